Background: an optimization exercise with open tools, aiming at small area, a short achievable clock period and few clock cycles per item. Do not read the settings as production practice. Where RTL was checked, it was by simulation tests only, not by an equivalence proof against the original. Runs are listed by start time; runs that overlapped did not see each other's results, and the first one shown may already differ from the original design. Not every run is shown, and edits may drop behaviour that the tests do not exercise. No functional check of the RTL was part of runs 13, 14 and 28. Power and IR drop assume default switching activity.

==> design/flow/design.v <==
`timescale 1ns / 1ps
`timescale 1ns / 1ps
`timescale 1ns / 1ps
`timescale 1ns / 1ps
`timescale 1ns / 1ps
`timescale 1ns / 1ps
module func (
        input clk_i,
        input rst_i,
        input [ 7 : 0 ] a_bi,
        input [ 7 : 0 ] b_bi,
        input start_i,
        output [ 1 : 0 ] busy_o,
        output reg [ 4 : 0 ] y_bo
    );
    wire [2:0] c;
    wire [4:0] r;
    cb u_cb (.b7(b_bi[7]), .b6(b_bi[6]), .b5(b_bi[5]), .b4(b_bi[4]),
             .b3(b_bi[3]), .b2(b_bi[2]), .b1(b_bi[1]), .b0(b_bi[0]),
             .c2(c[2]), .c1(c[1]), .c0(c[0]));
    ac u_ac (.c2(c[2]), .c1(c[1]), .c0(c[0]),
             .a7(a_bi[7]), .a6(a_bi[6]), .a5(a_bi[5]), .a4(a_bi[4]),
             .a3(a_bi[3]), .a2(a_bi[2]), .a1(a_bi[1]), .a0(a_bi[0]),
             .y4(r[4]), .y3(r[3]), .y2(r[2]), .y1(r[1]), .y0(r[0]));
    assign busy_o = 2'b00;
    always @(posedge clk_i) begin
        if (rst_i)
            y_bo <= 5'd0;
        else if (start_i)
            y_bo <= r;
    end
endmodule
module cb ( 
    b7, b6, b5, b4, b3, b2, b1, b0,
    c2, c1, c0  );
  input  b7, b6, b5, b4, b3, b2, b1, b0;
  output c2, c1, c0;
  wire new_n13, new_n14, new_n15, new_n16, new_n17, new_n18, new_n19,
    new_n21, new_n22, new_n23, new_n24, new_n25, new_n26, new_n27, new_n28,
    new_n29, new_n30, new_n31, new_n32, new_n33, new_n34, new_n35;
  assign c2 = b7 | b6;
  assign new_n13 = b7 & b6;
  assign new_n14 = c2 & ~new_n13;
  assign new_n15 = ~b4 & ~b3;
  assign new_n16 = ~b7 & ~new_n15;
  assign new_n17 = b4 & b3;
  assign new_n18 = ~b5 & ~new_n17;
  assign new_n19 = ~new_n16 & new_n18;
  assign c1 = ~new_n14 & ~new_n19;
  assign new_n21 = ~b1 & ~b0;
  assign new_n22 = ~b6 & new_n15;
  assign new_n23 = ~new_n15 & ~new_n17;
  assign new_n24 = b2 & ~new_n23;
  assign new_n25 = b5 & new_n16;
  assign new_n26 = new_n24 & new_n25;
  assign new_n27 = ~new_n22 & ~new_n26;
  assign new_n28 = ~new_n21 & ~new_n27;
  assign new_n29 = b7 & ~c1;
  assign new_n30 = b1 & b0;
  assign new_n31 = new_n17 & new_n30;
  assign new_n32 = ~b5 & ~new_n31;
  assign new_n33 = ~new_n24 & new_n32;
  assign new_n34 = ~b6 & ~new_n33;
  assign new_n35 = ~new_n29 & ~new_n34;
  assign c0 = new_n28 | ~new_n35;
endmodule
module ac ( 
    c2, c1, c0, a7, a6, a5, a4, a3, a2, a1, a0,
    y4, y3, y2, y1, y0  );
  input  c2, c1, c0, a7, a6, a5, a4, a3, a2, a1, a0;
  output y4, y3, y2, y1, y0;
  wire new_n17, new_n18, new_n19, new_n20, new_n21, new_n22, new_n23,
    new_n24, new_n25, new_n26, new_n27, new_n28, new_n29, new_n30, new_n31,
    new_n32, new_n34, new_n35, new_n36, new_n38, new_n39, new_n40, new_n41,
    new_n42, new_n43, new_n44, new_n46, new_n47, new_n48, new_n49, new_n50,
    new_n51, new_n52, new_n53, new_n54, new_n55, new_n56, new_n57, new_n58,
    new_n59, new_n60, new_n61, new_n62, new_n64, new_n65, new_n66, new_n67,
    new_n68, new_n69, new_n70, new_n71, new_n72, new_n73, new_n74, new_n75,
    new_n76, new_n77, new_n78, new_n79, new_n80, new_n81, new_n82, new_n83,
    new_n84, new_n85, new_n86, new_n87, new_n88, new_n89, new_n90, new_n91,
    new_n92, new_n93, new_n94, new_n95, new_n96, new_n97, new_n98, new_n99;
  assign new_n17 = c2 & c1;
  assign new_n18 = c0 & new_n17;
  assign new_n19 = a5 & a4;
  assign new_n20 = c2 & a2;
  assign new_n21 = c1 & a1;
  assign new_n22 = ~c1 & ~a1;
  assign new_n23 = c0 & a0;
  assign new_n24 = ~new_n22 & new_n23;
  assign new_n25 = ~new_n21 & ~new_n24;
  assign new_n26 = ~new_n20 & new_n25;
  assign new_n27 = ~c2 & ~a2;
  assign new_n28 = a3 & ~new_n27;
  assign new_n29 = ~new_n26 & new_n28;
  assign new_n30 = new_n19 & new_n29;
  assign new_n31 = a7 & a6;
  assign new_n32 = new_n30 & new_n31;
  assign y4 = ~new_n18 & new_n32;
  assign new_n34 = ~new_n18 & ~new_n32;
  assign new_n35 = ~a7 & ~a6;
  assign new_n36 = ~new_n30 & new_n35;
  assign y3 = new_n34 & ~new_n36;
  assign new_n38 = new_n30 & new_n35;
  assign new_n39 = new_n34 & ~new_n38;
  assign new_n40 = ~a6 & ~a4;
  assign new_n41 = ~a5 & new_n40;
  assign new_n42 = ~new_n29 & new_n41;
  assign new_n43 = ~a7 & a6;
  assign new_n44 = ~new_n42 & ~new_n43;
  assign y2 = new_n39 & new_n44;
  assign new_n46 = ~a7 & ~a5;
  assign new_n47 = a7 & ~a6;
  assign new_n48 = ~new_n46 & ~new_n47;
  assign new_n49 = a4 & new_n46;
  assign new_n50 = ~new_n19 & ~new_n49;
  assign new_n51 = a3 & new_n20;
  assign new_n52 = ~new_n25 & new_n51;
  assign new_n53 = ~new_n50 & new_n52;
  assign new_n54 = ~new_n48 & ~new_n53;
  assign new_n55 = ~new_n42 & new_n54;
  assign new_n56 = new_n25 & new_n27;
  assign new_n57 = a7 & a5;
  assign new_n58 = ~a4 & ~new_n57;
  assign new_n59 = ~a3 & new_n58;
  assign new_n60 = new_n56 & new_n59;
  assign new_n61 = ~new_n47 & new_n60;
  assign new_n62 = ~new_n55 & ~new_n61;
  assign y1 = new_n39 & new_n62;
  assign new_n64 = ~c0 & ~a0;
  assign new_n65 = new_n21 & ~new_n64;
  assign new_n66 = ~new_n20 & ~new_n65;
  assign new_n67 = new_n22 & new_n64;
  assign new_n68 = ~new_n27 & ~new_n67;
  assign new_n69 = ~new_n66 & new_n68;
  assign new_n70 = a3 & new_n69;
  assign new_n71 = new_n40 & ~new_n70;
  assign new_n72 = new_n27 & new_n67;
  assign new_n73 = ~a3 & new_n72;
  assign new_n74 = ~new_n43 & ~new_n73;
  assign new_n75 = ~new_n71 & new_n74;
  assign new_n76 = a5 & new_n75;
  assign new_n77 = ~a3 & ~new_n69;
  assign new_n78 = ~new_n58 & ~new_n72;
  assign new_n79 = ~new_n77 & new_n78;
  assign new_n80 = a7 & a4;
  assign new_n81 = ~new_n60 & ~new_n80;
  assign new_n82 = ~new_n42 & new_n81;
  assign new_n83 = ~new_n79 & new_n82;
  assign new_n84 = ~new_n76 & new_n83;
  assign new_n85 = new_n53 & new_n75;
  assign new_n86 = a7 & ~a4;
  assign new_n87 = ~a5 & ~new_n86;
  assign new_n88 = ~new_n56 & new_n77;
  assign new_n89 = new_n35 & ~new_n72;
  assign new_n90 = ~new_n88 & new_n89;
  assign new_n91 = new_n87 & ~new_n90;
  assign new_n92 = ~new_n85 & ~new_n91;
  assign new_n93 = ~new_n84 & new_n92;
  assign new_n94 = new_n70 & new_n87;
  assign new_n95 = ~new_n49 & ~new_n94;
  assign new_n96 = a6 & ~new_n73;
  assign new_n97 = ~new_n53 & new_n96;
  assign new_n98 = ~new_n95 & new_n97;
  assign new_n99 = ~new_n93 & ~new_n98;
  assign y0 = new_n39 & ~new_n99;
endmodule
==> design/flow/constraint.sdc <==
create_clock -name core_clock -period 5.0 [get_ports {clk_i}]
set_input_delay 1.0000 -clock core_clock [delete_from_list [all_inputs] [get_ports {clk_i}]]
set_output_delay 1.0000 -clock core_clock [all_outputs]
set_load 0.01 [all_outputs]
==> design/flow/run.sh <==
#!/bin/bash
# synth_recipe.tcl (not shown) runs the flow's synth.tcl, then flattens the netlist and writes it again
# the make line also repeats each setting of config.mk as NAME=value (left out here)
make -C /OpenROAD-flow-scripts/flow DESIGN_CONFIG=/design/flow/config.mk WORK_HOME=/design/flow/orfs CLKGATE_MAP_FILE= SYNTH_SCRIPT=/design/flow/synth_recipe.tcl finish
==> design/flow/config.mk <==
export PLATFORM = sky130hd
export DESIGN_NAME = func
export DESIGN_NICKNAME = func
export VERILOG_FILES = /design/flow/design.v
export SDC_FILE = /design/flow/constraint.sdc
export NUM_CORES = 4
export LEC_CHECK = 0
export ABC_AREA = 1
export CAP_MARGIN = 20
export CORE_AREA = 2.5 2.5 57.5 57.5
export DIE_AREA = 0 0 60 60
export SLEW_MARGIN = 20
==> summary.txt, run 1 <==
Share of flip-flops with an asynchronous set or reset after synthesis: 0%
Gate Count Post-Synth: 135
Placed wire-length estimate after detailed placement: 1558 um
Post-synth cell types: 23
Clock transition at path regs: 0.05 ns
Ports: 26
Cell Pwr Density: 162.0 mW/mm^2
Classification of the worst-slack hold path: reg -> reg
Min Clock Period, post-route: 2.938 ns
Number of gates given a new drive strength after cts: 0
Power, Total: 0.0001721 W
Cell accounting for the most synthesized area: nand2_1
Fraction of the mapped netlist area in compound gates: 11.92%
Crit path depth: 17
Critical Path RT: 5.12 ns
Sequential share of the synthesized area: 12.38%
Die ar.: 0.003600 sq mm
Worst path slowest cell: clkdlybuf4s50_1
Cell types with the largest area share after synthesis: nand2_1, dfxtp_1, inv_1
Number of I/O port buffers: 23
Most frequently used cell type in the post-synthesis netlist: nand2_1
Master cell of the clock root buffer: clkbuf_4
Average cell area after synthesis: 5.987 sq um
Clock tree from TritonCTS: built
Number of enable flip-flop cells after synthesis: 0
Violation count after the first detailed-route iteration: 15
Starting density of the core: 27.14%
Portion of synthesized cell area occupied by the leading cell type: 14.86%
P_leak: 0.5036 nW
Largest net degree at the start of global routing: 9
Height of the die: 60 um
Most prevalent standard cell on the critical path: nand2_4
Via-to-Cell Ratio: 4.503
Unrepaired setup endpoints after global routing: no
DRC viols: 0
Registers with the most flip-flops: y_bo: 5 flops
Upper clock frequency limit: 340.4 MHz
Number of buffers between clock root and the deepest sink: 2
GRT Overall Usage: 11.66%
Mux contribution to synthesized area: 0%
Global-route congestion overflow total: 0
Data arrival time at the worst-slack endpoint: 3.06 ns
Kind of end point of the critical path: flop
Cells on Worst Hold Path: 2
Synth Cell Area: 808.3 sq um
NumNets Final: 183
Run status: no timing/DRC/antenna violations
Area added between synthesis and finish: 31.42%
Setup WS pre-CTS: 1.803 ns
H-Tree Depth: 1
Filler cell count: 321
Initial antenna violation count: 0
Share of post-route cells with drive strength above 1: 16.25%
Post-route worst hold slack: 0.4613 ns
Total CTS buffers: 3
Core region area: 0.002978 sq mm
Synth Warn #: 1
Routability congestion estimate from global placement: 0.7655
Commonest cells in the synthesized netlist: nand2_1, inv_1, a21oi_1, nand3_1, nor2_1
Final critical-path setup slack: 2.062 ns
Number of clock sinks: 5
Area share of and/or/nand/nor cells after synthesis: 52.17%
Gate family responsible for the most delay along the worst path: simple AND/OR/NAND/NOR gates
Critical path buffers and inverters: 3
Count of cells along the worst register-to-register path: 2
FF-to-FF setup slack: 4.41 ns
Via count of the first global-routing pass: 810
Dominant combinational cell family by area after synthesis: simple AND/OR/NAND/NOR gates
Peak VDD IR: 0.1351 mV
CP Launch Type: input port
First-pass GRT wire length: 3298 um
Cells along the critical path: clkdlybuf4s50_1 -> inv_1 -> ha_1 -> nor2_1 -> nand3_1 -> nand2_1 -> nand2_4 -> nand2_4 -> nand2_4 -> nand3_4 -> nand3_4 -> nor3_4 -> inv_2 -> nor3_2 -> nor2_2 -> nand2_1 -> a21oi_1
Largest Register: y_bo
Via Count: 869
Average wire length per cell after detail routing: 9.259 um
Total Wirelength: 1787 um
Most used flip-flop cell after synthesis: dfxtp_1
Crit-path max cell delay: 0.48 ns
Number of setup violations in the final report: 0
Final count of pins violating max slew: 0
Crit path kind: in -> reg
First drt pass iteration count: 4
Tcrit/Tclk final: 58.76%
Remaining antenna violation count: 0
N_diodes: 0
Clock latency on the worst-skew pair: 0.24 ns
Maximum clock skew at final layout: 0 ns
Final Util: 35.67%
DIE WIDTH: 60 um
XOR/XNOR share of the synthesized area: 0%
Number of flip-flops in the largest register: 5
Aggregate negative setup slack: 0 ns
Number of synthesized register bits: 5
Number of hold buffers added after cts: 0
Maximum fanout encountered on the critical timing path: 4
Hold violation total from the final report: 0
Setup bufs post-CTS: 0
Area share of fa/ha/maj cells after synthesis: 4.644%
Standard-cell rows: 20
Number of max-capacitance violations reported: 0
-- metrics by stage --
step	instances	area, sq um
6_report	193	1062
5_1_grt	193	1062
4_1_cts	193	1062
3_5_place_dp	189	1036
3_3_place_gp	189	1036
2_1_floorplan	136	812.0
-- layout by cell type (no fill, tap or decap), types with 3 or more instances in the layout --
| master | Yosys | routed |
|---|---|---|
| nand3_1 | 13 | 13 |
| inv_1 | 21 | 21 |
| clkbuf_4 | 0 | 3 |
| nor2_1 | 12 | 12 |
| nand2_2 | 3 | 3 |
| nor2_2 | 3 | 3 |
| clkdlybuf4s50_1 | 0 | 23 |
| nand2_1 | 32 | 32 |
| nand4_1 | 3 | 3 |
| a21oi_1 | 13 | 13 |
| inv_2 | 6 | 6 |
| ha_1 | 3 | 3 |
| o21ai_0 | 3 | 3 |
| nand3_2 | 3 | 3 |
| dfxtp_1 | 5 | 5 |
| nand2_4 | 3 | 3 |
-- layout make-up --
class | instances | area (sq um) | share of cell area, %
Multi-Input combinational cell | 101 | 563.0 | 53.00
Timing Repair Buffer | 23 | 230.2 | 21.67
Inverter | 27 | 101.3 | 9.541
Sequential cell | 5 | 100.1 | 9.423
Tap cell | 33 | 41.29 | 3.887
Clock buffer | 4 | 26.28 | 2.473
-- kinds of logic after synthesis --
group	count (synthesis)
compound gates	18
fa+ha+maj	3
buf+inv	30
flops	5
other cells	1
simple gates	78
-- per-layer routing --
layer  track usage [%]  vias to the layer above  wire length (um)
li1                  -                      474                 -
met1             14.14                      376               825
met2             19.41                       17               834
met3             4.329                        2               115
met4             2.857                        0                12
met5                 0                        -                 0
-- worst reg2reg max path, delay by kind of cell (launching register included) --
family | cells | cell delay [ns]
flops | 1 | 0.33
compound gates | 1 | 0.14
simple gates | 1 | 0.06
-- final timing paths --
| kind | startpoint | end |
|---|---|---|
| setup / recovery | b_bi[3] | y_bo[0]$_SDFFE_PP0P_ |
| hold / removal | y_bo[2]$_SDFFE_PP0P_ | y_bo[2]$_SDFFE_PP0P_ |
| setup reg to reg | y_bo[3]$_SDFFE_PP0P_ | y_bo[3]$_SDFFE_PP0P_ |
| hold reg to reg | y_bo[2]$_SDFFE_PP0P_ | y_bo[2]$_SDFFE_PP0P_ |
-- power breakdown --
part | switching [W] | internal [W]
combinational | 0.0000443 | 0.0000360
sequential | 0.00000136 | 0.0000427
clock | 0.0000175 | 0.0000302
total | 0.0000631 | 0.000109
Testbench counts, summed over its fixed seeds: cycles 2,400, items 2,400.
==> run 2, diff against run 1 <==
--- a/design/flow/config.mk
+++ b/design/flow/config.mk
@@ -9,4 +9,5 @@
 export CAP_MARGIN = 20
 export CORE_AREA = 2.5 2.5 57.5 57.5
 export DIE_AREA = 0 0 60 60
+export SETUP_SLACK_MARGIN = 2.5
 export SLEW_MARGIN = 20
==> run 2 against run 1 <==
Against the previous run: first-iteration DRC count rose by 80%; critical path type unchanged; via count rose by 7.1%; hold slack improved by 0.0028 ns; utilization rose by 6.7 points.
==> summary.txt, run 2 <==
Run status: no timing/DRC/antenna violations (unchanged)
Master cell of the clock root buffer: clkbuf_4 (unchanged)
Via-to-Cell Ratio: 4.655 (was 4.503)
Placed wire-length estimate after detailed placement: 1599 um (was 1558 um)
Ports: 26 (unchanged)
Hold worst-path end: y_bo[2]$_SDFFE_PP0P_ (unchanged)
Clock tree from TritonCTS: built (unchanged)
Height of the die: 60 um (unchanged)
Synth Warn #: 1 (unchanged)
Leading cell types in the layout, fill and taps excluded: nand2_1, inv_1, clkdlybuf4s50_1, inv_2, a21oi_1 (was nand2_1, clkdlybuf4s50_1, inv_1, nand3_1, a21oi_1)
Die ar.: 0.003600 sq mm (unchanged)
N_diodes: 0 (unchanged)
Number of max-capacitance violations reported: 0 (unchanged)
Remaining antenna violation count: 0 (unchanged)
Clock latency on the worst-skew pair: 0.24 ns (about the same)
Power, Total: 0.0001935 W (was 0.0001721 W)
NumNets Final: 190 (was 183)
GRT Overall Usage: 12.98% (was 11.66%)
Total Wirelength: 2131 um (was 1787 um)
Register cell area after layout: 100.1 sq um (unchanged)
Number of I/O port buffers: 23 (unchanged)
Crit path kind: in -> reg (unchanged)
Initial antenna violation count: 0 (unchanged)
Worst path slowest cell: ha_4 (was clkdlybuf4s50_1)
Unrepaired setup endpoints after global routing: yes (was no)
Tcrit/Tclk final: 49.45% (was 58.76%)
Classification of the worst-slack hold path: reg -> reg (unchanged)
Min Clock Period, post-route: 2.472 ns (was 2.938 ns)
H-Tree Depth: 1 (unchanged)
Aggregate negative setup slack: 0 ns (unchanged)
Cell accounting for the most synthesized area: nand2_1 (unchanged)
Design internal power: 0.0001189 W (was 0.0001090 W)
Count of cells along the worst register-to-register path: 2 (unchanged)
Most frequently used cell type in the post-synthesis netlist: nand2_1 (unchanged)
DIE WIDTH: 60 um (unchanged)
Number of synthesized register bits: 5 (unchanged)
First drt pass iteration count: 4 (unchanged)
Via count of the first global-routing pass: 900 (was 810)
Global-route congestion overflow total: 0 (unchanged)
Reg power frac: 22.8% (was 25.6%)
Cell Pwr Density: 153.3 mW/mm^2 (was 162.0 mW/mm^2)
Gate Count Post-Synth: 135 (unchanged)
Number of hold buffers added after cts: 0 (unchanged)
Clock transition at path regs: 0.05 ns (about the same)
Most used flip-flop cell after synthesis: dfxtp_1 (unchanged)
DRC viols: 0 (unchanged)
Most prevalent standard cell on the critical path: nand2_1 (was nand2_4)
Upper clock frequency limit: 404.5 MHz (was 340.4 MHz)
Cells along the critical path: buf_4 -> inv_4 -> ha_4 -> inv_2 -> nand2_2 -> buf_4 -> nor2_4 -> inv_4 -> nand3_4 -> nand3_4 -> buf_6 -> a21oi_2 -> nand3_1 -> nand2_1 -> nand2_1 -> nand2_1 -> a21oi_2 (was clkdlybuf4s50_1 -> inv_1 -> ha_1 -> nor2_1 -> nand3_1 -> nand2_1 -> nand2_4 -> nand2_4 -> nand2_4 -> nand3_4 -> nand3_4 -> nor3_4 -> inv_2 -> nor3_2 -> nor2_2 -> nand2_1 -> a21oi_1)
Reg-to-Reg End: y_bo[4]$_SDFFE_PP0P_ (was y_bo[3]$_SDFFE_PP0P_)
Clk network pwr share: 24.4% (was 27.7%)
Number of buffers between clock root and the deepest sink: 2 (unchanged)
FF-to-FF setup slack: 4.42 ns (was 4.41 ns)
Routability congestion estimate from global placement: 0.7637 (was 0.7655)
Standard-cell rows: 20 (unchanged)
Maximum fanout encountered on the critical timing path: 4 (unchanged)
Peak VDD IR: 0.1353 mV (was 0.1351 mV)
Number of clock sinks: 5 (unchanged)
Share of flip-flops with an asynchronous set or reset after synthesis: 0% (unchanged)
Number of enable flip-flop cells after synthesis: 0 (unchanged)
Core region area: 0.002978 sq mm (unchanged)
Critical Path RT: 5.12 ns (about the same)
Data arrival time at the worst-slack endpoint: 2.60 ns (was 3.06 ns)
Area added between synthesis and finish: 56.19% (was 31.42%)
Switching part of the total power: 38.58% (was 36.68%)
Total CTS buffers: 3 (unchanged)
Largest net degree at the start of global routing: 9 (unchanged)
CP Launch Type: input port (unchanged)
Worst R2R Start: y_bo[4]$_SDFFE_PP0P_ (was y_bo[3]$_SDFFE_PP0P_)
Portion of synthesized cell area occupied by the leading cell type: 14.86% (unchanged)
Kind of end point of the critical path: flop (unchanged)
Post-synth cell types: 23 (unchanged)
Via Count: 931 (was 869)
Launch point of the worst hold path: y_bo[2]$_SDFFE_PP0P_ (unchanged)
Summed area of non-filler cells in the final layout: 0.001262 sq mm (was 0.001062 sq mm)
Registers with the most flip-flops: y_bo: 5 flops (unchanged)
Average cell area after synthesis: 5.987 sq um (unchanged)
Share of post-route cells with drive strength above 1: 38.32% (was 16.25%)
Gate family responsible for the most delay along the worst path: simple AND/OR/NAND/NOR gates (unchanged)
Commonest cells in the synthesized netlist: nand2_1, inv_1, a21oi_1, nand3_1, nor2_1 (unchanged)
Number of flip-flops in the largest register: 5 (unchanged)
Commonest non-fill, non-tap cell in the layout: nand2_1 (unchanged)
Filler cell count: 302 (was 321)
Starting density of the core: 27.14% (unchanged)
Cells on Worst Hold Path: 2 (unchanged)
Sequential share of the synthesized area: 12.38% (unchanged)
Largest Register: y_bo (unchanged)
Crit path depth: 17 (unchanged)
Area of the multi-input gates: 690.7 sq um (was 563.0 sq um)
Crit-path max cell delay: 0.19 ns (was 0.48 ns)
Share of power burned in combinational logic: 52.8% (was 46.6%)
Switching power: 0.00007467 W (was 0.00006311 W)
Final count of pins violating max slew: 0 (unchanged)
Maximum clock skew at final layout: 0 ns (unchanged)
Number of setup violations in the final report: 0 (unchanged)
Average wire length per cell after detail routing: 10.66 um (was 9.259 um)
P_leak: 0.5794 nW (was 0.5036 nW)
Critical path buffers and inverters: 6 (was 3)
Hold violation total from the final report: 0 (unchanged)
Standard cell area after detailed placement: 0.001036 sq mm (unchanged)
First-pass GRT wire length: 3726 um (was 3298 um)
Post-route worst hold slack: 0.4642 ns (was 0.4613 ns)
Violation count after the first detailed-route iteration: 27 (was 15)
Cell types with the largest area share after synthesis: nand2_1, dfxtp_1, inv_1 (unchanged)
Synth Cell Area: 808.3 sq um (unchanged)
[run 2: cell types whose count changed in the layout (fill, tap and decap cells not counted), moves of 5 or more]
cell and delta:
nand2_2 +5, buf_4 +6, nand2_1 -5, inv_1 -8
clkdlybuf4s50_1 -11
[run 2: per-stage QoR]
| stage | setup slack [ns] | utilization [%] | std cells |
|---|---|---|---|
| after floorplan | 2.498 | - | 136 |
| after global placement | 1.869 | 34.79 | 189 |
| after detailed placement | 1.813 | 34.79 | 189 |
| after CTS | 2.455 | 38.66 | 198 |
| after global routing | 2.373 | 42.39 | 200 |
| final | 2.528 | 42.39 | 200 |
[run 2: worst max path at each step]
stage	from	to
2_1_floorplan	b_bi[3]	y_bo[0]$_SDFFE_PP0P_
3_3_place_gp	b_bi[3]	y_bo[1]$_SDFFE_PP0P_
3_5_place_dp	b_bi[7]	y_bo[0]$_SDFFE_PP0P_
4_1_cts	b_bi[4]	y_bo[1]$_SDFFE_PP0P_
5_1_grt	b_bi[3]	y_bo[3]$_SDFFE_PP0P_
6_report	b_bi[7]	y_bo[0]$_SDFFE_PP0P_
[run 2: area by class of cell]
type / instances / area share [%]
clock buffer: 4 / 2.081
inverter: 27 / 8.821
multi-input combinational: 101 / 54.71
sequential: 5 / 7.929
tap: 33 / 3.271
timing repair buffer: 30 / 23.19
[run 2: tightest hold or removal path, delay by kind of cell (launching register included)]
kind               cells  cell delay [ns]
DFF                    1             0.30
and+or+nand+nor        1             0.06
AOI/OAI and AO/OA      1             0.05
[run 2: metal layers]
layer  global-route usage [%]  wire length, um  up-vias  part of all wire (%)
met5                        0                0        -                     0
met4                   0.9524                0        0                     0
met3                    3.463              128        0                   6.0
met2                    22.52             1061       22                    50
met1                    16.67              941      420                    44
li1                         -                -      489                     -
[run 2: cells by family after synthesis]
family | Yosys count | share of synthesized area, %
flip-flops | 5 | 12.38
AND/OR/NAND/NOR | 78 | 52.17
buffers and inverters | 30 | 18.42
adder cells (fa/ha/maj) | 3 | 4.644
AO/OA/AOI/OAI | 18 | 11.92
other | 1 | 0.4640
[run 2: power groups by stage]
stage               registers [W]  clock network, W  logic (W)
floorplan               0.0000461                 0  0.0000524
global placement        0.0000447                 0  0.0000799
detailed placement      0.0000448                 0  0.0000810
CTS                     0.0000441         0.0000500  0.0000905
global route            0.0000444         0.0000525   0.000114
finish                  0.0000441         0.0000473   0.000102
[run 2: what timing repair did]
action,in CTS,in global routing
resized for setup,42,28
buffers inserted,5,2
pin swaps,17,26
gates cloned,0,0
setup endpoints to repair,5,5
==> run 3, diff against run 2 <==
==> design/flow/flow/run.sh (new file) <==
#!/bin/bash
# Standard layout, with the port buffers made from sky130_fd_sc_hd__buf_2
# instead of the cell buffer_ports picks by default (a slow delay buffer).
set -euo pipefail
BUFFER_PORTS_ARGS="-buffer_cell sky130_fd_sc_hd__buf_2" bash standard.sh finish > standard.log 2>&1
==> design/flow/standard.sh (new file) <==
#!/bin/bash
# synth_recipe.tcl (not shown) runs the flow's synth.tcl, then flattens the netlist and writes it again
# the make line also repeats each setting of config.mk as NAME=value (left out here)
make -C /OpenROAD-flow-scripts/flow DESIGN_CONFIG=/design/flow/config.mk WORK_HOME=/design/flow/orfs CLKGATE_MAP_FILE= SYNTH_SCRIPT=/design/flow/synth_recipe.tcl "${@:-finish}"
--- a/design/flow/config.mk
+++ b/design/flow/config.mk
@@ -9,5 +9,4 @@
 export CAP_MARGIN = 20
 export CORE_AREA = 2.5 2.5 57.5 57.5
 export DIE_AREA = 0 0 60 60
-export SETUP_SLACK_MARGIN = 2.5
 export SLEW_MARGIN = 20
removed: design/flow/run.sh
==> run 3 against run 2 <==
Against the previous run: still clean on timing, DRC and antenna; maximum frequency decreased by 0.83%; hold slack better by 0.0025 ns; total power shrank 17%; register-to-register slack is essentially flat; utilization fell by 11 points; clock skew is the same; die area did not move; synthesized cell count unchanged; sequential share of layout area increased by 2.6 points; critical path type unchanged; largest power group unchanged; highest routed layer unchanged.
==> summary.txt, run 3 <==
Number of synthesized register bits: 5 (unchanged)
M1 GR Usage: 14.27% (was 16.67%)
Critical Path RT: 5.13 ns (was 5.12 ns)
First-pass GRT wire length: 3146 um (was 3726 um)
Sequential share of the synthesized area: 12.38% (unchanged)
Number of I/O port buffers: 23 (unchanged)
Crit-path max cell delay: 0.30 ns (was 0.19 ns)
GRT Overall Usage: 11.00% (was 12.98%)
N_diodes: 0 (unchanged)
Standard-cell rows: 20 (unchanged)
Reg-to-Reg End: y_bo[1]$_SDFFE_PP0P_ (was y_bo[4]$_SDFFE_PP0P_)
CP Launch Type: input port (unchanged)
Core region area: 0.002978 sq mm (unchanged)
Layer with the highest usage: met2 (unchanged)
Average wire length per cell after detail routing: 9.010 um (was 10.66 um)
P_leak: 0.5123 nW (was 0.5794 nW)
Clock tree from TritonCTS: built (unchanged)
Tcrit/Tclk final: 49.86% (was 49.45%)
Launch point of the worst hold path: y_bo[2]$_SDFFE_PP0P_ (unchanged)
Die ar.: 0.003600 sq mm (unchanged)
Height of the die: 60 um (unchanged)
Largest Register: y_bo (unchanged)
Worst R2R Start: y_bo[1]$_SDFFE_PP0P_ (was y_bo[4]$_SDFFE_PP0P_)
Cells along the critical path: buf_2 -> inv_1 -> ha_1 -> nor2_1 -> nand3_1 -> nand2_1 -> nand2_4 -> nand2_4 -> nand2_4 -> nand3_4 -> nand3_4 -> nor3_4 -> inv_2 -> nor3_2 -> nor2_2 -> nand2_1 -> a21oi_1 (was buf_4 -> inv_4 -> ha_4 -> inv_2 -> nand2_2 -> buf_4 -> nor2_4 -> inv_4 -> nand3_4 -> nand3_4 -> buf_6 -> a21oi_2 -> nand3_1 -> nand2_1 -> nand2_1 -> nand2_1 -> a21oi_2)
Number of enable flip-flop cells after synthesis: 0 (unchanged)
Initial antenna violation count: 0 (unchanged)
Number of setup violations in the final report: 0 (unchanged)
Maximum clock skew at final layout: 0 ns (unchanged)
Number of gates given a new drive strength after cts: 0 (was 42)
Global-route congestion overflow total: 0 (unchanged)
Maximum fanout encountered on the critical timing path: 4 (unchanged)
Total CTS buffers: 3 (unchanged)
Number of clock sinks: 5 (unchanged)
Cell Pwr Density: 169.8 mW/mm^2 (was 153.3 mW/mm^2)
Hold violation total from the final report: 0 (unchanged)
H-Tree Depth: 1 (unchanged)
Largest net degree at the start of global routing: 9 (unchanged)
Aggregate negative setup slack: 0 ns (unchanged)
DIE WIDTH: 60 um (unchanged)
Most frequently used cell type in the post-synthesis netlist: nand2_1 (unchanged)
Post-route worst hold slack: 0.4666 ns (was 0.4642 ns)
Critical path buffers and inverters: 3 (was 6)
Via Count: 881 (was 931)
Commonest cells in the synthesized netlist: nand2_1, inv_1, a21oi_1, nand3_1, nor2_1 (unchanged)
Data arrival time at the worst-slack endpoint: 2.62 ns (was 2.60 ns)
Gate Count Post-Synth: 135 (unchanged)
Placed wire-length estimate after detailed placement: 1511 um (was 1599 um)
Synth Warn #: 1 (unchanged)
Most prevalent standard cell on the critical path: nand2_4 (was nand2_1)
Filler cell count: 345 (was 302)
Via count of the first global-routing pass: 820 (was 900)
First drt pass iteration count: 4 (unchanged)
Master cell of the clock root buffer: clkbuf_4 (unchanged)
Average cell area after synthesis: 5.987 sq um (unchanged)
Leading cell types in the layout, fill and taps excluded: nand2_1, buf_2, inv_1, nand3_1, a21oi_1 (was nand2_1, inv_1, clkdlybuf4s50_1, inv_2, a21oi_1)
Met3 Use GR: 1.515% (was 3.463%)
Min Clock Period, post-route: 2.493 ns (was 2.472 ns)
Number of buffers between clock root and the deepest sink: 2 (unchanged)
Setup bufs post-CTS: 0 (was 5)
Area added between synthesis and finish: 17.18% (was 56.19%)
Area of the multi-input gates: 563.0 sq um (was 690.7 sq um)
Final Util: 31.81% (was 42.39%)
Portion of synthesized cell area occupied by the leading cell type: 14.86% (unchanged)
FF-to-FF setup slack: 4.42 ns (about the same)
Unrepaired setup endpoints after global routing: no (was yes)
Post-synth cell types: 23 (unchanged)
Number of cells after detailed placement: 189 (unchanged)
Remaining antenna violation count: 0 (unchanged)
Hold worst-path end: y_bo[2]$_SDFFE_PP0P_ (unchanged)
Cells on Worst Hold Path: 2 (unchanged)
Upper clock frequency limit: 401.1 MHz (was 404.5 MHz)
Cell accounting for the most synthesized area: nand2_1 (unchanged)
Met2 Usage GRT: 18.94% (was 22.52%)
Number of max-capacitance violations reported: 0 (unchanged)
Starting density of the core: 27.14% (unchanged)
Share of post-route cells with drive strength above 1: 30.63% (was 38.32%)
Ports: 26 (unchanged)
Share of flip-flops with an asynchronous set or reset after synthesis: 0% (unchanged)
Violation count after the first detailed-route iteration: 13 (was 27)
Via-to-Cell Ratio: 4.565 (was 4.655)
Routability congestion estimate from global placement: 0.8101 (was 0.7637)
Run status: no timing/DRC/antenna violations (unchanged)
Clock latency on the worst-skew pair: 0.24 ns (about the same)
Registers with the most flip-flops: y_bo: 5 flops (unchanged)
Cell types with the largest area share after synthesis: nand2_1, dfxtp_1, inv_1 (unchanged)
Total Wirelength: 1739 um (was 2131 um)
Kind of end point of the critical path: flop (unchanged)
Synth Cell Area: 808.3 sq um (unchanged)
Peak VDD IR: 0.1095 mV (was 0.1353 mV)
Final count of pins violating max slew: 0 (unchanged)
Power, Total: 0.0001608 W (was 0.0001935 W)
Gate family responsible for the most delay along the worst path: simple AND/OR/NAND/NOR gates (unchanged)
Classification of the worst-slack hold path: reg -> reg (unchanged)
NumNets Final: 183 (was 190)
DRC viols: 0 (unchanged)
Count of cells along the worst register-to-register path: 2 (unchanged)
Commonest non-fill, non-tap cell in the layout: nand2_1 (unchanged)
Filler-free cell count of the finished design: 193 (was 200)
Most used flip-flop cell after synthesis: dfxtp_1 (unchanged)
Register cell area after layout: 100.1 sq um (unchanged)
Clock transition at path regs: 0.04 ns (was 0.05 ns)
Crit path kind: in -> reg (unchanged)
Worst path slowest cell: ha_1 (was ha_4)
Number of flip-flops in the largest register: 5 (unchanged)
Number of hold buffers added after cts: 0 (unchanged)
-- run 3: cell count changes in the layout (fill, tap and decap cells not counted), sizes merged --
cell | before | now
buf | 11 | 23
clkdlybuf4s15 | 1 | 0
clkdlybuf4s50 | 12 | 0
dlygate4sd2 | 4 | 0
dlymetal6s2s | 2 | 0
-- run 3: area by class of cell --
cell class	instances	share of cell area [%]
repair buffers	23	12.15
flip-flops and latches	5	10.57
clock buffers	4	2.774
inverters	27	10.70
well taps	33	4.359
multi-input cells	101	59.45
-- run 3: logic make-up after synthesis --
kind of cell	after synthesis	synth area share, %
flip-flops	5	12.38
buffers and inverters	30	18.42
AND/OR/NAND/NOR	78	52.17
AO/OA/AOI/OAI	18	11.92
other	1	0.4640
adder cells (fa/ha/maj)	3	4.644
-- run 3: worst register-to-register path, delay by kind of cell (launching register included) --
kind             cells  cell delay, ns
AND/OR/NAND/NOR      1            0.05
AO/OA/AOI/OAI        1            0.14
flip-flops           1            0.33
-- run 3: where the power goes --
part / internal, W / switching, W / total, W
sequential: 0.0000428 / 0.00000121 / 0.0000440
combinational: 0.0000262 / 0.0000443 / 0.0000706
clock: 0.0000301 / 0.0000161 / 0.0000463
-- run 3: per-stage QoR --
| step | setup WS (ns) | cell area, sq um |
|---|---|---|
| after global routing | 2.296 | 947.2 |
| after global placement | 2.260 | 920.9 |
| after detailed placement | 2.252 | 920.9 |
| final | 2.507 | 947.2 |
| after floorplan | 2.488 | 812.0 |
| after CTS | 2.498 | 947.2 |
-- run 3: worst max path at each step --
stage / cells past startpoint / to / startpoint / slack, ns
5_1_grt: 21 / y_bo[0]$_SDFFE_PP0P_ / b_bi[3] / 2.30
3_3_place_gp: 17 / y_bo[0]$_SDFFE_PP0P_ / b_bi[3] / 2.26
4_1_cts: 17 / y_bo[0]$_SDFFE_PP0P_ / b_bi[3] / 2.50
2_1_floorplan: 16 / y_bo[0]$_SDFFE_PP0P_ / b_bi[3] / 2.49
3_5_place_dp: 17 / y_bo[0]$_SDFFE_PP0P_ / b_bi[3] / 2.25
6_report: 17 / y_bo[1]$_SDFFE_PP0P_ / b_bi[3] / 2.51
-- run 3: layer usage --
metal	part of all wire (%)	vias to the layer above	wire length [um]
met4	0	0	0
met5	0	-	0
met1	47	392	822
met2	48	17	840
met3	4.4	0	76
li1	-	472	-
==> run 4, diff against run 3 <==
==> design/flow/flow/run.sh (replaced) <==
#!/bin/bash
# Standard layout, with the port buffers made from sky130_fd_sc_hd__buf_1
# instead of the cell buffer_ports picks by default (a slow delay buffer).
set -euo pipefail
BUFFER_PORTS_ARGS="-buffer_cell sky130_fd_sc_hd__buf_1" bash standard.sh finish > standard.log 2>&1
--- a/design/flow/config.mk
+++ b/design/flow/config.mk
@@ -5,7 +5,7 @@
 export SDC_FILE = /design/flow/constraint.sdc
 export NUM_CORES = 4
 export LEC_CHECK = 0
-export ABC_AREA = 1
+export ABC_AREA = 0
 export CAP_MARGIN = 20
 export CORE_AREA = 2.5 2.5 57.5 57.5
 export DIE_AREA = 0 0 60 60
==> run 4 against run 3 <==
Against the previous run: final area is 1.6% lower; largest power group unchanged; die area unchanged; first-iteration DRC count up 130%; critical path depth decreased by 6; clock skew is the same; synthesized cell count is 13% lower; still clean on timing, DRC and antenna; count of clock-buffer cells in the layout did not move; largest cell class unchanged; total power is 1.3% higher.
==> summary.txt, run 4 <==
Run status: no timing/DRC/antenna violations (unchanged)
GRT Overall Usage: 13.64% (was 11.00%)
Filler cell count: 324 (was 345)
Placed wire-length estimate after detailed placement: 1829 um (was 1511 um)
Switching part of the total power: 38.14% (was 38.35%)
Cell Pwr Density: 174.8 mW/mm^2 (was 169.8 mW/mm^2)
Number of max-capacitance violations reported: 0 (unchanged)
Peak VDD IR: 0.04403 mV (was 0.1095 mV)
Min Clock Period, post-route: 3.282 ns (was 2.493 ns)
Setup bufs post-CTS: 0 (unchanged)
Height of the die: 60 um (unchanged)
Worst rel slew slack: 64.15%
Clock latency on the worst-skew pair: 0.24 ns (about the same)
Final count of pins violating max slew: 0 (unchanged)
Area added between synthesis and finish: 13.74% (was 17.18%)
Maximum fanout encountered on the critical timing path: 5 (was 4)
Maximum clock skew at final layout: 0 ns (unchanged)
Largest net degree at the start of global routing: 14 (was 9)
Master cell of the clock root buffer: clkbuf_4 (unchanged)
Hold violation total from the final report: 0 (unchanged)
First drt pass iteration count: 4 (unchanged)
Number of gates given a new drive strength after cts: 0 (unchanged)
Cell types with the largest area share after synthesis: dfxtp_1, o21ai_0, inv_1 (was nand2_1, dfxtp_1, inv_1)
Classification of the worst-slack hold path: reg -> reg (unchanged)
Filler-free cell count of the finished design: 170 (was 193)
Share of post-route cells with drive strength above 1: 10.22% (was 30.63%)
Summed area of non-filler cells in the final layout: 932.1 sq um (was 947.2 sq um)
Crit-path max cell delay: 0.52 ns (was 0.30 ns)
Sequential share of the synthesized area: 12.21% (was 12.38%)
Commonest non-fill, non-tap cell in the layout: buf_1 (was nand2_1)
Portion of synthesized cell area occupied by the leading cell type: 12.21% (was 14.86%)
N_diodes: 0 (unchanged)
Number of cells after detailed placement: 166 (was 189)
DRC viols: 0 (unchanged)
Critical Path RT: 5.19 ns (was 5.13 ns)
Critical path buffers and inverters: 2 (was 3)
Number of enable flip-flop cells after synthesis: 0 (unchanged)
Final Util: 31.30% (was 31.81%)
Reg power frac: 27.3% (about the same)
Commonest cells in the synthesized netlist: inv_1, nor2_1, o21ai_0 (was nand2_1, inv_1, a21oi_1, nand3_1, nor2_1)
Aggregate negative setup slack: 0 ns (unchanged)
Leading cell types in the layout, fill and taps excluded: buf_1, inv_1, nor2_1, o21ai_0, nand2_1 (was nand2_1, buf_2, inv_1, nand3_1, a21oi_1)
Share of flip-flops with an asynchronous set or reset after synthesis: 0% (unchanged)
Reg-to-Reg End: y_bo[4]$_SDFFE_PP0P_ (was y_bo[1]$_SDFFE_PP0P_)
Standard cell area after detailed placement: 905.9 sq um (was 920.9 sq um)
Unrepaired setup endpoints after global routing: no (unchanged)
Number of I/O port buffers: 23 (unchanged)
Cells on Worst Hold Path: 2 (unchanged)
Synth Cell Area: 819.5 sq um (was 808.3 sq um)
Average wire length per cell after detail routing: 13.07 um (was 9.010 um)
Worst R2R Start: y_bo[4]$_SDFFE_PP0P_ (was y_bo[1]$_SDFFE_PP0P_)
Gate family responsible for the most delay along the worst path: simple AND/OR/NAND/NOR gates (unchanged)
Via count of the first global-routing pass: 883 (was 820)
Via-to-Cell Ratio: 5.447 (was 4.565)
First-pass GRT wire length: 3808 um (was 3146 um)
Clock tree from TritonCTS: built (unchanged)
Worst slew pin tran: 0.5378 ns
Via Count: 926 (was 881)
Core region area: 0.002978 sq mm (unchanged)
Standard-cell rows: 20 (unchanged)
Registers with the most flip-flops: y_bo: 5 flops (unchanged)
Number of synthesized register bits: 5 (unchanged)
Kind of end point of the critical path: flop (unchanged)
Global-route congestion overflow total: 0 (unchanged)
Largest Register: y_bo (unchanged)
Number of setup violations in the final report: 0 (unchanged)
Starting density of the core: 27.52% (was 27.14%)
Routability congestion estimate from global placement: 0.8471 (was 0.8101)
Synth Warn #: 1 (unchanged)
DIE WIDTH: 60 um (unchanged)
Upper clock frequency limit: 304.7 MHz (was 401.1 MHz)
Total CTS buffers: 3 (unchanged)
Clock transition at path regs: 0.04 ns (about the same)
Most used flip-flop cell after synthesis: dfxtp_1 (unchanged)
Violation count after the first detailed-route iteration: 30 (was 13)
Design internal power: 0.0001008 W (was 0.00009914 W)
Launch point of the worst hold path: y_bo[0]$_SDFFE_PP0P_ (was y_bo[2]$_SDFFE_PP0P_)
Final critical-path setup slack: 1.718 ns (was 2.507 ns)
Worst path slowest cell: or4b_4 (was ha_1)
Data arrival time at the worst-slack endpoint: 3.47 ns (was 2.62 ns)
Crit path kind: in -> reg (unchanged)
Post-synth cell types: 51 (was 23)
NumNets Final: 160 (was 183)
Gate Count Post-Synth: 117 (was 135)
Total Wirelength: 2222 um (was 1739 um)
Number of flip-flops in the largest register: 5 (unchanged)
Number of buffers between clock root and the deepest sink: 2 (unchanged)
Clk network pwr share: 29.3% (was 28.8%)
Cells along the critical path: buf_1 -> inv_1 -> ha_1 -> or4b_4 -> o22ai_2 -> o31ai_1 -> nand3_2 -> nand2_2 -> maj3_2 -> or4b_1 -> nand3_1 (was buf_2 -> inv_1 -> ha_1 -> nor2_1 -> nand3_1 -> nand2_1 -> nand2_4 -> nand2_4 -> nand2_4 -> nand3_4 -> nand3_4 -> nor3_4 -> inv_2 -> nor3_2 -> nor2_2 -> nand2_1 -> a21oi_1)
Ports: 26 (unchanged)
Number of clock sinks: 5 (unchanged)
Remaining antenna violation count: 0 (unchanged)
Count of cells along the worst register-to-register path: 2 (unchanged)
Tcrit/Tclk final: 65.63% (was 49.86%)
Hold worst-path end: y_bo[0]$_SDFFE_PP0P_ (was y_bo[2]$_SDFFE_PP0P_)
Initial antenna violation count: 0 (unchanged)
Setup WS pre-CTS: 1.470 ns (was 2.252 ns)
Die ar.: 0.003600 sq mm (unchanged)
H-Tree Depth: 1 (unchanged)
P_leak: 0.3501 nW (was 0.5123 nW)
Average cell area after synthesis: 7.005 sq um (was 5.987 sq um)
Cell accounting for the most synthesized area: dfxtp_1 (was nand2_1)
Number of hold buffers added after cts: 0 (unchanged)
Share of power burned in combinational logic: 43.4% (was 43.9%)
CP Launch Type: input port (unchanged)
FF-to-FF setup slack: 4.39 ns (was 4.42 ns)
Switching power: 0.00006214 W (was 0.00006168 W)
==> run 4: layout make-up <==
type,instances,area (sq um),area share (%)
clock buffers,4,26.28,2.819
well taps,33,41.29,4.430
multi-input cells,93,633.1,67.92
flip-flops and latches,5,100.1,10.74
inverters,12,45.04,4.832
repair buffers,23,86.33,9.262
==> run 4: metrics by stage <==
step / hold WS [ns] / power (W)
2_1_floorplan: 0.4766 / 0.00009760
3_3_place_gp: 0.4402 / 0.0001138
3_5_place_dp: 0.4510 / 0.0001150
4_1_cts: 0.4583 / 0.0001645
5_1_grt: 0.4796 / 0.0001763
6_report: 0.4587 / 0.0001629
==> run 4: worst register-to-register path: stages, from the launching register on <==
cell and delay (ns):
dfxtp_1 0.31, a21oi_1 0.14, nor2_1 0.05
==> run 4: layer usage <==
metal,up-vias,global-route usage (%),part of all wire [%]
li1,478,-,-
met5,-,0,0
met2,31,23.91,48
met1,415,17.44,46
met4,0,3.810,0.86
met3,2,1.515,4.6
==> run 4: cell families after synthesis <==
group / count (synthesis) / share of synthesized area [%]
buffers and inverters: 20 / 10.99
adder cells (fa/ha/maj): 4 / 5.955
AND/OR/NAND/NOR: 44 / 29.62
AO/OA/AOI/OAI: 43 / 40.76
other: 1 / 0.4576
flip-flops: 5 / 12.21
==> run 4: worst max-delay path by stage <==
stage	from	depth (start not counted)	endpoint
after floorplan	b_bi[3]	10	y_bo[0]$_SDFFE_PP0P_
after detailed placement	b_bi[3]	11	y_bo[0]$_SDFFE_PP0P_
after global routing	b_bi[3]	11	y_bo[0]$_SDFFE_PP0P_
final	b_bi[3]	11	y_bo[0]$_SDFFE_PP0P_
after CTS	b_bi[3]	11	y_bo[0]$_SDFFE_PP0P_
after global placement	b_bi[3]	11	y_bo[0]$_SDFFE_PP0P_
==> run 4: power by group through the flow <==
stage	sequential (W)	combinational, W	clock [W]
3_3_place_gp	0.0000451	0.0000687	0
3_5_place_dp	0.0000453	0.0000697	0
2_1_floorplan	0.0000467	0.0000509	0
5_1_grt	0.0000449	0.0000797	0.0000518
4_1_cts	0.0000445	0.0000701	0.0000499
6_report	0.0000445	0.0000706	0.0000478
==> run 5, diff against run 4 <==
==> design/flow/flow/run.sh (replaced) <==
#!/bin/bash
# Standard layout with two changes: the port buffers are sky130_fd_sc_hd__buf_1
# instead of the cell buffer_ports picks by default (a slow delay buffer), and
# synthesis maps with flow/abc_area.script (ABC_AREA 1) instead of ORFS's.
set -euo pipefail
rm -rf scripts
cp -r "$FLOW_HOME/scripts" scripts
cp flow/abc_area.script scripts/abc_area.script
BUFFER_PORTS_ARGS="-buffer_cell sky130_fd_sc_hd__buf_1" bash standard.sh SCRIPTS_DIR=$PWD/scripts finish > standard.log 2>&1
==> design/flow/flow/abc_area.script (new file) <==
strash
&get -n
&dch
&nf -R 1000
&put
topo
stime -c
--- a/design/flow/config.mk
+++ b/design/flow/config.mk
@@ -5,7 +5,7 @@
 export SDC_FILE = /design/flow/constraint.sdc
 export NUM_CORES = 4
 export LEC_CHECK = 0
-export ABC_AREA = 0
+export ABC_AREA = 1
 export CAP_MARGIN = 20
 export CORE_AREA = 2.5 2.5 57.5 57.5
 export DIE_AREA = 0 0 60 60
==> run 5 against run 4 <==
Against the previous run: critical path depth increased by 6; synthesized cell count decreased by 28%; final area decreased by 24%; sequential share of layout area increased by 3.3 points; total power decreased by 15%; setup slack got worse by 0.077 ns; clock power decreased by 2%; count of clock-buffer cells in the layout unchanged; sequential cell count unchanged; hold slack improved by 0.033 ns; final cell count decreased by 16%; critical path type unchanged; largest cell class unchanged; largest power group unchanged.
==> summary.txt, run 5 <==
Most prevalent standard cell on the critical path: o21ai_0
Upper clock frequency limit: 297.7 MHz (was 304.7 MHz)
Worst R2R Start: y_bo[2]$_SDFFE_PP0P_ (was y_bo[4]$_SDFFE_PP0P_)
Die ar.: 0.003600 sq mm (unchanged)
First drt pass iteration count: 4 (unchanged)
Setup bufs post-CTS: 0 (unchanged)
Commonest non-fill, non-tap cell in the layout: buf_1 (unchanged)
Initial antenna violation count: 0 (unchanged)
Maximum clock skew at final layout: 0 ns (unchanged)
Cell Pwr Density: 194.8 mW/mm^2 (was 174.8 mW/mm^2)
Classification of the worst-slack hold path: reg -> reg (unchanged)
Master cell of the clock root buffer: clkbuf_4 (unchanged)
Most frequently used cell type in the post-synthesis netlist: nor2_1
Sequential share of the synthesized area: 17.62% (was 12.21%)
Post-synth cell types: 30 (was 51)
Routed wl met3: 138 um (was 103 um)
Total Wirelength: 1416 um (was 2222 um)
Number of enable flip-flop cells after synthesis: 0 (unchanged)
Clock transition at path regs: 0.05 ns (was 0.04 ns)
NumNets Final: 133 (was 160)
Filler-free cell count of the finished design: 143 (was 170)
Placed wire-length estimate after detailed placement: 1193 um (was 1829 um)
Registers with the most flip-flops: y_bo: 5 flops (unchanged)
Gate family responsible for the most delay along the worst path: compound AO/OA/AOI/OAI gates (was simple AND/OR/NAND/NOR gates)
Filler cell count: 354 (was 324)
Synth Warn #: 1 (unchanged)
Crit-path max cell delay: 0.37 ns (was 0.52 ns)
Area added between synthesis and finish: 25.11% (was 13.74%)
Number of max-capacitance violations reported: 0 (unchanged)
Share of power burned in combinational logic: 34.4% (was 43.4%)
Starting density of the core: 19.08% (was 27.52%)
Worst slew pin tran: 0.5133 ns (was 0.5378 ns)
DIE WIDTH: 60 um (unchanged)
Average wire length per cell after detail routing: 9.902 um (was 13.07 um)
Highest metal layer with signal wires: met4 (unchanged)
Standard-cell rows: 20 (unchanged)
Aggregate negative setup slack: 0 ns (unchanged)
Maximum fanout encountered on the critical timing path: 3 (was 5)
Number of clock sinks: 5 (unchanged)
Remaining antenna violation count: 0 (unchanged)
Cell accounting for the most synthesized area: dfxtp_1 (unchanged)
Final count of pins violating max slew: 0 (unchanged)
Violation count after the first detailed-route iteration: 20 (was 30)
Min Clock Period, post-route: 3.359 ns (was 3.282 ns)
Final critical-path setup slack: 1.641 ns (was 1.718 ns)
Switching part of the total power: 33.10% (was 38.14%)
H-Tree Depth: 1 (unchanged)
Crit path kind: in -> reg (unchanged)
Gate Count Post-Synth: 84 (was 117)
Number of flip-flops in the largest register: 5 (unchanged)
Unrepaired setup endpoints after global routing: no (unchanged)
Global-route congestion overflow total: 0 (unchanged)
Worst path slowest cell: a2111oi_0 (was or4b_4)
Met1 wire length: 653 um (was 1025 um)
Data arrival time at the worst-slack endpoint: 3.49 ns (was 3.47 ns)
Most used flip-flop cell after synthesis: dfxtp_1 (unchanged)
Number of synthesized register bits: 5 (unchanged)
Share of flip-flops with an asynchronous set or reset after synthesis: 0% (unchanged)
Synth Cell Area: 568.0 sq um (was 819.5 sq um)
CP Launch Type: input port (unchanged)
Number of gates given a new drive strength after cts: 0 (unchanged)
Via-to-Cell Ratio: 4.825 (was 5.447)
Switching power: 0.00004583 W (was 0.00006214 W)
GRT Overall Usage: 8.692% (was 13.64%)
Peak VDD IR: 0.07180 mV (was 0.04403 mV)
Portion of synthesized cell area occupied by the leading cell type: 17.62% (was 12.21%)
Critical path buffers and inverters: 2 (unchanged)
DRC viols: 0 (unchanged)
Start point of the critical path: b_bi[3] (unchanged)
Average cell area after synthesis: 6.762 sq um (was 7.005 sq um)
Setup WS pre-CTS: 1.380 ns (was 1.470 ns)
Design internal power: 0.00009261 W (was 0.0001008 W)
Launch point of the worst hold path: y_bo[3]$_SDFFE_PP0P_ (was y_bo[0]$_SDFFE_PP0P_)
Power, Total: 0.0001384 W (was 0.0001629 W)
N_diodes: 0 (unchanged)
Clock tree from TritonCTS: built (unchanged)
Tcrit/Tclk final: 67.18% (was 65.63%)
Hold violation total from the final report: 0 (unchanged)
P_leak: 0.2677 nW (was 0.3501 nW)
Via count of the first global-routing pass: 618 (was 883)
Number of buffers between clock root and the deepest sink: 2 (unchanged)
Critical Path RT: 5.13 ns (was 5.19 ns)
Final Util: 23.87% (was 31.30%)
Share of post-route cells with drive strength above 1: 2.727% (was 10.22%)
Total CTS buffers: 3 (unchanged)
Height of the die: 60 um (unchanged)
Number of I/O port buffers: 23 (unchanged)
Number of setup violations in the final report: 0 (unchanged)
Number of cells after detailed placement: 139 (was 166)
Clock latency on the worst-skew pair: 0.24 ns (about the same)
Worst rel slew slack: 65.47% (was 64.15%)
Cell types with the largest area share after synthesis: dfxtp_1, nor2_1, ha_1 (was dfxtp_1, o21ai_0, inv_1)
Ports: 26 (unchanged)
Largest Register: y_bo (unchanged)
Cells along the critical path: buf_1 -> clkinv_1 -> ha_1 -> nor2b_1 -> a32o_1 -> o21ai_0 -> o221ai_1 -> nand2_1 -> o21ai_0 -> o211a_1 -> nor4_1 -> a2111oi_0 -> o21ai_0 -> o221ai_1 -> o21ai_0 -> a22oi_1 -> nor2_1 (was buf_1 -> inv_1 -> ha_1 -> or4b_4 -> o22ai_2 -> o31ai_1 -> nand3_2 -> nand2_2 -> maj3_2 -> or4b_1 -> nand3_1)
Largest net degree at the start of global routing: 11 (was 14)
Commonest cells in the synthesized netlist: nor2_1, clkinv_1, o21ai_0 (was inv_1, nor2_1, o21ai_0)
Reg power frac: 31.9% (was 27.3%)
Clk network pwr share: 33.7% (was 29.3%)
Run status: no timing/DRC/antenna violations (unchanged)
First-pass GRT wire length: 2442 um (was 3808 um)
Via Count: 690 (was 926)
Routability congestion estimate from global placement: 0.8081 (was 0.8471)
Kind of end point of the critical path: flop (unchanged)
Met2 layer wire length in the routed design: 608 um (was 1073 um)
Number of hold buffers added after cts: 0 (unchanged)
Core region area: 0.002978 sq mm (unchanged)
Leading cell types in the layout, fill and taps excluded: buf_1, nor2_1, clkinv_1, o21ai_0 (was buf_1, inv_1, nor2_1, o21ai_0, nand2_1)
[run 5: cell count changes in the layout (fill, tap and decap cells not counted), moves of 3 or more]
cell,change
nor2b_1,+3
nand2_1,-5
o21ai_0,-3
inv_1,-12
a22oi_1,+4
o31ai_1,-3
nor2_1,+4
clkinv_1,+7
nand3_1,-3
[run 5: worst paths after layout]
check	depth (start not counted)	end	slack, ns
max	17	y_bo[0]$_SDFFE_PP0P_	1.64
min	2	y_bo[3]$_SDFFE_PP0P_	0.49
max reg2reg	2	y_bo[2]$_SDFFE_PP0P_	4.35
min reg2reg	2	y_bo[3]$_SDFFE_PP0P_	0.49
[run 5: kinds of logic (layout without fill, tap and decap cells)]
group | count (synthesis) | in the layout | share of synthesized area [%]
buffers and inverters | 9 | 34 | 7.269
adders and majority gates | 3 | 3 | 6.609
DFF | 5 | 5 | 17.62
AOI/OAI and AO/OA | 26 | 26 | 31.94
other | 1 | 2 | 0.6602
and+or+nand+nor | 40 | 40 | 35.91
[run 5: worst min-delay path, stage by stage, from the launching register on]
cell	delay, ns
dfxtp_1	0.32
a2bb2oi_1	0.06
nor2_1	0.07
[run 5: power groups by stage]
stage	registers (W)	clock network [W]	logic, W
3_5_place_dp	0.0000450	0	0.0000476
4_1_cts	0.0000443	0.0000486	0.0000478
6_report	0.0000441	0.0000467	0.0000476
2_1_floorplan	0.0000461	0	0.0000311
3_3_place_gp	0.0000450	0	0.0000478
5_1_grt	0.0000446	0.0000529	0.0000559
[run 5: layout make-up]
cell class	count	area, sq um	share of cell area, %
inverters	7	26.28	3.697
well taps	33	41.29	5.810
repair buffers	23	86.33	12.15
multi-input cells	71	430.4	60.56
flip-flops and latches	5	100.1	14.08
clock buffers	4	26.28	3.697
[run 5: metal layers]
metal,global-route usage (%),up-vias
li1,-,358
met1,10.12,294
met2,14.75,34
met3,4.329,4
met4,0.9524,0
met5,0,-
[run 5: per-stage QoR]
stage | hold WS [ns] | area [sq um]
finish | 0.4921 | 710.7
detailed placement | 0.4942 | 684.4
CTS | 0.5049 | 710.7
floorplan | 0.5242 | 571.8
global route | 0.5503 | 710.7
global placement | 0.4930 | 684.4
==> run 6, diff against run 5 <==
==> design/flow/flow/abc_area.script (replaced) <==
strash
dch
map -B 0.9
topo
stime -c
==> run 6 against run 5 <==
Against the previous run: still clean on timing, DRC and antenna; count of clock-buffer cells in the layout is the same; setup slack better by 0.36 ns; global-route usage increased by 2.1 points; critical endpoint unchanged; largest power group unchanged.
==> summary.txt, run 6 <==
Clock tree from TritonCTS: built (unchanged)
FF-to-FF setup slack: 4.39 ns (was 4.35 ns)
Via Count: 849 (was 690)
DIE WIDTH: 60 um (unchanged)
Synth Warn #: 1 (unchanged)
Number of buffers between clock root and the deepest sink: 2 (unchanged)
Number of setup violations in the final report: 0 (unchanged)
Via-to-Cell Ratio: 4.399 (was 4.825)
Routability congestion estimate from global placement: 0.7600 (was 0.8081)
Violation count after the first detailed-route iteration: 22 (was 20)
Cell Pwr Density: 180.2 mW/mm^2 (was 194.8 mW/mm^2)
Filler cell count: 348 (was 354)
DRC viols: 0 (unchanged)
Remaining antenna violation count: 0 (unchanged)
Synth Cell Area: 678.2 sq um (was 568.0 sq um)
Power, Total: 0.0001479 W (was 0.0001384 W)
Maximum fanout encountered on the critical timing path: 4 (was 3)
Commonest non-fill, non-tap cell in the layout: nand2_1 (was buf_1)
Cell types with the largest area share after synthesis: nand2_1, clkinv_1, dfxtp_1 (was dfxtp_1, nor2_1, ha_1)
Placed wire-length estimate after detailed placement: 1455 um (was 1193 um)
Post-synth cell types: 13 (was 30)
Clock latency on the worst-skew pair: 0.24 ns (about the same)
P_leak: 0.3349 nW (was 0.2677 nW)
N_diodes: 0 (unchanged)
Number of I/O port buffers: 23 (unchanged)
Design internal power: 0.00009284 W (was 0.00009261 W)
Clk network pwr share: 31.4% (was 33.7%)
Most frequently used cell type in the post-synthesis netlist: nand2_1 (was nor2_1)
Ports: 26 (unchanged)
Total CTS buffers: 3 (unchanged)
Largest Register: y_bo (unchanged)
Average cell area after synthesis: 5.061 sq um (was 6.762 sq um)
Count of cells along the worst register-to-register path: 2 (unchanged)
Clock transition at path regs: 0.04 ns (was 0.05 ns)
Commonest cells in the synthesized netlist: nand2_1, clkinv_1, nand3_1 (was nor2_1, clkinv_1, o21ai_0)
Maximum clock skew at final layout: 0 ns (unchanged)
H-Tree Depth: 1 (unchanged)
Worst R2R Start: y_bo[2]$_SDFFE_PP0P_ (unchanged)
Number of flip-flops in the largest register: 5 (unchanged)
Start point of the critical path: b_bi[7] (was b_bi[3])
Area of the multi-input gates: 465.4 sq um (was 430.4 sq um)
Portion of synthesized cell area occupied by the leading cell type: 21.03% (was 17.62%)
Total Wirelength: 1708 um (was 1416 um)
Final count of pins violating max slew: 0 (unchanged)
Aggregate negative setup slack: 0 ns (unchanged)
Final critical-path setup slack: 2.001 ns (was 1.641 ns)
Crit path kind: in -> reg (unchanged)
Global-route congestion overflow total: 0 (unchanged)
Critical Path RT: 5.12 ns (was 5.13 ns)
Share of flip-flops with an asynchronous set or reset after synthesis: 0% (unchanged)
Largest net degree at the start of global routing: 9 (was 11)
Initial antenna violation count: 0 (unchanged)
Number of max-capacitance violations reported: 0 (unchanged)
Setup WS pre-CTS: 1.739 ns (was 1.380 ns)
Hold violation total from the final report: 0 (unchanged)
Number of enable flip-flop cells after synthesis: 0 (unchanged)
Number of synthesized register bits: 5 (unchanged)
First drt pass iteration count: 4 (unchanged)
Die ar.: 0.003600 sq mm (unchanged)
Min Clock Period, post-route: 2.999 ns (was 3.359 ns)
Peak VDD IR: 0.07189 mV (was 0.07180 mV)
Upper clock frequency limit: 333.4 MHz (was 297.7 MHz)
Post-route worst hold slack: 0.4651 ns (was 0.4921 ns)
First-pass GRT wire length: 3049 um (was 2442 um)
Classification of the worst-slack hold path: reg -> reg (unchanged)
Setup bufs post-CTS: 0 (unchanged)
Reg power frac: 29.8% (was 31.9%)
Cell accounting for the most synthesized area: nand2_1 (was dfxtp_1)
Number of gates given a new drive strength after cts: 0 (unchanged)
Core region area: 0.002978 sq mm (unchanged)
Number of hold buffers added after cts: 0 (unchanged)
Master cell of the clock root buffer: clkbuf_4 (unchanged)
Tcrit/Tclk final: 59.99% (was 67.18%)
Gate Count Post-Synth: 134 (was 84)
Leading cell types in the layout, fill and taps excluded: nand2_1, clkinv_1, buf_1, nand3_1, nor2_1 (was buf_1, nor2_1, clkinv_1, o21ai_0)
Capturing instance or port of the critical path: y_bo[0]$_SDFFE_PP0P_ (unchanged)
Number of clock sinks: 5 (unchanged)
Standard cell area after detailed placement: 794.5 sq um (was 684.4 sq um)
GRT Overall Usage: 10.77% (was 8.692%)
Unrepaired setup endpoints after global routing: no (unchanged)
Sequential share of the synthesized area: 14.76% (was 17.62%)
Switching part of the total power: 37.24% (was 33.10%)
NumNets Final: 183 (was 133)
Height of the die: 60 um (unchanged)
Registers with the most flip-flops: y_bo: 5 flops (unchanged)
Average wire length per cell after detail routing: 8.850 um (was 9.902 um)
Starting density of the core: 22.77% (was 19.08%)
Run status: no timing/DRC/antenna violations (unchanged)
Via count of the first global-routing pass: 784 (was 618)
Share of post-route cells with drive strength above 1: 1.875% (was 2.727%)
Register cell area after layout: 100.1 sq um (unchanged)
Area added between synthesis and finish: 21.03% (was 25.11%)
Switching power: 0.00005508 W (was 0.00004583 W)
Data arrival time at the worst-slack endpoint: 3.12 ns (was 3.49 ns)
CP Launch Type: input port (unchanged)
Most used flip-flop cell after synthesis: dfxtp_1 (unchanged)
Reg-to-Reg End: y_bo[2]$_SDFFE_PP0P_ (unchanged)
Share of power burned in combinational logic: 38.8% (was 34.4%)
Standard-cell rows: 20 (unchanged)
Kind of end point of the critical path: flop (unchanged)
Summed area of non-filler cells in the final layout: 820.8 sq um (was 710.7 sq um)
## run 6: final cells by class
| class | count | area share, % |
|---|---|---|
| timing repair buffer | 23 | 10.52 |
| tap | 33 | 5.030 |
| clock buffer | 4 | 3.201 |
| multi-input combinational | 101 | 56.71 |
| inverter | 27 | 12.35 |
| sequential | 5 | 12.20 |
## run 6: worst min-delay path by stage
stage | start | endpoint | slack, ns | cells after the start
3_5_place_dp | y_bo[0]$_SDFFE_PP0P_ | y_bo[0]$_SDFFE_PP0P_ | 0.46 | 2
2_1_floorplan | y_bo[0]$_SDFFE_PP0P_ | y_bo[0]$_SDFFE_PP0P_ | 0.48 | 2
5_1_grt | y_bo[0]$_SDFFE_PP0P_ | y_bo[0]$_SDFFE_PP0P_ | 0.48 | 2
6_report | y_bo[0]$_SDFFE_PP0P_ | y_bo[0]$_SDFFE_PP0P_ | 0.47 | 2
3_3_place_gp | y_bo[3]$_SDFFE_PP0P_ | y_bo[3]$_SDFFE_PP0P_ | 0.46 | 2
4_1_cts | y_bo[0]$_SDFFE_PP0P_ | y_bo[0]$_SDFFE_PP0P_ | 0.47 | 2
## run 6: kinds of logic (layout without fill, tap and decap cells)
logic type      Yosys count  count (layout)  synth area share (%)
simple gates             78              78                 48.34
other cells               1               2                0.5530
buf+inv                  29              54                 17.16
compound gates           18              18                 13.65
flops                     5               5                 14.76
fa+ha+maj                 3               3                 5.536
## run 6: worst max-delay path, cell delays in order
cell and delay (ns):
buf_1 0.13, clkinv_1 0.10, ha_1 0.28, clkinv_1 0.07
nand2_1 0.10, nand2_1 0.06, nand2_1 0.06, clkinv_1 0.09
nand2_1 0.09, nand2_1 0.10, nand3_1 0.09, nand3_1 0.14
nor3_1 0.30, clkinv_1 0.14, nor3_1 0.16, nor2_1 0.09
nand2_1 0.08, a21oi_1 0.06
## run 6: stage by stage
step / std cells / util [%]
floorplan: 135 / -
global placement: 189 / 26.68
detailed placement: 189 / 26.68
CTS: 193 / 27.56
global route: 193 / 27.56
finish: 193 / 27.56
## run 6: power by group through the flow
stage | Combinational (W) | Clock [W] | Sequential, W
6_report | 0.0000574 | 0.0000464 | 0.0000441
5_1_grt | 0.0000673 | 0.0000511 | 0.0000443
4_1_cts | 0.0000578 | 0.0000486 | 0.0000442
3_5_place_dp | 0.0000574 | 0 | 0.0000449
3_3_place_gp | 0.0000574 | 0 | 0.0000447
2_1_floorplan | 0.0000389 | 0 | 0.0000461
## run 6: metal layers
metal / global-route usage, % / routed length [um] / up-vias
met5: 0 / 0 / -
met4: 3.810 / 0 / 0
met3: 2.597 / 91 / 0
met2: 17.86 / 791 / 15
met1: 13.45 / 825 / 357
li1: - / - / 477
==> run 7, diff against run 6 <==
==> design/flow/flow/abc_area.script (replaced) <==
strash
&get -n
&dch
&nf -R 1000
&put
topo
stime -c
--- a/design/flow/config.mk
+++ b/design/flow/config.mk
@@ -9,4 +9,5 @@
 export CAP_MARGIN = 20
 export CORE_AREA = 2.5 2.5 57.5 57.5
 export DIE_AREA = 0 0 60 60
+export SETUP_SLACK_MARGIN = 2.7
 export SLEW_MARGIN = 20
==> run 7 against run 6 <==
Against the previous run: non-clock buffer count up 8; still clean; critical endpoint unchanged; routed wire length grew 3.5%; global-route usage is 0.093 points higher; critical path depth stayed put; hold slack gained 0.075 ns; register-to-register slack lost 0.06 ns; clock power barely moved; first-iteration DRC count shrank 27%; count of clock-buffer cells in the layout unchanged; via count is 12% lower.
==> summary.txt, run 7 <==
Run status: no timing/DRC/antenna violations (unchanged)
Cell Pwr Density: 181.6 mW/mm^2 (was 180.2 mW/mm^2)
Upper clock frequency limit: 318.6 MHz (was 333.4 MHz)
Die ar.: 0.003600 sq mm (unchanged)
Cell types with the largest area share after synthesis: dfxtp_1, nor2_1, ha_1 (was nand2_1, clkinv_1, dfxtp_1)
CP Launch Type: input port (unchanged)
Total CTS buffers: 3 (unchanged)
Number of enable flip-flop cells after synthesis: 0 (unchanged)
P_leak: 0.3484 nW (was 0.3349 nW)
Remaining antenna violation count: 0 (unchanged)
Synth Cell Area: 568.0 sq um (was 678.2 sq um)
Leading cell types in the layout, fill and taps excluded: buf_1, nor2_1, buf_4, dfxtp_1, a21oi_1 (was nand2_1, clkinv_1, buf_1, nand3_1, nor2_1)
Portion of synthesized cell area occupied by the leading cell type: 17.62% (was 21.03%)
Number of I/O port buffers: 23 (unchanged)
Initial antenna violation count: 0 (unchanged)
Maximum fanout encountered on the critical timing path: 3 (was 4)
Share of flip-flops with an asynchronous set or reset after synthesis: 0% (unchanged)
Number of synthesized register bits: 5 (unchanged)
Routability congestion estimate from global placement: 0.8235 (was 0.7600)
Most frequently used cell type in the post-synthesis netlist: nor2_1 (was nand2_1)
Power, Total: 0.0001698 W (was 0.0001479 W)
Peak VDD IR: 0.04807 mV (was 0.07189 mV)
Average cell area after synthesis: 6.762 sq um (was 5.061 sq um)
Kind of end point of the critical path: flop (unchanged)
Area added between synthesis and finish: 64.54% (was 21.03%)
Via Count: 745 (was 849)
Largest net degree at the start of global routing: 11 (was 9)
DRC viols: 0 (unchanged)
Critical Path RT: 5.13 ns (was 5.12 ns)
Number of buffers between clock root and the deepest sink: 2 (unchanged)
Most used flip-flop cell after synthesis: dfxtp_1 (unchanged)
First-pass GRT wire length: 2980 um (was 3049 um)
H-Tree Depth: 1 (unchanged)
DIE WIDTH: 60 um (unchanged)
Final count of pins violating max slew: 0 (unchanged)
Starting density of the core: 19.08% (was 22.77%)
Master cell of the clock root buffer: clkbuf_4 (unchanged)
Commonest cells in the synthesized netlist: nor2_1, clkinv_1, o21ai_0 (was nand2_1, clkinv_1, nand3_1)
GRT Overall Usage: 10.86% (was 10.77%)
Largest Register: y_bo (unchanged)
Via count of the first global-routing pass: 742 (was 784)
Maximum clock skew at final layout: 0 ns (unchanged)
Commonest non-fill, non-tap cell in the layout: buf_1 (was nand2_1)
Standard cell area after detailed placement: 744.5 sq um (was 794.5 sq um)
Clock latency on the worst-skew pair: 0.24 ns (about the same)
Number of flip-flops in the largest register: 5 (unchanged)
NumNets Final: 141 (was 183)
First drt pass iteration count: 4 (unchanged)
Global-route congestion overflow total: 0 (unchanged)
Data arrival time at the worst-slack endpoint: 3.27 ns (was 3.12 ns)
Total Wirelength: 1768 um (was 1708 um)
Final Util: 31.39% (was 27.56%)
Height of the die: 60 um (unchanged)
Crit path kind: in -> reg (unchanged)
Gate Count Post-Synth: 84 (was 134)
Hold violation total from the final report: 0 (unchanged)
Core region area: 0.002978 sq mm (unchanged)
Unrepaired setup endpoints after global routing: yes (was no)
Cells on Worst Hold Path: 2 (unchanged)
Post-route worst hold slack: 0.5396 ns (was 0.4651 ns)
Aggregate negative setup slack: 0 ns (unchanged)
Clock transition at path regs: 0.04 ns (about the same)
Share of post-route cells with drive strength above 1: 29.66% (was 1.875%)
Placed wire-length estimate after detailed placement: 1326 um (was 1455 um)
N_diodes: 0 (unchanged)
Registers with the most flip-flops: y_bo: 5 flops (unchanged)
Standard-cell rows: 20 (unchanged)
Clock tree from TritonCTS: built (unchanged)
Average wire length per cell after detail routing: 11.71 um (was 8.850 um)
Summed area of non-filler cells in the final layout: 934.6 sq um (was 820.8 sq um)
Tcrit/Tclk final: 62.78% (was 59.99%)
Synth Warn #: 1 (unchanged)
Number of max-capacitance violations reported: 0 (unchanged)
Violation count after the first detailed-route iteration: 16 (was 22)
Sequential share of the synthesized area: 17.62% (was 14.76%)
Number of clock sinks: 5 (unchanged)
Ports: 26 (unchanged)
Via-to-Cell Ratio: 4.934 (was 4.399)
Classification of the worst-slack hold path: reg -> reg (unchanged)
Post-synth cell types: 30 (was 13)
Number of setup violations in the final report: 0 (unchanged)
Min Clock Period, post-route: 3.139 ns (was 2.999 ns)
Count of cells along the worst register-to-register path: 2 (unchanged)
Cell accounting for the most synthesized area: dfxtp_1 (was nand2_1)
[run 7: power breakdown]
part           internal [W]  total [W]  switching [W]
clock network     0.0000302  0.0000467      0.0000166
logic             0.0000386  0.0000786      0.0000400
registers         0.0000428  0.0000445     0.00000168
[run 7: repair_timing]
action                                  4_1_cts  5_1_grt
gates resized for setup                      25        2
buffers inserted                              7        1
pin swaps                                    10        7
endpoints found under the setup margin        5        5
hold buffers                                  0        0
[run 7: worst paths after layout]
| kind | from | end | slack, ns |
|---|---|---|---|
| setup / recovery | b_bi[4] | y_bo[0]$_SDFFE_PP0P_ | 1.86 |
| hold / removal | y_bo[3]$_SDFFE_PP0P_ | y_bo[3]$_SDFFE_PP0P_ | 0.54 |
| setup reg to reg | y_bo[0]$_SDFFE_PP0P_ | y_bo[0]$_SDFFE_PP0P_ | 4.33 |
| hold reg to reg | y_bo[3]$_SDFFE_PP0P_ | y_bo[3]$_SDFFE_PP0P_ | 0.54 |
[run 7: cells by family after synthesis]
logic type	synth area share, %
fa+ha+maj	6.609
flops	17.62
simple gates	35.91
other cells	0.6602
buf+inv	7.269
compound gates	31.94
[run 7: area by class of cell]
type	instances	area [sq um]
sequential	5	100.1
clock buffer	4	26.28
tap	33	41.29
multi-input combinational	71	550.5
inverter	7	46.29
fill	332	2043
timing repair buffer	31	170.2
[run 7: through the flow]
stage                     setup slack (ns)  cells
after global placement               1.410    139
final                                1.861    151
after CTS                            1.896    150
after global routing                 1.667    151
after floorplan                      1.914     85
after detailed placement             1.375    139
[run 7: worst max-delay path: stages]
cell and delay (ns):
buf_8 0.09, clkinv_8 0.04, ha_4 0.25, nor2b_4 0.03
a32o_1 0.20, o21ai_1 0.08, o221ai_2 0.12, nor2_1 0.14
nor2_1 0.06, o211a_1 0.23, nor2_2 0.10, nor3_1 0.05
a2111oi_1 0.36, o21ai_1 0.11, o221ai_1 0.08, o21ai_1 0.11
a22oi_1 0.15, nor2_1 0.07
[run 7: per-layer routing]
metal	global-route usage [%]	share of wire, %	up-vias
met5	0	0	-
met4	1.905	0	0
met3	3.680	5.9	0
met2	20.96	54	33
met1	11.27	40	337
li1	-	-	375
==> run 8, diff against run 7 <==
==> design/flow/flow/run.sh (replaced) <==
#!/bin/bash
# Standard layout, with the port buffers made from sky130_fd_sc_hd__buf_1
# instead of the cell buffer_ports picks by default (a slow delay buffer).
set -euo pipefail
BUFFER_PORTS_ARGS="-buffer_cell sky130_fd_sc_hd__buf_1" bash standard.sh finish > standard.log 2>&1
removed: design/flow/flow/abc_area.script
==> run 8 against run 7 <==
Against the previous run: still clean on timing, DRC and antenna; global-route usage increased by 1.2 points; routed wire length increased by 10%; die area unchanged; maximum frequency increased by 30%; non-clock buffer count decreased by 3; critical path depth decreased by 1; setup slack improved by 0.72 ns; utilization increased by 4.6 points; final area increased by 15%.
==> summary.txt, run 8 <==
Leading cell types in the layout, fill and taps excluded: nand2_1, buf_1, inv_1, nand3_1, a21oi_1 (was buf_1, nor2_1, buf_4, dfxtp_1, a21oi_1)
Total CTS buffers: 3 (unchanged)
N_diodes: 0 (unchanged)
Crit path kind: in -> reg (unchanged)
Upper clock frequency limit: 413.5 MHz (was 318.6 MHz)
Crit path depth: 17 (was 18)
Number of synthesized register bits: 5 (unchanged)
Share of flip-flops with an asynchronous set or reset after synthesis: 0% (unchanged)
Classification of the worst-slack hold path: reg -> reg (unchanged)
Final count of pins violating max slew: 0 (unchanged)
Area added between synthesis and finish: 32.51% (was 64.54%)
Commonest cells in the synthesized netlist: nand2_1, inv_1, a21oi_1, nand3_1, nor2_1 (was nor2_1, clkinv_1, o21ai_0)
Run status: no timing/DRC/antenna violations (unchanged)
Data arrival time at the worst-slack endpoint: 2.54 ns (was 3.27 ns)
Launch point of the worst hold path: y_bo[2]$_SDFFE_PP0P_ (was y_bo[3]$_SDFFE_PP0P_)
Critical Path RT: 5.12 ns (was 5.13 ns)
Number of I/O port buffers: 23 (unchanged)
Synth Warn #: 1 (unchanged)
Via count of the first global-routing pass: 839 (was 742)
Number of setup violations in the final report: 0 (unchanged)
Min Clock Period, post-route: 2.419 ns (was 3.139 ns)
Largest net degree at the start of global routing: 9 (was 11)
Number of max-capacitance violations reported: 0 (unchanged)
First drt pass iteration count: 4 (unchanged)
Number of clock sinks: 5 (unchanged)
DIE WIDTH: 60 um (unchanged)
Maximum clock skew at final layout: 0 ns (unchanged)
GRT Overall Usage: 12.03% (was 10.86%)
Crit-path max cell delay: 0.22 ns (was 0.36 ns)
CP Launch Type: input port (unchanged)
Standard-cell rows: 20 (unchanged)
Violation count after the first detailed-route iteration: 22 (was 16)
Initial antenna violation count: 0 (unchanged)
Post-synth cell types: 23 (was 30)
Synth Cell Area: 808.3 sq um (was 568.0 sq um)
Cells along the critical path: buf_12 -> inv_12 -> ha_4 -> nor2_1 -> nand3_1 -> nand2_1 -> nand2_4 -> nand2_4 -> nand2_4 -> nand3_4 -> nand3_4 -> nor3_4 -> inv_2 -> nor3_4 -> nor2_2 -> nand2_1 -> a21oi_1 (was buf_8 -> clkinv_8 -> ha_4 -> nor2b_4 -> a32o_1 -> o21ai_1 -> o221ai_2 -> nor2_1 -> nor2_1 -> o211a_1 -> nor2_2 -> nor3_1 -> a2111oi_1 -> o21ai_1 -> o221ai_1 -> o21ai_1 -> a22oi_1 -> nor2_1)
Critical path buffers and inverters: 3 (was 2)
Cells on Worst Hold Path: 2 (unchanged)
Via Count: 878 (was 745)
Number of buffers between clock root and the deepest sink: 2 (unchanged)
DRC viols: 0 (unchanged)
H-Tree Depth: 1 (unchanged)
Core region area: 0.002978 sq mm (unchanged)
Number of flip-flops in the largest register: 5 (unchanged)
Cell accounting for the most synthesized area: nand2_1 (was dfxtp_1)
Unrepaired setup endpoints after global routing: yes (unchanged)
Ports: 26 (unchanged)
First-pass GRT wire length: 3415 um (was 2980 um)
Total Wirelength: 1946 um (was 1768 um)
Most prevalent standard cell on the critical path: nand2_4
Via-to-Cell Ratio: 4.434 (was 4.934)
Largest Register: y_bo (unchanged)
Average wire length per cell after detail routing: 9.828 um (was 11.71 um)
P_leak: 0.4902 nW (was 0.3484 nW)
Peak VDD IR: 0.1311 mV (was 0.04807 mV)
Aggregate negative setup slack: 0 ns (unchanged)
Commonest non-fill, non-tap cell in the layout: nand2_1 (was buf_1)
Start point of the critical path: b_bi[3] (was b_bi[4])
Tcrit/Tclk final: 48.37% (was 62.78%)
Clock transition at path regs: 0.04 ns (about the same)
Final Util: 35.97% (was 31.39%)
Height of the die: 60 um (unchanged)
Most frequently used cell type in the post-synthesis netlist: nand2_1 (was nor2_1)
Remaining antenna violation count: 0 (unchanged)
Clock tree from TritonCTS: built (unchanged)
Starting density of the core: 27.14% (was 19.08%)
Cell Pwr Density: 160.6 mW/mm^2 (was 181.6 mW/mm^2)
NumNets Final: 188 (was 141)
Most used flip-flop cell after synthesis: dfxtp_1 (unchanged)
Sequential share of the synthesized area: 12.38% (was 17.62%)
Cell types with the largest area share after synthesis: nand2_1, dfxtp_1, inv_1 (was dfxtp_1, nor2_1, ha_1)
Maximum fanout encountered on the critical timing path: 4 (was 3)
Worst R2R Start: y_bo[1]$_SDFFE_PP0P_ (was y_bo[0]$_SDFFE_PP0P_)
Registers with the most flip-flops: y_bo: 5 flops (unchanged)
Routability congestion estimate from global placement: 0.8218 (was 0.8235)
Gate Count Post-Synth: 135 (was 84)
Master cell of the clock root buffer: clkbuf_4 (unchanged)
Gate family responsible for the most delay along the worst path: simple AND/OR/NAND/NOR gates (was compound AO/OA/AOI/OAI gates)
Count of cells along the worst register-to-register path: 2 (unchanged)
Clock latency on the worst-skew pair: 0.24 ns (about the same)
Kind of end point of the critical path: flop (unchanged)
Share of post-route cells with drive strength above 1: 27.88% (was 29.66%)
Portion of synthesized cell area occupied by the leading cell type: 14.86% (was 17.62%)
Number of enable flip-flop cells after synthesis: 0 (unchanged)
Global-route congestion overflow total: 0 (unchanged)
Hold violation total from the final report: 0 (unchanged)
Average cell area after synthesis: 5.987 sq um (was 6.762 sq um)
Worst path slowest cell: ha_4 (was a2111oi_1)
Placed wire-length estimate after detailed placement: 1571 um (was 1326 um)
Die ar.: 0.003600 sq mm (unchanged)
==> run 8: changes by cell type after synthesis, moves of 6 or more <==
cell	delta
nand2_1	+29
inv_1	+21
nand3_1	+13
a21oi_1	+8
clkinv_1	-7
inv_2	+6
==> run 8: final cells by class <==
type                    instances  area (sq um)
multi-input cells             101         631.9
repair buffers                 28         152.6
well taps                      33         41.29
fillers                       347          1907
clock buffers                   4         26.28
flip-flops and latches          5         100.1
inverters                      27         118.9
==> run 8: layer usage <==
metal,global-route usage [%],routed length (um),vias up
met4,0.6349,0,0
met5,0,0,-
met1,16.67,938,384
met3,3.030,58,0
met2,19.72,948,12
li1,-,-,482
==> run 8: per-stage QoR <==
stage	std cells	setup slack [ns]	area [sq um]	hold WS [ns]	total power (W)
2_1_floorplan	136	2.578	857.1	0.4823	0.0001021
3_3_place_gp	189	2.122	937.1	0.4543	0.0001177
3_5_place_dp	189	2.118	937.1	0.4615	0.0001180
4_1_cts	195	2.584	1018	0.4669	0.0001699
5_1_grt	198	2.412	1071	0.4806	0.0001895
6_report	198	2.581	1071	0.4641	0.0001720
==> run 8: repair_timing <==
item / 4_1_cts / 5_1_grt
cloned: 0 / 0
setup endpoints to repair: 5 / 5
pin swaps: 7 / 3
buffers inserted: 2 / 3
hold buffers: 0 / 0
resized for setup: 12 / 7
==> run 8: kinds of logic (layout without fill, tap and decap cells) <==
family	after synthesis	count (layout)	synth area share (%)
AOI/OAI and AO/OA	18	18	11.92
DFF	5	5	12.38
other	1	2	0.4640
adders and majority gates	3	3	4.644
and+or+nand+nor	78	78	52.17
buffers and inverters	30	59	18.42
==> run 8: tightest hold or removal path: stages (launching register included) <==
cell,delay [ns]
dfxtp_1,0.30
nand2_1,0.06
a21oi_1,0.06
==> run 8: where the power goes <==
part | internal, W | leakage [nW] | total [W] | switching, W
sequential | 0.0000428 | 0.0411 | 0.0000441 | 0.00000130
clock | 0.0000302 | 0.0150 | 0.0000466 | 0.0000165
combinational | 0.0000312 | 0.434 | 0.0000813 | 0.0000501
total | 0.000104 | 0.490 | 0.000172 | 0.0000679
==> run 8: worst paths after layout <==
kind                                             end  slack [ns]
worst max register to register  y_bo[1]$_SDFFE_PP0P_        4.42
worst max-delay path            y_bo[2]$_SDFFE_PP0P_        2.58
worst min register to register  y_bo[2]$_SDFFE_PP0P_        0.46
worst min-delay path            y_bo[2]$_SDFFE_PP0P_        0.46
==> run 9, diff against run 8 <==
--- a/design/flow/config.mk
+++ b/design/flow/config.mk
@@ -9,5 +9,4 @@
 export CAP_MARGIN = 20
 export CORE_AREA = 2.5 2.5 57.5 57.5
 export DIE_AREA = 0 0 60 60
-export SETUP_SLACK_MARGIN = 2.7
 export SLEW_MARGIN = 20
==> run 9 against run 8 <==
Against the previous run: first-iteration DRC count up 36%; combinational power decreased by 17%; maximum frequency decreased by 4.8%; total power is 8.7% lower; final cell count down 2.5%; global-route usage fell by 1.1 points; highest routed layer unchanged; register-to-register slack hardly changed; still clean.
==> summary.txt, run 9 <==
Area of the multi-input gates: 563.0 sq um (was 631.9 sq um)
Largest Register: y_bo (unchanged)
Sequential share of the synthesized area: 12.38% (unchanged)
Mux contribution to synthesized area: 0% (unchanged)
Switching part of the total power: 38.65% (was 39.45%)
DRC viols: 0 (unchanged)
Total Wirelength: 1733 um (was 1946 um)
NumNets Final: 183 (was 188)
Violation count after the first detailed-route iteration: 30 (was 22)
Via-to-Cell Ratio: 4.451 (was 4.434)
Setup bufs post-CTS: 0 (was 2)
Clock transition at path regs: 0.04 ns (about the same)
Maximum clock skew at final layout: 0 ns (unchanged)
CP Launch Type: input port (unchanged)
Filler-free cell count of the finished design: 193 (was 198)
Tcrit/Tclk final: 50.82% (was 48.37%)
Commonest non-fill, non-tap cell in the layout: nand2_1 (unchanged)
Aggregate negative setup slack: 0 ns (unchanged)
Most used flip-flop cell after synthesis: dfxtp_1 (unchanged)
Height of the die: 60 um (unchanged)
Register cell area after layout: 100.1 sq um (unchanged)
H-Tree Depth: 1 (unchanged)
Number of setup violations in the final report: 0 (unchanged)
Synth Warn #: 1 (unchanged)
Area added between synthesis and finish: 13.62% (was 32.51%)
Clock tree from TritonCTS: built (unchanged)
Gate Count Post-Synth: 135 (unchanged)
Number of synthesized register bits: 5 (unchanged)
Number of enable flip-flop cells after synthesis: 0 (unchanged)
Via Count: 859 (was 878)
First-pass GRT wire length: 3194 um (was 3415 um)
Design internal power: 0.00009633 W (was 0.0001041 W)
Largest net degree at the start of global routing: 9 (unchanged)
Master cell of the clock root buffer: clkbuf_4 (unchanged)
Fraction of the mapped netlist area in compound gates: 11.92% (unchanged)
First drt pass iteration count: 4 (unchanged)
Crit path kind: in -> reg (unchanged)
Area share of fa/ha/maj cells after synthesis: 4.644% (unchanged)
Post-route worst hold slack: 0.4673 ns (was 0.4641 ns)
Clock latency on the worst-skew pair: 0.23 ns (was 0.24 ns)
Number of clock sinks: 5 (unchanged)
Average wire length per cell after detail routing: 8.979 um (was 9.828 um)
Classification of the worst-slack hold path: reg -> reg (unchanged)
Portion of synthesized cell area occupied by the leading cell type: 14.86% (unchanged)
Core region area: 0.002978 sq mm (unchanged)
Min Clock Period, post-route: 2.541 ns (was 2.419 ns)
Dominant combinational cell family by area after synthesis: simple AND/OR/NAND/NOR gates (unchanged)
Reg power frac: 28.0% (was 25.6%)
Data arrival time at the worst-slack endpoint: 2.66 ns (was 2.54 ns)
N_diodes: 0 (unchanged)
Synth Cell Area: 808.3 sq um (unchanged)
GRT Overall Usage: 10.96% (was 12.03%)
Average cell area after synthesis: 5.987 sq um (unchanged)
Area share of and/or/nand/nor cells after synthesis: 52.17% (unchanged)
Share of post-route cells with drive strength above 1: 16.25% (was 27.88%)
Critical Path RT: 5.12 ns (about the same)
Cell accounting for the most synthesized area: nand2_1 (unchanged)
Standard-cell rows: 20 (unchanged)
Cell Pwr Density: 171.0 mW/mm^2 (was 160.6 mW/mm^2)
Kind of end point of the critical path: flop (unchanged)
DIE WIDTH: 60 um (unchanged)
Routability congestion estimate from global placement: 0.8176 (was 0.8218)
Number of max-capacitance violations reported: 0 (unchanged)
XOR/XNOR share of the synthesized area: 0% (unchanged)
Maximum fanout encountered on the critical timing path: 4 (unchanged)
Cell types with the largest area share after synthesis: nand2_1, dfxtp_1, inv_1 (unchanged)
Number of buffers between clock root and the deepest sink: 2 (unchanged)
Filler cell count: 344 (was 347)
Worst R2R Start: y_bo[0]$_SDFFE_PP0P_ (was y_bo[1]$_SDFFE_PP0P_)
Peak VDD IR: 0.1425 mV (was 0.1311 mV)
Run status: no timing/DRC/antenna violations (unchanged)
Via count of the first global-routing pass: 803 (was 839)
Initial antenna violation count: 0 (unchanged)
Number of cells after detailed placement: 189 (unchanged)
Final count of pins violating max slew: 0 (unchanged)
Commonest cells in the synthesized netlist: nand2_1, inv_1, a21oi_1, nand3_1, nor2_1 (unchanged)
Post-synth cell types: 23 (unchanged)
Remaining antenna violation count: 0 (unchanged)
Number of flip-flops in the largest register: 5 (unchanged)
Clk network pwr share: 29.0% (was 27.1%)
Die ar.: 0.003600 sq mm (unchanged)
Global-route congestion overflow total: 0 (unchanged)
Switching power: 0.00006069 W (was 0.00006785 W)
Start point of the critical path: b_bi[3] (unchanged)
Ports: 26 (unchanged)
Placed wire-length estimate after detailed placement: 1491 um (was 1571 um)
Starting density of the core: 27.14% (unchanged)
Registers with the most flip-flops: y_bo: 5 flops (unchanged)
Number of gates given a new drive strength after cts: 0 (was 12)
Most frequently used cell type in the post-synthesis netlist: nand2_1 (unchanged)
Number of I/O port buffers: 23 (unchanged)
Number of hold buffers added after cts: 0 (unchanged)
P_leak: 0.4428 nW (was 0.4902 nW)
Launch point of the worst hold path: y_bo[1]$_SDFFE_PP0P_ (was y_bo[2]$_SDFFE_PP0P_)
Unrepaired setup endpoints after global routing: no (was yes)
Total CTS buffers: 3 (unchanged)
Leading cell types in the layout, fill and taps excluded: nand2_1, buf_1, inv_1, nand3_1, a21oi_1 (unchanged)
Upper clock frequency limit: 393.6 MHz (was 413.5 MHz)
Share of power burned in combinational logic: 43.0% (was 47.3%)
Hold violation total from the final report: 0 (unchanged)
Share of flip-flops with an asynchronous set or reset after synthesis: 0% (unchanged)
## run 9: kinds of logic (layout without fill, tap and decap cells)
group | Yosys count | count (layout)
AND/OR/NAND/NOR | 78 | 78
buffers and inverters | 30 | 54
AO/OA/AOI/OAI | 18 | 18
flip-flops | 5 | 5
adder cells (fa/ha/maj) | 3 | 3
other | 1 | 2
## run 9: worst max-delay path: stages
cell and delay [ns]:
buf_1 0.09, inv_1 0.05, ha_1 0.30, nor2_1 0.11
nand3_1 0.07, nand2_1 0.11, nand2_4 0.08, nand2_4 0.08
nand2_4 0.06, nand3_4 0.07, nand3_4 0.08, nor3_4 0.18
inv_2 0.06, nor3_2 0.12, nor2_2 0.06, nand2_1 0.06
a21oi_1 0.06
## run 9: final timing paths
kind / to / slack [ns] / depth (start not counted)
max reg2reg: y_bo[0]$_SDFFE_PP0P_ / 4.41 / 2
min reg2reg: y_bo[1]$_SDFFE_PP0P_ / 0.47 / 2
max: y_bo[0]$_SDFFE_PP0P_ / 2.46 / 17
min: y_bo[1]$_SDFFE_PP0P_ / 0.47 / 2
## run 9: cell type report
cell class	instances	share of cell area, %
Clock buffer	4	2.861
Inverter	27	11.04
Multi-Input combinational cell	101	61.31
Sequential cell	5	10.90
Tap cell	33	4.496
Timing Repair Buffer	23	9.401
## run 9: routing by layer
layer | wire length, um | GRT usage [%] | vias up
li1 | - | - | 473
met3 | 108 | 3.247 | 0
met2 | 735 | 17.86 | 19
met5 | 0 | 0 | -
met1 | 890 | 14.81 | 367
met4 | 0 | 0.9524 | 0
## run 9: power groups by stage
| stage | logic [W] | registers [W] | clock network [W] |
|---|---|---|---|
| 2_1_floorplan | 0.0000524 | 0.0000461 | 0 |
| 3_3_place_gp | 0.0000685 | 0.0000447 | 0 |
| 3_5_place_dp | 0.0000680 | 0.0000447 | 0 |
| 4_1_cts | 0.0000684 | 0.0000440 | 0.0000476 |
| 5_1_grt | 0.0000789 | 0.0000442 | 0.0000496 |
| 6_report | 0.0000676 | 0.0000440 | 0.0000455 |
## run 9: through the flow
step / util (%) / setup slack (ns) / cell area (sq um) / total power [W]
after floorplan: - / 2.488 / 812.0 / 0.00009845
after global placement: 29.96 / 2.190 / 892.1 / 0.0001133
after detailed placement: 29.96 / 2.214 / 892.1 / 0.0001128
after CTS: 30.84 / 2.450 / 918.4 / 0.0001601
after global routing: 30.84 / 2.226 / 918.4 / 0.0001727
final: 30.84 / 2.459 / 918.4 / 0.0001570
==> run 10, diff against run 9 <==
==> design/flow/flow/run.sh (replaced) <==
#!/bin/bash
# Standard layout with two changes: the port buffers are sky130_fd_sc_hd__buf_1
# instead of the cell buffer_ports picks by default (a slow delay buffer), and
# synthesis maps with flow/abc_area.script (ABC_AREA 1) instead of ORFS's.
set -euo pipefail
rm -rf scripts
cp -r "$FLOW_HOME/scripts" scripts
cp flow/abc_area.script scripts/abc_area.script
BUFFER_PORTS_ARGS="-buffer_cell sky130_fd_sc_hd__buf_1" bash standard.sh SCRIPTS_DIR=$PWD/scripts finish > standard.log 2>&1
==> design/flow/flow/abc_area.script (new file) <==
strash
&get -n
&dch
&nf -R 1000
&put
topo
stime -c
buffer -c
upsize -c
dnsize -c
==> run 10 against run 9 <==
Against the previous run: highest routed layer unchanged; hold slack better by 0.030 ns; final cell count down 26%; total power is 7.3% lower; final area is 17% lower; routed wire length fell by 15%; largest power group unchanged.
==> summary.txt, run 10 <==
P_leak: 0.3048 nW (was 0.4428 nW)
Portion of synthesized cell area occupied by the leading cell type: 15.18% (was 14.86%)
Placed wire-length estimate after detailed placement: 1290 um (was 1491 um)
Peak VDD IR: 0.04926 mV (was 0.1425 mV)
Number of hold buffers added after cts: 0 (unchanged)
Area added between synthesis and finish: 16.13% (was 13.62%)
Final Util: 25.71% (was 30.84%)
Share of post-route cells with drive strength above 1: 14.55% (was 16.25%)
Tcrit/Tclk final: 65.79% (was 50.82%)
Number of gates given a new drive strength after cts: 0 (unchanged)
Setup bufs post-CTS: 0 (unchanged)
Number of max-capacitance violations reported: 0 (unchanged)
Number of I/O port buffers: 23 (unchanged)
Upper clock frequency limit: 304.0 MHz (was 393.6 MHz)
Ports: 26 (unchanged)
Filler cell count: 342 (was 344)
Post-synth cell types: 44 (was 23)
Cell accounting for the most synthesized area: dfxtp_1 (was nand2_1)
Commonest cells in the synthesized netlist: nor2_1, inv_1, dfxtp_1 (was nand2_1, inv_1, a21oi_1, nand3_1, nor2_1)
Maximum fanout encountered on the critical timing path: 3 (was 4)
Share of flip-flops with an asynchronous set or reset after synthesis: 0% (unchanged)
DIE WIDTH: 60 um (unchanged)
Registers with the most flip-flops: y_bo: 5 flops (unchanged)
Number of buffers between clock root and the deepest sink: 2 (unchanged)
Kind of end point of the critical path: flop (unchanged)
Unrepaired setup endpoints after global routing: no (unchanged)
Final count of pins violating max slew: 0 (unchanged)
Average cell area after synthesis: 7.579 sq um (was 5.987 sq um)
Critical Path RT: 5.12 ns (about the same)
Cell types with the largest area share after synthesis: dfxtp_1, nor2_1, ha_1 (was nand2_1, dfxtp_1, inv_1)
Run status: no timing/DRC/antenna violations (unchanged)
Commonest non-fill, non-tap cell in the layout: buf_1 (was nand2_1)
Global-route congestion overflow total: 0 (unchanged)
Core region area: 0.002978 sq mm (unchanged)
Number of clock sinks: 5 (unchanged)
N_diodes: 0 (unchanged)
Number of enable flip-flop cells after synthesis: 0 (unchanged)
Largest net degree at the start of global routing: 11 (was 9)
Area of the multi-input gates: 480.5 sq um (was 563.0 sq um)
Standard-cell rows: 20 (unchanged)
Via Count: 700 (was 859)
Master cell of the clock root buffer: clkbuf_4 (unchanged)
Total CTS buffers: 3 (unchanged)
Number of flip-flops in the largest register: 5 (unchanged)
Total Wirelength: 1469 um (was 1733 um)
Aggregate negative setup slack: 0 ns (unchanged)
Maximum clock skew at final layout: 0 ns (unchanged)
Gate Count Post-Synth: 87 (was 135)
Most used flip-flop cell after synthesis: dfxtp_1 (unchanged)
Sequential share of the synthesized area: 15.18% (was 12.38%)
Routability congestion estimate from global placement: 0.8051 (was 0.8176)
Cell Pwr Density: 190.0 mW/mm^2 (was 171.0 mW/mm^2)
NumNets Final: 133 (was 183)
Data arrival time at the worst-slack endpoint: 3.41 ns (was 2.66 ns)
Height of the die: 60 um (unchanged)
Initial antenna violation count: 0 (unchanged)
Average wire length per cell after detail routing: 10.27 um (was 8.979 um)
Classification of the worst-slack hold path: reg -> reg (unchanged)
Violation count after the first detailed-route iteration: 10 (was 30)
Min Clock Period, post-route: 3.290 ns (was 2.541 ns)
Synth Warn #: 1 (unchanged)
Synth Cell Area: 659.4 sq um (was 808.3 sq um)
Number of setup violations in the final report: 0 (unchanged)
First-pass GRT wire length: 2490 um (was 3194 um)
First drt pass iteration count: 4 (unchanged)
Leading cell types in the layout, fill and taps excluded: buf_1, nor2_1, inv_1, dfxtp_1 (was nand2_1, buf_1, inv_1, nand3_1, a21oi_1)
H-Tree Depth: 1 (unchanged)
Most frequently used cell type in the post-synthesis netlist: nor2_1 (was nand2_1)
GRT Overall Usage: 8.910% (was 10.96%)
Hold violation total from the final report: 0 (unchanged)
Remaining antenna violation count: 0 (unchanged)
Crit path kind: in -> reg (unchanged)
CP Launch Type: input port (unchanged)
Via-to-Cell Ratio: 4.895 (was 4.451)
Number of synthesized register bits: 5 (unchanged)
Via count of the first global-routing pass: 672 (was 803)
Clock transition at path regs: 0.04 ns (about the same)
Largest Register: y_bo (unchanged)
Clock latency on the worst-skew pair: 0.24 ns (was 0.23 ns)
DRC viols: 0 (unchanged)
Clock tree from TritonCTS: built (unchanged)
Register cell area after layout: 100.1 sq um (unchanged)
Starting density of the core: 22.14% (was 27.14%)
Die ar.: 0.003600 sq mm (unchanged)
run 10: cell count changes in the layout (fill, tap and decap cells not counted), moves of 3 or more:
| cell | delta |
|---|---|
| inv_1 | -15 |
| nand3_2 | -3 |
| a22oi_1 | +4 |
| inv_2 | -6 |
| o21ai_1 | +3 |
| nand2_1 | -29 |
| nand2_2 | -3 |
| a21oi_1 | -9 |
| nand3_1 | -13 |
| nand2_4 | -3 |
run 10: final timing paths:
path	startpoint	to	slack (ns)	cells past startpoint
hold reg to reg	y_bo[3]$_SDFFE_PP0P_	y_bo[3]$_SDFFE_PP0P_	0.50	2
hold / removal	y_bo[3]$_SDFFE_PP0P_	y_bo[3]$_SDFFE_PP0P_	0.50	2
setup / recovery	b_bi[3]	y_bo[0]$_SDFFE_PP0P_	1.71	17
setup reg to reg	y_bo[2]$_SDFFE_PP0P_	y_bo[2]$_SDFFE_PP0P_	4.34	2
run 10: cells by family (layout without fill, tap and decap cells):
family	count (synthesis)	in the layout	share of synthesized area, %
and+or+nand+nor	40	40	36.43
AOI/OAI and AO/OA	26	26	29.60
buffers and inverters	12	34	12.52
DFF	5	5	15.18
adders and majority gates	3	3	5.693
other	1	2	0.5687
run 10: per-stage QoR:
step | instance area, sq um | setup WS [ns] | hold slack [ns] | cells | total power [W]
after floorplan | 663.1 | 1.875 | 0.5236 | 88 | 0.00008795
after global placement | 739.5 | 1.548 | 0.4909 | 139 | 0.00009870
after detailed placement | 739.5 | 1.432 | 0.4964 | 139 | 0.0001009
after CTS | 765.7 | 1.685 | 0.5065 | 143 | 0.0001481
after global routing | 765.7 | 1.378 | 0.5499 | 143 | 0.0001589
final | 765.7 | 1.710 | 0.4969 | 143 | 0.0001455
run 10: power by group:
group	switching (W)	internal, W	total [W]
combinational	0.0000324	0.0000233	0.0000557
clock	0.0000156	0.0000301	0.0000457
sequential	0.00000130	0.0000428	0.0000441
run 10: cell type report:
class                      instances  share of cell area (%)
multi-input combinational         71                   62.75
inverter                           7                   4.085
tap                               33                   5.392
sequential                         5                   13.07
timing repair buffer              23                   11.27
clock buffer                       4                   3.431
run 10: worst max-delay path, cell delays in order:
cell	delay, ns
buf_1	0.10
inv_1	0.05
ha_1	0.31
nor2b_4	0.05
a311oi_1	0.29
o221ai_2	0.18
nor2_2	0.12
nor2_1	0.05
o211a_1	0.21
nor2_1	0.12
nor3_1	0.06
a2111oi_0	0.34
o21ai_1	0.12
o221ai_1	0.09
o21ai_1	0.11
a22oi_1	0.16
nor2_1	0.05
run 10: layer usage:
| layer | routed length (um) | vias up | track usage [%] |
|---|---|---|---|
| met3 | 122 | 0 | 3.247 |
| met5 | 0 | - | 0 |
| li1 | - | 360 | - |
| met2 | 764 | 22 | 15.53 |
| met1 | 582 | 318 | 9.456 |
| met4 | 0 | 0 | 4.127 |
==> run 11, diff against run 10 <==
==> design/flow/flow/abc_area.script (replaced) <==
strash
dch
map -D 1000 -B 0.9
topo
stime -c
buffer -c
upsize -c -D 1000
dnsize -c -D 1000
==> run 11 against run 10 <==
Against the previous run: via count grew 23%; sequential power is essentially flat; final cell count grew 35%; clock power is essentially flat; critical path type unchanged; critical endpoint unchanged; clock skew is the same; count of clock-buffer cells in the layout is the same; non-clock buffer count is the same; sequential cell count is the same.
==> summary.txt, run 11 <==
Synth Cell Area: 808.3 sq um (was 659.4 sq um)
First drt pass iteration count: 4 (unchanged)
Start point of the critical path: b_bi[3] (unchanged)
Clock latency on the worst-skew pair: 0.23 ns (was 0.24 ns)
Height of the die: 60 um (unchanged)
Placed wire-length estimate after detailed placement: 1491 um (was 1290 um)
Sequential share of the synthesized area: 12.38% (was 15.18%)
Upper clock frequency limit: 393.6 MHz (was 304.0 MHz)
N_diodes: 0 (unchanged)
Number of flip-flops in the largest register: 5 (unchanged)
Filler cell count: 344 (was 342)
Power, Total: 0.0001570 W (was 0.0001455 W)
Largest Register: y_bo (unchanged)
Number of I/O port buffers: 23 (unchanged)
Number of buffers between clock root and the deepest sink: 2 (unchanged)
Area share of fa/ha/maj cells after synthesis: 4.644% (was 5.693%)
Data arrival time at the worst-slack endpoint: 2.66 ns (was 3.41 ns)
Register cell area after layout: 100.1 sq um (unchanged)
Starting density of the core: 27.14% (was 22.14%)
Number of enable flip-flop cells after synthesis: 0 (unchanged)
Fraction of the mapped netlist area in compound gates: 11.92% (was 29.60%)
Count of cells along the worst register-to-register path: 2 (unchanged)
Synth Warn #: 1 (unchanged)
Total Wirelength: 1733 um (was 1469 um)
Number of max-capacitance violations reported: 0 (unchanged)
NumNets Final: 183 (was 133)
Violation count after the first detailed-route iteration: 30 (was 10)
Initial antenna violation count: 0 (unchanged)
Setup bufs post-CTS: 0 (unchanged)
Largest net degree at the start of global routing: 9 (was 11)
Reg-to-Reg End: y_bo[0]$_SDFFE_PP0P_ (was y_bo[2]$_SDFFE_PP0P_)
Cell types with the largest area share after synthesis: nand2_1, dfxtp_1, inv_1 (was dfxtp_1, nor2_1, ha_1)
Min Clock Period, post-route: 2.541 ns (was 3.290 ns)
Master cell of the clock root buffer: clkbuf_4 (unchanged)
Number of setup violations in the final report: 0 (unchanged)
Clock tree from TritonCTS: built (unchanged)
Run status: no timing/DRC/antenna violations (unchanged)
Average wire length per cell after detail routing: 8.979 um (was 10.27 um)
Portion of synthesized cell area occupied by the leading cell type: 14.86% (was 15.18%)
Capturing instance or port of the critical path: y_bo[0]$_SDFFE_PP0P_ (unchanged)
Number of gates given a new drive strength after cts: 0 (unchanged)
Leading cell types in the layout, fill and taps excluded: nand2_1, buf_1, inv_1, nand3_1, a21oi_1 (was buf_1, nor2_1, inv_1, dfxtp_1)
Most frequently used cell type in the post-synthesis netlist: nand2_1 (was nor2_1)
Number of hold buffers added after cts: 0 (unchanged)
Cell accounting for the most synthesized area: nand2_1 (was dfxtp_1)
Number of synthesized register bits: 5 (unchanged)
Unrepaired setup endpoints after global routing: no (unchanged)
Global-route congestion overflow total: 0 (unchanged)
Cell Pwr Density: 171.0 mW/mm^2 (was 190.0 mW/mm^2)
Area share of and/or/nand/nor cells after synthesis: 52.17% (was 36.43%)
XOR/XNOR share of the synthesized area: 0% (unchanged)
First-pass GRT wire length: 3194 um (was 2490 um)
Maximum fanout encountered on the critical timing path: 4 (was 3)
FF-to-FF setup slack: 4.41 ns (was 4.34 ns)
Launch point of the worst hold path: y_bo[1]$_SDFFE_PP0P_ (was y_bo[3]$_SDFFE_PP0P_)
Aggregate negative setup slack: 0 ns (unchanged)
Kind of end point of the critical path: flop (unchanged)
Remaining antenna violation count: 0 (unchanged)
Registers with the most flip-flops: y_bo: 5 flops (unchanged)
Hold violation total from the final report: 0 (unchanged)
Critical Path RT: 5.12 ns (about the same)
DRC viols: 0 (unchanged)
Ports: 26 (unchanged)
Crit path kind: in -> reg (unchanged)
Clock transition at path regs: 0.04 ns (about the same)
H-Tree Depth: 1 (unchanged)
P_leak: 0.4428 nW (was 0.3048 nW)
Share of flip-flops with an asynchronous set or reset after synthesis: 0% (unchanged)
Worst R2R Start: y_bo[0]$_SDFFE_PP0P_ (was y_bo[2]$_SDFFE_PP0P_)
Mux contribution to synthesized area: 0% (unchanged)
Area added between synthesis and finish: 13.62% (was 16.13%)
Commonest cells in the synthesized netlist: nand2_1, inv_1, a21oi_1, nand3_1, nor2_1 (was nor2_1, inv_1, dfxtp_1)
Tcrit/Tclk final: 50.82% (was 65.79%)
Standard cell area after detailed placement: 892.1 sq um (was 739.5 sq um)
Standard-cell rows: 20 (unchanged)
Die ar.: 0.003600 sq mm (unchanged)
Core region area: 0.002978 sq mm (unchanged)
DIE WIDTH: 60 um (unchanged)
Maximum clock skew at final layout: 0 ns (unchanged)
CP Launch Type: input port (unchanged)
Peak VDD IR: 0.1425 mV (was 0.04926 mV)
Dominant combinational cell family by area after synthesis: simple AND/OR/NAND/NOR gates (unchanged)
Share of post-route cells with drive strength above 1: 16.25% (was 14.55%)
Commonest non-fill, non-tap cell in the layout: nand2_1 (was buf_1)
Number of clock sinks: 5 (unchanged)
Post-route worst hold slack: 0.4673 ns (was 0.4969 ns)
Total CTS buffers: 3 (unchanged)
Area of the multi-input gates: 563.0 sq um (was 480.5 sq um)
Post-synth cell types: 23 (was 44)
Summed area of non-filler cells in the final layout: 918.4 sq um (was 765.7 sq um)
Gate Count Post-Synth: 135 (was 87)
Filler-free cell count of the finished design: 193 (was 143)
Routability congestion estimate from global placement: 0.8176 (was 0.8051)
Via-to-Cell Ratio: 4.451 (was 4.895)
Via Count: 859 (was 700)
Final count of pins violating max slew: 0 (unchanged)
Classification of the worst-slack hold path: reg -> reg (unchanged)
Via count of the first global-routing pass: 803 (was 672)
Average cell area after synthesis: 5.987 sq um (was 7.579 sq um)
GRT Overall Usage: 10.96% (was 8.910%)
Most used flip-flop cell after synthesis: dfxtp_1 (unchanged)
Number of cells after detailed placement: 189 (was 139)
## run 11: power breakdown
part	total (W)	leakage, nW	switching (W)	internal [W]
logic	0.0000676	0.387	0.0000441	0.0000234
clock network	0.0000455	0.0150	0.0000154	0.0000301
registers	0.0000440	0.0411	0.00000119	0.0000428
## run 11: metal layers
layer	up-vias	part of all wire [%]	global-route usage, %
met5	-	0	0
met4	0	0	0.9524
met3	0	6.2	3.247
met2	19	42	17.86
met1	367	51	14.81
li1	473	-	-
## run 11: worst min path at each step
stage	depth (start not counted)	to	slack (ns)
3_3_place_gp	2	y_bo[0]$_SDFFE_PP0P_	0.46
2_1_floorplan	2	y_bo[0]$_SDFFE_PP0P_	0.48
5_1_grt	2	y_bo[2]$_SDFFE_PP0P_	0.50
6_report	2	y_bo[1]$_SDFFE_PP0P_	0.47
4_1_cts	2	y_bo[2]$_SDFFE_PP0P_	0.47
3_5_place_dp	2	y_bo[4]$_SDFFE_PP0P_	0.46
## run 11: cells by family (layout without fill, tap and decap cells)
kind of cell / after synthesis / count (layout)
flops: 5 / 5
fa+ha+maj: 3 / 3
buf+inv: 30 / 54
other cells: 1 / 2
compound gates: 18 / 18
simple gates: 78 / 78
## run 11: cell type report
cell class / instances / area share, %
flip-flops and latches: 5 / 10.90
well taps: 33 / 4.496
multi-input cells: 101 / 61.31
inverters: 27 / 11.04
clock buffers: 4 / 2.861
repair buffers: 23 / 9.401
## run 11: worst max-delay path: stages
cell	delay, ns
buf_1	0.09
inv_1	0.05
ha_1	0.30
nor2_1	0.11
nand3_1	0.07
nand2_1	0.11
nand2_4	0.08
nand2_4	0.08
nand2_4	0.06
nand3_4	0.07
nand3_4	0.08
nor3_4	0.18
inv_2	0.06
nor3_2	0.12
nor2_2	0.06
nand2_1	0.06
a21oi_1	0.06
## run 11: stage by stage
stage	setup WS [ns]	utilization, %
after floorplan	2.488	-
after global placement	2.190	29.96
after detailed placement	2.214	29.96
after CTS	2.450	30.84
after global routing	2.226	30.84
final	2.459	30.84
==> run 12, diff against run 11 <==
==> design/flow/flow/abc_area.script (replaced) <==
strash
dch
map -D 1300 -B 0.9
topo
stime -c
buffer -c
upsize -c -D 1300
dnsize -c -D 1300
==> run 12 against run 11 <==
Against the previous run: routed wire length did not move; global-route usage did not move; still clean; via count unchanged; die area did not move.
==> summary.txt, run 12 <==
Filler cell count: 344 (unchanged)
Share of post-route cells with drive strength above 1: 16.25% (unchanged)
Largest net degree at the start of global routing: 9 (unchanged)
H-Tree Depth: 1 (unchanged)
Area of the multi-input gates: 563.0 sq um (unchanged)
Cell accounting for the most synthesized area: nand2_1 (unchanged)
DRC viols: 0 (unchanged)
Data arrival time at the worst-slack endpoint: 2.66 ns (about the same)
Core region area: 0.002978 sq mm (unchanged)
Remaining antenna violation count: 0 (unchanged)
Leading cell types in the layout, fill and taps excluded: nand2_1, buf_1, inv_1, nand3_1, a21oi_1 (unchanged)
Placed wire-length estimate after detailed placement: 1491 um (unchanged)
Number of hold buffers added after cts: 0 (unchanged)
Crit path kind: in -> reg (unchanged)
Area added between synthesis and finish: 13.62% (unchanged)
Maximum fanout encountered on the critical timing path: 4 (unchanged)
Kind of end point of the critical path: flop (unchanged)
DIE WIDTH: 60 um (unchanged)
Ports: 26 (unchanged)
Die ar.: 0.003600 sq mm (unchanged)
Run status: no timing/DRC/antenna violations (unchanged)
Average cell area after synthesis: 5.987 sq um (unchanged)
Number of clock sinks: 5 (unchanged)
Critical Path RT: 5.12 ns (about the same)
Power, Total: 0.0001570 W (unchanged)
Clock tree from TritonCTS: built (unchanged)
Total Wirelength: 1733 um (unchanged)
Number of synthesized register bits: 5 (unchanged)
First-pass GRT wire length: 3194 um (unchanged)
Number of enable flip-flop cells after synthesis: 0 (unchanged)
Violation count after the first detailed-route iteration: 30 (unchanged)
Average wire length per cell after detail routing: 8.979 um (unchanged)
Cell Pwr Density: 171.0 mW/mm^2 (unchanged)
Global-route congestion overflow total: 0 (unchanged)
Clock transition at path regs: 0.04 ns (about the same)
NumNets Final: 183 (unchanged)
Total CTS buffers: 3 (unchanged)
Final count of pins violating max slew: 0 (unchanged)
Setup WS pre-CTS: 2.214 ns (unchanged)
Clock latency on the worst-skew pair: 0.23 ns (about the same)
Synth Cell Area: 808.3 sq um (unchanged)
Register cell area after layout: 100.1 sq um (unchanged)
Via Count: 859 (unchanged)
Min Clock Period, post-route: 2.541 ns (unchanged)
Final Util: 30.84% (unchanged)
Summed area of non-filler cells in the final layout: 918.4 sq um (unchanged)
Tcrit/Tclk final: 50.82% (unchanged)
Most used flip-flop cell after synthesis: dfxtp_1 (unchanged)
Number of buffers between clock root and the deepest sink: 2 (unchanged)
Classification of the worst-slack hold path: reg -> reg (unchanged)
Commonest non-fill, non-tap cell in the layout: nand2_1 (unchanged)
Registers with the most flip-flops: y_bo: 5 flops (unchanged)
Unrepaired setup endpoints after global routing: no (unchanged)
Setup bufs post-CTS: 0 (unchanged)
Most frequently used cell type in the post-synthesis netlist: nand2_1 (unchanged)
P_leak: 0.4428 nW (unchanged)
Post-synth cell types: 23 (unchanged)
First drt pass iteration count: 4 (unchanged)
Number of setup violations in the final report: 0 (unchanged)
Peak VDD IR: 0.1425 mV (unchanged)
Largest Register: y_bo (unchanged)
Share of flip-flops with an asynchronous set or reset after synthesis: 0% (unchanged)
Routability congestion estimate from global placement: 0.8176 (unchanged)
GRT Overall Usage: 10.96% (unchanged)
Portion of synthesized cell area occupied by the leading cell type: 14.86% (unchanged)
Number of flip-flops in the largest register: 5 (unchanged)
Final critical-path setup slack: 2.459 ns (unchanged)
Via count of the first global-routing pass: 803 (unchanged)
Cell types with the largest area share after synthesis: nand2_1, dfxtp_1, inv_1 (unchanged)
Hold violation total from the final report: 0 (unchanged)
Number of max-capacitance violations reported: 0 (unchanged)
Starting density of the core: 27.14% (unchanged)
Gate Count Post-Synth: 135 (unchanged)
Via-to-Cell Ratio: 4.451 (unchanged)
Synth Warn #: 1 (unchanged)
Initial antenna violation count: 0 (unchanged)
Standard cell area after detailed placement: 892.1 sq um (unchanged)
Number of gates given a new drive strength after cts: 0 (unchanged)
Number of I/O port buffers: 23 (unchanged)
Commonest cells in the synthesized netlist: nand2_1, inv_1, a21oi_1, nand3_1, nor2_1 (unchanged)
Master cell of the clock root buffer: clkbuf_4 (unchanged)
Standard-cell rows: 20 (unchanged)
Maximum clock skew at final layout: 0 ns (unchanged)
Upper clock frequency limit: 393.6 MHz (unchanged)
Height of the die: 60 um (unchanged)
Aggregate negative setup slack: 0 ns (unchanged)
Sequential share of the synthesized area: 12.38% (unchanged)
N_diodes: 0 (unchanged)
CP Launch Type: input port (unchanged)
[run 12: metal layers]
metal	up-vias	wire length [um]	track usage [%]
met5	-	0	0
met4	0	0	0.9524
met3	0	108	3.247
met2	19	735	17.86
met1	367	890	14.81
li1	473	-	-
[run 12: cell families after synthesis]
kind of cell,after synthesis,synth area share (%)
AOI/OAI and AO/OA,18,11.92
DFF,5,12.38
buffers and inverters,30,18.42
other,1,0.4640
adders and majority gates,3,4.644
and+or+nand+nor,78,52.17
[run 12: final cells by class]
cell class / instances / share of cell area (%)
flip-flops and latches: 5 / 10.90
multi-input cells: 101 / 61.31
inverters: 27 / 11.04
clock buffers: 4 / 2.861
well taps: 33 / 4.496
repair buffers: 23 / 9.401
[run 12: worst paths after layout]
kind                             start                   end  slack, ns  cells after the start
setup / recovery               b_bi[3]  y_bo[0]$_SDFFE_PP0P_       2.46                     17
setup reg to reg  y_bo[0]$_SDFFE_PP0P_  y_bo[0]$_SDFFE_PP0P_       4.41                      2
hold / removal    y_bo[1]$_SDFFE_PP0P_  y_bo[1]$_SDFFE_PP0P_       0.47                      2
hold reg to reg   y_bo[1]$_SDFFE_PP0P_  y_bo[1]$_SDFFE_PP0P_       0.47                      2
[run 12: worst max-delay path: stages]
cell	delay, ns
buf_1	0.09
inv_1	0.05
ha_1	0.30
nor2_1	0.11
nand3_1	0.07
nand2_1	0.11
nand2_4	0.08
nand2_4	0.08
nand2_4	0.06
nand3_4	0.07
nand3_4	0.08
nor3_4	0.18
inv_2	0.06
nor3_2	0.12
nor2_2	0.06
nand2_1	0.06
a21oi_1	0.06
[run 12: metrics by stage]
step / cells / hold WS [ns]
6_report: 193 / 0.4673
5_1_grt: 193 / 0.5028
4_1_cts: 193 / 0.4717
3_5_place_dp: 189 / 0.4600
3_3_place_gp: 189 / 0.4563
2_1_floorplan: 136 / 0.4823
[run 12: power breakdown]
part / internal (W) / switching (W) / leakage (nW)
Sequential: 0.0000428 / 0.00000119 / 0.0411
Combinational: 0.0000234 / 0.0000441 / 0.387
Clock: 0.0000301 / 0.0000154 / 0.0150
Total: 0.0000963 / 0.0000607 / 0.443
==> run 13, diff against run 12 <==
==> design/flow/design.v (replaced) <==
`timescale 1ns / 1ps
`timescale 1ns / 1ps
`timescale 1ns / 1ps
`timescale 1ns / 1ps
`timescale 1ns / 1ps
`timescale 1ns / 1ps
module func (
        input clk_i,
        input rst_i,
        input [ 7 : 0 ] a_bi,
        input [ 7 : 0 ] b_bi,
        input start_i,
        output [ 1 : 0 ] busy_o,
        output reg [ 4 : 0 ] y_bo
    );
    wire [4:0] r;
    full u_full (.a7(a_bi[7]), .a6(a_bi[6]), .a5(a_bi[5]), .a4(a_bi[4]),
             .a3(a_bi[3]), .a2(a_bi[2]), .a1(a_bi[1]), .a0(a_bi[0]),
             .b7(b_bi[7]), .b6(b_bi[6]), .b5(b_bi[5]), .b4(b_bi[4]),
             .b3(b_bi[3]), .b2(b_bi[2]), .b1(b_bi[1]), .b0(b_bi[0]),
             .y4(r[4]), .y3(r[3]), .y2(r[2]), .y1(r[1]), .y0(r[0]));
    assign busy_o = 2'b00;
    always @(posedge clk_i) begin
        if (rst_i)
            y_bo <= 5'd0;
        else if (start_i)
            y_bo <= r;
    end
endmodule
module full ( 
    a7, a6, a5, a4, a3, a2, a1, a0, b7, b6, b5, b4, b3, b2, b1, b0,
    y4, y3, y2, y1, y0  );
  input  a7, a6, a5, a4, a3, a2, a1, a0, b7, b6, b5, b4, b3, b2, b1, b0;
  output y4, y3, y2, y1, y0;
  wire new_n22, new_n23, new_n24, new_n25, new_n26, new_n27, new_n28,
    new_n29, new_n30, new_n31, new_n32, new_n33, new_n34, new_n35, new_n36,
    new_n37, new_n38, new_n39, new_n40, new_n41, new_n42, new_n43, new_n44,
    new_n45, new_n46, new_n47, new_n48, new_n49, new_n50, new_n51, new_n52,
    new_n53, new_n54, new_n55, new_n56, new_n57, new_n58, new_n59, new_n60,
    new_n61, new_n62, new_n63, new_n65, new_n66, new_n68, new_n69, new_n70,
    new_n72, new_n73, new_n74, new_n75, new_n76, new_n77, new_n78, new_n79,
    new_n80, new_n81, new_n82, new_n83, new_n84, new_n85, new_n86, new_n87,
    new_n88, new_n89, new_n90, new_n91, new_n92, new_n93, new_n94, new_n95,
    new_n96, new_n97, new_n98, new_n99, new_n100, new_n101, new_n102,
    new_n103, new_n104, new_n105, new_n106, new_n107, new_n109, new_n110,
    new_n111, new_n112, new_n113, new_n114, new_n115, new_n116, new_n117,
    new_n118, new_n119, new_n120, new_n121, new_n122, new_n123, new_n124,
    new_n125, new_n126, new_n127, new_n128, new_n129, new_n130;
  assign new_n22 = ~b6 & ~b5;
  assign new_n23 = b4 & b3;
  assign new_n24 = b1 & b0;
  assign new_n25 = ~b2 & ~new_n24;
  assign new_n26 = new_n23 & ~new_n25;
  assign new_n27 = new_n22 & ~new_n26;
  assign new_n28 = ~a1 & new_n27;
  assign new_n29 = ~a1 & ~b6;
  assign new_n30 = ~b4 & ~b3;
  assign new_n31 = new_n22 & new_n30;
  assign new_n32 = ~new_n29 & ~new_n31;
  assign new_n33 = ~a0 & ~new_n32;
  assign new_n34 = ~new_n28 & ~new_n33;
  assign new_n35 = ~b7 & ~new_n34;
  assign new_n36 = ~b1 & ~b0;
  assign new_n37 = ~b7 & ~b2;
  assign new_n38 = new_n36 & new_n37;
  assign new_n39 = new_n31 & new_n38;
  assign new_n40 = ~new_n35 & ~new_n39;
  assign new_n41 = a3 & a2;
  assign new_n42 = new_n40 & new_n41;
  assign new_n43 = b6 & b5;
  assign new_n44 = b2 & new_n43;
  assign new_n45 = new_n23 & ~new_n36;
  assign new_n46 = new_n44 & new_n45;
  assign new_n47 = a0 & new_n46;
  assign new_n48 = ~b7 & ~new_n47;
  assign new_n49 = ~b5 & ~new_n23;
  assign new_n50 = b6 & ~new_n49;
  assign new_n51 = ~a0 & ~new_n50;
  assign new_n52 = a3 & a1;
  assign new_n53 = ~new_n51 & new_n52;
  assign new_n54 = ~new_n48 & new_n53;
  assign new_n55 = ~new_n42 & ~new_n54;
  assign new_n56 = ~a7 & ~a5;
  assign new_n57 = a7 & ~a6;
  assign new_n58 = ~new_n56 & ~new_n57;
  assign new_n59 = a5 & a4;
  assign new_n60 = ~a7 & a6;
  assign new_n61 = new_n59 & ~new_n60;
  assign new_n62 = new_n58 & new_n61;
  assign new_n63 = ~new_n55 & new_n62;
  assign y4 = a7 & new_n63;
  assign new_n65 = ~new_n60 & ~new_n63;
  assign new_n66 = ~a7 & new_n65;
  assign y3 = ~y4 & ~new_n66;
  assign new_n68 = ~a6 & ~a4;
  assign new_n69 = ~a5 & new_n68;
  assign new_n70 = new_n55 & new_n69;
  assign y2 = new_n65 & ~new_n70;
  assign new_n72 = ~new_n62 & ~new_n69;
  assign new_n73 = ~a4 & new_n40;
  assign new_n74 = ~a4 & ~a3;
  assign new_n75 = ~a2 & new_n74;
  assign new_n76 = ~new_n42 & ~new_n75;
  assign new_n77 = ~new_n73 & ~new_n76;
  assign new_n78 = ~new_n58 & new_n77;
  assign new_n79 = new_n72 & ~new_n78;
  assign new_n80 = new_n54 & ~new_n79;
  assign new_n81 = ~new_n58 & ~new_n70;
  assign new_n82 = ~new_n80 & new_n81;
  assign new_n83 = ~new_n77 & ~new_n80;
  assign new_n84 = a7 & a5;
  assign new_n85 = ~a7 & a4;
  assign new_n86 = ~new_n84 & ~new_n85;
  assign new_n87 = ~new_n69 & new_n86;
  assign new_n88 = ~a4 & ~new_n56;
  assign new_n89 = ~new_n84 & new_n88;
  assign new_n90 = a6 & ~new_n59;
  assign new_n91 = ~a3 & ~new_n61;
  assign new_n92 = ~new_n90 & new_n91;
  assign new_n93 = ~new_n89 & new_n92;
  assign new_n94 = ~new_n87 & ~new_n93;
  assign new_n95 = a1 & a0;
  assign new_n96 = new_n50 & new_n95;
  assign new_n97 = ~a2 & ~new_n96;
  assign new_n98 = ~new_n94 & new_n97;
  assign new_n99 = new_n41 & ~new_n72;
  assign new_n100 = a6 & ~new_n88;
  assign new_n101 = ~new_n68 & ~new_n100;
  assign new_n102 = a3 & ~new_n101;
  assign new_n103 = new_n87 & ~new_n102;
  assign new_n104 = ~new_n99 & ~new_n103;
  assign new_n105 = ~new_n98 & new_n104;
  assign new_n106 = new_n77 & new_n105;
  assign new_n107 = ~new_n83 & ~new_n106;
  assign y1 = ~new_n82 & ~new_n107;
  assign new_n109 = ~new_n82 & new_n107;
  assign new_n110 = a1 & ~new_n27;
  assign new_n111 = ~a0 & ~new_n46;
  assign new_n112 = ~new_n110 & new_n111;
  assign new_n113 = a2 & new_n32;
  assign new_n114 = ~new_n112 & new_n113;
  assign new_n115 = ~b7 & ~new_n94;
  assign new_n116 = ~new_n114 & new_n115;
  assign new_n117 = ~new_n109 & new_n116;
  assign new_n118 = new_n40 & ~new_n105;
  assign new_n119 = ~a6 & new_n59;
  assign new_n120 = ~new_n90 & ~new_n119;
  assign new_n121 = a3 & ~new_n120;
  assign new_n122 = a7 & a4;
  assign new_n123 = ~a2 & ~a1;
  assign new_n124 = ~a0 & new_n123;
  assign new_n125 = ~new_n122 & new_n124;
  assign new_n126 = new_n39 & new_n125;
  assign new_n127 = ~new_n89 & new_n126;
  assign new_n128 = ~new_n121 & new_n127;
  assign new_n129 = ~new_n118 & ~new_n128;
  assign new_n130 = ~new_n80 & new_n129;
  assign y0 = ~new_n117 & new_n130;
endmodule
==> run 13 against run 12 <==
Against the previous run: setup slack better by 0.32 ns; total power shrank 9.2%; global-route usage decreased by 1.0 points; final cell count fell by 5.7%; hold slack got worse by 0.0039 ns; clock skew stayed put; synthesized cell count down 8.9%; utilization shrank 4.5 points; area after synthesis fell by 20%; sequential cell count unchanged; sequential power about the same; critical path depth down 3; still clean; critical path type unchanged.
==> summary.txt, run 13 <==
First drt pass iteration count: 4 (unchanged)
Kind of end point of the critical path: flop (unchanged)
Hold violation total from the final report: 0 (unchanged)
Number of hold buffers added after cts: 0 (unchanged)
Average cell area after synthesis: 5.229 sq um (was 5.987 sq um)
Number of I/O port buffers: 23 (unchanged)
CP Launch Type: input port (unchanged)
Reg power frac: 31.1% (was 28.0%)
DIE WIDTH: 60 um (unchanged)
Crit path kind: in -> reg (unchanged)
Design internal power: 0.00009140 W (was 0.00009633 W)
Synth Warn #: 1 (unchanged)
P_leak: 0.4051 nW (was 0.4428 nW)
Switching part of the total power: 35.86% (was 38.65%)
Clk network pwr share: 34.2% (was 29.0%)
Via count of the first global-routing pass: 714 (was 803)
Peak VDD IR: 0.07829 mV (was 0.1425 mV)
Most frequently used cell type in the post-synthesis netlist: nand2_1 (unchanged)
Worst path slowest cell: or2_4 (was ha_1)
Launch point of the worst hold path: y_bo[2]$_SDFFE_PP0P_ (was y_bo[1]$_SDFFE_PP0P_)
Sequential share of the synthesized area: 15.56% (was 12.38%)
Data arrival time at the worst-slack endpoint: 2.36 ns (was 2.66 ns)
Clock transition at path regs: 0.05 ns (was 0.04 ns)
Commonest non-fill, non-tap cell in the layout: nand2_1 (unchanged)
Number of synthesized register bits: 5 (unchanged)
Master cell of the clock root buffer: clkbuf_4 (unchanged)
Final count of pins violating max slew: 0 (unchanged)
Final critical-path setup slack: 2.776 ns (was 2.459 ns)
Share of flip-flops with an asynchronous set or reset after synthesis: 0% (unchanged)
Number of clock sinks: 5 (unchanged)
N_diodes: 0 (unchanged)
Filler-free cell count of the finished design: 182 (was 193)
First-pass GRT wire length: 2732 um (was 3194 um)
Cell types with the largest area share after synthesis: nand2_1, dfxtp_1, inv_1 (unchanged)
Most prevalent standard cell on the critical path: nand2_1 (was nand2_4)
Global-route congestion overflow total: 0 (unchanged)
Maximum clock skew at final layout: 0 ns (unchanged)
FF-to-FF setup slack: 4.40 ns (was 4.41 ns)
Clock latency on the worst-skew pair: 0.25 ns (was 0.23 ns)
Die ar.: 0.003600 sq mm (unchanged)
Share of power burned in combinational logic: 34.7% (was 43.0%)
Cell accounting for the most synthesized area: nand2_1 (unchanged)
DRC viols: 0 (unchanged)
Synth Cell Area: 643.1 sq um (was 808.3 sq um)
Height of the die: 60 um (unchanged)
Unrepaired setup endpoints after global routing: no (unchanged)
Setup WS pre-CTS: 2.496 ns (was 2.214 ns)
Number of flip-flops in the largest register: 5 (unchanged)
Core region area: 0.002978 sq mm (unchanged)
Number of enable flip-flop cells after synthesis: 0 (unchanged)
Via Count: 803 (was 859)
Switching power: 0.00005111 W (was 0.00006069 W)
Number of cells after detailed placement: 178 (was 189)
Standard-cell rows: 20 (unchanged)
Starting density of the core: 21.60% (was 27.14%)
Gate Count Post-Synth: 123 (was 135)
Reg-to-Reg End: y_bo[1]$_SDFFE_PP0P_ (was y_bo[0]$_SDFFE_PP0P_)
Routability congestion estimate from global placement: 0.7815 (was 0.8176)
Total CTS buffers: 3 (unchanged)
Worst R2R Start: y_bo[1]$_SDFFE_PP0P_ (was y_bo[0]$_SDFFE_PP0P_)
Number of setup violations in the final report: 0 (unchanged)
Ports: 26 (unchanged)
Cell Pwr Density: 181.4 mW/mm^2 (was 171.0 mW/mm^2)
Share of post-route cells with drive strength above 1: 3.356% (was 16.25%)
Critical path buffers and inverters: 1 (was 3)
Maximum fanout encountered on the critical timing path: 4 (unchanged)
Count of cells along the worst register-to-register path: 2 (unchanged)
Number of gates given a new drive strength after cts: 0 (unchanged)
Portion of synthesized cell area occupied by the leading cell type: 25.68% (was 14.86%)
Average wire length per cell after detail routing: 8.659 um (was 8.979 um)
Aggregate negative setup slack: 0 ns (unchanged)
Remaining antenna violation count: 0 (unchanged)
Run status: no timing/DRC/antenna violations (unchanged)
Largest net degree at the start of global routing: 7 (was 9)
Crit-path max cell delay: 0.26 ns (was 0.30 ns)
Number of buffers between clock root and the deepest sink: 2 (unchanged)
Largest Register: y_bo (unchanged)
Gate family responsible for the most delay along the worst path: simple AND/OR/NAND/NOR gates (unchanged)
Crit path depth: 14 (was 17)
Leading cell types in the layout, fill and taps excluded: nand2_1, buf_1, inv_1, nand3_1, nor2_1 (was nand2_1, buf_1, inv_1, nand3_1, a21oi_1)
Cells along the critical path: buf_1 -> or2_4 -> nor3_2 -> nand3_1 -> nand3_1 -> nand2_1 -> nand3_1 -> nand2_1 -> nand2_1 -> nand2_1 -> nand2_1 -> nand2_1 -> nand2_1 -> a21oi_1 (was buf_1 -> inv_1 -> ha_1 -> nor2_1 -> nand3_1 -> nand2_1 -> nand2_4 -> nand2_4 -> nand2_4 -> nand3_4 -> nand3_4 -> nor3_4 -> inv_2 -> nor3_2 -> nor2_2 -> nand2_1 -> a21oi_1)
H-Tree Depth: 1 (unchanged)
Violation count after the first detailed-route iteration: 25 (was 30)
Hold worst-path end: y_bo[2]$_SDFFE_PP0P_ (was y_bo[1]$_SDFFE_PP0P_)
Most used flip-flop cell after synthesis: dfxtp_1 (unchanged)
Initial antenna violation count: 0 (unchanged)
Registers with the most flip-flops: y_bo: 5 flops (unchanged)
Cells on Worst Hold Path: 2 (unchanged)
Clock tree from TritonCTS: built (unchanged)
Tcrit/Tclk final: 44.48% (was 50.82%)
Classification of the worst-slack hold path: reg -> reg (unchanged)
Post-synth cell types: 20 (was 23)
Upper clock frequency limit: 449.6 MHz (was 393.6 MHz)
Commonest cells in the synthesized netlist: nand2_1, inv_1, nand3_1 (was nand2_1, inv_1, a21oi_1, nand3_1, nor2_1)
Number of max-capacitance violations reported: 0 (unchanged)
Min Clock Period, post-route: 2.224 ns (was 2.541 ns)
Setup bufs post-CTS: 0 (unchanged)
Total Wirelength: 1576 um (was 1733 um)
Placed wire-length estimate after detailed placement: 1350 um (was 1491 um)
Critical Path RT: 5.13 ns (was 5.12 ns)
GRT Overall Usage: 9.933% (was 10.96%)
Area added between synthesis and finish: 22.18% (was 13.62%)
NumNets Final: 170 (was 183)
Via-to-Cell Ratio: 4.412 (was 4.451)
## run 13: changes by cell type after synthesis, sizes merged, moves of 6 or more
| cell | before | now |
|---|---|---|
| nand2 | 38 | 44 |
| a21oi | 14 | 6 |
| inv | 27 | 21 |
| nor2 | 15 | 9 |
## run 13: through the flow
step	utilization [%]	hold WS (ns)	power [W]	cell area (sq um)
3_3_place_gp	25.50	0.4550	0.00009451	759.5
3_5_place_dp	25.50	0.4599	0.00009475	759.5
5_1_grt	26.39	0.4825	0.0001566	785.8
4_1_cts	26.39	0.4670	0.0001440	785.8
6_report	26.39	0.4634	0.0001425	785.8
2_1_floorplan	-	0.4817	0.00007898	646.9
## run 13: power groups by stage
stage | Combinational (W) | Clock (W) | Sequential, W
after global placement | 0.0000496 | 0 | 0.0000449
after detailed placement | 0.0000497 | 0 | 0.0000450
after global routing | 0.0000579 | 0.0000542 | 0.0000445
after floorplan | 0.0000326 | 0 | 0.0000463
final | 0.0000495 | 0.0000487 | 0.0000443
after CTS | 0.0000500 | 0.0000497 | 0.0000443
## run 13: worst max-delay path by stage
stage,startpoint,slack [ns],end
floorplan,b_bi[0],2.79,y_bo[0]$_SDFFE_PP0P_
global placement,b_bi[0],2.52,y_bo[0]$_SDFFE_PP0P_
detailed placement,b_bi[0],2.50,y_bo[0]$_SDFFE_PP0P_
CTS,b_bi[0],2.75,y_bo[0]$_SDFFE_PP0P_
global route,b_bi[5],2.52,y_bo[0]$_SDFFE_PP0P_
finish,b_bi[0],2.78,y_bo[0]$_SDFFE_PP0P_
## run 13: routing by layer
metal | global-route usage, % | share of wire, %
met5 | 0 | 0
met2 | 15.99 | 49
met3 | 3.896 | 4.3
met1 | 12.19 | 47
met4 | 2.857 | 0
## run 13: cell type report
class | count | area (sq um)
multi-input cells | 96 | 452.9
fillers | 345 | 2192
repair buffers | 23 | 86.33
inverters | 21 | 78.83
flip-flops and latches | 5 | 100.1
clock buffers | 4 | 26.28
well taps | 33 | 41.29
## run 13: logic make-up after synthesis
group | synth area share [%]
adders and majority gates | 1.945
and+or+nand+nor | 51.75
buffers and inverters | 14.59
AOI/OAI and AO/OA | 15.56
DFF | 15.56
other | 0.5831
## run 13: worst reg2reg max path, stage by stage, from the launching register on
cell and delay [ns]:
dfxtp_1 0.33, nand2_1 0.06, a21oi_1 0.14
==> run 14, diff against run 13 <==
==> design/flow/flow/run.sh (replaced) <==
#!/bin/bash
# Standard layout, with the port buffers made from sky130_fd_sc_hd__buf_1
# instead of the cell buffer_ports picks by default (a slow delay buffer).
set -euo pipefail
BUFFER_PORTS_ARGS="-buffer_cell sky130_fd_sc_hd__buf_1" bash standard.sh finish > standard.log 2>&1
removed: design/flow/flow/abc_area.script
==> run 14 against run 13 <==
Against the previous run: still clean on timing, DRC and antenna; maximum frequency increased by 2.4%; routed wire length is essentially flat; final cell count is the same; largest power group unchanged.
==> summary.txt, run 14 <==
Starting density of the core: 23.49% (was 21.60%)
Ports: 26 (unchanged)
Height of the die: 60 um (unchanged)
Initial antenna violation count: 0 (unchanged)
Cells on Worst Hold Path: 2 (unchanged)
Violation count after the first detailed-route iteration: 14 (was 25)
First-pass GRT wire length: 2780 um (was 2732 um)
Total CTS buffers: 3 (unchanged)
Area of the multi-input gates: 509.2 sq um (was 452.9 sq um)
Number of I/O port buffers: 23 (unchanged)
N_diodes: 0 (unchanged)
Area share of fa/ha/maj cells after synthesis: 1.789% (was 1.946%)
Number of enable flip-flop cells after synthesis: 0 (unchanged)
Final count of pins violating max slew: 0 (unchanged)
Commonest cells in the synthesized netlist: nand2_1, inv_1, nand3_1 (unchanged)
Min Clock Period, post-route: 2.171 ns (was 2.224 ns)
GRT Overall Usage: 9.760% (was 9.933%)
Hold worst-path end: y_bo[3]$_SDFFE_PP0P_ (was y_bo[2]$_SDFFE_PP0P_)
Sequential share of the synthesized area: 14.31% (was 15.56%)
Mux contribution to synthesized area: 0% (unchanged)
Largest Register: y_bo (unchanged)
Upper clock frequency limit: 460.6 MHz (was 449.6 MHz)
Maximum fanout encountered on the critical timing path: 4 (unchanged)
Final critical-path setup slack: 2.829 ns (was 2.776 ns)
DIE WIDTH: 60 um (unchanged)
Hold violation total from the final report: 0 (unchanged)
Share of post-route cells with drive strength above 1: 14.09% (was 3.356%)
Portion of synthesized cell area occupied by the leading cell type: 20.39% (was 25.68%)
H-Tree Depth: 1 (unchanged)
Cell types with the largest area share after synthesis: nand2_1, dfxtp_1, inv_1 (unchanged)
Number of setup violations in the final report: 0 (unchanged)
Share of flip-flops with an asynchronous set or reset after synthesis: 0% (unchanged)
Fraction of the mapped netlist area in compound gates: 15.92% (was 15.56%)
Setup WS pre-CTS: 2.577 ns (was 2.496 ns)
Synth Warn #: 1 (unchanged)
Clock latency on the worst-skew pair: 0.24 ns (was 0.25 ns)
Reg-to-Reg End: y_bo[0]$_SDFFE_PP0P_ (was y_bo[1]$_SDFFE_PP0P_)
Total Wirelength: 1575 um (was 1576 um)
Via count of the first global-routing pass: 726 (was 714)
Gate Count Post-Synth: 123 (unchanged)
Launch point of the worst hold path: y_bo[3]$_SDFFE_PP0P_ (was y_bo[2]$_SDFFE_PP0P_)
Classification of the worst-slack hold path: reg -> reg (unchanged)
Routability congestion estimate from global placement: 0.8184 (was 0.7815)
Standard cell area after detailed placement: 815.8 sq um (was 759.5 sq um)
Crit path kind: in -> reg (unchanged)
Peak VDD IR: 0.09261 mV (was 0.07829 mV)
Power, Total: 0.0001468 W (was 0.0001425 W)
FF-to-FF setup slack: 4.40 ns (about the same)
Largest net degree at the start of global routing: 7 (unchanged)
Post-synth cell types: 26 (was 20)
Placed wire-length estimate after detailed placement: 1384 um (was 1350 um)
Final Util: 28.28% (was 26.39%)
XOR/XNOR share of the synthesized area: 0% (unchanged)
Most used flip-flop cell after synthesis: dfxtp_1 (unchanged)
Core region area: 0.002978 sq mm (unchanged)
Register cell area after layout: 100.1 sq um (unchanged)
Number of synthesized register bits: 5 (unchanged)
Tcrit/Tclk final: 43.42% (was 44.48%)
Commonest non-fill, non-tap cell in the layout: nand2_1 (unchanged)
CP Launch Type: input port (unchanged)
Cell Pwr Density: 174.4 mW/mm^2 (was 181.4 mW/mm^2)
Leading cell types in the layout, fill and taps excluded: nand2_1, buf_1, inv_1, nand3_1, nor2_1 (unchanged)
Average wire length per cell after detail routing: 8.654 um (was 8.659 um)
Dominant combinational cell family by area after synthesis: simple AND/OR/NAND/NOR gates (unchanged)
Number of clock sinks: 5 (unchanged)
Worst R2R Start: y_bo[0]$_SDFFE_PP0P_ (was y_bo[1]$_SDFFE_PP0P_)
Global-route congestion overflow total: 0 (unchanged)
Via-to-Cell Ratio: 4.418 (was 4.412)
Area share of and/or/nand/nor cells after synthesis: 54.03% (was 51.75%)
Number of buffers between clock root and the deepest sink: 2 (unchanged)
Clock transition at path regs: 0.05 ns (about the same)
Die ar.: 0.003600 sq mm (unchanged)
Critical Path RT: 5.13 ns (about the same)
Most frequently used cell type in the post-synthesis netlist: nand2_1 (unchanged)
Master cell of the clock root buffer: clkbuf_4 (unchanged)
Filler cell count: 342 (was 345)
Run status: no timing/DRC/antenna violations (unchanged)
Registers with the most flip-flops: y_bo: 5 flops (unchanged)
Kind of end point of the critical path: flop (unchanged)
Clock tree from TritonCTS: built (unchanged)
Aggregate negative setup slack: 0 ns (unchanged)
Synth Cell Area: 699.4 sq um (was 643.1 sq um)
Average cell area after synthesis: 5.686 sq um (was 5.229 sq um)
NumNets Final: 170 (unchanged)
Area added between synthesis and finish: 20.39% (was 22.18%)
Count of cells along the worst register-to-register path: 2 (unchanged)
Via Count: 804 (was 803)
Number of max-capacitance violations reported: 0 (unchanged)
DRC viols: 0 (unchanged)
Standard-cell rows: 20 (unchanged)
Unrepaired setup endpoints after global routing: no (unchanged)
Setup bufs post-CTS: 0 (unchanged)
Data arrival time at the worst-slack endpoint: 2.30 ns (was 2.36 ns)
Cell accounting for the most synthesized area: nand2_1 (unchanged)
Number of gates given a new drive strength after cts: 0 (unchanged)
First drt pass iteration count: 4 (unchanged)
P_leak: 0.4147 nW (was 0.4051 nW)
Number of hold buffers added after cts: 0 (unchanged)
Number of flip-flops in the largest register: 5 (unchanged)
Maximum clock skew at final layout: 0 ns (unchanged)
Remaining antenna violation count: 0 (unchanged)
Summed area of non-filler cells in the final layout: 842.1 sq um (was 785.8 sq um)
-- run 14: cells by family after synthesis --
group / after synthesis
AOI/OAI and AO/OA: 16
DFF: 5
other: 1
adders and majority gates: 1
buffers and inverters: 23
and+or+nand+nor: 77
-- run 14: how the worst max path moves through the flow --
stage                        from              endpoint  slack [ns]  cells after the start
final                     b_bi[4]  y_bo[0]$_SDFFE_PP0P_        2.83                     16
after global routing      b_bi[6]  y_bo[0]$_SDFFE_PP0P_        2.60                     14
after CTS                 a_bi[6]  y_bo[0]$_SDFFE_PP0P_        2.83                     13
after detailed placement  a_bi[4]  y_bo[0]$_SDFFE_PP0P_        2.58                     14
after global placement    b_bi[6]  y_bo[0]$_SDFFE_PP0P_        2.59                     14
after floorplan           b_bi[0]  y_bo[0]$_SDFFE_PP0P_        2.84                     12
-- run 14: worst max-delay path: stages --
cell,delay [ns]
buf_1,0.09
nand2_1,0.06
inv_1,0.10
o21ai_1,0.09
nand2_1,0.07
nand3_1,0.08
a21oi_2,0.22
inv_1,0.09
nand3_1,0.10
nand2_1,0.06
inv_1,0.05
nand2_1,0.06
nand2_1,0.06
nand2_1,0.05
nand2_1,0.08
a21oi_2,0.05
-- run 14: cell type report --
class / instances / area share (%)
Multi-Input combinational cell: 96 / 60.48
Tap cell: 33 / 4.903
Timing Repair Buffer: 23 / 10.25
Sequential cell: 5 / 11.89
Inverter: 21 / 9.361
Clock buffer: 4 / 3.120
-- run 14: per-stage QoR --
stage,cells,hold slack [ns]
floorplan,124,0.4822
global placement,178,0.4604
detailed placement,178,0.4622
CTS,182,0.4697
global route,182,0.5049
finish,182,0.4661
-- run 14: layer usage --
metal	vias to the layer above	global-route usage, %	part of all wire [%]
met2	8	17.70	51
li1	444	-	-
met3	0	2.597	2.3
met5	-	0	0
met4	0	0	0
met1	352	12.21	47
-- run 14: report_power, final --
group          internal (W)  total [W]  leakage [nW]  switching, W
clock             0.0000302  0.0000475        0.0150     0.0000173
combinational     0.0000202  0.0000549         0.358     0.0000348
sequential        0.0000429  0.0000444        0.0413    0.00000152
==> run 15, diff against run 14 <==
==> design/flow/design.v (replaced) <==
`timescale 1ns / 1ps
`timescale 1ns / 1ps
`timescale 1ns / 1ps
`timescale 1ns / 1ps
`timescale 1ns / 1ps
`timescale 1ns / 1ps
module func (
        input clk_i,
        input rst_i,
        input [ 7 : 0 ] a_bi,
        input [ 7 : 0 ] b_bi,
        input start_i,
        output [ 1 : 0 ] busy_o,
        output reg [ 4 : 0 ] y_bo
    );
    wire [4:0] r;
    full u_full (.a7(a_bi[7]), .a6(a_bi[6]), .a5(a_bi[5]), .a4(a_bi[4]),
             .a3(a_bi[3]), .a2(a_bi[2]), .a1(a_bi[1]), .a0(a_bi[0]),
             .b7(b_bi[7]), .b6(b_bi[6]), .b5(b_bi[5]), .b4(b_bi[4]),
             .b3(b_bi[3]), .b2(b_bi[2]), .b1(b_bi[1]), .b0(b_bi[0]),
             .y4(r[4]), .y3(r[3]), .y2(r[2]), .y1(r[1]), .y0(r[0]));
    assign busy_o = 2'b00;
    always @(posedge clk_i) begin
        if (rst_i)
            y_bo <= 5'd0;
        else if (start_i)
            y_bo <= r;
    end
endmodule
module full ( 
    a7, a6, a5, a4, a3, a2, a1, a0, b7, b6, b5, b4, b3, b2, b1, b0,
    y4, y3, y2, y1, y0  );
  input  a7, a6, a5, a4, a3, a2, a1, a0, b7, b6, b5, b4, b3, b2, b1, b0;
  output y4, y3, y2, y1, y0;
  wire new_n22, new_n23, new_n24, new_n25, new_n26, new_n27, new_n28,
    new_n29, new_n30, new_n31, new_n32, new_n33, new_n34, new_n35, new_n36,
    new_n37, new_n38, new_n39, new_n40, new_n41, new_n42, new_n43, new_n44,
    new_n45, new_n46, new_n47, new_n48, new_n49, new_n50, new_n51, new_n52,
    new_n53, new_n54, new_n55, new_n56, new_n57, new_n58, new_n59, new_n60,
    new_n62, new_n63, new_n64, new_n66, new_n67, new_n68, new_n70, new_n71,
    new_n72, new_n73, new_n74, new_n75, new_n76, new_n77, new_n78, new_n79,
    new_n80, new_n81, new_n82, new_n83, new_n84, new_n85, new_n86, new_n87,
    new_n88, new_n89, new_n90, new_n91, new_n92, new_n93, new_n94, new_n95,
    new_n96, new_n97, new_n98, new_n99, new_n100, new_n101, new_n102,
    new_n103, new_n104, new_n105, new_n106, new_n108, new_n109, new_n110,
    new_n111, new_n112, new_n113, new_n114, new_n115, new_n116, new_n117,
    new_n118, new_n119, new_n120, new_n121, new_n122, new_n123;
  assign new_n22 = b4 & b3;
  assign new_n23 = ~b5 & ~new_n22;
  assign new_n24 = b1 & b0;
  assign new_n25 = ~b5 & ~b2;
  assign new_n26 = ~new_n24 & new_n25;
  assign new_n27 = ~new_n23 & ~new_n26;
  assign new_n28 = ~a1 & ~new_n27;
  assign new_n29 = a0 & ~new_n28;
  assign new_n30 = ~b7 & ~b6;
  assign new_n31 = ~b5 & ~b4;
  assign new_n32 = ~b3 & new_n31;
  assign new_n33 = a1 & ~new_n32;
  assign new_n34 = new_n30 & ~new_n33;
  assign new_n35 = ~new_n29 & new_n34;
  assign new_n36 = ~b1 & ~b0;
  assign new_n37 = ~b2 & new_n30;
  assign new_n38 = new_n36 & new_n37;
  assign new_n39 = new_n32 & new_n38;
  assign new_n40 = ~new_n35 & ~new_n39;
  assign new_n41 = a2 & new_n40;
  assign new_n42 = a1 & b6;
  assign new_n43 = b7 & new_n42;
  assign new_n44 = ~new_n23 & new_n43;
  assign new_n45 = b5 & b2;
  assign new_n46 = new_n22 & new_n45;
  assign new_n47 = ~new_n36 & new_n46;
  assign new_n48 = ~b7 & ~new_n47;
  assign new_n49 = a1 & a0;
  assign new_n50 = ~new_n30 & new_n49;
  assign new_n51 = ~new_n48 & new_n50;
  assign new_n52 = ~new_n44 & ~new_n51;
  assign new_n53 = ~new_n41 & new_n52;
  assign new_n54 = a3 & ~new_n53;
  assign new_n55 = a5 & a4;
  assign new_n56 = a7 & a6;
  assign new_n57 = ~a7 & a5;
  assign new_n58 = ~new_n56 & ~new_n57;
  assign new_n59 = new_n55 & ~new_n58;
  assign new_n60 = new_n54 & new_n59;
  assign y4 = a7 & new_n60;
  assign new_n62 = ~a7 & a6;
  assign new_n63 = ~new_n60 & ~new_n62;
  assign new_n64 = ~a7 & new_n63;
  assign y3 = ~y4 & ~new_n64;
  assign new_n66 = ~a6 & ~a5;
  assign new_n67 = ~a4 & new_n66;
  assign new_n68 = ~new_n54 & new_n67;
  assign y2 = new_n63 & ~new_n68;
  assign new_n70 = new_n59 & ~new_n62;
  assign new_n71 = ~new_n67 & ~new_n70;
  assign new_n72 = new_n54 & ~new_n71;
  assign new_n73 = a7 & ~a5;
  assign new_n74 = ~new_n57 & ~new_n73;
  assign new_n75 = a4 & a3;
  assign new_n76 = a2 & new_n75;
  assign new_n77 = new_n74 & new_n76;
  assign new_n78 = ~new_n52 & new_n77;
  assign new_n79 = new_n58 & ~new_n67;
  assign new_n80 = ~new_n78 & new_n79;
  assign new_n81 = ~a7 & ~a4;
  assign new_n82 = ~new_n73 & ~new_n81;
  assign new_n83 = ~new_n66 & ~new_n82;
  assign new_n84 = ~a4 & ~new_n74;
  assign new_n85 = a7 & a4;
  assign new_n86 = ~new_n84 & ~new_n85;
  assign new_n87 = ~a6 & ~new_n55;
  assign new_n88 = a6 & new_n55;
  assign new_n89 = ~new_n87 & ~new_n88;
  assign new_n90 = ~a3 & ~new_n89;
  assign new_n91 = new_n86 & new_n90;
  assign new_n92 = ~new_n83 & ~new_n91;
  assign new_n93 = a2 & ~new_n34;
  assign new_n94 = a0 & new_n44;
  assign new_n95 = ~new_n93 & ~new_n94;
  assign new_n96 = a1 & new_n27;
  assign new_n97 = ~a0 & ~new_n42;
  assign new_n98 = new_n48 & new_n97;
  assign new_n99 = ~new_n96 & new_n98;
  assign new_n100 = ~new_n95 & ~new_n99;
  assign new_n101 = ~new_n92 & ~new_n100;
  assign new_n102 = ~a4 & ~a3;
  assign new_n103 = ~a2 & new_n102;
  assign new_n104 = ~new_n40 & new_n103;
  assign new_n105 = new_n101 & new_n104;
  assign new_n106 = ~new_n80 & ~new_n105;
  assign y1 = ~new_n72 & new_n106;
  assign new_n108 = ~new_n80 & new_n104;
  assign new_n109 = a6 & new_n84;
  assign new_n110 = ~a3 & new_n83;
  assign new_n111 = ~new_n109 & ~new_n110;
  assign new_n112 = ~new_n78 & new_n111;
  assign new_n113 = ~new_n101 & new_n112;
  assign new_n114 = ~new_n72 & new_n113;
  assign new_n115 = ~new_n108 & ~new_n114;
  assign new_n116 = new_n66 & new_n85;
  assign new_n117 = ~a2 & ~a1;
  assign new_n118 = ~a0 & new_n117;
  assign new_n119 = new_n39 & new_n118;
  assign new_n120 = a3 & new_n89;
  assign new_n121 = new_n86 & ~new_n120;
  assign new_n122 = new_n119 & new_n121;
  assign new_n123 = ~new_n116 & ~new_n122;
  assign y0 = ~new_n115 & new_n123;
endmodule
==> run 15 against run 14 <==
Against the previous run: final area decreased by 6.4%; synthesized cell count is 4.1% higher; total power fell by 4.4%; critical endpoint unchanged; clock skew is the same.
==> summary.txt, run 15 <==
Min Clock Period, post-route: 2.024 ns (was 2.171 ns)
Sequential share of the synthesized area: 15.50% (was 14.31%)
Power, Total: 0.0001403 W (was 0.0001468 W)
Number of synthesized register bits: 5 (unchanged)
Synth Cell Area: 645.6 sq um (was 699.4 sq um)
Ports: 26 (unchanged)
Via-to-Cell Ratio: 4.310 (was 4.418)
NumNets Final: 174 (was 170)
Peak VDD IR: 0.1016 mV (was 0.09261 mV)
Cell Pwr Density: 178.0 mW/mm^2 (was 174.4 mW/mm^2)
Portion of synthesized cell area occupied by the leading cell type: 26.16% (was 20.39%)
Classification of the worst-slack hold path: reg -> reg (unchanged)
Aggregate negative setup slack: 0 ns (unchanged)
Clock latency on the worst-skew pair: 0.24 ns (about the same)
Share of power burned in combinational logic: 35.7% (was 37.4%)
Most used flip-flop cell after synthesis: dfxtp_1 (unchanged)
GRT Overall Usage: 9.760% (unchanged)
Average wire length per cell after detail routing: 8.519 um (was 8.654 um)
Clock tree from TritonCTS: built (unchanged)
Hold violation total from the final report: 0 (unchanged)
Clk network pwr share: 32.8% (was 32.4%)
Crit-path max cell delay: 0.23 ns (was 0.22 ns)
P_leak: 0.4118 nW (was 0.4147 nW)
Maximum clock skew at final layout: 0 ns (unchanged)
Design internal power: 0.00009049 W (was 0.00009326 W)
Registers with the most flip-flops: y_bo: 5 flops (unchanged)
Die ar.: 0.003600 sq mm (unchanged)
Post-synth cell types: 24 (was 26)
Standard-cell rows: 20 (unchanged)
Reg power frac: 31.5% (was 30.2%)
Run status: no timing/DRC/antenna violations (unchanged)
Number of enable flip-flop cells after synthesis: 0 (unchanged)
CP Launch Type: input port (unchanged)
Setup bufs post-CTS: 0 (unchanged)
Total CTS buffers: 3 (unchanged)
First drt pass iteration count: 4 (unchanged)
Number of hold buffers added after cts: 0 (unchanged)
First-pass GRT wire length: 2787 um (was 2780 um)
N_diodes: 0 (unchanged)
H-Tree Depth: 1 (unchanged)
Number of max-capacitance violations reported: 0 (unchanged)
Global-route congestion overflow total: 0 (unchanged)
Clock transition at path regs: 0.04 ns (was 0.05 ns)
DIE WIDTH: 60 um (unchanged)
Violation count after the first detailed-route iteration: 21 (was 14)
Number of setup violations in the final report: 0 (unchanged)
Via Count: 806 (was 804)
Switching part of the total power: 35.50% (was 36.48%)
Register cell area after layout: 100.1 sq um (unchanged)
Cells along the critical path: buf_1 -> inv_2 -> nand2_4 -> o21ai_2 -> or2_0 -> o21ai_1 -> nand2_1 -> nand2_1 -> nand2_1 -> nand2_1 -> a21oi_1 (was buf_1 -> nand2_1 -> inv_1 -> o21ai_1 -> nand2_1 -> nand3_1 -> a21oi_2 -> inv_1 -> nand3_1 -> nand2_1 -> inv_1 -> nand2_1 -> nand2_1 -> nand2_1 -> nand2_1 -> a21oi_2)
Commonest non-fill, non-tap cell in the layout: nand2_1 (unchanged)
Remaining antenna violation count: 0 (unchanged)
Number of buffers between clock root and the deepest sink: 2 (unchanged)
Commonest cells in the synthesized netlist: nand2_1, nor2_1, inv_1 (was nand2_1, inv_1, nand3_1)
Height of the die: 60 um (unchanged)
Cell types with the largest area share after synthesis: nand2_1, dfxtp_1, nor2_1 (was nand2_1, dfxtp_1, inv_1)
Total Wirelength: 1593 um (was 1575 um)
Final count of pins violating max slew: 0 (unchanged)
Initial antenna violation count: 0 (unchanged)
Layer with the highest usage: met2 (unchanged)
Average cell area after synthesis: 5.044 sq um (was 5.686 sq um)
Most prevalent standard cell on the critical path: nand2_1 (unchanged)
Routability congestion estimate from global placement: 0.8625 (was 0.8184)
Worst path slowest cell: buf_1 (was a21oi_2)
Met2 Usage GRT: 18.17% (was 17.70%)
Core region area: 0.002978 sq mm (unchanged)
Final Util: 26.47% (was 28.28%)
Tcrit/Tclk final: 40.48% (was 43.42%)
DRC viols: 0 (unchanged)
Critical Path RT: 5.12 ns (was 5.13 ns)
Largest Register: y_bo (unchanged)
Share of post-route cells with drive strength above 1: 6.494% (was 14.09%)
Number of gates given a new drive strength after cts: 0 (unchanged)
Met3 Use GR: 2.597% (unchanged)
Number of I/O port buffers: 23 (unchanged)
Largest net degree at the start of global routing: 8 (was 7)
Unrepaired setup endpoints after global routing: no (unchanged)
Switching power: 0.00004981 W (was 0.00005356 W)
Gate Count Post-Synth: 128 (was 123)
Filler cell count: 348 (was 342)
Leading cell types in the layout, fill and taps excluded: nand2_1, buf_1, nor2_1, inv_1, nand3_1 (was nand2_1, buf_1, inv_1, nand3_1, nor2_1)
Area added between synthesis and finish: 22.09% (was 20.39%)
Master cell of the clock root buffer: clkbuf_4 (unchanged)
Synth Warn #: 1 (unchanged)
Starting density of the core: 21.68% (was 23.49%)
Upper clock frequency limit: 494.1 MHz (was 460.6 MHz)
Number of clock sinks: 5 (unchanged)
Maximum fanout encountered on the critical timing path: 7 (was 4)
Kind of end point of the critical path: flop (unchanged)
Via count of the first global-routing pass: 730 (was 726)
Crit path kind: in -> reg (unchanged)
Share of flip-flops with an asynchronous set or reset after synthesis: 0% (unchanged)
Area of the multi-input gates: 455.4 sq um (was 509.2 sq um)
Most frequently used cell type in the post-synthesis netlist: nand2_1 (unchanged)
Data arrival time at the worst-slack endpoint: 2.15 ns (was 2.30 ns)
Placed wire-length estimate after detailed placement: 1385 um (was 1384 um)
M1 GR Usage: 11.82% (was 12.21%)
Number of flip-flops in the largest register: 5 (unchanged)
Cell accounting for the most synthesized area: nand2_1 (unchanged)
## run 15: worst paths after layout
check	slack, ns	cells past startpoint	startpoint	end
max	2.98	11	a_bi[7]	y_bo[0]$_SDFFE_PP0P_
min reg2reg	0.47	2	y_bo[0]$_SDFFE_PP0P_	y_bo[0]$_SDFFE_PP0P_
min	0.47	2	y_bo[0]$_SDFFE_PP0P_	y_bo[0]$_SDFFE_PP0P_
max reg2reg	4.36	4	y_bo[2]$_SDFFE_PP0P_	y_bo[2]$_SDFFE_PP0P_
## run 15: cell families after synthesis
group | after synthesis | share of synthesized area [%]
simple gates | 85 | 57.17
compound gates | 14 | 12.21
flops | 5 | 15.50
buf+inv | 23 | 14.53
other cells | 1 | 0.5808
## run 15: metal layers
layer  share of wire [%]  up-vias
met2                  49       16
met3                 3.8        0
met4                   0        0
li1                    -      447
met5                   0        -
met1                  47      343
## run 15: area by class of cell
type	instances	area share, %
flip-flops and latches	5	12.70
multi-input cells	101	57.78
clock buffers	4	3.333
inverters	21	10.00
repair buffers	23	10.95
well taps	33	5.238
## run 15: power groups by stage
| stage | sequential, W | combinational, W | clock (W) |
|---|---|---|---|
| CTS | 0.0000442 | 0.0000504 | 0.0000477 |
| floorplan | 0.0000463 | 0.0000322 | 0 |
| global placement | 0.0000449 | 0.0000501 | 0 |
| finish | 0.0000442 | 0.0000501 | 0.0000460 |
| detailed placement | 0.0000449 | 0.0000503 | 0 |
| global route | 0.0000443 | 0.0000590 | 0.0000511 |
## run 15: stage by stage
stage | setup WS, ns | hold slack [ns] | area, sq um | instances
after floorplan | 3.075 | 0.4814 | 649.4 | 129
after CTS | 2.970 | 0.4746 | 788.3 | 187
final | 2.976 | 0.4676 | 788.3 | 187
after global placement | 2.722 | 0.4553 | 762.0 | 183
after global routing | 2.758 | 0.4924 | 788.3 | 187
after detailed placement | 2.721 | 0.4608 | 762.0 | 183
## run 15: critical path: cells and delay by family
kind,cells,cell delay (ns)
buffers and inverters,2,0.34
AO/OA/AOI/OAI,3,0.24
AND/OR/NAND/NOR,6,0.57
Testbench counts for the RTL of run 15, summed over its fixed seeds: cycles 2,400, items 2,400.
==> run 16, diff against run 15 <==
==> design/flow/flow/run.sh (replaced) <==
#!/bin/bash
# Standard layout with two changes: the port buffers are sky130_fd_sc_hd__buf_1
# instead of the cell buffer_ports picks by default (a slow delay buffer), and
# synthesis maps with flow/abc_area.script (ABC_AREA 1) instead of ORFS's.
set -euo pipefail
rm -rf scripts
cp -r "$FLOW_HOME/scripts" scripts
cp flow/abc_area.script scripts/abc_area.script
BUFFER_PORTS_ARGS="-buffer_cell sky130_fd_sc_hd__buf_1" bash standard.sh SCRIPTS_DIR=$PWD/scripts finish > standard.log 2>&1
==> design/flow/flow/abc_area.script (new file) <==
strash
dch
map -D 1300 -B 0.9
topo
stime -c
buffer -c
upsize -c -D 1300
dnsize -c -D 1300
==> run 16 against run 15 <==
Against the previous run: die area is the same; still clean; via count shrank 0.62%; setup slack lost 0.11 ns; hold slack lost 0.0029 ns; sequential power is essentially flat; sequential cell count is the same; final cell count is the same; clock skew is the same; register-to-register slack is essentially flat; clock power grew 2%; utilization shrank 0.88 points.
==> summary.txt, run 16 <==
Run status: no timing/DRC/antenna violations (unchanged)
Share of post-route cells with drive strength above 1: 2.597% (was 6.494%)
Average wire length per cell after detail routing: 8.209 um (was 8.519 um)
NumNets Final: 174 (unchanged)
Maximum fanout encountered on the critical timing path: 7 (unchanged)
Most used flip-flop cell after synthesis: dfxtp_1 (unchanged)
Critical path buffers and inverters: 2 (unchanged)
GRT Overall Usage: 9.139% (was 9.760%)
Largest net degree at the start of global routing: 8 (unchanged)
Filler-free cell count of the finished design: 187 (unchanged)
Number of buffers between clock root and the deepest sink: 2 (unchanged)
DIE WIDTH: 60 um (unchanged)
Starting density of the core: 20.80% (was 21.68%)
Average cell area after synthesis: 4.839 sq um (was 5.044 sq um)
Unrepaired setup endpoints after global routing: no (unchanged)
Synth Cell Area: 619.3 sq um (was 645.6 sq um)
Commonest non-fill, non-tap cell in the layout: nand2_1 (unchanged)
Portion of synthesized cell area occupied by the leading cell type: 28.48% (was 26.16%)
Kind of end point of the critical path: flop (unchanged)
Gate Count Post-Synth: 128 (unchanged)
Reg power frac: 32.0% (was 31.5%)
Classification of the worst-slack hold path: reg -> reg (unchanged)
First drt pass iteration count: 4 (unchanged)
Routability congestion estimate from global placement: 0.8911 (was 0.8625)
Hold violation total from the final report: 0 (unchanged)
Area added between synthesis and finish: 23.03% (was 22.09%)
Cell types with the largest area share after synthesis: nand2_1, dfxtp_1, nor2_1 (unchanged)
Number of synthesized register bits: 5 (unchanged)
Total CTS buffers: 3 (unchanged)
Synth Warn #: 1 (unchanged)
Cells along the critical path: buf_1 -> inv_1 -> nand2_1 -> o21ai_0 -> or2_2 -> o21ai_0 -> nand2_1 -> nand2_1 -> nand2_1 -> nand2_1 -> a21oi_1 (was buf_1 -> inv_2 -> nand2_4 -> o21ai_2 -> or2_0 -> o21ai_1 -> nand2_1 -> nand2_1 -> nand2_1 -> nand2_1 -> a21oi_1)
Most prevalent standard cell on the critical path: nand2_1 (unchanged)
Standard-cell rows: 20 (unchanged)
Share of flip-flops with an asynchronous set or reset after synthesis: 0% (unchanged)
Cell Pwr Density: 181.7 mW/mm^2 (was 178.0 mW/mm^2)
Height of the die: 60 um (unchanged)
Aggregate negative setup slack: 0 ns (unchanged)
Sequential share of the synthesized area: 16.16% (was 15.50%)
Critical Path RT: 5.12 ns (about the same)
Initial antenna violation count: 0 (unchanged)
Post-synth cell types: 16 (was 24)
Dominant combinational cell family by area after synthesis: simple AND/OR/NAND/NOR gates (unchanged)
Area share of and/or/nand/nor cells after synthesis: 55.96% (was 57.17%)
Number of clock sinks: 5 (unchanged)
First-pass GRT wire length: 2573 um (was 2787 um)
Master cell of the clock root buffer: clkbuf_4 (unchanged)
Clock transition at path regs: 0.04 ns (about the same)
Number of enable flip-flop cells after synthesis: 0 (unchanged)
Data arrival time at the worst-slack endpoint: 2.26 ns (was 2.15 ns)
Via-to-Cell Ratio: 4.283 (was 4.310)
Largest Register: y_bo (unchanged)
Setup WS pre-CTS: 2.607 ns (was 2.721 ns)
Global-route congestion overflow total: 0 (unchanged)
Met2 Usage GRT: 14.75% (was 18.17%)
Ports: 26 (unchanged)
Met3 Use GR: 3.247% (was 2.597%)
Cell accounting for the most synthesized area: nand2_1 (unchanged)
Design internal power: 0.00008958 W (was 0.00009049 W)
Clk network pwr share: 34.0% (was 32.8%)
Registers with the most flip-flops: y_bo: 5 flops (unchanged)
Fraction of the mapped netlist area in compound gates: 12.12% (was 12.21%)
Leading cell types in the layout, fill and taps excluded: nand2_1, buf_1, nor2_1, inv_1, nand3_1 (unchanged)
Number of cells after detailed placement: 183 (unchanged)
Most frequently used cell type in the post-synthesis netlist: nand2_1 (unchanged)
P_leak: 0.4037 nW (was 0.4118 nW)
Switching power: 0.00004887 W (was 0.00004981 W)
Total Wirelength: 1535 um (was 1593 um)
M1 GR Usage: 12.08% (was 11.82%)
Worst R2R Start: y_bo[2]$_SDFFE_PP0P_ (unchanged)
CP Launch Type: input port (unchanged)
Commonest cells in the synthesized netlist: nand2_1, nor2_1, inv_1 (unchanged)
Area share of fa/ha/maj cells after synthesis: 0% (unchanged)
DRC viols: 0 (unchanged)
Maximum clock skew at final layout: 0 ns (unchanged)
Final critical-path setup slack: 2.866 ns (was 2.976 ns)
Number of flip-flops in the largest register: 5 (unchanged)
Number of max-capacitance violations reported: 0 (unchanged)
Tcrit/Tclk final: 42.69% (was 40.48%)
Gate family responsible for the most delay along the worst path: simple AND/OR/NAND/NOR gates (unchanged)
H-Tree Depth: 1 (unchanged)
Mux contribution to synthesized area: 0% (unchanged)
N_diodes: 0 (unchanged)
Number of hold buffers added after cts: 0 (unchanged)
Via count of the first global-routing pass: 663 (was 730)
Remaining antenna violation count: 0 (unchanged)
Violation count after the first detailed-route iteration: 21 (unchanged)
Worst path slowest cell: or2_2 (was buf_1)
Peak VDD IR: 0.09150 mV (was 0.1016 mV)
Share of power burned in combinational logic: 34.0% (was 35.7%)
Via Count: 801 (was 806)
Number of gates given a new drive strength after cts: 0 (unchanged)
Launch point of the worst hold path: y_bo[1]$_SDFFE_PP0P_ (was y_bo[0]$_SDFFE_PP0P_)
Clock tree from TritonCTS: built (unchanged)
Setup bufs post-CTS: 0 (unchanged)
Min Clock Period, post-route: 2.134 ns (was 2.024 ns)
Crit-path max cell delay: 0.29 ns (was 0.23 ns)
Final count of pins violating max slew: 0 (unchanged)
Placed wire-length estimate after detailed placement: 1320 um (was 1385 um)
Number of setup violations in the final report: 0 (unchanged)
Clock latency on the worst-skew pair: 0.24 ns (about the same)
Upper clock frequency limit: 468.5 MHz (was 494.1 MHz)
Core region area: 0.002978 sq mm (unchanged)
Switching part of the total power: 35.30% (was 35.50%)
XOR/XNOR share of the synthesized area: 0% (unchanged)
Die ar.: 0.003600 sq mm (unchanged)
Start point of the critical path: a_bi[7] (unchanged)
Crit path kind: in -> reg (unchanged)
Number of I/O port buffers: 23 (unchanged)
Layer with the highest usage: met2 (unchanged)
## run 16: worst reg2reg max path: cells and delay by family (launching register included)
| kind | cells | cell delay [ns] |
|---|---|---|
| flip-flops | 1 | 0.30 |
| AND/OR/NAND/NOR | 3 | 0.17 |
| buffers and inverters | 1 | 0.05 |
## run 16: path summary, 6_finish.rpt
kind | slack [ns] | depth (start not counted) | to
worst max register to register | 4.36 | 4 | y_bo[2]$_SDFFE_PP0P_
worst max-delay path | 2.87 | 11 | y_bo[0]$_SDFFE_PP0P_
worst min-delay path | 0.46 | 2 | y_bo[1]$_SDFFE_PP0P_
worst min register to register | 0.46 | 2 | y_bo[1]$_SDFFE_PP0P_
## run 16: logic make-up (layout without fill, tap and decap cells)
group,Yosys count,after routing
AOI/OAI and AO/OA,14,14
buffers and inverters,23,48
DFF,5,5
other,1,2
and+or+nand+nor,85,85
## run 16: metal layers
metal / up-vias / routed length [um]
li1: 449 / -
met1: 331 / 730
met2: 21 / 719
met3: 0 / 84
met4: 0 / 0
met5: - / 0
## run 16: power groups by stage
stage	clock [W]	sequential [W]	combinational, W
floorplan	0	0.0000463	0.0000297
global placement	0	0.0000449	0.0000473
detailed placement	0	0.0000451	0.0000471
CTS	0.0000487	0.0000443	0.0000472
global route	0.0000532	0.0000445	0.0000555
finish	0.0000471	0.0000443	0.0000470
## run 16: cell type report
class                           count  area (sq um)
Fill cell                         357          2216
Sequential cell                     5         100.1
Timing Repair Buffer               23         86.33
Clock buffer                        4         26.28
Multi-Input combinational cell    101         429.2
Tap cell                           33         41.29
Inverter                           21         78.83
## run 16: through the flow
stage | utilization [%] | cell area, sq um | power [W] | hold slack, ns
global route | 25.59 | 762.0 | 0.0001531 | 0.4809
CTS | 25.59 | 762.0 | 0.0001402 | 0.4689
detailed placement | 24.71 | 735.7 | 0.00009214 | 0.4616
floorplan | - | 623.1 | 0.00007601 | 0.4814
global placement | 24.71 | 735.7 | 0.00009219 | 0.4610
finish | 25.59 | 762.0 | 0.0001384 | 0.4647
==> run 17, diff against run 16 <==
==> design/flow/flow/abc_area.script (replaced) <==
strash
dch
map -B 0.5
topo
stime -c
buffer -c
upsize -c
dnsize -c
==> run 17 against run 16 <==
Against the previous run: still clean; non-clock buffer count unchanged; final cell count fell by 15%; maximum frequency up 7.9%; final area shrank 1.3%; utilization shrank 0.34 points; setup slack better by 0.16 ns; area after synthesis is 1.6% lower; total power is 2.4% higher; routed wire length is 2.4% lower; global-route usage up 0.13 points; via count fell by 10%; clock skew did not move.
==> summary.txt, run 17 <==
Run status: no timing/DRC/antenna violations (unchanged)
Switching power: 0.00005093 W (was 0.00004887 W)
Routability congestion estimate from global placement: 0.8091 (was 0.8911)
Dominant combinational cell family by area after synthesis: simple AND/OR/NAND/NOR gates (unchanged)
Total Wirelength: 1498 um (was 1535 um)
Share of power burned in combinational logic: 35.0% (was 34.0%)
Cells along the critical path: buf_1 -> nand2_1 -> nand3_2 -> o21ai_2 -> o31ai_2 -> nand2_1 -> nand3_1 -> nand2_1 -> nand2_1 -> a21oi_2 (was buf_1 -> inv_1 -> nand2_1 -> o21ai_0 -> or2_2 -> o21ai_0 -> nand2_1 -> nand2_1 -> nand2_1 -> nand2_1 -> a21oi_1)
Standard-cell rows: 20 (unchanged)
Post-synth cell types: 30 (was 16)
Area share of fa/ha/maj cells after synthesis: 0% (unchanged)
Highest metal layer with signal wires: met3 (unchanged)
Core region area: 0.002978 sq mm (unchanged)
Reg power frac: 31.2% (was 32.0%)
Initial antenna violation count: 0 (unchanged)
Number of clock sinks: 5 (unchanged)
XOR/XNOR share of the synthesized area: 1.437% (was 0%)
Setup bufs post-CTS: 0 (unchanged)
Synth Cell Area: 609.3 sq um (was 619.3 sq um)
Upper clock frequency limit: 505.5 MHz (was 468.5 MHz)
Design internal power: 0.00009085 W (was 0.00008958 W)
Number of enable flip-flop cells after synthesis: 0 (unchanged)
Clock transition at path regs: 0.04 ns (about the same)
Switching part of the total power: 35.92% (was 35.30%)
Clock tree from TritonCTS: built (unchanged)
Area share of and/or/nand/nor cells after synthesis: 44.35% (was 55.96%)
Summed area of non-filler cells in the final layout: 752.0 sq um (was 762.0 sq um)
Maximum clock skew at final layout: 0 ns (unchanged)
First-pass GRT wire length: 2608 um (was 2573 um)
Share of post-route cells with drive strength above 1: 13.49% (was 2.597%)
Final critical-path setup slack: 3.022 ns (was 2.866 ns)
Cell accounting for the most synthesized area: nand2_1 (unchanged)
Classification of the worst-slack hold path: reg -> reg (unchanged)
Aggregate negative setup slack: 0 ns (unchanged)
Data arrival time at the worst-slack endpoint: 2.11 ns (was 2.26 ns)
Filler cell count: 345 (was 357)
Fraction of the mapped netlist area in compound gates: 26.69% (was 12.12%)
Via Count: 720 (was 801)
Critical Path RT: 5.13 ns (was 5.12 ns)
Kind of end point of the critical path: flop (unchanged)
Crit path kind: in -> reg (unchanged)
Number of gates given a new drive strength after cts: 0 (unchanged)
Most prevalent standard cell on the critical path: nand2_1 (unchanged)
Sequential share of the synthesized area: 16.43% (was 16.16%)
Final count of pins violating max slew: 0 (unchanged)
Height of the die: 60 um (unchanged)
Worst R2R Start: y_bo[3]$_SDFFE_PP0P_ (was y_bo[2]$_SDFFE_PP0P_)
Starting density of the core: 20.46% (was 20.80%)
Number of max-capacitance violations reported: 0 (unchanged)
Clock latency on the worst-skew pair: 0.24 ns (about the same)
Most used flip-flop cell after synthesis: dfxtp_1 (unchanged)
Number of cells after detailed placement: 155 (was 183)
Mux contribution to synthesized area: 0% (unchanged)
Master cell of the clock root buffer: clkbuf_4 (unchanged)
Area of the multi-input gates: 449.2 sq um (was 429.2 sq um)
Commonest cells in the synthesized netlist: nand2_1, inv_1, nand3_1, nor2_1, a21oi_1 (was nand2_1, nor2_1, inv_1)
Peak VDD IR: 0.04547 mV (was 0.09150 mV)
Average cell area after synthesis: 6.093 sq um (was 4.839 sq um)
Tcrit/Tclk final: 39.57% (was 42.69%)
Cell types with the largest area share after synthesis: nand2_1, dfxtp_1, inv_1 (was nand2_1, dfxtp_1, nor2_1)
Cell Pwr Density: 188.5 mW/mm^2 (was 181.7 mW/mm^2)
Maximum fanout encountered on the critical timing path: 5 (was 7)
Start point of the critical path: a_bi[7] (unchanged)
Crit-path max cell delay: 0.23 ns (was 0.29 ns)
Routed wl met3: 68 um (was 84 um)
Total CTS buffers: 3 (unchanged)
Violation count after the first detailed-route iteration: 32 (was 21)
Largest Register: y_bo (unchanged)
Area added between synthesis and finish: 23.41% (was 23.03%)
Number of buffers between clock root and the deepest sink: 2 (unchanged)
First drt pass iteration count: 4 (unchanged)
Hold violation total from the final report: 0 (unchanged)
Number of hold buffers added after cts: 0 (unchanged)
Ports: 26 (unchanged)
DRC viols: 0 (unchanged)
Met2 layer wire length in the routed design: 700 um (was 719 um)
Leading cell types in the layout, fill and taps excluded: nand2_1, buf_1, inv_1, nand3_1, nor2_1 (was nand2_1, buf_1, nor2_1, inv_1, nand3_1)
Portion of synthesized cell area occupied by the leading cell type: 17.86% (was 28.48%)
Remaining antenna violation count: 0 (unchanged)
Placed wire-length estimate after detailed placement: 1262 um (was 1320 um)
Gate Count Post-Synth: 100 (was 128)
P_leak: 0.3239 nW (was 0.4037 nW)
Average wire length per cell after detail routing: 9.421 um (was 8.209 um)
Commonest non-fill, non-tap cell in the layout: nand2_1 (unchanged)
Global-route congestion overflow total: 0 (unchanged)
Met1 wire length: 730 um (unchanged)
Number of flip-flops in the largest register: 5 (unchanged)
Most frequently used cell type in the post-synthesis netlist: nand2_1 (unchanged)
Number of setup violations in the final report: 0 (unchanged)
Unrepaired setup endpoints after global routing: no (unchanged)
Setup WS pre-CTS: 2.778 ns (was 2.607 ns)
NumNets Final: 146 (was 174)
Register cell area after layout: 100.1 sq um (unchanged)
Registers with the most flip-flops: y_bo: 5 flops (unchanged)
Share of flip-flops with an asynchronous set or reset after synthesis: 0% (unchanged)
N_diodes: 0 (unchanged)
Min Clock Period, post-route: 1.978 ns (was 2.134 ns)
DIE WIDTH: 60 um (unchanged)
CP Launch Type: input port (unchanged)
Die ar.: 0.003600 sq mm (unchanged)
Final Util: 25.25% (was 25.59%)
Standard cell area after detailed placement: 725.7 sq um (was 735.7 sq um)
Worst path slowest cell: o31ai_2 (was or2_2)
Via count of the first global-routing pass: 668 (was 663)
Number of synthesized register bits: 5 (unchanged)
H-Tree Depth: 1 (unchanged)
Launch point of the worst hold path: y_bo[2]$_SDFFE_PP0P_ (was y_bo[1]$_SDFFE_PP0P_)
Filler-free cell count of the finished design: 159 (was 187)
Synth Warn #: 1 (unchanged)
Clk network pwr share: 33.8% (was 34.0%)
Via-to-Cell Ratio: 4.528 (was 4.283)
Largest net degree at the start of global routing: 8 (unchanged)
GRT Overall Usage: 9.268% (was 9.139%)
Number of I/O port buffers: 23 (unchanged)
## run 17: power by group through the flow
stage          Sequential, W   Clock, W  Combinational [W]
2_1_floorplan      0.0000462          0          0.0000322
3_3_place_gp       0.0000451          0          0.0000499
3_5_place_dp       0.0000449          0          0.0000495
4_1_cts            0.0000442  0.0000493          0.0000497
5_1_grt            0.0000446  0.0000507          0.0000572
6_report           0.0000442  0.0000479          0.0000496
## run 17: cell type report
| cell class | count | share of cell area [%] |
|---|---|---|
| multi-input combinational | 81 | 59.73 |
| timing repair buffer | 23 | 11.48 |
| tap | 33 | 5.491 |
| sequential | 5 | 13.31 |
| inverter | 13 | 6.489 |
| clock buffer | 4 | 3.494 |
## run 17: final timing paths
kind / end / slack [ns] / cells after the start
min: y_bo[2]$_SDFFE_PP0P_ / 0.47 / 2
max: y_bo[0]$_SDFFE_PP0P_ / 3.02 / 10
min reg2reg: y_bo[2]$_SDFFE_PP0P_ / 0.47 / 2
max reg2reg: y_bo[3]$_SDFFE_PP0P_ / 4.41 / 2
## run 17: critical path, delay by kind of cell
family	cells	cell delay [ns]
simple gates	6	0.56
buf+inv	1	0.20
compound gates	3	0.35
## run 17: logic make-up after synthesis
kind of cell / Yosys count
other cells: 1
simple gates: 57
xor+xnor: 1
flops: 5
compound gates: 21
buf+inv: 15
## run 17: per-stage QoR
step / power [W] / hold slack (ns)
after floorplan: 0.00007842 / 0.4828
after global placement: 0.00009496 / 0.4600
final: 0.0001418 / 0.4720
after global routing: 0.0001525 / 0.4897
after detailed placement: 0.00009441 / 0.4622
after CTS: 0.0001433 / 0.4719
## run 17: per-layer routing
| layer | vias to the layer above | GRT usage [%] |
|---|---|---|
| li1 | 390 | - |
| met1 | 317 | 12.71 |
| met2 | 13 | 13.98 |
| met3 | 0 | 2.814 |
| met4 | 0 | 2.540 |
| met5 | - | 0 |
==> run 18, diff against run 17 <==
==> design/flow/flow/abc_area.script (replaced) <==
strash
dch
map
topo
stime -c
buffer -c
upsize -c
dnsize -c
==> run 18 against run 17 <==
Against the previous run: final area decreased by 2.2%; sequential power about the same; non-clock buffer count unchanged; maximum frequency shrank 4.8%; sequential cell count is the same; total power down 1.3%; synthesized cell count down 2.0%; critical path type unchanged; largest cell class unchanged; largest power group unchanged.
==> summary.txt, run 18 <==
Clock latency on the worst-skew pair: 0.24 ns (about the same)
Synth Warn #: 1 (unchanged)
N_diodes: 0 (unchanged)
First-pass GRT wire length: 2780 um (was 2608 um)
Height of the die: 60 um (unchanged)
NumNets Final: 144 (was 146)
Crit path kind: in -> reg (unchanged)
Registers with the most flip-flops: y_bo: 5 flops (unchanged)
Final Util: 24.71% (was 25.25%)
Number of setup violations in the final report: 0 (unchanged)
Dominant combinational cell family by area after synthesis: simple AND/OR/NAND/NOR gates (unchanged)
Placed wire-length estimate after detailed placement: 1350 um (was 1262 um)
Post-synth cell types: 28 (was 30)
Share of post-route cells with drive strength above 1: 8.871% (was 13.49%)
Largest Register: y_bo (unchanged)
Tcrit/Tclk final: 41.57% (was 39.57%)
Number of max-capacitance violations reported: 0 (unchanged)
Portion of synthesized cell area occupied by the leading cell type: 16.88% (was 17.86%)
First drt pass iteration count: 4 (unchanged)
Aggregate negative setup slack: 0 ns (unchanged)
Maximum fanout encountered on the critical timing path: 6 (was 5)
Clock transition at path regs: 0.04 ns (about the same)
Ports: 26 (unchanged)
Most used flip-flop cell after synthesis: dfxtp_1 (unchanged)
Most frequently used cell type in the post-synthesis netlist: nand2_1 (unchanged)
Setup WS pre-CTS: 2.664 ns (was 2.778 ns)
Via Count: 768 (was 720)
P_leak: 0.2900 nW (was 0.3239 nW)
Number of flip-flops in the largest register: 5 (unchanged)
Synth Cell Area: 593.1 sq um (was 609.3 sq um)
Number of I/O port buffers: 23 (unchanged)
Initial antenna violation count: 0 (unchanged)
H-Tree Depth: 1 (unchanged)
Routability congestion estimate from global placement: 0.8852 (was 0.8091)
Unrepaired setup endpoints after global routing: no (unchanged)
Number of hold buffers added after cts: 0 (unchanged)
Hold violation total from the final report: 0 (unchanged)
Remaining antenna violation count: 0 (unchanged)
DIE WIDTH: 60 um (unchanged)
Commonest non-fill, non-tap cell in the layout: buf_1 (was nand2_1)
Starting density of the core: 19.92% (was 20.46%)
CP Launch Type: input port (unchanged)
Number of buffers between clock root and the deepest sink: 2 (unchanged)
Die ar.: 0.003600 sq mm (unchanged)
Number of enable flip-flop cells after synthesis: 0 (unchanged)
XOR/XNOR share of the synthesized area: 0% (was 1.437%)
Area share of and/or/nand/nor cells after synthesis: 39.87% (was 44.35%)
Share of flip-flops with an asynchronous set or reset after synthesis: 0% (unchanged)
Fraction of the mapped netlist area in compound gates: 32.49% (was 26.69%)
Total CTS buffers: 3 (unchanged)
Power, Total: 0.0001399 W (was 0.0001418 W)
Cell Pwr Density: 190.1 mW/mm^2 (was 188.5 mW/mm^2)
Average wire length per cell after detail routing: 10.14 um (was 9.421 um)
Sequential share of the synthesized area: 16.88% (was 16.43%)
Number of clock sinks: 5 (unchanged)
Setup bufs post-CTS: 0 (unchanged)
Cell accounting for the most synthesized area: dfxtp_1 (was nand2_1)
Gate Count Post-Synth: 98 (was 100)
Leading cell types in the layout, fill and taps excluded: buf_1, nand2_1, inv_1, nor2_1, a21oi_1 (was nand2_1, buf_1, inv_1, nand3_1, nor2_1)
Run status: no timing/DRC/antenna violations (unchanged)
Standard-cell rows: 20 (unchanged)
Classification of the worst-slack hold path: reg -> reg (unchanged)
Maximum clock skew at final layout: 0 ns (unchanged)
Area share of fa/ha/maj cells after synthesis: 0% (unchanged)
Critical Path RT: 5.13 ns (about the same)
Number of synthesized register bits: 5 (unchanged)
GRT Overall Usage: 9.663% (was 9.268%)
Number of gates given a new drive strength after cts: 0 (unchanged)
Kind of end point of the critical path: flop (unchanged)
Data arrival time at the worst-slack endpoint: 2.21 ns (was 2.11 ns)
Min Clock Period, post-route: 2.079 ns (was 1.978 ns)
Via-to-Cell Ratio: 4.892 (was 4.528)
Cell types with the largest area share after synthesis: dfxtp_1, nand2_1, a21oi_1 (was nand2_1, dfxtp_1, inv_1)
Peak VDD IR: 0.04621 mV (was 0.04547 mV)
DRC viols: 0 (unchanged)
Total Wirelength: 1592 um (was 1498 um)
Mux contribution to synthesized area: 0% (unchanged)
Final critical-path setup slack: 2.921 ns (was 3.022 ns)
Commonest cells in the synthesized netlist: nand2_1, inv_1, nor2_1 (was nand2_1, inv_1, nand3_1, nor2_1, a21oi_1)
Master cell of the clock root buffer: clkbuf_4 (unchanged)
Core region area: 0.002978 sq mm (unchanged)
Via count of the first global-routing pass: 727 (was 668)
Largest net degree at the start of global routing: 7 (was 8)
Area added between synthesis and finish: 24.05% (was 23.41%)
Global-route congestion overflow total: 0 (unchanged)
Average cell area after synthesis: 6.052 sq um (was 6.093 sq um)
Final count of pins violating max slew: 0 (unchanged)
Clock tree from TritonCTS: built (unchanged)
Violation count after the first detailed-route iteration: 28 (was 32)
Upper clock frequency limit: 481.1 MHz (was 505.5 MHz)
-- run 18: area by class of cell --
| class | instances | area, sq um |
|---|---|---|
| multi-input cells | 80 | 436.7 |
| clock buffers | 4 | 26.28 |
| well taps | 33 | 41.29 |
| repair buffers | 23 | 86.33 |
| fillers | 351 | 2242 |
| flip-flops and latches | 5 | 100.1 |
| inverters | 12 | 45.04 |
-- run 18: power breakdown --
group          switching [W]  total (W)  internal, W  leakage (nW)
clock              0.0000171  0.0000473    0.0000302        0.0150
sequential        0.00000145  0.0000443    0.0000429        0.0413
combinational      0.0000310  0.0000482    0.0000172         0.234
-- run 18: cell families (layout without fill, tap and decap cells) --
kind of cell | count (synthesis) | count (layout)
and+or+nand+nor | 51 | 51
AOI/OAI and AO/OA | 27 | 27
buffers and inverters | 14 | 39
DFF | 5 | 5
other | 1 | 2
-- run 18: per-layer routing --
metal / GRT usage, % / up-vias / wire length, um
li1: - / 402 / -
met1: 11.66 / 348 / 722
met2: 16.77 / 15 / 829
met3: 0.8658 / 3 / 26
met4: 5.079 / 0 / 13
met5: 0 / - / 0
-- run 18: worst max-delay path, cell delays in order --
cell,delay (ns)
buf_1,0.21
nand4_1,0.17
o21ai_1,0.18
o2bb2ai_2,0.15
nand2_2,0.09
nand2_2,0.09
a31oi_1,0.09
a22oi_1,0.18
nor2_1,0.05
-- run 18: stage by stage --
| step | instances | instance area, sq um | hold slack, ns |
|---|---|---|---|
| after floorplan | 99 | 596.8 | 0.4823 |
| after global placement | 153 | 709.4 | 0.4608 |
| after detailed placement | 153 | 709.4 | 0.4601 |
| after CTS | 157 | 735.7 | 0.4673 |
| after global routing | 157 | 735.7 | 0.4966 |
| final | 157 | 735.7 | 0.4662 |
-- run 18: final timing paths --
check / from / endpoint / slack (ns) / depth (start not counted)
setup / recovery: b_bi[5] / y_bo[3]$_SDFFE_PP0P_ / 2.92 / 9
hold / removal: y_bo[2]$_SDFFE_PP0P_ / y_bo[2]$_SDFFE_PP0P_ / 0.47 / 2
setup reg to reg: y_bo[3]$_SDFFE_PP0P_ / y_bo[3]$_SDFFE_PP0P_ / 4.34 / 2
hold reg to reg: y_bo[2]$_SDFFE_PP0P_ / y_bo[2]$_SDFFE_PP0P_ / 0.47 / 2
==> run 19, diff against run 18 <==
==> design/flow/flow/run.sh (replaced) <==
#!/bin/bash
# Standard layout (standard.sh) with two changes:
# - the port buffers are sky130_fd_sc_hd__buf_1 instead of the cell
#   buffer_ports picks by default (a slow delay buffer);
# - synthesis maps with flow/abc_area.script (ABC_AREA is 1) instead of
#   ORFS's own area script. The rest of ORFS's scripts are used unchanged.
# standard.sh's output goes to standard.log; each ORFS step writes its own
# log under orfs/logs/.
set -euo pipefail
rm -rf scripts
cp -r "$FLOW_HOME/scripts" scripts
cp flow/abc_area.script scripts/abc_area.script
BUFFER_PORTS_ARGS="-buffer_cell sky130_fd_sc_hd__buf_1" bash standard.sh SCRIPTS_DIR="$PWD/scripts" finish > standard.log 2>&1
==> design/flow/flow/abc_area.script (replaced) <==
strash
dch
map -B 0.5
topo
stime -c
buffer -c
upsize -c
dnsize -c
==> run 19 against run 18 <==
Against the previous run: still clean on timing, DRC and antenna; combinational power increased by 3%; synthesized cell count is 2.0% higher; routed wire length decreased by 5.9%; area after synthesis up 2.7%.
==> summary.txt, run 19 <==
Crit-path max cell delay: 0.23 ns (was 0.21 ns)
Die ar.: 0.003600 sq mm (unchanged)
Maximum clock skew at final layout: 0 ns (unchanged)
Final count of pins violating max slew: 0 (unchanged)
DIE WIDTH: 60 um (unchanged)
Data arrival time at the worst-slack endpoint: 2.11 ns (was 2.21 ns)
Number of hold buffers added after cts: 0 (unchanged)
Portion of synthesized cell area occupied by the leading cell type: 17.86% (was 16.88%)
XOR/XNOR share of the synthesized area: 1.437% (was 0%)
Standard-cell rows: 20 (unchanged)
Sequential share of the synthesized area: 16.43% (was 16.88%)
Cells along the critical path: buf_1 -> nand2_1 -> nand3_2 -> o21ai_2 -> o31ai_2 -> nand2_1 -> nand3_1 -> nand2_1 -> nand2_1 -> a21oi_2 (was buf_1 -> nand4_1 -> o21ai_1 -> o2bb2ai_2 -> nand2_2 -> nand2_2 -> a31oi_1 -> a22oi_1 -> nor2_1)
P_leak: 0.3239 nW (was 0.2900 nW)
GRT Overall Usage: 9.268% (was 9.663%)
Via-to-Cell Ratio: 4.528 (was 4.892)
Initial antenna violation count: 0 (unchanged)
N_diodes: 0 (unchanged)
Worst path slowest cell: o31ai_2 (was buf_1)
Number of synthesized register bits: 5 (unchanged)
Power, Total: 0.0001418 W (was 0.0001399 W)
Gate Count Post-Synth: 100 (was 98)
Total Wirelength: 1498 um (was 1592 um)
Reg power frac: 31.2% (was 31.7%)
Height of the die: 60 um (unchanged)
DRC viols: 0 (unchanged)
NumNets Final: 146 (was 144)
Ports: 26 (unchanged)
Share of post-route cells with drive strength above 1: 13.49% (was 8.871%)
Kind of end point of the critical path: flop (unchanged)
Number of max-capacitance violations reported: 0 (unchanged)
Average wire length per cell after detail routing: 9.421 um (was 10.14 um)
Leading cell types in the layout, fill and taps excluded: nand2_1, buf_1, inv_1, nand3_1, nor2_1 (was buf_1, nand2_1, inv_1, nor2_1, a21oi_1)
Crit path kind: in -> reg (unchanged)
Filler-free cell count of the finished design: 159 (was 157)
Number of flip-flops in the largest register: 5 (unchanged)
Master cell of the clock root buffer: clkbuf_4 (unchanged)
Via Count: 720 (was 768)
Fraction of the mapped netlist area in compound gates: 26.69% (was 32.49%)
Switching part of the total power: 35.92% (was 35.45%)
Number of buffers between clock root and the deepest sink: 2 (unchanged)
Routability congestion estimate from global placement: 0.8091 (was 0.8852)
Placed wire-length estimate after detailed placement: 1262 um (was 1350 um)
Min Clock Period, post-route: 1.978 ns (was 2.079 ns)
Number of cells after detailed placement: 155 (was 153)
Global-route congestion overflow total: 0 (unchanged)
H-Tree Depth: 1 (unchanged)
Classification of the worst-slack hold path: reg -> reg (unchanged)
Cell Pwr Density: 188.5 mW/mm^2 (was 190.1 mW/mm^2)
Maximum fanout encountered on the critical timing path: 5 (was 6)
Number of I/O port buffers: 23 (unchanged)
Share of flip-flops with an asynchronous set or reset after synthesis: 0% (unchanged)
Setup bufs post-CTS: 0 (unchanged)
Cell types with the largest area share after synthesis: nand2_1, dfxtp_1, inv_1 (was dfxtp_1, nand2_1, a21oi_1)
Clock tree from TritonCTS: built (unchanged)
Final Util: 25.25% (was 24.71%)
Aggregate negative setup slack: 0 ns (unchanged)
Synth Cell Area: 609.3 sq um (was 593.1 sq um)
Largest net degree at the start of global routing: 8 (was 7)
Via count of the first global-routing pass: 668 (was 727)
Total CTS buffers: 3 (unchanged)
Area added between synthesis and finish: 23.41% (was 24.05%)
Number of clock sinks: 5 (unchanged)
First-pass GRT wire length: 2608 um (was 2780 um)
Core region area: 0.002978 sq mm (unchanged)
Upper clock frequency limit: 505.5 MHz (was 481.1 MHz)
Synth Warn #: 1 (unchanged)
Tcrit/Tclk final: 39.57% (was 41.57%)
Mux contribution to synthesized area: 0% (unchanged)
Most prevalent standard cell on the critical path: nand2_1 (was nand2_2)
Design internal power: 0.00009085 W (was 0.00009029 W)
Cell accounting for the most synthesized area: nand2_1 (was dfxtp_1)
Violation count after the first detailed-route iteration: 32 (was 28)
Number of gates given a new drive strength after cts: 0 (unchanged)
Commonest non-fill, non-tap cell in the layout: nand2_1 (was buf_1)
Run status: no timing/DRC/antenna violations (unchanged)
Area share of and/or/nand/nor cells after synthesis: 44.35% (was 39.87%)
Largest Register: y_bo (unchanged)
Switching power: 0.00005093 W (was 0.00004958 W)
Starting density of the core: 20.46% (was 19.92%)
Unrepaired setup endpoints after global routing: no (unchanged)
Most frequently used cell type in the post-synthesis netlist: nand2_1 (unchanged)
Hold violation total from the final report: 0 (unchanged)
Most used flip-flop cell after synthesis: dfxtp_1 (unchanged)
Clock transition at path regs: 0.04 ns (about the same)
Dominant combinational cell family by area after synthesis: simple AND/OR/NAND/NOR gates (unchanged)
CP Launch Type: input port (unchanged)
Registers with the most flip-flops: y_bo: 5 flops (unchanged)
Clock latency on the worst-skew pair: 0.24 ns (about the same)
First drt pass iteration count: 4 (unchanged)
Share of power burned in combinational logic: 35.0% (was 34.5%)
Number of setup violations in the final report: 0 (unchanged)
Number of enable flip-flop cells after synthesis: 0 (unchanged)
Post-synth cell types: 30 (was 28)
Clk network pwr share: 33.8% (was 33.9%)
Area share of fa/ha/maj cells after synthesis: 0% (unchanged)
Commonest cells in the synthesized netlist: nand2_1, inv_1, nand3_1, nor2_1, a21oi_1 (was nand2_1, inv_1, nor2_1)
Average cell area after synthesis: 6.093 sq um (was 6.052 sq um)
Critical Path RT: 5.13 ns (about the same)
Peak VDD IR: 0.04547 mV (was 0.04621 mV)
Remaining antenna violation count: 0 (unchanged)
==> run 19: critical path, delay by kind of cell <==
kind            cells  cell delay, ns
buf+inv             1            0.20
simple gates        6            0.56
compound gates      3            0.35
==> run 19: cell families (layout without fill, tap and decap cells) <==
family,count (synthesis),count (layout)
xor gates and xnor gates,1,1
AOI/OAI and AO/OA,21,21
buffers and inverters,15,40
DFF,5,5
other,1,2
and+or+nand+nor,57,57
==> run 19: per-stage QoR <==
stage | setup slack [ns] | instance area [sq um] | hold slack (ns)
floorplan | 3.098 | 613.1 | 0.4828
global placement | 2.764 | 725.7 | 0.4600
detailed placement | 2.778 | 725.7 | 0.4622
CTS | 3.030 | 752.0 | 0.4719
global route | 2.864 | 752.0 | 0.4897
finish | 3.022 | 752.0 | 0.4720
==> run 19: path summary, 6_finish.rpt <==
path | startpoint | end | slack, ns | cells after the start
setup / recovery | a_bi[7] | y_bo[0]$_SDFFE_PP0P_ | 3.02 | 10
hold / removal | y_bo[2]$_SDFFE_PP0P_ | y_bo[2]$_SDFFE_PP0P_ | 0.47 | 2
setup reg to reg | y_bo[3]$_SDFFE_PP0P_ | y_bo[3]$_SDFFE_PP0P_ | 4.41 | 2
hold reg to reg | y_bo[2]$_SDFFE_PP0P_ | y_bo[2]$_SDFFE_PP0P_ | 0.47 | 2
==> run 19: final cells by class <==
class,count,area (sq um)
clock buffers,4,26.28
fillers,345,2226
inverters,13,48.80
multi-input cells,81,449.2
flip-flops and latches,5,100.1
well taps,33,41.29
repair buffers,23,86.33
==> run 19: power by group through the flow <==
| stage | combinational [W] | sequential [W] | clock, W |
|---|---|---|---|
| final | 0.0000496 | 0.0000442 | 0.0000479 |
| after floorplan | 0.0000322 | 0.0000462 | 0 |
| after global routing | 0.0000572 | 0.0000446 | 0.0000507 |
| after global placement | 0.0000499 | 0.0000451 | 0 |
| after CTS | 0.0000497 | 0.0000442 | 0.0000493 |
| after detailed placement | 0.0000495 | 0.0000449 | 0 |
==> run 19: metal layers <==
layer / GRT usage (%) / wire [um] / vias up
met4: 2.540 / 0 / 0
met2: 13.98 / 700 / 13
li1: - / - / 390
met1: 12.71 / 730 / 317
met3: 2.814 / 68 / 0
met5: 0 / 0 / -
==> run 20, diff against run 19 <==
==> design/flow/flow/run.sh (replaced) <==
#!/bin/bash
# Standard layout with two changes: the port buffers are sky130_fd_sc_hd__buf_1
# instead of the cell buffer_ports picks by default (a slow delay buffer), and
# synthesis maps with flow/abc_area.script (ABC_AREA 1) instead of ORFS's.
set -euo pipefail
rm -rf scripts
cp -r "$FLOW_HOME/scripts" scripts
cp flow/abc_area.script scripts/abc_area.script
BUFFER_PORTS_ARGS="-buffer_cell sky130_fd_sc_hd__buf_1" bash standard.sh SCRIPTS_DIR=$PWD/scripts finish > standard.log 2>&1
--- a/design/flow/config.mk
+++ b/design/flow/config.mk
@@ -8,5 +8,8 @@
 export ABC_AREA = 1
 export CAP_MARGIN = 20
 export CORE_AREA = 2.5 2.5 57.5 57.5
+export CTS_BUF_LIST = sky130_fd_sc_hd__clkbuf_1 sky130_fd_sc_hd__clkbuf_2
+export CTS_CLUSTER_DIAMETER = 100
+export CTS_CLUSTER_SIZE = 10
 export DIE_AREA = 0 0 60 60
 export SLEW_MARGIN = 20
==> run 20 against run 19 <==
Against the previous run: routed wire length is the same; final cell count is the same; hold slack gained 0.0024 ns; utilization shrank 0.25 points; combinational power is essentially flat; highest routed layer unchanged; critical path type unchanged; count of clock-buffer cells in the layout is the same.
==> summary.txt, run 20 <==
Via count of the first global-routing pass: 668 (unchanged)
DRC viols: 0 (unchanged)
Via Count: 722 (was 720)
NumNets Final: 146 (unchanged)
Core region area: 0.002978 sq mm (unchanged)
Standard-cell rows: 20 (unchanged)
Number of setup violations in the final report: 0 (unchanged)
Die ar.: 0.003600 sq mm (unchanged)
Upper clock frequency limit: 501.0 MHz (was 505.5 MHz)
Number of synthesized register bits: 5 (unchanged)
FF-to-FF setup slack: 4.40 ns (was 4.41 ns)
GRT Overall Usage: 9.268% (unchanged)
Highest metal layer with signal wires: met3 (unchanged)
Remaining antenna violation count: 0 (unchanged)
Hold worst-path end: y_bo[2]$_SDFFE_PP0P_ (unchanged)
Tcrit/Tclk final: 39.92% (was 39.57%)
Number of clock sinks: 5 (unchanged)
P_leak: 0.3225 nW (was 0.3239 nW)
Reg power frac: 33.7% (was 31.2%)
Largest Register: y_bo (unchanged)
Number of I/O port buffers: 23 (unchanged)
Number of hold buffers added after cts: 0 (unchanged)
Number of flip-flops in the largest register: 5 (unchanged)
Min Clock Period, post-route: 1.996 ns (was 1.978 ns)
Violation count after the first detailed-route iteration: 31 (was 32)
Registers with the most flip-flops: y_bo: 5 flops (unchanged)
Count of cells along the worst register-to-register path: 2 (unchanged)
Design internal power: 0.00007975 W (was 0.00009085 W)
Synth Warn #: 1 (unchanged)
Via-to-Cell Ratio: 4.541 (was 4.528)
Worst R2R Start: y_bo[3]$_SDFFE_PP0P_ (unchanged)
Setup WS pre-CTS: 2.778 ns (unchanged)
Sequential share of the synthesized area: 16.43% (unchanged)
Area share of and/or/nand/nor cells after synthesis: 44.35% (unchanged)
Cells on Worst Hold Path: 2 (unchanged)
Setup bufs post-CTS: 0 (unchanged)
Kind of end point of the critical path: flop (unchanged)
N_diodes: 0 (unchanged)
Master cell of the clock root buffer: clkbuf_2 (was clkbuf_4)
Number of max-capacitance violations reported: 0 (unchanged)
Average wire length per cell after detail routing: 9.421 um (unchanged)
Launch point of the worst hold path: y_bo[2]$_SDFFE_PP0P_ (unchanged)
Data arrival time at the worst-slack endpoint: 2.11 ns (about the same)
First drt pass iteration count: 4 (unchanged)
Aggregate negative setup slack: 0 ns (unchanged)
Peak VDD IR: 0.04328 mV (was 0.04547 mV)
Run status: no timing/DRC/antenna violations (unchanged)
Most frequently used cell type in the post-synthesis netlist: nand2_1 (unchanged)
Final critical-path setup slack: 3.004 ns (was 3.022 ns)
Met2 layer wire length in the routed design: 704 um (was 700 um)
CP Launch Type: input port (unchanged)
Routed wl met3: 53 um (was 68 um)
Starting density of the core: 20.46% (unchanged)
Switching power: 0.00005088 W (was 0.00005093 W)
Hold violation total from the final report: 0 (unchanged)
Crit path kind: in -> reg (unchanged)
Commonest non-fill, non-tap cell in the layout: nand2_1 (unchanged)
Routability congestion estimate from global placement: 0.8091 (unchanged)
Cell types with the largest area share after synthesis: nand2_1, dfxtp_1, inv_1 (unchanged)
Unrepaired setup endpoints after global routing: no (unchanged)
Clk network pwr share: 28.3% (was 33.8%)
Number of gates given a new drive strength after cts: 0 (unchanged)
Fraction of the mapped netlist area in compound gates: 26.69% (unchanged)
Clock transition at path regs: 0.06 ns (was 0.04 ns)
Number of enable flip-flop cells after synthesis: 0 (unchanged)
Maximum fanout encountered on the critical timing path: 5 (unchanged)
Dominant combinational cell family by area after synthesis: simple AND/OR/NAND/NOR gates (unchanged)
Portion of synthesized cell area occupied by the leading cell type: 17.86% (unchanged)
Total CTS buffers: 3 (unchanged)
Cell accounting for the most synthesized area: nand2_1 (unchanged)
Area added between synthesis and finish: 22.18% (was 23.41%)
Total Wirelength: 1498 um (unchanged)
Share of post-route cells with drive strength above 1: 13.49% (unchanged)
Cell Pwr Density: 175.5 mW/mm^2 (was 188.5 mW/mm^2)
Critical Path RT: 5.11 ns (was 5.13 ns)
Clock latency on the worst-skew pair: 0.22 ns (was 0.24 ns)
Height of the die: 60 um (unchanged)
Placed wire-length estimate after detailed placement: 1262 um (unchanged)
Largest net degree at the start of global routing: 8 (unchanged)
Met1 wire length: 740 um (was 730 um)
Synth Cell Area: 609.3 sq um (unchanged)
Commonest cells in the synthesized netlist: nand2_1, inv_1, nand3_1, nor2_1, a21oi_1 (unchanged)
H-Tree Depth: 1 (unchanged)
Average cell area after synthesis: 6.093 sq um (unchanged)
Clock tree from TritonCTS: built (unchanged)
Initial antenna violation count: 0 (unchanged)
First-pass GRT wire length: 2608 um (unchanged)
Most used flip-flop cell after synthesis: dfxtp_1 (unchanged)
Post-synth cell types: 30 (unchanged)
Switching part of the total power: 38.95% (was 35.92%)
Number of buffers between clock root and the deepest sink: 2 (unchanged)
Share of flip-flops with an asynchronous set or reset after synthesis: 0% (unchanged)
Maximum clock skew at final layout: 0 ns (unchanged)
Classification of the worst-slack hold path: reg -> reg (unchanged)
Ports: 26 (unchanged)
Gate Count Post-Synth: 100 (unchanged)
XOR/XNOR share of the synthesized area: 1.437% (unchanged)
Global-route congestion overflow total: 0 (unchanged)
Reg-to-Reg End: y_bo[3]$_SDFFE_PP0P_ (unchanged)
DIE WIDTH: 60 um (unchanged)
Area share of fa/ha/maj cells after synthesis: 0% (unchanged)
Mux contribution to synthesized area: 0% (unchanged)
Final count of pins violating max slew: 0 (unchanged)
Share of power burned in combinational logic: 38.0% (was 35.0%)
Final Util: 25.00% (was 25.25%)
Leading cell types in the layout, fill and taps excluded: nand2_1, buf_1, inv_1, nand3_1, nor2_1 (unchanged)
-- run 20: power by group through the flow --
stage | clock network, W | registers (W) | logic [W]
3_5_place_dp | 0 | 0.0000449 | 0.0000495
3_3_place_gp | 0 | 0.0000451 | 0.0000499
2_1_floorplan | 0 | 0.0000462 | 0.0000322
4_1_cts | 0.0000382 | 0.0000441 | 0.0000497
6_report | 0.0000369 | 0.0000441 | 0.0000496
5_1_grt | 0.0000395 | 0.0000445 | 0.0000572
-- run 20: layout make-up --
cell class,count,area (sq um)
fillers,345,2233
multi-input cells,81,449.2
flip-flops and latches,5,100.1
repair buffers,23,86.33
inverters,13,48.80
well taps,33,41.29
clock buffers,4,18.77
-- run 20: cells by family after synthesis --
| kind of cell | after synthesis |
|---|---|
| XOR/XNOR | 1 |
| flip-flops | 5 |
| AND/OR/NAND/NOR | 57 |
| buffers and inverters | 15 |
| other | 1 |
| AO/OA/AOI/OAI | 21 |
-- run 20: worst max path at each step --
stage | startpoint | end | slack (ns) | depth (start not counted)
3_3_place_gp | a_bi[7] | y_bo[0]$_SDFFE_PP0P_ | 2.76 | 12
6_report | a_bi[7] | y_bo[0]$_SDFFE_PP0P_ | 3.00 | 10
4_1_cts | a_bi[7] | y_bo[0]$_SDFFE_PP0P_ | 3.01 | 12
2_1_floorplan | a_bi[7] | y_bo[0]$_SDFFE_PP0P_ | 3.10 | 10
5_1_grt | a_bi[7] | y_bo[0]$_SDFFE_PP0P_ | 2.85 | 12
3_5_place_dp | a_bi[7] | y_bo[0]$_SDFFE_PP0P_ | 2.78 | 12
-- run 20: routing by layer --
metal	up-vias	track usage [%]
met5	-	0
met4	0	2.540
met3	0	2.814
met2	12	13.98
met1	319	12.71
li1	391	-
-- run 20: per-stage QoR --
stage / cells / total power [W] / hold WS [ns] / instance area (sq um)
floorplan: 101 / 0.00007842 / 0.4828 / 613.1
global placement: 155 / 0.00009496 / 0.4600 / 725.7
detailed placement: 155 / 0.00009441 / 0.4622 / 725.7
CTS: 159 / 0.0001321 / 0.4741 / 744.5
global route: 159 / 0.0001412 / 0.4919 / 744.5
finish: 159 / 0.0001306 / 0.4743 / 744.5
-- run 20: worst max-delay path: stages --
cell	delay [ns]
buf_1	0.20
nand2_1	0.16
nand3_2	0.12
o21ai_2	0.07
o31ai_2	0.23
nand2_1	0.08
nand3_1	0.09
nand2_1	0.05
nand2_1	0.06
a21oi_2	0.05
==> run 21, diff against run 20 <==
==> design/flow/config.mk (replaced) <==
export PLATFORM = sky130hd
export DESIGN_NAME = func
export DESIGN_NICKNAME = func
export VERILOG_FILES = /design/flow/design.v
export SDC_FILE = /design/flow/constraint.sdc
export NUM_CORES = 4
export LEC_CHECK = 0
export ABC_AREA = 1
export CAP_MARGIN = 20
export CORE_AREA = 2.5 2.5 57.5 57.5
export DIE_AREA = 0 0 60 60
export PLACE_DENSITY = 0.9
export SLEW_MARGIN = 20
==> run 21 against run 20 <==
Against the previous run: still clean; register-to-register slack about the same; maximum frequency decreased by 1.0%; routed wire length increased by 1.4%; largest cell class unchanged; largest power group unchanged.
==> summary.txt, run 21 <==
Run status: no timing/DRC/antenna violations (unchanged)
Average wire length per cell after detail routing: 9.553 um (was 9.421 um)
Clock transition at path regs: 0.04 ns (was 0.06 ns)
Number of cells after detailed placement: 155 (unchanged)
CP Launch Type: input port (unchanged)
Number of synthesized register bits: 5 (unchanged)
Share of power burned in combinational logic: 35.3% (was 38.0%)
Share of post-route cells with drive strength above 1: 13.49% (unchanged)
Gate Count Post-Synth: 100 (unchanged)
Ports: 26 (unchanged)
H-Tree Depth: 1 (unchanged)
Peak VDD IR: 0.04146 mV (was 0.04328 mV)
Via-to-Cell Ratio: 4.692 (was 4.541)
Leading cell types in the layout, fill and taps excluded: nand2_1, buf_1, inv_1, nand3_1, nor2_1 (unchanged)
Cells along the critical path: buf_1 -> inv_2 -> nand2_4 -> o21ai_2 -> nor2_2 -> o21ai_0 -> nand2_1 -> nand2_1 -> nand3_1 -> nand2_1 -> nand2_1 -> a21oi_2 (was buf_1 -> nand2_1 -> nand3_2 -> o21ai_2 -> o31ai_2 -> nand2_1 -> nand3_1 -> nand2_1 -> nand2_1 -> a21oi_2)
Register cell area after layout: 100.1 sq um (unchanged)
First-pass GRT wire length: 2428 um (was 2608 um)
Area of the multi-input gates: 449.2 sq um (unchanged)
Cell Pwr Density: 186.9 mW/mm^2 (was 175.5 mW/mm^2)
Standard-cell rows: 20 (unchanged)
Registers with the most flip-flops: y_bo: 5 flops (unchanged)
Data arrival time at the worst-slack endpoint: 2.14 ns (was 2.11 ns)
Number of enable flip-flop cells after synthesis: 0 (unchanged)
Number of setup violations in the final report: 0 (unchanged)
Reg power frac: 31.5% (was 33.7%)
Commonest cells in the synthesized netlist: nand2_1, inv_1, nand3_1, nor2_1, a21oi_1 (unchanged)
Most used flip-flop cell after synthesis: dfxtp_1 (unchanged)
Most frequently used cell type in the post-synthesis netlist: nand2_1 (unchanged)
Routability congestion estimate from global placement: 0.8809 (was 0.8091)
Summed area of non-filler cells in the final layout: 752.0 sq um (was 744.5 sq um)
Starting density of the core: 20.46% (unchanged)
Min Clock Period, post-route: 2.017 ns (was 1.996 ns)
Worst path slowest cell: buf_1 (was o31ai_2)
Core region area: 0.002978 sq mm (unchanged)
Maximum clock skew at final layout: 0 ns (unchanged)
Via Count: 746 (was 722)
Filler-free cell count of the finished design: 159 (unchanged)
Switching power: 0.00004979 W (was 0.00005088 W)
Portion of synthesized cell area occupied by the leading cell type: 17.86% (unchanged)
Design internal power: 0.00009078 W (was 0.00007975 W)
N_diodes: 0 (unchanged)
Switching part of the total power: 35.42% (was 38.95%)
NumNets Final: 146 (unchanged)
Classification of the worst-slack hold path: reg -> reg (unchanged)
Via count of the first global-routing pass: 614 (was 668)
Tcrit/Tclk final: 40.33% (was 39.92%)
Final count of pins violating max slew: 0 (unchanged)
Gate family responsible for the most delay along the worst path: simple AND/OR/NAND/NOR gates (unchanged)
Upper clock frequency limit: 495.9 MHz (was 501.0 MHz)
Number of clock sinks: 5 (unchanged)
Total CTS buffers: 3 (unchanged)
Number of gates given a new drive strength after cts: 0 (unchanged)
Largest Register: y_bo (unchanged)
Share of flip-flops with an asynchronous set or reset after synthesis: 0% (unchanged)
Crit path kind: in -> reg (unchanged)
Total Wirelength: 1519 um (was 1498 um)
Synth Cell Area: 609.3 sq um (unchanged)
Initial antenna violation count: 0 (unchanged)
Setup bufs post-CTS: 0 (unchanged)
Aggregate negative setup slack: 0 ns (unchanged)
Number of buffers between clock root and the deepest sink: 2 (unchanged)
First drt pass iteration count: 4 (unchanged)
Number of I/O port buffers: 23 (unchanged)
Final Util: 25.25% (was 25.00%)
Cell accounting for the most synthesized area: nand2_1 (unchanged)
Post-route worst hold slack: 0.4613 ns (was 0.4743 ns)
Critical path buffers and inverters: 2 (was 1)
Number of flip-flops in the largest register: 5 (unchanged)
Critical Path RT: 5.12 ns (was 5.11 ns)
Sequential share of the synthesized area: 16.43% (unchanged)
Hold violation total from the final report: 0 (unchanged)
Kind of end point of the critical path: flop (unchanged)
Average cell area after synthesis: 6.093 sq um (unchanged)
Area added between synthesis and finish: 23.41% (was 22.18%)
P_leak: 0.3239 nW (was 0.3225 nW)
Clock tree from TritonCTS: built (unchanged)
Height of the die: 60 um (unchanged)
Unrepaired setup endpoints after global routing: no (unchanged)
Maximum fanout encountered on the critical timing path: 6 (was 5)
Filler cell count: 351 (was 345)
Violation count after the first detailed-route iteration: 58 (was 31)
DRC viols: 0 (unchanged)
GRT Overall Usage: 8.684% (was 9.268%)
Crit-path max cell delay: 0.21 ns (was 0.23 ns)
Most prevalent standard cell on the critical path: nand2_1 (unchanged)
Remaining antenna violation count: 0 (unchanged)
Largest net degree at the start of global routing: 8 (unchanged)
Placed wire-length estimate after detailed placement: 1302 um (was 1262 um)
Clock latency on the worst-skew pair: 0.24 ns (was 0.22 ns)
Global-route congestion overflow total: 0 (unchanged)
Number of hold buffers added after cts: 0 (unchanged)
Commonest non-fill, non-tap cell in the layout: nand2_1 (unchanged)
Master cell of the clock root buffer: clkbuf_4 (was clkbuf_2)
Die ar.: 0.003600 sq mm (unchanged)
Post-synth cell types: 30 (unchanged)
Cell types with the largest area share after synthesis: nand2_1, dfxtp_1, inv_1 (unchanged)
DIE WIDTH: 60 um (unchanged)
Clk network pwr share: 33.2% (was 28.3%)
Standard cell area after detailed placement: 725.7 sq um (unchanged)
Number of max-capacitance violations reported: 0 (unchanged)
Synth Warn #: 1 (unchanged)
run 21: layout make-up:
| class | count | area share, % |
|---|---|---|
| clock buffer | 4 | 3.494 |
| inverter | 13 | 6.489 |
| multi-input combinational | 81 | 59.73 |
| sequential | 5 | 13.31 |
| tap | 33 | 5.491 |
| timing repair buffer | 23 | 11.48 |
run 21: final timing paths:
kind | slack, ns | cells past startpoint | startpoint | to
worst max-delay path | 2.98 | 12 | a_bi[7] | y_bo[0]$_SDFFE_PP0P_
worst min-delay path | 0.46 | 2 | y_bo[3]$_SDFFE_PP0P_ | y_bo[3]$_SDFFE_PP0P_
worst max register to register | 4.41 | 2 | y_bo[0]$_SDFFE_PP0P_ | y_bo[0]$_SDFFE_PP0P_
worst min register to register | 0.46 | 2 | y_bo[3]$_SDFFE_PP0P_ | y_bo[3]$_SDFFE_PP0P_
run 21: power groups by stage:
stage / Combinational [W] / Clock (W) / Sequential [W]
floorplan: 0.0000322 / 0 / 0.0000462
global placement: 0.0000485 / 0 / 0.0000449
detailed placement: 0.0000495 / 0 / 0.0000450
CTS: 0.0000497 / 0.0000489 / 0.0000443
global route: 0.0000558 / 0.0000524 / 0.0000445
finish: 0.0000496 / 0.0000467 / 0.0000443
run 21: per-layer routing:
metal  share of wire [%]  up-vias  global-route usage (%)
li1                    -      389                       -
met1                  48      336                   10.87
met2                  46       19                   15.53
met3                 5.2        2                  0.6494
met4                 1.2        0                   2.857
met5                   0        -                       0
run 21: per-stage QoR:
stage	worst slack, ns	total power (W)
final	2.983	0.0001406
after detailed placement	2.771	0.00009449
after floorplan	3.098	0.00007842
after global placement	2.803	0.00009337
after CTS	3.027	0.0001430
after global routing	2.896	0.0001526
run 21: worst reg2reg max path: stages (launching register included):
cell and delay [ns]:
dfxtp_1 0.33, nand2_1 0.07, a21oi_2 0.13
run 21: kinds of logic (layout without fill, tap and decap cells):
| group | after synthesis | in the layout | synth area share, % |
|---|---|---|---|
| XOR/XNOR | 1 | 1 | 1.438 |
| buffers and inverters | 15 | 40 | 10.47 |
| flip-flops | 5 | 5 | 16.43 |
| other | 1 | 2 | 0.6154 |
| AND/OR/NAND/NOR | 57 | 57 | 44.35 |
| AO/OA/AOI/OAI | 21 | 21 | 26.69 |
==> run 22, diff against run 21 <==
==> design/flow/flow/run.sh (replaced) <==
#!/bin/bash
set -euo pipefail
rm -rf scripts
cp -r "$FLOW_HOME/scripts" scripts
cp flow/abc_area.script scripts/abc_area.script
export FLOW_FO_LIMIT=3
export POST_GLOBAL_PLACE_TCL=$PWD/flow/post_gp.tcl
BUFFER_PORTS_ARGS="-buffer_cell sky130_fd_sc_hd__buf_1" bash standard.sh SCRIPTS_DIR=$PWD/scripts finish > standard.log 2>&1
==> design/flow/flow/post_gp.tcl (new file) <==
# Upsize the input-port buffers that drive many loads from buf_1 to buf_2.
set my_fo_limit [expr {[info exists ::env(FLOW_FO_LIMIT)] ? $::env(FLOW_FO_LIMIT) : 4}]
foreach inst [get_cells input*] {
  set master [get_property $inst ref_name]
  if {$master != "sky130_fd_sc_hd__buf_1"} { continue }
  set out [get_pins -of_objects $inst -filter "direction == output"]
  set net [get_nets -of_objects $out]
  set fo [llength [get_pins -of_objects $net -filter "direction == input"]]
  if {$fo >= $my_fo_limit} {
    puts "upsizing [get_full_name $inst] (fanout $fo) to buf_2"
    replace_cell $inst sky130_fd_sc_hd__buf_2
  }
}
--- a/design/flow/config.mk
+++ b/design/flow/config.mk
@@ -9,5 +9,4 @@
 export CAP_MARGIN = 20
 export CORE_AREA = 2.5 2.5 57.5 57.5
 export DIE_AREA = 0 0 60 60
-export PLACE_DENSITY = 0.9
 export SLEW_MARGIN = 20
==> run 22 against run 21 <==
Against the previous run: sequential power barely moved; final area is 2.5% higher; non-clock buffer count stayed put; area after synthesis unchanged; routed wire length up 0.72%; combinational power grew 4%; critical path type unchanged.
==> summary.txt, run 22 <==
Share of post-route cells with drive strength above 1: 25.40% (was 13.49%)
Starting density of the core: 20.46% (unchanged)
Average wire length per cell after detail routing: 9.623 um (was 9.553 um)
Number of I/O port buffers: 23 (unchanged)
Cell types with the largest area share after synthesis: nand2_1, dfxtp_1, inv_1 (unchanged)
Standard-cell rows: 20 (unchanged)
Number of flip-flops in the largest register: 5 (unchanged)
Via Count: 710 (was 746)
Total CTS buffers: 3 (unchanged)
Share of flip-flops with an asynchronous set or reset after synthesis: 0% (unchanged)
Upper clock frequency limit: 519.4 MHz (was 495.9 MHz)
N_diodes: 0 (unchanged)
H-Tree Depth: 1 (unchanged)
Registers with the most flip-flops: y_bo: 5 flops (unchanged)
Cells along the critical path: buf_2 -> inv_2 -> nand2_4 -> nand3_2 -> o21ai_2 -> o31ai_2 -> nand2_1 -> nand3_1 -> nand2_1 -> nand2_1 -> a21oi_2 (was buf_1 -> inv_2 -> nand2_4 -> o21ai_2 -> nor2_2 -> o21ai_0 -> nand2_1 -> nand2_1 -> nand3_1 -> nand2_1 -> nand2_1 -> a21oi_2)
DRC viols: 0 (unchanged)
Maximum clock skew at final layout: 0 ns (unchanged)
Number of setup violations in the final report: 0 (unchanged)
Largest Register: y_bo (unchanged)
First drt pass iteration count: 4 (unchanged)
Data arrival time at the worst-slack endpoint: 2.06 ns (was 2.14 ns)
Gate family responsible for the most delay along the worst path: simple AND/OR/NAND/NOR gates (unchanged)
Commonest non-fill, non-tap cell in the layout: nand2_1 (unchanged)
Clock tree from TritonCTS: built (unchanged)
P_leak: 0.3652 nW (was 0.3239 nW)
Synth Cell Area: 609.3 sq um (unchanged)
Number of buffers between clock root and the deepest sink: 2 (unchanged)
Initial antenna violation count: 0 (unchanged)
Cell accounting for the most synthesized area: nand2_1 (unchanged)
Launch point of the worst hold path: y_bo[1]$_SDFFE_PP0P_ (was y_bo[3]$_SDFFE_PP0P_)
Remaining antenna violation count: 0 (unchanged)
Worst R2R Start: y_bo[3]$_SDFFE_PP0P_ (was y_bo[0]$_SDFFE_PP0P_)
Final count of pins violating max slew: 0 (unchanged)
Critical path buffers and inverters: 2 (unchanged)
Commonest cells in the synthesized netlist: nand2_1, inv_1, nand3_1, nor2_1, a21oi_1 (unchanged)
DIE WIDTH: 60 um (unchanged)
Start point of the critical path: a_bi[7] (unchanged)
Setup bufs post-CTS: 0 (unchanged)
Gate Count Post-Synth: 100 (unchanged)
Classification of the worst-slack hold path: reg -> reg (unchanged)
Portion of synthesized cell area occupied by the leading cell type: 17.86% (unchanged)
Crit path kind: in -> reg (unchanged)
Number of gates given a new drive strength after cts: 0 (unchanged)
Filler-free cell count of the finished design: 159 (unchanged)
Min Clock Period, post-route: 1.925 ns (was 2.017 ns)
Sequential share of the synthesized area: 16.43% (unchanged)
Run status: no timing/DRC/antenna violations (unchanged)
Placed wire-length estimate after detailed placement: 1269 um (was 1302 um)
Number of clock sinks: 5 (unchanged)
Core region area: 0.002978 sq mm (unchanged)
Aggregate negative setup slack: 0 ns (unchanged)
Critical Path RT: 5.14 ns (was 5.12 ns)
Most used flip-flop cell after synthesis: dfxtp_1 (unchanged)
Cell Pwr Density: 185.4 mW/mm^2 (was 186.9 mW/mm^2)
Master cell of the clock root buffer: clkbuf_4 (unchanged)
Largest net degree at the start of global routing: 8 (unchanged)
Violation count after the first detailed-route iteration: 24 (was 58)
Die ar.: 0.003600 sq mm (unchanged)
Leading cell types in the layout, fill and taps excluded: nand2_1, buf_2, inv_1, buf_1 (was nand2_1, buf_1, inv_1, nand3_1, nor2_1)
Unrepaired setup endpoints after global routing: no (unchanged)
Synth Warn #: 1 (unchanged)
Peak VDD IR: 0.05535 mV (was 0.04146 mV)
Number of hold buffers added after cts: 0 (unchanged)
Most frequently used cell type in the post-synthesis netlist: nand2_1 (unchanged)
Via count of the first global-routing pass: 703 (was 614)
Total Wirelength: 1530 um (was 1519 um)
Most prevalent standard cell on the critical path: nand2_1 (unchanged)
Height of the die: 60 um (unchanged)
Kind of end point of the critical path: flop (unchanged)
Area added between synthesis and finish: 26.49% (was 23.41%)
Clock transition at path regs: 0.04 ns (about the same)
Global-route congestion overflow total: 0 (unchanged)
Number of synthesized register bits: 5 (unchanged)
Average cell area after synthesis: 6.093 sq um (unchanged)
Final Util: 25.88% (was 25.25%)
Number of enable flip-flop cells after synthesis: 0 (unchanged)
GRT Overall Usage: 9.752% (was 8.684%)
Tcrit/Tclk final: 38.51% (was 40.33%)
Ports: 26 (unchanged)
Maximum fanout encountered on the critical timing path: 6 (unchanged)
Post-synth cell types: 30 (unchanged)
Number of max-capacitance violations reported: 0 (unchanged)
Worst path slowest cell: o31ai_2 (was buf_1)
CP Launch Type: input port (unchanged)
Number of cells after detailed placement: 155 (unchanged)
Clock latency on the worst-skew pair: 0.24 ns (about the same)
Via-to-Cell Ratio: 4.465 (was 4.692)
First-pass GRT wire length: 2780 um (was 2428 um)
FF-to-FF setup slack: 4.39 ns (was 4.41 ns)
Hold violation total from the final report: 0 (unchanged)
Crit-path max cell delay: 0.22 ns (was 0.21 ns)
NumNets Final: 146 (unchanged)
-- run 22: cell counts after synthesis --
No cell type changed its count.
-- run 22: cells by family after synthesis --
kind of cell              Yosys count  synth area share (%)
AOI/OAI and AO/OA                  21                 26.69
and+or+nand+nor                    57                 44.35
buffers and inverters              15                 10.47
other                               1                0.6154
xor gates and xnor gates            1                 1.438
DFF                                 5                 16.43
-- run 22: per-layer routing --
metal | GRT usage, % | up-vias | wire, um
met2 | 15.22 | 13 | 691
met4 | 0.6349 | 0 | 0
met5 | 0 | - | 0
met3 | 3.896 | 0 | 75
li1 | - | 389 | -
met1 | 13.21 | 308 | 762
-- run 22: path summary, 6_finish.rpt --
check / to / cells after the start
max: y_bo[0]$_SDFFE_PP0P_ / 11
min: y_bo[1]$_SDFFE_PP0P_ / 2
max reg2reg: y_bo[3]$_SDFFE_PP0P_ / 2
min reg2reg: y_bo[1]$_SDFFE_PP0P_ / 2
-- run 22: worst min-delay path, cell delays in order (launching register included) --
cell and delay [ns]:
dfxtp_1 0.30, nand2_1 0.06, a21oi_1 0.06
-- run 22: per-stage QoR --
stage	hold WS (ns)	power, W	worst slack (ns)	area, sq um
4_1_cts	0.4789	0.0001440	3.062	770.7
5_1_grt	0.5048	0.0001551	2.906	770.7
2_1_floorplan	0.4828	0.00007842	3.098	613.1
3_3_place_gp	0.4600	0.00009496	2.764	725.7
3_5_place_dp	0.4645	0.00009624	2.827	744.5
6_report	0.4712	0.0001429	3.075	770.7
-- run 22: final cells by class --
| type | count | area [sq um] |
|---|---|---|
| Clock buffer | 4 | 26.28 |
| Fill cell | 341 | 2207 |
| Inverter | 13 | 48.80 |
| Multi-Input combinational cell | 81 | 449.2 |
| Sequential cell | 5 | 100.1 |
| Tap cell | 33 | 41.29 |
| Timing Repair Buffer | 23 | 105.1 |
-- run 22: power by group --
group	switching [W]	internal, W
clock network	0.0000169	0.0000302
logic	0.0000319	0.0000195
registers	0.00000148	0.0000429
==> run 23, diff against run 22 <==
==> design/flow/flow/run.sh (replaced) <==
#!/bin/bash
set -euo pipefail
rm -rf scripts
cp -r "$FLOW_HOME/scripts" scripts
cp flow/abc_area.script scripts/abc_area.script
export FLOW_FO_LIMIT=4
export POST_GLOBAL_PLACE_TCL=$PWD/flow/post_gp.tcl
BUFFER_PORTS_ARGS="-buffer_cell sky130_fd_sc_hd__buf_1" bash standard.sh SCRIPTS_DIR=$PWD/scripts finish > standard.log 2>&1
==> run 23 against run 22 <==
Against the previous run: still clean on timing, DRC and antenna; hold slack better by 0.0025 ns; utilization decreased by 0.29 points; clock skew did not move; maximum frequency grew 0.13%; clock power shrank 1%; non-clock buffer count unchanged; routed wire length is 2.2% lower; sequential cell count unchanged; critical path depth shrank 4; sequential share of layout area increased by 0.15 points; final cell count is the same; critical path type unchanged.
==> summary.txt, run 23 <==
Run status: no timing/DRC/antenna violations (unchanged)
Classification of the worst-slack hold path: reg -> reg (unchanged)
Gate Count Post-Synth: 100 (unchanged)
Setup bufs post-CTS: 0 (unchanged)
Master cell of the clock root buffer: clkbuf_4 (unchanged)
Via-to-Cell Ratio: 4.497 (was 4.465)
Upper clock frequency limit: 520.0 MHz (was 519.4 MHz)
Power, Total: 0.0001413 W (was 0.0001429 W)
NumNets Final: 146 (unchanged)
Min Clock Period, post-route: 1.923 ns (was 1.925 ns)
Most used flip-flop cell after synthesis: dfxtp_1 (unchanged)
Clock latency on the worst-skew pair: 0.24 ns (about the same)
First drt pass iteration count: 4 (unchanged)
Average cell area after synthesis: 6.093 sq um (unchanged)
Start point of the critical path: a_bi[4] (was a_bi[7])
Cell Pwr Density: 185.4 mW/mm^2 (about the same)
Global-route congestion overflow total: 0 (unchanged)
Registers with the most flip-flops: y_bo: 5 flops (unchanged)
Hold violation total from the final report: 0 (unchanged)
Post-synth cell types: 30 (unchanged)
Most frequently used cell type in the post-synthesis netlist: nand2_1 (unchanged)
Crit path kind: in -> reg (unchanged)
P_leak: 0.3459 nW (was 0.3652 nW)
Core region area: 0.002978 sq mm (unchanged)
Number of enable flip-flop cells after synthesis: 0 (unchanged)
Maximum clock skew at final layout: 0 ns (unchanged)
Worst R2R Start: y_bo[4]$_SDFFE_PP0P_ (was y_bo[3]$_SDFFE_PP0P_)
DIE WIDTH: 60 um (unchanged)
Share of flip-flops with an asynchronous set or reset after synthesis: 0% (unchanged)
Starting density of the core: 20.46% (unchanged)
Die ar.: 0.003600 sq mm (unchanged)
CP Launch Type: input port (unchanged)
Violation count after the first detailed-route iteration: 28 (was 24)
Commonest cells in the synthesized netlist: nand2_1, inv_1, nand3_1, nor2_1, a21oi_1 (unchanged)
Leading cell types in the layout, fill and taps excluded: nand2_1, buf_1, inv_1, buf_2 (was nand2_1, buf_2, inv_1, buf_1)
Synth Cell Area: 609.3 sq um (unchanged)
Worst path slowest cell: xnor2_1 (was o31ai_2)
Number of I/O port buffers: 23 (unchanged)
Number of hold buffers added after cts: 0 (unchanged)
Number of flip-flops in the largest register: 5 (unchanged)
H-Tree Depth: 1 (unchanged)
Aggregate negative setup slack: 0 ns (unchanged)
Filler cell count: 334 (was 341)
First-pass GRT wire length: 2697 um (was 2780 um)
Synth Warn #: 1 (unchanged)
Area added between synthesis and finish: 25.05% (was 26.49%)
Number of clock sinks: 5 (unchanged)
Via count of the first global-routing pass: 680 (was 703)
Remaining antenna violation count: 0 (unchanged)
Total Wirelength: 1496 um (was 1530 um)
Data arrival time at the worst-slack endpoint: 2.10 ns (was 2.06 ns)
Critical Path RT: 5.18 ns (was 5.14 ns)
Tcrit/Tclk final: 38.46% (was 38.51%)
Largest Register: y_bo (unchanged)
Kind of end point of the critical path: flop (unchanged)
Peak VDD IR: 0.06376 mV (was 0.05535 mV)
Share of post-route cells with drive strength above 1: 19.84% (was 25.40%)
Cells along the critical path: buf_1 -> nand2_1 -> xnor2_1 -> nand2_1 -> a311oi_2 -> nand2_1 -> a21oi_2 (was buf_2 -> inv_2 -> nand2_4 -> nand3_2 -> o21ai_2 -> o31ai_2 -> nand2_1 -> nand3_1 -> nand2_1 -> nand2_1 -> a21oi_2)
N_diodes: 0 (unchanged)
Placed wire-length estimate after detailed placement: 1259 um (was 1269 um)
Sequential share of the synthesized area: 16.43% (unchanged)
Reg-to-Reg End: y_bo[4]$_SDFFE_PP0P_ (was y_bo[3]$_SDFFE_PP0P_)
Standard-cell rows: 20 (unchanged)
Portion of synthesized cell area occupied by the leading cell type: 17.86% (unchanged)
GRT Overall Usage: 9.486% (was 9.752%)
Most prevalent standard cell on the critical path: nand2_1 (unchanged)
Cell types with the largest area share after synthesis: nand2_1, dfxtp_1, inv_1 (unchanged)
Unrepaired setup endpoints after global routing: no (unchanged)
Maximum fanout encountered on the critical timing path: 3 (was 6)
Commonest non-fill, non-tap cell in the layout: nand2_1 (unchanged)
DRC viols: 0 (unchanged)
Number of synthesized register bits: 5 (unchanged)
Number of cells after detailed placement: 155 (unchanged)
Largest net degree at the start of global routing: 8 (unchanged)
Clock tree from TritonCTS: built (unchanged)
Filler-free cell count of the finished design: 159 (unchanged)
Total CTS buffers: 3 (unchanged)
Final count of pins violating max slew: 0 (unchanged)
FF-to-FF setup slack: 4.41 ns (was 4.39 ns)
Ports: 26 (unchanged)
Initial antenna violation count: 0 (unchanged)
Count of cells along the worst register-to-register path: 2 (unchanged)
Height of the die: 60 um (unchanged)
Via Count: 715 (was 710)
Crit-path max cell delay: 0.28 ns (was 0.22 ns)
Final Util: 25.59% (was 25.88%)
Number of buffers between clock root and the deepest sink: 2 (unchanged)
Clock transition at path regs: 0.04 ns (about the same)
Cell accounting for the most synthesized area: nand2_1 (unchanged)
Number of max-capacitance violations reported: 0 (unchanged)
Average wire length per cell after detail routing: 9.409 um (was 9.623 um)
Number of gates given a new drive strength after cts: 0 (unchanged)
Capturing instance or port of the critical path: y_bo[0]$_SDFFE_PP0P_ (unchanged)
Number of setup violations in the final report: 0 (unchanged)
[run 23: cell counts after synthesis]
Identical to the previous run, type by type.
[run 23: cells by family after synthesis]
group	count (synthesis)	synth area share [%]
flip-flops	5	16.43
AO/OA/AOI/OAI	21	26.69
other	1	0.6154
XOR/XNOR	1	1.438
buffers and inverters	15	10.47
AND/OR/NAND/NOR	57	44.35
[run 23: worst min-delay path by stage]
stage	start	end	cells past startpoint
6_report	y_bo[1]$_SDFFE_PP0P_	y_bo[1]$_SDFFE_PP0P_	2
2_1_floorplan	y_bo[1]$_SDFFE_PP0P_	y_bo[1]$_SDFFE_PP0P_	2
3_3_place_gp	y_bo[1]$_SDFFE_PP0P_	y_bo[1]$_SDFFE_PP0P_	2
4_1_cts	y_bo[3]$_SDFFE_PP0P_	y_bo[3]$_SDFFE_PP0P_	2
3_5_place_dp	y_bo[3]$_SDFFE_PP0P_	y_bo[3]$_SDFFE_PP0P_	2
5_1_grt	y_bo[3]$_SDFFE_PP0P_	y_bo[3]$_SDFFE_PP0P_	2
[run 23: final cells by class]
class	count	area (sq um)	area share, %
clock buffer	4	26.28	3.448
sequential	5	100.1	13.14
inverter	13	48.80	6.404
timing repair buffer	23	96.34	12.64
tap	33	41.29	5.419
multi-input combinational	81	449.2	58.95
[run 23: critical path: cells and delay by family]
kind            cells  cell delay, ns
buf+inv             1            0.12
xor+xnor            1            0.28
compound gates      2            0.39
simple gates        3            0.31
[run 23: metrics by stage]
step	hold slack, ns	area [sq um]	setup slack (ns)
floorplan	0.4828	613.1	3.098
global placement	0.4600	725.7	2.764
detailed placement	0.4632	735.7	2.843
CTS	0.4733	762.0	3.093
global route	0.4890	762.0	2.863
finish	0.4737	762.0	3.077
[run 23: layer usage]
metal,track usage [%],wire [um]
met5,0,0
met4,0.6349,0
met3,3.896,77
met2,15.37,683
met1,12.31,734
[run 23: report_power, final]
group          total [W]  leakage (nW)  switching, W  internal, W
logic          0.0000505         0.290     0.0000318    0.0000187
clock network  0.0000464        0.0150     0.0000163    0.0000302
registers      0.0000443        0.0413    0.00000145    0.0000429
==> run 24, diff against run 23 <==
--- a/design/flow/config.mk
+++ b/design/flow/config.mk
@@ -8,5 +8,8 @@
 export ABC_AREA = 1
 export CAP_MARGIN = 20
 export CORE_AREA = 2.5 2.5 57.5 57.5
+export CTS_BUF_LIST = sky130_fd_sc_hd__clkbuf_1 sky130_fd_sc_hd__clkbuf_2
+export CTS_CLUSTER_DIAMETER = 100
+export CTS_CLUSTER_SIZE = 10
 export DIE_AREA = 0 0 60 60
 export SLEW_MARGIN = 20
==> run 24 against run 23 <==
Against the previous run: largest power group unchanged; area after synthesis did not move; critical path depth unchanged; critical path type unchanged; synthesized cell count stayed put; routed wire length fell by 0.33%; setup slack lost 0.024 ns; count of clock-buffer cells in the layout unchanged; die area stayed put; final cell count is the same; combinational power about the same; hold slack better by 0.0015 ns; maximum frequency fell by 1.2%.
==> summary.txt, run 24 <==
Number of I/O port buffers: 23 (unchanged)
Global-route congestion overflow total: 0 (unchanged)
FF-to-FF setup slack: 4.41 ns (about the same)
Run status: no timing/DRC/antenna violations (unchanged)
Most used flip-flop cell after synthesis: dfxtp_1 (unchanged)
Average wire length per cell after detail routing: 9.377 um (was 9.409 um)
Registers with the most flip-flops: y_bo: 5 flops (unchanged)
Number of buffers between clock root and the deepest sink: 2 (unchanged)
GRT Overall Usage: 9.441% (was 9.486%)
Number of hold buffers added after cts: 0 (unchanged)
Start point of the critical path: a_bi[4] (unchanged)
Via count of the first global-routing pass: 680 (unchanged)
Upper clock frequency limit: 513.6 MHz (was 520.0 MHz)
Clock transition at path regs: 0.05 ns (was 0.04 ns)
Portion of synthesized cell area occupied by the leading cell type: 17.86% (unchanged)
Capturing instance or port of the critical path: y_bo[0]$_SDFFE_PP0P_ (unchanged)
Number of clock sinks: 5 (unchanged)
DRC viols: 0 (unchanged)
Number of gates given a new drive strength after cts: 0 (unchanged)
Gate Count Post-Synth: 100 (unchanged)
Ports: 26 (unchanged)
Post-synth cell types: 30 (unchanged)
Crit path kind: in -> reg (unchanged)
Number of max-capacitance violations reported: 0 (unchanged)
Clock latency on the worst-skew pair: 0.21 ns (was 0.24 ns)
Remaining antenna violation count: 0 (unchanged)
Most frequently used cell type in the post-synthesis netlist: nand2_1 (unchanged)
Cell types with the largest area share after synthesis: nand2_1, dfxtp_1, inv_1 (unchanged)
Leading cell types in the layout, fill and taps excluded: nand2_1, buf_1, inv_1, buf_2 (unchanged)
Commonest non-fill, non-tap cell in the layout: nand2_1 (unchanged)
First drt pass iteration count: 4 (unchanged)
Critical Path RT: 5.15 ns (was 5.18 ns)
M1 GR Usage: 12.31% (unchanged)
Classification of the worst-slack hold path: reg -> reg (unchanged)
Maximum clock skew at final layout: 0 ns (unchanged)
Maximum fanout encountered on the critical timing path: 3 (unchanged)
Data arrival time at the worst-slack endpoint: 2.10 ns (about the same)
Final count of pins violating max slew: 0 (unchanged)
Average cell area after synthesis: 6.093 sq um (unchanged)
Largest net degree at the start of global routing: 8 (unchanged)
Starting density of the core: 20.46% (unchanged)
Tcrit/Tclk final: 38.94% (was 38.46%)
Worst R2R Start: y_bo[2]$_SDFFE_PP0P_ (was y_bo[4]$_SDFFE_PP0P_)
First-pass GRT wire length: 2684 um (was 2697 um)
Number of synthesized register bits: 5 (unchanged)
Via Count: 715 (unchanged)
Reg-to-Reg End: y_bo[2]$_SDFFE_PP0P_ (was y_bo[4]$_SDFFE_PP0P_)
Layer with the highest usage: met2 (unchanged)
Number of flip-flops in the largest register: 5 (unchanged)
NumNets Final: 146 (unchanged)
Setup bufs post-CTS: 0 (unchanged)
Power, Total: 0.0001304 W (was 0.0001413 W)
Total CTS buffers: 3 (unchanged)
CP Launch Type: input port (unchanged)
Unrepaired setup endpoints after global routing: no (unchanged)
Hold violation total from the final report: 0 (unchanged)
Aggregate negative setup slack: 0 ns (unchanged)
Post-route worst hold slack: 0.4751 ns (was 0.4737 ns)
P_leak: 0.3446 nW (was 0.3459 nW)
Placed wire-length estimate after detailed placement: 1259 um (unchanged)
Kind of end point of the critical path: flop (unchanged)
Count of cells along the worst register-to-register path: 2 (unchanged)
Share of post-route cells with drive strength above 1: 19.84% (unchanged)
Peak VDD IR: 0.05381 mV (was 0.06376 mV)
Violation count after the first detailed-route iteration: 26 (was 28)
Sequential share of the synthesized area: 16.43% (unchanged)
Number of enable flip-flop cells after synthesis: 0 (unchanged)
Min Clock Period, post-route: 1.947 ns (was 1.923 ns)
Cell accounting for the most synthesized area: nand2_1 (unchanged)
Cell Pwr Density: 172.8 mW/mm^2 (was 185.4 mW/mm^2)
Core region area: 0.002978 sq mm (unchanged)
H-Tree Depth: 1 (unchanged)
Share of flip-flops with an asynchronous set or reset after synthesis: 0% (unchanged)
Standard-cell rows: 20 (unchanged)
Met2 Usage GRT: 15.22% (was 15.37%)
N_diodes: 0 (unchanged)
Via-to-Cell Ratio: 4.497 (unchanged)
Commonest cells in the synthesized netlist: nand2_1, inv_1, nand3_1, nor2_1, a21oi_1 (unchanged)
Die ar.: 0.003600 sq mm (unchanged)
Height of the die: 60 um (unchanged)
Area added between synthesis and finish: 23.82% (was 25.05%)
Initial antenna violation count: 0 (unchanged)
Total Wirelength: 1491 um (was 1496 um)
Clock tree from TritonCTS: built (unchanged)
Synth Cell Area: 609.3 sq um (unchanged)
Master cell of the clock root buffer: clkbuf_2 (was clkbuf_4)
Number of setup violations in the final report: 0 (unchanged)
Largest Register: y_bo (unchanged)
Synth Warn #: 1 (unchanged)
Met3 Use GR: 3.896% (unchanged)
DIE WIDTH: 60 um (unchanged)
-- run 24: cell count changes in the layout (fill, tap and decap cells not counted) --
cell	change
clkbuf_2	+3
clkbuf_4	-3
-- run 24: final cells by class --
type	count	area, sq um
Fill cell	337	2223
Multi-Input combinational cell	81	449.2
Sequential cell	5	100.1
Timing Repair Buffer	23	96.34
Inverter	13	48.80
Tap cell	33	41.29
Clock buffer	4	18.77
-- run 24: critical path, stage by stage --
cell,delay [ns]
buf_1,0.12
nand2_1,0.11
xnor2_1,0.28
nand2_1,0.11
a311oi_2,0.28
nand2_1,0.09
a21oi_2,0.11
-- run 24: logic make-up after synthesis --
family	count (synthesis)	share of synthesized area, %
AND/OR/NAND/NOR	57	44.35
AO/OA/AOI/OAI	21	26.69
buffers and inverters	15	10.47
flip-flops	5	16.43
XOR/XNOR	1	1.438
other	1	0.6154
-- run 24: through the flow --
step	util, %	setup WS (ns)	cells	cell area, sq um
2_1_floorplan	-	3.098	101	613.1
3_3_place_gp	24.37	2.764	155	725.7
3_5_place_dp	24.71	2.843	155	735.7
4_1_cts	25.34	3.074	159	754.5
5_1_grt	25.34	2.848	159	754.5
6_report	25.34	3.053	159	754.5
-- run 24: how the worst min path moves through the flow --
stage / startpoint / end / cells after the start
2_1_floorplan: y_bo[1]$_SDFFE_PP0P_ / y_bo[1]$_SDFFE_PP0P_ / 2
4_1_cts: y_bo[3]$_SDFFE_PP0P_ / y_bo[3]$_SDFFE_PP0P_ / 2
3_5_place_dp: y_bo[3]$_SDFFE_PP0P_ / y_bo[3]$_SDFFE_PP0P_ / 2
3_3_place_gp: y_bo[1]$_SDFFE_PP0P_ / y_bo[1]$_SDFFE_PP0P_ / 2
5_1_grt: y_bo[3]$_SDFFE_PP0P_ / y_bo[3]$_SDFFE_PP0P_ / 2
6_report: y_bo[1]$_SDFFE_PP0P_ / y_bo[1]$_SDFFE_PP0P_ / 2
-- run 24: report_power, final --
part / total (W) / internal (W) / switching [W]
logic: 0.0000505 / 0.0000187 / 0.0000318
clock network: 0.0000357 / 0.0000193 / 0.0000164
registers: 0.0000442 / 0.0000427 / 0.00000147
total: 0.000130 / 0.0000808 / 0.0000496
-- run 24: metal layers --
layer	up-vias	wire length, um
met5	-	0
met4	0	0
met3	0	77
met2	15	677
met1	309	736
li1	391	-
==> run 25, diff against run 24 <==
==> design/flow/config.mk (replaced) <==
export PLATFORM = sky130hd
export DESIGN_NAME = func
export DESIGN_NICKNAME = func
export VERILOG_FILES = /design/flow/design.v
export SDC_FILE = /design/flow/constraint.sdc
export NUM_CORES = 4
export LEC_CHECK = 0
export ABC_AREA = 1
export CAP_MARGIN = 20
export CORE_AREA = 2.5 2.5 57.5 57.5
export DIE_AREA = 0 0 60 60
export GPL_TIMING_DRIVEN = 1
export SLEW_MARGIN = 20
==> run 25 against run 24 <==
Against the previous run: via count unchanged; maximum frequency grew 1.3%; first-iteration DRC count up 7.7%; clock skew unchanged; final cell count unchanged; hold slack got worse by 0.0015 ns; total power is 8.3% higher; clock power up about 30%; combinational power about the same; largest cell class unchanged; highest routed layer unchanged.
==> summary.txt, run 25 <==
Die ar.: 0.003600 sq mm (unchanged)
CP Launch Type: input port (unchanged)
Switching power: 0.00004950 W (was 0.00004963 W)
M1 GR Usage: 12.31% (unchanged)
Number of hold buffers added after cts: 0 (unchanged)
DRC viols: 0 (unchanged)
Portion of synthesized cell area occupied by the leading cell type: 17.86% (unchanged)
Area added between synthesis and finish: 25.05% (was 23.82%)
Kind of end point of the critical path: flop (unchanged)
P_leak: 0.3459 nW (was 0.3446 nW)
Post-synth cell types: 30 (unchanged)
GRT Overall Usage: 9.486% (was 9.441%)
Average cell area after synthesis: 6.093 sq um (unchanged)
Most used flip-flop cell after synthesis: dfxtp_1 (unchanged)
Sequential share of the synthesized area: 16.43% (unchanged)
Critical path buffers and inverters: 1 (unchanged)
Cell types with the largest area share after synthesis: nand2_1, dfxtp_1, inv_1 (unchanged)
Placed wire-length estimate after detailed placement: 1259 um (unchanged)
Area of the multi-input gates: 449.2 sq um (unchanged)
Filler cell count: 334 (was 337)
Ports: 26 (unchanged)
Maximum clock skew at final layout: 0 ns (unchanged)
Number of clock sinks: 5 (unchanged)
Crit path kind: in -> reg (unchanged)
Gate family responsible for the most delay along the worst path: compound AO/OA/AOI/OAI gates (unchanged)
Number of max-capacitance violations reported: 0 (unchanged)
First drt pass iteration count: 4 (unchanged)
Peak VDD IR: 0.06376 mV (was 0.05381 mV)
Via Count: 715 (unchanged)
Largest Register: y_bo (unchanged)
Setup bufs post-CTS: 0 (unchanged)
Number of gates given a new drive strength after cts: 0 (unchanged)
Register cell area after layout: 100.1 sq um (unchanged)
Number of setup violations in the final report: 0 (unchanged)
Cell accounting for the most synthesized area: nand2_1 (unchanged)
Commonest non-fill, non-tap cell in the layout: nand2_1 (unchanged)
Total Wirelength: 1496 um (was 1491 um)
DIE WIDTH: 60 um (unchanged)
Leading cell types in the layout, fill and taps excluded: nand2_1, buf_1, inv_1, buf_2 (unchanged)
Reg power frac: 31.4% (was 33.9%)
Clock transition at path regs: 0.04 ns (was 0.05 ns)
Clock latency on the worst-skew pair: 0.24 ns (was 0.21 ns)
Standard-cell rows: 20 (unchanged)
Registers with the most flip-flops: y_bo: 5 flops (unchanged)
Number of I/O port buffers: 23 (unchanged)
Upper clock frequency limit: 520.0 MHz (was 513.6 MHz)
Met2 Usage GRT: 15.37% (was 15.22%)
Clk network pwr share: 32.9% (was 27.4%)
H-Tree Depth: 1 (unchanged)
Layer with the highest usage: met2 (unchanged)
Final count of pins violating max slew: 0 (unchanged)
Share of power burned in combinational logic: 35.8% (was 38.7%)
Cell Pwr Density: 185.4 mW/mm^2 (was 172.8 mW/mm^2)
Master cell of the clock root buffer: clkbuf_4 (was clkbuf_2)
Largest net degree at the start of global routing: 8 (unchanged)
Aggregate negative setup slack: 0 ns (unchanged)
Tcrit/Tclk final: 38.46% (was 38.94%)
Share of post-route cells with drive strength above 1: 19.84% (unchanged)
Initial antenna violation count: 0 (unchanged)
Remaining antenna violation count: 0 (unchanged)
Design internal power: 0.00009177 W (was 0.00008076 W)
Worst path slowest cell: xnor2_1 (unchanged)
Starting density of the core: 20.46% (unchanged)
Global-route congestion overflow total: 0 (unchanged)
Min Clock Period, post-route: 1.923 ns (was 1.947 ns)
Run status: no timing/DRC/antenna violations (unchanged)
Summed area of non-filler cells in the final layout: 762.0 sq um (was 754.5 sq um)
Total CTS buffers: 3 (unchanged)
Hold violation total from the final report: 0 (unchanged)
Number of enable flip-flop cells after synthesis: 0 (unchanged)
First-pass GRT wire length: 2697 um (was 2684 um)
Violation count after the first detailed-route iteration: 28 (was 26)
Most frequently used cell type in the post-synthesis netlist: nand2_1 (unchanged)
Clock tree from TritonCTS: built (unchanged)
Unrepaired setup endpoints after global routing: no (unchanged)
Number of flip-flops in the largest register: 5 (unchanged)
Maximum fanout encountered on the critical timing path: 3 (unchanged)
Via count of the first global-routing pass: 680 (unchanged)
Gate Count Post-Synth: 100 (unchanged)
Most prevalent standard cell on the critical path: nand2_1 (unchanged)
Synth Warn #: 1 (unchanged)
Crit-path max cell delay: 0.28 ns (about the same)
N_diodes: 0 (unchanged)
Commonest cells in the synthesized netlist: nand2_1, inv_1, nand3_1, nor2_1, a21oi_1 (unchanged)
Number of buffers between clock root and the deepest sink: 2 (unchanged)
NumNets Final: 146 (unchanged)
Average wire length per cell after detail routing: 9.409 um (was 9.377 um)
Cells along the critical path: buf_1 -> nand2_1 -> xnor2_1 -> nand2_1 -> a311oi_2 -> nand2_1 -> a21oi_2 (unchanged)
Height of the die: 60 um (unchanged)
Core region area: 0.002978 sq mm (unchanged)
Number of synthesized register bits: 5 (unchanged)
Data arrival time at the worst-slack endpoint: 2.10 ns (about the same)
Met3 Use GR: 3.896% (unchanged)
Switching part of the total power: 35.04% (was 38.06%)
Share of flip-flops with an asynchronous set or reset after synthesis: 0% (unchanged)
Standard cell area after detailed placement: 735.7 sq um (unchanged)
Classification of the worst-slack hold path: reg -> reg (unchanged)
Synth Cell Area: 609.3 sq um (unchanged)
Via-to-Cell Ratio: 4.497 (unchanged)
Critical Path RT: 5.18 ns (was 5.15 ns)
==> run 25: tightest hold or removal path, stage by stage (launching register included) <==
cell	delay [ns]
dfxtp_1	0.30
nand2_1	0.06
a21oi_1	0.06
==> run 25: area by class of cell <==
class,count,share of cell area [%]
clock buffer,4,3.448
sequential,5,13.14
timing repair buffer,23,12.64
multi-input combinational,81,58.95
tap,33,5.419
inverter,13,6.404
==> run 25: power by group through the flow <==
| stage | logic [W] | clock network, W | registers, W |
|---|---|---|---|
| after CTS | 0.0000507 | 0.0000485 | 0.0000443 |
| after detailed placement | 0.0000504 | 0 | 0.0000450 |
| final | 0.0000505 | 0.0000464 | 0.0000443 |
| after floorplan | 0.0000322 | 0 | 0.0000462 |
| after global routing | 0.0000581 | 0.0000506 | 0.0000447 |
| after global placement | 0.0000499 | 0 | 0.0000451 |
==> run 25: kinds of logic after synthesis <==
logic type / share of synthesized area [%]
other cells: 0.6154
xor+xnor: 1.438
simple gates: 44.35
compound gates: 26.69
buf+inv: 10.47
flops: 16.43
==> run 25: final timing paths <==
kind	from	end	slack [ns]	cells after the start
worst max-delay path	a_bi[4]	y_bo[0]$_SDFFE_PP0P_	3.08	7
worst min-delay path	y_bo[1]$_SDFFE_PP0P_	y_bo[1]$_SDFFE_PP0P_	0.47	2
worst min register to register	y_bo[1]$_SDFFE_PP0P_	y_bo[1]$_SDFFE_PP0P_	0.47	2
worst max register to register	y_bo[4]$_SDFFE_PP0P_	y_bo[4]$_SDFFE_PP0P_	4.41	2
==> run 25: routing by layer <==
layer  vias up  wire [um]
met3         0         77
met4         0          0
met5         -          0
li1        391          -
met1       309        734
met2        15        683
==> run 25: stage by stage <==
stage / setup WS (ns) / std cells / hold slack, ns / power, W / util [%]
after floorplan: 3.098 / 101 / 0.4828 / 0.00007842 / -
after global placement: 2.764 / 155 / 0.4600 / 0.00009496 / 24.37
after detailed placement: 2.843 / 155 / 0.4632 / 0.00009539 / 24.71
after CTS: 3.093 / 159 / 0.4733 / 0.0001436 / 25.59
after global routing: 2.863 / 159 / 0.4890 / 0.0001534 / 25.59
final: 3.077 / 159 / 0.4737 / 0.0001413 / 25.59
==> run 26, diff against run 25 <==
==> design/flow/flow/run.sh (replaced) <==
#!/bin/bash
# Standard layout (standard.sh) with three changes:
# - the port buffers are sky130_fd_sc_hd__buf_1 instead of the cell
#   buffer_ports picks by default (a slow delay buffer);
# - right after global placement, flow/post_gp.tcl turns the input-port
#   buffers that drive 4 or more loads into sky130_fd_sc_hd__buf_2;
# - synthesis maps with flow/abc_area.script (ABC_AREA is 1) instead of
#   ORFS's own area script. The rest of ORFS's scripts are used unchanged.
# standard.sh's output goes to standard.log; each ORFS step writes its own
# log under orfs/logs/.
set -euo pipefail
rm -rf scripts
cp -r "$FLOW_HOME/scripts" scripts
cp flow/abc_area.script scripts/abc_area.script
export FLOW_FO_LIMIT=4
export POST_GLOBAL_PLACE_TCL="$PWD/flow/post_gp.tcl"
BUFFER_PORTS_ARGS="-buffer_cell sky130_fd_sc_hd__buf_1" bash standard.sh SCRIPTS_DIR="$PWD/scripts" finish > standard.log 2>&1
--- a/design/flow/config.mk
+++ b/design/flow/config.mk
@@ -9,5 +9,4 @@
 export CAP_MARGIN = 20
 export CORE_AREA = 2.5 2.5 57.5 57.5
 export DIE_AREA = 0 0 60 60
-export GPL_TIMING_DRIVEN = 1
 export SLEW_MARGIN = 20
==> run 26 against run 25 <==
Against the previous run: largest power group unchanged; critical path depth did not move; routed wire length did not move; still clean; die area did not move; combinational power barely moved; clock skew did not move.
==> summary.txt, run 26 <==
Share of post-route cells with drive strength above 1: 19.84% (unchanged)
Number of synthesized register bits: 5 (unchanged)
Standard-cell rows: 20 (unchanged)
Reg-to-Reg End: y_bo[4]$_SDFFE_PP0P_ (unchanged)
Met2 Usage GRT: 15.37% (unchanged)
Worst path slowest cell: xnor2_1 (unchanged)
Setup bufs post-CTS: 0 (unchanged)
Cells along the critical path: buf_1 -> nand2_1 -> xnor2_1 -> nand2_1 -> a311oi_2 -> nand2_1 -> a21oi_2 (unchanged)
Cell types with the largest area share after synthesis: nand2_1, dfxtp_1, inv_1 (unchanged)
Number of enable flip-flop cells after synthesis: 0 (unchanged)
GRT Overall Usage: 9.486% (unchanged)
FF-to-FF setup slack: 4.41 ns (about the same)
NumNets Final: 146 (unchanged)
Clock tree from TritonCTS: built (unchanged)
Number of flip-flops in the largest register: 5 (unchanged)
Core region area: 0.002978 sq mm (unchanged)
Cell Pwr Density: 185.4 mW/mm^2 (unchanged)
Setup WS pre-CTS: 2.843 ns (unchanged)
Largest Register: y_bo (unchanged)
Number of I/O port buffers: 23 (unchanged)
Commonest non-fill, non-tap cell in the layout: nand2_1 (unchanged)
Average wire length per cell after detail routing: 9.409 um (unchanged)
Average cell area after synthesis: 6.093 sq um (unchanged)
Most used flip-flop cell after synthesis: dfxtp_1 (unchanged)
Aggregate negative setup slack: 0 ns (unchanged)
Registers with the most flip-flops: y_bo: 5 flops (unchanged)
Post-synth cell types: 30 (unchanged)
Number of hold buffers added after cts: 0 (unchanged)
N_diodes: 0 (unchanged)
Share of flip-flops with an asynchronous set or reset after synthesis: 0% (unchanged)
Capturing instance or port of the critical path: y_bo[0]$_SDFFE_PP0P_ (unchanged)
P_leak: 0.3459 nW (unchanged)
Power, Total: 0.0001413 W (unchanged)
Commonest cells in the synthesized netlist: nand2_1, inv_1, nand3_1, nor2_1, a21oi_1 (unchanged)
CP Launch Type: input port (unchanged)
Start point of the critical path: a_bi[4] (unchanged)
Number of buffers between clock root and the deepest sink: 2 (unchanged)
Post-route worst hold slack: 0.4737 ns (unchanged)
Min Clock Period, post-route: 1.923 ns (unchanged)
Data arrival time at the worst-slack endpoint: 2.10 ns (about the same)
First-pass GRT wire length: 2697 um (unchanged)
Placed wire-length estimate after detailed placement: 1259 um (unchanged)
Count of cells along the worst register-to-register path: 2 (unchanged)
Maximum fanout encountered on the critical timing path: 3 (unchanged)
DIE WIDTH: 60 um (unchanged)
Synth Cell Area: 609.3 sq um (unchanged)
Via-to-Cell Ratio: 4.497 (unchanged)
Clock transition at path regs: 0.04 ns (about the same)
DRC viols: 0 (unchanged)
Area added between synthesis and finish: 25.05% (unchanged)
Starting density of the core: 20.46% (unchanged)
Critical Path RT: 5.18 ns (about the same)
Number of clock sinks: 5 (unchanged)
Sequential share of the synthesized area: 16.43% (unchanged)
Final count of pins violating max slew: 0 (unchanged)
Cell accounting for the most synthesized area: nand2_1 (unchanged)
Classification of the worst-slack hold path: reg -> reg (unchanged)
Violation count after the first detailed-route iteration: 28 (unchanged)
Portion of synthesized cell area occupied by the leading cell type: 17.86% (unchanged)
Peak VDD IR: 0.06376 mV (unchanged)
Largest net degree at the start of global routing: 8 (unchanged)
Upper clock frequency limit: 520.0 MHz (unchanged)
First drt pass iteration count: 4 (unchanged)
Global-route congestion overflow total: 0 (unchanged)
Die ar.: 0.003600 sq mm (unchanged)
Crit path kind: in -> reg (unchanged)
Number of gates given a new drive strength after cts: 0 (unchanged)
Ports: 26 (unchanged)
Worst R2R Start: y_bo[4]$_SDFFE_PP0P_ (unchanged)
Final critical-path setup slack: 3.077 ns (unchanged)
Synth Warn #: 1 (unchanged)
Layer with the highest usage: met2 (unchanged)
Run status: no timing/DRC/antenna violations (unchanged)
Via Count: 715 (unchanged)
Unrepaired setup endpoints after global routing: no (unchanged)
Master cell of the clock root buffer: clkbuf_4 (unchanged)
Total Wirelength: 1496 um (unchanged)
Total CTS buffers: 3 (unchanged)
Tcrit/Tclk final: 38.46% (unchanged)
Crit-path max cell delay: 0.28 ns (about the same)
Most prevalent standard cell on the critical path: nand2_1 (unchanged)
H-Tree Depth: 1 (unchanged)
Area of the multi-input gates: 449.2 sq um (unchanged)
Initial antenna violation count: 0 (unchanged)
Number of max-capacitance violations reported: 0 (unchanged)
Met3 Use GR: 3.896% (unchanged)
Gate Count Post-Synth: 100 (unchanged)
Most frequently used cell type in the post-synthesis netlist: nand2_1 (unchanged)
Kind of end point of the critical path: flop (unchanged)
M1 GR Usage: 12.31% (unchanged)
Via count of the first global-routing pass: 680 (unchanged)
Register cell area after layout: 100.1 sq um (unchanged)
Remaining antenna violation count: 0 (unchanged)
Height of the die: 60 um (unchanged)
Number of setup violations in the final report: 0 (unchanged)
Filler cell count: 334 (unchanged)
Leading cell types in the layout, fill and taps excluded: nand2_1, buf_1, inv_1, buf_2 (unchanged)
Maximum clock skew at final layout: 0 ns (unchanged)
Hold violation total from the final report: 0 (unchanged)
Clock latency on the worst-skew pair: 0.24 ns (about the same)
==> run 26: cell type report <==
class                   count  share of cell area, %
multi-input cells          81                  58.95
flip-flops and latches      5                  13.14
repair buffers             23                  12.64
inverters                  13                  6.404
well taps                  33                  5.419
clock buffers               4                  3.448
==> run 26: through the flow <==
stage	util, %	std cells	cell area, sq um
6_report	25.59	159	762.0
5_1_grt	25.59	159	762.0
4_1_cts	25.59	159	762.0
3_5_place_dp	24.71	155	735.7
3_3_place_gp	24.37	155	725.7
2_1_floorplan	-	101	613.1
==> run 26: worst max-delay path, delay by kind of cell <==
family / cells / cell delay [ns]
AOI/OAI and AO/OA: 2 / 0.39
buffers and inverters: 1 / 0.12
xor gates and xnor gates: 1 / 0.28
and+or+nand+nor: 3 / 0.31
==> run 26: logic make-up after synthesis <==
kind of cell / Yosys count / share of synthesized area [%]
and+or+nand+nor: 57 / 44.35
other: 1 / 0.6154
buffers and inverters: 15 / 10.47
xor gates and xnor gates: 1 / 1.438
AOI/OAI and AO/OA: 21 / 26.69
DFF: 5 / 16.43
==> run 26: worst min-delay path by stage <==
stage	start	endpoint	depth (start not counted)
2_1_floorplan	y_bo[1]$_SDFFE_PP0P_	y_bo[1]$_SDFFE_PP0P_	2
4_1_cts	y_bo[3]$_SDFFE_PP0P_	y_bo[3]$_SDFFE_PP0P_	2
3_5_place_dp	y_bo[3]$_SDFFE_PP0P_	y_bo[3]$_SDFFE_PP0P_	2
6_report	y_bo[1]$_SDFFE_PP0P_	y_bo[1]$_SDFFE_PP0P_	2
3_3_place_gp	y_bo[1]$_SDFFE_PP0P_	y_bo[1]$_SDFFE_PP0P_	2
5_1_grt	y_bo[3]$_SDFFE_PP0P_	y_bo[3]$_SDFFE_PP0P_	2
==> run 26: where the power goes <==
group / switching, W / total, W / internal (W)
Sequential: 0.00000145 / 0.0000443 / 0.0000429
Combinational: 0.0000318 / 0.0000505 / 0.0000187
Clock: 0.0000163 / 0.0000464 / 0.0000302
==> run 26: per-layer routing <==
metal,share of wire (%),vias to the layer above
met5,0,-
met4,0,0
li1,-,391
met2,46,15
met3,5.1,0
met1,49,309
==> run 27, diff against run 26 <==
==> design/flow/flow/run.sh (replaced) <==
#!/bin/bash
set -euo pipefail
rm -rf scripts
cp -r "$FLOW_HOME/scripts" scripts
cp flow/abc_area.script scripts/abc_area.script
export FLOW_FO_LIMIT=4
export POST_GLOBAL_PLACE_TCL=$PWD/flow/post_gp.tcl
BUFFER_PORTS_ARGS="-buffer_cell sky130_fd_sc_hd__buf_1" bash standard.sh SCRIPTS_DIR=$PWD/scripts finish > standard.log 2>&1
==> design/flow/flow/abc_area.script (replaced) <==
strash
dch
map -B 0.6
topo
stime -c
upsize -c
dnsize -c
==> run 27 against run 26 <==
Against the previous run: still clean on timing, DRC and antenna; sequential cell count is the same; routed wire length increased by 1.7%; utilization shrank 0.13 points; sequential power hardly changed; final area decreased by 0.49%; largest power group unchanged; highest routed layer unchanged.
==> summary.txt, run 27 <==
Clock latency on the worst-skew pair: 0.24 ns (about the same)
M1 GR Usage: 11.54% (was 12.31%)
N_diodes: 0 (unchanged)
Starting density of the core: 20.29% (was 20.46%)
Leading cell types in the layout, fill and taps excluded: nand2_1, buf_1, buf_2, clkinv_1 (was nand2_1, buf_1, inv_1, buf_2)
GRT Overall Usage: 9.180% (was 9.486%)
Cell types with the largest area share after synthesis: nand2_1, dfxtp_1, nand3_1 (was nand2_1, dfxtp_1, inv_1)
Gate family responsible for the most delay along the worst path: simple AND/OR/NAND/NOR gates (was compound AO/OA/AOI/OAI gates)
NumNets Final: 153 (was 146)
Synth Cell Area: 604.3 sq um (was 609.3 sq um)
Via-to-Cell Ratio: 4.602 (was 4.497)
Number of flip-flops in the largest register: 5 (unchanged)
Layer with the highest usage: met2 (unchanged)
Hold violation total from the final report: 0 (unchanged)
Average wire length per cell after detail routing: 9.163 um (was 9.409 um)
Setup bufs post-CTS: 0 (unchanged)
Aggregate negative setup slack: 0 ns (unchanged)
Placed wire-length estimate after detailed placement: 1299 um (was 1259 um)
Number of clock sinks: 5 (unchanged)
Number of I/O port buffers: 23 (unchanged)
Final count of pins violating max slew: 0 (unchanged)
Data arrival time at the worst-slack endpoint: 2.09 ns (was 2.10 ns)
Worst path slowest cell: a31oi_1 (was xnor2_1)
Commonest non-fill, non-tap cell in the layout: nand2_1 (unchanged)
Most frequently used cell type in the post-synthesis netlist: nand2_1 (unchanged)
Kind of end point of the critical path: flop (unchanged)
Core region area: 0.002978 sq mm (unchanged)
Height of the die: 60 um (unchanged)
Number of setup violations in the final report: 0 (unchanged)
Initial antenna violation count: 0 (unchanged)
Violation count after the first detailed-route iteration: 14 (was 28)
Crit-path max cell delay: 0.17 ns (was 0.28 ns)
Peak VDD IR: 0.06723 mV (was 0.06376 mV)
Number of hold buffers added after cts: 0 (unchanged)
Classification of the worst-slack hold path: reg -> reg (unchanged)
Final critical-path setup slack: 3.085 ns (was 3.077 ns)
Critical path buffers and inverters: 2 (was 1)
Via Count: 764 (was 715)
Clock transition at path regs: 0.04 ns (about the same)
Master cell of the clock root buffer: clkbuf_4 (unchanged)
Unrepaired setup endpoints after global routing: no (unchanged)
Share of flip-flops with an asynchronous set or reset after synthesis: 0% (unchanged)
Run status: no timing/DRC/antenna violations (unchanged)
Standard-cell rows: 20 (unchanged)
Upper clock frequency limit: 522.1 MHz (was 520.0 MHz)
First-pass GRT wire length: 2601 um (was 2697 um)
Post-synth cell types: 27 (was 30)
Filler cell count: 355 (was 334)
Synth Warn #: 1 (unchanged)
Largest net degree at the start of global routing: 7 (was 8)
Standard cell area after detailed placement: 732.0 sq um (was 735.7 sq um)
Met3 Use GR: 3.247% (was 3.896%)
Final Util: 25.46% (was 25.59%)
Registers with the most flip-flops: y_bo: 5 flops (unchanged)
Share of post-route cells with drive strength above 1: 21.05% (was 19.84%)
Average cell area after synthesis: 5.648 sq um (was 6.093 sq um)
DIE WIDTH: 60 um (unchanged)
Global-route congestion overflow total: 0 (unchanged)
Ports: 26 (unchanged)
Number of enable flip-flop cells after synthesis: 0 (unchanged)
Power, Total: 0.0001396 W (was 0.0001413 W)
Sequential share of the synthesized area: 16.56% (was 16.43%)
Most used flip-flop cell after synthesis: dfxtp_1 (unchanged)
Setup WS pre-CTS: 2.847 ns (was 2.843 ns)
Number of synthesized register bits: 5 (unchanged)
Min Clock Period, post-route: 1.915 ns (was 1.923 ns)
Number of max-capacitance violations reported: 0 (unchanged)
Tcrit/Tclk final: 38.31% (was 38.46%)
First drt pass iteration count: 4 (unchanged)
Largest Register: y_bo (unchanged)
Cells along the critical path: buf_1 -> nor2_4 -> inv_2 -> nor2_2 -> nand4_2 -> nand3_2 -> nand2_2 -> a31oi_1 -> nand2_1 -> a21oi_2 (was buf_1 -> nand2_1 -> xnor2_1 -> nand2_1 -> a311oi_2 -> nand2_1 -> a21oi_2)
Gate Count Post-Synth: 107 (was 100)
Cell Pwr Density: 184.1 mW/mm^2 (was 185.4 mW/mm^2)
Crit path kind: in -> reg (unchanged)
Summed area of non-filler cells in the final layout: 758.2 sq um (was 762.0 sq um)
Die ar.: 0.003600 sq mm (unchanged)
Number of buffers between clock root and the deepest sink: 2 (unchanged)
Maximum fanout encountered on the critical timing path: 4 (was 3)
Total CTS buffers: 3 (unchanged)
Cell accounting for the most synthesized area: nand2_1 (unchanged)
Critical Path RT: 5.17 ns (was 5.18 ns)
Via count of the first global-routing pass: 663 (was 680)
Number of gates given a new drive strength after cts: 0 (unchanged)
P_leak: 0.3140 nW (was 0.3459 nW)
DRC viols: 0 (unchanged)
H-Tree Depth: 1 (unchanged)
Area added between synthesis and finish: 25.47% (was 25.05%)
Met2 Usage GRT: 15.99% (was 15.37%)
CP Launch Type: input port (unchanged)
Remaining antenna violation count: 0 (unchanged)
Maximum clock skew at final layout: 0 ns (unchanged)
Commonest cells in the synthesized netlist: nand2_1, clkinv_1, nand3_1, nor2_1 (was nand2_1, inv_1, nand3_1, nor2_1, a21oi_1)
Portion of synthesized cell area occupied by the leading cell type: 22.36% (was 17.86%)
Clock tree from TritonCTS: built (unchanged)
Total Wirelength: 1521 um (was 1496 um)
run 27: cell types whose count changed in the layout (fill, tap and decap cells not counted), moves of 2 or more:
cell	delta
inv_1	-11
clkinv_1	+8
nand2_1	+7
inv_2	+4
o21ai_1	+3
nor3_1	+2
o21ai_2	-2
run 27: cells by family (layout without fill, tap and decap cells):
family / count (synthesis) / count (layout) / synth area share, %
flip-flops: 5 / 5 / 16.56
AND/OR/NAND/NOR: 67 / 67 / 51.55
XOR/XNOR: 1 / 1 / 1.450
buffers and inverters: 16 / 41 / 11.18
other: 1 / 2 / 0.6205
AO/OA/AOI/OAI: 17 / 17 / 18.63
run 27: tightest hold or removal path: stages (launching register included):
cell and delay [ns]:
dfxtp_1 0.30, nand2_1 0.06, a21oi_1 0.06
run 27: metal layers:
| layer | up-vias | share of wire, % |
|---|---|---|
| met3 | 0 | 6.3 |
| met2 | 22 | 49 |
| met1 | 336 | 45 |
| met4 | 0 | 0 |
| li1 | 406 | - |
| met5 | - | 0 |
run 27: area by class of cell:
type | instances | area (sq um) | share of cell area [%]
Sequential cell | 5 | 100.1 | 13.20
Timing Repair Buffer | 23 | 97.59 | 12.87
Clock buffer | 4 | 26.28 | 3.465
Inverter | 14 | 52.55 | 6.931
Multi-Input combinational cell | 87 | 440.4 | 58.09
Tap cell | 33 | 41.29 | 5.446
run 27: through the flow:
stage | hold slack, ns | cells
finish | 0.4628 | 166
global route | 0.4773 | 166
CTS | 0.4655 | 166
detailed placement | 0.4582 | 162
global placement | 0.4558 | 162
floorplan | 0.4839 | 108
run 27: report_power, final:
part	total (W)	switching, W	internal (W)
clock network	0.0000455	0.0000154	0.0000301
logic	0.0000498	0.0000319	0.0000179
registers	0.0000443	0.00000136	0.0000429
run 27: path summary, 6_finish.rpt:
path / slack (ns) / depth (start not counted) / to / start
hold / removal: 0.46 / 2 / y_bo[2]$_SDFFE_PP0P_ / y_bo[2]$_SDFFE_PP0P_
setup / recovery: 3.08 / 10 / y_bo[3]$_SDFFE_PP0P_ / b_bi[7]
hold reg to reg: 0.46 / 2 / y_bo[2]$_SDFFE_PP0P_ / y_bo[2]$_SDFFE_PP0P_
setup reg to reg: 4.38 / 2 / y_bo[4]$_SDFFE_PP0P_ / y_bo[4]$_SDFFE_PP0P_
==> run 28, diff against run 27 <==
==> design/flow/design.v (replaced) <==
`timescale 1ns / 1ps
`timescale 1ns / 1ps
`timescale 1ns / 1ps
`timescale 1ns / 1ps
`timescale 1ns / 1ps
`timescale 1ns / 1ps
module func (
        input clk_i,
        input rst_i,
        input [ 7 : 0 ] a_bi,
        input [ 7 : 0 ] b_bi,
        input start_i,
        output [ 1 : 0 ] busy_o,
        output reg [ 4 : 0 ] y_bo
    );
    wire [4:0] r;
    full u_full (.a7(a_bi[7]), .a6(a_bi[6]), .a5(a_bi[5]), .a4(a_bi[4]),
             .a3(a_bi[3]), .a2(a_bi[2]), .a1(a_bi[1]), .a0(a_bi[0]),
             .b7(b_bi[7]), .b6(b_bi[6]), .b5(b_bi[5]), .b4(b_bi[4]),
             .b3(b_bi[3]), .b2(b_bi[2]), .b1(b_bi[1]), .b0(b_bi[0]),
             .y4(r[4]), .y3(r[3]), .y2(r[2]), .y1(r[1]), .y0(r[0]));
    assign busy_o = 2'b00;
    always @(posedge clk_i) begin
        if (rst_i)
            y_bo <= 5'd0;
        else if (start_i)
            y_bo <= r;
    end
endmodule
module full ( 
    a7, a6, a5, a4, a3, a2, a1, a0, b7, b6, b5, b4, b3, b2, b1, b0,
    y4, y3, y2, y1, y0  );
  input  a7, a6, a5, a4, a3, a2, a1, a0, b7, b6, b5, b4, b3, b2, b1, b0;
  output y4, y3, y2, y1, y0;
  wire new_n22, new_n23, new_n24, new_n25, new_n26, new_n27, new_n28,
    new_n29, new_n30, new_n31, new_n32, new_n33, new_n34, new_n35, new_n36,
    new_n37, new_n38, new_n39, new_n40, new_n41, new_n42, new_n43, new_n44,
    new_n45, new_n46, new_n47, new_n48, new_n49, new_n50, new_n51, new_n52,
    new_n53, new_n54, new_n55, new_n56, new_n58, new_n59, new_n60, new_n62,
    new_n63, new_n64, new_n65, new_n67, new_n68, new_n69, new_n70, new_n71,
    new_n72, new_n73, new_n74, new_n75, new_n76, new_n77, new_n78, new_n79,
    new_n80, new_n81, new_n82, new_n83, new_n84, new_n85, new_n86, new_n87,
    new_n88, new_n89, new_n90, new_n91, new_n92, new_n93, new_n94, new_n95,
    new_n96, new_n97, new_n98, new_n99, new_n100, new_n102, new_n103,
    new_n104, new_n105, new_n106, new_n107, new_n108, new_n109, new_n110,
    new_n111, new_n112, new_n113, new_n114, new_n115, new_n116, new_n117,
    new_n118;
  assign new_n22 = ~b7 & ~b6;
  assign new_n23 = ~b5 & ~b4;
  assign new_n24 = ~b3 & new_n23;
  assign new_n25 = a1 & ~new_n24;
  assign new_n26 = new_n22 & ~new_n25;
  assign new_n27 = ~b1 & ~b0;
  assign new_n28 = ~b2 & new_n27;
  assign new_n29 = a1 & ~new_n28;
  assign new_n30 = b4 & b3;
  assign new_n31 = ~b5 & ~new_n30;
  assign new_n32 = b1 & b0;
  assign new_n33 = ~b5 & ~b2;
  assign new_n34 = ~new_n32 & new_n33;
  assign new_n35 = ~new_n31 & ~new_n34;
  assign new_n36 = ~new_n29 & ~new_n35;
  assign new_n37 = a0 & ~new_n36;
  assign new_n38 = new_n26 & ~new_n37;
  assign new_n39 = a2 & ~new_n38;
  assign new_n40 = a1 & b6;
  assign new_n41 = b7 & new_n40;
  assign new_n42 = ~new_n31 & new_n41;
  assign new_n43 = b5 & b2;
  assign new_n44 = ~new_n27 & new_n43;
  assign new_n45 = new_n30 & new_n44;
  assign new_n46 = ~b7 & ~new_n45;
  assign new_n47 = a1 & a0;
  assign new_n48 = ~new_n22 & new_n47;
  assign new_n49 = ~new_n46 & new_n48;
  assign new_n50 = ~new_n42 & ~new_n49;
  assign new_n51 = ~new_n39 & new_n50;
  assign new_n52 = a7 & ~a6;
  assign new_n53 = a5 & ~new_n52;
  assign new_n54 = a4 & a3;
  assign new_n55 = new_n53 & new_n54;
  assign new_n56 = ~new_n51 & new_n55;
  assign y4 = a7 & new_n56;
  assign new_n58 = ~a7 & a6;
  assign new_n59 = ~new_n56 & ~new_n58;
  assign new_n60 = ~a7 & new_n59;
  assign y3 = ~y4 & ~new_n60;
  assign new_n62 = a3 & ~new_n51;
  assign new_n63 = ~a4 & ~new_n62;
  assign new_n64 = ~a6 & ~a5;
  assign new_n65 = new_n63 & new_n64;
  assign y2 = new_n59 & ~new_n65;
  assign new_n67 = new_n56 & ~new_n58;
  assign new_n68 = a7 & ~a5;
  assign new_n69 = ~a7 & ~a4;
  assign new_n70 = ~new_n68 & ~new_n69;
  assign new_n71 = new_n64 & ~new_n70;
  assign new_n72 = ~new_n63 & new_n71;
  assign new_n73 = ~new_n67 & ~new_n72;
  assign new_n74 = a2 & new_n54;
  assign new_n75 = ~new_n50 & new_n74;
  assign new_n76 = ~new_n53 & ~new_n68;
  assign new_n77 = ~new_n71 & new_n76;
  assign new_n78 = ~new_n75 & new_n77;
  assign new_n79 = ~new_n64 & ~new_n70;
  assign new_n80 = a7 & a4;
  assign new_n81 = ~a3 & ~new_n80;
  assign new_n82 = a5 & new_n58;
  assign new_n83 = ~a6 & new_n76;
  assign new_n84 = ~new_n82 & ~new_n83;
  assign new_n85 = new_n81 & ~new_n84;
  assign new_n86 = ~new_n79 & ~new_n85;
  assign new_n87 = a0 & new_n42;
  assign new_n88 = a2 & ~new_n26;
  assign new_n89 = ~new_n87 & ~new_n88;
  assign new_n90 = a1 & new_n35;
  assign new_n91 = ~a0 & ~new_n40;
  assign new_n92 = new_n46 & new_n91;
  assign new_n93 = ~new_n90 & new_n92;
  assign new_n94 = ~new_n89 & ~new_n93;
  assign new_n95 = ~new_n86 & ~new_n94;
  assign new_n96 = ~a2 & ~new_n70;
  assign new_n97 = new_n81 & new_n96;
  assign new_n98 = new_n38 & new_n97;
  assign new_n99 = new_n95 & new_n98;
  assign new_n100 = ~new_n78 & ~new_n99;
  assign y1 = new_n73 & new_n100;
  assign new_n102 = a3 & new_n84;
  assign new_n103 = ~a2 & ~a1;
  assign new_n104 = ~a0 & new_n103;
  assign new_n105 = new_n22 & ~new_n80;
  assign new_n106 = new_n104 & new_n105;
  assign new_n107 = new_n24 & new_n28;
  assign new_n108 = new_n106 & new_n107;
  assign new_n109 = ~new_n79 & ~new_n108;
  assign new_n110 = ~new_n102 & ~new_n109;
  assign new_n111 = a6 & ~a4;
  assign new_n112 = new_n68 & new_n111;
  assign new_n113 = ~new_n110 & ~new_n112;
  assign new_n114 = ~new_n95 & new_n113;
  assign new_n115 = ~new_n98 & ~new_n114;
  assign new_n116 = ~new_n75 & ~new_n110;
  assign new_n117 = new_n76 & ~new_n116;
  assign new_n118 = ~new_n115 & ~new_n117;
  assign y0 = new_n73 & new_n118;
endmodule
==> design/flow/flow/abc_area.script (replaced) <==
strash
dch
map -B 0.3
topo
stime -c
buffer -c
upsize -c
dnsize -c
==> run 28 against run 27 <==
Against the previous run: clock skew unchanged; global-route usage up 0.56 points; register-to-register slack better by 0.02 ns; final cell count up 1.2%; sequential cell count unchanged; critical path depth down 1; combinational power up 5.6%; via count up 3.0%.
==> summary.txt, run 28 <==
Ports: 26 (unchanged)
Setup bufs post-CTS: 0 (unchanged)
Leading cell types in the layout, fill and taps excluded: nand2_1, nand3_1, buf_2, inv_1 (was nand2_1, buf_1, buf_2, clkinv_1)
First drt pass iteration count: 4 (unchanged)
Post-synth cell types: 26 (was 27)
Number of gates given a new drive strength after cts: 0 (unchanged)
Worst path slowest cell: a21oi_2 (was a31oi_1)
Clock transition at path regs: 0.05 ns (was 0.04 ns)
Run status: no timing/DRC/antenna violations (unchanged)
Number of I/O port buffers: 23 (unchanged)
Number of buffers between clock root and the deepest sink: 2 (unchanged)
Clock tree from TritonCTS: built (unchanged)
Most frequently used cell type in the post-synthesis netlist: nand2_1 (unchanged)
Number of flip-flops in the largest register: 5 (unchanged)
Average cell area after synthesis: 5.751 sq um (was 5.648 sq um)
Final count of pins violating max slew: 0 (unchanged)
Crit path kind: in -> reg (unchanged)
Number of clock sinks: 5 (unchanged)
Cell Pwr Density: 183.3 mW/mm^2 (was 184.1 mW/mm^2)
Reg power frac: 30.8% (was 31.7%)
Largest Register: y_bo (unchanged)
Cells along the critical path: buf_1 -> nor2_1 -> o21bai_1 -> a21oi_2 -> nand2_1 -> a21boi_1 -> nand2_1 -> nand2_1 -> a21oi_1 (was buf_1 -> nor2_4 -> inv_2 -> nor2_2 -> nand4_2 -> nand3_2 -> nand2_2 -> a31oi_1 -> nand2_1 -> a21oi_2)
Most prevalent standard cell on the critical path: nand2_1
Global-route congestion overflow total: 0 (unchanged)
N_diodes: 0 (unchanged)
Number of max-capacitance violations reported: 0 (unchanged)
Portion of synthesized cell area occupied by the leading cell type: 16.17% (was 22.36%)
Switching power: 0.00005129 W (was 0.00004863 W)
GRT Overall Usage: 9.739% (was 9.180%)
Share of post-route cells with drive strength above 1: 22.22% (was 21.05%)
Initial antenna violation count: 0 (unchanged)
Peak VDD IR: 0.04681 mV (was 0.06723 mV)
Unrepaired setup endpoints after global routing: no (unchanged)
Sequential share of the synthesized area: 15.97% (was 16.56%)
Area of the multi-input gates: 470.5 sq um (was 440.4 sq um)
Total CTS buffers: 3 (unchanged)
CP Launch Type: input port (unchanged)
Tcrit/Tclk final: 40.11% (was 38.31%)
Synth Warn #: 1 (unchanged)
Design internal power: 0.00009275 W (was 0.00009093 W)
DIE WIDTH: 60 um (unchanged)
P_leak: 0.3575 nW (was 0.3140 nW)
Starting density of the core: 21.05% (was 20.29%)
Clock latency on the worst-skew pair: 0.24 ns (about the same)
Core region area: 0.002978 sq mm (unchanged)
Die ar.: 0.003600 sq mm (unchanged)
Registers with the most flip-flops: y_bo: 5 flops (unchanged)
Via Count: 787 (was 764)
Number of enable flip-flop cells after synthesis: 0 (unchanged)
Placed wire-length estimate after detailed placement: 1337 um (was 1299 um)
Number of setup violations in the final report: 0 (unchanged)
Gate Count Post-Synth: 109 (was 107)
Via-to-Cell Ratio: 4.685 (was 4.602)
Gate family responsible for the most delay along the worst path: compound AO/OA/AOI/OAI gates (was simple AND/OR/NAND/NOR gates)
Total Wirelength: 1599 um (was 1521 um)
Summed area of non-filler cells in the final layout: 785.8 sq um (was 758.2 sq um)
Critical Path RT: 5.14 ns (was 5.17 ns)
DRC viols: 0 (unchanged)
Average wire length per cell after detail routing: 9.518 um (was 9.163 um)
First-pass GRT wire length: 2656 um (was 2601 um)
Cell types with the largest area share after synthesis: nand2_1, dfxtp_1, nand3_1 (unchanged)
Synth Cell Area: 626.9 sq um (was 604.3 sq um)
Data arrival time at the worst-slack endpoint: 2.14 ns (was 2.09 ns)
Clk network pwr share: 32.7% (was 32.6%)
Commonest non-fill, non-tap cell in the layout: nand2_1 (unchanged)
Standard cell area after detailed placement: 759.5 sq um (was 732.0 sq um)
Register cell area after layout: 100.1 sq um (unchanged)
NumNets Final: 155 (was 153)
Share of power burned in combinational logic: 36.5% (was 35.7%)
Crit-path max cell delay: 0.22 ns (was 0.17 ns)
Share of flip-flops with an asynchronous set or reset after synthesis: 0% (unchanged)
Violation count after the first detailed-route iteration: 43 (was 14)
Switching part of the total power: 35.61% (was 34.85%)
Aggregate negative setup slack: 0 ns (unchanged)
Number of synthesized register bits: 5 (unchanged)
Standard-cell rows: 20 (unchanged)
Number of hold buffers added after cts: 0 (unchanged)
Remaining antenna violation count: 0 (unchanged)
Critical path buffers and inverters: 1 (was 2)
Master cell of the clock root buffer: clkbuf_4 (unchanged)
H-Tree Depth: 1 (unchanged)
Height of the die: 60 um (unchanged)
Cell accounting for the most synthesized area: nand2_1 (unchanged)
Via count of the first global-routing pass: 648 (was 663)
Min Clock Period, post-route: 2.006 ns (was 1.915 ns)
Commonest cells in the synthesized netlist: nand2_1, nand3_1, inv_1 (was nand2_1, clkinv_1, nand3_1, nor2_1)
Most used flip-flop cell after synthesis: dfxtp_1 (unchanged)
Classification of the worst-slack hold path: reg -> reg (unchanged)
Filler cell count: 341 (was 355)
Area added between synthesis and finish: 25.35% (was 25.47%)
Upper clock frequency limit: 498.6 MHz (was 522.1 MHz)
Maximum fanout encountered on the critical timing path: 4 (unchanged)
Kind of end point of the critical path: flop (unchanged)
Hold violation total from the final report: 0 (unchanged)
Maximum clock skew at final layout: 0 ns (unchanged)
Largest net degree at the start of global routing: 8 (was 7)
run 28: layout make-up:
| cell class | count | area share [%] |
|---|---|---|
| Multi-Input combinational cell | 91 | 59.87 |
| Sequential cell | 5 | 12.74 |
| Timing Repair Buffer | 23 | 13.06 |
| Inverter | 12 | 5.732 |
| Tap cell | 33 | 5.255 |
| Clock buffer | 4 | 3.344 |
run 28: worst reg2reg max path, stage by stage, from the launching register on:
cell     delay [ns]
dfxtp_1        0.32
nor2_1         0.05
nor3_1         0.15
run 28: power by group through the flow:
stage          clock network, W   logic, W  registers (W)
5_1_grt               0.0000511  0.0000601      0.0000447
4_1_cts               0.0000495  0.0000527      0.0000443
2_1_floorplan                 0  0.0000316      0.0000465
3_3_place_gp                  0  0.0000516      0.0000450
6_report              0.0000472  0.0000526      0.0000443
3_5_place_dp                  0  0.0000526      0.0000450
run 28: worst paths after layout:
kind / start / endpoint / slack, ns / depth (start not counted)
hold reg to reg: y_bo[3]$_SDFFE_PP0P_ / y_bo[3]$_SDFFE_PP0P_ / 0.46 / 2
hold / removal: y_bo[3]$_SDFFE_PP0P_ / y_bo[3]$_SDFFE_PP0P_ / 0.46 / 2
setup reg to reg: y_bo[4]$_SDFFE_PP0P_ / y_bo[4]$_SDFFE_PP0P_ / 4.40 / 2
setup / recovery: b_bi[0] / y_bo[3]$_SDFFE_PP0P_ / 2.99 / 9
run 28: stage by stage:
stage          cells  total power [W]  utilization [%]  worst slack [ns]  hold WS [ns]
2_1_floorplan    110       0.00007808                -             3.049        0.4816
3_3_place_gp     164       0.00009659            24.96             2.724        0.4608
3_5_place_dp     164       0.00009756            25.50             2.742        0.4590
4_1_cts          168        0.0001465            26.39             3.002        0.4664
5_1_grt          168        0.0001559            26.39             2.867        0.4887
6_report         168        0.0001440            26.39             2.994        0.4644
run 28: cells by family (layout without fill, tap and decap cells):
logic type / Yosys count / count (layout) / share of synthesized area [%]
AND/OR/NAND/NOR: 65 / 65 / 48.30
AO/OA/AOI/OAI: 24 / 24 / 25.55
buffers and inverters: 14 / 39 / 9.580
flip-flops: 5 / 5 / 15.97
other: 1 / 2 / 0.5982
run 28: routing by layer:
metal  wire [um]  GRT usage (%)  vias to the layer above
met1         815          13.81                      342
met2         657          13.51                       28
met3         112          2.597                        2
li1            -              -                      415
met5           0              0                        -
met4          14          4.444                        0
==> run 29, diff against run 28 <==
==> design/flow/design.v: back to that of run 15 <==
==> design/flow/flow/run.sh (replaced) <==
#!/bin/bash
set -euo pipefail
rm -rf scripts
cp -r "$FLOW_HOME/scripts" scripts
cp flow/abc_area.script scripts/abc_area.script
export FLOW_FO_LIMIT=4
export SKIP_REPAIR_TIE_FANOUT=1
export POST_GLOBAL_PLACE_TCL=$PWD/flow/post_gp.tcl
BUFFER_PORTS_ARGS="-buffer_cell sky130_fd_sc_hd__buf_1" bash standard.sh SCRIPTS_DIR=$PWD/scripts finish > standard.log 2>&1
==> design/flow/flow/abc_area.script (replaced) <==
strash
dch
map -B 0.6
topo
stime -c
upsize -c
dnsize -c
==> run 29 against run 28 <==
Against the previous run: clock skew is the same; critical path type unchanged; still clean; largest cell class unchanged; area after synthesis is 3.6% lower; total power shrank 3.0%; maximum frequency rose by 5.0%.
==> summary.txt, run 29 <==
Via Count: 734 (was 787)
Maximum clock skew at final layout: 0 ns (unchanged)
N_diodes: 0 (unchanged)
Placed wire-length estimate after detailed placement: 1265 um (was 1337 um)
Clock transition at path regs: 0.04 ns (was 0.05 ns)
Share of flip-flops with an asynchronous set or reset after synthesis: 0% (unchanged)
Most used flip-flop cell after synthesis: dfxtp_1 (unchanged)
DRC viols: 0 (unchanged)
Commonest non-fill, non-tap cell in the layout: nand2_1 (unchanged)
Synth Cell Area: 604.3 sq um (was 626.9 sq um)
Leading cell types in the layout, fill and taps excluded: nand2_1, buf_1, buf_2, clkinv_1 (was nand2_1, nand3_1, buf_2, inv_1)
Share of post-route cells with drive strength above 1: 21.21% (was 22.22%)
First drt pass iteration count: 6 (was 4)
Critical Path RT: 5.18 ns (was 5.14 ns)
Kind of end point of the critical path: flop (unchanged)
Min Clock Period, post-route: 1.910 ns (was 2.006 ns)
Upper clock frequency limit: 523.6 MHz (was 498.6 MHz)
Portion of synthesized cell area occupied by the leading cell type: 22.36% (was 16.17%)
Commonest cells in the synthesized netlist: nand2_1, clkinv_1, nand3_1, nor2_1 (was nand2_1, nand3_1, inv_1)
Number of flip-flops in the largest register: 5 (unchanged)
Ports: 26 (unchanged)
Aggregate negative setup slack: 0 ns (unchanged)
Cell Pwr Density: 185.2 mW/mm^2 (was 183.3 mW/mm^2)
Cells on Worst Hold Path: 2 (unchanged)
Most frequently used cell type in the post-synthesis netlist: nand2_1 (unchanged)
Unrepaired setup endpoints after global routing: no (unchanged)
Total CTS buffers: 3 (unchanged)
Remaining antenna violation count: 0 (unchanged)
H-Tree Depth: 1 (unchanged)
Die ar.: 0.003600 sq mm (unchanged)
Global-route congestion overflow total: 0 (unchanged)
Critical path buffers and inverters: 1 (unchanged)
GRT Overall Usage: 8.773% (was 9.739%)
CP Launch Type: input port (unchanged)
Reg power frac: 31.7% (was 30.8%)
Number of I/O port buffers: 23 (unchanged)
Gate family responsible for the most delay along the worst path: simple AND/OR/NAND/NOR gates (was compound AO/OA/AOI/OAI gates)
Via-to-Cell Ratio: 4.448 (was 4.685)
Largest net degree at the start of global routing: 7 (was 8)
Area added between synthesis and finish: 24.84% (was 25.35%)
Initial antenna violation count: 0 (unchanged)
Data arrival time at the worst-slack endpoint: 2.09 ns (was 2.14 ns)
Largest Register: y_bo (unchanged)
Standard-cell rows: 20 (unchanged)
Number of setup violations in the final report: 0 (unchanged)
Clock latency on the worst-skew pair: 0.24 ns (about the same)
DIE WIDTH: 60 um (unchanged)
Height of the die: 60 um (unchanged)
Gate Count Post-Synth: 107 (was 109)
Peak VDD IR: 0.04885 mV (was 0.04681 mV)
Most prevalent standard cell on the critical path: nand2_1 (unchanged)
Cells along the critical path: buf_2 -> nor2_2 -> nand2_1 -> nand2_1 -> nand4_1 -> nand3_2 -> nand2_2 -> a31oi_1 -> nand2_1 -> a21oi_2 (was buf_1 -> nor2_1 -> o21bai_1 -> a21oi_2 -> nand2_1 -> a21boi_1 -> nand2_1 -> nand2_1 -> a21oi_1)
Crit path depth: 10 (was 9)
FF-to-FF setup slack: 4.40 ns (about the same)
Number of max-capacitance violations reported: 0 (unchanged)
Worst path slowest cell: a31oi_1 (was a21oi_2)
Tcrit/Tclk final: 38.20% (was 40.11%)
Maximum fanout encountered on the critical timing path: 4 (unchanged)
Total Wirelength: 1481 um (was 1599 um)
Violation count after the first detailed-route iteration: 23 (was 43)
Switching part of the total power: 34.91% (was 35.61%)
Crit path kind: in -> reg (unchanged)
Number of hold buffers added after cts: 0 (unchanged)
Post-synth cell types: 27 (was 26)
Crit-path max cell delay: 0.17 ns (was 0.22 ns)
Number of clock sinks: 5 (unchanged)
Classification of the worst-slack hold path: reg -> reg (unchanged)
Hold violation total from the final report: 0 (unchanged)
Core region area: 0.002978 sq mm (unchanged)
Switching power: 0.00004877 W (was 0.00005129 W)
Master cell of the clock root buffer: clkbuf_4 (unchanged)
Setup bufs post-CTS: 0 (unchanged)
Starting density of the core: 20.29% (was 21.05%)
First-pass GRT wire length: 2559 um (was 2656 um)
Average cell area after synthesis: 5.648 sq um (was 5.751 sq um)
Synth Warn #: 1 (unchanged)
Count of cells along the worst register-to-register path: 2 (unchanged)
Design internal power: 0.00009094 W (was 0.00009275 W)
NumNets Final: 152 (was 155)
Average wire length per cell after detail routing: 8.976 um (was 9.518 um)
Via count of the first global-routing pass: 654 (was 648)
Share of power burned in combinational logic: 35.3% (was 36.5%)
Final count of pins violating max slew: 0 (unchanged)
Number of buffers between clock root and the deepest sink: 2 (unchanged)
Final critical-path setup slack: 3.090 ns (was 2.994 ns)
Cell types with the largest area share after synthesis: nand2_1, dfxtp_1, nand3_1 (unchanged)
Clk network pwr share: 33.0% (was 32.7%)
P_leak: 0.3108 nW (was 0.3575 nW)
Sequential share of the synthesized area: 16.56% (was 15.97%)
Number of enable flip-flop cells after synthesis: 0 (unchanged)
Cell accounting for the most synthesized area: nand2_1 (unchanged)
Run status: no timing/DRC/antenna violations (unchanged)
Number of gates given a new drive strength after cts: 0 (unchanged)
Number of synthesized register bits: 5 (unchanged)
Clock tree from TritonCTS: built (unchanged)
Setup WS pre-CTS: 2.827 ns (was 2.742 ns)
Registers with the most flip-flops: y_bo: 5 flops (unchanged)
## run 29: changes by cell type in the layout (fill, tap and decap cells not counted), sizes merged, moves of 4 or more
cell    change
a21oi       -6
nand2       +9
nand3       -6
clkinv      +8
o21bai      -4
inv         -6
## run 29: power by group through the flow
| stage | clock network, W | registers (W) | logic (W) |
|---|---|---|---|
| global route | 0.0000515 | 0.0000445 | 0.0000569 |
| detailed placement | 0 | 0.0000450 | 0.0000493 |
| finish | 0.0000461 | 0.0000443 | 0.0000493 |
| global placement | 0 | 0.0000451 | 0.0000488 |
| floorplan | 0 | 0.0000463 | 0.0000306 |
| CTS | 0.0000489 | 0.0000444 | 0.0000495 |
## run 29: worst min-delay path, stage by stage (launching register included)
cell and delay, ns:
dfxtp_1 0.30, nand2_1 0.06, a21oi_1 0.05
## run 29: metal layers
layer / share of wire, % / global-route usage (%) / up-vias
met5: 0 / 0 / -
met4: 0 / 1.270 / 0
met3: 4.1 / 1.732 / 0
met2: 47 / 14.91 / 17
met1: 48 / 11.64 / 313
li1: - / - / 404
## run 29: layout make-up
cell class / count / area (sq um)
clock buffer: 4 / 26.28
fill: 339 / 2223
inverter: 14 / 52.55
multi-input combinational: 86 / 436.7
sequential: 5 / 100.1
tap: 33 / 41.29
timing repair buffer: 23 / 97.59
## run 29: final timing paths
| path | endpoint | from |
|---|---|---|
| min | y_bo[1]$_SDFFE_PP0P_ | y_bo[1]$_SDFFE_PP0P_ |
| min reg2reg | y_bo[1]$_SDFFE_PP0P_ | y_bo[1]$_SDFFE_PP0P_ |
| max | y_bo[3]$_SDFFE_PP0P_ | b_bi[5] |
| max reg2reg | y_bo[3]$_SDFFE_PP0P_ | y_bo[3]$_SDFFE_PP0P_ |
## run 29: cell families (layout without fill, tap and decap cells)
kind of cell    count (synthesis)  in the layout  share of synthesized area, %
simple gates                   67             67                         51.55
compound gates                 17             17                         18.63
buf+inv                        16             41                         11.18
flops                           5              5                         16.56
other cells                     1              1                        0.6205
xor+xnor                        1              1                         1.450
## run 29: stage by stage
step | total power (W) | utilization (%) | instance area (sq um) | hold slack, ns | instances
global placement | 0.00009387 | 24.08 | 716.9 | 0.4562 | 161
global route | 0.0001530 | 25.34 | 754.5 | 0.4774 | 165
detailed placement | 0.00009428 | 24.45 | 728.2 | 0.4575 | 161
floorplan | 0.00007686 | - | 604.3 | 0.4839 | 107
finish | 0.0001397 | 25.34 | 754.5 | 0.4623 | 165
CTS | 0.0001428 | 25.34 | 754.5 | 0.4647 | 165
Testbench counts for the RTL of run 29, summed over its fixed seeds: cycles 2,400, items 2,400.
==> run 30, diff against run 29 <==
==> design/flow/flow/run.sh (replaced) <==
#!/bin/bash
set -euo pipefail
rm -rf scripts
cp -r "$FLOW_HOME/scripts" scripts
cp flow/abc_area.script scripts/abc_area.script
export FLOW_FO_LIMIT=5

export POST_GLOBAL_PLACE_TCL=$PWD/flow/post_gp.tcl
BUFFER_PORTS_ARGS="-buffer_cell sky130_fd_sc_hd__buf_1" bash standard.sh SCRIPTS_DIR=$PWD/scripts finish > standard.log 2>&1
==> run 30 against run 29 <==
Against the previous run: non-clock buffer count unchanged; global-route usage increased by 0.36 points; area after synthesis unchanged; largest cell class unchanged; count of clock-buffer cells in the layout unchanged; synthesized cell count unchanged; critical endpoint is now y_bo[0]$_SDFFE_PP0P_; setup slack got worse by 0.053 ns; register-to-register slack got worse by 0.03 ns; largest power group unchanged.
==> summary.txt, run 30 <==
Registers with the most flip-flops: y_bo: 5 flops (unchanged)
Share of post-route cells with drive strength above 1: 17.29% (was 21.21%)
Setup bufs post-CTS: 0 (unchanged)
Peak VDD IR: 0.05041 mV (was 0.04885 mV)
Switching part of the total power: 35.86% (was 34.91%)
Master cell of the clock root buffer: clkbuf_4 (unchanged)
Violation count after the first detailed-route iteration: 41 (was 23)
Leading cell types in the layout, fill and taps excluded: nand2_1, buf_1, clkinv_1, nor2_1, nand3_1 (was nand2_1, buf_1, buf_2, clkinv_1)
Switching power: 0.00005052 W (was 0.00004877 W)
Number of gates given a new drive strength after cts: 0 (unchanged)
Final Util: 25.25% (was 25.34%)
Total Wirelength: 1576 um (was 1481 um)
Cell Pwr Density: 187.4 mW/mm^2 (was 185.2 mW/mm^2)
CP Launch Type: input port (unchanged)
Remaining antenna violation count: 0 (unchanged)
Number of buffers between clock root and the deepest sink: 2 (unchanged)
H-Tree Depth: 1 (unchanged)
DIE WIDTH: 60 um (unchanged)
Via-to-Cell Ratio: 4.602 (was 4.448)
Clock transition at path regs: 0.04 ns (about the same)
Cells on Worst Hold Path: 2 (unchanged)
Crit-path max cell delay: 0.19 ns (was 0.17 ns)
Upper clock frequency limit: 509.3 MHz (was 523.6 MHz)
Kind of end point of the critical path: flop (unchanged)
Largest Register: y_bo (unchanged)
Commonest cells in the synthesized netlist: nand2_1, clkinv_1, nand3_1, nor2_1 (unchanged)
Average wire length per cell after detail routing: 9.494 um (was 8.976 um)
First-pass GRT wire length: 2649 um (was 2559 um)
Share of flip-flops with an asynchronous set or reset after synthesis: 0% (unchanged)
Reg power frac: 31.5% (was 31.7%)
Final count of pins violating max slew: 0 (unchanged)
Die ar.: 0.003600 sq mm (unchanged)
Cells along the critical path: buf_1 -> inv_2 -> nand2_2 -> o21ai_1 -> nor2_1 -> nand2_1 -> nand2_1 -> nand2_1 -> nand3_1 -> nand2_1 -> nand2_1 -> a21oi_2 (was buf_2 -> nor2_2 -> nand2_1 -> nand2_1 -> nand4_1 -> nand3_2 -> nand2_2 -> a31oi_1 -> nand2_1 -> a21oi_2)
Via Count: 764 (was 734)
Post-synth cell types: 27 (unchanged)
Total CTS buffers: 3 (unchanged)
Clock tree from TritonCTS: built (unchanged)
Maximum clock skew at final layout: 0 ns (unchanged)
Starting density of the core: 20.29% (unchanged)
Average cell area after synthesis: 5.648 sq um (unchanged)
Share of power burned in combinational logic: 35.0% (was 35.3%)
Core region area: 0.002978 sq mm (unchanged)
Clk network pwr share: 33.5% (was 33.0%)
P_leak: 0.3002 nW (was 0.3108 nW)
Maximum fanout encountered on the critical timing path: 6 (was 4)
Critical Path RT: 5.13 ns (was 5.18 ns)
Count of cells along the worst register-to-register path: 2 (unchanged)
Crit path kind: in -> reg (unchanged)
Tcrit/Tclk final: 39.27% (was 38.20%)
Synth Warn #: 1 (unchanged)
Worst path slowest cell: nor2_1 (was a31oi_1)
Commonest non-fill, non-tap cell in the layout: nand2_1 (unchanged)
Min Clock Period, post-route: 1.963 ns (was 1.910 ns)
Aggregate negative setup slack: 0 ns (unchanged)
Most prevalent standard cell on the critical path: nand2_1 (unchanged)
Synth Cell Area: 604.3 sq um (unchanged)
Number of synthesized register bits: 5 (unchanged)
Placed wire-length estimate after detailed placement: 1313 um (was 1265 um)
Portion of synthesized cell area occupied by the leading cell type: 22.36% (unchanged)
Ports: 26 (unchanged)
Number of max-capacitance violations reported: 0 (unchanged)
Unrepaired setup endpoints after global routing: no (unchanged)
N_diodes: 0 (unchanged)
Classification of the worst-slack hold path: reg -> reg (unchanged)
Number of setup violations in the final report: 0 (unchanged)
Most used flip-flop cell after synthesis: dfxtp_1 (unchanged)
Cell types with the largest area share after synthesis: nand2_1, dfxtp_1, nand3_1 (unchanged)
Number of I/O port buffers: 23 (unchanged)
Design internal power: 0.00009038 W (was 0.00009094 W)
Number of enable flip-flop cells after synthesis: 0 (unchanged)
Run status: no timing/DRC/antenna violations (unchanged)
Number of flip-flops in the largest register: 5 (unchanged)
Height of the die: 60 um (unchanged)
First drt pass iteration count: 4 (was 6)
Area added between synthesis and finish: 24.43% (was 24.84%)
Global-route congestion overflow total: 0 (unchanged)
Largest net degree at the start of global routing: 7 (unchanged)
Cell accounting for the most synthesized area: nand2_1 (unchanged)
Number of hold buffers added after cts: 0 (unchanged)
Number of clock sinks: 5 (unchanged)
Standard-cell rows: 20 (unchanged)
GRT Overall Usage: 9.131% (was 8.773%)
Via count of the first global-routing pass: 659 (was 654)
Data arrival time at the worst-slack endpoint: 2.10 ns (was 2.09 ns)
Clock latency on the worst-skew pair: 0.24 ns (about the same)
DRC viols: 0 (unchanged)
Hold violation total from the final report: 0 (unchanged)
Most frequently used cell type in the post-synthesis netlist: nand2_1 (unchanged)
NumNets Final: 153 (was 152)
Sequential share of the synthesized area: 16.56% (unchanged)
Initial antenna violation count: 0 (unchanged)
Gate Count Post-Synth: 107 (unchanged)
-- run 30: cell counts after synthesis --
No cell type changed its count.
-- run 30: cells by family (layout without fill, tap and decap cells) --
kind of cell	count (synthesis)	in the layout	synth area share [%]
AO/OA/AOI/OAI	17	17	18.63
flip-flops	5	5	16.56
XOR/XNOR	1	1	1.450
other	1	2	0.6205
buffers and inverters	16	41	11.18
AND/OR/NAND/NOR	67	67	51.55
-- run 30: per-layer routing --
layer  vias to the layer above  GRT usage [%]  share of wire, %
met2                        20          15.53                47
li1                        403              -                 -
met1                       341          12.18                48
met5                         -              0                 0
met4                         0         0.9524                 0
met3                         0          1.948               5.3
-- run 30: final timing paths --
path	from	slack (ns)	endpoint
setup / recovery	a_bi[7]	3.04	y_bo[0]$_SDFFE_PP0P_
setup reg to reg	y_bo[4]$_SDFFE_PP0P_	4.37	y_bo[4]$_SDFFE_PP0P_
hold / removal	y_bo[2]$_SDFFE_PP0P_	0.47	y_bo[2]$_SDFFE_PP0P_
hold reg to reg	y_bo[2]$_SDFFE_PP0P_	0.47	y_bo[2]$_SDFFE_PP0P_
-- run 30: worst max-delay path: cells and delay by family --
family	cells	cell delay (ns)
AND/OR/NAND/NOR	8	0.66
buffers and inverters	2	0.27
AO/OA/AOI/OAI	2	0.14
-- run 30: final cells by class --
type / count / area (sq um)
multi-input combinational: 87 / 440.4
timing repair buffer: 23 / 91.34
sequential: 5 / 100.1
inverter: 14 / 52.55
fill: 347 / 2226
clock buffer: 4 / 26.28
tap: 33 / 41.29
-- run 30: power groups by stage --
stage | Clock (W) | Combinational (W) | Sequential, W
floorplan | 0 | 0.0000306 | 0.0000463
global placement | 0 | 0.0000489 | 0.0000451
detailed placement | 0 | 0.0000488 | 0.0000452
CTS | 0.0000493 | 0.0000491 | 0.0000444
global route | 0.0000539 | 0.0000560 | 0.0000446
finish | 0.0000472 | 0.0000493 | 0.0000444
-- run 30: through the flow --
step | cell area [sq um] | instances | setup WS (ns) | hold WS [ns] | power, W
6_report | 752.0 | 166 | 3.037 | 0.4654 | 0.0001409
2_1_floorplan | 608.1 | 108 | 3.089 | 0.4839 | 0.00007686
3_5_place_dp | 725.7 | 162 | 2.808 | 0.4582 | 0.00009399
3_3_place_gp | 720.7 | 162 | 2.769 | 0.4558 | 0.00009395
5_1_grt | 752.0 | 166 | 2.877 | 0.4787 | 0.0001544
4_1_cts | 752.0 | 166 | 3.066 | 0.4655 | 0.0001428
==> run 31, diff against run 30 <==
==> design/flow/flow/run.sh (replaced) <==
#!/bin/bash
# Standard layout (standard.sh) with four changes:
# - the port buffers are sky130_fd_sc_hd__buf_1 instead of the cell
#   buffer_ports picks by default (a slow delay buffer);
# - right after global placement, flow/post_gp.tcl turns the input-port
#   buffers that drive 4 or more loads into sky130_fd_sc_hd__buf_2;
# - synthesis maps with flow/abc_area.script (ABC_AREA is 1) instead of
#   ORFS's own area script;
# - SKIP_REPAIR_TIE_FANOUT: one tie cell drives both constant busy_o bits.
# The rest of ORFS's scripts are used unchanged.
# standard.sh's output goes to standard.log; each ORFS step writes its own
# log under orfs/logs/.
set -euo pipefail
rm -rf scripts
cp -r "$FLOW_HOME/scripts" scripts
cp flow/abc_area.script scripts/abc_area.script
export FLOW_FO_LIMIT=4
export POST_GLOBAL_PLACE_TCL="$PWD/flow/post_gp.tcl"
export SKIP_REPAIR_TIE_FANOUT=1
BUFFER_PORTS_ARGS="-buffer_cell sky130_fd_sc_hd__buf_1" bash standard.sh SCRIPTS_DIR="$PWD/scripts" finish > standard.log 2>&1
==> run 31 against run 30 <==
Against the previous run: count of clock-buffer cells in the layout unchanged; critical path depth decreased by 2; still clean; clock skew unchanged; largest cell class unchanged; synthesized cell count unchanged.
==> summary.txt, run 31 <==
Remaining antenna violation count: 0 (unchanged)
FF-to-FF setup slack: 4.40 ns (was 4.37 ns)
Number of hold buffers added after cts: 0 (unchanged)
Hold worst-path end: y_bo[1]$_SDFFE_PP0P_ (was y_bo[2]$_SDFFE_PP0P_)
Height of the die: 60 um (unchanged)
Clock tree from TritonCTS: built (unchanged)
Power, Total: 0.0001397 W (was 0.0001409 W)
Largest Register: y_bo (unchanged)
First drt pass iteration count: 6 (was 4)
Number of gates given a new drive strength after cts: 0 (unchanged)
Final count of pins violating max slew: 0 (unchanged)
P_leak: 0.3108 nW (was 0.3002 nW)
Post-synth cell types: 27 (unchanged)
Upper clock frequency limit: 523.6 MHz (was 509.3 MHz)
Average cell area after synthesis: 5.648 sq um (unchanged)
Commonest non-fill, non-tap cell in the layout: nand2_1 (unchanged)
Most used flip-flop cell after synthesis: dfxtp_1 (unchanged)
Number of max-capacitance violations reported: 0 (unchanged)
DIE WIDTH: 60 um (unchanged)
Die ar.: 0.003600 sq mm (unchanged)
Min Clock Period, post-route: 1.910 ns (was 1.963 ns)
Portion of synthesized cell area occupied by the leading cell type: 22.36% (unchanged)
Core region area: 0.002978 sq mm (unchanged)
Data arrival time at the worst-slack endpoint: 2.09 ns (was 2.10 ns)
Commonest cells in the synthesized netlist: nand2_1, clkinv_1, nand3_1, nor2_1 (unchanged)
Cell accounting for the most synthesized area: nand2_1 (unchanged)
Leading cell types in the layout, fill and taps excluded: nand2_1, buf_1, buf_2, clkinv_1 (was nand2_1, buf_1, clkinv_1, nor2_1, nand3_1)
Setup bufs post-CTS: 0 (unchanged)
Starting density of the core: 20.29% (unchanged)
Reg-to-Reg End: y_bo[3]$_SDFFE_PP0P_ (was y_bo[4]$_SDFFE_PP0P_)
Via Count: 734 (was 764)
Run status: no timing/DRC/antenna violations (unchanged)
First-pass GRT wire length: 2559 um (was 2649 um)
Count of cells along the worst register-to-register path: 2 (unchanged)
Number of enable flip-flop cells after synthesis: 0 (unchanged)
Initial antenna violation count: 0 (unchanged)
Number of setup violations in the final report: 0 (unchanged)
Master cell of the clock root buffer: clkbuf_4 (unchanged)
Launch point of the worst hold path: y_bo[1]$_SDFFE_PP0P_ (was y_bo[2]$_SDFFE_PP0P_)
Synth Cell Area: 604.3 sq um (unchanged)
H-Tree Depth: 1 (unchanged)
Cell Pwr Density: 185.2 mW/mm^2 (was 187.4 mW/mm^2)
Hold violation total from the final report: 0 (unchanged)
Standard-cell rows: 20 (unchanged)
Number of I/O port buffers: 23 (unchanged)
Placed wire-length estimate after detailed placement: 1265 um (was 1313 um)
Classification of the worst-slack hold path: reg -> reg (unchanged)
Total CTS buffers: 3 (unchanged)
Via count of the first global-routing pass: 654 (was 659)
Maximum clock skew at final layout: 0 ns (unchanged)
Kind of end point of the critical path: flop (unchanged)
Crit path kind: in -> reg (unchanged)
Filler cell count: 339 (was 347)
Maximum fanout encountered on the critical timing path: 4 (was 6)
N_diodes: 0 (unchanged)
Via-to-Cell Ratio: 4.448 (was 4.602)
Gate Count Post-Synth: 107 (unchanged)
Aggregate negative setup slack: 0 ns (unchanged)
Worst R2R Start: y_bo[3]$_SDFFE_PP0P_ (was y_bo[4]$_SDFFE_PP0P_)
Cells on Worst Hold Path: 2 (unchanged)
Peak VDD IR: 0.04885 mV (was 0.05041 mV)
Registers with the most flip-flops: y_bo: 5 flops (unchanged)
Number of buffers between clock root and the deepest sink: 2 (unchanged)
Final Util: 25.34% (was 25.25%)
Average wire length per cell after detail routing: 8.976 um (was 9.494 um)
Ports: 26 (unchanged)
Number of synthesized register bits: 5 (unchanged)
Share of post-route cells with drive strength above 1: 21.21% (was 17.29%)
Global-route congestion overflow total: 0 (unchanged)
Critical Path RT: 5.18 ns (was 5.13 ns)
Clock transition at path regs: 0.04 ns (about the same)
Unrepaired setup endpoints after global routing: no (unchanged)
Violation count after the first detailed-route iteration: 23 (was 41)
Synth Warn #: 1 (unchanged)
Cell types with the largest area share after synthesis: nand2_1, dfxtp_1, nand3_1 (unchanged)
Number of clock sinks: 5 (unchanged)
Largest net degree at the start of global routing: 7 (unchanged)
NumNets Final: 152 (was 153)
Number of flip-flops in the largest register: 5 (unchanged)
Tcrit/Tclk final: 38.20% (was 39.27%)
Area added between synthesis and finish: 24.84% (was 24.43%)
Most frequently used cell type in the post-synthesis netlist: nand2_1 (unchanged)
Sequential share of the synthesized area: 16.56% (unchanged)
Share of flip-flops with an asynchronous set or reset after synthesis: 0% (unchanged)
DRC viols: 0 (unchanged)
Total Wirelength: 1481 um (was 1576 um)
Clock latency on the worst-skew pair: 0.24 ns (about the same)
GRT Overall Usage: 8.773% (was 9.131%)
CP Launch Type: input port (unchanged)
==> run 31: report_power, final <==
part / switching, W / leakage, nW / internal, W / total [W]
Sequential: 0.00000145 / 0.0413 / 0.0000429 / 0.0000443
Clock: 0.0000160 / 0.0150 / 0.0000301 / 0.0000461
Combinational: 0.0000313 / 0.254 / 0.0000179 / 0.0000493
==> run 31: final cells by class <==
type / instances / area, sq um / share of cell area (%)
Inverter: 14 / 52.55 / 6.965
Multi-Input combinational cell: 86 / 436.7 / 57.88
Clock buffer: 4 / 26.28 / 3.483
Timing Repair Buffer: 23 / 97.59 / 12.94
Sequential cell: 5 / 100.1 / 13.27
Tap cell: 33 / 41.29 / 5.473
==> run 31: cell families after synthesis <==
| family | synth area share, % |
|---|---|
| buf+inv | 11.18 |
| other cells | 0.6205 |
| simple gates | 51.55 |
| compound gates | 18.63 |
| flops | 16.56 |
| xor+xnor | 1.450 |
==> run 31: stage by stage <==
step	setup slack [ns]	std cells	hold slack, ns	cell area (sq um)
2_1_floorplan	3.089	107	0.4839	604.3
3_3_place_gp	2.800	161	0.4562	716.9
3_5_place_dp	2.827	161	0.4575	728.2
4_1_cts	3.082	165	0.4647	754.5
5_1_grt	2.922	165	0.4774	754.5
6_report	3.090	165	0.4623	754.5
==> run 31: layer usage <==
layer | track usage [%] | vias up | wire length [um]
met5 | 0 | - | 0
met3 | 1.732 | 0 | 61
met1 | 11.64 | 313 | 717
met2 | 14.91 | 17 | 702
met4 | 1.270 | 0 | 0
li1 | - | 404 | -
==> run 31: how the worst max path moves through the flow <==
stage                     startpoint                    to  depth (start not counted)
after global routing         b_bi[5]  y_bo[0]$_SDFFE_PP0P_                         12
after floorplan              b_bi[0]  y_bo[3]$_SDFFE_PP0P_                         11
after detailed placement     b_bi[7]  y_bo[1]$_SDFFE_PP0P_                          9
after global placement       a_bi[7]  y_bo[0]$_SDFFE_PP0P_                         12
final                        b_bi[5]  y_bo[3]$_SDFFE_PP0P_                         10
after CTS                    b_bi[7]  y_bo[1]$_SDFFE_PP0P_                          9
==> run 31: worst max-delay path, stage by stage <==
cell     delay [ns]
buf_2          0.12
nor2_2         0.14
nand2_1        0.06
nand2_1        0.07
nand4_1        0.14
nand3_2        0.10
nand2_2        0.08
a31oi_1        0.17
nand2_1        0.09
a21oi_2        0.11
==> run 32, diff against run 31 <==
==> design/flow/flow/run.sh (replaced) <==
#!/bin/bash
set -euo pipefail
rm -rf scripts
cp -r "$FLOW_HOME/scripts" scripts
cp flow/abc_area.script scripts/abc_area.script
export FLOW_FO_LIMIT=4
export SKIP_REPAIR_TIE_FANOUT=1
export POST_GLOBAL_PLACE_TCL=$PWD/flow/post_gp.tcl
BUFFER_PORTS_ARGS="-buffer_cell sky130_fd_sc_hd__buf_1" bash standard.sh SCRIPTS_DIR=$PWD/scripts finish > standard.log 2>&1
--- a/design/flow/config.mk
+++ b/design/flow/config.mk
@@ -9,4 +9,5 @@
 export CAP_MARGIN = 20
 export CORE_AREA = 2.5 2.5 57.5 57.5
 export DIE_AREA = 0 0 60 60
+export PLACE_DENSITY = 0.45
 export SLEW_MARGIN = 20
==> run 32 against run 31 <==
Against the previous run: still clean; sequential share of layout area is the same; die area is the same; sequential power is essentially flat; critical path depth is the same; clock power grew 2%; total power grew 1.4%; via count grew 6.1%; clock skew is the same; global-route usage grew 0.80 points; combinational power grew 2%; critical path type unchanged; largest power group unchanged.
==> summary.txt, run 32 <==
Largest Register: y_bo (unchanged)
Peak VDD IR: 0.07298 mV (was 0.04885 mV)
Number of hold buffers added after cts: 0 (unchanged)
Global-route congestion overflow total: 0 (unchanged)
H-Tree Depth: 1 (unchanged)
Clock transition at path regs: 0.04 ns (about the same)
Min Clock Period, post-route: 1.953 ns (was 1.910 ns)
Portion of synthesized cell area occupied by the leading cell type: 22.36% (unchanged)
First-pass GRT wire length: 2732 um (was 2559 um)
Clock tree from TritonCTS: built (unchanged)
Via-to-Cell Ratio: 4.721 (was 4.448)
Number of buffers between clock root and the deepest sink: 2 (unchanged)
Standard-cell rows: 20 (unchanged)
Cells on Worst Hold Path: 2 (unchanged)
Run status: no timing/DRC/antenna violations (unchanged)
Core region area: 0.002978 sq mm (unchanged)
Number of I/O port buffers: 23 (unchanged)
Commonest cells in the synthesized netlist: nand2_1, clkinv_1, nand3_1, nor2_1 (unchanged)
Crit path kind: in -> reg (unchanged)
N_diodes: 0 (unchanged)
GRT Overall Usage: 9.574% (was 8.773%)
First drt pass iteration count: 4 (was 6)
Launch point of the worst hold path: y_bo[1]$_SDFFE_PP0P_ (unchanged)
Number of max-capacitance violations reported: 0 (unchanged)
Number of synthesized register bits: 5 (unchanged)
Cell Pwr Density: 187.7 mW/mm^2 (was 185.2 mW/mm^2)
Upper clock frequency limit: 512.0 MHz (was 523.6 MHz)
P_leak: 0.3108 nW (unchanged)
Height of the die: 60 um (unchanged)
Setup bufs post-CTS: 0 (unchanged)
Reg-to-Reg End: y_bo[4]$_SDFFE_PP0P_ (was y_bo[3]$_SDFFE_PP0P_)
Most frequently used cell type in the post-synthesis netlist: nand2_1 (unchanged)
Classification of the worst-slack hold path: reg -> reg (unchanged)
Share of flip-flops with an asynchronous set or reset after synthesis: 0% (unchanged)
Number of gates given a new drive strength after cts: 0 (unchanged)
Number of flip-flops in the largest register: 5 (unchanged)
Ports: 26 (unchanged)
FF-to-FF setup slack: 4.42 ns (was 4.40 ns)
Critical Path RT: 5.18 ns (about the same)
Total Wirelength: 1664 um (was 1481 um)
Data arrival time at the worst-slack endpoint: 2.13 ns (was 2.09 ns)
Tcrit/Tclk final: 39.06% (was 38.20%)
NumNets Final: 152 (unchanged)
Number of setup violations in the final report: 0 (unchanged)
Synth Warn #: 1 (unchanged)
Master cell of the clock root buffer: clkbuf_4 (unchanged)
Initial antenna violation count: 0 (unchanged)
Cell accounting for the most synthesized area: nand2_1 (unchanged)
Unrepaired setup endpoints after global routing: no (unchanged)
Registers with the most flip-flops: y_bo: 5 flops (unchanged)
Via count of the first global-routing pass: 700 (was 654)
Remaining antenna violation count: 0 (unchanged)
Count of cells along the worst register-to-register path: 2 (unchanged)
Number of clock sinks: 5 (unchanged)
Kind of end point of the critical path: flop (unchanged)
Hold worst-path end: y_bo[1]$_SDFFE_PP0P_ (unchanged)
DRC viols: 0 (unchanged)
Aggregate negative setup slack: 0 ns (unchanged)
Synth Cell Area: 604.3 sq um (unchanged)
Commonest non-fill, non-tap cell in the layout: nand2_1 (unchanged)
Cell types with the largest area share after synthesis: nand2_1, dfxtp_1, nand3_1 (unchanged)
Placed wire-length estimate after detailed placement: 1417 um (was 1265 um)
Starting density of the core: 20.29% (unchanged)
Power, Total: 0.0001416 W (was 0.0001397 W)
Via Count: 779 (was 734)
Maximum clock skew at final layout: 0 ns (unchanged)
Number of enable flip-flop cells after synthesis: 0 (unchanged)
Average cell area after synthesis: 5.648 sq um (unchanged)
Largest net degree at the start of global routing: 7 (unchanged)
Die ar.: 0.003600 sq mm (unchanged)
Total CTS buffers: 3 (unchanged)
Share of post-route cells with drive strength above 1: 21.21% (unchanged)
Sequential share of the synthesized area: 16.56% (unchanged)
Hold violation total from the final report: 0 (unchanged)
Violation count after the first detailed-route iteration: 16 (was 23)
Post-synth cell types: 27 (unchanged)
DIE WIDTH: 60 um (unchanged)
Most used flip-flop cell after synthesis: dfxtp_1 (unchanged)
Final Util: 25.34% (unchanged)
Maximum fanout encountered on the critical timing path: 4 (unchanged)
CP Launch Type: input port (unchanged)
Leading cell types in the layout, fill and taps excluded: nand2_1, buf_1, buf_2, clkinv_1 (unchanged)
Area added between synthesis and finish: 24.84% (unchanged)
Worst R2R Start: y_bo[4]$_SDFFE_PP0P_ (was y_bo[3]$_SDFFE_PP0P_)
Clock latency on the worst-skew pair: 0.24 ns (about the same)
Final count of pins violating max slew: 0 (unchanged)
Gate Count Post-Synth: 107 (unchanged)
Average wire length per cell after detail routing: 10.08 um (was 8.976 um)
Filler cell count: 340 (was 339)
[run 32: critical path, cell delays in order]
cell	delay, ns
buf_1	0.13
nor2_4	0.16
inv_2	0.04
nor2_2	0.08
nand4_2	0.12
nand3_2	0.11
nand2_2	0.08
a31oi_1	0.20
nand2_1	0.10
a21oi_2	0.11
[run 32: stage by stage]
step | std cells | setup WS [ns] | area, sq um | hold WS, ns
after floorplan | 107 | 3.089 | 604.3 | 0.4839
after global placement | 161 | 2.817 | 716.9 | 0.4574
after detailed placement | 161 | 2.791 | 728.2 | 0.4621
after CTS | 165 | 3.044 | 754.5 | 0.4695
after global routing | 165 | 2.897 | 754.5 | 0.4908
final | 165 | 3.047 | 754.5 | 0.4665
[run 32: cell families (layout without fill, tap and decap cells)]
logic type	Yosys count	count (layout)	synth area share, %
xor+xnor	1	1	1.450
simple gates	67	67	51.55
flops	5	5	16.56
compound gates	17	17	18.63
buf+inv	16	41	11.18
other cells	1	1	0.6205
[run 32: per-layer routing]
metal	GRT usage [%]	up-vias	wire length (um)	part of all wire, %
met2	18.17	16	858	52
li1	-	404	-	-
met1	11.66	359	742	45
met5	0	-	0	0
met4	0	0	0	0
met3	1.948	0	63	3.8
[run 32: worst max-delay path by stage]
stage / startpoint / to / cells after the start
after floorplan: b_bi[0] / y_bo[3]$_SDFFE_PP0P_ / 11
after global placement: b_bi[0] / y_bo[3]$_SDFFE_PP0P_ / 12
after detailed placement: b_bi[7] / y_bo[3]$_SDFFE_PP0P_ / 10
after CTS: b_bi[7] / y_bo[3]$_SDFFE_PP0P_ / 10
after global routing: a_bi[5] / y_bo[0]$_SDFFE_PP0P_ / 12
final: b_bi[7] / y_bo[3]$_SDFFE_PP0P_ / 10
[run 32: layout make-up]
class | count | area, sq um | area share [%]
multi-input cells | 86 | 436.7 | 57.88
inverters | 14 | 52.55 | 6.965
flip-flops and latches | 5 | 100.1 | 13.27
clock buffers | 4 | 26.28 | 3.483
repair buffers | 23 | 97.59 | 12.94
well taps | 33 | 41.29 | 5.473
[run 32: power by group]
part	internal, W	total (W)	switching [W]
combinational	0.0000179	0.0000503	0.0000324
clock	0.0000302	0.0000471	0.0000169
sequential	0.0000429	0.0000442	0.00000136
total	0.0000910	0.000142	0.0000506
==> run 33, diff against run 32 <==
--- a/design/flow/config.mk
+++ b/design/flow/config.mk
@@ -9,5 +9,5 @@
 export CAP_MARGIN = 20
 export CORE_AREA = 2.5 2.5 57.5 57.5
 export DIE_AREA = 0 0 60 60
-export PLACE_DENSITY = 0.45
+export PLACE_DENSITY = 0.75
 export SLEW_MARGIN = 20
==> run 33 against run 32 <==
Against the previous run: still clean; routed wire length down 9.4%; die area unchanged; first-iteration DRC count down 56%.
==> summary.txt, run 33 <==
Run status: no timing/DRC/antenna violations (unchanged)
Final critical-path setup slack: 3.079 ns (was 3.047 ns)
Tcrit/Tclk final: 38.43% (was 39.06%)
Total CTS buffers: 3 (unchanged)
Filler cell count: 342 (was 340)
Crit path kind: in -> reg (unchanged)
Data arrival time at the worst-slack endpoint: 2.10 ns (was 2.13 ns)
Number of clock sinks: 5 (unchanged)
Number of enable flip-flop cells after synthesis: 0 (unchanged)
Height of the die: 60 um (unchanged)
Summed area of non-filler cells in the final layout: 754.5 sq um (unchanged)
Aggregate negative setup slack: 0 ns (unchanged)
Final count of pins violating max slew: 0 (unchanged)
Clock latency on the worst-skew pair: 0.24 ns (about the same)
Via Count: 750 (was 779)
Min Clock Period, post-route: 1.921 ns (was 1.953 ns)
Setup bufs post-CTS: 0 (unchanged)
Unrepaired setup endpoints after global routing: no (unchanged)
Number of buffers between clock root and the deepest sink: 2 (unchanged)
First drt pass iteration count: 4 (unchanged)
Share of post-route cells with drive strength above 1: 21.21% (unchanged)
NumNets Final: 152 (unchanged)
Die ar.: 0.003600 sq mm (unchanged)
Dominant combinational cell family by area after synthesis: simple AND/OR/NAND/NOR gates (unchanged)
Core region area: 0.002978 sq mm (unchanged)
Most frequently used cell type in the post-synthesis netlist: nand2_1 (unchanged)
Hold violation total from the final report: 0 (unchanged)
Fraction of the mapped netlist area in compound gates: 18.63% (unchanged)
Most used flip-flop cell after synthesis: dfxtp_1 (unchanged)
Global-route congestion overflow total: 0 (unchanged)
Average wire length per cell after detail routing: 9.139 um (was 10.08 um)
Leading cell types in the layout, fill and taps excluded: nand2_1, buf_1, buf_2, clkinv_1 (unchanged)
First-pass GRT wire length: 2622 um (was 2732 um)
Area added between synthesis and finish: 24.84% (unchanged)
CP Launch Type: input port (unchanged)
XOR/XNOR share of the synthesized area: 1.449% (unchanged)
Number of hold buffers added after cts: 0 (unchanged)
Cell Pwr Density: 185.7 mW/mm^2 (was 187.7 mW/mm^2)
Number of setup violations in the final report: 0 (unchanged)
Area share of fa/ha/maj cells after synthesis: 0% (unchanged)
Sequential share of the synthesized area: 16.56% (unchanged)
Maximum fanout encountered on the critical timing path: 4 (unchanged)
Portion of synthesized cell area occupied by the leading cell type: 22.36% (unchanged)
Ports: 26 (unchanged)
Average cell area after synthesis: 5.648 sq um (unchanged)
Crit-path max cell delay: 0.19 ns (was 0.20 ns)
Remaining antenna violation count: 0 (unchanged)
Placed wire-length estimate after detailed placement: 1295 um (was 1417 um)
Share of flip-flops with an asynchronous set or reset after synthesis: 0% (unchanged)
Worst R2R Start: y_bo[4]$_SDFFE_PP0P_ (unchanged)
DRC viols: 0 (unchanged)
Number of flip-flops in the largest register: 5 (unchanged)
Start point of the critical path: b_bi[7] (unchanged)
Master cell of the clock root buffer: clkbuf_4 (unchanged)
Total Wirelength: 1508 um (was 1664 um)
Setup WS pre-CTS: 2.826 ns (was 2.791 ns)
Gate Count Post-Synth: 107 (unchanged)
Synth Warn #: 1 (unchanged)
Critical Path RT: 5.18 ns (about the same)
Standard-cell rows: 20 (unchanged)
Classification of the worst-slack hold path: reg -> reg (unchanged)
Number of synthesized register bits: 5 (unchanged)
Number of max-capacitance violations reported: 0 (unchanged)
Gate family responsible for the most delay along the worst path: simple AND/OR/NAND/NOR gates (unchanged)
P_leak: 0.3108 nW (unchanged)
Commonest cells in the synthesized netlist: nand2_1, clkinv_1, nand3_1, nor2_1 (unchanged)
Via-to-Cell Ratio: 4.545 (was 4.721)
Maximum clock skew at final layout: 0 ns (unchanged)
Commonest non-fill, non-tap cell in the layout: nand2_1 (unchanged)
H-Tree Depth: 1 (unchanged)
Mux contribution to synthesized area: 0% (unchanged)
Largest net degree at the start of global routing: 7 (unchanged)
Post-synth cell types: 27 (unchanged)
Initial antenna violation count: 0 (unchanged)
Upper clock frequency limit: 520.5 MHz (was 512.0 MHz)
GRT Overall Usage: 9.228% (was 9.574%)
Violation count after the first detailed-route iteration: 7 (was 16)
Critical path buffers and inverters: 2 (unchanged)
Largest Register: y_bo (unchanged)
Cell accounting for the most synthesized area: nand2_1 (unchanged)
Cell types with the largest area share after synthesis: nand2_1, dfxtp_1, nand3_1 (unchanged)
Clock transition at path regs: 0.04 ns (about the same)
Area share of and/or/nand/nor cells after synthesis: 51.55% (unchanged)
Launch point of the worst hold path: y_bo[2]$_SDFFE_PP0P_ (was y_bo[1]$_SDFFE_PP0P_)
Kind of end point of the critical path: flop (unchanged)
Clock tree from TritonCTS: built (unchanged)
Via count of the first global-routing pass: 706 (was 700)
N_diodes: 0 (unchanged)
Synth Cell Area: 604.3 sq um (unchanged)
Worst path slowest cell: a31oi_1 (unchanged)
Starting density of the core: 20.29% (unchanged)
Standard cell area after detailed placement: 728.2 sq um (unchanged)
DIE WIDTH: 60 um (unchanged)
Number of gates given a new drive strength after cts: 0 (unchanged)
Cells along the critical path: buf_1 -> nor2_4 -> inv_2 -> nor2_2 -> nand4_2 -> nand3_2 -> nand2_2 -> a31oi_1 -> nand2_1 -> a21oi_2 (unchanged)
Registers with the most flip-flops: y_bo: 5 flops (unchanged)
Number of I/O port buffers: 23 (unchanged)
Peak VDD IR: 0.03934 mV (was 0.07298 mV)
==> run 33: layout make-up <==
cell class,instances,area (sq um),area share (%)
Clock buffer,4,26.28,3.483
Timing Repair Buffer,23,97.59,12.94
Sequential cell,5,100.1,13.27
Inverter,14,52.55,6.965
Tap cell,33,41.29,5.473
Multi-Input combinational cell,86,436.7,57.88
==> run 33: metal layers <==
metal,global-route usage [%],share of wire [%],wire length [um]
met1,11.56,48,723
met2,15.06,48,723
met3,1.515,3.2,49
met4,4.762,0.80,12
met5,0,0,0
==> run 33: metrics by stage <==
| step | instances | util (%) | hold slack [ns] | total power [W] |
|---|---|---|---|---|
| 4_1_cts | 165 | 25.34 | 0.4717 | 0.0001421 |
| 3_5_place_dp | 161 | 24.45 | 0.4642 | 0.00009449 |
| 6_report | 165 | 25.34 | 0.4721 | 0.0001401 |
| 2_1_floorplan | 107 | - | 0.4839 | 0.00007686 |
| 5_1_grt | 165 | 25.34 | 0.5073 | 0.0001540 |
| 3_3_place_gp | 161 | 24.08 | 0.4586 | 0.00009331 |
==> run 33: cells by family after synthesis <==
family / Yosys count
buf+inv: 16
compound gates: 17
other cells: 1
simple gates: 67
flops: 5
xor+xnor: 1
==> run 33: worst register-to-register path, delay by kind of cell, from the launching register on <==
family,cells,cell delay [ns]
flops,1,0.34
simple gates,2,0.22
==> run 33: final timing paths <==
kind / to / slack [ns] / cells past startpoint
worst max-delay path: y_bo[3]$_SDFFE_PP0P_ / 3.08 / 10
worst min-delay path: y_bo[2]$_SDFFE_PP0P_ / 0.47 / 2
worst max register to register: y_bo[4]$_SDFFE_PP0P_ / 4.36 / 2
worst min register to register: y_bo[2]$_SDFFE_PP0P_ / 0.47 / 2
==> run 33: where the power goes <==
part	leakage [nW]	switching (W)	total, W	internal, W
registers	0.0413	0.00000158	0.0000445	0.0000429
logic	0.254	0.0000315	0.0000494	0.0000179
clock network	0.0150	0.0000161	0.0000463	0.0000301
total	0.311	0.0000492	0.000140	0.0000910
==> run 34, diff against run 33 <==
==> design/flow/flow/run.sh (replaced) <==
#!/bin/bash
set -euo pipefail
rm -rf scripts
cp -r "$FLOW_HOME/scripts" scripts
cp flow/abc_area.script scripts/abc_area.script
export FLOW_FO_LIMIT=4
export SKIP_REPAIR_TIE_FANOUT=1; export FLOW_FO4_LIMIT=6
export POST_GLOBAL_PLACE_TCL=$PWD/flow/post_gp.tcl
BUFFER_PORTS_ARGS="-buffer_cell sky130_fd_sc_hd__buf_1" bash standard.sh SCRIPTS_DIR=$PWD/scripts finish > standard.log 2>&1
==> design/flow/flow/post_gp.tcl (replaced) <==
# Upsize the input-port buffers that drive many loads: buf_2 from
# FLOW_FO_LIMIT loads, buf_4 from FLOW_FO4_LIMIT loads.
set lim2 $::env(FLOW_FO_LIMIT)
set lim4 $::env(FLOW_FO4_LIMIT)
foreach inst [get_cells input*] {
  if {[get_property $inst ref_name] != "sky130_fd_sc_hd__buf_1"} { continue }
  set out [get_pins -of_objects $inst -filter "direction == output"]
  set fo [llength [get_pins -of_objects [get_nets -of_objects $out] -filter "direction == input"]]
  if {$fo >= $lim4} {
    puts "upsizing [get_full_name $inst] (fanout $fo) to buf_4"
    replace_cell $inst sky130_fd_sc_hd__buf_4
  } elseif {$fo >= $lim2} {
    puts "upsizing [get_full_name $inst] (fanout $fo) to buf_2"
    replace_cell $inst sky130_fd_sc_hd__buf_2
  }
}
--- a/design/flow/config.mk
+++ b/design/flow/config.mk
@@ -9,5 +9,4 @@
 export CAP_MARGIN = 20
 export CORE_AREA = 2.5 2.5 57.5 57.5
 export DIE_AREA = 0 0 60 60
-export PLACE_DENSITY = 0.75
 export SLEW_MARGIN = 20
==> run 34 against run 33 <==
Against the previous run: critical path type unchanged; largest cell class unchanged; sequential power is essentially flat; sequential share of layout area is essentially flat; first-iteration DRC count grew 130%; via count shrank 2.0%; hold slack lost 0.0062 ns; count of clock-buffer cells in the layout is the same; still clean on timing, DRC and antenna; setup slack gained 0.014 ns.
==> summary.txt, run 34 <==
Run status: no timing/DRC/antenna violations (unchanged)
Die ar.: 0.003600 sq mm (unchanged)
Total Wirelength: 1483 um (was 1508 um)
Share of post-route cells with drive strength above 1: 21.21% (unchanged)
Area share of and/or/nand/nor cells after synthesis: 51.55% (unchanged)
Portion of synthesized cell area occupied by the leading cell type: 22.36% (unchanged)
Crit-path max cell delay: 0.17 ns (was 0.19 ns)
Share of power burned in combinational logic: 35.2% (about the same)
Mux contribution to synthesized area: 0% (unchanged)
Switching power: 0.00004945 W (was 0.00004915 W)
Classification of the worst-slack hold path: reg -> reg (unchanged)
Crit path kind: in -> reg (unchanged)
First-pass GRT wire length: 2656 um (was 2622 um)
Via count of the first global-routing pass: 672 (was 706)
Remaining antenna violation count: 0 (unchanged)
NumNets Final: 152 (unchanged)
Post-route worst hold slack: 0.4659 ns (was 0.4721 ns)
Sequential share of the synthesized area: 16.56% (unchanged)
Standard-cell rows: 20 (unchanged)
Synth Warn #: 1 (unchanged)
Setup bufs post-CTS: 0 (unchanged)
Number of I/O port buffers: 23 (unchanged)
Number of gates given a new drive strength after cts: 0 (unchanged)
Violation count after the first detailed-route iteration: 16 (was 7)
CP Launch Type: input port (unchanged)
Critical path buffers and inverters: 1 (was 2)
Hold violation total from the final report: 0 (unchanged)
Number of max-capacitance violations reported: 0 (unchanged)
Core region area: 0.002978 sq mm (unchanged)
Filler-free cell count of the finished design: 165 (unchanged)
DIE WIDTH: 60 um (unchanged)
Registers with the most flip-flops: y_bo: 5 flops (unchanged)
Filler cell count: 331 (was 342)
Average wire length per cell after detail routing: 8.988 um (was 9.139 um)
Number of synthesized register bits: 5 (unchanged)
Cell accounting for the most synthesized area: nand2_1 (unchanged)
Gate family responsible for the most delay along the worst path: simple AND/OR/NAND/NOR gates (unchanged)
Worst path slowest cell: a31oi_1 (unchanged)
Reg power frac: 31.5% (was 31.7%)
Start point of the critical path: b_bi[5] (was b_bi[7])
Peak VDD IR: 0.06300 mV (was 0.03934 mV)
Number of clock sinks: 5 (unchanged)
Cells along the critical path: buf_2 -> nor2_2 -> nand2_1 -> nand2_1 -> nand4_1 -> nand3_2 -> nand2_2 -> a31oi_1 -> nand2_1 -> a21oi_2 (was buf_1 -> nor2_4 -> inv_2 -> nor2_2 -> nand4_2 -> nand3_2 -> nand2_2 -> a31oi_1 -> nand2_1 -> a21oi_2)
FF-to-FF setup slack: 4.40 ns (was 4.36 ns)
Height of the die: 60 um (unchanged)
Area of the multi-input gates: 436.7 sq um (unchanged)
Number of flip-flops in the largest register: 5 (unchanged)
Worst R2R Start: y_bo[4]$_SDFFE_PP0P_ (unchanged)
Data arrival time at the worst-slack endpoint: 2.08 ns (was 2.10 ns)
Largest Register: y_bo (unchanged)
Via Count: 735 (was 750)
Upper clock frequency limit: 524.2 MHz (was 520.5 MHz)
Aggregate negative setup slack: 0 ns (unchanged)
H-Tree Depth: 1 (unchanged)
Most used flip-flop cell after synthesis: dfxtp_1 (unchanged)
Cell Pwr Density: 185.8 mW/mm^2 (was 185.7 mW/mm^2)
Master cell of the clock root buffer: clkbuf_4 (unchanged)
DRC viols: 0 (unchanged)
Ports: 26 (unchanged)
Largest net degree at the start of global routing: 7 (unchanged)
Final count of pins violating max slew: 0 (unchanged)
Dominant combinational cell family by area after synthesis: simple AND/OR/NAND/NOR gates (unchanged)
Min Clock Period, post-route: 1.908 ns (was 1.921 ns)
Starting density of the core: 20.29% (unchanged)
Average cell area after synthesis: 5.648 sq um (unchanged)
Hold worst-path end: y_bo[1]$_SDFFE_PP0P_ (was y_bo[2]$_SDFFE_PP0P_)
Commonest non-fill, non-tap cell in the layout: nand2_1 (unchanged)
Share of flip-flops with an asynchronous set or reset after synthesis: 0% (unchanged)
Unrepaired setup endpoints after global routing: no (unchanged)
Total CTS buffers: 3 (unchanged)
Maximum fanout encountered on the critical timing path: 4 (unchanged)
Gate Count Post-Synth: 107 (unchanged)
Tcrit/Tclk final: 38.15% (was 38.43%)
Cells on Worst Hold Path: 2 (unchanged)
Global-route congestion overflow total: 0 (unchanged)
Count of cells along the worst register-to-register path: 2 (unchanged)
Placed wire-length estimate after detailed placement: 1251 um (was 1295 um)
Post-synth cell types: 27 (unchanged)
Leading cell types in the layout, fill and taps excluded: nand2_1, buf_1, clkinv_1, buf_2 (was nand2_1, buf_1, buf_2, clkinv_1)
Initial antenna violation count: 0 (unchanged)
Most frequently used cell type in the post-synthesis netlist: nand2_1 (unchanged)
Number of enable flip-flop cells after synthesis: 0 (unchanged)
Clock transition at path regs: 0.05 ns (was 0.04 ns)
Launch point of the worst hold path: y_bo[1]$_SDFFE_PP0P_ (was y_bo[2]$_SDFFE_PP0P_)
First drt pass iteration count: 4 (unchanged)
Register cell area after layout: 100.1 sq um (unchanged)
Switching part of the total power: 35.15% (was 35.08%)
Area added between synthesis and finish: 25.26% (was 24.84%)
XOR/XNOR share of the synthesized area: 1.449% (unchanged)
Fraction of the mapped netlist area in compound gates: 18.63% (unchanged)
Cell types with the largest area share after synthesis: nand2_1, dfxtp_1, nand3_1 (unchanged)
Area share of fa/ha/maj cells after synthesis: 0% (unchanged)
Most prevalent standard cell on the critical path: nand2_1
Commonest cells in the synthesized netlist: nand2_1, clkinv_1, nand3_1, nor2_1 (unchanged)
Kind of end point of the critical path: flop (unchanged)
Design internal power: 0.00009122 W (was 0.00009096 W)
Via-to-Cell Ratio: 4.455 (was 4.545)
GRT Overall Usage: 9.361% (was 9.228%)
Clock latency on the worst-skew pair: 0.24 ns (about the same)
Clk network pwr share: 33.3% (was 33.0%)
Number of hold buffers added after cts: 0 (unchanged)
Clock tree from TritonCTS: built (unchanged)
Synth Cell Area: 604.3 sq um (unchanged)
Number of buffers between clock root and the deepest sink: 2 (unchanged)
Setup WS pre-CTS: 2.826 ns (about the same)
Reg-to-Reg End: y_bo[4]$_SDFFE_PP0P_ (unchanged)
N_diodes: 0 (unchanged)
Critical Path RT: 5.17 ns (was 5.18 ns)
Final Util: 25.42% (was 25.34%)
P_leak: 0.3116 nW (was 0.3108 nW)
Final critical-path setup slack: 3.092 ns (was 3.079 ns)
Maximum clock skew at final layout: 0 ns (unchanged)
Number of setup violations in the final report: 0 (unchanged)
Number of cells after detailed placement: 161 (unchanged)
-- run 34: cell counts after synthesis --
Identical to the previous run, type by type.
-- run 34: cell type report --
cell class / instances / area share (%)
Multi-Input combinational cell: 86 / 57.69
Tap cell: 33 / 5.455
Clock buffer: 4 / 3.471
Timing Repair Buffer: 23 / 13.22
Sequential cell: 5 / 13.22
Inverter: 14 / 6.942
-- run 34: cells by family (layout without fill, tap and decap cells) --
| group | Yosys count | count (layout) |
|---|---|---|
| xor gates and xnor gates | 1 | 1 |
| AOI/OAI and AO/OA | 17 | 17 |
| other | 1 | 1 |
| buffers and inverters | 16 | 41 |
| DFF | 5 | 5 |
| and+or+nand+nor | 67 | 67 |
-- run 34: how the worst max path moves through the flow --
stage                           endpoint  depth (start not counted)
floorplan           y_bo[3]$_SDFFE_PP0P_                         11
global route        y_bo[3]$_SDFFE_PP0P_                         10
detailed placement  y_bo[1]$_SDFFE_PP0P_                          9
CTS                 y_bo[3]$_SDFFE_PP0P_                         10
finish              y_bo[3]$_SDFFE_PP0P_                         10
global placement    y_bo[0]$_SDFFE_PP0P_                         12
-- run 34: metal layers --
layer	GRT usage [%]	routed length [um]	share of wire [%]
met5	0	0	0
met4	2.222	0	0
met3	3.247	51	3.4
met2	14.75	699	47
met1	12.21	732	49
-- run 34: per-stage QoR --
stage | power, W | cell area (sq um)
2_1_floorplan | 0.00007686 | 604.3
3_3_place_gp | 0.00009387 | 716.9
3_5_place_dp | 0.00009450 | 730.7
4_1_cts | 0.0001430 | 757.0
5_1_grt | 0.0001557 | 757.0
6_report | 0.0001407 | 757.0
-- run 34: power by group through the flow --
stage	sequential [W]	clock (W)	combinational, W
3_5_place_dp	0.0000450	0	0.0000495
4_1_cts	0.0000443	0.0000489	0.0000498
2_1_floorplan	0.0000463	0	0.0000306
5_1_grt	0.0000444	0.0000538	0.0000575
6_report	0.0000443	0.0000468	0.0000496
3_3_place_gp	0.0000451	0	0.0000488
-- run 34: worst reg2reg max path: cells and delay by family, from the launching register on --
family / cells / cell delay [ns]
flops: 1 / 0.32
simple gates: 2 / 0.19
==> run 35, diff against run 34 <==
==> design/flow/flow/run.sh (replaced) <==
#!/bin/bash
set -euo pipefail
rm -rf scripts
cp -r "$FLOW_HOME/scripts" scripts
cp flow/abc_area.script scripts/abc_area.script
export FLOW_FO_LIMIT=3
export SKIP_REPAIR_TIE_FANOUT=1; export FLOW_FO4_LIMIT=5
export POST_GLOBAL_PLACE_TCL=$PWD/flow/post_gp.tcl
BUFFER_PORTS_ARGS="-buffer_cell sky130_fd_sc_hd__buf_1" bash standard.sh SCRIPTS_DIR=$PWD/scripts finish > standard.log 2>&1
==> run 35 against run 34 <==
Against the previous run: first-iteration DRC count up 13%; maximum frequency up 0.13%; die area unchanged; routed wire length down 0.40%; clock skew unchanged; combinational power up 3%; final cell count unchanged; critical path type unchanged; largest cell class unchanged; largest power group unchanged.
==> summary.txt, run 35 <==
Cells along the critical path: buf_2 -> nor2_2 -> nand2_1 -> nand2_1 -> nand4_1 -> nand3_2 -> nand2_2 -> a31oi_1 -> nand2_1 -> a21oi_2 (unchanged)
Number of gates given a new drive strength after cts: 0 (unchanged)
CP Launch Type: input port (unchanged)
Number of flip-flops in the largest register: 5 (unchanged)
Clock tree from TritonCTS: built (unchanged)
Kind of end point of the critical path: flop (unchanged)
Unrepaired setup endpoints after global routing: no (unchanged)
XOR/XNOR share of the synthesized area: 1.449% (unchanged)
First-pass GRT wire length: 2497 um (was 2656 um)
Remaining antenna violation count: 0 (unchanged)
Sequential share of the synthesized area: 16.56% (unchanged)
Classification of the worst-slack hold path: reg -> reg (unchanged)
Starting density of the core: 20.29% (unchanged)
Min Clock Period, post-route: 1.905 ns (was 1.908 ns)
Number of enable flip-flop cells after synthesis: 0 (unchanged)
Data arrival time at the worst-slack endpoint: 2.08 ns (about the same)
Clock latency on the worst-skew pair: 0.24 ns (about the same)
Aggregate negative setup slack: 0 ns (unchanged)
Area share of and/or/nand/nor cells after synthesis: 51.55% (unchanged)
Final count of pins violating max slew: 0 (unchanged)
Maximum clock skew at final layout: 0 ns (unchanged)
Filler cell count: 334 (was 331)
Synth Cell Area: 604.3 sq um (unchanged)
Dominant combinational cell family by area after synthesis: simple AND/OR/NAND/NOR gates (unchanged)
Largest Register: y_bo (unchanged)
DRC viols: 0 (unchanged)
Standard-cell rows: 20 (unchanged)
Hold violation total from the final report: 0 (unchanged)
Critical path buffers and inverters: 1 (unchanged)
Ports: 26 (unchanged)
Area added between synthesis and finish: 27.54% (was 25.26%)
FF-to-FF setup slack: 4.39 ns (was 4.40 ns)
Maximum fanout encountered on the critical timing path: 4 (unchanged)
Registers with the most flip-flops: y_bo: 5 flops (unchanged)
Cell Pwr Density: 184.4 mW/mm^2 (was 185.8 mW/mm^2)
Final critical-path setup slack: 3.095 ns (was 3.092 ns)
Peak VDD IR: 0.06798 mV (was 0.06300 mV)
Mux contribution to synthesized area: 0% (unchanged)
Portion of synthesized cell area occupied by the leading cell type: 22.36% (unchanged)
Core region area: 0.002978 sq mm (unchanged)
Die ar.: 0.003600 sq mm (unchanged)
Post-synth cell types: 27 (unchanged)
Number of setup violations in the final report: 0 (unchanged)
Height of the die: 60 um (unchanged)
Most frequently used cell type in the post-synthesis netlist: nand2_1 (unchanged)
Initial antenna violation count: 0 (unchanged)
Number of clock sinks: 5 (unchanged)
H-Tree Depth: 1 (unchanged)
Most used flip-flop cell after synthesis: dfxtp_1 (unchanged)
Number of hold buffers added after cts: 0 (unchanged)
Placed wire-length estimate after detailed placement: 1254 um (was 1251 um)
NumNets Final: 152 (unchanged)
Area share of fa/ha/maj cells after synthesis: 0% (unchanged)
Cell types with the largest area share after synthesis: nand2_1, dfxtp_1, nand3_1 (unchanged)
Fraction of the mapped netlist area in compound gates: 18.63% (unchanged)
P_leak: 0.3280 nW (was 0.3116 nW)
Crit path kind: in -> reg (unchanged)
DIE WIDTH: 60 um (unchanged)
Clock transition at path regs: 0.05 ns (about the same)
Leading cell types in the layout, fill and taps excluded: nand2_1, buf_2, buf_1, clkinv_1 (was nand2_1, buf_1, clkinv_1, buf_2)
Number of synthesized register bits: 5 (unchanged)
GRT Overall Usage: 8.821% (was 9.361%)
Number of buffers between clock root and the deepest sink: 2 (unchanged)
Total CTS buffers: 3 (unchanged)
Number of I/O port buffers: 23 (unchanged)
Worst path slowest cell: a31oi_1 (unchanged)
Gate Count Post-Synth: 107 (unchanged)
Gate family responsible for the most delay along the worst path: simple AND/OR/NAND/NOR gates (unchanged)
Total Wirelength: 1477 um (was 1483 um)
Via-to-Cell Ratio: 4.412 (was 4.455)
Synth Warn #: 1 (unchanged)
Via count of the first global-routing pass: 663 (was 672)
Global-route congestion overflow total: 0 (unchanged)
Upper clock frequency limit: 524.9 MHz (was 524.2 MHz)
Share of post-route cells with drive strength above 1: 25.00% (was 21.21%)
Setup bufs post-CTS: 0 (unchanged)
Via Count: 728 (was 735)
Average cell area after synthesis: 5.648 sq um (unchanged)
Setup WS pre-CTS: 2.857 ns (was 2.826 ns)
Average wire length per cell after detail routing: 8.952 um (was 8.988 um)
Commonest non-fill, non-tap cell in the layout: nand2_1 (unchanged)
First drt pass iteration count: 4 (unchanged)
Cell accounting for the most synthesized area: nand2_1 (unchanged)
Share of flip-flops with an asynchronous set or reset after synthesis: 0% (unchanged)
Commonest cells in the synthesized netlist: nand2_1, clkinv_1, nand3_1, nor2_1 (unchanged)
Master cell of the clock root buffer: clkbuf_4 (unchanged)
Run status: no timing/DRC/antenna violations (unchanged)
Tcrit/Tclk final: 38.10% (was 38.15%)
Largest net degree at the start of global routing: 7 (unchanged)
Most prevalent standard cell on the critical path: nand2_1 (unchanged)
N_diodes: 0 (unchanged)
Violation count after the first detailed-route iteration: 18 (was 16)
Summed area of non-filler cells in the final layout: 770.7 sq um (was 757.0 sq um)
Crit-path max cell delay: 0.17 ns (about the same)
Standard cell area after detailed placement: 744.5 sq um (was 730.7 sq um)
Critical Path RT: 5.17 ns (about the same)
Number of max-capacitance violations reported: 0 (unchanged)
## run 35: tightest hold or removal path, cell delays in order, from the launching register on
cell and delay [ns]:
dfxtp_1 0.30, nand2_1 0.06, a21oi_1 0.05
## run 35: report_power, final
group | switching [W] | internal, W
Combinational | 0.0000314 | 0.0000195
Clock | 0.0000167 | 0.0000302
Sequential | 0.00000144 | 0.0000429
## run 35: layout make-up
| class | count | area (sq um) | share of cell area (%) |
|---|---|---|---|
| flip-flops and latches | 5 | 100.1 | 12.99 |
| clock buffers | 4 | 26.28 | 3.409 |
| inverters | 14 | 52.55 | 6.818 |
| well taps | 33 | 41.29 | 5.357 |
| multi-input cells | 86 | 436.7 | 56.66 |
| repair buffers | 23 | 113.9 | 14.77 |
## run 35: cell families after synthesis
group / after synthesis
compound gates: 17
xor+xnor: 1
other cells: 1
buf+inv: 16
flops: 5
simple gates: 67
## run 35: final timing paths
path / endpoint / start / cells past startpoint
max: y_bo[3]$_SDFFE_PP0P_ / b_bi[5] / 10
min: y_bo[1]$_SDFFE_PP0P_ / y_bo[1]$_SDFFE_PP0P_ / 2
max reg2reg: y_bo[4]$_SDFFE_PP0P_ / y_bo[4]$_SDFFE_PP0P_ / 2
min reg2reg: y_bo[1]$_SDFFE_PP0P_ / y_bo[1]$_SDFFE_PP0P_ / 2
## run 35: stage by stage
stage,total power [W],util (%),cells,hold slack (ns)
after floorplan,0.00007686,-,107,0.4839
after global placement,0.00009387,24.08,161,0.4562
after detailed placement,0.00009585,25.00,161,0.4552
after CTS,0.0001441,25.88,165,0.4627
after global routing,0.0001557,25.88,165,0.4750
final,0.0001421,25.88,165,0.4616
## run 35: metal layers
| layer | GRT usage, % | vias up | share of wire [%] |
|---|---|---|---|
| met5 | 0 | - | 0 |
| met3 | 3.030 | 0 | 5.5 |
| li1 | - | 405 | - |
| met2 | 15.53 | 16 | 47 |
| met4 | 1.270 | 0 | 0 |
| met1 | 10.49 | 307 | 47 |
==> run 36, diff against run 35 <==
==> design/flow/flow/run.sh (replaced) <==
#!/bin/bash
set -euo pipefail
rm -rf scripts
cp -r "$FLOW_HOME/scripts" scripts
cp flow/abc_area.script scripts/abc_area.script
export FLOW_FO_LIMIT=4
export SKIP_REPAIR_TIE_FANOUT=1
export POST_GLOBAL_PLACE_TCL=$PWD/flow/post_gp.tcl
BUFFER_PORTS_ARGS="-buffer_cell sky130_fd_sc_hd__buf_1" bash standard.sh SCRIPTS_DIR=$PWD/scripts finish > standard.log 2>&1
==> design/flow/flow/abc_area.script (replaced) <==
strash
dch
map -B 0.6
topo
stime -c
upsize
dnsize
==> design/flow/flow/post_gp.tcl (replaced) <==
# Upsize the input-port buffers that drive many loads from buf_1 to buf_2.
set my_fo_limit [expr {[info exists ::env(FLOW_FO_LIMIT)] ? $::env(FLOW_FO_LIMIT) : 4}]
foreach inst [get_cells input*] {
  set master [get_property $inst ref_name]
  if {$master != "sky130_fd_sc_hd__buf_1"} { continue }
  set out [get_pins -of_objects $inst -filter "direction == output"]
  set net [get_nets -of_objects $out]
  set fo [llength [get_pins -of_objects $net -filter "direction == input"]]
  if {$fo >= $my_fo_limit} {
    puts "upsizing [get_full_name $inst] (fanout $fo) to buf_2"
    replace_cell $inst sky130_fd_sc_hd__buf_2
  }
}
==> run 36 against run 35 <==
Against the previous run: maximum frequency down 1.5%; hold slack improved by 0.0019 ns; sequential cell count unchanged; still clean; combinational power shrank 6.3%; global-route usage down 0.30 points; first-iteration DRC count is 33% higher; final area shrank 4.4%; highest routed layer unchanged; clock skew unchanged.
==> summary.txt, run 36 <==
Run status: no timing/DRC/antenna violations (unchanged)
Upper clock frequency limit: 517.0 MHz (was 524.9 MHz)
Share of power burned in combinational logic: 34.7% (was 35.8%)
Via Count: 737 (was 728)
Summed area of non-filler cells in the final layout: 737.0 sq um (was 770.7 sq um)
Largest net degree at the start of global routing: 7 (unchanged)
Number of enable flip-flop cells after synthesis: 0 (unchanged)
Clk network pwr share: 33.1% (was 33.0%)
Standard-cell rows: 20 (unchanged)
Maximum clock skew at final layout: 0 ns (unchanged)
Setup bufs post-CTS: 0 (unchanged)
Via-to-Cell Ratio: 4.467 (was 4.412)
Design internal power: 0.00009035 W (was 0.00009256 W)
Synth Cell Area: 586.8 sq um (was 604.3 sq um)
Number of hold buffers added after cts: 0 (unchanged)
Hold violation total from the final report: 0 (unchanged)
Remaining antenna violation count: 0 (unchanged)
Portion of synthesized cell area occupied by the leading cell type: 23.03% (was 22.36%)
Tcrit/Tclk final: 38.68% (was 38.10%)
Registers with the most flip-flops: y_bo: 5 flops (unchanged)
Kind of end point of the critical path: flop (unchanged)
Number of max-capacitance violations reported: 0 (unchanged)
Reg power frac: 32.2% (was 31.2%)
Commonest non-fill, non-tap cell in the layout: nand2_1 (unchanged)
Most frequently used cell type in the post-synthesis netlist: nand2_1 (unchanged)
Final critical-path setup slack: 3.066 ns (was 3.095 ns)
Placed wire-length estimate after detailed placement: 1279 um (was 1254 um)
Number of clock sinks: 5 (unchanged)
N_diodes: 0 (unchanged)
DIE WIDTH: 60 um (unchanged)
Average cell area after synthesis: 5.484 sq um (was 5.648 sq um)
P_leak: 0.3220 nW (was 0.3280 nW)
Cell Pwr Density: 186.7 mW/mm^2 (was 184.4 mW/mm^2)
CP Launch Type: input port (unchanged)
Number of I/O port buffers: 23 (unchanged)
Average wire length per cell after detail routing: 9.127 um (was 8.952 um)
Post-route worst hold slack: 0.4636 ns (was 0.4616 ns)
Filler cell count: 350 (was 334)
Number of synthesized register bits: 5 (unchanged)
Total Wirelength: 1506 um (was 1477 um)
Starting density of the core: 19.71% (was 20.29%)
Crit path kind: in -> reg (unchanged)
Initial antenna violation count: 0 (unchanged)
Height of the die: 60 um (unchanged)
DRC viols: 0 (unchanged)
Cell types with the largest area share after synthesis: nand2_1, dfxtp_1, a21oi_1 (was nand2_1, dfxtp_1, nand3_1)
Min Clock Period, post-route: 1.934 ns (was 1.905 ns)
Largest Register: y_bo (unchanged)
Switching power: 0.00004726 W (was 0.00004954 W)
Core region area: 0.002978 sq mm (unchanged)
Critical Path RT: 5.17 ns (about the same)
Number of setup violations in the final report: 0 (unchanged)
Filler-free cell count of the finished design: 165 (unchanged)
Leading cell types in the layout, fill and taps excluded: nand2_1, buf_1, buf_2 (was nand2_1, buf_2, buf_1, clkinv_1)
Unrepaired setup endpoints after global routing: no (unchanged)
Violation count after the first detailed-route iteration: 24 (was 18)
First-pass GRT wire length: 2484 um (was 2497 um)
Sequential share of the synthesized area: 17.06% (was 16.56%)
GRT Overall Usage: 8.518% (was 8.821%)
Final count of pins violating max slew: 0 (unchanged)
Classification of the worst-slack hold path: reg -> reg (unchanged)
Cell accounting for the most synthesized area: nand2_1 (unchanged)
Synth Warn #: 1 (unchanged)
Area added between synthesis and finish: 25.59% (was 27.54%)
Standard cell area after detailed placement: 710.7 sq um (was 744.5 sq um)
Clock latency on the worst-skew pair: 0.23 ns (was 0.24 ns)
Clock transition at path regs: 0.04 ns (was 0.05 ns)
Maximum fanout encountered on the critical timing path: 4 (unchanged)
NumNets Final: 152 (unchanged)
Peak VDD IR: 0.07503 mV (was 0.06798 mV)
Commonest cells in the synthesized netlist: nand2_1, a21oi_1, nand3_1, nor2_1 (was nand2_1, clkinv_1, nand3_1, nor2_1)
Global-route congestion overflow total: 0 (unchanged)
Number of flip-flops in the largest register: 5 (unchanged)
Share of post-route cells with drive strength above 1: 18.94% (was 25.00%)
Gate Count Post-Synth: 107 (unchanged)
Switching part of the total power: 34.34% (was 34.86%)
Master cell of the clock root buffer: clkbuf_4 (unchanged)
Ports: 26 (unchanged)
Clock tree from TritonCTS: built (unchanged)
H-Tree Depth: 1 (unchanged)
First drt pass iteration count: 4 (unchanged)
Number of gates given a new drive strength after cts: 0 (unchanged)
Aggregate negative setup slack: 0 ns (unchanged)
Most used flip-flop cell after synthesis: dfxtp_1 (unchanged)
Data arrival time at the worst-slack endpoint: 2.10 ns (was 2.08 ns)
Post-synth cell types: 24 (was 27)
Via count of the first global-routing pass: 660 (was 663)
Number of cells after detailed placement: 161 (unchanged)
Die ar.: 0.003600 sq mm (unchanged)
Total CTS buffers: 3 (unchanged)
Share of flip-flops with an asynchronous set or reset after synthesis: 0% (unchanged)
Setup WS pre-CTS: 2.817 ns (was 2.857 ns)
Number of buffers between clock root and the deepest sink: 2 (unchanged)
## run 36: worst max-delay path: stages
cell	delay, ns
buf_1	0.10
nor2_2	0.19
inv_2	0.05
nor2_2	0.08
nand4_2	0.12
nand3_2	0.11
nand2_2	0.08
a31oi_1	0.18
nand2_1	0.08
a21oi_1	0.12
## run 36: stage by stage
step | total power, W | utilization, %
after global placement | 0.00009189 | 23.49
after CTS | 0.0001388 | 24.75
final | 0.0001376 | 24.75
after global routing | 0.0001473 | 24.75
after detailed placement | 0.00009266 | 23.87
after floorplan | 0.00007557 | -
## run 36: cell type report
class	count	area [sq um]	area share, %
flip-flops and latches	5	100.1	13.58
multi-input cells	86	419.2	56.88
inverters	14	52.55	7.131
clock buffers	4	26.28	3.565
repair buffers	23	97.59	13.24
well taps	33	41.29	5.603
## run 36: kinds of logic (layout without fill, tap and decap cells)
kind of cell / Yosys count / count (layout) / share of synthesized area [%]
and+or+nand+nor: 67 / 67 / 52.24
xor gates and xnor gates: 1 / 1 / 1.493
other: 1 / 1 / 0.6390
buffers and inverters: 16 / 41 / 11.51
DFF: 5 / 5 / 17.06
AOI/OAI and AO/OA: 17 / 17 / 17.06
## run 36: path summary, 6_finish.rpt
path	depth (start not counted)	start	slack [ns]	to
setup reg to reg	2	y_bo[4]$_SDFFE_PP0P_	4.40	y_bo[4]$_SDFFE_PP0P_
hold / removal	2	y_bo[1]$_SDFFE_PP0P_	0.46	y_bo[1]$_SDFFE_PP0P_
hold reg to reg	2	y_bo[1]$_SDFFE_PP0P_	0.46	y_bo[1]$_SDFFE_PP0P_
setup / recovery	10	b_bi[7]	3.07	y_bo[3]$_SDFFE_PP0P_
## run 36: power by group through the flow
stage                     Combinational, W  Sequential, W  Clock [W]
after detailed placement         0.0000477      0.0000450          0
after CTS                        0.0000478      0.0000444  0.0000466
final                            0.0000477      0.0000444  0.0000455
after floorplan                  0.0000293      0.0000463          0
after global placement           0.0000469      0.0000450          0
after global routing             0.0000550      0.0000446  0.0000476
## run 36: metal layers
metal	GRT usage (%)	part of all wire (%)	vias up
met5	0	0	-
met4	2.222	0	0
met3	0.2165	3.1	0
met2	14.60	45	12
met1	11.69	52	320
li1	-	-	405
==> run 37, diff against run 36 <==
==> design/flow/flow/run.sh (replaced) <==
#!/bin/bash
# Standard layout (standard.sh) with four changes:
# - the port buffers are sky130_fd_sc_hd__buf_1 instead of the cell
#   buffer_ports picks by default (a slow delay buffer);
# - right after global placement, flow/post_gp.tcl turns the input-port
#   buffers that drive 4 or more loads into sky130_fd_sc_hd__buf_2;
# - synthesis maps with flow/abc_area.script (ABC_AREA is 1) instead of
#   ORFS's own area script;
# - SKIP_REPAIR_TIE_FANOUT: one tie cell drives both constant busy_o bits.
# The rest of ORFS's scripts are used unchanged.
# standard.sh's output goes to standard.log; each ORFS step writes its own
# log under orfs/logs/.
set -euo pipefail
rm -rf scripts
cp -r "$FLOW_HOME/scripts" scripts
cp flow/abc_area.script scripts/abc_area.script
export FLOW_FO_LIMIT=4
export POST_GLOBAL_PLACE_TCL="$PWD/flow/post_gp.tcl"
export SKIP_REPAIR_TIE_FANOUT=1
BUFFER_PORTS_ARGS="-buffer_cell sky130_fd_sc_hd__buf_1" bash standard.sh SCRIPTS_DIR="$PWD/scripts" finish > standard.log 2>&1
==> run 37 against run 36 <==
Against the previous run: still clean; utilization is the same; total power unchanged; clock power about the same; critical path depth stayed put; first-iteration DRC count is the same; sequential power hardly changed; maximum frequency unchanged; routed wire length did not move; count of clock-buffer cells in the layout did not move; area after synthesis is the same; die area is the same; final area did not move; critical path type unchanged; largest cell class unchanged; largest power group unchanged; highest routed layer unchanged.
==> summary.txt, run 37 <==
Share of flip-flops with an asynchronous set or reset after synthesis: 0% (unchanged)
Number of gates given a new drive strength after cts: 0 (unchanged)
Violation count after the first detailed-route iteration: 24 (unchanged)
Leading cell types in the layout, fill and taps excluded: nand2_1, buf_1, buf_2 (unchanged)
Reg-to-Reg End: y_bo[4]$_SDFFE_PP0P_ (unchanged)
Setup bufs post-CTS: 0 (unchanged)
Sequential share of the synthesized area: 17.06% (unchanged)
First drt pass iteration count: 4 (unchanged)
Filler cell count: 350 (unchanged)
Remaining antenna violation count: 0 (unchanged)
GRT Overall Usage: 8.518% (unchanged)
Maximum clock skew at final layout: 0 ns (unchanged)
Unrepaired setup endpoints after global routing: no (unchanged)
Most used flip-flop cell after synthesis: dfxtp_1 (unchanged)
Die ar.: 0.003600 sq mm (unchanged)
Total Wirelength: 1506 um (unchanged)
Upper clock frequency limit: 517.0 MHz (unchanged)
Gate Count Post-Synth: 107 (unchanged)
Final count of pins violating max slew: 0 (unchanged)
Launch point of the worst hold path: y_bo[1]$_SDFFE_PP0P_ (unchanged)
FF-to-FF setup slack: 4.40 ns (about the same)
Cell types with the largest area share after synthesis: nand2_1, dfxtp_1, a21oi_1 (unchanged)
Clock transition at path regs: 0.04 ns (about the same)
Cells on Worst Hold Path: 2 (unchanged)
First-pass GRT wire length: 2484 um (unchanged)
P_leak: 0.3220 nW (unchanged)
Average wire length per cell after detail routing: 9.127 um (unchanged)
Commonest non-fill, non-tap cell in the layout: nand2_1 (unchanged)
Hold worst-path end: y_bo[1]$_SDFFE_PP0P_ (unchanged)
Hold violation total from the final report: 0 (unchanged)
Largest Register: y_bo (unchanged)
Most frequently used cell type in the post-synthesis netlist: nand2_1 (unchanged)
Switching power: 0.00004726 W (unchanged)
Maximum fanout encountered on the critical timing path: 4 (unchanged)
Run status: no timing/DRC/antenna violations (unchanged)
Commonest cells in the synthesized netlist: nand2_1, a21oi_1, nand3_1, nor2_1 (unchanged)
Number of flip-flops in the largest register: 5 (unchanged)
Standard-cell rows: 20 (unchanged)
Number of max-capacitance violations reported: 0 (unchanged)
Clock tree from TritonCTS: built (unchanged)
Switching part of the total power: 34.34% (unchanged)
Worst R2R Start: y_bo[4]$_SDFFE_PP0P_ (unchanged)
Tcrit/Tclk final: 38.68% (unchanged)
Via count of the first global-routing pass: 660 (unchanged)
N_diodes: 0 (unchanged)
Height of the die: 60 um (unchanged)
Cell Pwr Density: 186.7 mW/mm^2 (unchanged)
Via-to-Cell Ratio: 4.467 (unchanged)
Synth Warn #: 1 (unchanged)
Critical Path RT: 5.17 ns (about the same)
Number of clock sinks: 5 (unchanged)
Largest net degree at the start of global routing: 7 (unchanged)
Count of cells along the worst register-to-register path: 2 (unchanged)
Initial antenna violation count: 0 (unchanged)
Via Count: 737 (unchanged)
Number of buffers between clock root and the deepest sink: 2 (unchanged)
Min Clock Period, post-route: 1.934 ns (unchanged)
Number of synthesized register bits: 5 (unchanged)
Clock latency on the worst-skew pair: 0.23 ns (about the same)
Share of post-route cells with drive strength above 1: 18.94% (unchanged)
Cell accounting for the most synthesized area: nand2_1 (unchanged)
CP Launch Type: input port (unchanged)
Starting density of the core: 19.71% (unchanged)
Peak VDD IR: 0.07503 mV (unchanged)
Kind of end point of the critical path: flop (unchanged)
Total CTS buffers: 3 (unchanged)
Number of I/O port buffers: 23 (unchanged)
Average cell area after synthesis: 5.484 sq um (unchanged)
Number of enable flip-flop cells after synthesis: 0 (unchanged)
Reg power frac: 32.2% (about the same)
Synth Cell Area: 586.8 sq um (unchanged)
Post-synth cell types: 24 (unchanged)
DRC viols: 0 (unchanged)
Registers with the most flip-flops: y_bo: 5 flops (unchanged)
Master cell of the clock root buffer: clkbuf_4 (unchanged)
Classification of the worst-slack hold path: reg -> reg (unchanged)
Clk network pwr share: 33.1% (about the same)
Ports: 26 (unchanged)
Core region area: 0.002978 sq mm (unchanged)
DIE WIDTH: 60 um (unchanged)
Number of hold buffers added after cts: 0 (unchanged)
Global-route congestion overflow total: 0 (unchanged)
Filler-free cell count of the finished design: 165 (unchanged)
Crit path kind: in -> reg (unchanged)
H-Tree Depth: 1 (unchanged)
Area added between synthesis and finish: 25.59% (unchanged)
Placed wire-length estimate after detailed placement: 1279 um (unchanged)
Design internal power: 0.00009035 W (unchanged)
Number of setup violations in the final report: 0 (unchanged)
NumNets Final: 152 (unchanged)
Share of power burned in combinational logic: 34.7% (about the same)
Aggregate negative setup slack: 0 ns (unchanged)
Data arrival time at the worst-slack endpoint: 2.10 ns (about the same)
Number of cells after detailed placement: 161 (unchanged)
Portion of synthesized cell area occupied by the leading cell type: 23.03% (unchanged)
run 37: power groups by stage:
| stage | combinational [W] | sequential, W | clock, W |
|---|---|---|---|
| floorplan | 0.0000293 | 0.0000463 | 0 |
| global placement | 0.0000469 | 0.0000450 | 0 |
| detailed placement | 0.0000477 | 0.0000450 | 0 |
| CTS | 0.0000478 | 0.0000444 | 0.0000466 |
| global route | 0.0000550 | 0.0000446 | 0.0000476 |
| finish | 0.0000477 | 0.0000444 | 0.0000455 |
run 37: cell type report:
cell class	instances	area (sq um)	share of cell area [%]
Multi-Input combinational cell	86	419.2	56.88
Sequential cell	5	100.1	13.58
Timing Repair Buffer	23	97.59	13.24
Inverter	14	52.55	7.131
Tap cell	33	41.29	5.603
Clock buffer	4	26.28	3.565
run 37: cell families after synthesis:
kind of cell,count (synthesis),share of synthesized area (%)
AOI/OAI and AO/OA,17,17.06
xor gates and xnor gates,1,1.493
buffers and inverters,16,11.51
DFF,5,17.06
other,1,0.6390
and+or+nand+nor,67,52.24
run 37: worst max-delay path, stage by stage:
cell     delay, ns
buf_1         0.10
nor2_2        0.19
inv_2         0.05
nor2_2        0.08
nand4_2       0.12
nand3_2       0.11
nand2_2       0.08
a31oi_1       0.18
nand2_1       0.08
a21oi_1       0.12
run 37: worst max-delay path by stage:
| stage | start | endpoint | slack [ns] | depth (start not counted) |
|---|---|---|---|---|
| floorplan | b_bi[7] | y_bo[3]$_SDFFE_PP0P_ | 3.08 | 9 |
| global placement | b_bi[7] | y_bo[3]$_SDFFE_PP0P_ | 2.79 | 10 |
| detailed placement | b_bi[7] | y_bo[3]$_SDFFE_PP0P_ | 2.82 | 10 |
| CTS | b_bi[7] | y_bo[3]$_SDFFE_PP0P_ | 3.07 | 10 |
| global route | b_bi[4] | y_bo[0]$_SDFFE_PP0P_ | 2.94 | 14 |
| finish | b_bi[7] | y_bo[3]$_SDFFE_PP0P_ | 3.07 | 10 |
run 37: metal layers:
layer  wire (um)  global-route usage (%)  part of all wire (%)  vias up
met2         672                   14.60                    45       12
met4           0                   2.222                     0        0
met5           0                       0                     0        -
met1         786                   11.69                    52      320
met3          47                  0.2165                   3.1        0
li1            -                       -                     -      405
run 37: metrics by stage:
step / hold slack, ns / setup slack, ns / area [sq um] / power, W / util [%]
floorplan: 0.4839 / 3.084 / 586.8 / 0.00007557 / -
global placement: 0.4572 / 2.793 / 699.4 / 0.00009189 / 23.49
detailed placement: 0.4582 / 2.817 / 710.7 / 0.00009266 / 23.87
CTS: 0.4608 / 3.070 / 737.0 / 0.0001388 / 24.75
global route: 0.4801 / 2.938 / 737.0 / 0.0001473 / 24.75
finish: 0.4636 / 3.066 / 737.0 / 0.0001376 / 24.75

afterwards: timing with drivers on the ports:
In the flow no input, the clock included, has a driving cell. The finished layouts below were timed again as built, in two steps.
Step 1 sets driving cells, clkbuf_16 on the clock port and buf_2 on the other inputs (assumed; they add their load-dependent delay and slew).
Step 2 also shifts input and output timing later by t, the mid clock arrival at the registers, as if the neighbouring blocks saw the same clock.
a / b / c = ideal / step 1 / step 2; a / b = the first two.
| run | shift t [ns] | slack for setup (ns) | hold slack, ns | worst slew at a driven data input, ns |
|---|---|---|---|---|
| run 1 | 0.257 | 2.062 / 2.053 / 1.796 | 0.461 / 0.461 / 0.461 | 0.04 |
| run 2 | 0.256 | 2.528 / 2.500 / 2.244 | 0.464 / 0.464 / 0.464 | 0.05 |
| run 3 | 0.252 | 2.507 / 2.503 / 2.251 | 0.467 / 0.467 / 0.467 | 0.03 |
| run 4 | 0.261 | 1.718 / 1.711 / 1.450 | 0.459 / 0.459 / 0.459 | 0.03 |
| run 5 | 0.255 | 1.641 / 1.632 / 1.378 | 0.492 / 0.492 / 0.492 | 0.04 |
| run 6 | 0.253 | 2.001 / 1.995 / 1.742 | 0.465 / 0.465 / 0.465 | 0.03 |
| run 7 | 0.256 | 1.861 / 1.823 / 1.567 | 0.540 / 0.540 / 0.540 | 0.05 |
| run 8 | 0.254 | 2.581 / 2.523 / 2.269 | 0.464 / 0.464 / 0.464 | 0.07 |
| run 9 | 0.250 | 2.459 / 2.451 / 2.201 | 0.467 / 0.467 / 0.467 | 0.03 |
| run 10 | 0.253 | 1.710 / 1.701 / 1.449 | 0.497 / 0.497 / 0.497 | 0.03 |
| run 11 | 0.250 | 2.459 / 2.451 / 2.201 | 0.467 / 0.467 / 0.467 | 0.03 |
| run 12 | 0.250 | 2.459 / 2.451 / 2.201 | 0.467 / 0.467 / 0.467 | 0.03 |
| run 13 | 0.263 | 2.776 / 2.769 / 2.507 | 0.463 / 0.463 / 0.463 | 0.03 |
| run 14 | 0.255 | 2.829 / 2.820 / 2.566 | 0.466 / 0.466 / 0.466 | 0.03 |
| run 15 | 0.255 | 2.976 / 2.970 / 2.715 | 0.468 / 0.468 / 0.468 | 0.04 |
| run 16 | 0.257 | 2.866 / 2.857 / 2.600 | 0.465 / 0.465 / 0.465 | 0.03 |
| run 17 | 0.259 | 3.022 / 3.012 / 2.753 | 0.472 / 0.472 / 0.472 | 0.03 |
| run 18 | 0.259 | 2.921 / 2.916 / 2.657 | 0.466 / 0.466 / 0.466 | 0.04 |
| run 19 | 0.259 | 3.022 / 3.012 / 2.753 | 0.472 / 0.472 / 0.472 | 0.03 |
| run 20 | 0.236 | 3.004 / 2.994 / 2.758 | 0.474 / 0.474 / 0.474 | 0.03 |
| run 21 | 0.254 | 2.983 / 2.973 / 2.719 | 0.461 / 0.461 / 0.461 | 0.03 |
| run 22 | 0.258 | 3.075 / 3.068 / 2.810 | 0.471 / 0.471 / 0.471 | 0.04 |
| run 23 | 0.255 | 3.077 / 3.064 / 2.809 | 0.474 / 0.474 / 0.474 | 0.04 |
| run 24 | 0.231 | 3.053 / 3.040 / 2.809 | 0.475 / 0.475 / 0.475 | 0.04 |
| run 25 | 0.255 | 3.077 / 3.064 / 2.809 | 0.474 / 0.474 / 0.474 | 0.04 |
| run 26 | 0.255 | 3.077 / 3.064 / 2.809 | 0.474 / 0.474 / 0.474 | 0.04 |
| run 27 | 0.251 | 3.085 / 3.079 / 2.828 | 0.463 / 0.463 / 0.463 | 0.03 |
| run 28 | 0.261 | 2.994 / 2.991 / 2.730 | 0.464 / 0.464 / 0.464 | 0.03 |
| run 29 | 0.251 | 3.090 / 3.086 / 2.835 | 0.462 / 0.462 / 0.462 | 0.03 |
| run 30 | 0.254 | 3.037 / 3.023 / 2.770 | 0.465 / 0.465 / 0.465 | 0.03 |
| run 31 | 0.251 | 3.090 / 3.086 / 2.835 | 0.462 / 0.462 / 0.462 | 0.03 |
| run 32 | 0.257 | 3.047 / 3.042 / 2.786 | 0.467 / 0.467 / 0.467 | 0.03 |
| run 33 | 0.255 | 3.079 / 3.078 / 2.823 | 0.472 / 0.472 / 0.472 | 0.03 |
| run 34 | 0.255 | 3.092 / 3.089 / 2.835 | 0.466 / 0.466 / 0.466 | 0.03 |
| run 35 | 0.256 | 3.095 / 3.091 / 2.836 | 0.462 / 0.462 / 0.462 | 0.03 |
| run 36 | 0.249 | 3.066 / 3.058 / 2.809 | 0.464 / 0.464 / 0.464 | 0.03 |
| run 37 | 0.249 | 3.066 / 3.058 / 2.809 | 0.464 / 0.464 / 0.464 | 0.03 |
After both steps setup and hold are still met in every run listed. The setup slack of run 8, which loses most, moves by -0.058 ns with the drivers and by -0.312 ns with both steps.
